What follows belongs to an exercise in optimizing a design on an open flow for a short achievable clock period and few clock cycles per item; a production flow would make more cautious choices.
Only simulation tests tie the RTL to the original design; equivalence was not proved.
The runs stand in the order in which they began. Some may have run side by side, so a run need not build on the results above it, and the first need not be the original design.
Not every run is shown, and edits may drop behaviour that the tests do not exercise.

<file path="flow/design.v">
`timescale 1ns/1ps
module fp_arithmetic_sequence_generator (
    input wire clk,
    input wire rst_n,
    input wire activate,
    input wire [31:0] a1,
    input wire [31:0] d,
    input wire [31:0] n,
    input wire [31:0] saddr,
    output reg done,
    output reg [31:0] mem_addr,
    output reg [31:0] mem_wdata,
    output reg mem_write,
    input wire mem_ready
);
    function automatic [31:0] fadd(input [31:0] a, input [31:0] b);
        reg as, bs, rs;
        reg [7:0] ae, be, re;
        reg [23:0] am, bm;
        reg [24:0] rm;
        reg [4:0] lz;
        integer i;
        begin
            as = a[31]; ae = a[30:23]; am = {1'b1, a[22:0]};
            bs = b[31]; be = b[30:23]; bm = {1'b1, b[22:0]};
            if (ae > be) begin
                bm = bm >> (ae - be);
                re = ae;
            end else begin
                am = am >> (be - ae);
                re = be;
            end
            if (as == bs) begin
                rm = {1'b0, am} + {1'b0, bm}; rs = as;
            end else if (am >= bm) begin
                rm = {1'b0, am - bm}; rs = as;
            end else begin
                rm = {1'b0, bm - am}; rs = bs;
            end
            lz = 5'd0;
            for (i = 0; i < 24; i = i + 1)
                if (rm[i]) lz = 5'd23 - i[4:0];
            if (rm[24]) begin
                rm = rm >> 1; re = re + 8'd1;
            end else if (rm[23:0] != 24'd0) begin
                rm = rm << lz; re = re - {3'd0, lz};
            end else begin
                re = 8'd0;
            end
            fadd = {rs, re, rm[22:0]};
        end
    endfunction
    reg        busy;      
    reg        pend;      
    reg [31:0] rem;       
    reg [31:0] dreg;      
    wire        outst     = mem_write | pend;
    wire        rem_last  = mem_write ? (rem == 32'd1) : (rem == 32'd0);
    always @(posedge clk or negedge rst_n) begin
        if (!rst_n) begin
            busy      <= 1'b0;
            pend      <= 1'b0;
            mem_write <= 1'b0;
            done      <= 1'b0;
        end else if (!busy) begin
            pend      <= 1'b0;
            mem_write <= activate & (n != 32'd0);
            busy      <= activate & (n != 32'd0);
            done      <= activate & (n == 32'd0);
        end else begin
            if (outst & !mem_ready) begin
                pend      <= 1'b1;
                mem_write <= 1'b0;
                done      <= 1'b0;
            end else begin
                pend      <= 1'b0;
                mem_write <= !rem_last;
                done      <= rem_last;
                busy      <= !rem_last;
            end
        end
    end
    always @(posedge clk) begin
        if (!busy) begin
            mem_wdata <= a1;
            dreg      <= d;
            mem_addr  <= saddr;
            rem       <= n;
        end else if (mem_write) begin
            mem_wdata <= fadd(mem_wdata, dreg);
            mem_addr  <= mem_addr + 32'd4;
            rem       <= rem - 32'd1;
        end
    end
endmodule
</file>
<file path="flow/run.sh">
#!/bin/bash
# synth_recipe.tcl (not shown) runs the flow's synth.tcl, then flattens the netlist and writes it again
# the make line also repeats each setting of config.mk as NAME=value (left out here)
make -C /OpenROAD-flow-scripts/flow DESIGN_CONFIG=/design/flow/config.mk WORK_HOME=/design/flow/orfs CLKGATE_MAP_FILE= SYNTH_SCRIPT=/design/flow/synth_recipe.tcl finish
</file>
<file path="flow/config.mk">
export PLATFORM = sky130hd
export DESIGN_NAME = fp_arithmetic_sequence_generator
export DESIGN_NICKNAME = fp_arithmetic_sequence_generator
export VERILOG_FILES = /design/flow/design.v
export SDC_FILE = /design/flow/constraint.sdc
export NUM_CORES = 4
export LEC_CHECK = 0
export CAP_MARGIN = 20
export CORE_MARGIN = 2
export CORE_UTILIZATION = 40
export SLEW_MARGIN = 20
</file>
<file path="flow/constraint.sdc">
create_clock -name core_clock -period 12.0 [get_ports {clk}]
set_input_delay 2.4000 -clock core_clock [delete_from_list [all_inputs] [get_ports {clk}]]
set_output_delay 2.4000 -clock core_clock [all_outputs]
set_load 0.01 [all_outputs]
</file>
==> qor.txt, run 1 <==
CLOCK TREE
----------------------------------------------------------------------------------
Post-CTS Hold Buffers ...............................................            0
Clock tree from TritonCTS ...........................................          yes
Largest buffer count on any clock path ..............................            2
Postcts setup bufs ..................................................            0
Clock Sink Count ....................................................          132
Root Driver ......................................................... sky130_fd_sc_hd__clkbuf_16
Later-pin clock latency in the skew report ..........................      0.47 ns
Total clock buffers created by CTS ..................................           17
Clock-pin transition on the worst setup and hold timing paths .......      0.06 ns
Resized cells post-CTS ..............................................            0
CTS HTree Levels ....................................................            4

ROUTING
----------------------------------------------------------------------------------
Vias after detailed routing .........................................        16300
Via density per instance ............................................         6.12
Post-route ant nets .................................................            0
DRC .................................................................            0
Post-detailed-route wirelength per cell .............................      22.8 um
Number of DRC violations after detailed-routing iteration 0 .........         1819
DRT Pass-1 Iters ....................................................            8
Routed wire length ..................................................     60600 um

WORST SETUP PATH
----------------------------------------------------------------------------------
FF-to-FF End ........................................................ mem_wdata[29]$_DFFE_PN_
Peak per-stage delay on the critical path ...........................      0.93 ns
End point of the critical path ...................................... mem_wdata[29]$_DFFE_PN_
Reg-to-reg startpoint ............................................... mem_wdata[23]$_DFFE_PN_
Worst Setup Path Type ...............................................   reg -> reg
Cell repeated most along the worst path ............................. sky130_fd_sc_hd__a21oi_1
Length in cells of the worst reg-to-reg path ........................           42
Critical path origin ................................................ mem_wdata[23]$_DFFE_PN_
Arrival time worst endpoint .........................................     11.12 ns
Cell with the largest stage delay on the worst path ................. sky130_fd_sc_hd__xnor2_1
Endpoint kind of the worst setup timing path ........................     register
Minimum setup slack among reg-to-reg paths ..........................      1.09 ns
Biggest fanout along the worst timing path ..........................           25
Worst EP required ...................................................     12.21 ns
Kind of launch point of the worst setup path ........................     register

TIMING
----------------------------------------------------------------------------------
Number of setup violations in the final report ......................            0
Final Cycle Share ...................................................        0.910
Max frequency .......................................................     91.6 MHz
Least-Margin Pin Slew ...............................................      1.16 ns
Final-report max-slew violation count ...............................            0
Tightest slew margin relative to the limit ..........................        0.220
Clock period minus worst slack ......................................     10.91 ns
Final TNS setup .....................................................         0 ns
RSZ-0062 raised after global routing ................................        false
Post-Route Skew .....................................................    0.0220 ns
Final Hold Violating Endpoints ......................................            0
Final worst setup slack .............................................      1.09 ns

FLOORPLANNING
----------------------------------------------------------------------------------
Vertical extent of the die ..........................................       203 um
Row count ...........................................................           72
Placeable core region ...............................................   38800 um^2
Horizontal die dimension ............................................       203 um
Effective utilization at floorplan ..................................        0.406
Area of the die .....................................................   41000 um^2
Number of top-level design ports ....................................          198

FINAL LAYOUT
----------------------------------------------------------------------------------
Final net count .....................................................         2366
Post-route insts no fill ............................................         2663
Most common cell after layout, fill and taps aside .................. sky130_fd_sc_hd__nor2_1
Final-layout fill cell count ........................................         3848
Most frequent cells in the layout ................................... sky130_fd_sc_hd__nor2_1 (212), sky130_fd_sc_hd__a21oi_1 (208), sky130_fd_sc_hd__clkdlybuf4s50_1 (197)
Share of cells above drive strength 1 ...............................       0.0682
Signed area change from the synthesized netlist to the final layout .        18.9%

PLACE
----------------------------------------------------------------------------------
Pre-CTS WS ..........................................................      1.48 ns
DPL Wire Length .....................................................     47200 um
Port Buf Inserts ....................................................          197
Inst Count DP .......................................................         2629
Final weighted congestion in routability-driven placement ...........         1.01

GRT
----------------------------------------------------------------------------------
Vias in the first global route ......................................        15700
Pin count of the biggest net entering global routing ................           99
Number of antenna violations at the first check in global routing ...            3
Global-route wire length before repair ..............................     93300 um
Grt ovf .............................................................            0
Total Routing Usage GR ..............................................        0.292

LOGIC SYNTHESIS
----------------------------------------------------------------------------------
Area of the mapped netlist ..........................................   15800 um^2
Synthesis-stage register bit count ..................................          132
Ys Warns ............................................................            1
Gate Count Post-Synth ...............................................         1996
Average footprint of a synthesized cell .............................    7.90 um^2
Number of flops mapped to enable cells by yosys .....................          128
Fraction of synthesis flops using an asynchronous set or reset pin ..       0.0303
Net Count, Synth ....................................................         2232
Commonest register cell after synthesis ............................. sky130_fd_sc_hd__edfxtp_1
Count of different cell masters after synthesis .....................           93
Seq/Total Area, Yosys ...............................................        0.250

WORST HOLD PATH
----------------------------------------------------------------------------------
Path class of the lowest-slack min-delay path .......................   reg -> reg

OUTCOME
----------------------------------------------------------------------------------
Status ..............................................................  timing/DRC/antenna clean

FLOW RUN
----------------------------------------------------------------------------------
Count of maximum capacitance violations .............................            0

cell families after synthesis:
kind of cell / Yosys count / share of synthesized area
mux: 104 / 0.0818
flops: 132 / 0.250
compound gates: 613 / 0.252
simple gates: 700 / 0.212
xor+xnor: 100 / 0.0574
fa+ha+maj: 104 / 0.0854
buf+inv: 243 / 0.0615
sequential cells by signal, indices dropped and copies added, names as in the netlist:
name       flops
pend           1
rem           32
busy           1
mem_write      1
dreg          32
mem_addr      32
done           1
mem_wdata     32
synth_stat cells (6+ instances only):
master                       n  area share
sky130_fd_sc_hd__fa_1        6      0.0076
sky130_fd_sc_hd__o21ai_0   100       0.032
sky130_fd_sc_hd__nand4_1    18      0.0071
sky130_fd_sc_hd__xnor2_1    60       0.033
sky130_fd_sc_hd__or3_1      17      0.0067
sky130_fd_sc_hd__and2_1     14      0.0056
sky130_fd_sc_hd__a22oi_1    16      0.0076
sky130_fd_sc_hd__o31ai_1    15      0.0071
sky130_fd_sc_hd__nor3_1     55       0.017
sky130_fd_sc_hd__a21o_1     15      0.0071
sky130_fd_sc_hd__a221oi_1   18       0.010
sky130_fd_sc_hd__nand2_1   180       0.043
sky130_fd_sc_hd__o221ai_1   10      0.0056
sky130_fd_sc_hd__o22ai_1    16      0.0063
sky130_fd_sc_hd__o21a_1     26       0.012
sky130_fd_sc_hd__ha_1       98       0.078
sky130_fd_sc_hd__and3_1     25      0.0099
sky130_fd_sc_hd__nor4_1     29       0.012
sky130_fd_sc_hd__o31a_1      6      0.0033
sky130_fd_sc_hd__nand2b_1   25      0.0099
sky130_fd_sc_hd__mux2i_1    67       0.043
sky130_fd_sc_hd__nand3_1    57       0.018
sky130_fd_sc_hd__a21oi_1   208       0.066
sky130_fd_sc_hd__a22o_1     17      0.0094
sky130_fd_sc_hd__nor2_1    213       0.051
sky130_fd_sc_hd__buf_1       9      0.0021
sky130_fd_sc_hd__mux4_2     18       0.026
sky130_fd_sc_hd__clkbuf_1   85       0.020
sky130_fd_sc_hd__edfxtp_1  128        0.24
sky130_fd_sc_hd__or4_1       7      0.0033
sky130_fd_sc_hd__o21ai_1    10      0.0032
sky130_fd_sc_hd__a31oi_1    31       0.012
sky130_fd_sc_hd__o211ai_1   16      0.0076
sky130_fd_sc_hd__a211oi_1   34       0.016
sky130_fd_sc_hd__mux2_2     15       0.011
sky130_fd_sc_hd__inv_1     123       0.029
sky130_fd_sc_hd__o21bai_1   12      0.0057
sky130_fd_sc_hd__a211o_1     6      0.0033
sky130_fd_sc_hd__nor2b_1    32       0.013
sky130_fd_sc_hd__buf_2      15      0.0048
sky130_fd_sc_hd__xor2_1     36       0.020
worst min path at each step:
stage | end | from | cells after the start
after floorplan | pend$_DFF_PN0_ | pend$_DFF_PN0_ | 3
after global placement | rem[8]$_DFFE_PN_ | rem[8]$_DFFE_PN_ | 2
after detailed placement | rem[15]$_DFFE_PN_ | rem[15]$_DFFE_PN_ | 2
after CTS | rem[8]$_DFFE_PN_ | rem[8]$_DFFE_PN_ | 2
after global routing | rem[30]$_DFFE_PN_ | rem[30]$_DFFE_PN_ | 2
final | rem[8]$_DFFE_PN_ | rem[8]$_DFFE_PN_ | 2
critical path: cells and delay by family (launching register included):
family          cells  cell delay [ns]
buf+inv             5             1.04
mux                 1             0.14
xor+xnor            2             1.10
fa+ha+maj           5             1.53
simple gates       11             2.03
flops               1             0.45
compound gates     18             4.35
layout make-up:
type | instances | area [um^2] | area share
tap | 518 | 648 | 0.0346
clock buffer | 17 | 425 | 0.0227
sequential | 132 | 3950 | 0.211
timing repair buffer | 232 | 2230 | 0.119
antenna | 3 | 7.51 | 0.000400
multi-input combinational | 1621 | 10900 | 0.582
inverter | 126 | 473 | 0.0252
clock inverter | 14 | 106 | 0.00567
per-layer routing:
layer  track usage  vias to the layer above  share of wire
met5             0                        -        0.00045
met4         0.115                        4          0.035
met3        0.0751                      100          0.091
met2         0.451                      766           0.44
met1         0.390                     7805           0.43
li1              -                     7610              -
stage by stage:
stage / hold slack (ns) / area (um^2) / util
2_1_floorplan: 0.609 / 15800 / -
3_3_place_gp: 0.644 / 18200 / 0.469
3_5_place_dp: 0.665 / 18200 / 0.469
4_1_cts: 0.676 / 18700 / 0.483
5_1_grt: 0.708 / 18700 / 0.483
6_report: 0.675 / 18700 / 0.483
Testbench counts, summed over its fixed seeds: cycles 11,194, items 10,866.
Power of run 1 is left out: the tool's default activity adds up to more than one toggle a clock period on the data nets, which glitch-free logic cannot reach.
==> run 2: changes to the inputs <==
--- a/flow/config.mk
+++ b/flow/config.mk
@@ -5,7 +5,9 @@
 export SDC_FILE = /design/flow/constraint.sdc
 export NUM_CORES = 4
 export LEC_CHECK = 0
+export ABC_CLOCK_PERIOD_IN_PS = 2000
 export CAP_MARGIN = 20
 export CORE_MARGIN = 2
 export CORE_UTILIZATION = 40
+export SETUP_SLACK_MARGIN = 5
 export SLEW_MARGIN = 20
==> run 2 against run 1 <==
Net effect:
- largest cell class unchanged
- hold slack got worse by 0.011 ns
- critical path depth grew 8
- count of clock-buffer cells in the layout unchanged
- synthesized cell count did not move
- setup slack improved by 2.3 ns
- sequential cell count is the same
- core utilization is 7.7 points higher
==> qor.txt, run 2 <==
FLOORPLANNING
----------------------------------------------------------------------------------
Effective utilization at floorplan ..................................        0.406   unchanged
Number of top-level design ports ....................................          198   unchanged
Horizontal die dimension ............................................       203 um   unchanged
Placeable core region ...............................................   38800 um^2   unchanged
Vertical extent of the die ..........................................       203 um   unchanged
Area of the die .....................................................   41000 um^2   unchanged
Row count ...........................................................           72   unchanged

LOGIC SYNTHESIS
----------------------------------------------------------------------------------
Gate Count Post-Synth ...............................................         1996   unchanged
Fraction of synthesis flops using an asynchronous set or reset pin ..       0.0303   unchanged
Number of flops mapped to enable cells by yosys .....................          128   unchanged
Count of different cell masters after synthesis .....................           93   unchanged
Library cell with the largest summed area after synthesis ........... sky130_fd_sc_hd__edfxtp_1
Area of the mapped netlist ..........................................   15800 um^2   unchanged
Synthesis-stage register bit count ..................................          132   unchanged
Cells taking the most area after synthesis .......................... sky130_fd_sc_hd__edfxtp_1 (24%), sky130_fd_sc_hd__ha_1 (7.8%), sky130_fd_sc_hd__a21oi_1 (6.6%)
Ys Warns ............................................................            1   unchanged
Average footprint of a synthesized cell .............................    7.90 um^2   unchanged
Synth cell count leaders ............................................ sky130_fd_sc_hd__nor2_1 (213), sky130_fd_sc_hd__a21oi_1 (208), sky130_fd_sc_hd__nand2_1 (180)
Net Count, Synth ....................................................         2232   unchanged
Seq/Total Area, Yosys ...............................................        0.250   unchanged
Most numerous cell in the Yosys netlist ............................. sky130_fd_sc_hd__nor2_1
Fraction of synthesized cell area taken by the top area cell type ...        0.244   unchanged
Commonest register cell after synthesis ............................. sky130_fd_sc_hd__edfxtp_1

CLOCK TREE
----------------------------------------------------------------------------------
Largest buffer count on any clock path ..............................            2   unchanged
Total clock buffers created by CTS ..................................           17   unchanged
Later-pin clock latency in the skew report ..........................      0.47 ns   about the same
Root Driver ......................................................... sky130_fd_sc_hd__clkbuf_16
CTS HTree Levels ....................................................            4   unchanged
Post-CTS Hold Buffers ...............................................            0   unchanged
Clock-pin transition on the worst setup and hold timing paths .......      0.06 ns   about the same
Clock Sink Count ....................................................          132   unchanged
Clock tree from TritonCTS ...........................................          yes

WORST SETUP PATH
----------------------------------------------------------------------------------
Kind of launch point of the worst setup path ........................     register
Cell with the largest stage delay on the worst path ................. sky130_fd_sc_hd__edfxtp_1
Endpoint kind of the worst setup timing path ........................     register
Arrival time worst endpoint .........................................      8.79 ns   -2.33 ns
Largest delay contributor family on the critical path ............... compound AO/OA/AOI/OAI gates
Reg-to-reg startpoint ............................................... mem_wdata[23]$_DFFE_PN_
Bufs and invs on worst path .........................................           19   +14
Worst Setup Path Type ...............................................   reg -> reg
Peak per-stage delay on the critical path ...........................      0.41 ns   -0.52 ns
Biggest fanout along the worst timing path ..........................            6   -76%
Critical path origin ................................................ mem_wdata[23]$_DFFE_PN_
Minimum setup slack among reg-to-reg paths ..........................      3.42 ns   +2.33 ns
Cell repeated most along the worst path ............................. sky130_fd_sc_hd__buf_4
Worst EP required ...................................................     12.21 ns   about the same

FINAL LAYOUT
----------------------------------------------------------------------------------
Most common cell after layout, fill and taps aside .................. sky130_fd_sc_hd__nor2_1
Share of cells above drive strength 1 ...............................        0.228   +0.160
Number of diodes ....................................................            0   -3
Final net count .....................................................         2526   +6.8%
Most frequent cells in the layout ................................... sky130_fd_sc_hd__nor2_1 (209), sky130_fd_sc_hd__clkdlybuf4s50_1 (197), sky130_fd_sc_hd__a21oi_1 (175), sky130_fd_sc_hd__nand2_1 (175), sky130_fd_sc_hd__buf_4 (170)
Post-layout util ....................................................        0.560   +0.0773
Final-layout fill cell count ........................................         3547   -7.8%
Signed area change from the synthesized netlist to the final layout .        37.9%

FLOW RUN
----------------------------------------------------------------------------------
Count of maximum capacitance violations .............................            0   unchanged

TIMING
----------------------------------------------------------------------------------
Tightest slew margin relative to the limit ..........................        0.255   +0.0347
Post-Route Skew .....................................................    0.0110 ns   -0.0109 ns
Final TNS setup .....................................................         0 ns   unchanged
RSZ-0062 raised after global routing ................................         true
Max frequency .......................................................      117 MHz   +27%
Least-Margin Pin Slew ...............................................      1.11 ns   -0.0523 ns
Final-report max-slew violation count ...............................            0   unchanged
Number of setup violations in the final report ......................            0   unchanged
Final Cycle Share ...................................................        0.715   -0.195
Clock period minus worst slack ......................................      8.58 ns   -2.33 ns
Final Hold Violating Endpoints ......................................            0   unchanged

GRT
----------------------------------------------------------------------------------
Peak-usage layer in the global routing report .......................         met2
Grt ovf .............................................................            0   unchanged
Global-route wire length before repair ..............................     98600 um   +5.6%
Global-route met1 utilization .......................................        0.398   +0.00811
Met3 Use GR .........................................................       0.0788   +0.00369
Vias in the first global route ......................................        16700   +6.3%
Number of antenna violations at the first check in global routing ...            0   -3
Pin count of the biggest net entering global routing ................           83   -16%
Met2 capacity usage during global routing ...........................        0.489   +0.0380
Total Routing Usage GR ..............................................        0.311   +0.0187

ROUTING
----------------------------------------------------------------------------------
DRT Pass-1 Iters ....................................................            5   -3
Via density per instance ............................................         6.10   -0.24%
Number of DRC violations after detailed-routing iteration 0 .........         1701   -6.5%
Post-detailed-route wirelength per cell .............................      23.2 um   +2.0%
DRC .................................................................            0   unchanged
Routed wire length ..................................................     65500 um   +8.0%
Vias after detailed routing .........................................        17200   +5.7%
Post-route ant nets .................................................            0   unchanged

PLACE
----------------------------------------------------------------------------------
Port Buf Inserts ....................................................          197   unchanged
Final weighted congestion in routability-driven placement ...........        0.983   -3.0%
DPL Wire Length .....................................................     47800 um   +1.2%

OUTCOME
----------------------------------------------------------------------------------
Status ..............................................................  timing/DRC/antenna clean

WORST HOLD PATH
----------------------------------------------------------------------------------
Hold Path Origin .................................................... pend$_DFF_PN0_
Path class of the lowest-slack min-delay path .......................   reg -> reg

run 2: cell types whose count changed in the layout (fill, tap and decap cells not counted), sizes merged:
cell	change
bufinv	+2
clkinvlp	+2
o21ai	+3
buf	+157
clkinv	-2
inv	-1
diode	-3
run 2: worst min-delay path: stages (launching register included):
cell                      delay [ns]
sky130_fd_sc_hd__dfrtp_1        0.36
sky130_fd_sc_hd__nor2_1         0.07
sky130_fd_sc_hd__or3_1          0.15
sky130_fd_sc_hd__inv_1          0.05
run 2: cell type report:
| cell class | instances | area [um^2] | area share |
|---|---|---|---|
| multi-input combinational | 1624 | 12500 | 0.575 |
| sequential | 132 | 3950 | 0.181 |
| timing repair buffer | 389 | 3570 | 0.164 |
| tap | 518 | 648 | 0.0298 |
| inverter | 126 | 500 | 0.0230 |
| clock buffer | 17 | 425 | 0.0196 |
| clock inverter | 15 | 153 | 0.00702 |
run 2: layer usage:
| layer | wire length (um) | part of all wire |
|---|---|---|
| met5 | 0 | 0 |
| met4 | 3130 | 0.048 |
| met3 | 6110 | 0.093 |
| met2 | 29700 | 0.45 |
| met1 | 26500 | 0.40 |
run 2: worst paths after layout:
check | to | cells past startpoint
worst min-delay path | pend$_DFF_PN0_ | 3
min in group asynchronous | mem_write$_DFF_PN0_ | 1
worst max register to register | mem_wdata[15]$_DFFE_PN_ | 50
max in group asynchronous | busy$_DFF_PN0_ | 1
worst min register to register | pend$_DFF_PN0_ | 3
worst max-delay path | mem_wdata[15]$_DFFE_PN_ | 50
run 2: stage by stage:
stage	std cells	instance area, um^2	hold WS (ns)	worst slack [ns]
6_report	2821	21800	0.664	3.42
5_1_grt	2821	21800	0.718	3.10
4_1_cts	2782	21000	0.671	3.50
3_5_place_dp	2622	18500	0.654	1.52
3_3_place_gp	2622	18500	0.644	1.58
2_1_floorplan	1996	16200	0.609	3.83
run 2: kinds of logic (layout without fill, tap and decap cells):
family / Yosys count / after routing / share of synthesized area
AOI/OAI and AO/OA: 613 / 616 / 0.252
and+or+nand+nor: 700 / 700 / 0.212
xor gates and xnor gates: 100 / 100 / 0.0574
adders and majority gates: 104 / 104 / 0.0854
muxes: 104 / 104 / 0.0818
DFF: 132 / 132 / 0.250
buffers and inverters: 243 / 547 / 0.0615
run 2: timing repair:
| action | CTS | global route |
|---|---|---|
| endpoints found under the setup margin | 31 | 31 |
| cloned | 2 | 2 |
| endpoints found under the hold margin | 0 | 0 |
| resized for setup | 202 | 85 |
| pin swaps | 91 | 51 |
| buffers inserted | 126 | 37 |
Power of run 2 is left out for the same reason.
==> run 3: changes to the inputs <==
==> flow/design.v (replaced) <==
`timescale 1ns/1ps
module fp_arithmetic_sequence_generator (
    input wire clk,
    input wire rst_n,
    input wire activate,
    input wire [31:0] a1,
    input wire [31:0] d,
    input wire [31:0] n,
    input wire [31:0] saddr,
    output reg done,
    output reg [31:0] mem_addr,
    output reg [31:0] mem_wdata,
    output reg mem_write,
    input wire mem_ready
);
    reg        busy;      
    reg        pend;      
    reg        tv;        
    reg        pv;        
    reg        nrm;       
    reg [31:0] rem;       
    reg        sd;        
    reg [7:0]  ed;
    reg [23:0] md;
    reg [23:0] X, Y, L;  
    reg [7:0]  R;         
    reg [7:0]  dR;        
    reg        isA;       
    reg        sX, sY;    
    reg        esub;      
    wire        st = mem_wdata[31];
    wire [7:0]  et = mem_wdata[30:23];
    wire [23:0] mt = {1'b1, mem_wdata[22:0]};
    wire [24:0] sum  = {1'b0, X} + {1'b0, Y};
    wire [24:0] dxy  = {1'b0, X} - {1'b0, Y};
    wire [23:0] dyx  = Y - X;
    wire        xgey = !dxy[24];
    wire [24:0] r    = !esub ? sum : (xgey ? dxy : {1'b0, dyx});
    wire        sgn  = (esub & !xgey) ? sY : sX;
    wire kp = r[24];                     
    wire k0 = !r[24] & r[23];            
    wire km = !r[24] & !r[23] & r[22];   
    wire kw = !r[24] & !r[23] & !r[22];  
    wire [22:0] fn = kp ? r[23:1] : k0 ? r[22:0] : {r[21:0], 1'b0};
    wire [7:0]  en = kp ? R + 8'd1 : k0 ? R : R - 8'd1;
    wire        wrap = (kp & (R == 8'hff)) | (km & (R == 8'h00));
    wire [23:0] mn = {1'b1, fn};
    wire dR0 = (dR == 8'd0);
    wire dR1 = (dR == 8'd1);
    wire nA = kp | (k0 & !dR0) | (km & !dR0 & !dR1);
    wire nC = km & dR0;
    wire nB = !nA & !nC;
    wire [7:0] dRn = kp ? dR + 8'd1 : k0 ? dR : dR - 8'd1;
    wire [23:0] YA = !isA ? {1'b0, md[23:1]} :
                     kp   ? {1'b0, Y[23:1]} :
                     k0   ? Y : {Y[22:0], L[23]};
    wire [23:0] LA = !isA ? {md[0], 23'd0} :
                     kp   ? {Y[0], L[23:1]} :
                     k0   ? L : {L[22:0], 1'b0};
    wire [8:0]  pdiff = {1'b0, et} - {1'b0, ed};
    wire        pA = !pdiff[8] & (pdiff != 9'd0);
    wire        pC = pdiff[8];
    wire [7:0]  pnd = -pdiff[7:0];           
    wire [5:0]  pshA = (pdiff[7:6] != 2'b00) ? 6'd63 : pdiff[5:0];
    wire [47:0] pW = {md, 24'd0} >> pshA;
    wire [23:0] pYC = (pnd[7:5] != 3'b000) ? 24'd0 : (mt >> pnd[4:0]);
    reg [4:0] lz;
    integer i;
    always @* begin
        lz = 5'd0;
        for (i = 0; i < 24; i = i + 1)
            if (X[i]) lz = 5'd23 - i[4:0];
    end
    wire [23:0] nsh = X << lz;
    wire        nzero = (X == 24'd0);
    wire outst    = mem_write | pend;
    wire pend_n   = outst & !mem_ready;
    wire rem_last = mem_write ? (rem == 32'd1) : (rem == 32'd0);
    wire tfree    = !tv | mem_write;
    wire fast     = !nrm & pv & tfree;
    wire fast_ok  = fast & !kw;
    wire tv_n     = nrm | fast_ok | (tv & !mem_write);
    always @(posedge clk or negedge rst_n) begin
        if (!rst_n) begin
            busy      <= 1'b0;
            pend      <= 1'b0;
            mem_write <= 1'b0;
            done      <= 1'b0;
            tv        <= 1'b0;
            pv        <= 1'b0;
            nrm       <= 1'b0;
        end else if (!busy) begin
            pend      <= 1'b0;
            mem_write <= activate & (n != 32'd0);
            busy      <= activate & (n != 32'd0);
            done      <= activate & (n == 32'd0);
            tv        <= 1'b1;
            pv        <= 1'b0;
            nrm       <= 1'b0;
        end else begin
            pend      <= pend_n;
            mem_write <= tv_n & !pend_n & !rem_last;
            done      <= !pend_n & rem_last;
            busy      <= !(!pend_n & rem_last);
            tv        <= tv_n;
            nrm       <= fast & kw;
            if (nrm)          pv <= 1'b0;
            else if (!pv)     pv <= 1'b1;
            else if (fast_ok) pv <= !wrap;
        end
    end
    always @(posedge clk) begin
        if (!busy) begin
            mem_addr <= saddr;
            rem      <= n;
        end else if (mem_write) begin
            mem_addr <= mem_addr + 32'd4;
            rem      <= rem - 32'd1;
        end
    end
    always @(posedge clk) begin
        if (!busy) begin
            mem_wdata <= a1;
            sd <= d[31];
            ed <= d[30:23];
            md <= {1'b1, d[22:0]};
        end else if (nrm) begin
            mem_wdata <= nzero ? {mem_wdata[31], 31'd0}
                               : {mem_wdata[31], R - {3'd0, lz}, nsh[22:0]};
        end else if (!pv) begin
            isA  <= pA;
            esub <= st ^ sd;
            if (pA) begin
                X <= mt; Y <= pW[47:24]; L <= pW[23:0];
                R <= et; dR <= pdiff[7:0]; sX <= st; sY <= sd;
            end else if (!pC) begin
                X <= mt; Y <= md; L <= 24'd0;
                R <= et; dR <= 8'd0; sX <= st; sY <= sd;
            end else begin
                X <= md; Y <= pYC; L <= 24'd0;
                R <= ed; dR <= 8'd0; sX <= sd; sY <= st;
            end
        end else if (fast) begin
            if (kw) begin
                X <= r[23:0];
                mem_wdata[31] <= sgn;
            end else begin
                mem_wdata <= {sgn, en, fn};
                isA  <= nA;
                esub <= sgn ^ sd;
                if (nA) begin
                    X <= mn; Y <= YA; L <= LA;
                    R <= en; dR <= dRn; sX <= sgn; sY <= sd;
                end else if (nB) begin
                    X <= mn; Y <= md; L <= 24'd0;
                    R <= en; dR <= 8'd0; sX <= sgn; sY <= sd;
                end else begin
                    X <= md; Y <= {1'b0, mn[23:1]}; L <= 24'd0;
                    R <= ed; dR <= 8'd0; sX <= sd; sY <= sgn;
                end
            end
        end
    end
endmodule
==> run 3 against run 2 <==
Net effect:
- still clean
- critical path depth fell by 33
- die area increased by 38%
- first-iteration DRC count up 86%
- routed wire length increased by 39%
- synthesized cell count up 37%
- non-clock buffer count down 149
- area after synthesis rose by 38%
- critical endpoint is now L[10]$_DFFE_PP_
==> qor.txt, run 3 <==
LOGIC SYNTHESIS
----------------------------------------------------------------------------------
Ys Warns ............................................................            1   unchanged
Net Count, Synth ....................................................         2958   +33%
Gate Count Post-Synth ...............................................         2725   +37%
Commonest register cell after synthesis ............................. sky130_fd_sc_hd__edfxtp_1
Most numerous cell in the Yosys netlist ............................. sky130_fd_sc_hd__nand2_1
Fraction of synthesis flops using an asynchronous set or reset pin ..       0.0308   +0.000534
Cells taking the most area after synthesis .......................... sky130_fd_sc_hd__edfxtp_1 (30%), sky130_fd_sc_hd__a21oi_1 (6.8%), sky130_fd_sc_hd__ha_1 (5.5%)
Library cell with the largest summed area after synthesis ........... sky130_fd_sc_hd__edfxtp_1
Area of the mapped netlist ..........................................   21800 um^2   +38%
Seq/Total Area, Yosys ...............................................        0.311   +0.0607
Count of different cell masters after synthesis .....................           94   +1.1%
Fraction of synthesized cell area taken by the top area cell type ...        0.303   +0.0590
Synth cell count leaders ............................................ sky130_fd_sc_hd__nand2_1 (319), sky130_fd_sc_hd__nor2_1 (300), sky130_fd_sc_hd__a21oi_1 (296)
Synthesis-stage register bit count ..................................          227   +72%
Average footprint of a synthesized cell .............................    8.01 um^2   +1.4%
Number of flops mapped to enable cells by yosys .....................          220   +72%

FLOORPLANNING
----------------------------------------------------------------------------------
Area of the die .....................................................   56400 um^2   +38%
Vertical extent of the die ..........................................       238 um   +17%
Horizontal die dimension ............................................       238 um   +17%
Row count ...........................................................           85   +18%
Effective utilization at floorplan ..................................        0.405   -0.00147
Number of top-level design ports ....................................          198   unchanged
Placeable core region ...............................................   53900 um^2   +39%

CLOCK TREE
----------------------------------------------------------------------------------
CTS HTree Levels ....................................................            1   -3
Clock Sink Count ....................................................          227   +72%
Root Driver ......................................................... sky130_fd_sc_hd__clkbuf_16
Resized cells post-CTS ..............................................            0   -100%
Post-CTS Hold Buffers ...............................................            0   unchanged
Clock-pin transition on the worst setup and hold timing paths .......      0.06 ns   about the same
Largest buffer count on any clock path ..............................            3   +1
Total clock buffers created by CTS ..................................           30   +13
Postcts setup bufs ..................................................            0   -100%
Later-pin clock latency in the skew report ..........................      0.58 ns   +0.11 ns
Clock tree from TritonCTS ...........................................          yes

GRT
----------------------------------------------------------------------------------
Vias in the first global route ......................................        21200   +28%
Grt ovf .............................................................            0   unchanged
Pin count of the biggest net entering global routing ................           83   unchanged
Total Routing Usage GR ..............................................        0.309   -0.00158
Global-route wire length before repair ..............................    134000 um   +36%
Number of antenna violations at the first check in global routing ...            2   +2

WORST SETUP PATH
----------------------------------------------------------------------------------
Endpoint kind of the worst setup timing path ........................     register
Biggest fanout along the worst timing path ..........................           48   +42
Length in cells of the worst reg-to-reg path ........................           17   -66%
Worst EP required ...................................................     12.21 ns   about the same
Kind of launch point of the worst setup path ........................     register
Arrival time worst endpoint .........................................      6.32 ns   -2.47 ns
Worst Setup Path Type ...............................................   reg -> reg

FINAL LAYOUT
----------------------------------------------------------------------------------
Largest registers ................................................... mem_addr (32), mem_wdata (32), rem (32)
Most common cell after layout, fill and taps aside .................. sky130_fd_sc_hd__nand2_1
Most frequent cells in the layout ................................... sky130_fd_sc_hd__nand2_1 (319), sky130_fd_sc_hd__nor2_1 (299), sky130_fd_sc_hd__a21oi_1 (295)
Post-layout util ....................................................        0.467   -0.0934
Final-layout fill cell count ........................................         5305   +50%
Signed area change from the synthesized netlist to the final layout .        15.3%
Number of diodes ....................................................            0   unchanged
Final net count .....................................................         3022   +20%
Share of cells above drive strength 1 ...............................       0.0558   -0.172

TIMING
----------------------------------------------------------------------------------
Least-Margin Pin Slew ...............................................      1.13 ns   +0.0259 ns
Max frequency .......................................................      164 MHz   +40%
Final Cycle Share ...................................................        0.509   -0.206
Post-Route Skew .....................................................    0.0119 ns   +0.000911 ns
Clock period minus worst slack ......................................      6.11 ns   -2.47 ns
RSZ-0062 raised after global routing ................................        false
Final TNS setup .....................................................         0 ns   unchanged
Final Hold Violating Endpoints ......................................            0   unchanged
Final-report max-slew violation count ...............................            0   unchanged
Number of setup violations in the final report ......................            0   unchanged
Tightest slew margin relative to the limit ..........................        0.236   -0.0196
Worst-case hold slack ...............................................     0.592 ns   -0.0722 ns

ROUTING
----------------------------------------------------------------------------------
DRT Pass-1 Iters ....................................................            9   +4
Routed wire length ..................................................     91100 um   +39%
Via density per instance ............................................         6.49   +6.3%
Vias after detailed routing .........................................        22800   +32%
Number of DRC violations after detailed-routing iteration 0 .........         3165   +86%
Post-route ant nets .................................................            0   unchanged
DRC .................................................................            0   unchanged
Post-detailed-route wirelength per cell .............................      26.0 um   +12%

WORST HOLD PATH
----------------------------------------------------------------------------------
Number of cells on the worst hold path ..............................            2   -1
Path class of the lowest-slack min-delay path .......................   reg -> reg

PLACE
----------------------------------------------------------------------------------
DPL Wire Length .....................................................     68200 um   +43%
Port Buf Inserts ....................................................          197   unchanged
Final weighted congestion in routability-driven placement ...........        0.987   +0.40%

OUTCOME
----------------------------------------------------------------------------------
Status ..............................................................  timing/DRC/antenna clean

FLOW RUN
----------------------------------------------------------------------------------
Count of maximum capacitance violations .............................            0   unchanged

-- run 3: routing by layer --
layer / global-route usage / vias to the layer above / share of wire
met5: 0 / - / 0
met4: 0.0934 / 0 / 0.033
met3: 0.0685 / 204 / 0.11
met2: 0.480 / 1431 / 0.44
met1: 0.429 / 10900 / 0.41
li1: - / 10300 / -
-- run 3: logic make-up (layout without fill, tap and decap cells) --
| kind of cell | after synthesis | after routing | share of synthesized area |
|---|---|---|---|
| mux | 128 | 128 | 0.0620 |
| fa+ha+maj | 101 | 101 | 0.0596 |
| xor+xnor | 109 | 109 | 0.0437 |
| compound gates | 902 | 902 | 0.269 |
| buf+inv | 320 | 408 | 0.0606 |
| flops | 227 | 227 | 0.311 |
| simple gates | 938 | 938 | 0.194 |
-- run 3: layout make-up --
type	count	area (um^2)	share of cell area
timing repair buffer	240	2290	0.0912
tap	696	871	0.0346
clock inverter	14	160	0.00636
multi-input combinational	2178	13800	0.549
clock buffer	42	827	0.0329
inverter	112	420	0.0167
sequential	227	6790	0.270
-- run 3: stage by stage --
step	cells	area, um^2	setup slack [ns]
2_1_floorplan	2725	21800	5.51
3_3_place_gp	3453	24200	6.14
3_5_place_dp	3453	24200	6.11
4_1_cts	3509	25200	6.09
5_1_grt	3509	25200	5.74
6_report	3509	25200	5.89
-- run 3: critical path, stage by stage, from the launching register on --
cell and delay [ns]:
sky130_fd_sc_hd__edfxtp_1 0.61, sky130_fd_sc_hd__inv_1 0.11, sky130_fd_sc_hd__ha_1 0.25, sky130_fd_sc_hd__fa_1 0.40
sky130_fd_sc_hd__nand2b_1 0.16, sky130_fd_sc_hd__a21oi_1 0.30, sky130_fd_sc_hd__o2111ai_1 0.42, sky130_fd_sc_hd__a41o_1 0.41
sky130_fd_sc_hd__o311ai_1 0.34, sky130_fd_sc_hd__a21oi_1 0.15, sky130_fd_sc_hd__nor2_2 0.15, sky130_fd_sc_hd__buf_4 0.36
sky130_fd_sc_hd__nor2_4 0.10, sky130_fd_sc_hd__and3_1 0.42, sky130_fd_sc_hd__inv_1 0.46, sky130_fd_sc_hd__nand2_1 0.25
sky130_fd_sc_hd__a31oi_4 0.19, sky130_fd_sc_hd__buf_4 0.56
-- run 3: final timing paths --
| kind | end | slack [ns] | start |
|---|---|---|---|
| max reg2reg | L[10]$_DFFE_PP_ | 5.89 | X[0]$_DFFE_PP_ |
| max | L[10]$_DFFE_PP_ | 5.89 | X[0]$_DFFE_PP_ |
| min | pend$_DFF_PN0_ | 0.59 | pend$_DFF_PN0_ |
| min in group asynchronous | nrm$_DFF_PN0_ | 2.16 | rst_n |
| max in group asynchronous | busy$_DFF_PN0_ | 9.45 | rst_n |
| min reg2reg | pend$_DFF_PN0_ | 0.59 | pend$_DFF_PN0_ |
Testbench counts for the RTL of run 3, summed over its fixed seeds: cycles 11,554, items 10,866.
Power of run 3 is left out for the same reason.
==> run 4: changes to the inputs <==
==> flow/flow/run.sh (new file) <==
#!/bin/bash
# Standard ORFS layout, with timing repair aimed well below the clock period.
set -euo pipefail
bash standard.sh finish SETUP_SLACK_MARGIN=9 > standard_flow.log 2>&1
==> flow/standard.sh (new file) <==
#!/bin/bash
# synth_recipe.tcl (not shown) runs the flow's synth.tcl, then flattens the netlist and writes it again
# the make line also repeats each setting of config.mk as NAME=value (left out here)
make -C /OpenROAD-flow-scripts/flow DESIGN_CONFIG=/design/flow/config.mk WORK_HOME=/design/flow/orfs CLKGATE_MAP_FILE= SYNTH_SCRIPT=/design/flow/synth_recipe.tcl "${@:-finish}"
removed: flow/run.sh
==> run 4 against run 3 <==
Net effect:
- via count is 12% higher
- maximum frequency is 37% higher
- first-iteration DRC count is 16% higher
- critical path type unchanged
==> qor.txt, run 4 <==
GRT
----------------------------------------------------------------------------------
Vias in the first global route ......................................        23900   +13%
Number of antenna violations at the first check in global routing ...            2   unchanged
Total Routing Usage GR ..............................................        0.359   +0.0496
Pin count of the biggest net entering global routing ................           85   +2.4%
Grt ovf .............................................................            0   unchanged
Global-route wire length before repair ..............................    153000 um   +14%

WORST SETUP PATH
----------------------------------------------------------------------------------
Critical path origin ................................................ X[0]$_DFFE_PP_
Worst EP required ...................................................     12.22 ns   about the same
Endpoint kind of the worst setup timing path ........................     register
Worst Setup Path Type ...............................................   reg -> reg
Arrival time worst endpoint .........................................      4.68 ns   -1.64 ns
Peak per-stage delay on the critical path ...........................      0.50 ns   -0.11 ns
Cell with the largest stage delay on the worst path ................. sky130_fd_sc_hd__edfxtp_1
Reg-to-reg startpoint ............................................... X[0]$_DFFE_PP_
Biggest fanout along the worst timing path ..........................            8   -83%
Largest delay contributor family on the critical path ............... compound AO/OA/AOI/OAI gates
Bufs and invs on worst path .........................................            5   +1
Critical path cell sequence ......................................... ha_2 -> inv_2 -> fa_2 -> o21bai_1 -> nand2_1 -> a2111o_1 -> a211oi_4 -> buf_6 -> nor4_4 -> or2_4 -> o211ai_4 -> buf_12 -> or4_4 -> buf_12 -> nor2_8 -> buf_6 -> a221oi_2 -> nand4_1
Kind of launch point of the worst setup path ........................     register

LOGIC SYNTHESIS
----------------------------------------------------------------------------------
Average footprint of a synthesized cell .............................    8.01 um^2   unchanged
Number of flops mapped to enable cells by yosys .....................          220   unchanged
Gate Count Post-Synth ...............................................         2725   unchanged
Area of the mapped netlist ..........................................   21800 um^2   unchanged
Fraction of synthesized cell area taken by the top area cell type ...        0.303   unchanged
Cells taking the most area after synthesis .......................... sky130_fd_sc_hd__edfxtp_1 (30%), sky130_fd_sc_hd__a21oi_1 (6.8%), sky130_fd_sc_hd__ha_1 (5.5%)
Synthesis-stage register bit count ..................................          227   unchanged
Seq/Total Area, Yosys ...............................................        0.311   unchanged
Most numerous cell in the Yosys netlist ............................. sky130_fd_sc_hd__nand2_1
Ys Warns ............................................................            1   unchanged
Commonest register cell after synthesis ............................. sky130_fd_sc_hd__edfxtp_1
Synth cell count leaders ............................................ sky130_fd_sc_hd__nand2_1 (319), sky130_fd_sc_hd__nor2_1 (300), sky130_fd_sc_hd__a21oi_1 (296)
Count of different cell masters after synthesis .....................           94   unchanged
Fraction of synthesis flops using an asynchronous set or reset pin ..       0.0308   unchanged
Net Count, Synth ....................................................         2958   unchanged
Library cell with the largest summed area after synthesis ........... sky130_fd_sc_hd__edfxtp_1

FINAL LAYOUT
----------------------------------------------------------------------------------
Number of diodes ....................................................            0   unchanged
Final net count .....................................................         3388   +12%
Share of cells above drive strength 1 ...............................        0.313   +0.257
Most frequent cells in the layout ................................... sky130_fd_sc_hd__nand2_1 (300), sky130_fd_sc_hd__nor2_1 (275), sky130_fd_sc_hd__buf_4 (249)
Sequential cell area in the final layout ............................    6790 um^2   about the same
Most common cell after layout, fill and taps aside .................. sky130_fd_sc_hd__nand2_1
Final-layout fill cell count ........................................         4690   -12%
Multi-input combinational cell area .................................   17000 um^2   +23%
Post-route insts no fill ............................................         3873   +10%
Signed area change from the synthesized netlist to the final layout .        45.6%
Largest registers ................................................... mem_addr (32), mem_wdata (32), rem (32)

FLOORPLANNING
----------------------------------------------------------------------------------
Row count ...........................................................           85   unchanged
Area of the die .....................................................   56400 um^2   unchanged
Effective utilization at floorplan ..................................        0.405   unchanged
Placeable core region ...............................................   53900 um^2   unchanged
Number of top-level design ports ....................................          198   unchanged
Horizontal die dimension ............................................       238 um   unchanged
Vertical extent of the die ..........................................       238 um   unchanged

ROUTING
----------------------------------------------------------------------------------
DRC .................................................................            0   unchanged
Post-detailed-route wirelength per cell .............................      27.8 um   +7.1%
Post-route ant nets .................................................            0   unchanged
Via density per instance ............................................         6.61   +1.9%
DRT Pass-1 Iters ....................................................           11   +2
Number of DRC violations after detailed-routing iteration 0 .........         3656   +16%
Vias after detailed routing .........................................        25600   +12%
Routed wire length ..................................................    108000 um   +18%

TIMING
----------------------------------------------------------------------------------
Final TNS setup .....................................................         0 ns   unchanged
Tightest slew margin relative to the limit ..........................        0.154   -0.0818
Final-report max-slew violation count ...............................            0   unchanged
Post-Route Skew .....................................................    0.0609 ns   +0.0490 ns
Clock period minus worst slack ......................................      4.46 ns   -1.65 ns
Final Hold Violating Endpoints ......................................            0   unchanged
Final Cycle Share ...................................................        0.372   -0.138
Least-Margin Pin Slew ...............................................      1.27 ns   +0.135 ns
RSZ-0062 raised after global routing ................................         true
Worst-case hold slack ...............................................     0.598 ns   +0.00580 ns
Max frequency .......................................................      224 MHz   +37%
Number of setup violations in the final report ......................            0   unchanged

WORST HOLD PATH
----------------------------------------------------------------------------------
Hold Path Origin .................................................... pend$_DFF_PN0_
Path class of the lowest-slack min-delay path .......................   reg -> reg

CLOCK TREE
----------------------------------------------------------------------------------
Clock Sink Count ....................................................          227   unchanged
Largest buffer count on any clock path ..............................            3   unchanged
CTS HTree Levels ....................................................            1   unchanged
Total clock buffers created by CTS ..................................           28   -6.7%
Clock-pin transition on the worst setup and hold timing paths .......      0.07 ns   about the same
Later-pin clock latency in the skew report ..........................      0.62 ns   +0.04 ns
Clock tree from TritonCTS ...........................................          yes
Root Driver ......................................................... sky130_fd_sc_hd__clkbuf_16

PLACE
----------------------------------------------------------------------------------
Inst Count DP .......................................................         3453   unchanged
Final weighted congestion in routability-driven placement ...........         1.00   +1.4%
DPL Wire Length .....................................................     69600 um   +2.1%
Port Buf Inserts ....................................................          197   unchanged

OUTCOME
----------------------------------------------------------------------------------
Status ..............................................................  timing/DRC/antenna clean

FLOW RUN
----------------------------------------------------------------------------------
Count of maximum capacitance violations .............................            0   unchanged

run 4: timing repair:
action                     CTS  global route
cloned                      29             2
pin swaps                  153           125
hold buffers                 0             0
gates resized for setup    774           280
hold endpoints to repair     0             0
setup endpoints to repair  299           303
buffers inserted           252            85
run 4: through the flow:
step / util / instance area (um^2) / setup slack, ns
3_3_place_gp: 0.457 / 24600 / 6.46
4_1_cts: 0.556 / 30000 / 7.71
3_5_place_dp: 0.457 / 24600 / 6.26
2_1_floorplan: - / 22500 / 7.16
5_1_grt: 0.589 / 31800 / 7.53
6_report: 0.589 / 31800 / 7.54
run 4: final timing paths:
path,endpoint,slack (ns),depth (start not counted)
worst max-delay path,Y[17]$_DFFE_PP_,7.54,18
worst min-delay path,pend$_DFF_PN0_,0.60,2
worst max register to register,Y[17]$_DFFE_PP_,7.54,18
worst min register to register,pend$_DFF_PN0_,0.60,2
max in group asynchronous,busy$_DFF_PN0_,9.51,1
min in group asynchronous,nrm$_DFF_PN0_,2.11,1
run 4: cell type report:
type / count / area share
repair inverters: 1 / 0.000354
flip-flops and latches: 227 / 0.214
clock buffers: 32 / 0.0225
repair buffers: 594 / 0.182
inverters: 112 / 0.0140
clock inverters: 20 / 0.00630
well taps: 696 / 0.0274
multi-input cells: 2191 / 0.534
run 4: layer usage:
layer	share of wire	up-vias	global-route usage
met5	0.00066	-	0
li1	-	11000	-
met1	0.38	12200	0.469
met2	0.43	1885	0.536
met3	0.13	483	0.113
met4	0.062	6	0.176
run 4: kinds of logic after synthesis:
group,count (synthesis),synth area share
muxes,128,0.0620
buffers and inverters,320,0.0606
AOI/OAI and AO/OA,902,0.269
adders and majority gates,101,0.0596
and+or+nand+nor,938,0.194
DFF,227,0.311
xor gates and xnor gates,109,0.0437
run 4: worst register-to-register path: stages, from the launching register on:
cell and delay, ns:
sky130_fd_sc_hd__edfxtp_1 0.50, sky130_fd_sc_hd__ha_2 0.26, sky130_fd_sc_hd__inv_2 0.04, sky130_fd_sc_hd__fa_2 0.35
sky130_fd_sc_hd__o21bai_1 0.18, sky130_fd_sc_hd__nand2_1 0.13, sky130_fd_sc_hd__a2111o_1 0.48, sky130_fd_sc_hd__a211oi_4 0.24
sky130_fd_sc_hd__buf_6 0.17, sky130_fd_sc_hd__nor4_4 0.06, sky130_fd_sc_hd__or2_4 0.27, sky130_fd_sc_hd__o211ai_4 0.17
sky130_fd_sc_hd__buf_12 0.16, sky130_fd_sc_hd__or4_4 0.15, sky130_fd_sc_hd__buf_12 0.15, sky130_fd_sc_hd__nor2_8 0.07
sky130_fd_sc_hd__buf_6 0.14, sky130_fd_sc_hd__a221oi_2 0.27, sky130_fd_sc_hd__nand4_1 0.32
Power of run 4 is left out for the same reason.
==> run 5: changes to the inputs <==
==> flow/design.v (replaced) <==
`timescale 1ns/1ps
module fp_arithmetic_sequence_generator (
    input wire clk,
    input wire rst_n,
    input wire activate,
    input wire [31:0] a1,
    input wire [31:0] d,
    input wire [31:0] n,
    input wire [31:0] saddr,
    output reg done,
    output reg [31:0] mem_addr,
    output reg [31:0] mem_wdata,
    output reg mem_write,
    input wire mem_ready
);
    reg        busy;      
    reg        pend;      
    reg        tv;        
    reg        pv;        
    reg        nrm;       
    reg [31:0] rem;       
    reg        sd;        
    reg [7:0]  ed;
    reg [23:0] md;
    reg [23:0] X, Y;      
    reg [47:0] W;         
    reg [7:0]  R;         
    reg [7:0]  dR;        
    reg        isB;       
    reg        sX, sY;    
    reg        esub;      
    reg [8:0]  PD;        
    reg [23:0] rN;        
    reg [7:0]  eN;
    reg        sN;
    wire        st = mem_wdata[31];
    wire [7:0]  et = mem_wdata[30:23];
    wire [23:0] mt = {1'b1, mem_wdata[22:0]};
    wire [24:0] sum = {1'b0, X} + {1'b0, Y};
    wire [24:0] dxy = {1'b0, X} - {1'b0, Y};
    wire [23:0] dyx = Y - X;
    wire        bor = dxy[24];                        
    wire [23:0] rb  = bor ? dyx : dxy[23:0];          
    wire kp = !esub & sum[24];
    wire k0 = !esub ? !sum[24] : (!isB & dxy[23]);
    wire km = esub & (isB ? rb[22] : (!dxy[23] & dxy[22]));
    wire kw = esub & (isB ? !rb[22] : (!dxy[23] & !dxy[22]));
    wire [22:0] f_p  = sum[23:1];
    wire [22:0] f_0  = esub ? dxy[22:0] : sum[22:0];
    wire [22:0] f_m  = isB ? {rb[21:0], 1'b0} : {dxy[21:0], 1'b0};
    wire [22:0] fn   = kp ? f_p : k0 ? f_0 : f_m;
    wire [23:0] mn   = {1'b1, fn};
    wire        sgn  = (esub & isB & bor) ? sY : sX;
    wire dR0  = (dR == 8'd0);
    wire dR1  = (dR == 8'd1);
    wire wrap = (kp & (R == 8'hff)) | (km & (R == 8'h00));
    wire [7:0]  Rp1 = R + 8'd1;
    wire [7:0]  Rm1 = R - 8'd1;
    wire [7:0]  en  = kp ? Rp1 : k0 ? R : Rm1;        
    wire        nC  = km & dR0;                       
    wire        nB  = (k0 & dR0) | (km & dR1);
    wire [7:0]  Rn  = nC ? R : en;
    wire [7:0]  dRn = nC ? 8'd0 : PDf[7:0];
    wire [47:0] Wn  = kp ? {1'b0, W[47:1]} : (k0 | dR0) ? W : {W[46:0], 1'b0};
    wire [8:0]  dRp9 = {1'b0, dR} + 9'd1;
    wire [8:0]  dRm9 = ~(~{1'b0, dR} + 9'd1);
    wire [8:0]  PDf  = kp ? dRp9 : k0 ? {1'b0, dR} : dRm9;
    wire [8:0]  PDwp = 9'd0 - {1'b0, ed};             
    wire [8:0]  PDwm = {1'b0, ~ed};                   
    wire [8:0]  PDN  = {1'b0, eN} - {1'b0, ed};
    wire [8:0]  pdiff = PD;
    wire        pC = pdiff[8];
    wire        pB = (pdiff == 9'd0);
    wire [7:0]  pnd = -pdiff[7:0];                    
    wire [5:0]  pshA = pC ? 6'd0 : (pdiff[7:6] != 2'b00) ? 6'd63 : pdiff[5:0];
    wire [47:0] pW = {md, 24'd0} >> pshA;
    wire [23:0] pYC = (pnd[7:5] != 3'b000) ? 24'd0 : (mt >> pnd[4:0]);
    reg [4:0] lz;
    integer i;
    always @* begin
        lz = 5'd0;
        for (i = 0; i < 24; i = i + 1)
            if (rN[i]) lz = 5'd23 - i[4:0];
    end
    wire [23:0] nsh = rN << lz;
    wire        nzero = (rN == 24'd0);
    wire [8:0]  eNlz  = {1'b0, eN} - {4'd0, lz};      
    wire outst    = mem_write | pend;
    wire pend_n   = outst & !mem_ready;
    wire rem_last = mem_write ? (rem == 32'd1) : (rem == 32'd0);
    wire tfree    = !tv | mem_write;
    wire fast     = !nrm & pv & tfree;
    wire fast_ok  = fast & !kw;
    wire tv_n     = nrm | fast_ok | (tv & !mem_write);
    always @(posedge clk or negedge rst_n) begin
        if (!rst_n) begin
            busy      <= 1'b0;
            pend      <= 1'b0;
            mem_write <= 1'b0;
            done      <= 1'b0;
            tv        <= 1'b0;
            pv        <= 1'b0;
            nrm       <= 1'b0;
        end else if (!busy) begin
            pend      <= 1'b0;
            mem_write <= activate & (n != 32'd0);
            busy      <= activate & (n != 32'd0);
            done      <= activate & (n == 32'd0);
            tv        <= 1'b1;
            pv        <= 1'b0;
            nrm       <= 1'b0;
        end else begin
            pend      <= pend_n;
            mem_write <= tv_n & !pend_n & !rem_last;
            done      <= !pend_n & rem_last;
            busy      <= !(!pend_n & rem_last);
            tv        <= tv_n;
            nrm       <= fast & kw;
            pv        <= fast ? (!kw & !wrap) : !nrm;
        end
    end
    always @(posedge clk) begin
        if (!busy) begin
            mem_addr <= saddr;
            rem      <= n;
        end else if (mem_write) begin
            mem_addr <= mem_addr + 32'd4;
            rem      <= rem - 32'd1;
        end
    end
    always @(posedge clk) begin
        if (!busy) begin
            PD <= {1'b0, a1[30:23]} - {1'b0, d[30:23]};
            mem_wdata <= a1;
            sd <= d[31];
            ed <= d[30:23];
            md <= {1'b1, d[22:0]};
        end else if (nrm) begin
            mem_wdata <= nzero ? {sN, 31'd0} : {sN, eNlz[7:0], nsh[22:0]};
            PD <= nzero ? 9'd0 - {1'b0, ed} : (PDN - {4'd0, lz}) ^ {eNlz[8], 8'd0};
        end else if (fast_ok) begin
            mem_wdata <= {sgn, en, fn};
            PD <= !wrap ? PDf : kp ? PDwp : PDwm;
        end
    end
    always @(posedge clk) begin
        rN <= rb;
        eN <= R;
        sN <= sgn;
        if (fast) begin
            X    <= nC ? md : mn;
            Y    <= nC ? {1'b0, mn[23:1]} : Wn[47:24];
            W    <= Wn;
            R    <= Rn;
            dR   <= dRn;
            isB  <= nB;
            sX   <= nC ? sd : sgn;
            sY   <= nC ? sgn : sd;
            esub <= sgn ^ sd;
        end else begin
            X    <= pC ? md : mt;
            Y    <= pC ? pYC : pW[47:24];
            W    <= pW;
            R    <= pC ? ed : et;
            dR   <= pC ? 8'd0 : pdiff[7:0];
            isB  <= pB;
            sX   <= pC ? sd : st;
            sY   <= pC ? st : sd;
            esub <= st ^ sd;
        end
    end
endmodule
==> run 5 against run 4 <==
Net effect:
- critical path depth fell by 17
- routed wire length rose by 8.9%
- area after synthesis rose by 10%
- final cell count increased by 9.3%
- maximum frequency grew 17%
- highest routed layer unchanged
==> qor.txt, run 5 <==
OUTCOME
----------------------------------------------------------------------------------
Status ..............................................................  timing/DRC/antenna clean

WORST SETUP PATH
----------------------------------------------------------------------------------
Kind of launch point of the worst setup path ........................     register
Bufs and invs on worst path .........................................            1   -4
Biggest fanout along the worst timing path ..........................            5   -3
FF-to-FF End ........................................................ mem_wdata[1]$_DFFE_PP_
Arrival time worst endpoint .........................................      1.42 ns   -3.26 ns
Worst Setup Path Type ...............................................   reg -> out
Length in cells of the worst reg-to-reg path ........................           14   -4
Critical path cell sequence .........................................        buf_2
Endpoint kind of the worst setup timing path ........................  output port
Reg-to-reg startpoint ............................................... X[0]$_DFF_P_
Cell with the largest stage delay on the worst path ................. sky130_fd_sc_hd__edfxtp_1
Worst EP required ...................................................      9.60 ns   -2.62 ns
Minimum setup slack among reg-to-reg paths ..........................      8.25 ns   +0.71 ns
Largest delay contributor family on the critical path ...............   flip-flops
Peak per-stage delay on the critical path ...........................      0.62 ns   +0.12 ns

FLOORPLANNING
----------------------------------------------------------------------------------
Row count ...........................................................           89   +4.7%
Vertical extent of the die ..........................................       249 um   +4.8%
Area of the die .....................................................   62000 um^2   +9.9%
Number of top-level design ports ....................................          198   unchanged
Placeable core region ...............................................   59200 um^2   +9.9%
Effective utilization at floorplan ..................................        0.405   +0.000603
Horizontal die dimension ............................................       249 um   +4.8%

LOGIC SYNTHESIS
----------------------------------------------------------------------------------
Seq/Total Area, Yosys ...............................................        0.315   +0.00460
Most numerous cell in the Yosys netlist ............................. sky130_fd_sc_hd__nor2_1
Cells taking the most area after synthesis .......................... sky130_fd_sc_hd__edfxtp_1 (21%), sky130_fd_sc_hd__dfxtp_1 (9.7%), sky130_fd_sc_hd__mux2i_1 (6.0%)
Number of flops mapped to enable cells by yosys .....................          169   -23%
Commonest register cell after synthesis ............................. sky130_fd_sc_hd__edfxtp_1
Library cell with the largest summed area after synthesis ........... sky130_fd_sc_hd__edfxtp_1
Fraction of synthesis flops using an asynchronous set or reset pin ..       0.0240   -0.00686
Average footprint of a synthesized cell .............................    8.38 um^2   +4.6%
Area of the mapped netlist ..........................................   24000 um^2   +10%
Fraction of synthesized cell area taken by the top area cell type ...        0.211   -0.0914
Ys Warns ............................................................            1   unchanged
Gate Count Post-Synth ...............................................         2866   +5.2%
Synthesis-stage register bit count ..................................          292   +29%
Net Count, Synth ....................................................         3115   +5.3%
Count of different cell masters after synthesis .....................           97   +3.2%
Synth cell count leaders ............................................ sky130_fd_sc_hd__nor2_1 (300), sky130_fd_sc_hd__a21oi_1 (263), sky130_fd_sc_hd__nand2_1 (255)

ROUTING
----------------------------------------------------------------------------------
Post-detailed-route wirelength per cell .............................      27.7 um   -0.43%
Routed wire length ..................................................    117000 um   +8.9%
Post-route ant nets .................................................            0   unchanged
Vias after detailed routing .........................................        27300   +6.7%
Via density per instance ............................................         6.45   -2.4%
DRC .................................................................            0   unchanged
DRT Pass-1 Iters ....................................................            7   -4
Number of DRC violations after detailed-routing iteration 0 .........         3138   -14%

FINAL LAYOUT
----------------------------------------------------------------------------------
Share of cells above drive strength 1 ...............................        0.372   +0.0599
Most flops, register ................................................            W
Sequential cell area in the final layout ............................    7670 um^2   +13%
Largest register FFs ................................................           48
Multi-input combinational cell area .................................   19300 um^2   +14%
Most frequent cells in the layout ................................... sky130_fd_sc_hd__buf_4 (300), sky130_fd_sc_hd__nor2_1 (266), sky130_fd_sc_hd__nand2_1 (223)
Signed area change from the synthesized netlist to the final layout .        52.6%
Post-route insts no fill ............................................         4235   +9.3%
Final net count .....................................................         3677   +8.5%
Final-layout fill cell count ........................................         4855   +3.5%
Post-layout util ....................................................        0.619   +0.0294
Most common cell after layout, fill and taps aside .................. sky130_fd_sc_hd__buf_4

WORST HOLD PATH
----------------------------------------------------------------------------------
Path class of the lowest-slack min-delay path .......................   reg -> reg
Number of cells on the worst hold path ..............................            0   -2
Worst min-delay path endpoint ....................................... eN[3]$_DFF_P_
Hold Path Origin .................................................... R[3]$_DFFE_PP_

TIMING
----------------------------------------------------------------------------------
Final Hold Violating Endpoints ......................................            0   unchanged
Least-Margin Pin Slew ...............................................      1.24 ns   -0.0342 ns
Final-report max-slew violation count ...............................            0   unchanged
Tightest slew margin relative to the limit ..........................        0.174   +0.0197
Max frequency .......................................................      261 MHz   +17%
Final Cycle Share ...................................................        0.319   -0.0528
RSZ-0062 raised after global routing ................................         true
Post-Route Skew .....................................................    0.0382 ns   -0.0227 ns
Clock period minus worst slack ......................................      3.82 ns   -0.634 ns
Number of setup violations in the final report ......................            0   unchanged
Final TNS setup .....................................................         0 ns   unchanged

PLACE
----------------------------------------------------------------------------------
Inst Count DP .......................................................         3700   +7.2%
DPL Wire Length .....................................................     77100 um   +11%
Final weighted congestion in routability-driven placement ...........        0.979   -2.2%
Port Buf Inserts ....................................................          197   unchanged

GRT
----------------------------------------------------------------------------------
Vias in the first global route ......................................        25800   +7.8%
Number of antenna violations at the first check in global routing ...            5   +3
Grt ovf .............................................................            0   unchanged
Pin count of the biggest net entering global routing ................           74   -13%
Total Routing Usage GR ..............................................        0.353   -0.00634
Global-route wire length before repair ..............................    167000 um   +8.7%

CLOCK TREE
----------------------------------------------------------------------------------
Largest buffer count on any clock path ..............................            3   unchanged
Post-CTS Hold Buffers ...............................................            0   unchanged
Clock-pin transition on the worst setup and hold timing paths .......      0.06 ns   about the same
Clock tree from TritonCTS ...........................................          yes
CTS HTree Levels ....................................................            2   +1
Later-pin clock latency in the skew report ..........................      0.61 ns   about the same
Root Driver ......................................................... sky130_fd_sc_hd__clkbuf_16
Total clock buffers created by CTS ..................................           38   +36%
Clock Sink Count ....................................................          292   +29%

FLOW RUN
----------------------------------------------------------------------------------
Count of maximum capacitance violations .............................            0   unchanged

## run 5: cell count changes in the layout (fill, tap and decap cells not counted), moves of 16 or more
| cell | before | now |
|---|---|---|
| sky130_fd_sc_hd__dfxtp_1 | 0 | 68 |
| sky130_fd_sc_hd__buf_4 | 249 | 300 |
| sky130_fd_sc_hd__o22ai_4 | 0 | 17 |
| sky130_fd_sc_hd__nand2_1 | 300 | 223 |
| sky130_fd_sc_hd__mux4_2 | 4 | 21 |
| sky130_fd_sc_hd__edfxtp_1 | 220 | 169 |
| sky130_fd_sc_hd__buf_2 | 44 | 60 |
| sky130_fd_sc_hd__dfxtp_2 | 0 | 34 |
| sky130_fd_sc_hd__a21oi_1 | 238 | 198 |
| sky130_fd_sc_hd__mux2i_1 | 96 | 131 |
| sky130_fd_sc_hd__xnor2_1 | 46 | 94 |
| sky130_fd_sc_hd__nor2b_1 | 24 | 40 |
| sky130_fd_sc_hd__o211ai_1 | 61 | 26 |
## run 5: stage by stage
| step | cell area [um^2] | worst slack (ns) | hold WS [ns] |
|---|---|---|---|
| final | 36700 | 8.18 | 0.449 |
| after global routing | 36600 | 8.16 | 0.491 |
| after CTS | 34200 | 8.22 | 0.460 |
| after detailed placement | 27200 | 7.00 | 0.436 |
| after global placement | 27200 | 7.01 | 0.437 |
| after floorplan | 24900 | 7.91 | 0.404 |
## run 5: how the worst max path moves through the flow
stage | startpoint | to | slack [ns] | cells past startpoint
4_1_cts | d[24] | PD[7]$_DFFE_PP_ | 8.22 | 13
5_1_grt | d[24] | PD[7]$_DFFE_PP_ | 8.16 | 13
3_5_place_dp | d[24] | PD[7]$_DFFE_PP_ | 7.00 | 13
2_1_floorplan | d[24] | PD[7]$_DFFE_PP_ | 7.91 | 12
6_report | mem_wdata[12]$_DFFE_PP_ | mem_wdata[12] | 8.18 | 1
3_3_place_gp | d[24] | PD[7]$_DFFE_PP_ | 7.01 | 13
## run 5: kinds of logic (layout without fill, tap and decap cells)
logic type | count (synthesis) | after routing | synth area share
other cells | 0 | 4 | 0
flops | 292 | 292 | 0.315
fa+ha+maj | 117 | 117 | 0.0641
simple gates | 913 | 920 | 0.176
compound gates | 899 | 900 | 0.248
xor+xnor | 167 | 167 | 0.0609
buf+inv | 303 | 887 | 0.0511
mux | 175 | 175 | 0.0844
## run 5: what timing repair did
action,4_1_cts,5_1_grt
pin swaps,218,195
setup endpoints to repair,326,310
gates resized for setup,1032,335
cloned,32,3
buffers inserted,297,129
## run 5: metal layers
metal	vias to the layer above	track usage	routed length (um)
li1	11800	-	-
met1	13200	0.470	46500
met2	1855	0.533	50500
met3	428	0.0869	13200
met4	4	0.175	7100
met5	-	0	27
## run 5: layout make-up
type / count / area share
Clock buffer: 49 / 0.0288
Clock inverter: 21 / 0.00662
Timing Repair inverter: 1 / 0.000205
Timing Repair Buffer: 680 / 0.185
Inverter: 136 / 0.0160
Multi-Input combinational cell: 2279 / 0.528
Tap cell: 773 / 0.0264
Antenna cell: 4 / 0.000273
Sequential cell: 292 / 0.209
Testbench counts for the RTL of run 5, summed over its fixed seeds: cycles 11,554, items 10,866.
Power of run 5 is left out for the same reason.
==> run 6: changes to the inputs <==
--- a/flow/config.mk
+++ b/flow/config.mk
@@ -8,6 +8,6 @@
 export ABC_CLOCK_PERIOD_IN_PS = 2000
 export CAP_MARGIN = 20
 export CORE_MARGIN = 2
-export CORE_UTILIZATION = 40
+export CORE_UTILIZATION = 60
 export SETUP_SLACK_MARGIN = 5
 export SLEW_MARGIN = 20
==> run 6 against run 5 <==
Net effect:
- the flow now stops in 5_1_grt
- synthesized cell count stayed put
- area after synthesis is the same
==> qor.txt, run 6 <==
LOGIC SYNTHESIS
---------------------------------------------------------------------------------
Most numerous cell in the Yosys netlist ............................ sky130_fd_sc_hd__nor2_1
Synth cell count leaders ........................................... sky130_fd_sc_hd__nor2_1 (300), sky130_fd_sc_hd__a21oi_1 (263), sky130_fd_sc_hd__nand2_1 (255)
Cells taking the most area after synthesis ......................... sky130_fd_sc_hd__edfxtp_1 (21%), sky130_fd_sc_hd__dfxtp_1 (9.7%), sky130_fd_sc_hd__mux2i_1 (6.0%)
Library cell with the largest summed area after synthesis .......... sky130_fd_sc_hd__edfxtp_1
Number of flops mapped to enable cells by yosys ....................          169   unchanged
Fraction of synthesized cell area taken by the top area cell type ..        0.211   unchanged
Seq/Total Area, Yosys ..............................................        0.315   unchanged
Average footprint of a synthesized cell ............................    8.38 um^2   unchanged
Synthesis-stage register bit count .................................          292   unchanged
Net Count, Synth ...................................................         3115   unchanged
Commonest register cell after synthesis ............................ sky130_fd_sc_hd__edfxtp_1
Count of different cell masters after synthesis ....................           97   unchanged
Area of the mapped netlist .........................................   24000 um^2   unchanged
Ys Warns ...........................................................            1   unchanged
Gate Count Post-Synth ..............................................         2866   unchanged
Fraction of synthesis flops using an asynchronous set or reset pin .       0.0240   unchanged

FLOORPLANNING
---------------------------------------------------------------------------------
Horizontal die dimension ...........................................       204 um   -18%
Vertical extent of the die .........................................       204 um   -18%
Row count ..........................................................           73   -18%
Effective utilization at floorplan .................................        0.606   +0.200
Number of top-level design ports ...................................          198   unchanged

TIMING
---------------------------------------------------------------------------------
Last worst endpoint in the global-route repair_timing .............. PD[7]$_DFFE_PP_/D
Worst endpoint type ................................................ register input

CLOCK TREE
---------------------------------------------------------------------------------
CTS HTree Levels ...................................................            2   unchanged
Total clock buffers created by CTS .................................           34   -11%
Largest buffer count on any clock path .............................            3   unchanged
Clock Sink Count ...................................................          292   unchanged
Root Driver ........................................................ sky130_fd_sc_hd__clkbuf_16

GRT
---------------------------------------------------------------------------------
Pin count of the biggest net entering global routing ...............           74
Grt ovf ............................................................          102
Total Routing Usage GR .............................................        0.756

PLACE
---------------------------------------------------------------------------------
Final weighted congestion in routability-driven placement ..........         1.05   +6.8%
Inst Count DP ......................................................         3449   -6.8%
Port Buf Inserts ...................................................          197   unchanged
DPL Wire Length ....................................................     72300 um   -6.2%

OUTCOME
---------------------------------------------------------------------------------
Terminating stage of the flow ......................................      5_1_grt
Status ............................................................. did not finish
Error that ended the run ........................................... [ERROR GRT-0232] Routing congestion too high. Check the congestion heatmap in the GUI.

run 6: cell counts after synthesis:
Identical to the previous run, type by type.
run 6: layer usage:
metal / overflow / global-route usage
met1: 0 / 0.757
met2: 60 / 0.921
met3: 1 / 0.615
met4: 41 / 0.709
met5: 0 / 0.398
run 6: worst max-delay path by stage:
stage | start | slack, ns | to | depth (start not counted)
4_1_cts | d[24] | 8.16 | PD[7]$_DFFE_PP_ | 13
3_5_place_dp | d[24] | 6.93 | PD[7]$_DFFE_PP_ | 13
3_3_place_gp | d[24] | 7.05 | PD[7]$_DFFE_PP_ | 13
2_1_floorplan | d[24] | 7.91 | PD[7]$_DFFE_PP_ | 12
run 6: cells by family after synthesis:
group	after synthesis	share of synthesized area
AO/OA/AOI/OAI	899	0.248
flip-flops	292	0.315
buffers and inverters	303	0.0511
multiplexers	175	0.0844
adder cells (fa/ha/maj)	117	0.0641
AND/OR/NAND/NOR	913	0.176
XOR/XNOR	167	0.0609
run 6: through the flow:
step           instance area [um^2]  worst slack (ns)   util
4_1_cts                       32900              8.16  0.830
2_1_floorplan                 24900              7.91      -
3_5_place_dp                  26900              6.93  0.678
3_3_place_gp                  26900              7.05  0.678
run 6: repair_timing:
| action | 4_1_cts |
|---|---|
| cloned | 35 |
| pin swaps | 173 |
| gates resized for setup | 939 |
| endpoints found under the setup margin | 325 |
| buffers inserted | 262 |
| hold buffers | 0 |
==> run 7: changes to the inputs <==
==> flow/design.v (replaced) <==
`timescale 1ns/1ps
module fp_arithmetic_sequence_generator (
    input wire clk,
    input wire rst_n,
    input wire activate,
    input wire [31:0] a1,
    input wire [31:0] d,
    input wire [31:0] n,
    input wire [31:0] saddr,
    output reg done,
    output reg [31:0] mem_addr,
    output reg [31:0] mem_wdata,
    output reg mem_write,
    input wire mem_ready
);
    reg        busy;      
    reg        pend;      
    reg        tv;        
    reg        pv;        
    reg        nrm;       
    reg [31:0] rem;       
    reg        sd;        
    reg [7:0]  ed;
    reg [23:0] md;
    reg [23:0] X, Y;      
    reg [47:0] W;         
    reg [7:0]  R;         
    reg [7:0]  dR;        
    reg        isB;       
    reg        isA;       
    reg        sX, sY;    
    reg        esub;      
    reg [23:0] rN;        
    reg [7:0]  eN;
    reg        sN;
    reg [31:0] T;         
    reg [31:0] A;         
    reg        wrn;       
    wire       wr = !wrn;
    wire        st = T[31];
    wire [7:0]  et = T[30:23];
    wire [23:0] mt = {1'b1, T[22:0]};
    wire [24:0] sum = {1'b0, X} + {1'b0, Y};
    wire [24:0] dxy = {1'b0, X} - {1'b0, Y};
    wire [23:0] dyx = Y - X;
    wire        bor = dxy[24];                        
    wire [23:0] rb  = bor ? dyx : dxy[23:0];          
    wire kp = !esub & sum[24];
    wire k0 = !esub ? !sum[24] : (!isB & dxy[23]);
    wire km = esub & (isB ? rb[22] : (!dxy[23] & dxy[22]));
    wire kw = esub & (isB ? !rb[22] : (!dxy[23] & !dxy[22]));
    wire [22:0] f_p  = sum[23:1];
    wire [22:0] f_0  = esub ? dxy[22:0] : sum[22:0];
    wire [22:0] f_m  = isB ? {rb[21:0], 1'b0} : {dxy[21:0], 1'b0};
    wire [22:0] fn   = kp ? f_p : k0 ? f_0 : f_m;
    wire [23:0] mn   = {1'b1, fn};
    wire        sgn  = (esub & isB & bor) ? sY : sX;
    wire dR0  = (dR == 8'd0);
    wire dR1  = (dR == 8'd1);
    wire wrap = (kp & (R == 8'hff)) | (km & (R == 8'h00));
    wire [7:0]  Rp1 = R + 8'd1;
    wire [7:0]  Rm1 = R - 8'd1;
    wire [7:0]  en  = kp ? Rp1 : k0 ? R : Rm1;        
    wire        nC  = km & dR0;                       
    wire        nB  = (k0 & dR0) | (km & dR1);
    wire [7:0]  Rn  = nC ? R : en;
    wire [7:0]  dRp = dR + 8'd1;
    wire [7:0]  dRm = ~(~dR + 8'd1);
    wire [7:0]  dRn = kp ? dRp : k0 ? dR : dR0 ? 8'd0 : dRm;
    wire [47:0] Wn  = !isA ? (kp ? {1'b0, md, 23'd0} : {md, 24'd0}) :
                      kp ? {1'b0, W[47:1]} : k0 ? W : {W[46:0], 1'b0};
    wire [8:0]  pdiff = {1'b0, et} - {1'b0, ed};
    wire [8:0]  pndiff = {1'b0, ed} - {1'b0, et};
    wire        pC = pdiff[8];
    wire        pB = (pdiff == 9'd0);
    wire [7:0]  pnd = pndiff[7:0];                    
    wire [47:0] pW = ({md, 24'd0} >> pdiff[4:0]) & {48{pdiff[7:5] == 3'b000}};
    wire [23:0] pYC = (mt >> pnd[4:0]) & {24{pnd[7:5] == 3'b000}};
    reg [4:0] lz;
    integer i;
    always @* begin
        lz = 5'd0;
        for (i = 0; i < 24; i = i + 1)
            if (rN[i]) lz = 5'd23 - i[4:0];
    end
    wire [23:0] nsh = rN << lz;
    wire        nzero = (rN == 24'd0);
    wire [8:0]  eNlz  = {1'b0, eN} - {4'd0, lz};      
    wire outst    = wr | pend;
    wire pend_n   = outst & !mem_ready;
    wire rem_last = wr ? (rem == 32'd1) : (rem == 32'd0);
    wire tfree    = !tv | wr;
    wire fast     = !nrm & pv & tfree;
    wire fast_ok  = fast & !kw;
    wire tv_n     = nrm | fast_ok | (tv & !wr);
    wire wr_n     = busy ? (tv_n & !pend_n & !rem_last) : (activate & (n != 32'd0));
    always @(posedge clk or negedge rst_n) begin
        if (!rst_n) begin
            busy      <= 1'b0;
            pend      <= 1'b0;
            mem_write <= 1'b0;
            wrn       <= 1'b1;
            done      <= 1'b0;
            tv        <= 1'b0;
            pv        <= 1'b0;
            nrm       <= 1'b0;
        end else if (!busy) begin
            pend      <= 1'b0;
            mem_write <= wr_n;
            wrn       <= !wr_n;
            busy      <= activate & (n != 32'd0);
            done      <= activate & (n == 32'd0);
            tv        <= 1'b1;
            pv        <= 1'b0;
            nrm       <= 1'b0;
        end else begin
            pend      <= pend_n;
            mem_write <= wr_n;
            wrn       <= !wr_n;
            done      <= !pend_n & rem_last;
            busy      <= !(!pend_n & rem_last);
            tv        <= tv_n;
            nrm       <= fast & kw;
            pv        <= fast ? (!kw & !wrap) : !nrm;
        end
    end
    wire        A_en = !busy | wr;
    wire [31:0] A_n  = !busy ? saddr : A + 32'd4;
    wire        T_en = !busy | nrm | fast_ok;
    wire [31:0] T_n  = !busy ? a1 :
                       nrm   ? (nzero ? {sN, 31'd0} : {sN, eNlz[7:0], nsh[22:0]}) :
                               {sgn, en, fn};
    always @(posedge clk) begin
        if (A_en) A <= A_n;
        if (T_en) T <= T_n;
    end
    always @(posedge clk or negedge rst_n) begin
        if (!rst_n) begin
            mem_addr  <= 32'd0;
            mem_wdata <= 32'd0;
        end else begin
            if (A_en) mem_addr  <= A_n;
            if (T_en) mem_wdata <= T_n;
        end
    end
    always @(posedge clk) begin
        if (!busy)
            rem <= n;
        else if (wr)
            rem <= rem - 32'd1;
    end
    always @(posedge clk) begin
        if (!busy) begin
            sd <= d[31];
            ed <= d[30:23];
            md <= {1'b1, d[22:0]};
        end
    end
    always @(posedge clk) begin
        rN <= rb;
        eN <= R;
        sN <= sgn;
        if (fast) begin
            X    <= nC ? md : mn;
            Y    <= nC ? {1'b0, mn[23:1]} : Wn[47:24];
            W    <= Wn;
            R    <= Rn;
            dR   <= dRn;
            isB  <= nB;
            isA  <= !nB & !nC;
            sX   <= nC ? sd : sgn;
            sY   <= nC ? sgn : sd;
            esub <= sgn ^ sd;
        end else begin
            X    <= pC ? md : mt;
            Y    <= pC ? pYC : pW[47:24];
            W    <= pW;
            R    <= pC ? ed : et;
            dR   <= pC ? 8'd0 : pdiff[7:0];
            isB  <= pB;
            isA  <= !pB & !pC;
            sX   <= pC ? sd : st;
            sY   <= pC ? st : sd;
            esub <= st ^ sd;
        end
    end
endmodule
--- a/flow/config.mk
+++ b/flow/config.mk
@@ -8,6 +8,6 @@
 export ABC_CLOCK_PERIOD_IN_PS = 2000
 export CAP_MARGIN = 20
 export CORE_MARGIN = 2
-export CORE_UTILIZATION = 60
+export CORE_UTILIZATION = 40
 export SETUP_SLACK_MARGIN = 5
 export SLEW_MARGIN = 20
==> run 7 against run 6 <==
Net effect:
- now clean on timing, DRC and antenna
- synthesized cell count grew 8.4%
- area after synthesis grew 9.5%
==> qor.txt, run 7 <==
GRT
----------------------------------------------------------------------------------
Grt ovf .............................................................            0
Pin count of the biggest net entering global routing ................           87
Global-route wire length before repair ..............................    194000 um
Total Routing Usage GR ..............................................        0.385
Vias in the first global route ......................................        28900
Number of antenna violations at the first check in global routing ...           10

WORST SETUP PATH
----------------------------------------------------------------------------------
Kind of launch point of the worst setup path ........................     register
Arrival time worst endpoint .........................................      4.49 ns
Biggest fanout along the worst timing path ..........................            4
Critical path cell sequence ......................................... inv_1 -> ha_1 -> fa_2 -> inv_1 -> a21oi_1 -> o21bai_1 -> a21o_1 -> a21oi_1 -> xnor2_2 -> buf_4 -> nor4b_4 -> buf_4 -> buf_4 -> a22oi_1 -> o221ai_2
Cell repeated most along the worst path ............................. sky130_fd_sc_hd__buf_4
Minimum setup slack among reg-to-reg paths ..........................      7.95 ns
Worst EP required ...................................................     12.44 ns
Endpoint kind of the worst setup timing path ........................     register
Bufs and invs on worst path .........................................            5
Largest delay contributor family on the critical path ............... compound AO/OA/AOI/OAI gates
Peak per-stage delay on the critical path ...........................      0.98 ns
Cell with the largest stage delay on the worst path ................. sky130_fd_sc_hd__a22oi_1
Worst Setup Path Type ...............................................   reg -> reg

TIMING
----------------------------------------------------------------------------------
RSZ-0062 raised after global routing ................................         true
Final TNS setup .....................................................         0 ns
Number of setup violations in the final report ......................            0
Final Cycle Share ...................................................        0.337
Final Hold Violating Endpoints ......................................            0
Tightest slew margin relative to the limit ..........................        0.129
Final-report max-slew violation count ...............................            0
Max frequency .......................................................      247 MHz
Clock period minus worst slack ......................................      4.05 ns
Post-Route Skew .....................................................    0.0448 ns
Least-Margin Pin Slew ...............................................      1.31 ns

CLOCK TREE
----------------------------------------------------------------------------------
CTS HTree Levels ....................................................            2   unchanged
Post-CTS Hold Buffers ...............................................            0   unchanged
Clock-pin transition on the worst setup and hold timing paths .......      0.06 ns
Clock Sink Count ....................................................          349   +20%
Largest buffer count on any clock path ..............................            3   unchanged
Root Driver ......................................................... sky130_fd_sc_hd__clkbuf_16
Clock tree from TritonCTS ...........................................          yes
Later-pin clock latency in the skew report ..........................      0.63 ns
Total clock buffers created by CTS ..................................           44   +29%

LOGIC SYNTHESIS
----------------------------------------------------------------------------------
Number of flops mapped to enable cells by yosys .....................          168   -0.59%
Fraction of synthesized cell area taken by the top area cell type ...        0.192   -0.0195
Adder-cell share of the synthesized area ............................       0.0517   -0.0124
Most numerous cell in the Yosys netlist ............................. sky130_fd_sc_hd__nand2_1
Gate Count Post-Synth ...............................................         3108   +8.4%
Fraction of synthesis flops using an asynchronous set or reset pin ..        0.206   +0.182
Synth cell count leaders ............................................ sky130_fd_sc_hd__nand2_1 (404), sky130_fd_sc_hd__nor2_1 (283), sky130_fd_sc_hd__a21oi_1 (250)
Post-synthesis compound-gate area fraction ..........................        0.224   -0.0244
Area of the mapped netlist ..........................................   26300 um^2   +9.5%
Count of different cell masters after synthesis .....................          106   +9.3%
Cells taking the most area after synthesis .......................... sky130_fd_sc_hd__edfxtp_1 (19%), sky130_fd_sc_hd__dfxtp_1 (8.3%), sky130_fd_sc_hd__dfrtp_1 (6.8%)
Seq/Total Area, Yosys ...............................................        0.343   +0.0281
Synth Area in XOR/XNOR ..............................................       0.0476   -0.0133
Library cell with the largest summed area after synthesis ........... sky130_fd_sc_hd__edfxtp_1
Fraction of synthesized area in multiplexers ........................       0.0944   +0.00999
Commonest register cell after synthesis ............................. sky130_fd_sc_hd__edfxtp_1
Synthesis-stage register bit count ..................................          349   +20%
Synthesized-area fraction occupied by and/or/nand/nor cells .........        0.188   +0.0122
Ys Warns ............................................................            1   unchanged
Average footprint of a synthesized cell .............................    8.46 um^2   +0.98%
Net Count, Synth ....................................................         3345   +7.4%
Largest family of logic cells by synthesized area ................... compound AO/OA/AOI/OAI gates

FINAL LAYOUT
----------------------------------------------------------------------------------
Most common cell after layout, fill and taps aside .................. sky130_fd_sc_hd__nand2_1
Share of cells above drive strength 1 ...............................        0.399
Post-route insts no fill ............................................         4627
Final net count .....................................................         3962
Final-layout fill cell count ........................................         5293
Most flops, register ................................................            W
Multi-input combinational cell area .................................   20800 um^2
Most frequent cells in the layout ................................... sky130_fd_sc_hd__nand2_1 (343), sky130_fd_sc_hd__buf_4 (327), sky130_fd_sc_hd__nor2_1 (251)
Largest register FFs ................................................           48
Post-layout util ....................................................        0.628
Sequential cell area in the final layout ............................    9140 um^2
Signed area change from the synthesized netlist to the final layout .        56.1%
Finished Cell Area ..................................................   41100 um^2

FLOORPLANNING
----------------------------------------------------------------------------------
Number of top-level design ports ....................................          198   unchanged
Horizontal die dimension ............................................       260 um   +28%
Vertical extent of the die ..........................................       260 um   +28%
Placeable core region ...............................................   65400 um^2
Effective utilization at floorplan ..................................        0.402   -0.204
Area of the die .....................................................   67800 um^2
Row count ...........................................................           94   +29%

FLOW RUN
----------------------------------------------------------------------------------
Count of maximum capacitance violations .............................            0

ROUTING
----------------------------------------------------------------------------------
Vias after detailed routing .........................................        29900
DRC .................................................................            0
Post-route ant nets .................................................            0
Number of DRC violations after detailed-routing iteration 0 .........         3412
DRT Pass-1 Iters ....................................................           10
Post-detailed-route wirelength per cell .............................      29.7 um
Via density per instance ............................................         6.46
Routed wire length ..................................................    137000 um

PLACE
----------------------------------------------------------------------------------
Final weighted congestion in routability-driven placement ...........        0.987   -5.6%
Inst Count DP .......................................................         4022   +17%
Port Buf Inserts ....................................................          197   unchanged
DPL Wire Length .....................................................     86100 um   +19%
DP Area .............................................................   29400 um^2   +9.5%

WORST HOLD PATH
----------------------------------------------------------------------------------
Path class of the lowest-slack min-delay path .......................   reg -> reg

OUTCOME
----------------------------------------------------------------------------------
Status ..............................................................  timing/DRC/antenna clean

-- run 7: cell count changes after synthesis, moves of 15 or more --
| cell | before | now |
|---|---|---|
| sky130_fd_sc_hd__a21o_1 | 40 | 20 |
| sky130_fd_sc_hd__nor2_1 | 300 | 283 |
| sky130_fd_sc_hd__mux2_2 | 10 | 57 |
| sky130_fd_sc_hd__dfrtp_1 | 7 | 71 |
| sky130_fd_sc_hd__a221oi_1 | 23 | 3 |
| sky130_fd_sc_hd__clkbuf_1 | 89 | 104 |
| sky130_fd_sc_hd__xor2_1 | 58 | 41 |
| sky130_fd_sc_hd__o21ai_0 | 156 | 185 |
| sky130_fd_sc_hd__nand2_1 | 255 | 404 |
| sky130_fd_sc_hd__nand3_1 | 66 | 89 |
| sky130_fd_sc_hd__mux2i_1 | 144 | 119 |
-- run 7: layout make-up --
cell class	count	share of cell area
clock buffer	60	0.0312
multi-input combinational	2441	0.508
sequential	349	0.223
antenna	2	0.000122
timing repair inverter	5	0.00186
clock inverter	22	0.00783
inverter	142	0.0148
timing repair buffer	742	0.187
tap	864	0.0263
-- run 7: path summary, 6_finish.rpt --
kind,startpoint,cells after the start,to
max,ed[0]$_DFFE_PN_,15,Y[9]$_DFF_P_
min reg2reg,mem_addr[20]$_DFFE_PN0P_,2,mem_addr[20]$_DFFE_PN0P_
max in group asynchronous,rst_n,2,busy$_DFF_PN0_
min in group asynchronous,rst_n,1,mem_addr[16]$_DFFE_PN0P_
min,mem_addr[20]$_DFFE_PN0P_,2,mem_addr[20]$_DFFE_PN0P_
max reg2reg,ed[0]$_DFFE_PN_,15,Y[9]$_DFF_P_
-- run 7: logic make-up (layout without fill, tap and decap cells) --
kind of cell | after synthesis | in the layout
DFF | 349 | 349
muxes | 208 | 208
AOI/OAI and AO/OA | 902 | 903
buffers and inverters | 326 | 971
xor gates and xnor gates | 143 | 143
and+or+nand+nor | 1075 | 1082
other | 0 | 2
adders and majority gates | 105 | 105
-- run 7: worst register-to-register path, cell delays in order, from the launching register on --
cell                       delay (ns)
sky130_fd_sc_hd__edfxtp_1        0.49
sky130_fd_sc_hd__inv_1           0.09
sky130_fd_sc_hd__ha_1            0.23
sky130_fd_sc_hd__fa_2            0.43
sky130_fd_sc_hd__inv_1           0.12
sky130_fd_sc_hd__a21oi_1         0.07
sky130_fd_sc_hd__o21bai_1        0.21
sky130_fd_sc_hd__a21o_1          0.16
sky130_fd_sc_hd__a21oi_1         0.10
sky130_fd_sc_hd__xnor2_2         0.20
sky130_fd_sc_hd__buf_4           0.18
sky130_fd_sc_hd__nor4b_4         0.07
sky130_fd_sc_hd__buf_4           0.16
sky130_fd_sc_hd__buf_4           0.16
sky130_fd_sc_hd__a22oi_1         0.98
sky130_fd_sc_hd__o221ai_2        0.22
-- run 7: metrics by stage --
step                      setup WS [ns]  hold slack [ns]
after floorplan                    8.52            0.346
after global placement             6.42            0.456
after detailed placement           6.58            0.464
after CTS                          8.37            0.485
after global routing               7.87            0.517
final                              7.95            0.482
-- run 7: metal layers --
layer / up-vias / GRT usage / routed length (um)
met1: 14500 / 0.475 / 49900
met5: - / 0 / 73
met3: 680 / 0.106 / 16100
met2: 2025 / 0.596 / 59800
met4: 12 / 0.242 / 11400
li1: 12700 / - / -
-- run 7: repair_timing --
action / in CTS / in global routing
setup endpoints to repair: 438 / 370
pin swaps: 291 / 194
gates cloned: 42 / 0
endpoints found under the hold margin: 0 / 0
buffers inserted: 360 / 119
resized for setup: 1298 / 260
Testbench counts for the RTL of run 7, summed over its fixed seeds: cycles 11,554, items 10,866.
Power of run 7 is left out for the same reason.
==> run 8: changes to the inputs <==
--- a/flow/design.v
+++ b/flow/design.v
@@ -34,6 +34,7 @@
     reg [7:0]  eN;
     reg        sN;
     reg [31:0] T;         
+    reg        tsync;     
     reg [31:0] A;         
     reg        wrn;       
     wire       wr = !wrn;
@@ -104,6 +105,7 @@
             tv        <= 1'b0;
             pv        <= 1'b0;
             nrm       <= 1'b0;
+            tsync     <= 1'b0;
         end else if (!busy) begin
             pend      <= 1'b0;
             mem_write <= wr_n;
@@ -113,6 +115,7 @@
             tv        <= 1'b1;
             pv        <= 1'b0;
             nrm       <= 1'b0;
+            tsync     <= 1'b1;
         end else begin
             pend      <= pend_n;
             mem_write <= wr_n;
@@ -121,27 +124,25 @@
             busy      <= !(!pend_n & rem_last);
             tv        <= tv_n;
             nrm       <= fast & kw;
-            pv        <= fast ? (!kw & !wrap) : !nrm;
+            pv        <= fast ? (!kw & !wrap) : (!nrm & tsync);
+            tsync     <= !fast;
         end
     end
     wire        A_en = !busy | wr;
     wire [31:0] A_n  = !busy ? saddr : A + 32'd4;
-    wire        T_en = !busy | nrm | fast_ok;
-    wire [31:0] T_n  = !busy ? a1 :
-                       nrm   ? (nzero ? {sN, 31'd0} : {sN, eNlz[7:0], nsh[22:0]}) :
-                               {sgn, en, fn};
+    wire        T_en = !busy | nrm | fast;
+    wire [31:0] T_nrm = nzero ? {sN, 31'd0} : {sN, eNlz[7:0], nsh[22:0]};
+    wire [31:0] T_n  = !busy ? a1 : nrm ? T_nrm : {sgn, en, fn};
     always @(posedge clk) begin
         if (A_en) A <= A_n;
-        if (T_en) T <= T_n;
+        if (T_en) mem_wdata <= T_n;
+        T <= !busy ? a1 : nrm ? T_nrm : mem_wdata;
     end
     always @(posedge clk or negedge rst_n) begin
-        if (!rst_n) begin
-            mem_addr  <= 32'd0;
-            mem_wdata <= 32'd0;
-        end else begin
-            if (A_en) mem_addr  <= A_n;
-            if (T_en) mem_wdata <= T_n;
-        end
+        if (!rst_n)
+            mem_addr <= 32'd0;
+        else if (A_en)
+            mem_addr <= A_n;
     end
     always @(posedge clk) begin
         if (!busy)
--- a/flow/config.mk
+++ b/flow/config.mk
@@ -6,8 +6,8 @@
 export NUM_CORES = 4
 export LEC_CHECK = 0
 export ABC_CLOCK_PERIOD_IN_PS = 2000
-export CAP_MARGIN = 20
+export CAP_MARGIN = 50
 export CORE_MARGIN = 2
 export CORE_UTILIZATION = 40
 export SETUP_SLACK_MARGIN = 5
-export SLEW_MARGIN = 20
+export SLEW_MARGIN = 50
==> run 8 against run 7 <==
Net effect:
- still clean
- synthesized cell count is essentially flat
- non-clock buffer count shrank 61
- area after synthesis shrank 1.4%
- critical path type unchanged
- critical endpoint is now X[12]$_DFF_P_
- highest routed layer unchanged
==> qor.txt, run 8 <==
OUTCOME
----------------------------------------------------------------------------------
Status ..............................................................  timing/DRC/antenna clean

ROUTING
----------------------------------------------------------------------------------
Vias after detailed routing .........................................        29400   -1.8%
DRT Pass-1 Iters ....................................................            7   -3
Routed wire length ..................................................    126000 um   -8.3%
Post-detailed-route wirelength per cell .............................      27.7 um   -6.5%
Post-route ant nets .................................................            0   unchanged
Via density per instance ............................................         6.47   about the same
Number of DRC violations after detailed-routing iteration 0 .........         4220   +24%
DRC .................................................................            0   unchanged

CLOCK TREE
----------------------------------------------------------------------------------
Later-pin clock latency in the skew report ..........................      0.61 ns   -0.02 ns
Clock tree from TritonCTS ...........................................          yes
Root Driver ......................................................... sky130_fd_sc_hd__clkbuf_16
Largest buffer count on any clock path ..............................            3   unchanged
Post-CTS Hold Buffers ...............................................            0   unchanged
Total clock buffers created by CTS ..................................           43   -2.3%
Clock-pin transition on the worst setup and hold timing paths .......      0.07 ns   about the same
Clock Sink Count ....................................................          350   +0.29%
CTS HTree Levels ....................................................            2   unchanged

TIMING
----------------------------------------------------------------------------------
Post-Route Skew .....................................................    0.0536 ns   +0.00877 ns
Least-Margin Pin Slew ...............................................      1.13 ns   -0.173 ns
Max frequency .......................................................      234 MHz   -5.2%
Final Hold Violating Endpoints ......................................            0   unchanged
Final TNS setup .....................................................         0 ns   unchanged
Tightest slew margin relative to the limit ..........................        0.244   +0.115
RSZ-0062 raised after global routing ................................         true
Final Cycle Share ...................................................        0.356   +0.0186
Number of setup violations in the final report ......................            0   unchanged
Clock period minus worst slack ......................................      4.27 ns   +0.223 ns
Final-report max-slew violation count ...............................            0   unchanged

WORST SETUP PATH
----------------------------------------------------------------------------------
Peak per-stage delay on the critical path ...........................      0.54 ns   -0.44 ns
Minimum setup slack among reg-to-reg paths ..........................      7.73 ns   -0.22 ns
Cell with the largest stage delay on the worst path ................. sky130_fd_sc_hd__o221ai_2
Worst Setup Path Type ...............................................   reg -> reg
Cell repeated most along the worst path ............................. sky130_fd_sc_hd__a211oi_4
Endpoint kind of the worst setup timing path ........................     register
Arrival time worst endpoint .........................................      4.70 ns   +0.21 ns
Critical path cell sequence ......................................... inv_2 -> ha_4 -> fa_2 -> and2b_2 -> o2111ai_4 -> a311o_1 -> a21o_4 -> a211oi_4 -> a211oi_4 -> or3_4 -> a211oi_4 -> buf_12 -> o21ai_4 -> clkbuf_16 -> o221ai_2
Kind of launch point of the worst setup path ........................     register
Worst EP required ...................................................     12.43 ns   about the same
Biggest fanout along the worst timing path ..........................            5   +1

PLACE
----------------------------------------------------------------------------------
Final weighted congestion in routability-driven placement ...........         1.02   +3.0%
Port Buf Inserts ....................................................          197   unchanged
DPL Wire Length .....................................................     77700 um   -9.8%

FINAL LAYOUT
----------------------------------------------------------------------------------
Final net count .....................................................         3880   -2.1%
Multi-input combinational cell area .................................   19600 um^2   -5.8%
Signed area change from the synthesized netlist to the final layout .        49.1%
Most flops, register ................................................            W
Final-layout fill cell count ........................................         5230   -1.2%
Most common cell after layout, fill and taps aside .................. sky130_fd_sc_hd__nand2_1
Largest register FFs ................................................           48   unchanged
Sequential cell area in the final layout ............................    8980 um^2   -1.8%
Share of cells above drive strength 1 ...............................        0.355   -0.0437
Most frequent cells in the layout ................................... sky130_fd_sc_hd__nand2_1 (347), sky130_fd_sc_hd__buf_4 (309), sky130_fd_sc_hd__nor2_1 (281)

LOGIC SYNTHESIS
----------------------------------------------------------------------------------
Fraction of synthesized cell area taken by the top area cell type ...        0.194   +0.00265
Seq/Total Area, Yosys ...............................................        0.343   -0.000472
Library cell with the largest summed area after synthesis ........... sky130_fd_sc_hd__edfxtp_1
Net Count, Synth ....................................................         3343   -0.060%
Number of flops mapped to enable cells by yosys .....................          168   unchanged
Most numerous cell in the Yosys netlist ............................. sky130_fd_sc_hd__nand2_1
Area of the mapped netlist ..........................................   25900 um^2   -1.4%
Cells taking the most area after synthesis .......................... sky130_fd_sc_hd__edfxtp_1 (19%), sky130_fd_sc_hd__dfxtp_1 (11%), sky130_fd_sc_hd__nand2_1 (5.5%)
Average footprint of a synthesized cell .............................    8.35 um^2   -1.3%
Gate Count Post-Synth ...............................................         3106   -0.064%
Commonest register cell after synthesis ............................. sky130_fd_sc_hd__edfxtp_1
Ys Warns ............................................................            1   unchanged
Count of different cell masters after synthesis .....................          109   +2.8%
Fraction of synthesis flops using an asynchronous set or reset pin ..        0.117   -0.0892
Synth cell count leaders ............................................ sky130_fd_sc_hd__nand2_1 (382), sky130_fd_sc_hd__nor2_1 (315), sky130_fd_sc_hd__a21oi_1 (262)
Synthesis-stage register bit count ..................................          350   +0.29%

GRT
----------------------------------------------------------------------------------
Grt ovf .............................................................            0   unchanged
Vias in the first global route ......................................        27600   -4.6%
Number of antenna violations at the first check in global routing ...            5   -5
Global-route wire length before repair ..............................    174000 um   -11%
Total Routing Usage GR ..............................................        0.341   -0.0442
Pin count of the biggest net entering global routing ................           74   -15%

FLOORPLANNING
----------------------------------------------------------------------------------
Number of top-level design ports ....................................          198   unchanged
Vertical extent of the die ..........................................       259 um   -0.67%
Placeable core region ...............................................   64200 um^2   -1.8%
Effective utilization at floorplan ..................................        0.404   +0.00170
Horizontal die dimension ............................................       259 um   -0.67%
Area of the die .....................................................   66900 um^2   -1.3%
Row count ...........................................................           93   -1.1%

FLOW RUN
----------------------------------------------------------------------------------
Count of maximum capacitance violations .............................            0   unchanged

WORST HOLD PATH
----------------------------------------------------------------------------------
Path class of the lowest-slack min-delay path .......................   reg -> reg

run 8: final timing paths:
path,startpoint,to,cells after the start
worst max-delay path,Y[0]$_DFF_P_,X[12]$_DFF_P_,15
worst min-delay path,R[6]$_DFFE_PP_,eN[6]$_DFF_P_,0
worst max register to register,Y[0]$_DFF_P_,X[12]$_DFF_P_,15
worst min register to register,R[6]$_DFFE_PP_,eN[6]$_DFF_P_,0
max in group asynchronous,rst_n,busy$_DFF_PN0_,2
min in group asynchronous,rst_n,mem_addr[28]$_DFFE_PN0P_,2
run 8: kinds of logic after synthesis:
logic type,synth area share
mux,0.0782
flops,0.343
xor+xnor,0.0492
fa+ha+maj,0.0524
buf+inv,0.0578
simple gates,0.184
compound gates,0.235
run 8: stage by stage:
stage | instances | util | setup slack, ns | instance area, um^2 | hold slack (ns)
final | 4537 | 0.602 | 7.73 | 38700 | 0.438
after global placement | 3995 | 0.449 | 7.42 | 28800 | 0.427
after CTS | 4399 | 0.558 | 8.26 | 35800 | 0.441
after detailed placement | 3997 | 0.451 | 7.37 | 29000 | 0.428
after floorplan | 3106 | - | 8.75 | 26500 | 0.391
after global routing | 4534 | 0.602 | 7.70 | 38700 | 0.456
run 8: routing by layer:
metal	global-route usage	routed length, um	vias to the layer above
met5	0	74	-
met4	0.231	11000	6
met3	0.0889	15100	730
met2	0.516	53900	2221
met1	0.427	45700	14000
li1	-	-	12400
run 8: timing repair:
item	in CTS	in global routing
setup endpoints to repair	313	294
hold endpoints to repair	0	0
resized for setup	942	371
pin swaps	229	190
gates cloned	29	7
setup buffers	293	127
run 8: worst max-delay path, delay by kind of cell, from the launching register on:
kind            cells  cell delay [ns]
buf+inv             3             0.43
compound gates      8             2.14
simple gates        2             0.66
flops               1             0.36
fa+ha+maj           2             0.51
run 8: cell type report:
type                    count  share of cell area
diodes                      4            0.000259
clock buffers              60              0.0316
clock inverters            20             0.00521
inverters                 165              0.0183
multi-input cells        2400               0.508
flip-flops and latches    350               0.232
well taps                 855              0.0277
repair buffers            681               0.176
repair inverters            2            0.000582
Testbench counts for the RTL of run 8, summed over its fixed seeds: cycles 11,554, items 10,866.
Power of run 8 is left out for the same reason.
==> run 9: changes to the inputs <==
--- a/flow/config.mk
+++ b/flow/config.mk
@@ -6,8 +6,8 @@
 export NUM_CORES = 4
 export LEC_CHECK = 0
 export ABC_CLOCK_PERIOD_IN_PS = 2000
-export CAP_MARGIN = 50
+export CAP_MARGIN = 20
 export CORE_MARGIN = 2
 export CORE_UTILIZATION = 40
 export SETUP_SLACK_MARGIN = 5
-export SLEW_MARGIN = 50
+export SLEW_MARGIN = 20
==> run 9 against run 8 <==
Net effect:
- highest routed layer unchanged
- sequential cell count unchanged
- critical path depth is 3 higher
- sequential share of layout area grew 0.33 points
- die area unchanged
- clock skew down 0.010 ns
- synthesized cell count stayed put
- first-iteration DRC count is 3.1% lower
- still clean on timing, DRC and antenna
==> qor.txt, run 9 <==
GRT
----------------------------------------------------------------------------------
Pin count of the biggest net entering global routing ................           74   unchanged
Met3 Use GR .........................................................       0.0763   -0.0126
Peak-usage layer in the global routing report .......................         met2
Total Routing Usage GR ..............................................        0.335   -0.00625
Number of antenna violations at the first check in global routing ...            5   unchanged
Met2 capacity usage during global routing ...........................        0.514   -0.00283
Vias in the first global route ......................................        26800   -2.8%
Global-route met1 utilization .......................................        0.430   +0.00289
Grt ovf .............................................................            0   unchanged
Global-route wire length before repair ..............................    171000 um   -1.7%

LOGIC SYNTHESIS
----------------------------------------------------------------------------------
Synthesis-stage register bit count ..................................          350   unchanged
Cells taking the most area after synthesis .......................... sky130_fd_sc_hd__edfxtp_1 (19%), sky130_fd_sc_hd__dfxtp_1 (11%), sky130_fd_sc_hd__nand2_1 (5.5%)
Commonest register cell after synthesis ............................. sky130_fd_sc_hd__edfxtp_1
Gate Count Post-Synth ...............................................         3106   unchanged
Count of different cell masters after synthesis .....................          109   unchanged
Average footprint of a synthesized cell .............................    8.35 um^2   unchanged
Synth cell count leaders ............................................ sky130_fd_sc_hd__nand2_1 (382), sky130_fd_sc_hd__nor2_1 (315), sky130_fd_sc_hd__a21oi_1 (262)
Area of the mapped netlist ..........................................   25900 um^2   unchanged
Ys Warns ............................................................            1   unchanged
Most numerous cell in the Yosys netlist ............................. sky130_fd_sc_hd__nand2_1
Library cell with the largest summed area after synthesis ........... sky130_fd_sc_hd__edfxtp_1
Fraction of synthesis flops using an asynchronous set or reset pin ..        0.117   unchanged
Number of flops mapped to enable cells by yosys .....................          168   unchanged
Seq/Total Area, Yosys ...............................................        0.343   unchanged
Net Count, Synth ....................................................         3343   unchanged
Fraction of synthesized cell area taken by the top area cell type ...        0.194   unchanged

CLOCK TREE
----------------------------------------------------------------------------------
Root Driver ......................................................... sky130_fd_sc_hd__clkbuf_16
Clock-pin transition on the worst setup and hold timing paths .......      0.07 ns   about the same
Post-CTS Hold Buffers ...............................................            0   unchanged
Largest buffer count on any clock path ..............................            3   unchanged
CTS HTree Levels ....................................................            2   unchanged
Clock tree from TritonCTS ...........................................          yes
Later-pin clock latency in the skew report ..........................      0.61 ns   about the same
Clock Sink Count ....................................................          350   unchanged
Total clock buffers created by CTS ..................................           43   unchanged

WORST SETUP PATH
----------------------------------------------------------------------------------
Worst EP required ...................................................     12.46 ns   +0.03 ns
Endpoint kind of the worst setup timing path ........................     register
Worst Setup Path Type ...............................................   reg -> reg
Peak per-stage delay on the critical path ...........................      0.41 ns   -0.13 ns
Critical path cell sequence ......................................... buf_6 -> buf_6 -> buf_6 -> ha_4 -> fa_2 -> nor2b_2 -> o31a_1 -> o21ai_2 -> and3_4 -> nor2_4 -> a211oi_4 -> buf_4 -> nor3_4 -> o211ai_4 -> buf_8 -> buf_6 -> mux2i_1 -> o21ai_2
Kind of launch point of the worst setup path ........................     register
Cell repeated most along the worst path ............................. sky130_fd_sc_hd__buf_6
Cell with the largest stage delay on the worst path ................. sky130_fd_sc_hd__a211oi_4
Largest delay contributor family on the critical path ............... compound AO/OA/AOI/OAI gates
Biggest fanout along the worst timing path ..........................            8   +3
Bufs and invs on worst path .........................................            6   +3
Arrival time worst endpoint .........................................      4.29 ns   -0.41 ns

TIMING
----------------------------------------------------------------------------------
Final Cycle Share ...................................................        0.319   -0.0365
Final worst setup slack .............................................      8.17 ns   +0.438 ns
Tightest slew margin relative to the limit ..........................        0.167   -0.0773
Number of setup violations in the final report ......................            0   unchanged
Final-report max-slew violation count ...............................            0   unchanged
Post-Route Skew .....................................................    0.0435 ns   -0.0101 ns
Final Hold Violating Endpoints ......................................            0   unchanged
Final TNS setup .....................................................         0 ns   unchanged
Clock period minus worst slack ......................................      3.83 ns   -0.438 ns
Worst-case hold slack ...............................................     0.451 ns   +0.0129 ns
Least-Margin Pin Slew ...............................................      1.24 ns   +0.104 ns
Max frequency .......................................................      261 MHz   +11%
RSZ-0062 raised after global routing ................................         true

FINAL LAYOUT
----------------------------------------------------------------------------------
Most common cell after layout, fill and taps aside .................. sky130_fd_sc_hd__nand2_1
Most flops, register ................................................            W
Share of cells above drive strength 1 ...............................        0.339   -0.0168
Final net count .....................................................         3847   -0.85%
Largest register FFs ................................................           48   unchanged
Final-layout fill cell count ........................................         5353   +2.4%
Signed area change from the synthesized netlist to the final layout .        46.9%
Most frequent cells in the layout ................................... sky130_fd_sc_hd__nand2_1 (339), sky130_fd_sc_hd__buf_4 (285), sky130_fd_sc_hd__nor2_1 (283)

ROUTING
----------------------------------------------------------------------------------
Post-detailed-route wirelength per cell .............................      26.7 um   -3.9%
DRT Pass-1 Iters ....................................................           14   +7
DRC .................................................................            0   unchanged
Post-route ant nets .................................................            0   unchanged
Vias after detailed routing .........................................        28700   -2.4%
Number of DRC violations after detailed-routing iteration 0 .........         4091   -3.1%
Routed wire length ..................................................    120000 um   -4.6%
Via density per instance ............................................         6.37   -1.6%

PLACE
----------------------------------------------------------------------------------
Port Buf Inserts ....................................................          197   unchanged
Final weighted congestion in routability-driven placement ...........         1.02   unchanged
DPL Wire Length .....................................................     77700 um   about the same
Pre-CTS WS ..........................................................      7.33 ns   -0.0405 ns

FLOORPLANNING
----------------------------------------------------------------------------------
Placeable core region ...............................................   64200 um^2   unchanged
Area of the die .....................................................   66900 um^2   unchanged
Row count ...........................................................           93   unchanged
Number of top-level design ports ....................................          198   unchanged
Effective utilization at floorplan ..................................        0.404   unchanged
Vertical extent of the die ..........................................       259 um   unchanged
Horizontal die dimension ............................................       259 um   unchanged

OUTCOME
----------------------------------------------------------------------------------
Status ..............................................................  timing/DRC/antenna clean

FLOW RUN
----------------------------------------------------------------------------------
Count of maximum capacitance violations .............................            0   unchanged

WORST HOLD PATH
----------------------------------------------------------------------------------
Path class of the lowest-slack min-delay path .......................   reg -> reg

run 9: cell counts after synthesis:
Identical to the previous run, type by type.
run 9: metrics by stage:
stage	instance area, um^2	instances	utilization
final	38100	4501	0.593
after global routing	38100	4501	0.593
after CTS	36000	4384	0.561
after detailed placement	28900	3996	0.449
after global placement	28800	3995	0.449
after floorplan	26500	3106	-
run 9: final timing paths:
| check | from | to | slack, ns | cells after the start |
|---|---|---|---|---|
| max in group asynchronous | rst_n | busy$_DFF_PN0_ | 9.63 | 2 |
| min in group asynchronous | rst_n | mem_addr[28]$_DFFE_PN0P_ | 1.88 | 2 |
| worst max register to register | Y[0]$_DFF_P_ | Y[14]$_DFF_P_ | 8.17 | 18 |
| worst min register to register | R[6]$_DFFE_PP_ | eN[6]$_DFF_P_ | 0.45 | 0 |
| worst max-delay path | Y[0]$_DFF_P_ | Y[14]$_DFF_P_ | 8.17 | 18 |
| worst min-delay path | R[6]$_DFFE_PP_ | eN[6]$_DFF_P_ | 0.45 | 0 |
run 9: routing by layer:
layer,vias up,wire (um)
met4,8,9610
met1,13700,45300
li1,12300,-
met5,-,52
met3,617,13100
met2,2012,51900
run 9: worst register-to-register path: cells and delay by family, from the launching register on:
family / cells / cell delay [ns]
fa+ha+maj: 2 / 0.37
mux: 1 / 0.27
flops: 1 / 0.35
simple gates: 4 / 0.45
buf+inv: 6 / 0.79
compound gates: 5 / 1.48
run 9: kinds of logic after synthesis:
family                   count (synthesis)  share of synthesized area
XOR/XNOR                               145                     0.0492
buffers and inverters                  364                     0.0578
AND/OR/NAND/NOR                       1062                      0.184
multiplexers                           175                     0.0782
AO/OA/AOI/OAI                          905                      0.235
adder cells (fa/ha/maj)                105                     0.0524
flip-flops                             350                      0.343
run 9: area by class of cell:
type | count | area (um^2) | share of cell area
well taps | 855 | 1070 | 0.0281
flip-flops and latches | 350 | 8970 | 0.235
multi-input cells | 2401 | 19400 | 0.508
diodes | 1 | 2.50 | 0.0000657
repair buffers | 645 | 6420 | 0.168
inverters | 165 | 706 | 0.0185
repair inverters | 4 | 38.8 | 0.00102
clock buffers | 60 | 1290 | 0.0340
clock inverters | 20 | 256 | 0.00673
run 9: repair_timing:
action | CTS | global route
setup buffers | 281 | 107
pin swaps | 225 | 154
endpoints found under the setup margin | 398 | 300
endpoints found under the hold margin | 0 | 0
gates cloned | 27 | 9
resized for setup | 1035 | 269
Power of run 9 is left out for the same reason.
==> run 10: changes to the inputs <==
--- a/flow/design.v
+++ b/flow/design.v
@@ -41,21 +41,15 @@
     wire        st = T[31];
     wire [7:0]  et = T[30:23];
     wire [23:0] mt = {1'b1, T[22:0]};
-    wire [24:0] sum = {1'b0, X} + {1'b0, Y};
-    wire [24:0] dxy = {1'b0, X} - {1'b0, Y};
-    wire [23:0] dyx = Y - X;
-    wire        bor = dxy[24];                        
-    wire [23:0] rb  = bor ? dyx : dxy[23:0];          
-    wire kp = !esub & sum[24];
-    wire k0 = !esub ? !sum[24] : (!isB & dxy[23]);
-    wire km = esub & (isB ? rb[22] : (!dxy[23] & dxy[22]));
-    wire kw = esub & (isB ? !rb[22] : (!dxy[23] & !dxy[22]));
-    wire [22:0] f_p  = sum[23:1];
-    wire [22:0] f_0  = esub ? dxy[22:0] : sum[22:0];
-    wire [22:0] f_m  = isB ? {rb[21:0], 1'b0} : {dxy[21:0], 1'b0};
-    wire [22:0] fn   = kp ? f_p : k0 ? f_0 : f_m;
+    wire [24:0] r   = {1'b0, X} + {1'b0, Y ^ {24{esub}}} + {24'd0, esub};
+    wire        bor = !r[24];                         
+    wire kp = !esub & r[24];
+    wire k0 = esub ? r[23] : !r[24];
+    wire km = esub & !r[23] & r[22];
+    wire kw = esub & !r[23] & !r[22];
+    wire [22:0] fn   = kp ? r[23:1] : k0 ? r[22:0] : {r[21:0], 1'b0};
     wire [23:0] mn   = {1'b1, fn};
-    wire        sgn  = (esub & isB & bor) ? sY : sX;
+    wire        sgn  = sX;
     wire dR0  = (dR == 8'd0);
     wire dR1  = (dR == 8'd1);
     wire wrap = (kp & (R == 8'hff)) | (km & (R == 8'h00));
@@ -91,7 +85,9 @@
     wire pend_n   = outst & !mem_ready;
     wire rem_last = wr ? (rem == 32'd1) : (rem == 32'd0);
     wire tfree    = !tv | wr;
-    wire fast     = !nrm & pv & tfree;
+    wire bsub     = isB & esub;
+    wire fast     = !nrm & pv & tfree & !bsub;
+    wire swap     = !nrm & pv & bsub;
     wire fast_ok  = fast & !kw;
     wire tv_n     = nrm | fast_ok | (tv & !wr);
     wire wr_n     = busy ? (tv_n & !pend_n & !rem_last) : (activate & (n != 32'd0));
@@ -124,7 +120,7 @@
             busy      <= !(!pend_n & rem_last);
             tv        <= tv_n;
             nrm       <= fast & kw;
-            pv        <= fast ? (!kw & !wrap) : (!nrm & tsync);
+            pv        <= fast ? (!kw & !wrap) : swap | (!nrm & tsync);
             tsync     <= !fast;
         end
     end
@@ -151,14 +147,12 @@
             rem <= rem - 32'd1;
     end
     always @(posedge clk) begin
-        if (!busy) begin
-            sd <= d[31];
-            ed <= d[30:23];
-            md <= {1'b1, d[22:0]};
-        end
+        sd <= d[31];
+        ed <= d[30:23];
+        md <= {1'b1, d[22:0]};
     end
     always @(posedge clk) begin
-        rN <= rb;
+        rN <= r[23:0];
         eN <= R;
         sN <= sgn;
         if (fast) begin
@@ -172,6 +166,17 @@
             sX   <= nC ? sd : sgn;
             sY   <= nC ? sgn : sd;
             esub <= sgn ^ sd;
+        end else if (swap) begin
+            X    <= bor ? Y : X;
+            Y    <= bor ? X : Y;
+            sX   <= bor ? sY : sX;
+            sY   <= bor ? sX : sY;
+            isB  <= 1'b0;
+            isA  <= 1'b0;
+            esub <= 1'b1;
+            R    <= ed;
+            dR   <= 8'd0;
+            W    <= pW;
         end else begin
             X    <= pC ? md : mt;
             Y    <= pC ? pYC : pW[47:24];
==> run 10 against run 9 <==
Net effect:
- maximum frequency down 4.8%
- global-route usage down 1.2 points
- final cell count down 15%
- area after synthesis down 11%
- sequential cell count up 1
- hold slack better by 0.015 ns
- critical endpoint is now X[17]$_DFFE_PP_
- highest routed layer is now met4
==> qor.txt, run 10 <==
FLOORPLANNING
----------------------------------------------------------------------------------
Area of the die .....................................................   59600 um^2   -11%
Horizontal die dimension ............................................       244 um   -5.6%
Number of top-level design ports ....................................          198   unchanged
Row count ...........................................................           87   -6.5%
Placeable core region ...............................................   56700 um^2   -12%
Vertical extent of the die ..........................................       244 um   -5.6%
Effective utilization at floorplan ..................................        0.406   +0.00262

CLOCK TREE
----------------------------------------------------------------------------------
Clock Sink Count ....................................................          351   +0.29%
CTS HTree Levels ....................................................            2   unchanged
Clock-pin transition on the worst setup and hold timing paths .......      0.06 ns   about the same
Clock tree from TritonCTS ...........................................          yes
Root Driver ......................................................... sky130_fd_sc_hd__clkbuf_16
Largest buffer count on any clock path ..............................            3   unchanged
Later-pin clock latency in the skew report ..........................      0.58 ns   -0.03 ns
Total clock buffers created by CTS ..................................           42   -2.3%

ROUTING
----------------------------------------------------------------------------------
Vias after detailed routing .........................................        24300   -15%
Post-detailed-route wirelength per cell .............................      26.4 um   -1.0%
Routed wire length ..................................................    101000 um   -16%
Post-route ant nets .................................................            0   unchanged
DRT Pass-1 Iters ....................................................            8   -6
DRC .................................................................            0   unchanged
Number of DRC violations after detailed-routing iteration 0 .........         2815   -31%
Via density per instance ............................................         6.35   -0.32%

FINAL LAYOUT
----------------------------------------------------------------------------------
Post-layout util ....................................................        0.581   -0.0120
Signed area change from the synthesized netlist to the final layout .        43.0%
Most frequent cells in the layout ................................... sky130_fd_sc_hd__nand2_1 (336), sky130_fd_sc_hd__nor2_1 (237), sky130_fd_sc_hd__buf_4 (192)
Final-layout fill cell count ........................................         4815   -10%
Largest register FFs ................................................           48   unchanged
Most flops, register ................................................            W
Share of cells above drive strength 1 ...............................        0.313   -0.0257
Final net count .....................................................         3227   -16%
Most common cell after layout, fill and taps aside .................. sky130_fd_sc_hd__nand2_1
Post-route insts no fill ............................................         3830   -15%

WORST SETUP PATH
----------------------------------------------------------------------------------
Endpoint kind of the worst setup timing path ........................     register
Critical path origin ................................................ esub$_DFF_P_
Worst Setup Path Type ...............................................   reg -> reg
Biggest fanout along the worst timing path ..........................            7   -1
Arrival time worst endpoint .........................................      4.33 ns   +0.04 ns
Kind of launch point of the worst setup path ........................     register
Reg-to-reg startpoint ............................................... esub$_DFF_P_
Worst EP required ...................................................     12.30 ns   -0.16 ns

TIMING
----------------------------------------------------------------------------------
Final Hold Violating Endpoints ......................................            0   unchanged
Final-report max-slew violation count ...............................            0   unchanged
Final worst setup slack .............................................      7.97 ns   -0.193 ns
RSZ-0062 raised after global routing ................................         true
Number of setup violations in the final report ......................            0   unchanged
Final Cycle Share ...................................................        0.336   +0.0161
Max frequency .......................................................      248 MHz   -4.8%
Clock period minus worst slack ......................................      4.03 ns   +0.193 ns
Final TNS setup .....................................................         0 ns   unchanged
Post-Route Skew .....................................................    0.0256 ns   -0.0178 ns
Least-Margin Pin Slew ...............................................      1.13 ns   -0.108 ns
Tightest slew margin relative to the limit ..........................        0.244   +0.0779

GRT
----------------------------------------------------------------------------------
Pin count of the biggest net entering global routing ................           71   -4.1%
Number of antenna violations at the first check in global routing ...            0   -5
Global-route met1 utilization .......................................        0.421   -0.00895
Met3 Use GR .........................................................       0.0656   -0.0107
Met2 capacity usage during global routing ...........................        0.504   -0.00921
Peak-usage layer in the global routing report .......................         met2
Grt ovf .............................................................            0   unchanged
Vias in the first global route ......................................        23000   -14%
Global-route wire length before repair ..............................    147000 um   -14%
Total Routing Usage GR ..............................................        0.323   -0.0120

LOGIC SYNTHESIS
----------------------------------------------------------------------------------
Average footprint of a synthesized cell .............................    8.77 um^2   +5.0%
Gate Count Post-Synth ...............................................         2628   -15%
Cells taking the most area after synthesis .......................... sky130_fd_sc_hd__edfxtp_1 (24%), sky130_fd_sc_hd__dfxtp_1 (11%), sky130_fd_sc_hd__nand2_1 (5.9%)
Fraction of synthesized cell area taken by the top area cell type ...        0.242   +0.0478
Most numerous cell in the Yosys netlist ............................. sky130_fd_sc_hd__nand2_1
Library cell with the largest summed area after synthesis ........... sky130_fd_sc_hd__edfxtp_1
Seq/Total Area, Yosys ...............................................        0.395   +0.0516
Synthesis-stage register bit count ..................................          351   +0.29%
Area of the mapped netlist ..........................................   23100 um^2   -11%
Count of different cell masters after synthesis .....................           97   -11%
Ys Warns ............................................................            1   unchanged
Net Count, Synth ....................................................         2817   -16%
Fraction of synthesis flops using an asynchronous set or reset pin ..        0.117   -0.000334
Synth cell count leaders ............................................ sky130_fd_sc_hd__nand2_1 (362), sky130_fd_sc_hd__nor2_1 (254), sky130_fd_sc_hd__edfxtp_1 (186)
Number of flops mapped to enable cells by yosys .....................          186   +11%
Commonest register cell after synthesis ............................. sky130_fd_sc_hd__edfxtp_1

PLACE
----------------------------------------------------------------------------------
Pre-CTS WS ..........................................................      6.61 ns   -0.716 ns
Inst Count DP .......................................................         3450   -14%
DPL Wire Length .....................................................     63600 um   -18%
Port Buf Inserts ....................................................          197   unchanged
Final weighted congestion in routability-driven placement ...........        0.943   -7.3%

OUTCOME
----------------------------------------------------------------------------------
Status ..............................................................  timing/DRC/antenna clean

WORST HOLD PATH
----------------------------------------------------------------------------------
Hold Path Origin .................................................... mem_addr[19]$_DFFE_PN0P_
Path class of the lowest-slack min-delay path .......................   reg -> reg

FLOW RUN
----------------------------------------------------------------------------------
Count of maximum capacitance violations .............................            0   unchanged

==> run 10: cell count changes after synthesis, sizes merged, moves of 35 or more <==
cell   change
nor2      -62
buf       -38
mux2i     -35
xnor2     -36
ha        -46
o21ai     +38
a21oi     -83
inv       -90
==> run 10: layer usage <==
metal / part of all wire / up-vias / wire length (um)
li1: - / 10700 / -
met1: 0.38 / 11700 / 38600
met2: 0.45 / 1510 / 45100
met3: 0.11 / 405 / 10800
met4: 0.065 / 0 / 6560
met5: 0 / - / 0
==> run 10: worst max-delay path, cell delays in order, from the launching register on <==
cell,delay (ns)
sky130_fd_sc_hd__dfxtp_4,0.41
sky130_fd_sc_hd__buf_12,0.17
sky130_fd_sc_hd__mux2_4,0.28
sky130_fd_sc_hd__fa_2,0.38
sky130_fd_sc_hd__a211oi_4,0.32
sky130_fd_sc_hd__o211ai_1,0.19
sky130_fd_sc_hd__nand4_1,0.23
sky130_fd_sc_hd__buf_4,0.18
sky130_fd_sc_hd__a21oi_4,0.08
sky130_fd_sc_hd__o41ai_4,0.33
sky130_fd_sc_hd__xnor2_4,0.22
sky130_fd_sc_hd__buf_6,0.21
sky130_fd_sc_hd__nand3_4,0.19
sky130_fd_sc_hd__buf_12,0.24
sky130_fd_sc_hd__buf_6,0.12
sky130_fd_sc_hd__o21ai_2,0.12
sky130_fd_sc_hd__o21ai_1,0.07
==> run 10: kinds of logic (layout without fill, tap and decap cells) <==
family | count (synthesis) | after routing | share of synthesized area
buffers and inverters | 240 | 666 | 0.0422
AOI/OAI and AO/OA | 802 | 802 | 0.234
DFF | 351 | 351 | 0.395
xor gates and xnor gates | 123 | 123 | 0.0471
and+or+nand+nor | 913 | 931 | 0.177
adders and majority gates | 57 | 57 | 0.0322
muxes | 142 | 142 | 0.0721
other | 0 | 2 | 0
==> run 10: stage by stage <==
stage | hold WS [ns] | cell area (um^2)
5_1_grt | 0.489 | 33000
4_1_cts | 0.468 | 31600
3_5_place_dp | 0.453 | 26300
3_3_place_gp | 0.453 | 26300
6_report | 0.467 | 33000
2_1_floorplan | 0.346 | 23900
==> run 10: final timing paths <==
| check | endpoint | slack [ns] | depth (start not counted) |
|---|---|---|---|
| min in group asynchronous | done$_DFF_PN0_ | 1.92 | 2 |
| max in group asynchronous | busy$_DFF_PN0_ | 9.60 | 2 |
| hold reg to reg | mem_addr[19]$_DFFE_PN0P_ | 0.47 | 2 |
| setup / recovery | X[17]$_DFFE_PP_ | 7.97 | 16 |
| hold / removal | mem_addr[19]$_DFFE_PN0P_ | 0.47 | 2 |
| setup reg to reg | X[17]$_DFFE_PP_ | 7.97 | 16 |
==> run 10: layout make-up <==
type                            count  area [um^2]  share of cell area
Sequential cell                   351         9140               0.277
Clock inverter                     22          148             0.00448
Timing Repair Buffer              514         5460               0.165
Tap cell                          756          946              0.0287
Antenna cell                        2         5.00            0.000152
Clock buffer                       56         1260              0.0382
Multi-Input combinational cell   2055        15700               0.476
Inverter                           74          317             0.00960
==> run 10: what timing repair did <==
action | CTS | global route
pin swaps | 159 | 121
cloned | 42 | 1
buffers inserted | 174 | 83
hold buffers | 0 | 0
setup endpoints to repair | 448 | 349
resized for setup | 766 | 237
Testbench counts for the RTL of run 10, summed over its fixed seeds: cycles 11,571, items 10,866.
Power of run 10 is left out for the same reason.
==> run 11: changes to the inputs <==
--- a/flow/design.v
+++ b/flow/design.v
@@ -33,6 +33,7 @@
     reg [23:0] rN;        
     reg [7:0]  eN;
     reg        sN;
+    reg [31:0] H;         
     reg [31:0] T;         
     reg        tsync;     
     reg [31:0] A;         
@@ -41,13 +42,19 @@
     wire        st = T[31];
     wire [7:0]  et = T[30:23];
     wire [23:0] mt = {1'b1, T[22:0]};
-    wire [24:0] r   = {1'b0, X} + {1'b0, Y ^ {24{esub}}} + {24'd0, esub};
-    wire        bor = !r[24];                         
-    wire kp = !esub & r[24];
-    wire k0 = esub ? r[23] : !r[24];
-    wire km = esub & !r[23] & r[22];
-    wire kw = esub & !r[23] & !r[22];
-    wire [22:0] fn   = kp ? r[23:1] : k0 ? r[22:0] : {r[21:0], 1'b0};
+    wire [24:0] sum = {1'b0, X} + {1'b0, Y};
+    wire [24:0] dxy = {1'b0, X} - {1'b0, Y};
+    wire [23:0] dyx = Y - X;
+    wire        bor = dxy[24];                        
+    wire [23:0] rb  = bor ? dyx : dxy[23:0];          
+    wire kp = !esub & sum[24];
+    wire k0 = !esub ? !sum[24] : (!isB & dxy[23]);
+    wire km = esub & !isB & !dxy[23] & dxy[22];
+    wire kw = esub & (isB | (!dxy[23] & !dxy[22]));
+    wire [22:0] f_p  = sum[23:1];
+    wire [22:0] f_0  = esub ? dxy[22:0] : sum[22:0];
+    wire [22:0] f_m  = {dxy[21:0], 1'b0};
+    wire [22:0] fn   = kp ? f_p : k0 ? f_0 : f_m;
     wire [23:0] mn   = {1'b1, fn};
     wire        sgn  = sX;
     wire dR0  = (dR == 8'd0);
@@ -85,9 +92,7 @@
     wire pend_n   = outst & !mem_ready;
     wire rem_last = wr ? (rem == 32'd1) : (rem == 32'd0);
     wire tfree    = !tv | wr;
-    wire bsub     = isB & esub;
-    wire fast     = !nrm & pv & tfree & !bsub;
-    wire swap     = !nrm & pv & bsub;
+    wire fast     = !nrm & pv & tfree;
     wire fast_ok  = fast & !kw;
     wire tv_n     = nrm | fast_ok | (tv & !wr);
     wire wr_n     = busy ? (tv_n & !pend_n & !rem_last) : (activate & (n != 32'd0));
@@ -120,7 +125,7 @@
             busy      <= !(!pend_n & rem_last);
             tv        <= tv_n;
             nrm       <= fast & kw;
-            pv        <= fast ? (!kw & !wrap) : swap | (!nrm & tsync);
+            pv        <= fast ? (!kw & !wrap) : (!nrm & tsync);
             tsync     <= !fast;
         end
     end
@@ -131,14 +136,17 @@
     wire [31:0] T_n  = !busy ? a1 : nrm ? T_nrm : {sgn, en, fn};
     always @(posedge clk) begin
         if (A_en) A <= A_n;
-        if (T_en) mem_wdata <= T_n;
-        T <= !busy ? a1 : nrm ? T_nrm : mem_wdata;
+        if (T_en) H <= T_n;
+        T <= !busy ? a1 : nrm ? T_nrm : H;
     end
     always @(posedge clk or negedge rst_n) begin
-        if (!rst_n)
-            mem_addr <= 32'd0;
-        else if (A_en)
-            mem_addr <= A_n;
+        if (!rst_n) begin
+            mem_addr  <= 32'd0;
+            mem_wdata <= 32'd0;
+        end else begin
+            if (A_en) mem_addr  <= A_n;
+            if (T_en) mem_wdata <= T_n;
+        end
     end
     always @(posedge clk) begin
         if (!busy)
@@ -152,9 +160,9 @@
         md <= {1'b1, d[22:0]};
     end
     always @(posedge clk) begin
-        rN <= r[23:0];
+        rN <= isB ? rb : dxy[23:0];
         eN <= R;
-        sN <= sgn;
+        sN <= (isB & bor) ? sY : sX;
         if (fast) begin
             X    <= nC ? md : mn;
             Y    <= nC ? {1'b0, mn[23:1]} : Wn[47:24];
@@ -166,17 +174,6 @@
             sX   <= nC ? sd : sgn;
             sY   <= nC ? sgn : sd;
             esub <= sgn ^ sd;
-        end else if (swap) begin
-            X    <= bor ? Y : X;
-            Y    <= bor ? X : Y;
-            sX   <= bor ? sY : sX;
-            sY   <= bor ? sX : sY;
-            isB  <= 1'b0;
-            isA  <= 1'b0;
-            esub <= 1'b1;
-            R    <= ed;
-            dR   <= 8'd0;
-            W    <= pW;
         end else begin
             X    <= pC ? md : mt;
             Y    <= pC ? pYC : pW[47:24];
==> run 11 against run 10 <==
Net effect:
- setup slack better by 0.29 ns
- sequential cell count up 31
- critical path depth down 2
- critical endpoint is now mem_wdata[19]$_DFFE_PN0P_
- register-to-register slack better by 0.29 ns
- maximum frequency up 7.9%
- global-route usage up 1.0 points
==> qor.txt, run 11 <==
OUTCOME
----------------------------------------------------------------------------------
Status ..............................................................  timing/DRC/antenna clean

PLACE
----------------------------------------------------------------------------------
Final weighted congestion in routability-driven placement ...........        0.996   +5.7%
DPL Wire Length .....................................................     76400 um   +20%
Port Buf Inserts ....................................................          197   unchanged

CLOCK TREE
----------------------------------------------------------------------------------
Later-pin clock latency in the skew report ..........................      0.62 ns   +0.04 ns
Clock tree from TritonCTS ...........................................          yes
Clock-pin transition on the worst setup and hold timing paths .......      0.07 ns   about the same
Largest buffer count on any clock path ..............................            3   unchanged
Total clock buffers created by CTS ..................................           44   +4.8%
CTS HTree Levels ....................................................            2   unchanged
Clock Sink Count ....................................................          382   +8.8%
Root Driver ......................................................... sky130_fd_sc_hd__clkbuf_16
Post-CTS Hold Buffers ...............................................            0   unchanged

LOGIC SYNTHESIS
----------------------------------------------------------------------------------
Cells taking the most area after synthesis .......................... sky130_fd_sc_hd__edfxtp_1 (16%), sky130_fd_sc_hd__dfxtp_1 (13%), sky130_fd_sc_hd__dfrtp_1 (7.0%)
Library cell with the largest summed area after synthesis ........... sky130_fd_sc_hd__edfxtp_1
Ys Warns ............................................................            1   unchanged
Fraction of synthesized cell area taken by the top area cell type ...        0.159   -0.0829
Most numerous cell in the Yosys netlist ............................. sky130_fd_sc_hd__nand2_1
Count of different cell masters after synthesis .....................          105   +8.2%
Gate Count Post-Synth ...............................................         3015   +15%
Net Count, Synth ....................................................         3252   +15%
Number of flops mapped to enable cells by yosys .....................          137   -26%
Fraction of synthesis flops using an asynchronous set or reset pin ..        0.191   +0.0743
Synthesis-stage register bit count ..................................          382   +8.8%
Commonest register cell after synthesis ............................. sky130_fd_sc_hd__dfxtp_1
Synth cell count leaders ............................................ sky130_fd_sc_hd__nand2_1 (335), sky130_fd_sc_hd__nor2_1 (309), sky130_fd_sc_hd__a21oi_1 (246)
Area of the mapped netlist ..........................................   25800 um^2   +12%
Seq/Total Area, Yosys ...............................................        0.364   -0.0310
Average footprint of a synthesized cell .............................    8.56 um^2   -2.4%

WORST SETUP PATH
----------------------------------------------------------------------------------
Largest delay contributor family on the critical path ............... compound AO/OA/AOI/OAI gates
Worst EP required ...................................................     12.49 ns   +0.19 ns
FF-to-FF End ........................................................ mem_wdata[19]$_DFFE_PN0P_
Bufs and invs on worst path .........................................            3   -2
Peak per-stage delay on the critical path ...........................      0.51 ns   +0.10 ns
Length in cells of the worst reg-to-reg path ........................           14   -2
Worst Setup Path Type ...............................................   reg -> reg
Endpoint kind of the worst setup timing path ........................     register
Minimum setup slack among reg-to-reg paths ..........................      8.27 ns   +0.29 ns
Critical path cell sequence ......................................... ha_4 -> inv_2 -> fa_2 -> nor2_4 -> o311a_4 -> o221ai_4 -> or3_4 -> a21oi_4 -> o21ai_4 -> buf_12 -> buf_16 -> o21ai_1 -> o21bai_4 -> mux2_4
Cell with the largest stage delay on the worst path ................. sky130_fd_sc_hd__o21ai_1
Biggest fanout along the worst timing path ..........................           21   +14
Arrival time worst endpoint .........................................      4.22 ns   -0.11 ns
Kind of launch point of the worst setup path ........................     register
Reg-to-reg startpoint ............................................... X[0]$_DFF_P_

FINAL LAYOUT
----------------------------------------------------------------------------------
Most frequent cells in the layout ................................... sky130_fd_sc_hd__nand2_1 (294), sky130_fd_sc_hd__nor2_1 (270), sky130_fd_sc_hd__buf_4 (248)
Signed area change from the synthesized netlist to the final layout .        52.3%
Final net count .....................................................         3769   +17%
Largest register FFs ................................................           48   unchanged
Most common cell after layout, fill and taps aside .................. sky130_fd_sc_hd__nand2_1
Most flops, register ................................................            W
Share of cells above drive strength 1 ...............................        0.372   +0.0588

TIMING
----------------------------------------------------------------------------------
Least-Margin Pin Slew ...............................................     0.936 ns   -0.193 ns
Tightest slew margin relative to the limit ..........................        0.375   +0.131
Post-Route Skew .....................................................    0.0265 ns   +0.000810 ns
Clock period minus worst slack ......................................      3.73 ns   -0.294 ns
Final Hold Violating Endpoints ......................................            0   unchanged
Final TNS setup .....................................................         0 ns   unchanged
RSZ-0062 raised after global routing ................................         true
Number of setup violations in the final report ......................            0   unchanged
Max frequency .......................................................      268 MHz   +7.9%
Final Cycle Share ...................................................        0.311   -0.0245
Final-report max-slew violation count ...............................            0   unchanged

GRT
----------------------------------------------------------------------------------
Global-route wire length before repair ..............................    169000 um   +15%
Grt ovf .............................................................            0   unchanged
Pin count of the biggest net entering global routing ................           82   +15%
Number of antenna violations at the first check in global routing ...            7   +7
Vias in the first global route ......................................        26300   +14%
Total Routing Usage GR ..............................................        0.333   +0.0103

FLOORPLANNING
----------------------------------------------------------------------------------
Row count ...........................................................           93   +6.9%
Vertical extent of the die ..........................................       258 um   +5.7%
Number of top-level design ports ....................................          198   unchanged
Area of the die .....................................................   66600 um^2   +12%
Horizontal die dimension ............................................       258 um   +5.7%
Effective utilization at floorplan ..................................        0.403   -0.00382
Placeable core region ...............................................   64100 um^2   +13%

WORST HOLD PATH
----------------------------------------------------------------------------------
Number of cells on the worst hold path ..............................            0   -2
Worst min-delay path endpoint ....................................... eN[7]$_DFF_P_
Path class of the lowest-slack min-delay path .......................   reg -> reg
Hold Path Origin .................................................... R[7]$_DFFE_PP_

ROUTING
----------------------------------------------------------------------------------
Post-route ant nets .................................................            0   unchanged
Number of DRC violations after detailed-routing iteration 0 .........         3064   +8.8%
Via density per instance ............................................         6.31   -0.57%
DRT Pass-1 Iters ....................................................            8   unchanged
DRC .................................................................            0   unchanged
Vias after detailed routing .........................................        28000   +15%
Post-detailed-route wirelength per cell .............................      26.9 um   +1.8%
Routed wire length ..................................................    119000 um   +18%

FLOW RUN
----------------------------------------------------------------------------------
Count of maximum capacitance violations .............................            0   unchanged

run 11: routing by layer:
layer,GRT usage,up-vias,part of all wire
met5,0,-,0.00011
met4,0.163,2,0.061
met3,0.0792,487,0.11
met2,0.515,1889,0.44
met1,0.437,13500,0.39
li1,-,12100,-
run 11: worst max-delay path by stage:
stage,from,end,slack [ns],cells past startpoint
after floorplan,X[2]$_DFF_P_,Y[5]$_DFF_P_,8.60,14
after global placement,X[19]$_DFF_P_,Y[10]$_DFF_P_,6.95,13
after detailed placement,X[19]$_DFF_P_,Y[10]$_DFF_P_,6.87,13
after CTS,X[0]$_DFF_P_,Y[10]$_DFF_P_,8.38,16
after global routing,X[1]$_DFF_P_,W[23]$_DFFE_PP_,8.25,18
final,X[0]$_DFF_P_,mem_wdata[19]$_DFFE_PN0P_,8.27,14
run 11: timing repair:
action                     4_1_cts  5_1_grt
cloned                          37        4
pin swaps                      222      201
buffers inserted               248      131
gates resized for setup       1073      331
setup endpoints to repair      462      355
run 11: area by class of cell:
type                            count  area, um^2
Fill cell                        5157       24800
Multi-Input combinational cell   2322       19600
Sequential cell                   382        9470
Timing Repair Buffer              641        6950
Clock buffer                       58        1240
Tap cell                          855        1070
Inverter                          134         582
Clock inverter                     24         314
Timing Repair inverter              7        78.8
Antenna cell                        7        17.5
run 11: kinds of logic after synthesis:
family	Yosys count	synth area share
xor gates and xnor gates	146	0.0495
muxes	172	0.0757
buffers and inverters	317	0.0497
and+or+nand+nor	978	0.170
adders and majority gates	105	0.0526
AOI/OAI and AO/OA	915	0.239
DFF	382	0.364
run 11: stage by stage:
stage / hold slack [ns] / cells / worst slack (ns) / instance area [um^2] / utilization
floorplan: 0.348 / 3015 / 8.60 / 26700 / -
global placement: 0.365 / 3921 / 6.95 / 29100 / 0.454
detailed placement: 0.369 / 3921 / 6.87 / 29100 / 0.454
CTS: 0.399 / 4288 / 8.38 / 36900 / 0.576
global route: 0.411 / 4423 / 8.25 / 39300 / 0.613
finish: 0.397 / 4430 / 8.27 / 39300 / 0.613
Testbench counts for the RTL of run 11, summed over its fixed seeds: cycles 11,560, items 10,866.
Power of run 11 is left out for the same reason.
==> run 12: changes to the inputs <==
--- a/flow/design.v
+++ b/flow/design.v
@@ -137,15 +137,14 @@
     always @(posedge clk) begin
         if (A_en) A <= A_n;
         if (T_en) H <= T_n;
+        mem_wdata <= T_en ? T_n : H;
         T <= !busy ? a1 : nrm ? T_nrm : H;
     end
     always @(posedge clk or negedge rst_n) begin
         if (!rst_n) begin
             mem_addr  <= 32'd0;
-            mem_wdata <= 32'd0;
         end else begin
             if (A_en) mem_addr  <= A_n;
-            if (T_en) mem_wdata <= T_n;
         end
     end
     always @(posedge clk) begin
==> run 12 against run 11 <==
Net effect:
- clock skew up 0.0059 ns
- final cell count down 0.36%
- die area down 1.2%
- routed wire length up 3.8%
- via count up 1.5%
- critical path depth unchanged
- critical endpoint is now Y[5]$_DFF_P_
==> qor.txt, run 12 <==
OUTCOME
----------------------------------------------------------------------------------
Status ..............................................................  timing/DRC/antenna clean

FLOORPLANNING
----------------------------------------------------------------------------------
Row count ...........................................................           92   -1.1%
Area of the die .....................................................   65800 um^2   -1.2%
Effective utilization at floorplan ..................................        0.404   +0.00163
Placeable core region ...............................................   63100 um^2   -1.6%
Horizontal die dimension ............................................       256 um   -0.60%
Vertical extent of the die ..........................................       256 um   -0.60%
Number of top-level design ports ....................................          198   unchanged

TIMING
----------------------------------------------------------------------------------
Post-Route Skew .....................................................    0.0323 ns   +0.00586 ns
Final Cycle Share ...................................................        0.318   +0.00708
RSZ-0062 raised after global routing ................................         true
Number of setup violations in the final report ......................            0   unchanged
Final-report max-slew violation count ...............................            0   unchanged
Clock period minus worst slack ......................................      3.82 ns   +0.0850 ns
Final TNS setup .....................................................         0 ns   unchanged
Least-Margin Pin Slew ...............................................      1.17 ns   +0.230 ns
Max frequency .......................................................      262 MHz   -2.2%
Final Hold Violating Endpoints ......................................            0   unchanged
Tightest slew margin relative to the limit ..........................        0.216   -0.159
Final worst setup slack .............................................      8.18 ns   -0.0850 ns

FINAL LAYOUT
----------------------------------------------------------------------------------
Most flops, register ................................................            W
Share of cells above drive strength 1 ...............................        0.356   -0.0153
Final net count .....................................................         3763   -0.16%
Most common cell after layout, fill and taps aside .................. sky130_fd_sc_hd__nand2_1
Most frequent cells in the layout ................................... sky130_fd_sc_hd__nand2_1 (316), sky130_fd_sc_hd__buf_4 (291), sky130_fd_sc_hd__nor2_1 (233)
Signed area change from the synthesized netlist to the final layout .        48.5%
Largest register FFs ................................................           48   unchanged

ROUTING
----------------------------------------------------------------------------------
DRC .................................................................            0   unchanged
DRT Pass-1 Iters ....................................................            9   +1
Vias after detailed routing .........................................        28400   +1.5%
Number of DRC violations after detailed-routing iteration 0 .........         3377   +10%
Routed wire length ..................................................    123000 um   +3.8%
Post-route ant nets .................................................            0   unchanged
Post-detailed-route wirelength per cell .............................      28.0 um   +4.2%
Via density per instance ............................................         6.43   +1.8%

LOGIC SYNTHESIS
----------------------------------------------------------------------------------
Synth cell count leaders ............................................ sky130_fd_sc_hd__nand2_1 (339), sky130_fd_sc_hd__nor2_1 (255), sky130_fd_sc_hd__a21oi_1 (211)
Net Count, Synth ....................................................         3228   -0.74%
Ys Warns ............................................................            1   unchanged
Area of the mapped netlist ..........................................   25500 um^2   -1.2%
Fraction of synthesis flops using an asynchronous set or reset pin ..        0.117   -0.0740
Synthesis-stage register bit count ..................................          350   -8.4%
Average footprint of a synthesized cell .............................    8.53 um^2   -0.42%
Most numerous cell in the Yosys netlist ............................. sky130_fd_sc_hd__nand2_1
Fraction of synthesized cell area taken by the top area cell type ...        0.161   +0.00196
Number of flops mapped to enable cells by yosys .....................          137   unchanged
Count of different cell masters after synthesis .....................           99   -5.7%
Gate Count Post-Synth ...............................................         2991   -0.80%
Library cell with the largest summed area after synthesis ........... sky130_fd_sc_hd__edfxtp_1
Seq/Total Area, Yosys ...............................................        0.337   -0.0269
Cells taking the most area after synthesis .......................... sky130_fd_sc_hd__edfxtp_1 (16%), sky130_fd_sc_hd__dfxtp_1 (14%), sky130_fd_sc_hd__nand2_1 (5.0%)
Commonest register cell after synthesis ............................. sky130_fd_sc_hd__dfxtp_1

WORST SETUP PATH
----------------------------------------------------------------------------------
Endpoint kind of the worst setup timing path ........................     register
Worst Setup Path Type ...............................................   reg -> reg
Worst EP required ...................................................     12.46 ns   -0.03 ns
Biggest fanout along the worst timing path ..........................            5   -76%
Arrival time worst endpoint .........................................      4.28 ns   +0.06 ns
Kind of launch point of the worst setup path ........................     register

GRT
----------------------------------------------------------------------------------
Number of antenna violations at the first check in global routing ...            9   +2
Global-route wire length before repair ..............................    174000 um   +2.7%
Total Routing Usage GR ..............................................        0.347   +0.0144
Vias in the first global route ......................................        26600   +0.85%
Grt ovf .............................................................            0   unchanged
Pin count of the biggest net entering global routing ................           84   +2.4%

CLOCK TREE
----------------------------------------------------------------------------------
Clock Sink Count ....................................................          350   -8.4%
Clock tree from TritonCTS ...........................................          yes
Later-pin clock latency in the skew report ..........................      0.61 ns   about the same
Root Driver ......................................................... sky130_fd_sc_hd__clkbuf_16
Clock-pin transition on the worst setup and hold timing paths .......      0.06 ns   about the same
CTS HTree Levels ....................................................            2   unchanged
Total clock buffers created by CTS ..................................           43   -2.3%
Largest buffer count on any clock path ..............................            3   unchanged
Post-CTS Hold Buffers ...............................................            0   unchanged

PLACE
----------------------------------------------------------------------------------
Port Buf Inserts ....................................................          197   unchanged
DPL Wire Length .....................................................     80300 um   +5.1%
Pre-CTS WS ..........................................................      7.35 ns   +0.474 ns
Final weighted congestion in routability-driven placement ...........         1.01   +1.6%

WORST HOLD PATH
----------------------------------------------------------------------------------
Path class of the lowest-slack min-delay path .......................   reg -> reg

FLOW RUN
----------------------------------------------------------------------------------
Count of maximum capacitance violations .............................            0   unchanged

run 12: cell count changes in the layout (fill, tap and decap cells not counted), sizes merged, moves of 19 or more:
cell / delta
a211oi: +20
a21oi: -37
a221o: +19
a31oi: +23
buf: +33
dfrtp: -32
inv: +21
mux2: +20
nor2: -52
o211ai: +47
o21ai: -33
o22ai: -27
run 12: metrics by stage:
step	hold WS, ns	cell area [um^2]	util	std cells
CTS	0.454	35400	0.561	4269
global placement	0.428	28600	0.454	3887
finish	0.467	37900	0.600	4414
global route	0.496	37900	0.600	4412
floorplan	0.346	26100	-	2991
detailed placement	0.434	28600	0.454	3887
run 12: area by class of cell:
class / count / area, um^2
Antenna cell: 7 / 17.5
Multi-Input combinational cell: 2310 / 19400
Sequential cell: 350 / 8680
Tap cell: 846 / 1060
Inverter: 154 / 651
Timing Repair inverter: 7 / 85.1
Fill cell: 5272 / 25200
Timing Repair Buffer: 660 / 6510
Clock buffer: 63 / 1230
Clock inverter: 17 / 283
run 12: logic make-up after synthesis:
| group | Yosys count | share of synthesized area |
|---|---|---|
| AOI/OAI and AO/OA | 883 | 0.236 |
| xor gates and xnor gates | 139 | 0.0477 |
| adders and majority gates | 105 | 0.0533 |
| buffers and inverters | 339 | 0.0526 |
| DFF | 350 | 0.337 |
| muxes | 204 | 0.0959 |
| and+or+nand+nor | 971 | 0.177 |
run 12: final timing paths:
path,endpoint,from,slack (ns),cells past startpoint
worst max-delay path,Y[5]$_DFF_P_,X[0]$_DFF_P_,8.18,14
worst min-delay path,sN$_DFF_P_,sY$_DFF_P_,0.47,2
worst max register to register,Y[5]$_DFF_P_,X[0]$_DFF_P_,8.18,14
worst min register to register,sN$_DFF_P_,sY$_DFF_P_,0.47,2
max in group asynchronous,busy$_DFF_PN0_,rst_n,9.75,1
min in group asynchronous,mem_addr[11]$_DFFE_PN0P_,rst_n,1.81,1
run 12: what timing repair did:
| action | CTS | global route |
|---|---|---|
| cloned | 28 | 5 |
| gates resized for setup | 984 | 329 |
| setup endpoints to repair | 386 | 305 |
| pin swaps | 233 | 175 |
| buffers inserted | 274 | 133 |
run 12: worst max-delay path: stages, from the launching register on:
cell	delay (ns)
sky130_fd_sc_hd__dfxtp_4	0.37
sky130_fd_sc_hd__ha_4	0.14
sky130_fd_sc_hd__inv_2	0.04
sky130_fd_sc_hd__fa_2	0.36
sky130_fd_sc_hd__o21ba_4	0.25
sky130_fd_sc_hd__nor4_4	0.24
sky130_fd_sc_hd__o41a_4	0.22
sky130_fd_sc_hd__nand4bb_4	0.22
sky130_fd_sc_hd__a2111oi_4	0.37
sky130_fd_sc_hd__buf_6	0.23
sky130_fd_sc_hd__nor2_4	0.10
sky130_fd_sc_hd__buf_12	0.15
sky130_fd_sc_hd__buf_16	0.14
sky130_fd_sc_hd__mux4_2	0.47
sky130_fd_sc_hd__a221o_1	0.35
run 12: routing by layer:
metal,track usage,wire length [um],vias to the layer above
met2,0.529,53600,1899
met5,0,41,-
met4,0.224,9590,6
met3,0.0788,13200,550
met1,0.444,47100,13700
li1,-,-,12200
Testbench counts for the RTL of run 12, summed over its fixed seeds: cycles 11,560, items 10,866.
Power of run 12 is left out for the same reason.
==> run 13: changes to the inputs <==
--- a/flow/design.v
+++ b/flow/design.v
@@ -18,6 +18,7 @@
     reg        tv;        
     reg        pv;        
     reg        nrm;       
+    reg        neg;       
     reg [31:0] rem;       
     reg        sd;        
     reg [7:0]  ed;
@@ -42,18 +43,15 @@
     wire        st = T[31];
     wire [7:0]  et = T[30:23];
     wire [23:0] mt = {1'b1, T[22:0]};
-    wire [24:0] sum = {1'b0, X} + {1'b0, Y};
-    wire [24:0] dxy = {1'b0, X} - {1'b0, Y};
-    wire [23:0] dyx = Y - X;
-    wire        bor = dxy[24];                        
-    wire [23:0] rb  = bor ? dyx : dxy[23:0];          
-    wire kp = !esub & sum[24];
-    wire k0 = !esub ? !sum[24] : (!isB & dxy[23]);
-    wire km = esub & !isB & !dxy[23] & dxy[22];
-    wire kw = esub & (isB | (!dxy[23] & !dxy[22]));
-    wire [22:0] f_p  = sum[23:1];
-    wire [22:0] f_0  = esub ? dxy[22:0] : sum[22:0];
-    wire [22:0] f_m  = {dxy[21:0], 1'b0};
+    wire [24:0] r   = {1'b0, X} + {1'b0, Y} + {24'd0, esub};
+    wire        bor = !r[24];                         
+    wire kp = !esub & r[24];
+    wire k0 = !esub ? !r[24] : (!isB & r[23]);
+    wire km = esub & !isB & !r[23] & r[22];
+    wire kw = esub & (isB | (!r[23] & !r[22]));
+    wire [22:0] f_p  = r[23:1];
+    wire [22:0] f_0  = r[22:0];
+    wire [22:0] f_m  = {r[21:0], 1'b0};
     wire [22:0] fn   = kp ? f_p : k0 ? f_0 : f_m;
     wire [23:0] mn   = {1'b1, fn};
     wire        sgn  = sX;
@@ -92,9 +90,10 @@
     wire pend_n   = outst & !mem_ready;
     wire rem_last = wr ? (rem == 32'd1) : (rem == 32'd0);
     wire tfree    = !tv | wr;
-    wire fast     = !nrm & pv & tfree;
+    wire fast     = !nrm & !neg & pv & tfree;
     wire fast_ok  = fast & !kw;
     wire tv_n     = nrm | fast_ok | (tv & !wr);
+    wire to_neg   = fast & isB & esub & bor;
     wire wr_n     = busy ? (tv_n & !pend_n & !rem_last) : (activate & (n != 32'd0));
     always @(posedge clk or negedge rst_n) begin
         if (!rst_n) begin
@@ -106,6 +105,7 @@
             tv        <= 1'b0;
             pv        <= 1'b0;
             nrm       <= 1'b0;
+            neg       <= 1'b0;
             tsync     <= 1'b0;
         end else if (!busy) begin
             pend      <= 1'b0;
@@ -116,6 +116,7 @@
             tv        <= 1'b1;
             pv        <= 1'b0;
             nrm       <= 1'b0;
+            neg       <= 1'b0;
             tsync     <= 1'b1;
         end else begin
             pend      <= pend_n;
@@ -124,8 +125,9 @@
             done      <= !pend_n & rem_last;
             busy      <= !(!pend_n & rem_last);
             tv        <= tv_n;
-            nrm       <= fast & kw;
-            pv        <= fast ? (!kw & !wrap) : (!nrm & tsync);
+            nrm       <= (fast & kw & !to_neg) | neg;
+            neg       <= to_neg;
+            pv        <= fast ? (!kw & !wrap) : (!nrm & !neg & tsync);
             tsync     <= !fast;
         end
     end
@@ -159,12 +161,12 @@
         md <= {1'b1, d[22:0]};
     end
     always @(posedge clk) begin
-        rN <= isB ? rb : dxy[23:0];
-        eN <= R;
-        sN <= (isB & bor) ? sY : sX;
+        rN <= neg ? ~rN + 24'd1 : r[23:0];
+        eN <= neg ? eN : R;
+        sN <= neg ? sN : (isB & bor) ? sY : sX;
         if (fast) begin
             X    <= nC ? md : mn;
-            Y    <= nC ? {1'b0, mn[23:1]} : Wn[47:24];
+            Y    <= (nC ? {1'b0, mn[23:1]} : Wn[47:24]) ^ {24{sgn ^ sd}};
             W    <= Wn;
             R    <= Rn;
             dR   <= dRn;
@@ -175,7 +177,7 @@
             esub <= sgn ^ sd;
         end else begin
             X    <= pC ? md : mt;
-            Y    <= pC ? pYC : pW[47:24];
+            Y    <= (pC ? pYC : pW[47:24]) ^ {24{st ^ sd}};
             W    <= pW;
             R    <= pC ? ed : et;
             dR   <= pC ? 8'd0 : pdiff[7:0];
==> run 13 against run 12 <==
Net effect:
- largest cell class unchanged
- setup slack lost 0.070 ns
- critical path depth grew 4
- core utilization shrank 2.3 points
- still clean
- area after synthesis shrank 7.1%
==> qor.txt, run 13 <==
ROUTING
----------------------------------------------------------------------------------
Number of DRC violations after detailed-routing iteration 0 .........         3050   -9.7%
Via density per instance ............................................         6.42   -0.11%
DRC .................................................................            0   unchanged
Vias after detailed routing .........................................        25300   -11%
DRT Pass-1 Iters ....................................................            7   -2
Routed wire length ..................................................    105000 um   -15%
Post-detailed-route wirelength per cell .............................      26.8 um   -4.3%
Post-route ant nets .................................................            0   unchanged

FINAL LAYOUT
----------------------------------------------------------------------------------
Final net count .....................................................         3319   -12%
Share of cells above drive strength 1 ...............................        0.326   -0.0299
Largest register FFs ................................................           48   unchanged
Most flops, register ................................................            W
Most frequent cells in the layout ................................... sky130_fd_sc_hd__nor2_1 (263), sky130_fd_sc_hd__nand2_1 (261), sky130_fd_sc_hd__buf_4 (171)
Most common cell after layout, fill and taps aside .................. sky130_fd_sc_hd__nor2_1
Final-layout fill cell count ........................................         5040   -4.4%
Signed area change from the synthesized netlist to the final layout .        43.3%

WORST SETUP PATH
----------------------------------------------------------------------------------
Minimum setup slack among reg-to-reg paths ..........................      8.11 ns   -0.07 ns
FF-to-FF End ........................................................ Y[17]$_DFF_P_
Worst EP required ...................................................     12.44 ns   -0.02 ns
Endpoint kind of the worst setup timing path ........................     register
Biggest fanout along the worst timing path ..........................            4   -1
Reg-to-reg startpoint ............................................... X[0]$_DFF_P_
Arrival time worst endpoint .........................................      4.32 ns   +0.04 ns
Length in cells of the worst reg-to-reg path ........................           18   +4
Kind of launch point of the worst setup path ........................     register
Worst Setup Path Type ...............................................   reg -> reg

LOGIC SYNTHESIS
----------------------------------------------------------------------------------
Largest family of logic cells by synthesized area ................... compound AO/OA/AOI/OAI gates
Library cell with the largest summed area after synthesis ........... sky130_fd_sc_hd__edfxtp_1
Fraction of synthesized cell area taken by the top area cell type ...        0.186   +0.0251
Area of the mapped netlist ..........................................   23700 um^2   -7.1%
Net Count, Synth ....................................................         2955   -8.5%
Ys Warns ............................................................            1   unchanged
Count of different cell masters after synthesis .....................           92   -7.1%
Fraction of synthesized area in multiplexers ........................        0.103   +0.00679
Fraction of synthesis flops using an asynchronous set or reset pin ..        0.120   +0.00252
Number of flops mapped to enable cells by yosys .....................          147   +7.3%
Synthesized-area fraction occupied by and/or/nand/nor cells .........        0.185   +0.00715
Post-synthesis compound-gate area fraction ..........................        0.215   -0.0211
Gate Count Post-Synth ...............................................         2763   -7.6%
Synthesis-stage register bit count ..................................          351   +0.29%
Commonest register cell after synthesis ............................. sky130_fd_sc_hd__dfxtp_1
Most numerous cell in the Yosys netlist ............................. sky130_fd_sc_hd__nand2_1
Average footprint of a synthesized cell .............................    8.57 um^2   +0.52%
Synth cell count leaders ............................................ sky130_fd_sc_hd__nand2_1 (295), sky130_fd_sc_hd__nor2_1 (286), sky130_fd_sc_hd__a21oi_1 (195)
Synth Area in XOR/XNOR ..............................................       0.0503   +0.00256
Adder-cell share of the synthesized area ............................       0.0333   -0.0200
Seq/Total Area, Yosys ...............................................        0.368   +0.0312
Cells taking the most area after synthesis .......................... sky130_fd_sc_hd__edfxtp_1 (19%), sky130_fd_sc_hd__dfxtp_1 (14%), sky130_fd_sc_hd__mux2i_1 (5.4%)

OUTCOME
----------------------------------------------------------------------------------
Status ..............................................................  timing/DRC/antenna clean

CLOCK TREE
----------------------------------------------------------------------------------
Post-CTS Hold Buffers ...............................................            0   unchanged
Clock tree from TritonCTS ...........................................          yes
Root Driver ......................................................... sky130_fd_sc_hd__clkbuf_16
CTS HTree Levels ....................................................            2   unchanged
Clock-pin transition on the worst setup and hold timing paths .......      0.06 ns   about the same
Total clock buffers created by CTS ..................................           42   -2.3%
Later-pin clock latency in the skew report ..........................      0.59 ns   -0.02 ns
Clock Sink Count ....................................................          351   +0.29%
Largest buffer count on any clock path ..............................            3   unchanged

TIMING
----------------------------------------------------------------------------------
Final-report max-slew violation count ...............................            0   unchanged
Final TNS setup .....................................................         0 ns   unchanged
RSZ-0062 raised after global routing ................................         true
Least-Margin Pin Slew ...............................................      1.28 ns   +0.112 ns
Final Cycle Share ...................................................        0.324   +0.00587
Final worst setup slack .............................................      8.11 ns   -0.0704 ns
Clock period minus worst slack ......................................      3.89 ns   +0.0704 ns
Post-Route Skew .....................................................    0.0299 ns   -0.00245 ns
Worst-case hold slack ...............................................     0.474 ns   +0.00690 ns
Number of setup violations in the final report ......................            0   unchanged
Max frequency .......................................................      257 MHz   -1.8%
Tightest slew margin relative to the limit ..........................        0.140   -0.0764
Final Hold Violating Endpoints ......................................            0   unchanged

GRT
----------------------------------------------------------------------------------
Pin count of the biggest net entering global routing ................           77   -8.3%
Total Routing Usage GR ..............................................        0.332   -0.0153
Number of antenna violations at the first check in global routing ...            3   -6
Global-route wire length before repair ..............................    154000 um   -12%
Grt ovf .............................................................            0   unchanged
Vias in the first global route ......................................        24500   -7.8%

WORST HOLD PATH
----------------------------------------------------------------------------------
Path class of the lowest-slack min-delay path .......................   reg -> reg
Worst min-delay path endpoint ....................................... mem_addr[8]$_DFFE_PN0P_
Hold Path Origin .................................................... mem_addr[8]$_DFFE_PN0P_
Number of cells on the worst hold path ..............................            2   unchanged

PLACE
----------------------------------------------------------------------------------
Pre-CTS WS ..........................................................      6.97 ns   -0.373 ns
Port Buf Inserts ....................................................          197   unchanged
Final weighted congestion in routability-driven placement ...........        0.976   -3.5%
DPL Wire Length .....................................................     68600 um   -15%

FLOORPLANNING
----------------------------------------------------------------------------------
Horizontal die dimension ............................................       247 um   -3.6%
Number of top-level design ports ....................................          198   unchanged
Effective utilization at floorplan ..................................        0.403   -0.00153
Row count ...........................................................           89   -3.3%
Placeable core region ...............................................   58800 um^2   -6.8%
Area of the die .....................................................   61200 um^2   -7.0%
Vertical extent of the die ..........................................       247 um   -3.6%

FLOW RUN
----------------------------------------------------------------------------------
Count of maximum capacitance violations .............................            0   unchanged

-- run 13: changes by cell type after synthesis, moves of 18 or more --
cell,previous run,this run
sky130_fd_sc_hd__o21ai_0,132,183
sky130_fd_sc_hd__ha_1,99,55
sky130_fd_sc_hd__nand3_1,78,96
sky130_fd_sc_hd__nand2_1,339,295
sky130_fd_sc_hd__nor3_1,61,82
sky130_fd_sc_hd__o221ai_1,34,8
sky130_fd_sc_hd__inv_1,144,69
sky130_fd_sc_hd__nor2_1,255,286
sky130_fd_sc_hd__o32ai_1,5,37
sky130_fd_sc_hd__o211ai_1,62,22
-- run 13: critical path: stages, from the launching register on --
cell and delay, ns:
sky130_fd_sc_hd__dfxtp_2 0.35, sky130_fd_sc_hd__fa_2 0.21, sky130_fd_sc_hd__inv_2 0.04, sky130_fd_sc_hd__fa_2 0.35, sky130_fd_sc_hd__nand2b_4 0.16, sky130_fd_sc_hd__a21oi_4 0.14
sky130_fd_sc_hd__nand4bb_4 0.19, sky130_fd_sc_hd__nand4_1 0.15, sky130_fd_sc_hd__buf_4 0.20, sky130_fd_sc_hd__a21oi_4 0.18, sky130_fd_sc_hd__buf_12 0.17, sky130_fd_sc_hd__o21ai_4 0.07
sky130_fd_sc_hd__buf_12 0.18, sky130_fd_sc_hd__buf_6 0.12, sky130_fd_sc_hd__buf_16 0.14, sky130_fd_sc_hd__mux2_4 0.31, sky130_fd_sc_hd__o32ai_4 0.17, sky130_fd_sc_hd__mux2i_2 0.49
sky130_fd_sc_hd__nor3_1 0.08
-- run 13: through the flow --
stage	util	instance area, um^2	std cells
6_report	0.577	33900	3936
5_1_grt	0.577	33900	3934
4_1_cts	0.550	32300	3857
3_5_place_dp	0.452	26600	3574
3_3_place_gp	0.452	26600	3574
2_1_floorplan	-	24200	2763
-- run 13: how the worst max path moves through the flow --
| stage | from | cells past startpoint | endpoint | slack [ns] |
|---|---|---|---|---|
| floorplan | rN[0]$_DFFE_PN_ | 18 | H[30]$_DFFE_PP_ | 8.74 |
| global placement | esub$_DFF_P_ | 14 | Y[14]$_DFF_P_ | 7.15 |
| detailed placement | esub$_DFF_P_ | 14 | Y[14]$_DFF_P_ | 6.97 |
| CTS | H[10]$_DFFE_PP_ | 1 | mem_wdata[10] | 8.29 |
| global route | X[0]$_DFF_P_ | 18 | Y[17]$_DFF_P_ | 8.07 |
| finish | X[0]$_DFF_P_ | 18 | Y[17]$_DFF_P_ | 8.11 |
-- run 13: logic make-up (layout without fill, tap and decap cells) --
| group | Yosys count | count (layout) |
|---|---|---|
| compound gates | 780 | 782 |
| xor+xnor | 136 | 136 |
| fa+ha+maj | 60 | 60 |
| buf+inv | 269 | 660 |
| flops | 351 | 351 |
| mux | 210 | 210 |
| other cells | 0 | 2 |
| simple gates | 957 | 962 |
-- run 13: metal layers --
| layer | global-route usage | wire length [um] |
|---|---|---|
| met3 | 0.0964 | 12400 |
| met1 | 0.432 | 41300 |
| met5 | 0 | 9 |
| met4 | 0.187 | 6910 |
| met2 | 0.493 | 44800 |
-- run 13: area by class of cell --
cell class / instances / area [um^2] / area share
Inverter: 74 / 344 / 0.0101
Sequential cell: 351 / 8730 / 0.257
Timing Repair inverter: 1 / 20.0 / 0.000590
Timing Repair Buffer: 507 / 5190 / 0.153
Clock inverter: 16 / 186 / 0.00549
Multi-Input combinational cell: 2150 / 17300 / 0.508
Antenna cell: 2 / 5.00 / 0.000147
Clock buffer: 62 / 1240 / 0.0365
Tap cell: 773 / 967 / 0.0285
-- run 13: what timing repair did --
item | in CTS | in global routing
resized for setup | 845 | 292
cloned | 25 | 0
setup endpoints to repair | 328 | 316
setup buffers | 180 | 77
pin swaps | 180 | 143
Testbench counts for the RTL of run 13, summed over its fixed seeds: cycles 11,567, items 10,866.
Power of run 13 is left out for the same reason.
==> run 14: changes to the inputs <==
--- a/flow/design.v
+++ b/flow/design.v
@@ -18,7 +18,6 @@
     reg        tv;        
     reg        pv;        
     reg        nrm;       
-    reg        neg;       
     reg [31:0] rem;       
     reg        sd;        
     reg [7:0]  ed;
@@ -43,32 +42,39 @@
     wire        st = T[31];
     wire [7:0]  et = T[30:23];
     wire [23:0] mt = {1'b1, T[22:0]};
-    wire [24:0] r   = {1'b0, X} + {1'b0, Y} + {24'd0, esub};
-    wire        bor = !r[24];                         
-    wire kp = !esub & r[24];
-    wire k0 = !esub ? !r[24] : (!isB & r[23]);
-    wire km = esub & !isB & !r[23] & r[22];
-    wire kw = esub & (isB | (!r[23] & !r[22]));
-    wire [22:0] f_p  = r[23:1];
-    wire [22:0] f_0  = r[22:0];
-    wire [22:0] f_m  = {r[21:0], 1'b0};
-    wire [22:0] fn   = kp ? f_p : k0 ? f_0 : f_m;
-    wire [23:0] mn   = {1'b1, fn};
-    wire        sgn  = sX;
+    wire [24:0] sum = {1'b0, X} + {1'b0, Y};
+    wire [24:0] dxy = {1'b0, X} - {1'b0, Y};
+    wire [23:0] dyx = Y - X;
+    wire        bor = dxy[24];                        
+    wire [23:0] rb  = bor ? dyx : dxy[23:0];          
+    wire s24 = sum[24];
+    wire d23 = dxy[23];
+    wire d22 = dxy[22];
+    wire kw  = esub & (isB | (!d23 & !d22));
+    wire sgn = sX;
     wire dR0  = (dR == 8'd0);
     wire dR1  = (dR == 8'd1);
-    wire wrap = (kp & (R == 8'hff)) | (km & (R == 8'h00));
+    wire wrap = esub ? (!d23 & (R == 8'h00)) : (s24 & (R == 8'hff));
     wire [7:0]  Rp1 = R + 8'd1;
-    wire [7:0]  Rm1 = R - 8'd1;
-    wire [7:0]  en  = kp ? Rp1 : k0 ? R : Rm1;        
-    wire        nC  = km & dR0;                       
-    wire        nB  = (k0 & dR0) | (km & dR1);
-    wire [7:0]  Rn  = nC ? R : en;
+    wire [7:0]  Rm1 = ~(~R + 8'd1);
     wire [7:0]  dRp = dR + 8'd1;
     wire [7:0]  dRm = ~(~dR + 8'd1);
-    wire [7:0]  dRn = kp ? dRp : k0 ? dR : dR0 ? 8'd0 : dRm;
-    wire [47:0] Wn  = !isA ? (kp ? {1'b0, md, 23'd0} : {md, 24'd0}) :
-                      kp ? {1'b0, W[47:1]} : k0 ? W : {W[46:0], 1'b0};
+    wire [47:0] W_p = isA ? {1'b0, W[47:1]} : {1'b0, md, 23'd0};
+    wire [47:0] W_0 = isA ? W : {md, 24'd0};
+    wire [47:0] W_m = isA ? {W[46:0], 1'b0} : {md, 24'd0};
+    wire [22:0] fn  = esub ? (d23 ? dxy[22:0] : {dxy[21:0], 1'b0})
+                           : (s24 ? sum[23:1] : sum[22:0]);
+    wire [7:0]  en  = esub ? (d23 ? R : Rm1) : (s24 ? Rp1 : R);
+    wire        nC  = esub & !d23 & dR0;              
+    wire [23:0] Xn  = esub ? (d23 ? {1'b1, dxy[22:0]} : (dR0 ? md : {1'b1, dxy[21:0], 1'b0}))
+                           : (s24 ? {1'b1, sum[23:1]} : {1'b1, sum[22:0]});
+    wire [23:0] Yn  = esub ? (d23 ? W_0[47:24] : (dR0 ? {2'b01, dxy[21:0]} : W_m[47:24]))
+                           : (s24 ? W_p[47:24] : W_0[47:24]);
+    wire [47:0] Wn  = esub ? (d23 ? W_0 : W_m) : (s24 ? W_p : W_0);
+    wire [7:0]  Rn  = esub ? (d23 ? R : (dR0 ? R : Rm1)) : (s24 ? Rp1 : R);
+    wire [7:0]  dRn = esub ? (d23 ? dR : (dR0 ? 8'd0 : dRm)) : (s24 ? dRp : dR);
+    wire        nA  = esub ? (d23 ? !dR0 : (!dR0 & !dR1)) : (s24 | !dR0);
+    wire        nB  = esub ? (d23 ? dR0 : dR1) : (!s24 & dR0);
     wire [8:0]  pdiff = {1'b0, et} - {1'b0, ed};
     wire [8:0]  pndiff = {1'b0, ed} - {1'b0, et};
     wire        pC = pdiff[8];
@@ -90,10 +96,9 @@
     wire pend_n   = outst & !mem_ready;
     wire rem_last = wr ? (rem == 32'd1) : (rem == 32'd0);
     wire tfree    = !tv | wr;
-    wire fast     = !nrm & !neg & pv & tfree;
+    wire fast     = !nrm & pv & tfree;
     wire fast_ok  = fast & !kw;
     wire tv_n     = nrm | fast_ok | (tv & !wr);
-    wire to_neg   = fast & isB & esub & bor;
     wire wr_n     = busy ? (tv_n & !pend_n & !rem_last) : (activate & (n != 32'd0));
     always @(posedge clk or negedge rst_n) begin
         if (!rst_n) begin
@@ -105,7 +110,6 @@
             tv        <= 1'b0;
             pv        <= 1'b0;
             nrm       <= 1'b0;
-            neg       <= 1'b0;
             tsync     <= 1'b0;
         end else if (!busy) begin
             pend      <= 1'b0;
@@ -116,7 +120,6 @@
             tv        <= 1'b1;
             pv        <= 1'b0;
             nrm       <= 1'b0;
-            neg       <= 1'b0;
             tsync     <= 1'b1;
         end else begin
             pend      <= pend_n;
@@ -125,9 +128,8 @@
             done      <= !pend_n & rem_last;
             busy      <= !(!pend_n & rem_last);
             tv        <= tv_n;
-            nrm       <= (fast & kw & !to_neg) | neg;
-            neg       <= to_neg;
-            pv        <= fast ? (!kw & !wrap) : (!nrm & !neg & tsync);
+            nrm       <= fast & kw;
+            pv        <= fast ? (!kw & !wrap) : (!nrm & tsync);
             tsync     <= !fast;
         end
     end
@@ -139,14 +141,15 @@
     always @(posedge clk) begin
         if (A_en) A <= A_n;
         if (T_en) H <= T_n;
-        mem_wdata <= T_en ? T_n : H;
         T <= !busy ? a1 : nrm ? T_nrm : H;
     end
     always @(posedge clk or negedge rst_n) begin
         if (!rst_n) begin
             mem_addr  <= 32'd0;
+            mem_wdata <= 32'd0;
         end else begin
             if (A_en) mem_addr  <= A_n;
+            if (T_en) mem_wdata <= T_n;
         end
     end
     always @(posedge clk) begin
@@ -161,23 +164,23 @@
         md <= {1'b1, d[22:0]};
     end
     always @(posedge clk) begin
-        rN <= neg ? ~rN + 24'd1 : r[23:0];
-        eN <= neg ? eN : R;
-        sN <= neg ? sN : (isB & bor) ? sY : sX;
+        rN <= isB ? rb : dxy[23:0];
+        eN <= R;
+        sN <= (isB & bor) ? sY : sX;
         if (fast) begin
-            X    <= nC ? md : mn;
-            Y    <= (nC ? {1'b0, mn[23:1]} : Wn[47:24]) ^ {24{sgn ^ sd}};
+            X    <= Xn;
+            Y    <= Yn;
             W    <= Wn;
             R    <= Rn;
             dR   <= dRn;
             isB  <= nB;
-            isA  <= !nB & !nC;
+            isA  <= nA;
             sX   <= nC ? sd : sgn;
             sY   <= nC ? sgn : sd;
             esub <= sgn ^ sd;
         end else begin
             X    <= pC ? md : mt;
-            Y    <= (pC ? pYC : pW[47:24]) ^ {24{st ^ sd}};
+            Y    <= pC ? pYC : pW[47:24];
             W    <= pW;
             R    <= pC ? ed : et;
             dR   <= pC ? 8'd0 : pdiff[7:0];
==> run 14 against run 13 <==
Net effect:
- register-to-register slack better by 0.29 ns
- core utilization is 1.3 points higher
- final area is 16% higher
==> qor.txt, run 14 <==
CLOCK TREE
----------------------------------------------------------------------------------
Largest buffer count on any clock path ..............................            3   unchanged
Root Driver ......................................................... sky130_fd_sc_hd__clkbuf_16
CTS HTree Levels ....................................................            2   unchanged
Clock-pin transition on the worst setup and hold timing paths .......      0.06 ns   about the same
Clock tree from TritonCTS ...........................................          yes
Later-pin clock latency in the skew report ..........................      0.62 ns   +0.03 ns
Total clock buffers created by CTS ..................................           46   +9.5%
Post-CTS Hold Buffers ...............................................            0   unchanged
Clock Sink Count ....................................................          382   +8.8%

WORST HOLD PATH
----------------------------------------------------------------------------------
Worst min-delay path endpoint ....................................... T[22]$_DFF_P_
Hold Path Origin .................................................... H[22]$_DFFE_PP_
Path class of the lowest-slack min-delay path .......................   reg -> reg
Number of cells on the worst hold path ..............................            2   unchanged

LOGIC SYNTHESIS
----------------------------------------------------------------------------------
Net Count, Synth ....................................................         3635   +23%
Fraction of synthesis flops using an asynchronous set or reset pin ..        0.191   +0.0714
Synth cell count leaders ............................................ sky130_fd_sc_hd__nand2_1 (554), sky130_fd_sc_hd__nor2_1 (341), sky130_fd_sc_hd__a21oi_1 (281)
Area of the mapped netlist ..........................................   26900 um^2   +14%
Library cell with the largest summed area after synthesis ........... sky130_fd_sc_hd__dfxtp_1
Synthesis-stage register bit count ..................................          382   +8.8%
Seq/Total Area, Yosys ...............................................        0.340   -0.0280
Number of flops mapped to enable cells by yosys .....................          113   -23%
Cells taking the most area after synthesis .......................... sky130_fd_sc_hd__dfxtp_1 (15%), sky130_fd_sc_hd__edfxtp_1 (13%), sky130_fd_sc_hd__nand2_1 (7.7%)
Most numerous cell in the Yosys netlist ............................. sky130_fd_sc_hd__nand2_1
Gate Count Post-Synth ...............................................         3399   +23%
Fraction of synthesized cell area taken by the top area cell type ...        0.146   -0.0406
Count of different cell masters after synthesis .....................           92   unchanged
Ys Warns ............................................................            1   unchanged
Commonest register cell after synthesis ............................. sky130_fd_sc_hd__dfxtp_1
Average footprint of a synthesized cell .............................    7.92 um^2   -7.6%

ROUTING
----------------------------------------------------------------------------------
Via density per instance ............................................         6.17   -3.9%
Post-route ant nets .................................................            0   unchanged
Number of DRC violations after detailed-routing iteration 0 .........         3787   +24%
DRC .................................................................            0   unchanged
DRT Pass-1 Iters ....................................................            9   +2
Vias after detailed routing .........................................        29400   +16%
Routed wire length ..................................................    119000 um   +13%
Post-detailed-route wirelength per cell .............................      24.9 um   -7.0%

TIMING
----------------------------------------------------------------------------------
Clock period minus worst slack ......................................      3.60 ns   -0.288 ns
Post-Route Skew .....................................................    0.0251 ns   -0.00479 ns
Worst-case hold slack ...............................................     0.440 ns   -0.0340 ns
Final-report max-slew violation count ...............................            0   unchanged
Number of setup violations in the final report ......................            0   unchanged
Final Cycle Share ...................................................        0.300   -0.0240
Tightest slew margin relative to the limit ..........................        0.275   +0.135
Least-Margin Pin Slew ...............................................      1.09 ns   -0.191 ns
Max frequency .......................................................      278 MHz   +8.0%
Final Hold Violating Endpoints ......................................            0   unchanged
Final TNS setup .....................................................         0 ns   unchanged
RSZ-0062 raised after global routing ................................         true

FLOORPLANNING
----------------------------------------------------------------------------------
Vertical extent of the die ..........................................       263 um   +6.5%
Row count ...........................................................           95   +6.7%
Horizontal die dimension ............................................       263 um   +6.5%
Placeable core region ...............................................   66900 um^2   +14%
Number of top-level design ports ....................................          198   unchanged
Area of the die .....................................................   69400 um^2   +13%
Effective utilization at floorplan ..................................        0.402   -0.000578

PLACE
----------------------------------------------------------------------------------
DPL Wire Length .....................................................     75600 um   +10%
Port Buf Inserts ....................................................          197   unchanged
DP Area .............................................................   30000 um^2   +13%
Final weighted congestion in routability-driven placement ...........        0.973   -0.37%
Inst Count DP .......................................................         4299   +20%

WORST SETUP PATH
----------------------------------------------------------------------------------
Cell with the largest stage delay on the worst path ................. sky130_fd_sc_hd__dfrtp_1
Biggest fanout along the worst timing path ..........................            2   -2
FF-to-FF End ........................................................ Y[18]$_DFF_P_
Kind of launch point of the worst setup path ........................     register
Arrival time worst endpoint .........................................      1.20 ns   -3.12 ns
Worst EP required ...................................................      9.60 ns   -2.84 ns
Minimum setup slack among reg-to-reg paths ..........................      8.40 ns   +0.29 ns
Length in cells of the worst reg-to-reg path ........................           15   -3
Endpoint kind of the worst setup timing path ........................  output port
Peak per-stage delay on the critical path ...........................      0.42 ns   -0.07 ns
Worst Setup Path Type ...............................................   reg -> out
Largest delay contributor family on the critical path ...............   flip-flops
Critical path cell sequence .........................................        buf_2
Reg-to-reg startpoint ............................................... X[10]$_DFF_P_
Bufs and invs on worst path .........................................            1   -5

FINAL LAYOUT
----------------------------------------------------------------------------------
Signed area change from the synthesized netlist to the final layout .        46.8%
Most frequent cells in the layout ................................... sky130_fd_sc_hd__nand2_1 (491), sky130_fd_sc_hd__nor2_1 (282), sky130_fd_sc_hd__buf_4 (250)
Largest register FFs ................................................           48   unchanged
Most flops, register ................................................            W
Share of cells above drive strength 1 ...............................        0.333   +0.00685
Final net count .....................................................         4094   +23%
Post-route insts no fill ............................................         4767   +21%
Final-layout fill cell count ........................................         5690   +13%
Most common cell after layout, fill and taps aside .................. sky130_fd_sc_hd__nand2_1
Number of diodes ....................................................            0   -2
Finished Cell Area ..................................................   39500 um^2   +16%

GRT
----------------------------------------------------------------------------------
Pin count of the biggest net entering global routing ................           90   +17%
Total Routing Usage GR ..............................................        0.317   -0.0148
Number of antenna violations at the first check in global routing ...            3   unchanged
Vias in the first global route ......................................        27000   +10%
Global-route wire length before repair ..............................    170000 um   +10%
Grt ovf .............................................................            0   unchanged

FLOW RUN
----------------------------------------------------------------------------------
Count of maximum capacitance violations .............................            0   unchanged

OUTCOME
----------------------------------------------------------------------------------
Status ..............................................................  timing/DRC/antenna clean

==> run 14: changes by cell type in the layout (fill, tap and decap cells not counted), moves of 37 or more <==
cell,delta
sky130_fd_sc_hd__nand2_1,+230
sky130_fd_sc_hd__buf_4,+79
sky130_fd_sc_hd__o21ai_1,+51
sky130_fd_sc_hd__a21oi_1,+77
sky130_fd_sc_hd__inv_1,+41
sky130_fd_sc_hd__o21ai_0,-37
==> run 14: layer usage <==
metal / part of all wire / routed length (um) / up-vias / global-route usage
met4: 0.065 / 7680 / 6 / 0.158
met2: 0.43 / 51300 / 1803 / 0.486
met5: 0.00027 / 32 / - / 0
met1: 0.40 / 47000 / 14000 / 0.419
met3: 0.11 / 12700 / 518 / 0.0757
li1: - / - / 13100 / -
==> run 14: worst max-delay path by stage <==
stage,cells after the start,endpoint,from
6_report,1,mem_wdata[24],mem_wdata[24]$_DFFE_PN0P_
3_5_place_dp,13,mem_wdata[23]$_DFFE_PN0P_,X[2]$_DFF_P_
2_1_floorplan,6,H[18]$_DFFE_PP_,a1[18]
4_1_cts,1,mem_wdata[24],mem_wdata[24]$_DFFE_PN0P_
5_1_grt,1,mem_wdata[24],mem_wdata[24]$_DFFE_PN0P_
3_3_place_gp,12,H[4]$_DFFE_PP_,X[2]$_DFF_P_
==> run 14: what timing repair did <==
item,4_1_cts,5_1_grt
buffers inserted,224,127
endpoints found under the setup margin,332,323
pin swaps,266,218
cloned,26,7
resized for setup,1111,426
==> run 14: metrics by stage <==
stage | setup WS [ns] | util
detailed placement | 7.28 | 0.449
finish | 8.40 | 0.590
global placement | 7.32 | 0.449
floorplan | 8.74 | -
CTS | 8.38 | 0.548
global route | 8.38 | 0.590
==> run 14: cell type report <==
type / instances / area [um^2] / share of cell area
multi-input combinational: 2678 / 20700 / 0.524
sequential: 382 / 9240 / 0.234
timing repair buffer: 623 / 6420 / 0.162
clock buffer: 74 / 1390 / 0.0351
tap: 873 / 1090 / 0.0277
inverter: 126 / 529 / 0.0134
clock inverter: 10 / 115 / 0.00291
timing repair inverter: 1 / 7.51 / 0.000190
==> run 14: logic make-up after synthesis <==
logic type | Yosys count | synth area share
mux | 167 | 0.0705
simple gates | 1261 | 0.206
fa+ha+maj | 104 | 0.0500
compound gates | 990 | 0.233
buf+inv | 343 | 0.0509
xor+xnor | 152 | 0.0495
flops | 382 | 0.340
Testbench counts for the RTL of run 14, summed over its fixed seeds: cycles 11,560, items 10,866.
Power of run 14 is left out for the same reason.
==> run 15: changes to the inputs <==
--- a/flow/design.v
+++ b/flow/design.v
@@ -54,7 +54,7 @@
     wire sgn = sX;
     wire dR0  = (dR == 8'd0);
     wire dR1  = (dR == 8'd1);
-    wire wrap = esub ? (!d23 & (R == 8'h00)) : (s24 & (R == 8'hff));
+    wire wrap = esub ? (!d23 & ((R == 8'h00) | dR0)) : (s24 & (R == 8'hff));
     wire [7:0]  Rp1 = R + 8'd1;
     wire [7:0]  Rm1 = ~(~R + 8'd1);
     wire [7:0]  dRp = dR + 8'd1;
@@ -65,14 +65,13 @@
     wire [22:0] fn  = esub ? (d23 ? dxy[22:0] : {dxy[21:0], 1'b0})
                            : (s24 ? sum[23:1] : sum[22:0]);
     wire [7:0]  en  = esub ? (d23 ? R : Rm1) : (s24 ? Rp1 : R);
-    wire        nC  = esub & !d23 & dR0;              
-    wire [23:0] Xn  = esub ? (d23 ? {1'b1, dxy[22:0]} : (dR0 ? md : {1'b1, dxy[21:0], 1'b0}))
+    wire [23:0] Xn  = esub ? (d23 ? {1'b1, dxy[22:0]} : {1'b1, dxy[21:0], 1'b0})
                            : (s24 ? {1'b1, sum[23:1]} : {1'b1, sum[22:0]});
-    wire [23:0] Yn  = esub ? (d23 ? W_0[47:24] : (dR0 ? {2'b01, dxy[21:0]} : W_m[47:24]))
+    wire [23:0] Yn  = esub ? (d23 ? W_0[47:24] : W_m[47:24])
                            : (s24 ? W_p[47:24] : W_0[47:24]);
     wire [47:0] Wn  = esub ? (d23 ? W_0 : W_m) : (s24 ? W_p : W_0);
-    wire [7:0]  Rn  = esub ? (d23 ? R : (dR0 ? R : Rm1)) : (s24 ? Rp1 : R);
-    wire [7:0]  dRn = esub ? (d23 ? dR : (dR0 ? 8'd0 : dRm)) : (s24 ? dRp : dR);
+    wire [7:0]  Rn  = esub ? (d23 ? R : Rm1) : (s24 ? Rp1 : R);
+    wire [7:0]  dRn = esub ? (d23 ? dR : dRm) : (s24 ? dRp : dR);
     wire        nA  = esub ? (d23 ? !dR0 : (!dR0 & !dR1)) : (s24 | !dR0);
     wire        nB  = esub ? (d23 ? dR0 : dR1) : (!s24 & dR0);
     wire [8:0]  pdiff = {1'b0, et} - {1'b0, ed};
@@ -175,8 +174,8 @@
             dR   <= dRn;
             isB  <= nB;
             isA  <= nA;
-            sX   <= nC ? sd : sgn;
-            sY   <= nC ? sgn : sd;
+            sX   <= sgn;
+            sY   <= sd;
             esub <= sgn ^ sd;
         end else begin
             X    <= pC ? md : mt;
==> run 15 against run 14 <==
Net effect:
- final area down 2.0%
- non-clock buffer count down 34
- hold slack got worse by 0.0023 ns
- sequential cell count did not move
- first-iteration DRC count is 9.2% lower
- final cell count shrank 5.7%
- critical path depth stayed put
- sequential share of layout area is 0.29 points higher
- maximum frequency down 0.96%
- setup slack got worse by 0.035 ns
- area after synthesis fell by 3.9%
- highest routed layer unchanged
==> qor.txt, run 15 <==
FINAL LAYOUT
----------------------------------------------------------------------------------
Final net count .....................................................         3836   -6.3%
Most frequent cells in the layout ................................... sky130_fd_sc_hd__nand2_1 (378), sky130_fd_sc_hd__nor2_1 (269), sky130_fd_sc_hd__buf_4 (231)
Post-route insts no fill ............................................         4494   -5.7%
Share of cells above drive strength 1 ...............................        0.367   +0.0336
Most common cell after layout, fill and taps aside .................. sky130_fd_sc_hd__nand2_1
Signed area change from the synthesized netlist to the final layout .        49.6%
Most flops, register ................................................            W
Largest register FFs ................................................           48   unchanged
Finished Cell Area ..................................................   38700 um^2   -2.0%

ROUTING
----------------------------------------------------------------------------------
Post-route ant nets .................................................            0   unchanged
DRC .................................................................            0   unchanged
Vias after detailed routing .........................................        28100   -4.4%
Via density per instance ............................................         6.26   +1.5%
Routed wire length ..................................................    118000 um   -0.35%
Number of DRC violations after detailed-routing iteration 0 .........         3440   -9.2%
DRT Pass-1 Iters ....................................................            6   -3
Post-detailed-route wirelength per cell .............................      26.3 um   +5.7%

TIMING
----------------------------------------------------------------------------------
Tightest slew margin relative to the limit ..........................        0.212   -0.0638
Clock period minus worst slack ......................................      3.63 ns   +0.0350 ns
Least-Margin Pin Slew ...............................................      1.18 ns   +0.0957 ns
RSZ-0062 raised after global routing ................................         true
Final Hold Violating Endpoints ......................................            0   unchanged
Final TNS setup .....................................................         0 ns   unchanged
Final-report max-slew violation count ...............................            0   unchanged
Post-Route Skew .....................................................    0.0344 ns   +0.00929 ns
Worst-case hold slack ...............................................     0.437 ns   -0.00225 ns
Number of setup violations in the final report ......................            0   unchanged
Final Cycle Share ...................................................        0.303   +0.00291
Max frequency .......................................................      275 MHz   -0.96%

WORST HOLD PATH
----------------------------------------------------------------------------------
Path class of the lowest-slack min-delay path .......................   reg -> reg
Number of cells on the worst hold path ..............................            0   -2
Worst min-delay path endpoint ....................................... eN[4]$_DFF_P_
Hold Path Origin .................................................... R[4]$_DFF_P_

PLACE
----------------------------------------------------------------------------------
DPL Wire Length .....................................................     75300 um   -0.40%
Final weighted congestion in routability-driven placement ...........        0.984   +1.2%
DP Area .............................................................   28800 um^2   -4.0%
Port Buf Inserts ....................................................          197   unchanged
Inst Count DP .......................................................         4049   -5.8%

LOGIC SYNTHESIS
----------------------------------------------------------------------------------
Area of the mapped netlist ..........................................   25900 um^2   -3.9%
Seq/Total Area, Yosys ...............................................        0.350   +0.0106
Fraction of synthesis flops using an asynchronous set or reset pin ..        0.191   unchanged
Gate Count Post-Synth ...............................................         3158   -7.1%
Fraction of synthesized cell area taken by the top area cell type ...        0.158   +0.0121
Synth cell count leaders ............................................ sky130_fd_sc_hd__nand2_1 (431), sky130_fd_sc_hd__a21oi_1 (327), sky130_fd_sc_hd__nor2_1 (316)
Cells taking the most area after synthesis .......................... sky130_fd_sc_hd__dfxtp_1 (16%), sky130_fd_sc_hd__edfxtp_1 (12%), sky130_fd_sc_hd__dfrtp_1 (7.0%)
Most numerous cell in the Yosys netlist ............................. sky130_fd_sc_hd__nand2_1
Library cell with the largest summed area after synthesis ........... sky130_fd_sc_hd__dfxtp_1
Synthesis-stage register bit count ..................................          382   unchanged
Ys Warns ............................................................            1   unchanged
Number of flops mapped to enable cells by yosys .....................          105   -7.1%
Count of different cell masters after synthesis .....................           90   -2.2%
Commonest register cell after synthesis ............................. sky130_fd_sc_hd__dfxtp_1
Net Count, Synth ....................................................         3394   -6.6%
Average footprint of a synthesized cell .............................    8.19 um^2   +3.5%

WORST SETUP PATH
----------------------------------------------------------------------------------
Kind of launch point of the worst setup path ........................     register
Cell with the largest stage delay on the worst path ................. sky130_fd_sc_hd__dfrtp_2
Length in cells of the worst reg-to-reg path ........................           20   +5
FF-to-FF End ........................................................ X[15]$_DFF_P_
Reg-to-reg startpoint ............................................... X[1]$_DFF_P_
Worst EP required ...................................................      9.60 ns   about the same
Worst Setup Path Type ...............................................   reg -> out
Biggest fanout along the worst timing path ..........................            2   unchanged
Arrival time worst endpoint .........................................      1.23 ns   +0.03 ns
Peak per-stage delay on the critical path ...........................      0.46 ns   +0.04 ns
Critical path cell sequence .........................................        buf_6
Bufs and invs on worst path .........................................            1   unchanged
Endpoint kind of the worst setup timing path ........................  output port
Largest delay contributor family on the critical path ...............   flip-flops
Minimum setup slack among reg-to-reg paths ..........................      8.38 ns   -0.02 ns

FLOORPLANNING
----------------------------------------------------------------------------------
Effective utilization at floorplan ..................................        0.403   +0.000628
Number of top-level design ports ....................................          198   unchanged
Horizontal die dimension ............................................       258 um   -1.9%
Vertical extent of the die ..........................................       258 um   -1.9%
Area of the die .....................................................   66700 um^2   -3.8%
Placeable core region ...............................................   64200 um^2   -4.0%
Row count ...........................................................           93   -2.1%

CLOCK TREE
----------------------------------------------------------------------------------
CTS HTree Levels ....................................................            2   unchanged
Root Driver ......................................................... sky130_fd_sc_hd__clkbuf_16
Clock-pin transition on the worst setup and hold timing paths .......      0.06 ns   about the same
Largest buffer count on any clock path ..............................            3   unchanged
Clock tree from TritonCTS ...........................................          yes
Later-pin clock latency in the skew report ..........................      0.63 ns   about the same
Clock Sink Count ....................................................          382   unchanged
Total clock buffers created by CTS ..................................           46   unchanged

FLOW RUN
----------------------------------------------------------------------------------
Count of maximum capacitance violations .............................            0   unchanged

GRT
----------------------------------------------------------------------------------
Global-route wire length before repair ..............................    167000 um   -1.6%
Vias in the first global route ......................................        26600   -1.2%
Grt ovf .............................................................            0   unchanged
Pin count of the biggest net entering global routing ................           95   +5.6%
Total Routing Usage GR ..............................................        0.327   +0.00960
Number of antenna violations at the first check in global routing ...            4   +1

OUTCOME
----------------------------------------------------------------------------------
Status ..............................................................  timing/DRC/antenna clean

[run 15: cell count changes after synthesis, moves of 12 or more]
cell                       delta
sky130_fd_sc_hd__mux2_2      +25
sky130_fd_sc_hd__a21oi_1     +46
sky130_fd_sc_hd__o22ai_1     +12
sky130_fd_sc_hd__nand3_1     -17
sky130_fd_sc_hd__and3_1      +16
sky130_fd_sc_hd__o211ai_1    -19
sky130_fd_sc_hd__a221o_1     -12
sky130_fd_sc_hd__nand2_1    -123
sky130_fd_sc_hd__o21ai_0     -80
sky130_fd_sc_hd__nor3_1      -20
sky130_fd_sc_hd__nand2b_1    -20
sky130_fd_sc_hd__nor2_1      -25
[run 15: what timing repair did]
| item | CTS | global route |
|---|---|---|
| pin swaps | 233 | 228 |
| hold buffers | 0 | 0 |
| endpoints found under the setup margin | 339 | 341 |
| resized for setup | 1103 | 480 |
| gates cloned | 23 | 5 |
| buffers inserted | 234 | 96 |
[run 15: layout make-up]
type                       instances  area, um^2
fill                            5251       25500
multi-input combinational       2446       20300
sequential                       382        9170
timing repair buffer             589        6070
clock buffer                      57        1250
tap                              855        1070
inverter                         134         584
clock inverter                    29         267
timing repair inverter             1        8.76
antenna                            1        2.50
[run 15: kinds of logic after synthesis]
kind of cell             count (synthesis)  synth area share
adder cells (fa/ha/maj)                104            0.0520
multiplexers                           204            0.0913
XOR/XNOR                               139            0.0471
flip-flops                             382             0.350
buffers and inverters                  334            0.0518
AO/OA/AOI/OAI                          899             0.218
AND/OR/NAND/NOR                       1096             0.190
[run 15: how the worst max path moves through the flow]
stage | cells past startpoint | slack [ns] | end | startpoint
floorplan | 18 | 8.70 | H[30]$_DFFE_PP_ | rN[17]$_DFF_P_
global placement | 11 | 7.45 | Y[20]$_DFF_P_ | T[25]$_DFF_P_
detailed placement | 11 | 7.43 | Y[21]$_DFF_P_ | T[25]$_DFF_P_
CTS | 1 | 8.35 | mem_wdata[19] | mem_wdata[19]$_DFFE_PN0P_
global route | 20 | 8.32 | mem_wdata[19]$_DFFE_PN0P_ | X[1]$_DFF_P_
finish | 1 | 8.37 | mem_wdata[11] | mem_wdata[11]$_DFFE_PN0P_
[run 15: metal layers]
| layer | up-vias | global-route usage | share of wire |
|---|---|---|---|
| met1 | 13700 | 0.426 | 0.39 |
| met2 | 1690 | 0.509 | 0.45 |
| met4 | 2 | 0.157 | 0.064 |
| met5 | - | 0 | 0.00011 |
| li1 | 12200 | - | - |
| met3 | 450 | 0.0804 | 0.10 |
[run 15: stage by stage]
stage | utilization | setup slack [ns]
final | 0.603 | 8.37
after global routing | 0.603 | 8.32
after CTS | 0.559 | 8.35
after detailed placement | 0.449 | 7.43
after global placement | 0.449 | 7.45
after floorplan | - | 8.70
Testbench counts for the RTL of run 15, summed over its fixed seeds: cycles 11,588, items 10,866.
Power of run 15 is left out for the same reason.
==> run 16: changes to the inputs <==
--- a/flow/design.v
+++ b/flow/design.v
@@ -54,7 +54,7 @@
     wire sgn = sX;
     wire dR0  = (dR == 8'd0);
     wire dR1  = (dR == 8'd1);
-    wire wrap = esub ? (!d23 & ((R == 8'h00) | dR0)) : (s24 & (R == 8'hff));
+    wire wrap = esub ? (!d23 & (R == 8'h00)) : (s24 & (R == 8'hff));
     wire [7:0]  Rp1 = R + 8'd1;
     wire [7:0]  Rm1 = ~(~R + 8'd1);
     wire [7:0]  dRp = dR + 8'd1;
@@ -65,13 +65,14 @@
     wire [22:0] fn  = esub ? (d23 ? dxy[22:0] : {dxy[21:0], 1'b0})
                            : (s24 ? sum[23:1] : sum[22:0]);
     wire [7:0]  en  = esub ? (d23 ? R : Rm1) : (s24 ? Rp1 : R);
-    wire [23:0] Xn  = esub ? (d23 ? {1'b1, dxy[22:0]} : {1'b1, dxy[21:0], 1'b0})
+    wire        nC  = esub & !d23 & dR0;              
+    wire [23:0] Xn  = esub ? (d23 ? {1'b1, dxy[22:0]} : (dR0 ? md : {1'b1, dxy[21:0], 1'b0}))
                            : (s24 ? {1'b1, sum[23:1]} : {1'b1, sum[22:0]});
-    wire [23:0] Yn  = esub ? (d23 ? W_0[47:24] : W_m[47:24])
+    wire [23:0] Yn  = esub ? (d23 ? W_0[47:24] : (dR0 ? {2'b01, dxy[21:0]} : W_m[47:24]))
                            : (s24 ? W_p[47:24] : W_0[47:24]);
     wire [47:0] Wn  = esub ? (d23 ? W_0 : W_m) : (s24 ? W_p : W_0);
-    wire [7:0]  Rn  = esub ? (d23 ? R : Rm1) : (s24 ? Rp1 : R);
-    wire [7:0]  dRn = esub ? (d23 ? dR : dRm) : (s24 ? dRp : dR);
+    wire [7:0]  Rn  = esub ? (d23 ? R : (dR0 ? R : Rm1)) : (s24 ? Rp1 : R);
+    wire [7:0]  dRn = esub ? (d23 ? dR : (dR0 ? 8'd0 : dRm)) : (s24 ? dRp : dR);
     wire        nA  = esub ? (d23 ? !dR0 : (!dR0 & !dR1)) : (s24 | !dR0);
     wire        nB  = esub ? (d23 ? dR0 : dR1) : (!s24 & dR0);
     wire [8:0]  pdiff = {1'b0, et} - {1'b0, ed};
@@ -174,8 +175,8 @@
             dR   <= dRn;
             isB  <= nB;
             isA  <= nA;
-            sX   <= sgn;
-            sY   <= sd;
+            sX   <= nC ? sd : sgn;
+            sY   <= nC ? sgn : sd;
             esub <= sgn ^ sd;
         end else begin
             X    <= pC ? md : mt;
--- a/flow/config.mk
+++ b/flow/config.mk
@@ -9,5 +9,7 @@
 export CAP_MARGIN = 20
 export CORE_MARGIN = 2
 export CORE_UTILIZATION = 40
+export CTS_CLUSTER_DIAMETER = 100
+export CTS_CLUSTER_SIZE = 20
 export SETUP_SLACK_MARGIN = 5
 export SLEW_MARGIN = 20
==> run 16 against run 15 <==
Net effect:
- setup slack improved by 0.028 ns
- critical path depth did not move
- non-clock buffer count rose by 16
- global-route usage fell by 1.5 points
==> qor.txt, run 16 <==
FLOORPLANNING
----------------------------------------------------------------------------------
Area of the die .....................................................   69400 um^2   +4.0%
Number of top-level design ports ....................................          198   unchanged
Horizontal die dimension ............................................       263 um   +2.0%
Vertical extent of the die ..........................................       263 um   +2.0%
Row count ...........................................................           95   +2.2%
Effective utilization at floorplan ..................................        0.402   -0.000628
Placeable core region ...............................................   66900 um^2   +4.2%

TIMING
----------------------------------------------------------------------------------
Max frequency .......................................................      277 MHz   +0.78%
RSZ-0062 raised after global routing ................................         true
Post-Route Skew .....................................................    0.0320 ns   -0.00235 ns
Final Hold Violating Endpoints ......................................            0   unchanged
Final-report max-slew violation count ...............................            0   unchanged
Clock period minus worst slack ......................................      3.61 ns   -0.0281 ns
Final Cycle Share ...................................................        0.301   -0.00234
Least-Margin Pin Slew ...............................................      1.08 ns   -0.105 ns
Tightest slew margin relative to the limit ..........................        0.282   +0.0701
Final worst setup slack .............................................      8.39 ns   +0.0281 ns
Final TNS setup .....................................................         0 ns   unchanged
Number of setup violations in the final report ......................            0   unchanged

CLOCK TREE
----------------------------------------------------------------------------------
Clock tree from TritonCTS ...........................................          yes
CTS HTree Levels ....................................................            1   -1
Root Driver ......................................................... sky130_fd_sc_hd__clkbuf_16
Clock-pin transition on the worst setup and hold timing paths .......      0.09 ns   +0.03 ns
Largest buffer count on any clock path ..............................            3   unchanged
Later-pin clock latency in the skew report ..........................      0.61 ns   -0.02 ns
Post-CTS Hold Buffers ...............................................            0   unchanged
Clock Sink Count ....................................................          382   unchanged
Total clock buffers created by CTS ..................................           27   -41%

LOGIC SYNTHESIS
----------------------------------------------------------------------------------
Synth cell count leaders ............................................ sky130_fd_sc_hd__nand2_1 (554), sky130_fd_sc_hd__nor2_1 (341), sky130_fd_sc_hd__a21oi_1 (281)
Number of flops mapped to enable cells by yosys .....................          113   +7.6%
Post-synthesis compound-gate area fraction ..........................        0.233   +0.0157
Cells taking the most area after synthesis .......................... sky130_fd_sc_hd__dfxtp_1 (15%), sky130_fd_sc_hd__edfxtp_1 (13%), sky130_fd_sc_hd__nand2_1 (7.7%)
Area of the mapped netlist ..........................................   26900 um^2   +4.0%
Synthesized-area fraction occupied by and/or/nand/nor cells .........        0.206   +0.0162
Gate Count Post-Synth ...............................................         3399   +7.6%
Fraction of synthesized cell area taken by the top area cell type ...        0.146   -0.0121
Commonest register cell after synthesis ............................. sky130_fd_sc_hd__dfxtp_1
Fraction of synthesized area in multiplexers ........................       0.0705   -0.0208
Most numerous cell in the Yosys netlist ............................. sky130_fd_sc_hd__nand2_1
Ys Warns ............................................................            1   unchanged
Fraction of synthesis flops using an asynchronous set or reset pin ..        0.191   unchanged
Average footprint of a synthesized cell .............................    7.92 um^2   -3.4%
Largest family of logic cells by synthesized area ................... compound AO/OA/AOI/OAI gates
Seq/Total Area, Yosys ...............................................        0.340   -0.0106
Net Count, Synth ....................................................         3635   +7.1%
Synthesis-stage register bit count ..................................          382   unchanged
Count of different cell masters after synthesis .....................           92   +2.2%
Adder-cell share of the synthesized area ............................       0.0500   -0.00201
Synth Area in XOR/XNOR ..............................................       0.0495   +0.00241
Library cell with the largest summed area after synthesis ........... sky130_fd_sc_hd__dfxtp_1

WORST SETUP PATH
----------------------------------------------------------------------------------
Arrival time worst endpoint .........................................      1.21 ns   -0.02 ns
Largest delay contributor family on the critical path ...............   flip-flops
Worst EP required ...................................................      9.60 ns   about the same
Worst Setup Path Type ...............................................   reg -> out
Kind of launch point of the worst setup path ........................     register
Minimum setup slack among reg-to-reg paths ..........................      8.40 ns   +0.02 ns
Biggest fanout along the worst timing path ..........................            2   unchanged
Critical path cell sequence .........................................        buf_2
Bufs and invs on worst path .........................................            1   unchanged
Reg-to-reg startpoint ............................................... X[10]$_DFF_P_
Endpoint kind of the worst setup timing path ........................  output port
Length in cells of the worst reg-to-reg path ........................           15   -25%
FF-to-FF End ........................................................ Y[18]$_DFF_P_
Cell with the largest stage delay on the worst path ................. sky130_fd_sc_hd__dfrtp_1
Peak per-stage delay on the critical path ...........................      0.44 ns   -0.02 ns

ROUTING
----------------------------------------------------------------------------------
Number of DRC violations after detailed-routing iteration 0 .........         3761   +9.3%
Vias after detailed routing .........................................        29200   +3.8%
Routed wire length ..................................................    118000 um   -0.43%
DRC .................................................................            0   unchanged
Via density per instance ............................................         6.19   -1.1%
DRT Pass-1 Iters ....................................................            8   +2
Post-route ant nets .................................................            0   unchanged
Post-detailed-route wirelength per cell .............................      25.0 um   -5.1%

GRT
----------------------------------------------------------------------------------
Grt ovf .............................................................            0   unchanged
Number of antenna violations at the first check in global routing ...            3   -1
Total Routing Usage GR ..............................................        0.312   -0.0149
Vias in the first global route ......................................        27000   +1.2%
Global-route wire length before repair ..............................    168000 um   +0.68%
Pin count of the biggest net entering global routing ................           90   -5.3%

FINAL LAYOUT
----------------------------------------------------------------------------------
Share of cells above drive strength 1 ...............................        0.317   -0.0497
Most frequent cells in the layout ................................... sky130_fd_sc_hd__nand2_1 (493), sky130_fd_sc_hd__nor2_1 (283), sky130_fd_sc_hd__a21oi_1 (246)
Number of diodes ....................................................            0   -1
Largest register FFs ................................................           48   unchanged
Most flops, register ................................................            W
Final-layout fill cell count ........................................         5841   +11%
Signed area change from the synthesized netlist to the final layout .        42.9%
Most common cell after layout, fill and taps aside .................. sky130_fd_sc_hd__nand2_1
Final net count .....................................................         4057   +5.8%

PLACE
----------------------------------------------------------------------------------
DPL Wire Length .....................................................     75600 um   +0.40%
Final weighted congestion in routability-driven placement ...........        0.973   -1.2%
Port Buf Inserts ....................................................          197   unchanged
Pre-CTS WS ..........................................................      7.28 ns   -0.149 ns

FLOW RUN
----------------------------------------------------------------------------------
Count of maximum capacitance violations .............................            0   unchanged

OUTCOME
----------------------------------------------------------------------------------
Status ..............................................................  timing/DRC/antenna clean

WORST HOLD PATH
----------------------------------------------------------------------------------
Number of cells on the worst hold path ..............................            2   +2
Path class of the lowest-slack min-delay path .......................   reg -> reg
Hold Path Origin .................................................... H[5]$_DFFE_PP_
Worst min-delay path endpoint ....................................... T[5]$_DFF_P_

==> run 16: cell types whose count changed in the layout (fill, tap and decap cells not counted), moves of 16 or more <==
cell	delta
sky130_fd_sc_hd__a21oi_1	+22
sky130_fd_sc_hd__mux2i_2	-18
sky130_fd_sc_hd__clkbuf_16	-19
sky130_fd_sc_hd__o21ai_2	+16
sky130_fd_sc_hd__nand2_1	+115
sky130_fd_sc_hd__a21oi_2	-55
sky130_fd_sc_hd__nand2b_1	+21
sky130_fd_sc_hd__mux2_2	-16
sky130_fd_sc_hd__o21ai_1	+58
sky130_fd_sc_hd__nand2_2	+19
sky130_fd_sc_hd__mux2i_4	-21
sky130_fd_sc_hd__mux2i_1	+32
sky130_fd_sc_hd__o211ai_1	+19
==> run 16: stage by stage <==
| stage | instance area, um^2 | hold WS [ns] | instances | util |
|---|---|---|---|---|
| detailed placement | 30000 | 0.414 | 4299 | 0.449 |
| finish | 38500 | 0.432 | 4715 | 0.575 |
| global route | 38500 | 0.447 | 4715 | 0.575 |
| floorplan | 27500 | 0.346 | 3399 | - |
| global placement | 30000 | 0.408 | 4299 | 0.449 |
| CTS | 36000 | 0.432 | 4592 | 0.538 |
==> run 16: cell type report <==
cell class	instances	area [um^2]	share of cell area
Timing Repair inverter	1	7.51	0.000195
Clock inverter	14	181	0.00472
Sequential cell	382	9240	0.240
Multi-Input combinational cell	2678	20400	0.530
Inverter	126	529	0.0138
Timing Repair Buffer	605	6300	0.164
Clock buffer	36	719	0.0187
Tap cell	873	1090	0.0284
==> run 16: layer usage <==
layer	GRT usage	vias to the layer above	routed length, um
li1	-	13000	-
met1	0.416	14000	47400
met2	0.481	1736	51200
met3	0.0680	468	11900
met4	0.149	2	7260
met5	0	-	10
==> run 16: kinds of logic after synthesis <==
group,count (synthesis)
buf+inv,343
flops,382
fa+ha+maj,104
compound gates,990
mux,167
xor+xnor,152
simple gates,1261
==> run 16: worst max path at each step <==
stage | from | end | slack (ns) | cells after the start
after detailed placement | X[2]$_DFF_P_ | mem_wdata[23]$_DFFE_PN0P_ | 7.28 | 13
after global routing | X[10]$_DFF_P_ | H[1]$_DFFE_PP_ | 8.37 | 15
after CTS | mem_wdata[24]$_DFFE_PN0P_ | mem_wdata[24] | 8.37 | 1
final | mem_wdata[24]$_DFFE_PN0P_ | mem_wdata[24] | 8.39 | 1
after floorplan | a1[18] | H[18]$_DFFE_PP_ | 8.74 | 6
after global placement | X[2]$_DFF_P_ | H[4]$_DFFE_PP_ | 7.32 | 12
==> run 16: repair_timing <==
action	4_1_cts	5_1_grt
pin swaps	252	192
buffers inserted	217	116
gates cloned	26	7
setup endpoints to repair	330	317
resized for setup	1124	326
Testbench counts for the RTL of run 16, summed over its fixed seeds: cycles 11,560, items 10,866.
Power of run 16 is left out for the same reason.
==> run 17: changes to the inputs <==
--- a/flow/config.mk
+++ b/flow/config.mk
@@ -9,7 +9,6 @@
 export CAP_MARGIN = 20
 export CORE_MARGIN = 2
 export CORE_UTILIZATION = 40
-export CTS_CLUSTER_DIAMETER = 100
-export CTS_CLUSTER_SIZE = 20
+export PLACE_DENSITY = 0.7
 export SETUP_SLACK_MARGIN = 5
 export SLEW_MARGIN = 20
==> run 17 against run 16 <==
Net effect:
- final cell count shrank 0.21%
- core utilization up 0.39 points
- synthesized cell count unchanged
- setup slack worse by 0.091 ns
- first-iteration DRC count grew 20%
- register-to-register slack got worse by 0.098 ns
- via count up 1.2%
- largest cell class unchanged
==> qor.txt, run 17 <==
OUTCOME
----------------------------------------------------------------------------------
Status ..............................................................  timing/DRC/antenna clean

WORST SETUP PATH
----------------------------------------------------------------------------------
Worst EP required ...................................................     12.54 ns   +2.94 ns
Biggest fanout along the worst timing path ..........................            4   +2
Kind of launch point of the worst setup path ........................     register
Arrival time worst endpoint .........................................      4.24 ns   +3.03 ns
Endpoint kind of the worst setup timing path ........................     register
Worst Setup Path Type ...............................................   reg -> reg

GRT
----------------------------------------------------------------------------------
Total Routing Usage GR ..............................................        0.315   +0.00318
Vias in the first global route ......................................        27300   +1.1%
Number of antenna violations at the first check in global routing ...            3   unchanged
Global-route wire length before repair ..............................    169000 um   +0.80%
Grt ovf .............................................................            0   unchanged
Pin count of the biggest net entering global routing ................           75   -17%

ROUTING
----------------------------------------------------------------------------------
Routed wire length ..................................................    119000 um   +1.2%
Post-detailed-route wirelength per cell .............................      25.3 um   +1.5%
DRT Pass-1 Iters ....................................................            7   -1
Via density per instance ............................................         6.27   +1.4%
Vias after detailed routing .........................................        29500   +1.2%
Post-route ant nets .................................................            0   unchanged
Number of DRC violations after detailed-routing iteration 0 .........         4508   +20%
DRC .................................................................            0   unchanged

FLOORPLANNING
----------------------------------------------------------------------------------
Vertical extent of the die ..........................................       263 um   unchanged
Horizontal die dimension ............................................       263 um   unchanged
Placeable core region ...............................................   66900 um^2   unchanged
Row count ...........................................................           95   unchanged
Number of top-level design ports ....................................          198   unchanged
Effective utilization at floorplan ..................................        0.402   unchanged
Area of the die .....................................................   69400 um^2   unchanged

CLOCK TREE
----------------------------------------------------------------------------------
CTS HTree Levels ....................................................            2   +1
Later-pin clock latency in the skew report ..........................      0.63 ns   +0.02 ns
Clock tree from TritonCTS ...........................................          yes
Root Driver ......................................................... sky130_fd_sc_hd__clkbuf_16
Total clock buffers created by CTS ..................................           45   +67%
Largest buffer count on any clock path ..............................            3   unchanged
Clock-pin transition on the worst setup and hold timing paths .......      0.07 ns   -0.02 ns
Post-CTS Hold Buffers ...............................................            0   unchanged
Clock Sink Count ....................................................          382   unchanged

TIMING
----------------------------------------------------------------------------------
RSZ-0062 raised after global routing ................................         true
Tightest slew margin relative to the limit ..........................        0.289   +0.00738
Final Cycle Share ...................................................        0.308   +0.00762
Clock period minus worst slack ......................................      3.70 ns   +0.0914 ns
Number of setup violations in the final report ......................            0   unchanged
Final-report max-slew violation count ...............................            0   unchanged
Least-Margin Pin Slew ...............................................      1.07 ns   -0.0111 ns
Worst-case hold slack ...............................................     0.440 ns   +0.00881 ns
Final TNS setup .....................................................         0 ns   unchanged
Max frequency .......................................................      270 MHz   -2.5%
Final Hold Violating Endpoints ......................................            0   unchanged
Post-Route Skew .....................................................    0.0323 ns   +0.000267 ns

LOGIC SYNTHESIS
----------------------------------------------------------------------------------
Library cell with the largest summed area after synthesis ........... sky130_fd_sc_hd__dfxtp_1
Number of flops mapped to enable cells by yosys .....................          113   unchanged
Fraction of synthesized cell area taken by the top area cell type ...        0.146   unchanged
Net Count, Synth ....................................................         3635   unchanged
Seq/Total Area, Yosys ...............................................        0.340   unchanged
Cells taking the most area after synthesis .......................... sky130_fd_sc_hd__dfxtp_1 (15%), sky130_fd_sc_hd__edfxtp_1 (13%), sky130_fd_sc_hd__nand2_1 (7.7%)
Synthesis-stage register bit count ..................................          382   unchanged
Area of the mapped netlist ..........................................   26900 um^2   unchanged
Gate Count Post-Synth ...............................................         3399   unchanged
Synth cell count leaders ............................................ sky130_fd_sc_hd__nand2_1 (554), sky130_fd_sc_hd__nor2_1 (341), sky130_fd_sc_hd__a21oi_1 (281)
Count of different cell masters after synthesis .....................           92   unchanged
Average footprint of a synthesized cell .............................    7.92 um^2   unchanged
Ys Warns ............................................................            1   unchanged
Commonest register cell after synthesis ............................. sky130_fd_sc_hd__dfxtp_1
Fraction of synthesis flops using an asynchronous set or reset pin ..        0.191   unchanged
Most numerous cell in the Yosys netlist ............................. sky130_fd_sc_hd__nand2_1

WORST HOLD PATH
----------------------------------------------------------------------------------
Path class of the lowest-slack min-delay path .......................   reg -> reg

FINAL LAYOUT
----------------------------------------------------------------------------------
Most flops, register ................................................            W
Most frequent cells in the layout ................................... sky130_fd_sc_hd__nand2_1 (492), sky130_fd_sc_hd__nor2_1 (282), sky130_fd_sc_hd__a21oi_1 (241)
Share of cells above drive strength 1 ...............................        0.316   -0.00170
Post-layout util ....................................................        0.579   +0.00387
Multi-input combinational cell area .................................   20300 um^2   -0.23%
Final net count .....................................................         4032   -0.62%
Signed area change from the synthesized netlist to the final layout .        43.9%
Largest register FFs ................................................           48   unchanged
Sequential cell area in the final layout ............................    9250 um^2   +0.11%
Finished Cell Area ..................................................   38700 um^2   +0.67%
Final-layout fill cell count ........................................         5619   -3.8%
Most common cell after layout, fill and taps aside .................. sky130_fd_sc_hd__nand2_1

FLOW RUN
----------------------------------------------------------------------------------
Count of maximum capacitance violations .............................            0   unchanged

PLACE
----------------------------------------------------------------------------------
DP Area .............................................................   30000 um^2   -0.12%
Port Buf Inserts ....................................................          197   unchanged
DPL Wire Length .....................................................     74200 um   -1.8%
Final weighted congestion in routability-driven placement ...........        0.999   +2.7%

[run 17: cell counts after synthesis]
No cell type changed its count.
[run 17: critical path: stages (launching register included)]
cell	delay, ns
sky130_fd_sc_hd__dfxtp_2	0.35
sky130_fd_sc_hd__inv_2	0.05
sky130_fd_sc_hd__ha_4	0.24
sky130_fd_sc_hd__or4_4	0.52
sky130_fd_sc_hd__nand4b_4	0.20
sky130_fd_sc_hd__a211oi_4	0.28
sky130_fd_sc_hd__o311ai_4	0.13
sky130_fd_sc_hd__buf_12	0.19
sky130_fd_sc_hd__o211a_4	0.27
sky130_fd_sc_hd__buf_4	0.15
sky130_fd_sc_hd__nor4_4	0.34
sky130_fd_sc_hd__and4_4	0.32
sky130_fd_sc_hd__a31oi_4	0.05
sky130_fd_sc_hd__xor2_2	0.20
sky130_fd_sc_hd__buf_4	0.15
sky130_fd_sc_hd__a31oi_1	0.16
[run 17: logic make-up (layout without fill, tap and decap cells)]
| family | Yosys count | after routing | share of synthesized area |
|---|---|---|---|
| xor+xnor | 152 | 152 | 0.0495 |
| fa+ha+maj | 104 | 104 | 0.0500 |
| compound gates | 990 | 990 | 0.233 |
| buf+inv | 343 | 774 | 0.0509 |
| flops | 382 | 382 | 0.340 |
| simple gates | 1261 | 1262 | 0.206 |
| mux | 167 | 167 | 0.0705 |
| other cells | 0 | 1 | 0 |
[run 17: metrics by stage]
stage,setup slack [ns],std cells
global route,8.26,4704
global placement,7.46,4293
detailed placement,7.44,4293
floorplan,8.74,3399
finish,8.30,4705
CTS,8.34,4599
[run 17: layout make-up]
cell class,count,area share
Sequential cell,382,0.239
Clock buffer,59,0.0331
Inverter,126,0.0141
Multi-Input combinational cell,2675,0.525
Timing Repair inverter,1,0.000194
Timing Repair Buffer,565,0.153
Antenna cell,1,0.0000646
Clock inverter,23,0.00691
Tap cell,873,0.0282
[run 17: path summary, 6_finish.rpt]
path                                  from                   endpoint  slack [ns]  cells past startpoint
setup / recovery             X[12]$_DFF_P_  mem_wdata[30]$_DFFE_PN0P_        8.30                     15
min in group asynchronous            rst_n   mem_addr[27]$_DFFE_PN0P_        1.68                      1
max in group asynchronous            rst_n             busy$_DFF_PN0_        9.18                      2
hold / removal             H[16]$_DFFE_PP_              T[16]$_DFF_P_        0.44                      1
hold reg to reg            H[16]$_DFFE_PP_              T[16]$_DFF_P_        0.44                      1
setup reg to reg             X[12]$_DFF_P_  mem_wdata[30]$_DFFE_PN0P_        8.30                     15
[run 17: metal layers]
layer / wire [um] / up-vias / GRT usage / share of wire
met5: 0 / - / 0 / 0
met4: 8520 / 0 / 0.166 / 0.071
met3: 13700 / 562 / 0.0747 / 0.11
met2: 51500 / 2001 / 0.485 / 0.43
met1: 45600 / 14000 / 0.411 / 0.38
li1: - / 13000 / - / -
[run 17: repair_timing]
action,CTS,global route
pin swaps,273,151
setup buffers,198,93
gates cloned,26,12
setup endpoints to repair,319,321
resized for setup,1088,362
Power of run 17 is left out for the same reason.
==> run 18: changes to the inputs <==
--- a/flow/config.mk
+++ b/flow/config.mk
@@ -8,7 +8,6 @@
 export ABC_CLOCK_PERIOD_IN_PS = 2000
 export CAP_MARGIN = 20
 export CORE_MARGIN = 2
-export CORE_UTILIZATION = 40
-export PLACE_DENSITY = 0.7
+export CORE_UTILIZATION = 45
 export SETUP_SLACK_MARGIN = 5
 export SLEW_MARGIN = 20
==> run 18 against run 17 <==
Net effect:
- via count decreased by 0.97%
- first-iteration DRC count shrank 30%
- register-to-register slack gained 0.06 ns
- critical path type unchanged
- routed wire length is 1.1% higher
- largest cell class unchanged
- still clean
- die area decreased by 11%
- setup slack gained 0.058 ns
==> qor.txt, run 18 <==
WORST SETUP PATH
----------------------------------------------------------------------------------
Critical path origin ................................................ Y[10]$_DFF_P_
Worst Setup Path Type ...............................................   reg -> reg
End point of the critical path ...................................... Y[7]$_DFF_P_
Reg-to-reg startpoint ............................................... Y[10]$_DFF_P_
Length in cells of the worst reg-to-reg path ........................           14   -1
Biggest fanout along the worst timing path ..........................            8   +4
FF-to-FF End ........................................................ Y[7]$_DFF_P_
Arrival time worst endpoint .........................................      4.10 ns   -0.14 ns
Endpoint kind of the worst setup timing path ........................     register
Minimum setup slack among reg-to-reg paths ..........................      8.36 ns   +0.06 ns
Worst EP required ...................................................     12.46 ns   -0.08 ns
Kind of launch point of the worst setup path ........................     register

LOGIC SYNTHESIS
----------------------------------------------------------------------------------
Synth cell count leaders ............................................ sky130_fd_sc_hd__nand2_1 (554), sky130_fd_sc_hd__nor2_1 (341), sky130_fd_sc_hd__a21oi_1 (281)
Fraction of synthesized cell area taken by the top area cell type ...        0.146   unchanged
Gate Count Post-Synth ...............................................         3399   unchanged
Library cell with the largest summed area after synthesis ........... sky130_fd_sc_hd__dfxtp_1
Count of different cell masters after synthesis .....................           92   unchanged
Cells taking the most area after synthesis .......................... sky130_fd_sc_hd__dfxtp_1 (15%), sky130_fd_sc_hd__edfxtp_1 (13%), sky130_fd_sc_hd__nand2_1 (7.7%)
Fraction of synthesis flops using an asynchronous set or reset pin ..        0.191   unchanged
Seq/Total Area, Yosys ...............................................        0.340   unchanged
Synthesis-stage register bit count ..................................          382   unchanged
Net Count, Synth ....................................................         3635   unchanged
Number of flops mapped to enable cells by yosys .....................          113   unchanged
Commonest register cell after synthesis ............................. sky130_fd_sc_hd__dfxtp_1
Average footprint of a synthesized cell .............................    7.92 um^2   unchanged
Area of the mapped netlist ..........................................   26900 um^2   unchanged
Ys Warns ............................................................            1   unchanged
Most numerous cell in the Yosys netlist ............................. sky130_fd_sc_hd__nand2_1

CLOCK TREE
----------------------------------------------------------------------------------
Later-pin clock latency in the skew report ..........................      0.62 ns   about the same
Clock Sink Count ....................................................          382   unchanged
Clock-pin transition on the worst setup and hold timing paths .......      0.06 ns   about the same
Largest buffer count on any clock path ..............................            3   unchanged
Clock tree from TritonCTS ...........................................          yes
Root Driver ......................................................... sky130_fd_sc_hd__clkbuf_16
CTS HTree Levels ....................................................            2   unchanged
Post-CTS Hold Buffers ...............................................            0   unchanged
Total clock buffers created by CTS ..................................           47   +4.4%

FINAL LAYOUT
----------------------------------------------------------------------------------
Most frequent cells in the layout ................................... sky130_fd_sc_hd__nand2_1 (493), sky130_fd_sc_hd__nor2_1 (278), sky130_fd_sc_hd__a21oi_1 (233)
Most flops, register ................................................            W
Share of cells above drive strength 1 ...............................        0.315   -0.000440
Largest register FFs ................................................           48   unchanged
Multi-input combinational cell area .................................   20300 um^2   -0.14%
Most common cell after layout, fill and taps aside .................. sky130_fd_sc_hd__nand2_1
Final-layout fill cell count ........................................         4823   -14%
Signed area change from the synthesized netlist to the final layout .        44.5%
Sequential cell area in the final layout ............................    9230 um^2   -0.23%
Final net count .....................................................         4027   -0.12%

ROUTING
----------------------------------------------------------------------------------
DRC .................................................................            0   unchanged
Routed wire length ..................................................    121000 um   +1.1%
Post-detailed-route wirelength per cell .............................      26.2 um   +3.4%
Vias after detailed routing .........................................        29200   -0.97%
DRT Pass-1 Iters ....................................................            6   -1
Number of DRC violations after detailed-routing iteration 0 .........         3175   -30%
Post-route ant nets .................................................            0   unchanged
Via density per instance ............................................         6.35   +1.2%

TIMING
----------------------------------------------------------------------------------
Least-Margin Pin Slew ...............................................      1.08 ns   +0.0185 ns
Max frequency .......................................................      275 MHz   +1.6%
Final TNS setup .....................................................         0 ns   unchanged
Clock period minus worst slack ......................................      3.64 ns   -0.0584 ns
Number of setup violations in the final report ......................            0   unchanged
Post-Route Skew .....................................................    0.0261 ns   -0.00617 ns
Final-report max-slew violation count ...............................            0   unchanged
Final Cycle Share ...................................................        0.303   -0.00487
RSZ-0062 raised after global routing ................................         true
Tightest slew margin relative to the limit ..........................        0.277   -0.0123
Final Hold Violating Endpoints ......................................            0   unchanged

FLOORPLANNING
----------------------------------------------------------------------------------
Area of the die .....................................................   61800 um^2   -11%
Effective utilization at floorplan ..................................        0.456   +0.0538
Placeable core region ...............................................   59000 um^2   -12%
Vertical extent of the die ..........................................       249 um   -5.6%
Horizontal die dimension ............................................       249 um   -5.6%
Number of top-level design ports ....................................          198   unchanged
Row count ...........................................................           89   -6.3%

PLACE
----------------------------------------------------------------------------------
DPL Wire Length .....................................................     76400 um   +2.9%
Final weighted congestion in routability-driven placement ...........        0.966   -3.3%
Port Buf Inserts ....................................................          197   unchanged

GRT
----------------------------------------------------------------------------------
Grt ovf .............................................................            0   unchanged
Total Routing Usage GR ..............................................        0.365   +0.0496
Vias in the first global route ......................................        27500   +0.78%
Number of antenna violations at the first check in global routing ...            4   +1
Pin count of the biggest net entering global routing ................          106   +41%
Global-route wire length before repair ..............................    175000 um   +3.0%

OUTCOME
----------------------------------------------------------------------------------
Status ..............................................................  timing/DRC/antenna clean

WORST HOLD PATH
----------------------------------------------------------------------------------
Path class of the lowest-slack min-delay path .......................   reg -> reg

FLOW RUN
----------------------------------------------------------------------------------
Count of maximum capacitance violations .............................            0   unchanged

run 18: cell count changes in the layout (fill, tap and decap cells not counted), moves of 8 or more:
cell,change
sky130_fd_sc_hd__clkbuf_2,-15
sky130_fd_sc_hd__nand3_2,-12
sky130_fd_sc_hd__dfxtp_2,+9
sky130_fd_sc_hd__dlygate4sd2_1,+11
sky130_fd_sc_hd__a21oi_1,-8
sky130_fd_sc_hd__buf_12,+13
sky130_fd_sc_hd__nand2_2,+9
sky130_fd_sc_hd__clkbuf_8,+8
sky130_fd_sc_hd__nand2_4,-10
sky130_fd_sc_hd__nand3_1,+9
sky130_fd_sc_hd__o21ai_1,-11
sky130_fd_sc_hd__buf_4,-14
sky130_fd_sc_hd__buf_16,+9
run 18: layer usage:
layer | track usage | wire length, um | vias up
li1 | - | - | 13000
met2 | 0.557 | 52400 | 1731
met5 | 0.000772 | 27 | -
met1 | 0.479 | 47500 | 14000
met3 | 0.0745 | 12300 | 467
met4 | 0.209 | 8360 | 4
run 18: kinds of logic (layout without fill, tap and decap cells):
family	Yosys count	after routing	share of synthesized area
compound gates	990	990	0.233
flops	382	382	0.340
xor+xnor	152	152	0.0495
mux	167	167	0.0705
buf+inv	343	774	0.0509
simple gates	1261	1261	0.206
fa+ha+maj	104	104	0.0500
other cells	0	1	0
run 18: timing repair:
action | CTS | global route
gates resized for setup | 1132 | 314
setup buffers | 192 | 92
pin swaps | 265 | 178
endpoints found under the setup margin | 445 | 331
cloned | 31 | 8
run 18: worst min-delay path by stage:
stage / startpoint / end / slack (ns) / depth (start not counted)
4_1_cts: H[15]$_DFFE_PP_ / T[15]$_DFF_P_ / 0.45 / 2
3_3_place_gp: H[12]$_DFFE_PP_ / T[12]$_DFF_P_ / 0.42 / 1
5_1_grt: H[12]$_DFFE_PP_ / T[12]$_DFF_P_ / 0.47 / 1
2_1_floorplan: R[2]$_DFFE_PP_ / eN[2]$_DFF_P_ / 0.35 / 0
6_report: H[28]$_DFFE_PP_ / T[28]$_DFF_P_ / 0.44 / 1
3_5_place_dp: H[15]$_DFFE_PP_ / T[15]$_DFF_P_ / 0.43 / 2
run 18: final cells by class:
type / instances / area share
Multi-Input combinational cell: 2674 / 0.522
Sequential cell: 382 / 0.237
Timing Repair Buffer: 559 / 0.159
Clock buffer: 66 / 0.0376
Tap cell: 773 / 0.0249
Inverter: 126 / 0.0141
Clock inverter: 22 / 0.00473
Timing Repair inverter: 1 / 0.000193
Antenna cell: 1 / 0.0000644
run 18: per-stage QoR:
stage                     setup slack, ns  instances  hold slack (ns)   util  cell area (um^2)
after floorplan                      8.74       3399            0.346      -             27500
after global placement               7.22       4192            0.425  0.506             29900
after detailed placement             7.24       4192            0.427  0.506             29900
after CTS                            8.37       4503            0.446  0.619             36600
after global routing                 8.32       4603            0.469  0.659             38900
final                                8.36       4604            0.441  0.659             38900
run 18: worst max-delay path, cell delays in order (launching register included):
cell and delay, ns:
sky130_fd_sc_hd__dfxtp_4 0.40, sky130_fd_sc_hd__ha_4 0.23, sky130_fd_sc_hd__or4_4 0.53, sky130_fd_sc_hd__nand4b_4 0.20
sky130_fd_sc_hd__a211oi_4 0.24, sky130_fd_sc_hd__o311ai_4 0.12, sky130_fd_sc_hd__buf_6 0.16, sky130_fd_sc_hd__o211a_4 0.33
sky130_fd_sc_hd__buf_12 0.17, sky130_fd_sc_hd__buf_16 0.15, sky130_fd_sc_hd__nor2_4 0.08, sky130_fd_sc_hd__nor3_2 0.04
sky130_fd_sc_hd__a31oi_1 0.28, sky130_fd_sc_hd__a21oi_1 0.12, sky130_fd_sc_hd__a221o_1 0.41
Power of run 18 is left out for the same reason.
==> run 19: changes to the inputs <==
==> flow/flow/run.sh (replaced) <==
#!/bin/bash
# Standard ORFS layout, with timing repair aimed well below the clock period.
set -euo pipefail
bash standard.sh finish SETUP_SLACK_MARGIN=8 > standard_flow.log 2>&1
--- a/flow/config.mk
+++ b/flow/config.mk
@@ -8,6 +8,6 @@
 export ABC_CLOCK_PERIOD_IN_PS = 2000
 export CAP_MARGIN = 20
 export CORE_MARGIN = 2
-export CORE_UTILIZATION = 45
+export CORE_UTILIZATION = 40
 export SETUP_SLACK_MARGIN = 5
 export SLEW_MARGIN = 20
==> run 19 against run 18 <==
Net effect:
- non-clock buffer count is 300 lower
- synthesized cell count stayed put
- largest cell class unchanged
- critical path depth down 13
==> qor.txt, run 19 <==
OUTCOME
----------------------------------------------------------------------------------
Status ..............................................................  timing/DRC/antenna clean

PLACE
----------------------------------------------------------------------------------
DPL Wire Length .....................................................     74900 um   -1.9%
Final weighted congestion in routability-driven placement ...........        0.957   -0.88%
Port Buf Inserts ....................................................          197   unchanged

FINAL LAYOUT
----------------------------------------------------------------------------------
Sequential cell area in the final layout ............................    9160 um^2   -0.79%
Final net count .....................................................         3726   -7.5%
Most flops, register ................................................            W
Most common cell after layout, fill and taps aside .................. sky130_fd_sc_hd__nand2_1
Signed area change from the synthesized netlist to the final layout .        18.1%
Final-layout fill cell count ........................................         6682   +39%
Most frequent cells in the layout ................................... sky130_fd_sc_hd__nand2_1 (551), sky130_fd_sc_hd__nor2_1 (340), sky130_fd_sc_hd__a21oi_1 (277)
Multi-input combinational cell area .................................   16800 um^2   -17%
Largest register FFs ................................................           48   unchanged
Share of cells above drive strength 1 ...............................       0.0876   -0.228

WORST SETUP PATH
----------------------------------------------------------------------------------
Largest delay contributor family on the critical path ............... buffers and inverters
Worst EP required ...................................................      9.60 ns   -2.86 ns
Critical path cell sequence ......................................... clkdlybuf4s50_1
Arrival time worst endpoint .........................................      1.60 ns   -2.50 ns
Peak per-stage delay on the critical path ...........................      0.58 ns   +0.05 ns
Endpoint kind of the worst setup timing path ........................  output port
Cell with the largest stage delay on the worst path ................. sky130_fd_sc_hd__clkdlybuf4s50_1
Worst Setup Path Type ...............................................   reg -> out
Biggest fanout along the worst timing path ..........................            2   -6
Kind of launch point of the worst setup path ........................     register
Bufs and invs on worst path .........................................            1   -2

CLOCK TREE
----------------------------------------------------------------------------------
Root Driver ......................................................... sky130_fd_sc_hd__clkbuf_16
Clock tree from TritonCTS ...........................................          yes
Clock Sink Count ....................................................          382   unchanged
Total clock buffers created by CTS ..................................           46   -2.1%
CTS HTree Levels ....................................................            2   unchanged
Later-pin clock latency in the skew report ..........................      0.62 ns   about the same
Post-CTS Hold Buffers ...............................................            0   unchanged
Largest buffer count on any clock path ..............................            3   unchanged
Clock-pin transition on the worst setup and hold timing paths .......      0.06 ns   about the same

LOGIC SYNTHESIS
----------------------------------------------------------------------------------
Synthesized-area fraction occupied by and/or/nand/nor cells .........        0.206   unchanged
Number of flops mapped to enable cells by yosys .....................          113   unchanged
Post-synthesis compound-gate area fraction ..........................        0.233   unchanged
Fraction of synthesized area in multiplexers ........................       0.0705   unchanged
Area of the mapped netlist ..........................................   26900 um^2   unchanged
Commonest register cell after synthesis ............................. sky130_fd_sc_hd__dfxtp_1
Largest family of logic cells by synthesized area ................... compound AO/OA/AOI/OAI gates
Seq/Total Area, Yosys ...............................................        0.340   unchanged
Synth Area in XOR/XNOR ..............................................       0.0495   unchanged
Count of different cell masters after synthesis .....................           92   unchanged
Library cell with the largest summed area after synthesis ........... sky130_fd_sc_hd__dfxtp_1
Average footprint of a synthesized cell .............................    7.92 um^2   unchanged
Synthesis-stage register bit count ..................................          382   unchanged
Adder-cell share of the synthesized area ............................       0.0500   unchanged
Ys Warns ............................................................            1   unchanged
Net Count, Synth ....................................................         3635   unchanged
Fraction of synthesis flops using an asynchronous set or reset pin ..        0.191   unchanged
Synth cell count leaders ............................................ sky130_fd_sc_hd__nand2_1 (554), sky130_fd_sc_hd__nor2_1 (341), sky130_fd_sc_hd__a21oi_1 (281)
Fraction of synthesized cell area taken by the top area cell type ...        0.146   unchanged
Most numerous cell in the Yosys netlist ............................. sky130_fd_sc_hd__nand2_1
Gate Count Post-Synth ...............................................         3399   unchanged
Cells taking the most area after synthesis .......................... sky130_fd_sc_hd__dfxtp_1 (15%), sky130_fd_sc_hd__edfxtp_1 (13%), sky130_fd_sc_hd__nand2_1 (7.7%)

ROUTING
----------------------------------------------------------------------------------
Routed wire length ..................................................    103000 um   -15%
Via density per instance ............................................         5.97   -6.0%
DRC .................................................................            0   unchanged
Vias after detailed routing .........................................        26300   -10%
Post-route ant nets .................................................            0   unchanged
Post-detailed-route wirelength per cell .............................      23.4 um   -11%
DRT Pass-1 Iters ....................................................            8   +2
Number of DRC violations after detailed-routing iteration 0 .........         3115   -1.9%

GRT
----------------------------------------------------------------------------------
Global-route wire length before repair ..............................    154000 um   -12%
Total Routing Usage GR ..............................................        0.287   -0.0782
Number of antenna violations at the first check in global routing ...            6   +2
Pin count of the biggest net entering global routing ................          109   +2.8%
Grt ovf .............................................................            0   unchanged
Vias in the first global route ......................................        24400   -11%

WORST HOLD PATH
----------------------------------------------------------------------------------
Path class of the lowest-slack min-delay path .......................   reg -> reg

TIMING
----------------------------------------------------------------------------------
Worst-case hold slack ...............................................     0.420 ns   -0.0212 ns
Final Cycle Share ...................................................        0.333   +0.0297
Final Hold Violating Endpoints ......................................            0   unchanged
Tightest slew margin relative to the limit ..........................        0.228   -0.0488
Final TNS setup .....................................................         0 ns   unchanged
Number of setup violations in the final report ......................            0   unchanged
Post-Route Skew .....................................................    0.0316 ns   +0.00544 ns
Least-Margin Pin Slew ...............................................      1.16 ns   +0.0733 ns
Clock period minus worst slack ......................................      4.00 ns   +0.356 ns
Max frequency .......................................................      250 MHz   -8.9%
RSZ-0062 raised after global routing ................................         true
Final-report max-slew violation count ...............................            0   unchanged

FLOORPLANNING
----------------------------------------------------------------------------------
Horizontal die dimension ............................................       263 um   +6.0%
Area of the die .....................................................   69400 um^2   +12%
Placeable core region ...............................................   66900 um^2   +13%
Row count ...........................................................           95   +6.7%
Vertical extent of the die ..........................................       263 um   +6.0%
Number of top-level design ports ....................................          198   unchanged
Effective utilization at floorplan ..................................        0.402   -0.0538

FLOW RUN
----------------------------------------------------------------------------------
Count of maximum capacitance violations .............................            0   unchanged

## run 19: repair_timing
item / CTS / global route
endpoints found under the setup margin: 236 / 120
gates cloned: 1 / 1
pin swaps: 5 / 6
setup buffers: 7 / 10
gates resized for setup: 71 / 50
## run 19: routing by layer
layer  GRT usage  part of all wire  wire, um  vias up
met4       0.102             0.034      3490        2
met3      0.0501             0.088      9060      182
met2       0.445              0.44     45300     1257
met5           0          0.000097        10        -
met1       0.400              0.44     45200    12500
li1            -                 -         -    12400
## run 19: final timing paths
path                       slack [ns]                startpoint  cells after the start                        to
min reg2reg                      0.42                sY$_DFF_P_                      2                sN$_DFF_P_
min                              0.42                sY$_DFF_P_                      2                sN$_DFF_P_
min in group asynchronous        1.69                     rst_n                      1  mem_addr[28]$_DFFE_PN0P_
max in group asynchronous        9.14                     rst_n                      2            busy$_DFF_PN0_
max reg2reg                      8.02              X[5]$_DFF_P_                     12            H[4]$_DFFE_PP_
max                              8.00  mem_wdata[6]$_DFFE_PN0P_                      1              mem_wdata[6]
## run 19: logic make-up (layout without fill, tap and decap cells)
kind of cell,Yosys count,in the layout
adders and majority gates,104,104
other,0,3
xor gates and xnor gates,152,152
and+or+nand+nor,1261,1261
muxes,167,167
DFF,382,382
buffers and inverters,343,471
AOI/OAI and AO/OA,990,990
## run 19: area by class of cell
| class | instances | share of cell area |
|---|---|---|
| clock buffers | 64 | 0.0448 |
| well taps | 873 | 0.0344 |
| flip-flops and latches | 382 | 0.288 |
| diodes | 3 | 0.000236 |
| clock inverters | 21 | 0.00748 |
| multi-input cells | 2674 | 0.530 |
| inverters | 126 | 0.0154 |
| repair buffers | 259 | 0.0791 |
| repair inverters | 1 | 0.000157 |
## run 19: tightest hold or removal path: cells and delay by family (launching register included)
kind	cells	cell delay (ns)
and+or+nand+nor	2	0.08
DFF	1	0.31
## run 19: through the flow
stage	worst slack [ns]	area (um^2)	instances	utilization
6_report	8.00	31800	4403	0.475
5_1_grt	7.91	31800	4401	0.475
4_1_cts	7.99	31400	4389	0.470
2_1_floorplan	8.36	26900	3399	-
3_5_place_dp	6.92	29500	4296	0.441
3_3_place_gp	6.97	29500	4296	0.441
Power of run 19 is not shown: the default activity estimate is doubtful for this run.
==> run 20: changes to the inputs <==
==> flow/flow/run.sh (replaced) <==
#!/bin/bash
# Standard ORFS layout, with timing repair aimed well below the clock period.
set -euo pipefail
bash standard.sh finish SETUP_SLACK_MARGIN=9 > standard_flow.log 2>&1
--- a/flow/config.mk
+++ b/flow/config.mk
@@ -9,5 +9,6 @@
 export CAP_MARGIN = 20
 export CORE_MARGIN = 2
 export CORE_UTILIZATION = 40
+export GPL_ROUTABILITY_DRIVEN = 0
 export SETUP_SLACK_MARGIN = 5
 export SLEW_MARGIN = 20
==> run 20 against run 19 <==
Net effect:
- final cell count rose by 8.4%
- global-route usage rose by 2.5 points
- routed wire length grew 15%
- count of clock-buffer cells in the layout fell by 1
- register-to-register slack improved by 0.38 ns
- first-iteration DRC count rose by 39%
- maximum frequency grew 11%
- area after synthesis stayed put
- sequential share of layout area shrank 5.2 points
- core utilization rose by 11 points
- synthesized cell count did not move
- critical path depth is 10 higher
- critical path type is now reg -> reg
==> qor.txt, run 20 <==
OUTCOME
----------------------------------------------------------------------------------
Status ..............................................................  timing/DRC/antenna clean

CLOCK TREE
----------------------------------------------------------------------------------
Post-CTS Hold Buffers ...............................................            0   unchanged
Later-pin clock latency in the skew report ..........................      0.62 ns   about the same
Clock tree from TritonCTS ...........................................          yes
Root Driver ......................................................... sky130_fd_sc_hd__clkbuf_16
Clock Sink Count ....................................................          382   unchanged
Total clock buffers created by CTS ..................................           46   unchanged
CTS HTree Levels ....................................................            2   unchanged
Largest buffer count on any clock path ..............................            3   unchanged
Clock-pin transition on the worst setup and hold timing paths .......      0.06 ns   about the same

LOGIC SYNTHESIS
----------------------------------------------------------------------------------
Commonest register cell after synthesis ............................. sky130_fd_sc_hd__dfxtp_1
Count of different cell masters after synthesis .....................           92   unchanged
Ys Warns ............................................................            1   unchanged
Fraction of synthesized cell area taken by the top area cell type ...        0.146   unchanged
Average footprint of a synthesized cell .............................    7.92 um^2   unchanged
Synthesis-stage register bit count ..................................          382   unchanged
Fraction of synthesis flops using an asynchronous set or reset pin ..        0.191   unchanged
Most numerous cell in the Yosys netlist ............................. sky130_fd_sc_hd__nand2_1
Cells taking the most area after synthesis .......................... sky130_fd_sc_hd__dfxtp_1 (15%), sky130_fd_sc_hd__edfxtp_1 (13%), sky130_fd_sc_hd__nand2_1 (7.7%)
Seq/Total Area, Yosys ...............................................        0.340   unchanged
Gate Count Post-Synth ...............................................         3399   unchanged
Net Count, Synth ....................................................         3635   unchanged
Library cell with the largest summed area after synthesis ........... sky130_fd_sc_hd__dfxtp_1
Number of flops mapped to enable cells by yosys .....................          113   unchanged
Area of the mapped netlist ..........................................   26900 um^2   unchanged
Synth cell count leaders ............................................ sky130_fd_sc_hd__nand2_1 (554), sky130_fd_sc_hd__nor2_1 (341), sky130_fd_sc_hd__a21oi_1 (281)

WORST SETUP PATH
----------------------------------------------------------------------------------
Cell with the largest stage delay on the worst path ................. sky130_fd_sc_hd__xnor2_1
Largest delay contributor family on the critical path ............... XOR/XNOR gates
Critical path cell sequence ......................................... inv_2 -> ha_4 -> or3_4 -> or2_4 -> buf_4 -> o21a_1 -> xnor2_1 -> nor2_1 -> a21oi_1 -> o22ai_1 -> o31a_1
Endpoint kind of the worst setup timing path ........................     register
Arrival time worst endpoint .........................................      4.05 ns   +2.45 ns
Worst EP required ...................................................     12.44 ns   +2.84 ns
Kind of launch point of the worst setup path ........................     register
Bufs and invs on worst path .........................................            2   +1
Worst Setup Path Type ...............................................   reg -> reg
Biggest fanout along the worst timing path ..........................            4   +2
Peak per-stage delay on the critical path ...........................      1.01 ns   +0.43 ns

TIMING
----------------------------------------------------------------------------------
Final Hold Violating Endpoints ......................................            0   unchanged
Final Cycle Share ...................................................        0.300   -0.0327
Number of setup violations in the final report ......................            0   unchanged
Post-Route Skew .....................................................    0.0337 ns   +0.00210 ns
Tightest slew margin relative to the limit ..........................        0.127   -0.101
Worst-case hold slack ...............................................     0.421 ns   +0.00171 ns
Clock period minus worst slack ......................................      3.60 ns   -0.392 ns
Max frequency .......................................................      278 MHz   +11%
Final-report max-slew violation count ...............................            0   unchanged
Least-Margin Pin Slew ...............................................      1.30 ns   +0.142 ns
Final TNS setup .....................................................         0 ns   unchanged
RSZ-0062 raised after global routing ................................         true

GRT
----------------------------------------------------------------------------------
Grt ovf .............................................................            0   unchanged
Vias in the first global route ......................................        27000   +11%
Total Routing Usage GR ..............................................        0.312   +0.0251
Pin count of the biggest net entering global routing ................           87   -20%
Number of antenna violations at the first check in global routing ...            4   -2
Global-route wire length before repair ..............................    168000 um   +9.0%

FINAL LAYOUT
----------------------------------------------------------------------------------
Share of cells above drive strength 1 ...............................        0.335   +0.247
Most frequent cells in the layout ................................... sky130_fd_sc_hd__nand2_1 (496), sky130_fd_sc_hd__nor2_1 (283), sky130_fd_sc_hd__buf_4 (281)
Most common cell after layout, fill and taps aside .................. sky130_fd_sc_hd__nand2_1
Final net count .....................................................         4097   +10%
Largest register FFs ................................................           48   unchanged
Signed area change from the synthesized netlist to the final layout .        45.5%
Sequential cell area in the final layout ............................    9240 um^2   +0.89%
Final-layout fill cell count ........................................         5610   -16%
Multi-input combinational cell area .................................   20500 um^2   +22%
Most flops, register ................................................            W

PLACE
----------------------------------------------------------------------------------
DPL Wire Length .....................................................     73700 um   -1.7%
Port Buf Inserts ....................................................          197   unchanged

FLOORPLANNING
----------------------------------------------------------------------------------
Row count ...........................................................           95   unchanged
Effective utilization at floorplan ..................................        0.402   unchanged
Area of the die .....................................................   69400 um^2   unchanged
Vertical extent of the die ..........................................       263 um   unchanged
Horizontal die dimension ............................................       263 um   unchanged
Number of top-level design ports ....................................          198   unchanged
Placeable core region ...............................................   66900 um^2   unchanged

ROUTING
----------------------------------------------------------------------------------
DRC .................................................................            0   unchanged
Via density per instance ............................................         6.24   +4.5%
Routed wire length ..................................................    119000 um   +15%
Post-detailed-route wirelength per cell .............................      24.8 um   +6.1%
Vias after detailed routing .........................................        29800   +13%
Number of DRC violations after detailed-routing iteration 0 .........         4328   +39%
DRT Pass-1 Iters ....................................................            8   unchanged
Post-route ant nets .................................................            0   unchanged

FLOW RUN
----------------------------------------------------------------------------------
Count of maximum capacitance violations .............................            0   unchanged

WORST HOLD PATH
----------------------------------------------------------------------------------
Path class of the lowest-slack min-delay path .......................   reg -> reg

[run 20: cell counts after synthesis]
Identical to the previous run, type by type.
[run 20: path summary, 6_finish.rpt]
kind                         startpoint                  endpoint  slack, ns  cells after the start
min in group asynchronous         rst_n  mem_addr[19]$_DFFE_PN0P_       1.80                      1
hold reg to reg              sY$_DFF_P_                sN$_DFF_P_       0.42                      2
setup reg to reg           Y[6]$_DFF_P_              X[8]$_DFF_P_       8.40                     11
max in group asynchronous         rst_n            busy$_DFF_PN0_       9.20                      2
setup / recovery           Y[6]$_DFF_P_              X[8]$_DFF_P_       8.40                     11
hold / removal               sY$_DFF_P_                sN$_DFF_P_       0.42                      2
[run 20: repair_timing]
action | in CTS | in global routing
endpoints found under the setup margin | 336 | 321
buffers inserted | 209 | 152
pin swaps | 260 | 210
gates cloned | 24 | 7
gates resized for setup | 1087 | 395
[run 20: final cells by class]
type | count | share of cell area
clock inverter | 22 | 0.00575
inverter | 126 | 0.0136
clock buffer | 63 | 0.0336
antenna | 1 | 0.0000639
multi-input combinational | 2679 | 0.524
timing repair buffer | 625 | 0.159
sequential | 382 | 0.236
tap | 873 | 0.0279
timing repair inverter | 1 | 0.000192
[run 20: per-layer routing]
| layer | vias to the layer above | routed length [um] | track usage |
|---|---|---|---|
| li1 | 13100 | - | - |
| met1 | 14000 | 45700 | 0.410 |
| met2 | 2077 | 49800 | 0.462 |
| met3 | 557 | 14800 | 0.0853 |
| met4 | 4 | 8220 | 0.175 |
| met5 | - | 36 | 0 |
[run 20: cells by family after synthesis]
logic type / Yosys count / synth area share
simple gates: 1261 / 0.206
mux: 167 / 0.0705
xor+xnor: 152 / 0.0495
buf+inv: 343 / 0.0509
compound gates: 990 / 0.233
fa+ha+maj: 104 / 0.0500
flops: 382 / 0.340
[run 20: metrics by stage]
stage          setup WS, ns  instance area, um^2  instances  utilization
2_1_floorplan          8.74                27500       3399            -
3_3_place_gp           7.66                30000       4294        0.448
3_5_place_dp           7.60                30000       4294        0.448
4_1_cts                8.38                36400       4612        0.544
5_1_grt                8.27                39200       4771        0.585
6_report               8.40                39200       4772        0.585
[run 20: worst reg2reg max path, delay by kind of cell, from the launching register on]
kind	cells	cell delay (ns)
xor+xnor	1	1.01
compound gates	4	0.96
simple gates	3	0.77
flops	1	0.34
buf+inv	2	0.19
fa+ha+maj	1	0.16
Power of run 20 is left out: the tool's default activity adds up to more than one toggle a clock period on the data nets, which glitch-free logic cannot reach.
==> run 21: changes to the inputs <==
==> flow/flow/run.sh (replaced) <==
#!/bin/bash
# Standard ORFS layout, with timing repair aimed well below the clock period.
set -euo pipefail
bash standard.sh finish SETUP_SLACK_MARGIN=11 > standard_flow.log 2>&1
--- a/flow/config.mk
+++ b/flow/config.mk
@@ -9,6 +9,5 @@
 export CAP_MARGIN = 20
 export CORE_MARGIN = 2
 export CORE_UTILIZATION = 40
-export GPL_ROUTABILITY_DRIVEN = 0
 export SETUP_SLACK_MARGIN = 5
 export SLEW_MARGIN = 20
==> run 21 against run 20 <==
Net effect:
- still clean
- clock skew decreased by 0.010 ns
- sequential share of layout area decreased by 2.9 points
- count of clock-buffer cells in the layout increased by 3
- global-route usage increased by 3.6 points
- first-iteration DRC count decreased by 8.2%
==> qor.txt, run 21 <==
FINAL LAYOUT
----------------------------------------------------------------------------------
Largest register FFs ................................................           48   unchanged
Signed area change from the synthesized netlist to the final layout .        66.5%
Most frequent cells in the layout ................................... sky130_fd_sc_hd__nand2_1 (463), sky130_fd_sc_hd__buf_4 (309), sky130_fd_sc_hd__buf_6 (248)
Post-route insts no fill ............................................         4959   +3.9%
Most common cell after layout, fill and taps aside .................. sky130_fd_sc_hd__nand2_1
Most flops, register ................................................            W
Share of cells above drive strength 1 ...............................        0.459   +0.124
Final net count .....................................................         4280   +4.5%

TIMING
----------------------------------------------------------------------------------
Final TNS setup .....................................................         0 ns   unchanged
RSZ-0062 raised after global routing ................................         true
Final Cycle Share ...................................................        0.304   +0.00375
Least-Margin Pin Slew ...............................................      1.04 ns   -0.258 ns
Max frequency .......................................................      274 MHz   -1.2%
Tightest slew margin relative to the limit ..........................        0.301   +0.173
Worst-case hold slack ...............................................     0.435 ns   +0.0135 ns
Final-report max-slew violation count ...............................            0   unchanged
Number of setup violations in the final report ......................            0   unchanged
Post-Route Skew .....................................................    0.0234 ns   -0.0103 ns
Final Hold Violating Endpoints ......................................            0   unchanged
Clock period minus worst slack ......................................      3.65 ns   +0.0450 ns

ROUTING
----------------------------------------------------------------------------------
Via density per instance ............................................         6.26   +0.26%
DRC .................................................................            0   unchanged
Vias after detailed routing .........................................        31000   +4.2%
Number of DRC violations after detailed-routing iteration 0 .........         3973   -8.2%
Post-detailed-route wirelength per cell .............................      26.7 um   +7.3%
Routed wire length ..................................................    132000 um   +12%
Post-route ant nets .................................................            0   unchanged
DRT Pass-1 Iters ....................................................            9   +1

PLACE
----------------------------------------------------------------------------------
Inst Count DP .......................................................         4293   -0.023%
Port Buf Inserts ....................................................          197   unchanged
DPL Wire Length .....................................................     76000 um   +3.2%
Final weighted congestion in routability-driven placement ...........        0.977

LOGIC SYNTHESIS
----------------------------------------------------------------------------------
Average footprint of a synthesized cell .............................    7.92 um^2   unchanged
Fraction of synthesized cell area taken by the top area cell type ...        0.146   unchanged
Fraction of synthesis flops using an asynchronous set or reset pin ..        0.191   unchanged
Ys Warns ............................................................            1   unchanged
Net Count, Synth ....................................................         3635   unchanged
Commonest register cell after synthesis ............................. sky130_fd_sc_hd__dfxtp_1
Seq/Total Area, Yosys ...............................................        0.340   unchanged
Count of different cell masters after synthesis .....................           92   unchanged
Cells taking the most area after synthesis .......................... sky130_fd_sc_hd__dfxtp_1 (15%), sky130_fd_sc_hd__edfxtp_1 (13%), sky130_fd_sc_hd__nand2_1 (7.7%)
Synth cell count leaders ............................................ sky130_fd_sc_hd__nand2_1 (554), sky130_fd_sc_hd__nor2_1 (341), sky130_fd_sc_hd__a21oi_1 (281)
Synthesis-stage register bit count ..................................          382   unchanged
Area of the mapped netlist ..........................................   26900 um^2   unchanged
Number of flops mapped to enable cells by yosys .....................          113   unchanged
Gate Count Post-Synth ...............................................         3399   unchanged
Most numerous cell in the Yosys netlist ............................. sky130_fd_sc_hd__nand2_1
Library cell with the largest summed area after synthesis ........... sky130_fd_sc_hd__dfxtp_1

GRT
----------------------------------------------------------------------------------
Number of antenna violations at the first check in global routing ...            5   +1
Global-route wire length before repair ..............................    184000 um   +9.4%
Vias in the first global route ......................................        28500   +5.4%
Total Routing Usage GR ..............................................        0.348   +0.0360
Met2 capacity usage during global routing ...........................        0.534   +0.0718
Met3 Use GR .........................................................       0.0867   +0.00140
Grt ovf .............................................................            0   unchanged
Global-route met1 utilization .......................................        0.450   +0.0401
Pin count of the biggest net entering global routing ................           69   -21%
Peak-usage layer in the global routing report .......................         met2

CLOCK TREE
----------------------------------------------------------------------------------
Later-pin clock latency in the skew report ..........................      0.63 ns   about the same
Post-CTS Hold Buffers ...............................................            0   unchanged
Total clock buffers created by CTS ..................................           47   +2.2%
Clock tree from TritonCTS ...........................................          yes
Clock Sink Count ....................................................          382   unchanged
CTS HTree Levels ....................................................            2   unchanged
Root Driver ......................................................... sky130_fd_sc_hd__clkbuf_16
Clock-pin transition on the worst setup and hold timing paths .......      0.07 ns   about the same
Largest buffer count on any clock path ..............................            3   unchanged

FLOW RUN
----------------------------------------------------------------------------------
Count of maximum capacitance violations .............................            0   unchanged

WORST SETUP PATH
----------------------------------------------------------------------------------
Worst Setup Path Type ...............................................   reg -> out
Cell with the largest stage delay on the worst path ................. sky130_fd_sc_hd__dfrtp_2
Largest delay contributor family on the critical path ...............   flip-flops
Biggest fanout along the worst timing path ..........................            2   -2
Peak per-stage delay on the critical path ...........................      0.48 ns   -0.53 ns
Endpoint kind of the worst setup timing path ........................  output port
Bufs and invs on worst path .........................................            1   -1
Kind of launch point of the worst setup path ........................     register
Worst EP required ...................................................      9.60 ns   -2.84 ns
Critical path cell sequence .........................................        buf_6
Arrival time worst endpoint .........................................      1.25 ns   -2.80 ns

OUTCOME
----------------------------------------------------------------------------------
Status ..............................................................  timing/DRC/antenna clean

FLOORPLANNING
----------------------------------------------------------------------------------
Area of the die .....................................................   69400 um^2   unchanged
Row count ...........................................................           95   unchanged
Effective utilization at floorplan ..................................        0.402   unchanged
Placeable core region ...............................................   66900 um^2   unchanged
Vertical extent of the die ..........................................       263 um   unchanged
Number of top-level design ports ....................................          198   unchanged
Horizontal die dimension ............................................       263 um   unchanged

WORST HOLD PATH
----------------------------------------------------------------------------------
Path class of the lowest-slack min-delay path .......................   reg -> reg

run 21: final timing paths:
kind / slack (ns) / to / from / depth (start not counted)
min in group asynchronous: 1.56 / mem_addr[25]$_DFFE_PN0P_ / rst_n / 1
worst min register to register: 0.43 / T[7]$_DFF_P_ / H[7]$_DFFE_PP_ / 2
worst max-delay path: 8.35 / mem_wdata[12] / mem_wdata[12]$_DFFE_PN0P_ / 1
max in group asynchronous: 10.04 / mem_wdata[4]$_DFFE_PN0P_ / rst_n / 3
worst max register to register: 8.36 / Y[17]$_DFF_P_ / Y[12]$_DFF_P_ / 15
worst min-delay path: 0.43 / T[7]$_DFF_P_ / H[7]$_DFFE_PP_ / 2
run 21: layout make-up:
class                   count  area (um^2)
multi-input cells        2686        22800
fillers                  4962        22100
flip-flops and latches    382         9260
repair buffers            792         9190
clock buffers              66         1420
well taps                 873         1090
inverters                 126          581
clock inverters            22          337
repair inverters            9          116
diodes                      3         7.51
run 21: metal layers:
| layer | up-vias | wire (um) |
|---|---|---|
| met3 | 600 | 15000 |
| li1 | 13500 | - |
| met4 | 4 | 9640 |
| met5 | - | 29 |
| met1 | 14900 | 50200 |
| met2 | 2030 | 57300 |
run 21: logic make-up after synthesis:
kind of cell,synth area share
DFF,0.340
AOI/OAI and AO/OA,0.233
xor gates and xnor gates,0.0495
adders and majority gates,0.0500
buffers and inverters,0.0509
and+or+nand+nor,0.206
muxes,0.0705
run 21: through the flow:
step | util | cell area, um^2 | worst slack (ns)
floorplan | - | 29600 | 8.74
global placement | 0.471 | 31500 | 7.47
detailed placement | 0.471 | 31500 | 7.43
CTS | 0.612 | 41000 | 8.37
global route | 0.670 | 44800 | 8.32
finish | 0.670 | 44800 | 8.35
run 21: what timing repair did:
| action | CTS | global route |
|---|---|---|
| gates resized for setup | 1732 | 445 |
| endpoints found under the setup margin | 626 | 626 |
| cloned | 59 | 11 |
| setup buffers | 309 | 196 |
| pin swaps | 376 | 330 |
Power of run 21 is left out for the same reason.
==> run 22: changes to the inputs <==
--- a/flow/design.v
+++ b/flow/design.v
@@ -34,14 +34,12 @@
     reg [7:0]  eN;
     reg        sN;
     reg [31:0] H;         
-    reg [31:0] T;         
-    reg        tsync;     
     reg [31:0] A;         
     reg        wrn;       
     wire       wr = !wrn;
-    wire        st = T[31];
-    wire [7:0]  et = T[30:23];
-    wire [23:0] mt = {1'b1, T[22:0]};
+    wire        st = H[31];
+    wire [7:0]  et = H[30:23];
+    wire [23:0] mt = {1'b1, H[22:0]};
     wire [24:0] sum = {1'b0, X} + {1'b0, Y};
     wire [24:0] dxy = {1'b0, X} - {1'b0, Y};
     wire [23:0] dyx = Y - X;
@@ -75,6 +73,26 @@
     wire [7:0]  dRn = esub ? (d23 ? dR : (dR0 ? 8'd0 : dRm)) : (s24 ? dRp : dR);
     wire        nA  = esub ? (d23 ? !dR0 : (!dR0 & !dR1)) : (s24 | !dR0);
     wire        nB  = esub ? (d23 ? dR0 : dR1) : (!s24 & dR0);
+    wire        c    = esub ? d23 : s24;
+    wire [22:0] fn1  = esub ? dxy[22:0] : sum[23:1];
+    wire [22:0] fn0  = esub ? {dxy[21:0], 1'b0} : sum[22:0];
+    wire [7:0]  en1  = esub ? R : Rp1;
+    wire [7:0]  en0  = esub ? Rm1 : R;
+    wire [23:0] Xn1  = {1'b1, fn1};
+    wire [23:0] Xn0  = (esub & dR0) ? md : {1'b1, fn0};
+    wire [23:0] Yn1  = esub ? W_0[47:24] : W_p[47:24];
+    wire [23:0] Yn0  = esub ? (dR0 ? {2'b01, dxy[21:0]} : W_m[47:24]) : W_0[47:24];
+    wire [47:0] Wn1  = esub ? W_0 : W_p;
+    wire [47:0] Wn0  = esub ? W_m : W_0;
+    wire [7:0]  Rn1  = esub ? R : Rp1;
+    wire [7:0]  Rn0  = esub ? (dR0 ? R : Rm1) : R;
+    wire [7:0]  dRn1 = esub ? dR : dRp;
+    wire [7:0]  dRn0 = esub ? (dR0 ? 8'd0 : dRm) : dR;
+    wire        nA1  = esub ? !dR0 : 1'b1;
+    wire        nA0  = esub ? (!dR0 & !dR1) : !dR0;
+    wire        nB1  = esub & dR0;
+    wire        nB0  = esub ? dR1 : dR0;
+    wire        nC0  = esub & dR0;
     wire [8:0]  pdiff = {1'b0, et} - {1'b0, ed};
     wire [8:0]  pndiff = {1'b0, ed} - {1'b0, et};
     wire        pC = pdiff[8];
@@ -110,7 +128,6 @@
             tv        <= 1'b0;
             pv        <= 1'b0;
             nrm       <= 1'b0;
-            tsync     <= 1'b0;
         end else if (!busy) begin
             pend      <= 1'b0;
             mem_write <= wr_n;
@@ -120,7 +137,6 @@
             tv        <= 1'b1;
             pv        <= 1'b0;
             nrm       <= 1'b0;
-            tsync     <= 1'b1;
         end else begin
             pend      <= pend_n;
             mem_write <= wr_n;
@@ -129,19 +145,19 @@
             busy      <= !(!pend_n & rem_last);
             tv        <= tv_n;
             nrm       <= fast & kw;
-            pv        <= fast ? (!kw & !wrap) : (!nrm & tsync);
-            tsync     <= !fast;
+            pv        <= fast ? (!kw & !wrap) : !nrm;
         end
     end
     wire        A_en = !busy | wr;
     wire [31:0] A_n  = !busy ? saddr : A + 32'd4;
     wire        T_en = !busy | nrm | fast;
     wire [31:0] T_nrm = nzero ? {sN, 31'd0} : {sN, eNlz[7:0], nsh[22:0]};
-    wire [31:0] T_n  = !busy ? a1 : nrm ? T_nrm : {sgn, en, fn};
+    wire [31:0] T_n1 = !busy ? a1 : nrm ? T_nrm : {sgn, en1, fn1};
+    wire [31:0] T_n0 = !busy ? a1 : nrm ? T_nrm : {sgn, en0, fn0};
+    wire [31:0] T_n  = c ? T_n1 : T_n0;
     always @(posedge clk) begin
         if (A_en) A <= A_n;
         if (T_en) H <= T_n;
-        T <= !busy ? a1 : nrm ? T_nrm : H;
     end
     always @(posedge clk or negedge rst_n) begin
         if (!rst_n) begin
@@ -163,32 +179,26 @@
         ed <= d[30:23];
         md <= {1'b1, d[22:0]};
     end
+    wire [23:0] pX  = pC ? md : mt;
+    wire [23:0] pY  = pC ? pYC : pW[47:24];
+    wire [7:0]  pR  = pC ? ed : et;
+    wire [7:0]  pdR = pC ? 8'd0 : pdiff[7:0];
+    wire        pA  = !pB & !pC;
+    wire        psX = pC ? sd : st;
+    wire        psY = pC ? st : sd;
     always @(posedge clk) begin
         rN <= isB ? rb : dxy[23:0];
         eN <= R;
         sN <= (isB & bor) ? sY : sX;
-        if (fast) begin
-            X    <= Xn;
-            Y    <= Yn;
-            W    <= Wn;
-            R    <= Rn;
-            dR   <= dRn;
-            isB  <= nB;
-            isA  <= nA;
-            sX   <= nC ? sd : sgn;
-            sY   <= nC ? sgn : sd;
-            esub <= sgn ^ sd;
-        end else begin
-            X    <= pC ? md : mt;
-            Y    <= pC ? pYC : pW[47:24];
-            W    <= pW;
-            R    <= pC ? ed : et;
-            dR   <= pC ? 8'd0 : pdiff[7:0];
-            isB  <= pB;
-            isA  <= !pB & !pC;
-            sX   <= pC ? sd : st;
-            sY   <= pC ? st : sd;
-            esub <= st ^ sd;
-        end
+        X    <= c ? (fast ? Xn1 : pX) : (fast ? Xn0 : pX);
+        Y    <= c ? (fast ? Yn1 : pY) : (fast ? Yn0 : pY);
+        W    <= c ? (fast ? Wn1 : pW) : (fast ? Wn0 : pW);
+        R    <= c ? (fast ? Rn1 : pR) : (fast ? Rn0 : pR);
+        dR   <= c ? (fast ? dRn1 : pdR) : (fast ? dRn0 : pdR);
+        isB  <= c ? (fast ? nB1 : pB) : (fast ? nB0 : pB);
+        isA  <= c ? (fast ? nA1 : pA) : (fast ? nA0 : pA);
+        sX   <= c ? (fast ? sgn : psX) : (fast ? (nC0 ? sd : sgn) : psX);
+        sY   <= c ? (fast ? sd : psY) : (fast ? (nC0 ? sgn : sd) : psY);
+        esub <= fast ? sgn ^ sd : st ^ sd;
     end
 endmodule
==> flow/flow/run.sh (replaced) <==
#!/bin/bash
# Standard ORFS layout, with timing repair aimed well below the clock period.
set -euo pipefail
bash standard.sh finish SETUP_SLACK_MARGIN=9 > standard_flow.log 2>&1
==> run 22 against run 21 <==
Net effect:
- register-to-register slack gained 0.07 ns
- sequential share of layout area up 1.6 points
- routed wire length down 9.1%
- critical path type unchanged
==> qor.txt, run 22 <==
WORST SETUP PATH
----------------------------------------------------------------------------------
Arrival time worst endpoint .........................................      1.24 ns   about the same
Reg-to-reg startpoint ............................................... X[0]$_DFF_P_
Biggest fanout along the worst timing path ..........................            2   unchanged
Critical path cell sequence .........................................        buf_2
Worst Setup Path Type ...............................................   reg -> out
Cell with the largest stage delay on the worst path ................. sky130_fd_sc_hd__dfrtp_1
Kind of launch point of the worst setup path ........................     register
FF-to-FF End ........................................................ mem_wdata[9]$_DFFE_PN0P_
Peak per-stage delay on the critical path ...........................      0.45 ns   -0.03 ns
Minimum setup slack among reg-to-reg paths ..........................      8.43 ns   +0.07 ns
Bufs and invs on worst path .........................................            1   unchanged
Worst EP required ...................................................      9.60 ns   about the same
Length in cells of the worst reg-to-reg path ........................           16   +1
Largest delay contributor family on the critical path ...............   flip-flops
Endpoint kind of the worst setup timing path ........................  output port

FINAL LAYOUT
----------------------------------------------------------------------------------
Post-route insts no fill ............................................         4474   -9.8%
Final net count .....................................................         3820   -11%
Share of cells above drive strength 1 ...............................        0.351   -0.108
Largest register FFs ................................................           48   unchanged
Post-layout util ....................................................        0.596   -0.0739
Most frequent cells in the layout ................................... sky130_fd_sc_hd__nand2_1 (296), sky130_fd_sc_hd__nor2_1 (280), sky130_fd_sc_hd__buf_4 (213)
Most common cell after layout, fill and taps aside .................. sky130_fd_sc_hd__nand2_1
Most flops, register ................................................            W
Signed area change from the synthesized netlist to the final layout .        47.1%

PLACE
----------------------------------------------------------------------------------
Pre-CTS WS ..........................................................      7.31 ns   -0.128 ns
Port Buf Inserts ....................................................          197   unchanged
DPL Wire Length .....................................................     80200 um   +5.4%
Inst Count DP .......................................................         4035   -6.0%
Final weighted congestion in routability-driven placement ...........        0.977   about the same

WORST HOLD PATH
----------------------------------------------------------------------------------
Path class of the lowest-slack min-delay path .......................   reg -> reg
Hold Path Origin ....................................................   sY$_DFF_P_
Number of cells on the worst hold path ..............................            1   -1
Worst min-delay path endpoint .......................................   sN$_DFF_P_

LOGIC SYNTHESIS
----------------------------------------------------------------------------------
Commonest register cell after synthesis ............................. sky130_fd_sc_hd__dfxtp_1
Ys Warns ............................................................            1   unchanged
Count of different cell masters after synthesis .....................          104   +13%
Cells taking the most area after synthesis .......................... sky130_fd_sc_hd__edfxtp_1 (13%), sky130_fd_sc_hd__dfxtp_1 (13%), sky130_fd_sc_hd__mux2i_1 (8.1%)
Average footprint of a synthesized cell .............................    8.30 um^2   +4.9%
Gate Count Post-Synth ...............................................         3145   -7.5%
Net Count, Synth ....................................................         3381   -7.0%
Most numerous cell in the Yosys netlist ............................. sky130_fd_sc_hd__nand2_1
Number of flops mapped to enable cells by yosys .....................          113   unchanged
Library cell with the largest summed area after synthesis ........... sky130_fd_sc_hd__edfxtp_1
Seq/Total Area, Yosys ...............................................        0.325   -0.0151
Fraction of synthesis flops using an asynchronous set or reset pin ..        0.206   +0.0152
Fraction of synthesized cell area taken by the top area cell type ...        0.130   -0.0159
Synthesis-stage register bit count ..................................          349   -8.6%
Synth cell count leaders ............................................ sky130_fd_sc_hd__nand2_1 (326), sky130_fd_sc_hd__nor2_1 (323), sky130_fd_sc_hd__a21oi_1 (248)
Area of the mapped netlist ..........................................   26100 um^2   -3.0%

TIMING
----------------------------------------------------------------------------------
Final TNS setup .....................................................         0 ns   unchanged
Final-report max-slew violation count ...............................            0   unchanged
Final worst setup slack .............................................      8.36 ns   +0.00404 ns
Clock period minus worst slack ......................................      3.64 ns   -0.00404 ns
RSZ-0062 raised after global routing ................................         true
Post-Route Skew .....................................................    0.0325 ns   +0.00910 ns
Least-Margin Pin Slew ...............................................      1.16 ns   +0.115 ns
Max frequency .......................................................      274 MHz   +0.11%
Tightest slew margin relative to the limit ..........................        0.219   -0.0813
Final Hold Violating Endpoints ......................................            0   unchanged
Number of setup violations in the final report ......................            0   unchanged
Final Cycle Share ...................................................        0.304   -0.000337

FLOORPLANNING
----------------------------------------------------------------------------------
Effective utilization at floorplan ..................................        0.405   +0.00296
Area of the die .....................................................   67300 um^2   -2.9%
Placeable core region ...............................................   64500 um^2   -3.7%
Number of top-level design ports ....................................          198   unchanged
Vertical extent of the die ..........................................       260 um   -1.5%
Row count ...........................................................           93   -2.1%
Horizontal die dimension ............................................       260 um   -1.5%

CLOCK TREE
----------------------------------------------------------------------------------
Clock Sink Count ....................................................          349   -8.6%
CTS HTree Levels ....................................................            2   unchanged
Clock-pin transition on the worst setup and hold timing paths .......      0.06 ns   about the same
Largest buffer count on any clock path ..............................            3   unchanged
Later-pin clock latency in the skew report ..........................      0.61 ns   -0.02 ns
Total clock buffers created by CTS ..................................           42   -11%
Root Driver ......................................................... sky130_fd_sc_hd__clkbuf_16
Clock tree from TritonCTS ...........................................          yes

FLOW RUN
----------------------------------------------------------------------------------
Count of maximum capacitance violations .............................            0   unchanged

OUTCOME
----------------------------------------------------------------------------------
Status ..............................................................  timing/DRC/antenna clean

ROUTING
----------------------------------------------------------------------------------
Number of DRC violations after detailed-routing iteration 0 .........         3065   -23%
DRT Pass-1 Iters ....................................................            6   -3
Routed wire length ..................................................    120000 um   -9.1%
Post-route ant nets .................................................            0   unchanged
Via density per instance ............................................         6.29   +0.55%
DRC .................................................................            0   unchanged
Vias after detailed routing .........................................        28100   -9.3%
Post-detailed-route wirelength per cell .............................      26.9 um   +0.79%

GRT
----------------------------------------------------------------------------------
Pin count of the biggest net entering global routing ................           77   +12%
Grt ovf .............................................................            0   unchanged
Vias in the first global route ......................................        26800   -5.8%
Global-route wire length before repair ..............................    172000 um   -6.3%
Total Routing Usage GR ..............................................        0.337   -0.0104
Number of antenna violations at the first check in global routing ...            3   -2

==> run 22: area by class of cell <==
class                           instances  area (um^2)
Fill cell                            5391        26100
Clock buffer                           52         1140
Inverter                              128          542
Antenna cell                            1         2.50
Multi-Input combinational cell       2463        20400
Tap cell                              855         1070
Sequential cell                       349         8560
Timing Repair inverter                  3         22.5
Clock inverter                         26          324
Timing Repair Buffer                  597         6340
==> run 22: worst max path at each step <==
stage | startpoint | to | slack (ns) | depth (start not counted)
after floorplan | n[26] | mem_write$_DFF_PN0_ | 8.77 | 4
after global placement | X[9]$_DFF_P_ | Y[18]$_DFF_P_ | 7.33 | 12
after detailed placement | X[9]$_DFF_P_ | Y[18]$_DFF_P_ | 7.31 | 12
after CTS | mem_wdata[17]$_DFFE_PN0P_ | mem_wdata[17] | 8.35 | 1
after global routing | mem_wdata[17]$_DFFE_PN0P_ | mem_wdata[17] | 8.35 | 1
final | mem_wdata[1]$_DFFE_PN0P_ | mem_wdata[1] | 8.36 | 1
==> run 22: kinds of logic (layout without fill, tap and decap cells) <==
family                     Yosys count  count (layout)  share of synthesized area
AOI/OAI and AO/OA                  911             911                      0.225
xor gates and xnor gates           148             148                     0.0496
adders and majority gates          104             104                     0.0516
buffers and inverters              334             806                     0.0520
DFF                                349             349                      0.325
muxes                              294             294                      0.122
other                                0               1                          0
and+or+nand+nor                   1005            1006                      0.176
==> run 22: repair_timing <==
action	CTS	global route
setup endpoints to repair	413	318
hold buffers	0	0
resized for setup	1185	351
pin swaps	226	161
buffers inserted	249	82
cloned	24	4
==> run 22: stage by stage <==
step | hold slack (ns) | area (um^2)
6_report | 0.481 | 38400
5_1_grt | 0.481 | 38400
4_1_cts | 0.473 | 36000
3_5_place_dp | 0.459 | 28900
3_3_place_gp | 0.445 | 28900
2_1_floorplan | 0.343 | 26400
==> run 22: layer usage <==
layer  vias to the layer above  wire (um)  global-route usage
met2                      1608      53700               0.523
met4                         4       8120               0.197
met5                         -         30                   0
li1                      12300          -                   -
met1                     13800      47200               0.434
met3                       430      11100              0.0720
Testbench counts for the RTL of run 22, summed over its fixed seeds: cycles 11,560, items 10,866.
Power of run 22 is left out for the same reason.
==> run 23: changes to the inputs <==
--- a/flow/design.v
+++ b/flow/design.v
@@ -165,7 +165,7 @@
             mem_wdata <= 32'd0;
         end else begin
             if (A_en) mem_addr  <= A_n;
-            if (T_en) mem_wdata <= T_n;
+            mem_wdata <= T_en ? T_n : H;    
         end
     end
     always @(posedge clk) begin
==> run 23 against run 22 <==
Net effect:
- first-iteration DRC count up 17%
- maximum frequency increased by 1.6%
- sequential share of layout area increased by 0.088 points
- core utilization down 1.3 points
- setup slack better by 0.058 ns
- final cell count is 2.0% lower
- die area shrank 2.4%
- area after synthesis decreased by 2.4%
- non-clock buffer count fell by 61
- critical path depth unchanged
- sequential cell count is the same
- synthesized cell count fell by 0.92%
==> qor.txt, run 23 <==
ROUTING
----------------------------------------------------------------------------------
DRC .................................................................            0   unchanged
Post-detailed-route wirelength per cell .............................      26.5 um   -1.3%
DRT Pass-1 Iters ....................................................            6   unchanged
Post-route ant nets .................................................            0   unchanged
Routed wire length ..................................................    116000 um   -3.3%
Vias after detailed routing .........................................        27500   -2.2%
Number of DRC violations after detailed-routing iteration 0 .........         3578   +17%
Via density per instance ............................................         6.28   -0.21%

WORST HOLD PATH
----------------------------------------------------------------------------------
Worst min-delay path endpoint .......................................   sN$_DFF_P_
Path class of the lowest-slack min-delay path .......................   reg -> reg
Number of cells on the worst hold path ..............................            2   +1
Hold Path Origin ....................................................   sY$_DFF_P_

LOGIC SYNTHESIS
----------------------------------------------------------------------------------
Gate Count Post-Synth ...............................................         3116   -0.92%
Fraction of synthesized cell area taken by the top area cell type ...        0.154   +0.0240
Synth Area in XOR/XNOR ..............................................       0.0509   +0.00122
Adder-cell share of the synthesized area ............................       0.0528   +0.00127
Post-synthesis compound-gate area fraction ..........................        0.223   -0.00227
Library cell with the largest summed area after synthesis ........... sky130_fd_sc_hd__dfxtp_1
Synth cell count leaders ............................................ sky130_fd_sc_hd__nand2_1 (359), sky130_fd_sc_hd__nor2_1 (322), sky130_fd_sc_hd__a21oi_1 (268)
Fraction of synthesized area in multiplexers ........................        0.118   -0.00359
Synthesized-area fraction occupied by and/or/nand/nor cells .........        0.180   +0.00432
Most numerous cell in the Yosys netlist ............................. sky130_fd_sc_hd__nand2_1
Number of flops mapped to enable cells by yosys .....................           81   -28%
Average footprint of a synthesized cell .............................    8.18 um^2   -1.5%
Fraction of synthesis flops using an asynchronous set or reset pin ..        0.206   unchanged
Largest family of logic cells by synthesized area ................... compound AO/OA/AOI/OAI gates
Net Count, Synth ....................................................         3352   -0.86%
Seq/Total Area, Yosys ...............................................        0.320   -0.00458
Ys Warns ............................................................            1   unchanged
Count of different cell masters after synthesis .....................           95   -8.7%
Cells taking the most area after synthesis .......................... sky130_fd_sc_hd__dfxtp_1 (15%), sky130_fd_sc_hd__edfxtp_1 (9.5%), sky130_fd_sc_hd__mux2i_1 (7.4%)
Synthesis-stage register bit count ..................................          349   unchanged
Commonest register cell after synthesis ............................. sky130_fd_sc_hd__dfxtp_1
Area of the mapped netlist ..........................................   25500 um^2   -2.4%

FINAL LAYOUT
----------------------------------------------------------------------------------
Sequential cell area in the final layout ............................    8230 um^2   -3.9%
Final-layout fill cell count ........................................         5508   +2.2%
Most frequent cells in the layout ................................... sky130_fd_sc_hd__nand2_1 (328), sky130_fd_sc_hd__nor2_1 (270), sky130_fd_sc_hd__a21oi_1 (200)
Share of cells above drive strength 1 ...............................        0.326   -0.0251
Final net count .....................................................         3733   -2.3%
Finished Cell Area ..................................................   36800 um^2   -4.2%
Signed area change from the synthesized netlist to the final layout .        44.3%
Most common cell after layout, fill and taps aside .................. sky130_fd_sc_hd__nand2_1
Largest register FFs ................................................           48   unchanged
Most flops, register ................................................            W
Multi-input combinational cell area .................................   19800 um^2   -3.2%

CLOCK TREE
----------------------------------------------------------------------------------
Clock-pin transition on the worst setup and hold timing paths .......      0.06 ns   about the same
Root Driver ......................................................... sky130_fd_sc_hd__clkbuf_16
Clock Sink Count ....................................................          349   unchanged
Largest buffer count on any clock path ..............................            3   unchanged
Later-pin clock latency in the skew report ..........................      0.60 ns   about the same
Total clock buffers created by CTS ..................................           43   +2.4%
Clock tree from TritonCTS ...........................................          yes
CTS HTree Levels ....................................................            2   unchanged

FLOORPLANNING
----------------------------------------------------------------------------------
Placeable core region ...............................................   63100 um^2   -2.1%
Number of top-level design ports ....................................          198   unchanged
Effective utilization at floorplan ..................................        0.404   -0.00105
Horizontal die dimension ............................................       256 um   -1.2%
Vertical extent of the die ..........................................       256 um   -1.2%
Area of the die .....................................................   65800 um^2   -2.4%
Row count ...........................................................           92   -1.1%

TIMING
----------------------------------------------------------------------------------
RSZ-0062 raised after global routing ................................         true
Max frequency .......................................................      279 MHz   +1.6%
Least-Margin Pin Slew ...............................................      1.24 ns   +0.0863 ns
Final Cycle Share ...................................................        0.299   -0.00481
Final TNS setup .....................................................         0 ns   unchanged
Post-Route Skew .....................................................    0.0269 ns   -0.00560 ns
Clock period minus worst slack ......................................      3.59 ns   -0.0577 ns
Final Hold Violating Endpoints ......................................            0   unchanged
Number of setup violations in the final report ......................            0   unchanged
Final-report max-slew violation count ...............................            0   unchanged
Tightest slew margin relative to the limit ..........................        0.171   -0.0486

WORST SETUP PATH
----------------------------------------------------------------------------------
Endpoint kind of the worst setup timing path ........................  output port
Kind of launch point of the worst setup path ........................     register
Arrival time worst endpoint .........................................      1.19 ns   -0.05 ns
Bufs and invs on worst path .........................................            1   unchanged
Critical path cell sequence .........................................        buf_6
Worst EP required ...................................................      9.60 ns   about the same
Worst Setup Path Type ...............................................   reg -> out
Largest delay contributor family on the critical path ...............   flip-flops
Biggest fanout along the worst timing path ..........................            1   -1
Peak per-stage delay on the critical path ...........................      0.45 ns   about the same
Length in cells of the worst reg-to-reg path ........................           17   +1
Reg-to-reg startpoint ............................................... Y[0]$_DFF_P_
FF-to-FF End ........................................................ mem_wdata[7]$_DFF_PN0_
Cell with the largest stage delay on the worst path ................. sky130_fd_sc_hd__dfrtp_2
Minimum setup slack among reg-to-reg paths ..........................      8.44 ns   about the same

GRT
----------------------------------------------------------------------------------
Grt ovf .............................................................            0   unchanged
Pin count of the biggest net entering global routing ................           91   +18%
Global-route wire length before repair ..............................    168000 um   -2.6%
Vias in the first global route ......................................        26200   -2.3%
Number of antenna violations at the first check in global routing ...            3   unchanged
Total Routing Usage GR ..............................................        0.334   -0.00332

FLOW RUN
----------------------------------------------------------------------------------
Count of maximum capacitance violations .............................            0   unchanged

OUTCOME
----------------------------------------------------------------------------------
Status ..............................................................  timing/DRC/antenna clean

PLACE
----------------------------------------------------------------------------------
Final weighted congestion in routability-driven placement ...........         1.01   +3.8%
Port Buf Inserts ....................................................          197   unchanged
DPL Wire Length .....................................................     75400 um   -6.0%
DP Area .............................................................   28100 um^2   -2.6%

-- run 23: cell count changes after synthesis, sizes merged, moves of 13 or more --
cell    before  now
dfxtp      164  196
o211ai      50   26
o22ai       20   43
a21o        23   37
o22a        22    9
mux2i      214  189
a21oi      249  272
edfxtp     113   81
o21ai      252  214
nand2      327  360
-- run 23: per-layer routing --
layer,vias up,wire length (um),global-route usage
li1,12000,-,-
met1,13300,44800,0.423
met2,1735,51200,0.518
met3,439,12700,0.0912
met4,2,7520,0.177
met5,-,49,0
-- run 23: per-stage QoR --
step,worst slack (ns),utilization,hold WS [ns],instances
detailed placement,6.91,0.446,0.407,3986
CTS,8.40,0.553,0.419,4306
global route,8.38,0.583,0.458,4378
floorplan,8.77,-,0.346,3116
global placement,6.96,0.446,0.407,3986
finish,8.41,0.583,0.440,4385
-- run 23: layout make-up --
cell class,instances,share of cell area
Multi-Input combinational cell,2437,0.537
Sequential cell,349,0.224
Timing Repair Buffer,536,0.155
Clock buffer,58,0.0330
Tap cell,846,0.0288
Inverter,130,0.0141
Clock inverter,22,0.00772
Antenna cell,7,0.000476
-- run 23: cells by family (layout without fill, tap and decap cells) --
| kind of cell | Yosys count | after routing |
|---|---|---|
| adders and majority gates | 104 | 104 |
| buffers and inverters | 339 | 746 |
| DFF | 349 | 349 |
| muxes | 267 | 267 |
| xor gates and xnor gates | 148 | 148 |
| and+or+nand+nor | 1021 | 1030 |
| other | 0 | 7 |
| AOI/OAI and AO/OA | 888 | 888 |
-- run 23: repair_timing --
action,4_1_cts,5_1_grt
setup buffers,215,68
setup endpoints to repair,291,297
hold buffers,0,0
pin swaps,207,144
gates cloned,25,4
resized for setup,1081,303
-- run 23: worst max path at each step --
stage | startpoint | end | cells after the start
floorplan | n[26] | mem_write$_DFF_PN0_ | 4
global route | Y[0]$_DFF_P_ | Y[17]$_DFF_P_ | 15
CTS | mem_wdata[11]$_DFF_PN0_ | mem_wdata[11] | 1
detailed placement | X[10]$_DFF_P_ | Y[17]$_DFF_P_ | 13
global placement | X[10]$_DFF_P_ | Y[17]$_DFF_P_ | 13
finish | mem_wdata[2]$_DFF_PN0_ | mem_wdata[2] | 1
Testbench counts for the RTL of run 23, summed over its fixed seeds: cycles 11,560, items 10,866.
Power of run 23 is left out for the same reason.
==> run 24: changes to the inputs <==
--- a/flow/design.v
+++ b/flow/design.v
@@ -165,7 +165,7 @@
             mem_wdata <= 32'd0;
         end else begin
             if (A_en) mem_addr  <= A_n;
-            mem_wdata <= T_en ? T_n : H;    
+            if (T_en) mem_wdata <= T_n;
         end
     end
     always @(posedge clk) begin
--- a/flow/config.mk
+++ b/flow/config.mk
@@ -9,5 +9,7 @@
 export CAP_MARGIN = 20
 export CORE_MARGIN = 2
 export CORE_UTILIZATION = 40
+export CTS_CLUSTER_DIAMETER = 100
+export CTS_CLUSTER_SIZE = 20
 export SETUP_SLACK_MARGIN = 5
 export SLEW_MARGIN = 20
==> run 24 against run 23 <==
Net effect:
- now fails the layout checks on capacitance limit, slew limit
- core utilization is 1.5 points lower
- maximum frequency down 2.1%
- via count is 0.19% higher
- routed wire length up 1.5%
- area after synthesis up 2.5%
- non-clock buffer count grew 13
- die area is 2.4% higher
- largest cell class unchanged
- highest routed layer unchanged
==> qor.txt, run 24 <==
LOGIC SYNTHESIS
----------------------------------------------------------------------------------
Count of different cell masters after synthesis .....................          104   +9.5%
Most numerous cell in the Yosys netlist ............................. sky130_fd_sc_hd__nand2_1
Number of flops mapped to enable cells by yosys .....................          113   +40%
Area of the mapped netlist ..........................................   26100 um^2   +2.5%
Fraction of synthesis flops using an asynchronous set or reset pin ..        0.206   unchanged
Commonest register cell after synthesis ............................. sky130_fd_sc_hd__dfxtp_1
Gate Count Post-Synth ...............................................         3145   +0.93%
Seq/Total Area, Yosys ...............................................        0.325   +0.00458
Net Count, Synth ....................................................         3381   +0.87%
Cells taking the most area after synthesis .......................... sky130_fd_sc_hd__edfxtp_1 (13%), sky130_fd_sc_hd__dfxtp_1 (13%), sky130_fd_sc_hd__mux2i_1 (8.1%)
Fraction of synthesized cell area taken by the top area cell type ...        0.130   -0.0240
Synthesis-stage register bit count ..................................          349   unchanged
Average footprint of a synthesized cell .............................    8.30 um^2   +1.5%
Library cell with the largest summed area after synthesis ........... sky130_fd_sc_hd__edfxtp_1
Synth cell count leaders ............................................ sky130_fd_sc_hd__nand2_1 (326), sky130_fd_sc_hd__nor2_1 (323), sky130_fd_sc_hd__a21oi_1 (248)
Ys Warns ............................................................            1   unchanged

TIMING
----------------------------------------------------------------------------------
Post-Route Skew .....................................................    0.0140 ns   -0.0129 ns
RSZ-0062 raised after global routing ................................         true
Final Cycle Share ...................................................        0.305   +0.00626
Final Hold Violating Endpoints ......................................            0   unchanged
Least-Margin Pin Slew ...............................................      1.49 ns   +0.248 ns
Max frequency .......................................................      273 MHz   -2.1%
Final-report max-slew violation count ...............................            1   +1
Number of setup violations in the final report ......................            0   unchanged
Final worst setup slack .............................................      8.34 ns   -0.0752 ns
Final TNS setup .....................................................         0 ns   unchanged
Clock period minus worst slack ......................................      3.66 ns   +0.0752 ns
Tightest slew margin relative to the limit ..........................     -0.00442   -0.175

FLOORPLANNING
----------------------------------------------------------------------------------
Area of the die .....................................................   67300 um^2   +2.4%
Number of top-level design ports ....................................          198   unchanged
Vertical extent of the die ..........................................       260 um   +1.2%
Effective utilization at floorplan ..................................        0.405   +0.00105
Row count ...........................................................           93   +1.1%
Horizontal die dimension ............................................       260 um   +1.2%
Placeable core region ...............................................   64500 um^2   +2.2%

ROUTING
----------------------------------------------------------------------------------
Vias after detailed routing .........................................        27600   +0.19%
Post-route ant nets .................................................            0   unchanged
DRC .................................................................            0   unchanged
Post-detailed-route wirelength per cell .............................      26.9 um   +1.4%
Number of DRC violations after detailed-routing iteration 0 .........         2847   -20%
Routed wire length ..................................................    118000 um   +1.5%
Via density per instance ............................................         6.28   about the same
Highest metal layer with signal wires ...............................         met5
Met2 routed WL ......................................................     53100 um   +3.7%
DR WL met3 ..........................................................     10800 um   -15%
Met1 Wirelength .....................................................     46500 um   +3.7%
DRT Pass-1 Iters ....................................................            6   unchanged

CLOCK TREE
----------------------------------------------------------------------------------
Clock Sink Count ....................................................          349   unchanged
Clock tree from TritonCTS ...........................................          yes
CTS HTree Levels ....................................................            1   -1
Later-pin clock latency in the skew report ..........................      0.59 ns   about the same
Root Driver ......................................................... sky130_fd_sc_hd__clkbuf_16
Clock-pin transition on the worst setup and hold timing paths .......      0.09 ns   +0.03 ns
Largest buffer count on any clock path ..............................            3   unchanged
Total clock buffers created by CTS ..................................           23   -47%

OUTCOME
----------------------------------------------------------------------------------
Status .............................................................. failed layout checks
Reasons for failing layout checks ................................... capacitance limit, slew limit

WORST SETUP PATH
----------------------------------------------------------------------------------
Biggest fanout along the worst timing path ..........................            6   +5
Kind of launch point of the worst setup path ........................     register
Worst EP required ...................................................     12.35 ns   +2.75 ns
Worst Setup Path Type ...............................................   reg -> reg
Arrival time worst endpoint .........................................      4.01 ns   +2.82 ns
Endpoint kind of the worst setup timing path ........................     register

WORST HOLD PATH
----------------------------------------------------------------------------------
Path class of the lowest-slack min-delay path .......................   reg -> reg

FINAL LAYOUT
----------------------------------------------------------------------------------
Signed area change from the synthesized netlist to the final layout .        40.1%
Largest register FFs ................................................           48   unchanged
Share of cells above drive strength 1 ...............................        0.314   -0.0116
Post-layout util ....................................................        0.568   -0.0154
Final net count .....................................................         3754   +0.56%
Most frequent cells in the layout ................................... sky130_fd_sc_hd__nand2_1 (301), sky130_fd_sc_hd__nor2_1 (287), sky130_fd_sc_hd__a21oi_1 (201)
Most common cell after layout, fill and taps aside .................. sky130_fd_sc_hd__nand2_1
Most flops, register ................................................            W

FLOW RUN
----------------------------------------------------------------------------------
Count of maximum capacitance violations .............................            1   +1

GRT
----------------------------------------------------------------------------------
Grt ovf .............................................................            0   unchanged
Number of antenna violations at the first check in global routing ...            3   unchanged
Global-route wire length before repair ..............................    172000 um   +2.5%
Total Routing Usage GR ..............................................        0.336   +0.00241
Pin count of the biggest net entering global routing ................           77   -15%
Vias in the first global route ......................................        26600   +1.6%

PLACE
----------------------------------------------------------------------------------
Final weighted congestion in routability-driven placement ...........        0.977   -3.7%
Pre-CTS WS ..........................................................      7.31 ns   +0.394 ns
Port Buf Inserts ....................................................          197   unchanged
DPL Wire Length .....................................................     80200 um   +6.4%

run 24: changes by cell type after synthesis, sizes merged, moves of 24 or more:
| cell | delta |
|---|---|
| o211ai | +24 |
| nand2 | -33 |
| o21ai | +38 |
| edfxtp | +32 |
| dfxtp | -32 |
| mux2i | +25 |
run 24: logic make-up (layout without fill, tap and decap cells):
| family | Yosys count | count (layout) | synth area share |
|---|---|---|---|
| fa+ha+maj | 104 | 104 | 0.0516 |
| buf+inv | 334 | 722 | 0.0520 |
| mux | 294 | 294 | 0.122 |
| compound gates | 911 | 911 | 0.225 |
| xor+xnor | 148 | 148 | 0.0496 |
| flops | 349 | 349 | 0.325 |
| simple gates | 1005 | 1007 | 0.176 |
| other cells | 0 | 2 | 0 |
run 24: stage by stage:
step	instances	hold slack (ns)	area [um^2]
finish	4392	0.481	36600
detailed placement	4035	0.459	28900
global placement	4035	0.445	28900
CTS	4337	0.479	35100
global route	4390	0.498	36600
floorplan	3145	0.343	26400
run 24: area by class of cell:
cell class                 count  area (um^2)
clock inverter                 8         81.3
antenna                        2         5.00
timing repair inverter         3         22.5
clock buffer                  34          617
fill                        5631        27900
inverter                     128          537
multi-input combinational   2464        19900
sequential                   349         8550
tap                          855         1070
timing repair buffer         549         5830
run 24: repair_timing:
item,4_1_cts,5_1_grt
hold buffers,0,0
setup endpoints to repair,413,309
pin swaps,226,105
gates cloned,29,1
buffers inserted,231,52
resized for setup,1182,207
run 24: worst max-delay path, cell delays in order (launching register included):
cell                       delay [ns]
sky130_fd_sc_hd__dfxtp_4         0.36
sky130_fd_sc_hd__buf_6           0.11
sky130_fd_sc_hd__ha_4            0.15
sky130_fd_sc_hd__inv_2           0.05
sky130_fd_sc_hd__fa_2            0.23
sky130_fd_sc_hd__nor2_4          0.05
sky130_fd_sc_hd__o311ai_4        0.38
sky130_fd_sc_hd__a211oi_4        0.12
sky130_fd_sc_hd__buf_12          0.16
sky130_fd_sc_hd__a211oi_4        0.23
sky130_fd_sc_hd__buf_12          0.17
sky130_fd_sc_hd__o21a_4          0.17
sky130_fd_sc_hd__o21ai_4         0.10
sky130_fd_sc_hd__buf_6           0.16
sky130_fd_sc_hd__buf_12          0.11
sky130_fd_sc_hd__buf_16          0.15
sky130_fd_sc_hd__nand2_4         0.08
sky130_fd_sc_hd__a21oi_4         0.07
sky130_fd_sc_hd__or3_4           0.42
sky130_fd_sc_hd__nor2b_1         0.14
run 24: path summary, 6_finish.rpt:
path | from | end | slack, ns | cells past startpoint
max in group asynchronous | rst_n | busy$_DFF_PN0_ | 9.29 | 1
worst max-delay path | X[0]$_DFF_P_ | H[13]$_DFFE_PP_ | 8.34 | 19
min in group asynchronous | rst_n | mem_addr[21]$_DFFE_PN0P_ | 1.97 | 1
worst min-delay path | mem_addr[20]$_DFFE_PN0P_ | mem_addr[20]$_DFFE_PN0P_ | 0.48 | 2
worst max register to register | X[0]$_DFF_P_ | H[13]$_DFFE_PP_ | 8.34 | 19
worst min register to register | mem_addr[20]$_DFFE_PN0P_ | mem_addr[20]$_DFFE_PN0P_ | 0.48 | 2
run 24: routing by layer:
layer	up-vias	track usage
li1	12200	-
met1	13500	0.435
met2	1507	0.525
met3	397	0.0665
met4	4	0.191
met5	-	0
Testbench counts for the RTL of run 24, summed over its fixed seeds: cycles 11,560, items 10,866.
Power of run 24 is left out for the same reason.
==> run 25: changes to the inputs <==
--- a/flow/design.v
+++ b/flow/design.v
@@ -164,8 +164,8 @@
             mem_addr  <= 32'd0;
             mem_wdata <= 32'd0;
         end else begin
-            if (A_en) mem_addr  <= A_n;
-            if (T_en) mem_wdata <= T_n;
+            mem_addr  <= A_en ? A_n : A;
+            mem_wdata <= T_en ? T_n : H;    
         end
     end
     always @(posedge clk) begin
--- a/flow/config.mk
+++ b/flow/config.mk
@@ -9,7 +9,5 @@
 export CAP_MARGIN = 20
 export CORE_MARGIN = 2
 export CORE_UTILIZATION = 40
-export CTS_CLUSTER_DIAMETER = 100
-export CTS_CLUSTER_SIZE = 20
 export SETUP_SLACK_MARGIN = 5
 export SLEW_MARGIN = 20
==> run 25 against run 24 <==
Net effect:
- core utilization grew 3.0 points
- global-route usage shrank 0.063 points
- first-iteration DRC count grew 20%
- die area shrank 6.2%
- critical endpoint is now mem_wdata[16]$_DFF_PN0_
- final area shrank 1.3%
- now clean on timing, DRC and antenna
==> qor.txt, run 25 <==
WORST HOLD PATH
----------------------------------------------------------------------------------
Path class of the lowest-slack min-delay path .......................   reg -> reg

CLOCK TREE
----------------------------------------------------------------------------------
Total clock buffers created by CTS ..................................           42   +83%
Later-pin clock latency in the skew report ..........................      0.60 ns   about the same
Largest buffer count on any clock path ..............................            3   unchanged
Clock Sink Count ....................................................          349   unchanged
Clock-pin transition on the worst setup and hold timing paths .......      0.07 ns   -0.02 ns
CTS HTree Levels ....................................................            2   +1
Root Driver ......................................................... sky130_fd_sc_hd__clkbuf_16
Clock tree from TritonCTS ...........................................          yes

ROUTING
----------------------------------------------------------------------------------
Post-detailed-route wirelength per cell .............................      26.9 um   about the same
Routed wire length ..................................................    114000 um   -3.3%
DRC .................................................................            0   unchanged
Vias after detailed routing .........................................        27000   -2.0%
Number of DRC violations after detailed-routing iteration 0 .........         3420   +20%
DRT Pass-1 Iters ....................................................            9   +3
Post-route ant nets .................................................            0   unchanged
Via density per instance ............................................         6.37   +1.4%

FINAL LAYOUT
----------------------------------------------------------------------------------
Most frequent cells in the layout ................................... sky130_fd_sc_hd__nand2_1 (290), sky130_fd_sc_hd__nor2_1 (277), sky130_fd_sc_hd__buf_4 (197)
Largest register FFs ................................................           48   unchanged
Most flops, register ................................................            W
Signed area change from the synthesized netlist to the final layout .        47.6%
Finished Cell Area ..................................................   36100 um^2   -1.3%
Share of cells above drive strength 1 ...............................        0.336   +0.0220
Final net count .....................................................         3660   -2.5%
Most common cell after layout, fill and taps aside .................. sky130_fd_sc_hd__nand2_1
Final-layout fill cell count ........................................         5040   -10%

TIMING
----------------------------------------------------------------------------------
Final Hold Violating Endpoints ......................................            0   unchanged
Least-Margin Pin Slew ...............................................      1.08 ns   -0.411 ns
Clock period minus worst slack ......................................      3.62 ns   -0.0461 ns
Final TNS setup .....................................................         0 ns   unchanged
Final-report max-slew violation count ...............................            0   -1
Number of setup violations in the final report ......................            0   unchanged
Tightest slew margin relative to the limit ..........................        0.268   +0.273
Post-Route Skew .....................................................    0.0301 ns   +0.0161 ns
RSZ-0062 raised after global routing ................................         true
Final Cycle Share ...................................................        0.301   -0.00384
Max frequency .......................................................      277 MHz   +1.3%

GRT
----------------------------------------------------------------------------------
Vias in the first global route ......................................        25000   -6.2%
Pin count of the biggest net entering global routing ................           73   -5.2%
Peak-usage layer in the global routing report .......................         met2
Global-route wire length before repair ..............................    161000 um   -6.0%
Met3 Use GR .........................................................       0.0846   +0.0181
Global-route met1 utilization .......................................        0.446   +0.0113
Met2 capacity usage during global routing ...........................        0.510   -0.0148
Total Routing Usage GR ..............................................        0.336   -0.000626
Number of antenna violations at the first check in global routing ...            8   +5
Grt ovf .............................................................            0   unchanged

LOGIC SYNTHESIS
----------------------------------------------------------------------------------
Most numerous cell in the Yosys netlist ............................. sky130_fd_sc_hd__nor2_1
Cells taking the most area after synthesis .......................... sky130_fd_sc_hd__dfxtp_1 (19%), sky130_fd_sc_hd__mux2i_1 (8.3%), sky130_fd_sc_hd__dfrtp_1 (7.3%)
Fraction of synthesis flops using an asynchronous set or reset pin ..        0.206   unchanged
Commonest register cell after synthesis ............................. sky130_fd_sc_hd__dfxtp_1
Synth cell count leaders ............................................ sky130_fd_sc_hd__nor2_1 (323), sky130_fd_sc_hd__nand2_1 (316), sky130_fd_sc_hd__a21oi_1 (255)
Synthesis-stage register bit count ..................................          349   unchanged
Net Count, Synth ....................................................         3256   -3.7%
Library cell with the largest summed area after synthesis ........... sky130_fd_sc_hd__dfxtp_1
Average footprint of a synthesized cell .............................    8.10 um^2   -2.4%
Fraction of synthesized cell area taken by the top area cell type ...        0.187   +0.0566
Seq/Total Area, Yosys ...............................................        0.320   -0.00438
Gate Count Post-Synth ...............................................         3020   -4.0%
Number of flops mapped to enable cells by yosys .....................           49   -57%
Ys Warns ............................................................            1   unchanged
Count of different cell masters after synthesis .....................           92   -12%
Area of the mapped netlist ..........................................   24500 um^2   -6.3%

WORST SETUP PATH
----------------------------------------------------------------------------------
Biggest fanout along the worst timing path ..........................            4   -2
Arrival time worst endpoint .........................................      4.14 ns   +0.13 ns
Worst Setup Path Type ...............................................   reg -> reg
Worst EP required ...................................................     12.52 ns   +0.17 ns
Kind of launch point of the worst setup path ........................     register
Minimum setup slack among reg-to-reg paths ..........................      8.38 ns   +0.05 ns
Endpoint kind of the worst setup timing path ........................     register

FLOORPLANNING
----------------------------------------------------------------------------------
Effective utilization at floorplan ..................................        0.405   -0.000412
Row count ...........................................................           90   -3.2%
Number of top-level design ports ....................................          198   unchanged
Vertical extent of the die ..........................................       251 um   -3.1%
Area of the die .....................................................   63200 um^2   -6.2%
Horizontal die dimension ............................................       251 um   -3.1%
Placeable core region ...............................................   60500 um^2   -6.2%

PLACE
----------------------------------------------------------------------------------
DPL Wire Length .....................................................     74100 um   -7.6%
DP Area .............................................................   27200 um^2   -5.8%
Port Buf Inserts ....................................................          197   unchanged
Final weighted congestion in routability-driven placement ...........        0.967   -1.0%

OUTCOME
----------------------------------------------------------------------------------
Status ..............................................................  timing/DRC/antenna clean

FLOW RUN
----------------------------------------------------------------------------------
Count of maximum capacitance violations .............................            0   -1

[run 25: cell count changes after synthesis, moves of 10 or more]
cell / previous run / this run
sky130_fd_sc_hd__dfxtp_1: 164 / 228
sky130_fd_sc_hd__edfxtp_1: 113 / 49
sky130_fd_sc_hd__o21ai_0: 234 / 189
sky130_fd_sc_hd__mux2_2: 67 / 32
sky130_fd_sc_hd__o211ai_1: 50 / 28
sky130_fd_sc_hd__o22a_1: 22 / 4
sky130_fd_sc_hd__o22ai_1: 20 / 36
sky130_fd_sc_hd__nor2b_1: 25 / 39
sky130_fd_sc_hd__a22oi_1: 20 / 8
sky130_fd_sc_hd__nand2_1: 326 / 316
sky130_fd_sc_hd__xnor2_1: 97 / 107
[run 25: final cells by class]
type	instances	area, um^2	share of cell area
timing repair buffer	542	5580	0.155
tap	782	978	0.0271
clock inverter	30	393	0.0109
antenna	5	12.5	0.000346
inverter	122	497	0.0138
timing repair inverter	1	7.51	0.000208
multi-input combinational	2366	19600	0.541
clock buffer	48	1130	0.0314
sequential	349	7950	0.220
[run 25: kinds of logic after synthesis]
logic type | Yosys count | share of synthesized area
flops | 349 | 0.320
buf+inv | 313 | 0.0521
mux | 244 | 0.106
compound gates | 856 | 0.224
fa+ha+maj | 104 | 0.0550
simple gates | 999 | 0.187
xor+xnor | 155 | 0.0555
[run 25: what timing repair did]
item,CTS,global route
gates cloned,25,1
resized for setup,1064,330
endpoints found under the setup margin,291,293
buffers inserted,203,92
pin swaps,211,171
hold buffers,0,0
[run 25: path summary, 6_finish.rpt]
kind | start | end | depth (start not counted)
min reg2reg | sY$_DFF_P_ | sN$_DFF_P_ | 2
min | sY$_DFF_P_ | sN$_DFF_P_ | 2
max | Y[7]$_DFF_P_ | mem_wdata[16]$_DFF_PN0_ | 14
min in group asynchronous | rst_n | mem_addr[21]$_DFF_PN0_ | 1
max in group asynchronous | rst_n | busy$_DFF_PN0_ | 2
max reg2reg | Y[7]$_DFF_P_ | mem_wdata[16]$_DFF_PN0_ | 14
[run 25: per-stage QoR]
step           hold WS, ns  setup WS (ns)  std cells   util
4_1_cts              0.429           8.40       4146  0.560
3_3_place_gp         0.418           7.34       3840  0.451
3_5_place_dp         0.414           7.32       3840  0.451
6_report             0.449           8.38       4245  0.597
5_1_grt              0.453           8.37       4240  0.597
2_1_floorplan        0.346           8.80       3020      -
[run 25: metal layers]
| layer | up-vias | share of wire |
|---|---|---|
| met1 | 13000 | 0.40 |
| met5 | - | 0.00029 |
| li1 | 11700 | - |
| met2 | 1759 | 0.43 |
| met3 | 512 | 0.11 |
| met4 | 4 | 0.059 |
[run 25: worst max-delay path, stage by stage (launching register included)]
cell                       delay [ns]
sky130_fd_sc_hd__dfxtp_4         0.37
sky130_fd_sc_hd__inv_1           0.07
sky130_fd_sc_hd__ha_4            0.18
sky130_fd_sc_hd__or4_4           0.53
sky130_fd_sc_hd__o211ai_1        0.30
sky130_fd_sc_hd__buf_4           0.20
sky130_fd_sc_hd__a21oi_4         0.07
sky130_fd_sc_hd__buf_6           0.12
sky130_fd_sc_hd__buf_6           0.10
sky130_fd_sc_hd__buf_6           0.12
sky130_fd_sc_hd__xnor2_1         0.57
sky130_fd_sc_hd__nand2_1         0.21
sky130_fd_sc_hd__o21ai_4         0.22
sky130_fd_sc_hd__o211ai_1        0.24
sky130_fd_sc_hd__a21oi_2         0.23
Testbench counts for the RTL of run 25, summed over its fixed seeds: cycles 11,560, items 10,866.
Power of run 25 is left out for the same reason.
==> run 26: changes to the inputs <==
--- a/flow/design.v
+++ b/flow/design.v
@@ -164,7 +164,7 @@
             mem_addr  <= 32'd0;
             mem_wdata <= 32'd0;
         end else begin
-            mem_addr  <= A_en ? A_n : A;
+            if (A_en) mem_addr  <= A_n;
             mem_wdata <= T_en ? T_n : H;    
         end
     end
==> flow/flow/run.sh (replaced) <==
#!/bin/bash
# Standard ORFS layout, with timing repair aimed well below the clock period.
set -euo pipefail
bash standard.sh finish SETUP_SLACK_MARGIN=10 > standard_flow.log 2>&1
==> run 26 against run 25 <==
Net effect:
- via count grew 2.5%
- final area grew 7.6%
- critical path depth shrank 13
- still clean on timing, DRC and antenna
- global-route usage grew 0.47 points
- sequential share of layout area shrank 0.79 points
- highest routed layer unchanged
==> qor.txt, run 26 <==
LOGIC SYNTHESIS
----------------------------------------------------------------------------------
Net Count, Synth ....................................................         3352   +2.9%
Adder-cell share of the synthesized area ............................       0.0528   -0.00219
Seq/Total Area, Yosys ...............................................        0.320   about the same
Cells taking the most area after synthesis .......................... sky130_fd_sc_hd__dfxtp_1 (15%), sky130_fd_sc_hd__edfxtp_1 (9.5%), sky130_fd_sc_hd__mux2i_1 (7.4%)
Fraction of synthesized area in multiplexers ........................        0.118   +0.0119
Fraction of synthesized cell area taken by the top area cell type ...        0.154   -0.0326
Largest family of logic cells by synthesized area ................... compound AO/OA/AOI/OAI gates
Synthesized-area fraction occupied by and/or/nand/nor cells .........        0.180   -0.00701
Number of flops mapped to enable cells by yosys .....................           81   +65%
Most numerous cell in the Yosys netlist ............................. sky130_fd_sc_hd__nand2_1
Library cell with the largest summed area after synthesis ........... sky130_fd_sc_hd__dfxtp_1
Gate Count Post-Synth ...............................................         3116   +3.2%
Synth cell count leaders ............................................ sky130_fd_sc_hd__nand2_1 (359), sky130_fd_sc_hd__nor2_1 (322), sky130_fd_sc_hd__a21oi_1 (268)
Post-synthesis compound-gate area fraction ..........................        0.223   -0.00137
Synth Area in XOR/XNOR ..............................................       0.0509   -0.00462
Average footprint of a synthesized cell .............................    8.18 um^2   +0.94%
Fraction of synthesis flops using an asynchronous set or reset pin ..        0.206   unchanged
Synthesis-stage register bit count ..................................          349   unchanged
Count of different cell masters after synthesis .....................           95   +3.3%
Ys Warns ............................................................            1   unchanged
Commonest register cell after synthesis ............................. sky130_fd_sc_hd__dfxtp_1
Area of the mapped netlist ..........................................   25500 um^2   +4.2%

PLACE
----------------------------------------------------------------------------------
Port Buf Inserts ....................................................          197   unchanged
DPL Wire Length .....................................................     76600 um   +3.4%
Final weighted congestion in routability-driven placement ...........         1.01   +4.5%

ROUTING
----------------------------------------------------------------------------------
Routed wire length ..................................................    118000 um   +3.3%
DRT Pass-1 Iters ....................................................            6   -3
Via density per instance ............................................         6.23   -2.1%
DRC .................................................................            0   unchanged
Post-detailed-route wirelength per cell .............................      26.5 um   -1.3%
Post-route ant nets .................................................            0   unchanged
Number of DRC violations after detailed-routing iteration 0 .........         2981   -13%
Vias after detailed routing .........................................        27700   +2.5%

FLOORPLANNING
----------------------------------------------------------------------------------
Placeable core region ...............................................   63100 um^2   +4.3%
Number of top-level design ports ....................................          198   unchanged
Row count ...........................................................           92   +2.2%
Effective utilization at floorplan ..................................        0.404   -0.000639
Area of the die .....................................................   65800 um^2   +4.1%
Horizontal die dimension ............................................       256 um   +2.0%
Vertical extent of the die ..........................................       256 um   +2.0%

TIMING
----------------------------------------------------------------------------------
Number of setup violations in the final report ......................            0   unchanged
Final Cycle Share ...................................................        0.303   +0.00173
Least-Margin Pin Slew ...............................................      1.04 ns   -0.0442 ns
Final-report max-slew violation count ...............................            0   unchanged
Final Hold Violating Endpoints ......................................            0   unchanged
Max frequency .......................................................      275 MHz   -0.57%
RSZ-0062 raised after global routing ................................         true
Clock period minus worst slack ......................................      3.64 ns   +0.0207 ns
Final TNS setup .....................................................         0 ns   unchanged
Tightest slew margin relative to the limit ..........................        0.309   +0.0409
Post-Route Skew .....................................................    0.0334 ns   +0.00328 ns

GRT
----------------------------------------------------------------------------------
Grt ovf .............................................................            0   unchanged
Peak-usage layer in the global routing report .......................         met2
Met3 Use GR .........................................................       0.0640   -0.0206
Total Routing Usage GR ..............................................        0.341   +0.00473
Global-route met1 utilization .......................................        0.429   -0.0175
Global-route wire length before repair ..............................    172000 um   +6.6%
Pin count of the biggest net entering global routing ................           67   -8.2%
Vias in the first global route ......................................        26800   +7.2%
Met2 capacity usage during global routing ...........................        0.544   +0.0344
Number of antenna violations at the first check in global routing ...            2   -6

FINAL LAYOUT
----------------------------------------------------------------------------------
Most common cell after layout, fill and taps aside .................. sky130_fd_sc_hd__nand2_1
Largest register FFs ................................................           48   unchanged
Multi-input combinational cell area .................................   21000 um^2   +7.4%
Sequential cell area in the final layout ............................    8250 um^2   +3.7%
Final-layout fill cell count ........................................         5191   +3.0%
Most frequent cells in the layout ................................... sky130_fd_sc_hd__nand2_1 (313), sky130_fd_sc_hd__buf_4 (220), sky130_fd_sc_hd__nor2_1 (199)
Post-layout util ....................................................        0.616   +0.0186
Share of cells above drive strength 1 ...............................        0.420   +0.0832
Signed area change from the synthesized netlist to the final layout .        52.4%
Final net count .....................................................         3798   +3.8%
Number of diodes ....................................................            0   -5
Most flops, register ................................................            W

WORST SETUP PATH
----------------------------------------------------------------------------------
Peak per-stage delay on the critical path ...........................      0.47 ns   -0.10 ns
Largest delay contributor family on the critical path ...............   flip-flops
Bufs and invs on worst path .........................................            1   -4
FF-to-FF End ........................................................ mem_wdata[27]$_DFF_PN0_
Length in cells of the worst reg-to-reg path ........................           17   +3
Arrival time worst endpoint .........................................      1.24 ns   -2.90 ns
Critical path cell sequence .........................................        buf_6
Number of stages on the worst setup path ............................            1   -13
Biggest fanout along the worst timing path ..........................            1   -3
Cell with the largest stage delay on the worst path ................. sky130_fd_sc_hd__dfrtp_2
Endpoint kind of the worst setup timing path ........................  output port
Kind of launch point of the worst setup path ........................     register
Reg-to-reg startpoint ............................................... X[0]$_DFF_P_
Worst EP required ...................................................      9.60 ns   -2.92 ns
Worst Setup Path Type ...............................................   reg -> out
Minimum setup slack among reg-to-reg paths ..........................      8.47 ns   +0.09 ns

OUTCOME
----------------------------------------------------------------------------------
Status ..............................................................  timing/DRC/antenna clean

CLOCK TREE
----------------------------------------------------------------------------------
Clock tree from TritonCTS ...........................................          yes
Root Driver ......................................................... sky130_fd_sc_hd__clkbuf_16
Total clock buffers created by CTS ..................................           43   +2.4%
Largest buffer count on any clock path ..............................            3   unchanged
Clock-pin transition on the worst setup and hold timing paths .......      0.06 ns   about the same
Clock Sink Count ....................................................          349   unchanged
Post-CTS Hold Buffers ...............................................            0   unchanged
Later-pin clock latency in the skew report ..........................      0.62 ns   +0.02 ns
CTS HTree Levels ....................................................            2   unchanged

WORST HOLD PATH
----------------------------------------------------------------------------------
Path class of the lowest-slack min-delay path .......................   reg -> reg
Worst min-delay path endpoint .......................................   sN$_DFF_P_
Number of cells on the worst hold path ..............................            2   unchanged
Hold Path Origin ....................................................   sY$_DFF_P_

FLOW RUN
----------------------------------------------------------------------------------
Count of maximum capacitance violations .............................            0   unchanged

run 26: repair_timing:
item,4_1_cts,5_1_grt
pin swaps,240,197
buffers inserted,256,83
resized for setup,1400,270
gates cloned,32,1
endpoints found under the setup margin,558,413
run 26: logic make-up (layout without fill, tap and decap cells):
kind of cell | after synthesis | in the layout
buffers and inverters | 339 | 810
AND/OR/NAND/NOR | 1021 | 1031
flip-flops | 349 | 349
AO/OA/AOI/OAI | 888 | 888
adder cells (fa/ha/maj) | 104 | 104
XOR/XNOR | 148 | 148
multiplexers | 267 | 267
run 26: area by class of cell:
type | count | share of cell area
clock buffer | 63 | 0.0331
clock inverter | 17 | 0.00596
inverter | 130 | 0.0135
multi-input combinational | 2438 | 0.540
timing repair buffer | 600 | 0.167
tap | 846 | 0.0273
sequential | 349 | 0.212
run 26: worst reg2reg max path: stages (launching register included):
cell	delay [ns]
sky130_fd_sc_hd__dfxtp_4	0.37
sky130_fd_sc_hd__ha_4	0.15
sky130_fd_sc_hd__inv_2	0.04
sky130_fd_sc_hd__fa_2	0.37
sky130_fd_sc_hd__nor2_4	0.14
sky130_fd_sc_hd__o221ai_4	0.16
sky130_fd_sc_hd__a211o_1	0.38
sky130_fd_sc_hd__o21ai_4	0.20
sky130_fd_sc_hd__a21oi_4	0.12
sky130_fd_sc_hd__buf_6	0.16
sky130_fd_sc_hd__o21ai_4	0.18
sky130_fd_sc_hd__nand2b_4	0.14
sky130_fd_sc_hd__buf_6	0.15
sky130_fd_sc_hd__buf_16	0.15
sky130_fd_sc_hd__buf_12	0.14
sky130_fd_sc_hd__a41oi_4	0.21
sky130_fd_sc_hd__mux2_4	0.33
sky130_fd_sc_hd__nor2_4	0.08
run 26: how the worst max path moves through the flow:
stage                                start                   to  slack [ns]
finish              mem_wdata[2]$_DFF_PN0_         mem_wdata[2]        8.36
global route        mem_wdata[2]$_DFF_PN0_         mem_wdata[2]        8.38
CTS                 mem_wdata[2]$_DFF_PN0_         mem_wdata[2]        8.35
detailed placement           X[10]$_DFF_P_        W[27]$_DFF_P_        7.43
global placement             X[10]$_DFF_P_      dR[5]$_DFFE_PP_        7.57
floorplan                            n[26]  mem_write$_DFF_PN0_        8.77
run 26: per-layer routing:
layer / vias up / share of wire
li1: 12200 / -
met1: 13400 / 0.39
met2: 1596 / 0.45
met3: 478 / 0.089
met4: 2 / 0.071
met5: - / 0.00011
run 26: through the flow:
| step | hold WS [ns] | std cells | worst slack [ns] | cell area (um^2) |
|---|---|---|---|---|
| 2_1_floorplan | 0.346 | 3116 | 8.77 | 27600 |
| 3_3_place_gp | 0.408 | 3991 | 7.57 | 29800 |
| 3_5_place_dp | 0.416 | 3991 | 7.43 | 29800 |
| 4_1_cts | 0.439 | 4359 | 8.35 | 36800 |
| 5_1_grt | 0.457 | 4443 | 8.38 | 38800 |
| 6_report | 0.440 | 4443 | 8.36 | 38800 |
Testbench counts for the RTL of run 26, summed over its fixed seeds: cycles 11,560, items 10,866.
Power of run 26 is left out for the same reason.
==> run 27: changes to the inputs <==
==> flow/flow/run.sh (replaced) <==
#!/bin/bash
# Standard ORFS layout, with timing repair aimed well below the clock period.
set -euo pipefail
bash standard.sh finish SETUP_SLACK_MARGIN=9 > standard_flow.log 2>&1
--- a/flow/config.mk
+++ b/flow/config.mk
@@ -9,5 +9,6 @@
 export CAP_MARGIN = 20
 export CORE_MARGIN = 2
 export CORE_UTILIZATION = 40
+export PLACE_DENSITY = 0.55
 export SETUP_SLACK_MARGIN = 5
 export SLEW_MARGIN = 20
==> run 27 against run 26 <==
Net effect:
- sequential cell count is the same
- via count decreased by 0.69%
- synthesized cell count unchanged
- non-clock buffer count is 36 lower
- count of clock-buffer cells in the layout did not move
- critical path depth unchanged
- routed wire length hardly changed
- largest cell class unchanged
- clock skew fell by 0.014 ns
- global-route usage decreased by 0.14 points
- sequential share of layout area up 0.93 points
==> qor.txt, run 27 <==
OUTCOME
----------------------------------------------------------------------------------
Status ..............................................................  timing/DRC/antenna clean

PLACE
----------------------------------------------------------------------------------
DPL Wire Length .....................................................     77100 um   +0.58%
Final weighted congestion in routability-driven placement ...........        0.998   -1.2%
Port Buf Inserts ....................................................          197   unchanged

CLOCK TREE
----------------------------------------------------------------------------------
Clock tree from TritonCTS ...........................................          yes
CTS HTree Levels ....................................................            2   unchanged
Later-pin clock latency in the skew report ..........................      0.61 ns   about the same
Total clock buffers created by CTS ..................................           44   +2.3%
Clock Sink Count ....................................................          349   unchanged
Largest buffer count on any clock path ..............................            3   unchanged
Clock-pin transition on the worst setup and hold timing paths .......      0.06 ns   about the same
Root Driver ......................................................... sky130_fd_sc_hd__clkbuf_16

ROUTING
----------------------------------------------------------------------------------
Post-route ant nets .................................................            0   unchanged
Met1 Wirelength .....................................................     46200 um   +1.0%
Number of DRC violations after detailed-routing iteration 0 .........         3357   +13%
Met2 routed WL ......................................................     52100 um   -2.3%
DR WL met3 ..........................................................     12000 um   +15%
Via density per instance ............................................         6.24   +0.14%
Routed wire length ..................................................    118000 um   about the same
Highest metal layer with signal wires ...............................         met5
Vias after detailed routing .........................................        27500   -0.69%
DRT Pass-1 Iters ....................................................            7   +1
Post-detailed-route wirelength per cell .............................      26.8 um   +0.86%
DRC .................................................................            0   unchanged

FINAL LAYOUT
----------------------------------------------------------------------------------
Final net count .....................................................         3759   -1.0%
Signed area change from the synthesized netlist to the final layout .        46.1%
Most common cell after layout, fill and taps aside .................. sky130_fd_sc_hd__nand2_1
Most frequent cells in the layout ................................... sky130_fd_sc_hd__nand2_1 (325), sky130_fd_sc_hd__nor2_1 (266), sky130_fd_sc_hd__buf_4 (216)
Share of cells above drive strength 1 ...............................        0.343   -0.0762
Most flops, register ................................................            W
Largest register FFs ................................................           48   unchanged

TIMING
----------------------------------------------------------------------------------
Clock period minus worst slack ......................................      3.59 ns   -0.0424 ns
Final-report max-slew violation count ...............................            0   unchanged
Max frequency .......................................................      278 MHz   +1.2%
Final Hold Violating Endpoints ......................................            0   unchanged
RSZ-0062 raised after global routing ................................         true
Least-Margin Pin Slew ...............................................      1.33 ns   +0.294 ns
Final Cycle Share ...................................................        0.299   -0.00353
Post-Route Skew .....................................................    0.0194 ns   -0.0140 ns
Number of setup violations in the final report ......................            0   unchanged
Tightest slew margin relative to the limit ..........................        0.104   -0.205
Final TNS setup .....................................................         0 ns   unchanged

GRT
----------------------------------------------------------------------------------
Vias in the first global route ......................................        26500   -1.1%
Pin count of the biggest net entering global routing ................           91   +36%
Global-route wire length before repair ..............................    170000 um   -1.2%
Total Routing Usage GR ..............................................        0.339   -0.00139
Grt ovf .............................................................            0   unchanged
Number of antenna violations at the first check in global routing ...            3   +1

WORST SETUP PATH
----------------------------------------------------------------------------------
Length in cells of the worst reg-to-reg path ........................           17   unchanged
Number of stages on the worst setup path ............................            1   unchanged
Reg-to-reg startpoint ............................................... X[0]$_DFF_P_
Worst EP required ...................................................      9.60 ns   about the same
Critical path origin ................................................ mem_wdata[2]$_DFF_PN0_
Kind of launch point of the worst setup path ........................     register
Peak per-stage delay on the critical path ...........................      0.42 ns   -0.05 ns
Biggest fanout along the worst timing path ..........................            1   unchanged
End point of the critical path ...................................... mem_wdata[2]
Endpoint kind of the worst setup timing path ........................  output port
Arrival time worst endpoint .........................................      1.19 ns   -0.05 ns
Cell with the largest stage delay on the worst path ................. sky130_fd_sc_hd__dfrtp_1
Critical path cell sequence .........................................        buf_2
Largest delay contributor family on the critical path ...............   flip-flops
Bufs and invs on worst path .........................................            1   unchanged
Minimum setup slack among reg-to-reg paths ..........................      8.42 ns   -0.05 ns
Worst Setup Path Type ...............................................   reg -> out
FF-to-FF End ........................................................ mem_wdata[7]$_DFF_PN0_

LOGIC SYNTHESIS
----------------------------------------------------------------------------------
Number of flops mapped to enable cells by yosys .....................           81   unchanged
Cells taking the most area after synthesis .......................... sky130_fd_sc_hd__dfxtp_1 (15%), sky130_fd_sc_hd__edfxtp_1 (9.5%), sky130_fd_sc_hd__mux2i_1 (7.4%)
Most numerous cell in the Yosys netlist ............................. sky130_fd_sc_hd__nand2_1
Gate Count Post-Synth ...............................................         3116   unchanged
Seq/Total Area, Yosys ...............................................        0.320   unchanged
Net Count, Synth ....................................................         3352   unchanged
Area of the mapped netlist ..........................................   25500 um^2   unchanged
Synth cell count leaders ............................................ sky130_fd_sc_hd__nand2_1 (359), sky130_fd_sc_hd__nor2_1 (322), sky130_fd_sc_hd__a21oi_1 (268)
Fraction of synthesis flops using an asynchronous set or reset pin ..        0.206   unchanged
Ys Warns ............................................................            1   unchanged
Library cell with the largest summed area after synthesis ........... sky130_fd_sc_hd__dfxtp_1
Commonest register cell after synthesis ............................. sky130_fd_sc_hd__dfxtp_1
Fraction of synthesized cell area taken by the top area cell type ...        0.154   unchanged
Synthesis-stage register bit count ..................................          349   unchanged
Average footprint of a synthesized cell .............................    8.18 um^2   unchanged
Count of different cell masters after synthesis .....................           95   unchanged

FLOORPLANNING
----------------------------------------------------------------------------------
Row count ...........................................................           92   unchanged
Number of top-level design ports ....................................          198   unchanged
Effective utilization at floorplan ..................................        0.404   unchanged
Horizontal die dimension ............................................       256 um   unchanged
Placeable core region ...............................................   63100 um^2   unchanged
Area of the die .....................................................   65800 um^2   unchanged
Vertical extent of the die ..........................................       256 um   unchanged

WORST HOLD PATH
----------------------------------------------------------------------------------
Path class of the lowest-slack min-delay path .......................   reg -> reg
Number of cells on the worst hold path ..............................            2   unchanged

FLOW RUN
----------------------------------------------------------------------------------
Count of maximum capacitance violations .............................            0   unchanged

==> run 27: cells by family after synthesis <==
logic type / Yosys count / share of synthesized area
compound gates: 888 / 0.223
xor+xnor: 148 / 0.0509
fa+ha+maj: 104 / 0.0528
buf+inv: 339 / 0.0556
flops: 349 / 0.320
mux: 267 / 0.118
simple gates: 1021 / 0.180
==> run 27: worst min path at each step <==
stage,slack [ns],to,startpoint
detailed placement,0.44,sN$_DFF_P_,sY$_DFF_P_
global route,0.48,sN$_DFF_P_,sY$_DFF_P_
global placement,0.42,sN$_DFF_P_,sY$_DFF_P_
floorplan,0.35,eN[2]$_DFF_P_,R[2]$_DFFE_PP_
CTS,0.44,sN$_DFF_P_,sY$_DFF_P_
finish,0.46,sN$_DFF_P_,sY$_DFF_P_
==> run 27: worst min-delay path, delay by kind of cell, from the launching register on <==
kind	cells	cell delay, ns
and+or+nand+nor	2	0.12
DFF	1	0.30
==> run 27: final cells by class <==
class	count	area [um^2]
diodes	1	2.50
clock buffers	63	1360
clock inverters	19	244
fillers	5523	25800
inverters	130	529
multi-input cells	2433	19800
flip-flops and latches	349	8260
well taps	846	1060
repair buffers	564	5970
repair inverters	1	5.00
==> run 27: metrics by stage <==
step	util	setup WS (ns)	hold slack (ns)	instances	area, um^2
after detailed placement	0.446	6.89	0.435	3984	28100
final	0.591	8.41	0.458	4406	37300
after global placement	0.446	7.03	0.416	3984	28100
after global routing	0.590	8.40	0.479	4405	37200
after floorplan	-	8.77	0.346	3116	25700
after CTS	0.561	8.38	0.443	4322	35400
==> run 27: per-layer routing <==
layer	track usage	up-vias
li1	-	12100
met1	0.431	13300
met2	0.534	1635
met3	0.0861	479
met4	0.171	2
met5	0	-
==> run 27: timing repair <==
action                                   CTS  global route
resized for setup                       1124           278
hold buffers                               0             0
endpoints found under the setup margin   381           294
setup buffers                            228            79
cloned                                    28             3
pin swaps                                216           151
Power of run 27 is left out for the same reason.
==> run 28: changes to the inputs <==
--- a/flow/config.mk
+++ b/flow/config.mk
@@ -8,7 +8,6 @@
 export ABC_CLOCK_PERIOD_IN_PS = 2000
 export CAP_MARGIN = 20
 export CORE_MARGIN = 2
-export CORE_UTILIZATION = 40
-export PLACE_DENSITY = 0.55
+export CORE_UTILIZATION = 42
 export SETUP_SLACK_MARGIN = 5
 export SLEW_MARGIN = 20
==> run 28 against run 27 <==
Net effect:
- final area decreased by 1.8%
- maximum frequency shrank 1.0%
- still clean on timing, DRC and antenna
- critical path depth is 15 higher
- global-route usage increased by 1.3 points
- hold slack lost 0.014 ns
- area after synthesis did not move
- count of clock-buffer cells in the layout decreased by 14
- final cell count fell by 2.4%
- sequential share of layout area rose by 0.38 points
- die area shrank 4.7%
- routed wire length shrank 1.1%
- first-iteration DRC count up 8.5%
==> qor.txt, run 28 <==
LOGIC SYNTHESIS
----------------------------------------------------------------------------------
Count of different cell masters after synthesis .....................           95   unchanged
Cells taking the most area after synthesis .......................... sky130_fd_sc_hd__dfxtp_1 (15%), sky130_fd_sc_hd__edfxtp_1 (9.5%), sky130_fd_sc_hd__mux2i_1 (7.4%)
Fraction of synthesized cell area taken by the top area cell type ...        0.154   unchanged
Commonest register cell after synthesis ............................. sky130_fd_sc_hd__dfxtp_1
Average footprint of a synthesized cell .............................    8.18 um^2   unchanged
Number of flops mapped to enable cells by yosys .....................           81   unchanged
Gate Count Post-Synth ...............................................         3116   unchanged
Net Count, Synth ....................................................         3352   unchanged
Ys Warns ............................................................            1   unchanged
Library cell with the largest summed area after synthesis ........... sky130_fd_sc_hd__dfxtp_1
Area of the mapped netlist ..........................................   25500 um^2   unchanged
Synth cell count leaders ............................................ sky130_fd_sc_hd__nand2_1 (359), sky130_fd_sc_hd__nor2_1 (322), sky130_fd_sc_hd__a21oi_1 (268)
Most numerous cell in the Yosys netlist ............................. sky130_fd_sc_hd__nand2_1
Fraction of synthesis flops using an asynchronous set or reset pin ..        0.206   unchanged
Seq/Total Area, Yosys ...............................................        0.320   unchanged
Synthesis-stage register bit count ..................................          349   unchanged

FLOW RUN
----------------------------------------------------------------------------------
Count of maximum capacitance violations .............................            0   unchanged

CLOCK TREE
----------------------------------------------------------------------------------
Root Driver ......................................................... sky130_fd_sc_hd__clkbuf_16
Total clock buffers created by CTS ..................................           43   -2.3%
Clock tree from TritonCTS ...........................................          yes
Post-CTS Hold Buffers ...............................................            0   unchanged
Clock-pin transition on the worst setup and hold timing paths .......      0.07 ns   about the same
Clock Sink Count ....................................................          349   unchanged
Largest buffer count on any clock path ..............................            3   unchanged
Later-pin clock latency in the skew report ..........................      0.61 ns   about the same
CTS HTree Levels ....................................................            2   unchanged

ROUTING
----------------------------------------------------------------------------------
Number of DRC violations after detailed-routing iteration 0 .........         3641   +8.5%
Post-route ant nets .................................................            0   unchanged
DRC .................................................................            0   unchanged
Routed wire length ..................................................    117000 um   -1.1%
Via density per instance ............................................         6.44   +3.3%
Post-detailed-route wirelength per cell .............................      27.1 um   +1.4%
DRT Pass-1 Iters ....................................................            8   +1
Vias after detailed routing .........................................        27700   +0.77%

WORST SETUP PATH
----------------------------------------------------------------------------------
Biggest fanout along the worst timing path ..........................            6   +5
Kind of launch point of the worst setup path ........................     register
Endpoint kind of the worst setup timing path ........................     register
Arrival time worst endpoint .........................................      4.08 ns   +2.89 ns
Worst Setup Path Type ...............................................   reg -> reg
Worst EP required ...................................................     12.45 ns   +2.85 ns

FLOORPLANNING
----------------------------------------------------------------------------------
Horizontal die dimension ............................................       250 um   -2.4%
Placeable core region ...............................................   60100 um^2   -4.7%
Number of top-level design ports ....................................          198   unchanged
Area of the die .....................................................   62700 um^2   -4.7%
Row count ...........................................................           90   -2.2%
Effective utilization at floorplan ..................................        0.424   +0.0198
Vertical extent of the die ..........................................       250 um   -2.4%

TIMING
----------------------------------------------------------------------------------
Post-Route Skew .....................................................    0.0231 ns   +0.00365 ns
Max frequency .......................................................      275 MHz   -1.0%
Least-Margin Pin Slew ...............................................      1.21 ns   -0.119 ns
Tightest slew margin relative to the limit ..........................        0.193   +0.0890
Final Cycle Share ...................................................        0.303   +0.00305
Final Hold Violating Endpoints ......................................            0   unchanged
Clock period minus worst slack ......................................      3.63 ns   +0.0365 ns
RSZ-0062 raised after global routing ................................         true
Final-report max-slew violation count ...............................            0   unchanged
Final TNS setup .....................................................         0 ns   unchanged
Number of setup violations in the final report ......................            0   unchanged

FINAL LAYOUT
----------------------------------------------------------------------------------
Signed area change from the synthesized netlist to the final layout .        43.6%
Most flops, register ................................................            W
Largest register FFs ................................................           48   unchanged
Most frequent cells in the layout ................................... sky130_fd_sc_hd__nand2_1 (326), sky130_fd_sc_hd__nor2_1 (263), sky130_fd_sc_hd__a21oi_1 (196)
Share of cells above drive strength 1 ...............................        0.331   -0.0128
Most common cell after layout, fill and taps aside .................. sky130_fd_sc_hd__nand2_1
Finished Cell Area ..................................................   36600 um^2   -1.8%
Final-layout fill cell count ........................................         5027   -9.0%
Final net count .....................................................         3714   -1.2%

PLACE
----------------------------------------------------------------------------------
Port Buf Inserts ....................................................          197   unchanged
DP Area .............................................................   28100 um^2   -0.27%
Final weighted congestion in routability-driven placement ...........         1.03   +3.3%
DPL Wire Length .....................................................     74300 um   -3.6%

WORST HOLD PATH
----------------------------------------------------------------------------------
Path class of the lowest-slack min-delay path .......................   reg -> reg

GRT
----------------------------------------------------------------------------------
Pin count of the biggest net entering global routing ................           93   +2.2%
Number of antenna violations at the first check in global routing ...           10   +7
Grt ovf .............................................................            0   unchanged
Global-route wire length before repair ..............................    167000 um   -1.6%
Vias in the first global route ......................................        26200   -1.0%
Total Routing Usage GR ..............................................        0.352   +0.0126

OUTCOME
----------------------------------------------------------------------------------
Status ..............................................................  timing/DRC/antenna clean

run 28: cell count changes in the layout (fill, tap and decap cells not counted), sizes merged, moves of 3 or more:
cell / before / now
nand2b: 32 / 37
clkbuf: 76 / 56
buf: 437 / 390
clkinv: 13 / 20
diode: 1 / 6
inv: 127 / 130
run 28: cell families after synthesis:
logic type	count (synthesis)	share of synthesized area
xor gates and xnor gates	148	0.0509
muxes	267	0.118
and+or+nand+nor	1021	0.180
adders and majority gates	104	0.0528
DFF	349	0.320
buffers and inverters	339	0.0556
AOI/OAI and AO/OA	888	0.223
run 28: path summary, 6_finish.rpt:
check                              from                       to  slack [ns]  depth (start not counted)
min in group asynchronous         rst_n           done$_DFF_PN0_        1.84                          1
setup / recovery           Y[0]$_DFF_P_  mem_wdata[24]$_DFF_PN0_        8.37                         16
hold / removal               sY$_DFF_P_               sN$_DFF_P_        0.44                          2
max in group asynchronous         rst_n           busy$_DFF_PN0_        9.61                          1
setup reg to reg           Y[0]$_DFF_P_  mem_wdata[24]$_DFF_PN0_        8.37                         16
hold reg to reg              sY$_DFF_P_               sN$_DFF_P_        0.44                          2
run 28: layout make-up:
type / instances / area (um^2) / area share
clock buffers: 49 / 1150 / 0.0314
repair inverters: 1 / 5.00 / 0.000137
diodes: 6 / 15.0 / 0.000410
inverters: 130 / 520 / 0.0142
repair buffers: 512 / 5330 / 0.146
clock inverters: 30 / 343 / 0.00937
well taps: 782 / 978 / 0.0267
multi-input cells: 2441 / 20000 / 0.547
flip-flops and latches: 349 / 8250 / 0.225
run 28: timing repair:
action                     in CTS  in global routing
resized for setup            1074                332
setup endpoints to repair     310                300
buffers inserted              199                 64
cloned                         29                  2
pin swaps                     209                157
run 28: metal layers:
metal / vias up / track usage / part of all wire
li1: 12000 / - / -
met1: 13300 / 0.449 / 0.39
met2: 1830 / 0.532 / 0.43
met3: 530 / 0.109 / 0.12
met4: 12 / 0.185 / 0.066
met5: - / 0.00849 / 0.0020
run 28: per-stage QoR:
| stage | util | instances | setup WS (ns) | hold WS, ns |
|---|---|---|---|---|
| finish | 0.608 | 4300 | 8.37 | 0.443 |
| global route | 0.608 | 4294 | 8.33 | 0.468 |
| CTS | 0.574 | 4228 | 8.38 | 0.434 |
| detailed placement | 0.467 | 3921 | 7.24 | 0.419 |
| global placement | 0.466 | 3921 | 7.34 | 0.423 |
| floorplan | - | 3116 | 8.77 | 0.346 |
run 28: critical path, stage by stage (launching register included):
cell                       delay [ns]
sky130_fd_sc_hd__dfxtp_4         0.38
sky130_fd_sc_hd__ha_4            0.15
sky130_fd_sc_hd__inv_2           0.04
sky130_fd_sc_hd__fa_2            0.41
sky130_fd_sc_hd__nor2_4          0.15
sky130_fd_sc_hd__o221ai_4        0.12
sky130_fd_sc_hd__a211o_1         0.36
sky130_fd_sc_hd__o21ai_4         0.20
sky130_fd_sc_hd__buf_12          0.13
sky130_fd_sc_hd__a21oi_4         0.07
sky130_fd_sc_hd__o21a_4          0.27
sky130_fd_sc_hd__buf_6           0.14
sky130_fd_sc_hd__buf_12          0.14
sky130_fd_sc_hd__o21ai_0         0.24
sky130_fd_sc_hd__o31ai_1         0.15
sky130_fd_sc_hd__o31ai_1         0.35
sky130_fd_sc_hd__a22oi_1         0.16
Power of run 28 is left out for the same reason.

port drivers added, routing unchanged:
How much do the figures lean on ideal ports? The routed layouts below were timed once more, with nothing changed but the port constraints. Step 1, drivers: a clkbuf_16 drives clk and a buf_2 each remaining input, both assumed. Step 2 moves the port delays by t, midway between the first and last clock arrival at a register: inputs arrive t later, outputs are due t later. That takes back most of the time a late clock gives input paths. Slacks: ideal ports / drivers / drivers and shift; pairs: ideal ports / drivers.
| run | t (ns) | slack for setup (ns) | hold WS [ns] | slew at the worst register clock pin (ns) |
|---|---|---|---|---|
| run 1 | 0.514 | 1.086 / 1.086 / 1.086 | 0.675 / 0.675 / 0.675 | 0.07 / 0.07 |
| run 2 | 0.514 | 3.421 / 3.421 / 3.421 | 0.664 / 0.664 / 0.664 | 0.07 / 0.07 |
| run 3 | 0.637 | 5.891 / 5.891 / 5.891 | 0.592 / 0.592 / 0.592 | 0.06 / 0.06 |
| run 4 | 0.658 | 7.542 / 7.542 / 7.542 | 0.598 / 0.598 / 0.598 | 0.07 / 0.07 |
| run 5 | 0.651 | 8.176 / 8.113 / 7.563 | 0.449 / 0.449 / 0.449 | 0.08 / 0.08 |
| run 7 | 0.670 | 7.952 / 7.952 / 7.952 | 0.482 / 0.482 / 0.482 | 0.07 / 0.07 |
| run 8 | 0.650 | 7.729 / 7.729 / 7.729 | 0.438 / 0.438 / 0.438 | 0.07 / 0.07 |
| run 9 | 0.658 | 8.167 / 8.167 / 8.167 | 0.451 / 0.451 / 0.451 | 0.07 / 0.07 |
| run 10 | 0.627 | 7.974 / 7.974 / 7.974 | 0.467 / 0.467 / 0.467 | 0.07 / 0.07 |
| run 11 | 0.666 | 8.268 / 8.268 / 8.154 | 0.397 / 0.397 / 0.397 | 0.07 / 0.07 |
| run 12 | 0.657 | 8.183 / 8.183 / 8.134 | 0.467 / 0.467 / 0.467 | 0.07 / 0.07 |
| run 13 | 0.635 | 8.112 / 8.112 / 8.112 | 0.474 / 0.474 / 0.474 | 0.06 / 0.06 |
| run 14 | 0.682 | 8.401 / 8.330 / 8.159 | 0.440 / 0.440 / 0.440 | 0.07 / 0.07 |
| run 15 | 0.681 | 8.366 / 8.301 / 8.143 | 0.437 / 0.437 / 0.437 | 0.07 / 0.07 |
| run 16 | 0.663 | 8.394 / 8.329 / 8.169 | 0.432 / 0.432 / 0.432 | 0.09 / 0.09 |
| run 17 | 0.674 | 8.302 / 8.302 / 8.100 | 0.440 / 0.440 / 0.440 | 0.08 / 0.08 |
| run 18 | 0.677 | 8.361 / 8.303 / 8.155 | 0.441 / 0.441 / 0.441 | 0.08 / 0.08 |
| run 19 | 0.665 | 8.005 / 7.942 / 7.663 | 0.420 / 0.420 / 0.420 | 0.07 / 0.07 |
| run 20 | 0.662 | 8.397 / 8.352 / 8.094 | 0.421 / 0.421 / 0.421 | 0.07 / 0.07 |
| run 21 | 0.687 | 8.352 / 8.286 / 8.345 | 0.435 / 0.435 / 0.435 | 0.07 / 0.07 |
| run 22 | 0.661 | 8.356 / 8.290 / 8.136 | 0.481 / 0.481 / 0.481 | 0.07 / 0.07 |
| run 23 | 0.653 | 8.414 / 8.351 / 8.251 | 0.440 / 0.440 / 0.440 | 0.07 / 0.07 |
| run 24 | 0.649 | 8.338 / 8.317 / 8.176 | 0.481 / 0.481 / 0.481 | 0.09 / 0.09 |
| run 25 | 0.653 | 8.384 / 8.329 / 8.280 | 0.449 / 0.449 / 0.449 | 0.07 / 0.07 |
| run 26 | 0.670 | 8.364 / 8.298 / 8.301 | 0.440 / 0.440 / 0.440 | 0.07 / 0.07 |
| run 27 | 0.665 | 8.406 / 8.346 / 8.288 | 0.458 / 0.458 / 0.458 | 0.07 / 0.07 |
| run 28 | 0.665 | 8.370 / 8.330 / 8.292 | 0.443 / 0.443 / 0.443 | 0.07 / 0.07 |
The setup slack of run 5, which loses most, moves by -0.063 ns with the drivers and by -0.613 ns with both steps.
